What follows belongs to an exercise in optimizing a design on an open flow for small area, a short achievable clock period and few clock cycles; a production flow would make more cautious choices. At most, simulation tests tie the RTL to the original design; equivalence was not proved. Runs are listed by start time; runs that overlapped did not see each other's results, and the first one shown may already differ from the original design. The series may have gaps, and a smaller design here may also do less where the tests do not look. For runs 3 to 7, 9 to 11, 16, 17, 19 to 28, 33 to 35, 37, 38, 41 and 43, only the layout was checked, not whether the RTL still works. No activity file was given, so power comes from the tool's default toggle rates.

`flow/constraint.sdc`:
```
create_clock -name core_clock -period 5.0 [get_ports {clock}]
set_input_delay 1.0000 -clock core_clock [delete_from_list [all_inputs] [get_ports {clock}]]
set_output_delay 1.0000 -clock core_clock [all_outputs]
set_load 0.01 [all_outputs]
```
`flow/design.v`:
```
module ModuleReg(clock,load,clear,IN,OUT);
  parameter size =8;
	input clock;
	input load,clear;
	input [size-1:0]IN;
	output reg[size-1:0]OUT;
	always@(posedge clock,negedge clear)
	if(~clear)
		OUT<=0;
	else
		if(load)
			OUT<=IN;
		else
			OUT<=OUT;
endmodule
module RamReg(
	input clock,
	input [4:0]address,
	input WE,
	input [7:0]D,
	input prog_we,
	input [4:0]prog_addr,
	input [7:0]prog_data,
	output reg[7:0]Q);
	reg [7:0]RAM[31:0];
	always@(posedge clock)begin
	if(prog_we)begin
		RAM[prog_addr]<=prog_data;
		end
	else if(!WE)begin
		Q<=RAM[address];
		end
	else begin
		RAM[address]<=D;
		end
	end
endmodule
module lab_cu(
 input clock,
 input reset,enter,Aeq0,Apos,
 input [2:0]IR,
 output reg IRload,JMPmux,PCload,Meminst,MemWr,
 output reg [1:0]Asel,
 output reg Aload,Sub,Halt,
 output  [3:0]StateNo
 );
reg [3:0]state,n_state;
reg [9:0]temp;
wire clkoutput;
parameter S0=4'b0000,S1=4'b0001,S2=4'b0010,S3=4'b1000,S4=4'b1001,S5=4'b1010,S6=4'b1011,S7=4'b1100,S8=4'b1101,S9=4'b1110,S10=4'b1111;
always @ (posedge clock, negedge reset) begin
	if(reset==0) 
		state<=S0;
	else
		state<=n_state;
	end
always@* begin
	{IRload,JMPmux,PCload,Meminst,MemWr,Asel,Aload,Sub,Halt}=10'b0000000000;
	case(state)
	S0:begin
		{IRload,JMPmux,PCload,Meminst,MemWr,Asel,Aload,Sub,Halt}=10'b0000000000;
		n_state=S1;
		end
	S1:begin
		{IRload,JMPmux,PCload,Meminst,MemWr,Asel,Aload,Sub,Halt}=10'b1010000000;
		n_state=S2;
		end
	S2:begin
		{IRload,JMPmux,PCload,Meminst,MemWr,Asel,Aload,Sub,Halt}=10'b0001000000;
		case(IR)
		3'b000:n_state=S3;
		3'b001:n_state=S4;
		3'b010:n_state=S5;
		3'b011:n_state=S6;
		3'b100:n_state=S7;
		3'b101:n_state=S8;
		3'b110:n_state=S9;
		3'b111:n_state=S10;
		endcase
		end
	S3:begin
		{IRload,JMPmux,PCload,Meminst,MemWr,Asel,Aload,Sub,Halt}=10'b0000010100;
		n_state=S0;
		end
	S4:begin
		{IRload,JMPmux,PCload,Meminst,MemWr,Asel,Aload,Sub,Halt}=10'b0001100000;
		n_state=S0;
		end
	S5:begin
		{IRload,JMPmux,PCload,Meminst,MemWr,Asel,Aload,Sub,Halt}=10'b0000000100;
		n_state=S0;
		end
	S6:begin
		{IRload,JMPmux,PCload,Meminst,MemWr,Asel,Aload,Sub,Halt}=10'b0000000110;
		n_state=S0;
		end
	S7:begin
		{IRload,JMPmux,PCload,Meminst,MemWr,Asel,Aload,Sub,Halt}=10'b0000001100;
		if(enter==1)
			n_state=S0;
		else
			n_state=S7;
		end
	S8:begin
		if(Aeq0==0)
		{IRload,JMPmux,PCload,Meminst,MemWr,Asel,Aload,Sub,Halt}=10'b0100000000;
		else
		{IRload,JMPmux,PCload,Meminst,MemWr,Asel,Aload,Sub,Halt}=10'b0110000000;
		n_state=S0;
		end
	S9:begin
		if(Apos==0)
		{IRload,JMPmux,PCload,Meminst,MemWr,Asel,Aload,Sub,Halt}=10'b0100000000;
		else
		{IRload,JMPmux,PCload,Meminst,MemWr,Asel,Aload,Sub,Halt}=10'b0110000000;
		n_state=S0;
		end
	S10:begin
		{IRload,JMPmux,PCload,Meminst,MemWr,Asel,Aload,Sub,Halt}=10'b0000000001;
		n_state=S10;
		end
	default:n_state=S0;
	endcase
	end
 assign StateNo=state;
endmodule
module lab_dp_pro(
input clock,
input reset,
input [7:0]Input,
input IRload,JMPmux,PCload,Meminst,MemWr,
input [1:0]Asel,
input Aload,Sub,
input prog_we,
input [4:0]prog_addr,
input [7:0]prog_data,
output  Aeq0,Apos,
output [2:0]IR75,
output [7:0]OUT,
output [4:0]meminst,
output [7:0]da70,q70,ir70,
output [4:0]pc40,a70
);
wire [4:0]PC40;
wire [7:0]A70,IR70,Q70;
wire [7:0]addSubOUT,XOROUT;
reg [7:0]DA70;
reg [4:0]address;
reg [4:0]JMPm,Memm;
reg [7:0]Aselm,DIR,SubData;
ModuleReg #(8)IRregister(clock,IRload,reset,DIR,IR70);
ModuleReg #(5)PCregister(clock,PCload,reset,JMPm,PC40);
ModuleReg #(8)Aregister(clock,Aload,reset,DA70,A70);
RamReg RAM(clock,address,MemWr,A70,prog_we,prog_addr,prog_data,Q70);
always@* begin
	if(Meminst)
		address=IR70[4:0];
	else
		address=PC40;
	if(JMPmux)
		JMPm=IR70[4:0];
	else
		JMPm=PC40+1;
	if(Sub)
		SubData=A70-Q70;
	else
		SubData=A70+Q70;
	DIR=Q70;
	end
always@(Asel,SubData,Input,Q70)begin
	case(Asel)
	0:DA70=SubData;
	1:DA70=Input;
	2:DA70=Q70;
	default:DA70=0;
	endcase
	end
	assign Aeq0=~(|A70);
	assign Apos=~(A70>>7);  
	assign OUT=A70;
	assign IR75=IR70[7:5];
	assign meminst=address;
	assign da70=DA70;
	assign q70=Q70;
	assign ir70=IR70;
  assign pc40=PC40;
  assign a70=A70;
	endmodule
module Integrate(
input clock,
input reset,enter,
input [7:0]Nin,
input prog_we,
input [4:0]prog_addr,
input [7:0]prog_data,
output halt,
output [7:0]Nout,
output inwait
);
wire IRload,JMPmux,PCload,Meminst,MemWr;
wire [1:0]Asel;
wire Aload,Sub;
wire  Aeq0,Apos;
wire [2:0]IR75;
wire [3:0]StateNo;
wire [4:0]meminst;
wire [7:0]da70,q70,ir70;
wire [4:0]pc40,a70;
lab_cu CU(clock,reset,enter,Aeq0,Apos,IR75,IRload,JMPmux,PCload,Meminst,MemWr,Asel,Aload,Sub,halt,StateNo);
lab_dp_pro DP(clock,reset,Nin,IRload,JMPmux,PCload,Meminst,MemWr,Asel,Aload,Sub,prog_we,prog_addr,prog_data,Aeq0,Apos,IR75,Nout,meminst,da70,q70,ir70,pc40,a70);
assign inwait=(StateNo==4'b1100);
endmodule
```
`flow/config.mk`:
```
export PLATFORM = sky130hd
export DESIGN_NAME = Integrate
export DESIGN_NICKNAME = Integrate
export VERILOG_FILES = /design/flow/design.v
export SDC_FILE = /design/flow/constraint.sdc
export NUM_CORES = 4
export LEC_CHECK = 0
export CAP_MARGIN = 20
export CORE_MARGIN = 2
export CORE_UTILIZATION = 40
export SLEW_MARGIN = 20
```
`flow/run.sh`:
```
#!/bin/bash
# synth_recipe.tcl (not shown) runs the flow's synth.tcl, then flattens the netlist and writes it again
# the make line also repeats each setting of config.mk as NAME=value (left out here)
make -C /OpenROAD-flow-scripts/flow DESIGN_CONFIG=/design/flow/config.mk WORK_HOME=/design/flow/orfs CLKGATE_MAP_FILE= SYNTH_SCRIPT=/design/flow/synth_recipe.tcl finish
```
==> results.sh, run 1 <==
export IMPL_drive_gt1_frac=0.08818
export IMPL_postRouteAntennaNets=0
export IMPL_crit_end="DP.RAM.Q[0]"
export IMPL_worst_r2r_endpoint="DP.RAM.Q[0]"
export IMPL_htreeDepth=1
export IMPL_die_x_um=183.3
export IMPL_routedWlPerCell_um=22.33
export IMPL_fin_setup_tns_ns=0
export IMPL_synthesis_nets=1083
export IMPL_cts_inserted_buffers=30
export IMPL_critical_path_max_fanout=24
export IMPL_min_period_over_period=0.7092
export IMPL_dp_hpwl_um=21000
export IMPL_nets=1112
export IMPL_crit_start="CU.state[3]"
export IMPL_wl_um=33530
export IMPL_start_util=0.4064
export IMPL_post_cts_setup_buffers=0
export IMPL_gp_congestion=0.8312
export IMPL_synth_edf_count=264
export IMPL_grt_usage=0.1990
export IMPL_grt_pass1_wl_um=50470
export IMPL_vdd_ir_drop_max_mv=0.4092
export IMPL_timing_slew_headroom=0.3578
export IMPL_arrival_ns=3.84
export IMPL_row_count=65
export IMPL_die_y_um=183.3
export IMPL_reg2reg_slack_ns=1.45
export IMPL_end_kind="flop"
export IMPL_status="no timing/DRC/antenna violations"
export IMPL_hold_ws_ns=0.5111
export IMPL_syn_area_per_cell_um2=12.27
export IMPL_area_growth_pct=12.89
export IMPL_clockBufferDepth=3
export IMPL_drv_cap=0
export IMPL_worstReg2RegStart="CU.state[3]"
export IMPL_r2r_cells=9
export IMPL_min_path_type="flop to flop"
export IMPL_vias=8594
export IMPL_power_mw=10.25
export IMPL_drt_iter0_markers=844
export IMPL_crit_path_start_kind="flop"
export IMPL_yosysWarningCount=5
export IMPL_firstDrtPassIters=6
export IMPL_antenna_found_initial=0
export IMPL_critPathKind="flop to flop"
export IMPL_diodes=0
export IMPL_cts_sinks=289
export IMPL_cts_repair_resize_count=0
export IMPL_ys_async_sr_fraction=0.08651
export IMPL_grt_setup_unrepaired="false"
export IMPL_clkLatencyLatePin_ns=0.58
export IMPL_leakage_nw=5.085
export IMPL_setup_violations=0
export IMPL_hold_viol=0
export IMPL_tightest_slew_ns=0.9588
export IMPL_ys_ff_latch=289
export IMPL_drc=0
export IMPL_drv_slew=0
export IMPL_io_buffers=34
export IMPL_core_mm2=0.03164
export IMPL_synth_seq_area_share=0.6652
export IMPL_syn_area_mm2=0.01286
export IMPL_tritoncts="done"
export IMPL_cts_hold_buf=0
export IMPL_first_global_vias=8150
export IMPL_worst_clock_skew_ns=0.03792
export IMPL_cts_root_buffer="clkbuf_16"
export IMPL_cp_required_ns=5.30
export IMPL_power_density_mw_per_mm2=706.3
export IMPL_synthFlopType="edfxtp_1"
export IMPL_gr_total_overflow=0
export IMPL_clk_pin_slew_ns=0.06
export IMPL_min_period_ns=3.546
export IMPL_io_pins=35
export IMPL_syn_inst=1048
export IMPL_fmaxAchievable_mhz=282.0
export IMPL_via_per_inst=5.722
export IMPL_grt_max_degree=93
export IMPL_yosysUniqueCellTypes=62
export IMPL_die_area_mm2=0.03359
Yosys cell counts, types with 11 or more instances:
| cell | instances | area [um2] |
|---|---|---|
| edfxtp_1 | 264 | 7928 |
| nand2_1 | 251 | 942.2 |
| nor2_1 | 58 | 217.7 |
| a31oi_1 | 49 | 306.5 |
| and3_1 | 48 | 300.3 |
| mux2i_1 | 42 | 420.4 |
| a21oi_1 | 36 | 180.2 |
| dfrtp_1 | 25 | 625.6 |
| o21ai_0 | 24 | 120.1 |
| buf_2 | 21 | 105.1 |
| buf_4 | 17 | 127.6 |
| clkbuf_1 | 17 | 63.81 |
| o22ai_1 | 14 | 87.58 |
| nor3_1 | 11 | 55.05 |
registers in the layout (all words and copies together), names as in the netlist:
register,cells
DP.RAM.RAM,256
DP.Aregister.OUT,8
DP.IRregister.OUT,8
DP.RAM.Q,8
DP.PCregister.OUT,5
CU.state,4
placed cells by master (no fill, tap or decap), types with 8 or more instances in the layout:
cell / count
clkbuf_16: 30
nor2b_1: 10
buf_4: 24
nor3_1: 11
nand2_1: 246
nand2b_1: 9
a31oi_1: 49
a21oi_1: 36
dfrtp_1: 25
clkdlybuf4s50_1: 34
a211oi_1: 8
nor4_1: 10
mux2_2: 8
o21ai_0: 22
clkbuf_1: 10
mux2i_1: 42
inv_1: 8
and3_1: 47
nor2_1: 58
o22ai_1: 14
edfxtp_1: 264
o221ai_1: 9
ha_1: 9
stage by stage:
stage                 util  worst slack (ns)  instance area, um2  std cells
global route        0.4588             1.246               14520       1502
floorplan                -             1.479               12860       1048
finish              0.4588             1.454               14520       1502
CTS                 0.4588             1.503               14520       1502
detailed placement  0.4292             1.116               13580       1447
global placement    0.4292             1.201               13580       1447
critical path, stage by stage (launching register included):
cell and delay, ns:
dfrtp_1 0.67, a21oi_2 0.14, o21ai_0 0.36, and3_2 0.63, buf_4 0.32, nand2_1 0.07
and3_1 0.20, a31oi_1 0.23, o22ai_1 0.20, a211oi_1 0.45
worst min-delay path by stage:
stage / depth (start not counted) / endpoint / slack (ns) / startpoint
3_3_place_gp: 1 / DP.IRregister.OUT[5] / 0.49 / DP.IRregister.OUT[5]
6_report: 1 / DP.IRregister.OUT[6] / 0.51 / DP.IRregister.OUT[6]
3_5_place_dp: 2 / CU.state[0] / 0.50 / DP.IRregister.OUT[5]
5_1_grt: 1 / DP.IRregister.OUT[6] / 0.53 / DP.IRregister.OUT[6]
2_1_floorplan: 2 / CU.state[0] / 0.47 / DP.IRregister.OUT[5]
4_1_cts: 1 / DP.IRregister.OUT[6] / 0.51 / DP.IRregister.OUT[6]
cells by family (layout without fill, tap and decap cells):
logic type	Yosys count	after routing	share of synthesized area
xor+xnor	12	12	0.008174
flops	289	289	0.6652
compound gates	189	189	0.09527
fa+ha+maj	10	10	0.01032
buf+inv	70	122	0.03017
simple gates	428	428	0.1511
mux	50	50	0.03970
routing by layer:
metal	GRT usage	vias up	wire (um)	part of all wire
met5	0	-	0	0
met4	0.05568	0	792	0.024
met3	0.02105	60	1997	0.060
met2	0.3200	333	15670	0.47
met1	0.2883	4258	15070	0.45
li1	-	3943	-	-
final cells by class:
type                       count  area (um2)
clock buffer                  40       788.3
clock inverter                15       147.6
fill                        2876       17120
inverter                       8       30.03
multi-input combinational    689        3953
sequential                   289        8553
tap                          402       503.0
timing repair buffer          59       540.5
power by group:
group | internal, mW | switching, mW
registers | 2.93 | 0.258
logic | 1.78 | 3.16
clock network | 1.21 | 0.915
total | 5.92 | 4.34
Testbench counts, summed over its fixed seeds: cycles 44,568.
==> run 2: changes to the inputs <==
==> flow/design.v (replaced) <==
module Integrate(
input clock,
input reset,enter,
input [7:0]Nin,
input prog_we,
input [4:0]prog_addr,
input [7:0]prog_data,
output halt,
output [7:0]Nout,
output inwait
);
reg [7:0] mem [0:31];
reg [7:0] IR;
reg [7:0] A;
reg [4:0] pcn;       
reg       started;   
wire [2:0] op = IR[7:5];
wire [4:0] a  = IR[4:0];
wire is_load  = (op == 3'd0);
wire is_store = (op == 3'd1);
wire is_add   = (op == 3'd2);
wire is_sub   = (op == 3'd3);
wire is_in    = (op == 3'd4);
wire is_jz    = (op == 3'd5);
wire is_jpos  = (op == 3'd6);
wire is_halt  = (op == 3'd7);
assign inwait = is_in & started;
assign halt   = is_halt & started;
assign Nout   = A;
wire [7:0] opnd  = mem[a];
wire       taken = (is_jz & (A == 8'd0)) | (is_jpos & ~A[7]);
wire       stall = is_halt | (is_in & ~(started & enter));
wire [4:0] fa    = taken ? a : pcn;
wire [7:0] fetch = (is_store && a == fa) ? A : mem[fa];
always @(posedge clock) begin
	if (prog_we)
		mem[prog_addr] <= prog_data;
	else if (reset && is_store)
		mem[a] <= A;
end
always @(posedge clock) begin
	if (!reset)
		IR <= (prog_we && prog_addr == 5'd0) ? prog_data : mem[0];
	else if (!stall)
		IR <= fetch;
end
always @(posedge clock, negedge reset) begin
	if (!reset) begin
		A <= 8'd0;
		pcn <= 5'd1;
		started <= 1'b0;
	end else begin
		started <= 1'b1;
		if (!stall)
			pcn <= fa + 5'd1;
		case (op)
		3'd0: A <= opnd;
		3'd2: A <= A + opnd;
		3'd3: A <= A - opnd;
		3'd4: if (started & enter) A <= Nin;
		default: ;
		endcase
	end
end
endmodule
==> results.sh, run 2 <==
export IMPL_swShare=0.4215
export IMPL_via_per_inst=6.463
export IMPL_regMostFlops="mem"
export IMPL_synthesis_nets=1097
export IMPL_synthTopCellsByCount="edfxtp_1 (264), nand2_1 (78), mux2i_1 (77)"
export IMPL_post_cts_setup_buffers=0
export IMPL_first_global_vias=10100
export IMPL_r2r_cells=11
export IMPL_path_cells="or3_1 -> o31ai_4 -> and2_1 -> nor2_4 -> inv_2 -> buf_12 -> nand3_1 -> o22ai_1 -> or3_1 -> o31ai_1 -> a221oi_1"
export IMPL_cts_repair_resize_count=0
export IMPL_cts_hold_buf=0
export IMPL_max_stage_delay_ns=0.58
export IMPL_largest_reg_flops=256
export IMPL_fin_setup_tns_ns=0
export IMPL_die_area_mm2=0.03805
export IMPL_ys_ff_latch=283
export IMPL_antenna_found_initial=2
export IMPL_worstReg2RegStart="A[2]"
export IMPL_vdd_ir_drop_max_mv=0.3119
export IMPL_io_buffers=34
export IMPL_worst_slack_ns=0.4458
export IMPL_drv_slew=0
export IMPL_reg2reg_slack_ns=0.45
export IMPL_p_sw_mw=4.707
export IMPL_gp_congestion=0.9153
export IMPL_end_kind="flop"
export IMPL_power_density_mw_per_mm2=665.0
export IMPL_drive_gt1_frac=0.1952
export IMPL_grt_setup_unrepaired="false"
export IMPL_reg_top3="mem: 256 flops, A: 8 flops, IR: 8 flops"
export IMPL_clk_pin_slew_ns=0.07
export IMPL_ys_top_cells_by_area="edfxtp_1 (54%), mux4_2 (11%), mux2i_1 (5.3%), dfrtp_1 (2.2%), nand2_1 (2.0%)"
export IMPL_routedWlPerCell_um=29.50
export IMPL_combPwrFrac=0.527
export IMPL_p_seq_frac=0.277
export IMPL_mostFrequentLayoutCell="edfxtp_1"
export IMPL_n_fill_cell=3102
export IMPL_cp_top_family="compound AO/OA/AOI/OAI gates"
export IMPL_synth_most_common_cell="edfxtp_1"
export IMPL_drc=0
export IMPL_io_pins=35
export IMPL_ys_async_sr_fraction=0.04947
export IMPL_p_clk_frac=0.196
export IMPL_row_count=69
export IMPL_fmaxAchievable_mhz=219.6
export IMPL_dp_hpwl_um=32830
export IMPL_final_cell_mix="edfxtp_1 (264), buf_4 (80), nand2_1 (78), mux2i_1 (77), mux4_2 (73)"
export IMPL_clkLatencyLatePin_ns=0.58
export IMPL_synth_edf_count=264
export IMPL_start_util=0.4086
export IMPL_tightest_slew_ns=1.175
export IMPL_synth_seq_area_share=0.5738
export IMPL_arrival_ns=4.96
export IMPL_cts_sinks=283
export IMPL_clockBufferDepth=3
export IMPL_min_path_type="input pin to asynchronous set/reset pin"
export IMPL_cts_inserted_buffers=30
export IMPL_diodes=0
export IMPL_multi_input_area_mm2=0.005856
export IMPL_p_int_mw=6.460
export IMPL_die_x_um=195.1
export IMPL_cpMaxStageDelayCell="a221oi_1"
export IMPL_status="no timing/DRC/antenna violations"
export IMPL_postRouteAntennaNets=0
export IMPL_hold_ws_ns=0.4881
export IMPL_critPathMostFrequentCell="or3_1"
export IMPL_synth_top_cell_area_share=0.5428
export IMPL_gr_total_overflow=0
export IMPL_pre_cts_ws_ns=0.4885
export IMPL_timing_slew_headroom=0.2166
export IMPL_dp_cells=1572
export IMPL_placed_area_mm2=0.01585
export IMPL_yosysWarningCount=1
export IMPL_synthFlopType="edfxtp_1"
export IMPL_cts_root_buffer="clkbuf_16"
export IMPL_min_period_over_period=0.9108
export IMPL_drt_iter0_markers=1410
export IMPL_wl_um=47910
export IMPL_syn_area_per_cell_um2=13.75
export IMPL_area_growth_pct=14.98
export IMPL_nets=1178
export IMPL_syn_inst=1062
export IMPL_tritoncts="done"
export IMPL_grt_usage=0.2517
export IMPL_grt_pass1_wl_um=70410
export IMPL_leakage_nw=5.738
export IMPL_critPathKind="flop to flop"
export IMPL_worst_path_stages=11
export IMPL_path_buf_inv=2
export IMPL_critical_path_max_fanout=24
export IMPL_ff_latch_area_mm2=0.008384
export IMPL_grt_max_degree=45
export IMPL_drv_cap=0
export IMPL_yosysUniqueCellTypes=71
export IMPL_cp_required_ns=5.41
export IMPL_synth_top_area_cell="edfxtp_1"
export IMPL_syn_area_mm2=0.01460
export IMPL_worst_clock_skew_ns=0.01660
export IMPL_hold_viol=0
export IMPL_core_mm2=0.03574
export IMPL_min_period_ns=4.554
export IMPL_setup_violations=0
export IMPL_die_y_um=195.1
export IMPL_final_cells=1624
export IMPL_vias=10500
export IMPL_htreeDepth=1
export IMPL_crit_path_start_kind="flop"
export IMPL_stdcell_area_mm2=0.01679
export IMPL_firstDrtPassIters=7
-- run 2: through the flow --
stage                 util  total power [mW]
finish              0.4698             11.17
global route        0.4698             11.66
CTS                 0.4698             11.06
detailed placement  0.4434             8.880
global placement    0.4434             8.837
floorplan                -             6.939
-- run 2: logic make-up after synthesis --
| logic type | synth area share |
|---|---|
| flops | 0.5738 |
| simple gates | 0.09159 |
| compound gates | 0.1141 |
| mux | 0.1746 |
| buf+inv | 0.02579 |
| xor+xnor | 0.01079 |
| fa+ha+maj | 0.009082 |
| other cells | 0.0002568 |
-- run 2: area by class of cell --
class                   count  area share
flip-flops and latches    283      0.4993
inverters                  14    0.003204
multi-input cells         698      0.3487
well taps                 461     0.03435
repair buffers            116     0.05812
clock inverters            17    0.009239
clock buffers              35     0.04709
-- run 2: worst max-delay path by stage --
stage               endpoint  startpoint
floorplan               A[7]        flop
global route            A[7]        flop
finish                  flop        A[2]
detailed placement      A[7]        flop
global placement        A[7]        flop
CTS                     A[7]        flop
-- run 2: per-layer routing --
layer	GRT usage	vias up	share of wire	wire [um]
met5	0	-	0	0
met4	0.1012	0	0.043	2041
met3	0.03990	125	0.098	4707
met2	0.3870	659	0.45	21390
met1	0.3587	5258	0.41	19770
li1	-	4454	-	-
-- run 2: power groups by stage --
stage	registers (mW)	logic [mW]	clock network, mW
final	3.10	5.88	2.19
after global routing	3.12	6.23	2.31
after CTS	3.09	5.76	2.21
after detailed placement	3.14	5.74	0
after global placement	3.14	5.70	0
after floorplan	2.99	3.95	0
Testbench counts for the RTL of run 2, summed over its fixed seeds: cycles 10,845.
==> run 3: changes to the inputs <==
==> flow/design.v (replaced) <==
module Integrate(
input clock,
input reset,enter,
input [7:0]Nin,
input prog_we,
input [4:0]prog_addr,
input [7:0]prog_data,
output halt,
output [7:0]Nout,
output inwait
);
reg [7:0] mem [0:31];
reg [4:0] PC;       
reg [7:0] IR;       
reg       iok;      
reg [7:0] XI;       
reg       vX;       
reg [7:0] OPR;      
reg [4:0] XAP1;     
reg       hz;       
reg       ok;       
reg       inr;      
reg       started;  
reg [7:0] A;
reg       Z;        
wire [2:0] xop = XI[7:5];
wire [4:0] xa  = XI[4:0];
assign halt   = started & vX & (xop == 3'd7);
assign inwait = started & vX & (xop == 3'd4);
assign Nout   = A;
wire taken  = vX & (((xop == 3'd5) & Z) | ((xop == 3'd6) & ~A[7]));
wire stall  = vX & ((xop == 3'd7) | ((xop == 3'd4) & ~(enter & started)));
wire xstore = vX & (xop == 3'd1) & reset;
wire [7:0] axo = A ^ OPR;
wire [7:0] aor = A | OPR;
wire       sum0 = (axo == {aor[6:0], 1'b0});
wire [7:0] Oi    = taken ? OPR : IR;
wire       vO    = taken | (iok & ~hz);
wire [4:0] oaddr = Oi[4:0];
wire [7:0] opnd  = (xstore && xa == oaddr) ? A : mem[oaddr];
wire [4:0] faddr = taken ? XAP1 : (hz ? PC - 5'd1 : PC);
wire [7:0] fword = (xstore && xa == faddr) ? A : mem[faddr];
wire [7:0] w0 = (prog_we && prog_addr == 5'd0) ? prog_data : mem[0];
wire [7:0] w1 = (prog_we && prog_addr == 5'd1) ? prog_data : mem[1];
wire       cap = prog_we && (prog_addr == w0[4:0]);
wire       ok_n = cap | (ok & inr & ~(prog_we && prog_addr == 5'd0));
always @(posedge clock) begin
	if (prog_we)
		mem[prog_addr] <= prog_data;
	else if (xstore)
		mem[xa] <= A;
end
always @(posedge clock) begin
	inr <= ~reset;
	if (!reset) begin
		ok <= ok_n;
		if (cap)
			OPR <= prog_data;
		XI <= w0;
		XAP1 <= w0[4:0] + 5'd1;
		IR <= ok_n ? w1 : w0;
		PC <= ok_n ? 5'd2 : 5'd1;
		vX <= ok_n;
		iok <= 1'b1;
		hz <= ok_n & (w0[7:5] == 3'd1) & (w0[4:0] == 5'd1);
	end else if (!stall) begin
		IR <= fword;
		XI <= Oi;
		OPR <= opnd;
		XAP1 <= oaddr + 5'd1;
		PC <= faddr + 5'd1;
		vX <= vO;
		iok <= 1'b1;
		hz <= vO & (Oi[7:5] == 3'd1) & (oaddr == faddr);
	end
end
always @(posedge clock, negedge reset) begin
	if (!reset) begin
		started <= 1'b0;
		A <= 8'd0;
		Z <= 1'b1;
	end else begin
		started <= 1'b1;
		if (vX)
			case (xop)
			3'd0: begin A <= OPR; Z <= (OPR == 8'd0); end
			3'd2: begin A <= A + OPR; Z <= sum0; end
			3'd3: begin A <= A - OPR; Z <= (A == OPR); end
			3'd4: if (enter & started) begin A <= Nin; Z <= (Nin == 8'd0); end
			default: ;
			endcase
	end
end
endmodule
==> results.sh, run 3 <==
export IMPL_critical_path_max_fanout=56
export IMPL_end_kind="flop"
export IMPL_crit_start="XI[5]"
export IMPL_path_buf_inv=2
export IMPL_swShare=0.4409
export IMPL_drv_cap=0
export IMPL_largest_reg_flops=256
export IMPL_leakage_nw=7.329
export IMPL_synth_top_cell_area_share=0.5060
export IMPL_pre_cts_ws_ns=0.5460
export IMPL_syn_inst=1522
export IMPL_reg2reg_slack_ns=0.89
export IMPL_path_cells="buf_4 -> nor3b_2 -> o21ai_2 -> mux2i_4 -> buf_12 -> mux2i_1 -> o221ai_1 -> o22ai_1 -> or3_2 -> o311ai_1"
export IMPL_synth_top_area_cell="edfxtp_1"
export IMPL_synth_seq_area_share=0.5216
export IMPL_p_clk_frac=0.202
export IMPL_min_path_type="flop to flop"
export IMPL_synth_edf_count=293
export IMPL_grt_max_degree=66
export IMPL_synthFlopType="edfxtp_1"
export IMPL_grt_setup_unrepaired="false"
export IMPL_cp_top_family="compound AO/OA/AOI/OAI gates"
export IMPL_start_util=0.4045
export IMPL_tightest_slew_ns=1.181
export IMPL_cp_required_ns=5.36
export IMPL_synth_most_common_cell="edfxtp_1"
export IMPL_clockBufferDepth=3
export IMPL_cts_inserted_buffers=36
export IMPL_cts_repair_resize_count=0
export IMPL_combPwrFrac=0.525
export IMPL_cpMaxStageDelayCell="o21ai_2"
export IMPL_hold_viol=0
export IMPL_timing_slew_headroom=0.2110
export IMPL_wl_um=57590
export IMPL_first_global_vias=13140
export IMPL_io_buffers=34
export IMPL_area_growth_pct=14.03
export IMPL_final_cell_mix="edfxtp_1 (293), mux2i_1 (214), nand2_1 (187), nor2_1 (75), buf_4 (73)"
export IMPL_grt_usage=0.2588
export IMPL_drv_slew=0
export IMPL_clkLatencyLatePin_ns=0.56
export IMPL_die_x_um=212.5
export IMPL_worst_slack_ns=0.8883
export IMPL_hold_ws_ns=0.5380
export IMPL_fmaxAchievable_mhz=243.2
export IMPL_stdcell_area_mm2=0.01983
export IMPL_drive_gt1_frac=0.1159
export IMPL_htreeDepth=2
export IMPL_critPathKind="flop to flop"
export IMPL_setup_violations=0
export IMPL_fin_setup_tns_ns=0
export IMPL_clk_pin_slew_ns=0.07
export IMPL_min_period_ns=4.112
export IMPL_io_pins=35
export IMPL_die_y_um=212.5
export IMPL_cts_root_buffer="clkbuf_16"
export IMPL_worst_clock_skew_ns=0.01936
export IMPL_n_fill_cell=3924
export IMPL_status="no timing/DRC/antenna violations"
export IMPL_syn_area_mm2=0.01739
export IMPL_drt_iter0_markers=1565
export IMPL_tritoncts="done"
export IMPL_crit_end="IR[0]"
export IMPL_cts_hold_buf=0
export IMPL_p_seq_frac=0.273
export IMPL_gp_congestion=0.9906
export IMPL_post_cts_setup_buffers=0
export IMPL_yosysWarningCount=1
export IMPL_crit_path_start_kind="flop"
export IMPL_routedWlPerCell_um=26.51
export IMPL_synthTopCellsByCount="edfxtp_1 (293), mux2i_1 (217), nand2_1 (187)"
export IMPL_drc=0
export IMPL_worstReg2RegStart="XI[5]"
export IMPL_cts_sinks=304
export IMPL_vdd_ir_drop_max_mv=0.3298
export IMPL_dp_cells=2109
export IMPL_vias=13520
export IMPL_p_sw_mw=5.452
export IMPL_power_mw=12.37
export IMPL_final_cells=2172
export IMPL_mostFrequentLayoutCell="edfxtp_1"
export IMPL_die_area_mm2=0.04515
export IMPL_core_mm2=0.04298
export IMPL_worst_r2r_endpoint="IR[0]"
export IMPL_power_density_mw_per_mm2=623.7
export IMPL_p_int_mw=6.915
export IMPL_row_count=76
export IMPL_nets=1613
export IMPL_postRouteAntennaNets=0
export IMPL_ys_async_sr_fraction=0.03289
export IMPL_arrival_ns=4.47
export IMPL_antenna_found_initial=0
export IMPL_ys_ff_latch=304
export IMPL_fin_util=0.4613
export IMPL_diodes=0
export IMPL_syn_area_per_cell_um2=11.42
export IMPL_max_stage_delay_ns=0.77
export IMPL_dp_hpwl_um=39680
export IMPL_ys_top_cells_by_area="edfxtp_1 (51%), mux2i_1 (12%), nand2_1 (4.0%), a211oi_1 (2.1%), a311oi_1 (1.9%)"
export IMPL_worst_path_stages=10
export IMPL_grt_pass1_wl_um=85860
export IMPL_firstDrtPassIters=5
export IMPL_via_per_inst=6.222
export IMPL_regMostFlops="mem"
export IMPL_min_period_over_period=0.8223
export IMPL_yosysUniqueCellTypes=95
export IMPL_synthesis_nets=1573
export IMPL_placed_area_mm2=0.01873
export IMPL_r2r_cells=10
export IMPL_gr_total_overflow=0
run 3: worst min path at each step:
stage               from  end  slack [ns]  cells after the start
floorplan              Z    Z        0.50                      2
global placement       Z    Z        0.53                      2
detailed placement     Z    Z        0.52                      2
CTS                    Z    Z        0.54                      2
global route           Z    Z        0.55                      2
finish                 Z    Z        0.54                      2
run 3: cell type report:
type	instances	area, um2	area share
clock inverter	15	108.9	0.005490
clock buffer	48	988.4	0.04985
sequential	304	9070	0.4574
inverter	34	127.6	0.006437
tap	585	732.0	0.03692
timing repair buffer	113	1008	0.05086
multi-input combinational	1073	7792	0.3930
run 3: per-layer routing:
layer  up-vias  GRT usage  wire, um
met2       661     0.4077     26100
li1       5977          -         -
met3       128    0.04018      4739
met1      6749     0.3539     24260
met5         -          0         0
met4         0     0.1138      2486
run 3: power by group through the flow:
stage               Sequential, mW  Combinational (mW)  Clock (mW)
finish                        3.38                6.49        2.50
global route                  3.39                6.91        2.64
CTS                           3.37                6.39        2.53
detailed placement            3.42                6.37           0
global placement              3.42                6.35           0
floorplan                     3.28                4.28           0
run 3: tightest hold or removal path: cells and delay by family (launching register included):
family | cells | cell delay [ns]
simple gates | 1 | 0.10
compound gates | 1 | 0.05
flops | 1 | 0.39
run 3: cell families (layout without fill, tap and decap cells):
| group | Yosys count | after routing | share of synthesized area |
|---|---|---|---|
| and+or+nand+nor | 426 | 426 | 0.1164 |
| AOI/OAI and AO/OA | 351 | 351 | 0.1503 |
| DFF | 304 | 304 | 0.5216 |
| muxes | 233 | 233 | 0.1363 |
| buffers and inverters | 145 | 210 | 0.03749 |
| xor gates and xnor gates | 36 | 36 | 0.01813 |
| adders and majority gates | 26 | 26 | 0.01957 |
| other | 1 | 1 | 0.0002157 |
==> run 4: changes to the inputs <==
--- a/flow/config.mk
+++ b/flow/config.mk
@@ -8,4 +8,5 @@
 export CAP_MARGIN = 20
 export CORE_MARGIN = 2
 export CORE_UTILIZATION = 40
+export SETUP_SLACK_MARGIN = 1.5
 export SLEW_MARGIN = 20
==> results.sh, run 4 <==
export IMPL_hold_viol=0
export IMPL_synth_top_cell_area_share=0.5060
export IMPL_fin_util=0.4734
export IMPL_dp_hpwl_um=39010
export IMPL_vdd_ir_drop_max_mv=0.3925
export IMPL_cts_sinks=304
export IMPL_grt_setup_unrepaired="true"
export IMPL_drt_iter0_markers=1386
export IMPL_nets=1639
export IMPL_synth_seq_area_share=0.5216
export IMPL_die_y_um=212.5
export IMPL_drc=0
export IMPL_fmaxAchievable_mhz=284.2
export IMPL_mostFrequentLayoutCell="edfxtp_1"
export IMPL_row_count=76
export IMPL_critPathKind="flop to flop"
export IMPL_largest_reg_flops=256
export IMPL_start_util=0.4045
export IMPL_syn_area_per_cell_um2=11.42
export IMPL_clkLatencyLatePin_ns=0.57
export IMPL_status="no timing/DRC/antenna violations"
export IMPL_grt_usage=0.2604
export IMPL_ys_top_cells_by_area="edfxtp_1 (51%), mux2i_1 (12%), nand2_1 (4.0%), a211oi_1 (2.1%), a311oi_1 (1.9%)"
export IMPL_via_per_inst=6.220
export IMPL_timing_slew_headroom=0.2838
export IMPL_grt_max_degree=72
export IMPL_drv_slew=0
export IMPL_area_growth_pct=17.01
export IMPL_power_mw=12.61
export IMPL_cts_inserted_buffers=36
export IMPL_combPwrFrac=0.534
export IMPL_synth_edf_count=293
export IMPL_ys_ff_latch=304
export IMPL_core_mm2=0.04298
export IMPL_synthFlopType="edfxtp_1"
export IMPL_diodes=0
export IMPL_min_path_type="flop to flop"
export IMPL_first_global_vias=13360
export IMPL_grt_pass1_wl_um=86000
export IMPL_worst_slack_ns=1.482
export IMPL_min_period_ns=3.518
export IMPL_vias=13690
export IMPL_die_area_mm2=0.04515
export IMPL_gr_total_overflow=0
export IMPL_fin_setup_tns_ns=0
export IMPL_yosysUniqueCellTypes=95
export IMPL_min_period_over_period=0.7037
export IMPL_p_clk_frac=0.196
export IMPL_io_buffers=34
export IMPL_synthesis_nets=1573
export IMPL_clockBufferDepth=3
export IMPL_htreeDepth=2
export IMPL_tightest_slew_ns=1.070
export IMPL_drive_gt1_frac=0.1585
export IMPL_setup_violations=0
export IMPL_firstDrtPassIters=8
export IMPL_final_cell_mix="edfxtp_1 (293), mux2i_1 (213), nand2_1 (187), buf_4 (86), nor2_1 (61)"
export IMPL_end_kind="flop"
export IMPL_worst_clock_skew_ns=0.02161
export IMPL_wl_um=58390
export IMPL_cts_hold_buf=0
export IMPL_p_seq_frac=0.270
export IMPL_drv_cap=0
export IMPL_syn_inst=1522
export IMPL_power_density_mw_per_mm2=620.0
export IMPL_synth_top_area_cell="edfxtp_1"
export IMPL_routedWlPerCell_um=26.54
export IMPL_synthTopCellsByCount="edfxtp_1 (293), mux2i_1 (217), nand2_1 (187)"
export IMPL_regMostFlops="mem"
export IMPL_gp_congestion=0.9629
export IMPL_clk_pin_slew_ns=0.06
export IMPL_tritoncts="done"
export IMPL_io_pins=35
export IMPL_crit_path_start_kind="flop"
export IMPL_p_int_mw=7.028
export IMPL_antenna_found_initial=0
export IMPL_postRouteAntennaNets=0
export IMPL_critical_path_max_fanout=12
export IMPL_cp_required_ns=5.31
export IMPL_die_x_um=212.5
export IMPL_ys_async_sr_fraction=0.03289
export IMPL_cts_root_buffer="clkbuf_16"
export IMPL_leakage_nw=7.532
export IMPL_synth_most_common_cell="edfxtp_1"
export IMPL_syn_area_mm2=0.01739
export IMPL_swShare=0.4428
export IMPL_pre_cts_ws_ns=0.5993
export IMPL_arrival_ns=3.83
export IMPL_yosysWarningCount=1
export IMPL_p_sw_mw=5.586
-- run 4: cell counts after synthesis --
No cell type changed its count.
-- run 4: metrics by stage --
step	area, um2	cells	hold WS (ns)
after CTS	20020	2185	0.5366
final	20350	2200	0.5461
after detailed placement	18670	2103	0.5249
after global routing	20350	2200	0.6123
after floorplan	17400	1522	0.4982
after global placement	18670	2103	0.5333
-- run 4: layout make-up --
cell class / count / area (um2)
flip-flops and latches: 304 / 9071
multi-input cells: 1075 / 8070
repair buffers: 137 / 1256
well taps: 585 / 732.0
clock buffers: 45 / 955.9
fillers: 3911 / 22640
clock inverters: 20 / 130.1
inverters: 34 / 130.1
-- run 4: path summary, 6_finish.rpt --
| check | start | to | slack [ns] | cells after the start |
|---|---|---|---|---|
| min in group asynchronous | reset | A[6] | 0.95 | 2 |
| setup reg to reg | XI[5] | OPR[6] | 1.48 | 10 |
| max in group asynchronous | reset | Z | 3.72 | 2 |
| hold reg to reg | Z | Z | 0.55 | 2 |
| setup / recovery | XI[5] | OPR[6] | 1.48 | 10 |
| hold / removal | Z | Z | 0.55 | 2 |
-- run 4: timing repair --
item                                    in CTS  in global routing
setup buffers                               15                 15
endpoints found under the setup margin      79                129
pin swaps                                    8                  8
gates resized for setup                     32                 40
cloned                                       2                  0
-- run 4: power by group through the flow --
stage / sequential, mW / combinational [mW] / clock, mW
2_1_floorplan: 3.28 / 4.28 / 0
3_3_place_gp: 3.42 / 6.17 / 0
4_1_cts: 3.38 / 6.43 / 2.50
5_1_grt: 3.42 / 7.13 / 2.61
3_5_place_dp: 3.43 / 6.22 / 0
6_report: 3.40 / 6.74 / 2.47
-- run 4: critical path: stages (launching register included) --
cell and delay [ns]:
edfxtp_1 0.49, and3b_1 0.30, o21ai_4 0.31, buf_4 0.31, mux2i_2 0.38, xnor2_1 0.12
nor4_2 0.32, buf_4 0.26, a22o_1 0.22, a2111oi_0 0.08, nor3_1 0.46
-- run 4: cells by family after synthesis --
| kind of cell | Yosys count | synth area share |
|---|---|---|
| AOI/OAI and AO/OA | 351 | 0.1503 |
| xor gates and xnor gates | 36 | 0.01813 |
| adders and majority gates | 26 | 0.01957 |
| buffers and inverters | 145 | 0.03749 |
| DFF | 304 | 0.5216 |
| muxes | 233 | 0.1363 |
| other | 1 | 0.0002157 |
| and+or+nand+nor | 426 | 0.1164 |
-- run 4: per-layer routing --
layer	vias up	GRT usage	part of all wire	wire, um
li1	6037	-	-	-
met1	6813	0.3410	0.41	24020
met2	697	0.4122	0.46	26630
met3	138	0.06647	0.092	5361
met4	0	0.1059	0.041	2378
met5	-	0	0	0
==> run 5: changes to the inputs <==
==> flow/design.v (replaced) <==
module Integrate(
input clock,
input reset,enter,
input [7:0]Nin,
input prog_we,
input [4:0]prog_addr,
input [7:0]prog_data,
output halt,
output [7:0]Nout,
output inwait
);
reg [7:0] mem [0:31];
reg [4:0] PC;       
reg [7:0] IR;       
reg       iok;      
reg [7:0] XI;       
reg       vX;       
reg [7:0] OPR;      
reg [4:0] XAP1;     
reg       tk;       
reg       ok;       
reg       inr;      
reg       started;  
reg [7:0] A;
reg       Z;        
wire [2:0] xop = XI[7:5];
wire [4:0] xa  = XI[4:0];
assign halt   = started & vX & (xop == 3'd7);
assign inwait = started & vX & (xop == 3'd4);
assign Nout   = A;
wire stall  = vX & ((xop == 3'd7) | ((xop == 3'd4) & ~(enter & started)));
wire xstore = vX & (xop == 3'd1) & reset;
reg [7:0] An;
reg       Zn;
wire [7:0] axo = A ^ OPR;
wire [7:0] aor = A | OPR;
wire       sum0 = (axo == {aor[6:0], 1'b0});
always @* begin
	An = A;
	Zn = Z;
	if (vX)
		case (xop)
		3'd0: begin An = OPR; Zn = (OPR == 8'd0); end
		3'd2: begin An = A + OPR; Zn = sum0; end
		3'd3: begin An = A - OPR; Zn = (A == OPR); end
		3'd4: if (enter & started) begin An = Nin; Zn = (Nin == 8'd0); end
		default: ;
		endcase
end
wire [7:0] Oi    = tk ? OPR : IR;
wire       vO    = tk | iok;
wire [4:0] oaddr = Oi[4:0];
wire [7:0] opnd  = (xstore && xa == IR[4:0]) ? A : mem[oaddr];
wire [4:0] faddr = tk ? XAP1 : PC;
wire [7:0] fword = (xstore && xa == PC) ? A : mem[faddr];
wire       hzn   = (Oi[7:5] == 3'd1) & (oaddr == faddr);
wire       tkn   = vO & (((Oi[7:5] == 3'd5) & Zn) | ((Oi[7:5] == 3'd6) & ~An[7]));
wire [7:0] w0 = (prog_we && prog_addr == 5'd0) ? prog_data : mem[0];
wire [7:0] w1 = (prog_we && prog_addr == 5'd1) ? prog_data : mem[1];
wire       cap = prog_we && (prog_addr == w0[4:0]);
wire       ok_n = cap | (ok & inr & ~(prog_we && prog_addr == 5'd0));
always @(posedge clock) begin
	if (prog_we)
		mem[prog_addr] <= prog_data;
	else if (xstore)
		mem[xa] <= A;
end
always @(posedge clock) begin
	inr <= ~reset;
	if (!reset) begin
		ok <= ok_n;
		if (cap)
			OPR <= prog_data;
		XI <= w0;
		XAP1 <= w0[4:0] + 5'd1;
		IR <= ok_n ? w1 : w0;
		iok <= ~(ok_n & (w0[7:5] == 3'd1) & (w0[4:0] == 5'd1));
		PC <= (ok_n & ~((w0[7:5] == 3'd1) & (w0[4:0] == 5'd1))) ? 5'd2 : 5'd1;
		vX <= ok_n;
		tk <= ok_n & ((w0[7:5] == 3'd5) | (w0[7:5] == 3'd6));
	end else if (!stall) begin
		IR <= fword;
		XI <= Oi;
		OPR <= opnd;
		XAP1 <= oaddr + 5'd1;
		PC <= vO & hzn ? faddr : faddr + 5'd1;
		vX <= vO;
		iok <= ~(vO & hzn);
		tk <= tkn;
	end
end
always @(posedge clock, negedge reset) begin
	if (!reset) begin
		started <= 1'b0;
		A <= 8'd0;
		Z <= 1'b1;
	end else begin
		started <= 1'b1;
		A <= An;
		Z <= Zn;
	end
end
endmodule
==> results.sh, run 5 <==
export IMPL_cts_root_buffer="clkbuf_16"
export IMPL_critPathKind="flop to flop"
export IMPL_p_clk_frac=0.216
export IMPL_firstDrtPassIters=5
export IMPL_timing_slew_headroom=0.02096
export IMPL_min_period_over_period=0.6915
export IMPL_ys_top_cells_by_area="edfxtp_1 (53%), nand2_1 (10%), nand3_1 (3.9%), mux4_2 (2.4%), a21oi_1 (2.3%)"
export IMPL_synth_top_area_cell="edfxtp_1"
export IMPL_row_count=75
export IMPL_die_area_mm2=0.04366
export IMPL_first_global_vias=13530
export IMPL_cpMaxStageDelayCell="a2111oi_0"
export IMPL_combPwrFrac=0.514
export IMPL_placed_area_mm2=0.01790
export IMPL_drv_cap=0
export IMPL_dp_hpwl_um=37730
export IMPL_vdd_ir_drop_max_mv=0.3357
export IMPL_mostFrequentLayoutCell="nand2_1"
export IMPL_status="no timing/DRC/antenna violations"
export IMPL_arrival_ns=3.72
export IMPL_ys_ff_latch=305
export IMPL_syn_area_mm2=0.01680
export IMPL_end_kind="flop"
export IMPL_path_cells="buf_4 -> and3b_1 -> o21ai_2 -> a21oi_1 -> a2111oi_0 -> a21oi_1 -> a21oi_1 -> a22oi_1"
export IMPL_die_y_um=208.9
export IMPL_final_cells=2253
export IMPL_antenna_found_initial=0
export IMPL_synth_seq_area_share=0.5416
export IMPL_crit_path_start_kind="flop"
export IMPL_nets=1737
export IMPL_grt_max_degree=100
export IMPL_area_growth_pct=16.00
export IMPL_drt_iter0_markers=2108
export IMPL_power_density_mw_per_mm2=646.3
export IMPL_yosysUniqueCellTypes=76
export IMPL_synthFlopType="edfxtp_1"
export IMPL_setup_violations=0
export IMPL_grt_setup_unrepaired="true"
export IMPL_io_buffers=34
export IMPL_ys_async_sr_fraction=0.03279
export IMPL_synthesis_nets=1709
export IMPL_routedWlPerCell_um=25.83
export IMPL_fmaxAchievable_mhz=289.2
export IMPL_clockBufferDepth=3
export IMPL_drive_gt1_frac=0.1266
export IMPL_tritoncts="done"
export IMPL_die_x_um=208.9
export IMPL_stdcell_area_mm2=0.01949
export IMPL_io_pins=35
export IMPL_tightest_slew_ns=1.464
export IMPL_max_stage_delay_ns=0.80
export IMPL_hold_viol=0
export IMPL_largest_reg_flops=256
export IMPL_core_mm2=0.04167
export IMPL_fin_setup_tns_ns=0
export IMPL_yosysWarningCount=1
export IMPL_grt_pass1_wl_um=85350
export IMPL_critical_path_max_fanout=15
export IMPL_synth_top_cell_area_share=0.5255
export IMPL_start_util=0.4032
export IMPL_grt_usage=0.2613
export IMPL_synth_most_common_cell="nand2_1"
export IMPL_vias=14120
export IMPL_wl_met3_um=5850
export IMPL_final_cell_mix="nand2_1 (461), edfxtp_1 (294), nand3_1 (130), a21oi_1 (77), buf_4 (52)"
export IMPL_swShare=0.4448
export IMPL_n_fill_cell=3842
export IMPL_gp_congestion=0.9191
export IMPL_crit_start="tk"
export IMPL_via_per_inst=6.267
export IMPL_min_period_ns=3.457
export IMPL_wl_um=58200
export IMPL_route_met2_wl_um=26180
export IMPL_syn_area_per_cell_um2=10.13
export IMPL_clkLatencyLatePin_ns=0.55
export IMPL_hold_ws_ns=0.5940
export IMPL_topRoutingLayerUsed="met4"
export IMPL_regMostFlops="mem"
export IMPL_clk_pin_slew_ns=0.06
export IMPL_postRouteAntennaNets=0
export IMPL_cts_sinks=305
export IMPL_p_int_mw=6.994
export IMPL_syn_inst=1659
export IMPL_wl_met1_um=23240
export IMPL_htreeDepth=2
export IMPL_worst_clock_skew_ns=0.02244
export IMPL_cts_inserted_buffers=36
export IMPL_cts_hold_buf=0
export IMPL_cp_required_ns=5.27
export IMPL_worstReg2RegStart="tk"
export IMPL_p_sw_mw=5.602
export IMPL_leakage_nw=6.998
export IMPL_p_seq_frac=0.270
export IMPL_synthTopCellsByCount="nand2_1 (462), edfxtp_1 (294), nand3_1 (130)"
export IMPL_diodes=0
export IMPL_critPathMostFrequentCell="a21oi_1"
export IMPL_drc=0
export IMPL_gr_total_overflow=0
export IMPL_dp_cells=2176
export IMPL_drv_slew=0
export IMPL_synth_edf_count=294
export IMPL_min_path_type="input pin to asynchronous set/reset pin"
[run 5: cell count changes after synthesis, sizes merged, moves of 18 or more]
cell	delta
mux2i	-190
and3	+33
mux4	+18
nand3	+75
nand2	+274
a21oi	+34
a211oi	-36
o22ai	-21
o31a	-24
[run 5: cells by family (layout without fill, tap and decap cells)]
| logic type | Yosys count | count (layout) | synth area share |
|---|---|---|---|
| mux | 60 | 60 | 0.05109 |
| buf+inv | 146 | 201 | 0.03575 |
| flops | 305 | 305 | 0.5416 |
| fa+ha+maj | 25 | 25 | 0.01951 |
| xor+xnor | 38 | 38 | 0.01981 |
| compound gates | 292 | 292 | 0.1239 |
| simple gates | 792 | 792 | 0.2081 |
| other cells | 1 | 1 | 0.0002232 |
[run 5: cell type report]
type | count | area, um2 | share of cell area
Inverter | 36 | 142.6 | 0.007319
Tap cell | 539 | 674.4 | 0.03460
Multi-Input combinational cell | 1208 | 7407 | 0.3800
Clock inverter | 23 | 282.8 | 0.01451
Sequential cell | 305 | 9100 | 0.4669
Timing Repair Buffer | 100 | 959.7 | 0.04924
Clock buffer | 42 | 923.4 | 0.04738
[run 5: routing by layer]
metal  track usage  up-vias
met3       0.05651      173
met1        0.3500     6872
li1              -     6188
met4        0.1268        0
met5             0        -
met2        0.4041      887
[run 5: critical path, delay by kind of cell, from the launching register on]
kind	cells	cell delay, ns
DFF	1	0.50
and+or+nand+nor	1	0.22
AOI/OAI and AO/OA	6	2.26
buffers and inverters	1	0.19
[run 5: final timing paths]
path	endpoint	slack (ns)	depth (start not counted)
max reg2reg	IR[2]	1.54	8
min reg2reg	Z	0.60	1
min	A[1]	0.59	2
max in group asynchronous	A[6]	4.01	2
max	IR[2]	1.54	8
min in group core_clock	Z	0.60	1
[run 5: metrics by stage]
| stage | worst slack, ns | power (mW) | utilization |
|---|---|---|---|
| floorplan | 1.527 | 7.217 | - |
| global placement | 0.9053 | 9.485 | 0.4297 |
| detailed placement | 0.8637 | 9.520 | 0.4297 |
| CTS | 1.364 | 12.34 | 0.4615 |
| global route | 1.425 | 13.12 | 0.4678 |
| finish | 1.543 | 12.60 | 0.4678 |
[run 5: power groups by stage]
stage / sequential, mW / clock [mW] / combinational [mW]
6_report: 3.40 / 2.72 / 6.48
3_5_place_dp: 3.45 / 0 / 6.07
2_1_floorplan: 3.27 / 0 / 3.95
5_1_grt: 3.42 / 2.84 / 6.86
3_3_place_gp: 3.46 / 0 / 6.03
4_1_cts: 3.40 / 2.75 / 6.19
[run 5: repair_timing]
item,CTS,global route
pin swaps,0,3
cloned,0,1
endpoints found under the setup margin,161,209
setup buffers,6,5
resized for setup,18,54
==> run 6: changes to the inputs <==
--- a/flow/config.mk
+++ b/flow/config.mk
@@ -8,5 +8,5 @@
 export CAP_MARGIN = 20
 export CORE_MARGIN = 2
 export CORE_UTILIZATION = 40
-export SETUP_SLACK_MARGIN = 1.5
+export SETUP_SLACK_MARGIN = 2.0
 export SLEW_MARGIN = 20
==> results.sh, run 6 <==
export IMPL_status="no timing/DRC/antenna violations"
export IMPL_die_x_um=208.9
export IMPL_row_count=75
export IMPL_first_global_vias=13360
export IMPL_p_clk_frac=0.192
export IMPL_worst_slack_ns=1.936
export IMPL_via_per_inst=6.235
export IMPL_power_density_mw_per_mm2=655.5
export IMPL_antenna_found_initial=0
export IMPL_ys_top_cells_by_area="edfxtp_1 (53%), nand2_1 (10%), nand3_1 (3.9%), mux4_2 (2.4%), a21oi_1 (2.3%)"
export IMPL_arrival_ns=3.33
export IMPL_r2r_cells=10
export IMPL_area_growth_pct=20.58
export IMPL_swShare=0.4542
export IMPL_vdd_ir_drop_max_mv=0.3298
export IMPL_core_mm2=0.04167
export IMPL_cts_inserted_buffers=35
export IMPL_synth_top_cell_area_share=0.5255
export IMPL_drc=0
export IMPL_synth_top_area_cell="edfxtp_1"
export IMPL_power_mw=13.28
export IMPL_routedWlPerCell_um=26.50
export IMPL_synthesis_nets=1709
export IMPL_io_buffers=34
export IMPL_critical_path_max_fanout=15
export IMPL_syn_area_mm2=0.01680
export IMPL_drt_iter0_markers=1819
export IMPL_combPwrFrac=0.553
export IMPL_end_kind="flop"
export IMPL_fin_setup_tns_ns=0
export IMPL_nets=1758
export IMPL_pre_cts_ws_ns=0.7729
export IMPL_setup_violations=0
export IMPL_grt_setup_unrepaired="true"
export IMPL_firstDrtPassIters=8
export IMPL_drv_cap=0
export IMPL_clkLatencyLatePin_ns=0.56
export IMPL_hold_viol=0
export IMPL_worstReg2RegStart="tk"
export IMPL_cts_hold_buf=0
export IMPL_reg2reg_slack_ns=1.94
export IMPL_fmaxAchievable_mhz=326.3
export IMPL_grt_pass1_wl_um=86510
export IMPL_min_period_ns=3.064
export IMPL_diodes=0
export IMPL_yosysUniqueCellTypes=76
export IMPL_yosysWarningCount=1
export IMPL_synth_edf_count=294
export IMPL_synth_most_common_cell="nand2_1"
export IMPL_p_seq_frac=0.255
export IMPL_start_util=0.4032
export IMPL_worst_r2r_endpoint="IR[3]"
export IMPL_synthTopCellsByCount="nand2_1 (462), edfxtp_1 (294), nand3_1 (130)"
export IMPL_drive_gt1_frac=0.1766
export IMPL_timing_slew_headroom=0.2903
export IMPL_gr_total_overflow=0
export IMPL_gp_congestion=0.9773
export IMPL_n_fill_cell=3781
export IMPL_tritoncts="done"
export IMPL_worst_clock_skew_ns=0.02631
export IMPL_clockBufferDepth=3
export IMPL_largest_reg_flops=256
export IMPL_crit_path_start_kind="flop"
export IMPL_syn_area_per_cell_um2=10.13
export IMPL_drv_slew=0
export IMPL_grt_max_degree=84
export IMPL_cp_required_ns=5.27
export IMPL_min_period_over_period=0.6129
export IMPL_vias=14170
export IMPL_postRouteAntennaNets=0
export IMPL_io_pins=35
export IMPL_wl_um=60210
export IMPL_tightest_slew_ns=1.065
export IMPL_clk_pin_slew_ns=0.06
export IMPL_grt_usage=0.2658
export IMPL_die_y_um=208.9
export IMPL_synthFlopType="edfxtp_1"
export IMPL_p_int_mw=7.248
export IMPL_critPathKind="flop to flop"
export IMPL_die_area_mm2=0.04366
export IMPL_ys_ff_latch=305
export IMPL_cts_root_buffer="clkbuf_16"
export IMPL_hold_ws_ns=0.5439
export IMPL_regMostFlops="mem"
export IMPL_final_cell_mix="nand2_1 (461), edfxtp_1 (294), nand3_1 (126), a21oi_1 (76), buf_4 (58)"
export IMPL_htreeDepth=2
export IMPL_mostFrequentLayoutCell="nand2_1"
export IMPL_dp_hpwl_um=37200
export IMPL_p_sw_mw=6.032
export IMPL_ys_async_sr_fraction=0.03279
export IMPL_synth_seq_area_share=0.5416
export IMPL_syn_inst=1659
export IMPL_cts_sinks=305
export IMPL_leakage_nw=7.233
export IMPL_min_path_type="input pin to asynchronous set/reset pin"
run 6: cell counts after synthesis:
No cell type changed its count.
run 6: repair_timing:
action                     CTS  global route
buffers inserted            27            12
pin swaps                    9            23
setup endpoints to repair  478           154
gates cloned                 2             6
gates resized for setup    100            73
run 6: routing by layer:
metal	up-vias	part of all wire	global-route usage
met4	0	0.036	0.09729
li1	6234	-	-
met3	143	0.096	0.04373
met2	842	0.46	0.4276
met1	6947	0.41	0.3633
met5	-	0	0
run 6: logic make-up (layout without fill, tap and decap cells):
group                      count (synthesis)  in the layout  share of synthesized area
and+or+nand+nor                          792            792                     0.2081
DFF                                      305            305                     0.5416
AOI/OAI and AO/OA                        292            292                     0.1239
buffers and inverters                    146            218                    0.03575
muxes                                     60             62                    0.05109
xor gates and xnor gates                  38             38                    0.01981
adders and majority gates                 25             25                    0.01951
other                                      1              1                  0.0002232
run 6: final cells by class:
cell class              count  area, um2  area share
flip-flops and latches    305       9102      0.4493
multi-input cells        1210       7938      0.3918
repair buffers            119       1285     0.06343
clock buffers              43      927.1     0.04577
well taps                 539      674.4     0.03329
clock inverters            19      177.7    0.008770
inverters                  36      147.6    0.007288
repair inverters            1      6.256   0.0003088
run 6: through the flow:
stage                     utilization  area [um2]  std cells
after global placement         0.4329       18040       2163
after global routing           0.4862       20260       2272
after floorplan                     -       17040       1659
after detailed placement       0.4329       18040       2163
after CTS                      0.4721       19670       2254
final                          0.4862       20260       2272
run 6: worst max-delay path: stages, from the launching register on:
cell and delay, ns:
edfxtp_1 0.48, buf_4 0.21, buf_4 0.15, and3b_1 0.24
o21ai_1 0.17, buf_4 0.28, a21oi_1 0.10, a2111oi_2 0.48
o211ai_1 0.28, a31oi_1 0.27, a22oi_1 0.12
run 6: power groups by stage:
stage	logic, mW	clock network (mW)	registers, mW
floorplan	3.97	0	3.27
global placement	6.06	0	3.46
detailed placement	6.10	0	3.46
CTS	6.65	2.57	3.38
global route	7.70	2.66	3.41
finish	7.34	2.54	3.39
run 6: worst max path at each step:
stage / from / endpoint / slack, ns / cells past startpoint
final: tk / IR[3] / 1.94 / 10
after global routing: prog_addr[2] / IR[3] / 1.90 / 9
after CTS: tk / OPR[5] / 1.95 / 12
after detailed placement: prog_we / PC[1] / 0.77 / 8
after global placement: prog_we / tk / 0.86 / 10
after floorplan: prog_addr[2] / IR[6] / 1.95 / 9
==> run 7: changes to the inputs <==
--- a/flow/design.v
+++ b/flow/design.v
@@ -10,13 +10,13 @@
 output inwait
 );
 reg [7:0] mem [0:31];
-reg [4:0] PC;       
+reg [4:0] FA;       
+reg [4:0] OA;       
 reg [7:0] IR;       
 reg       iok;      
 reg [7:0] XI;       
 reg       vX;       
 reg [7:0] OPR;      
-reg [4:0] XAP1;     
 reg       tk;       
 reg       ok;       
 reg       inr;      
@@ -49,44 +49,45 @@
 end
 wire [7:0] Oi    = tk ? OPR : IR;
 wire       vO    = tk | iok;
-wire [4:0] oaddr = Oi[4:0];
-wire [7:0] opnd  = (xstore && xa == IR[4:0]) ? A : mem[oaddr];
-wire [4:0] faddr = tk ? XAP1 : PC;
-wire [7:0] fword = (xstore && xa == PC) ? A : mem[faddr];
-wire       hzn   = (Oi[7:5] == 3'd1) & (oaddr == faddr);
+wire [7:0] opnd  = (xstore && xa == OA) ? A : mem[OA];
+wire [7:0] fword = (xstore && xa == FA) ? A : mem[FA];
+wire       hzn   = vO & (Oi[7:5] == 3'd1) & (Oi[4:0] == FA);
 wire       tkn   = vO & (((Oi[7:5] == 3'd5) & Zn) | ((Oi[7:5] == 3'd6) & ~An[7]));
+wire [4:0] OAn   = tkn ? opnd[4:0] : fword[4:0];
+wire [4:0] FAn   = tkn ? Oi[4:0] + 5'd1 : (hzn ? FA : FA + 5'd1);
 wire [7:0] w0 = (prog_we && prog_addr == 5'd0) ? prog_data : mem[0];
 wire [7:0] w1 = (prog_we && prog_addr == 5'd1) ? prog_data : mem[1];
 wire       cap = prog_we && (prog_addr == w0[4:0]);
 wire       ok_n = cap | (ok & inr & ~(prog_we && prog_addr == 5'd0));
-always @(posedge clock) begin
-	if (prog_we)
-		mem[prog_addr] <= prog_data;
-	else if (xstore)
-		mem[xa] <= A;
-end
+wire [7:0] opr_p = cap ? prog_data : OPR;
+wire       tk_p = ok_n & ((w0[7:5] == 3'd5) | (w0[7:5] == 3'd6));
+wire       hz_p = ok_n & (w0[7:5] == 3'd1) & (w0[4:0] == 5'd1);
+wire [4:0] waddr = prog_we ? prog_addr : xa;
+wire [7:0] wdata = prog_we ? prog_data : A;
+always @(posedge clock)
+	if (prog_we | xstore)
+		mem[waddr] <= wdata;
 always @(posedge clock) begin
 	inr <= ~reset;
 	if (!reset) begin
 		ok <= ok_n;
-		if (cap)
-			OPR <= prog_data;
+		OPR <= opr_p;
 		XI <= w0;
-		XAP1 <= w0[4:0] + 5'd1;
 		IR <= ok_n ? w1 : w0;
-		iok <= ~(ok_n & (w0[7:5] == 3'd1) & (w0[4:0] == 5'd1));
-		PC <= (ok_n & ~((w0[7:5] == 3'd1) & (w0[4:0] == 5'd1))) ? 5'd2 : 5'd1;
 		vX <= ok_n;
-		tk <= ok_n & ((w0[7:5] == 3'd5) | (w0[7:5] == 3'd6));
+		iok <= ~hz_p;
+		tk <= tk_p;
+		FA <= tk_p ? w0[4:0] + 5'd1 : (ok_n & ~hz_p) ? 5'd2 : 5'd1;
+		OA <= tk_p ? opr_p[4:0] : ok_n ? w1[4:0] : w0[4:0];
 	end else if (!stall) begin
 		IR <= fword;
 		XI <= Oi;
 		OPR <= opnd;
-		XAP1 <= oaddr + 5'd1;
-		PC <= vO & hzn ? faddr : faddr + 5'd1;
 		vX <= vO;
-		iok <= ~(vO & hzn);
+		iok <= ~hzn;
 		tk <= tkn;
+		FA <= FAn;
+		OA <= OAn;
 	end
 end
 always @(posedge clock, negedge reset) begin
==> results.sh, run 7 <==
export IMPL_via_per_inst=6.147
export IMPL_diodes=0
export IMPL_path_buf_inv=3
export IMPL_io_pins=35
export IMPL_synth_top_cell_area_share=0.5209
export IMPL_syn_inst=1110
export IMPL_worst_slack_ns=1.313
export IMPL_fmaxAchievable_mhz=271.2
export IMPL_fin_util=0.4805
export IMPL_placed_area_mm2=0.01805
export IMPL_synth_edf_count=294
export IMPL_status="no timing/DRC/antenna violations"
export IMPL_stdcell_area_mm2=0.02011
export IMPL_htreeDepth=2
export IMPL_routedWlPerCell_um=26.88
export IMPL_postRouteAntennaNets=0
export IMPL_worstReg2RegStart="A[1]"
export IMPL_synthTopCellsByCount="edfxtp_1 (294), mux4_2 (160), nor2_1 (109)"
export IMPL_min_path_type="flop to flop"
export IMPL_cp_top_family="compound AO/OA/AOI/OAI gates"
export IMPL_cpMaxStageDelayCell="dfrtp_2"
export IMPL_min_period_over_period=0.7373
export IMPL_min_period_ns=3.687
export IMPL_drt_iter0_markers=1316
export IMPL_power_mw=12.00
export IMPL_tritoncts="done"
export IMPL_drv_cap=0
export IMPL_gr_total_overflow=0
export IMPL_arrival_ns=4.10
export IMPL_tightest_slew_ns=0.8920
export IMPL_max_stage_delay_ns=0.42
export IMPL_cts_inserted_buffers=35
export IMPL_firstDrtPassIters=7
export IMPL_die_area_mm2=0.04404
export IMPL_grt_usage=0.2156
export IMPL_clk_pin_slew_ns=0.06
export IMPL_end_kind="flop"
export IMPL_cts_hold_buf=0
export IMPL_min_from="FA[0]"
export IMPL_ys_ff_latch=315
export IMPL_synthFlopType="edfxtp_1"
export IMPL_clkLatencyLatePin_ns=0.53
export IMPL_drive_gt1_frac=0.3590
export IMPL_cts_root_buffer="clkbuf_16"
export IMPL_pre_cts_ws_ns=0.5856
export IMPL_synth_most_common_cell="edfxtp_1"
export IMPL_syn_area_mm2=0.01695
export IMPL_hold_ws_ns=0.6467
export IMPL_final_cell_mix="edfxtp_1 (294), mux4_2 (160), nor2_1 (74), buf_4 (67), mux2i_1 (53)"
export IMPL_crit_path_start_kind="flop"
export IMPL_synth_seq_area_share=0.5487
export IMPL_yosysWarningCount=1
export IMPL_start_util=0.4050
export IMPL_die_x_um=209.9
export IMPL_row_count=75
export IMPL_synthesis_nets=1161
export IMPL_yosysUniqueCellTypes=73
export IMPL_grt_pass1_wl_um=70190
export IMPL_n_fill_cell=3562
export IMPL_hold_viol=0
export IMPL_leakage_nw=6.792
export IMPL_gp_congestion=0.8902
export IMPL_io_buffers=34
export IMPL_syn_area_per_cell_um2=15.27
export IMPL_vias=10810
export IMPL_critical_path_max_fanout=5
export IMPL_path_cells="inv_2 -> ha_4 -> nor3_4 -> o31a_1 -> or3_4 -> a32o_2 -> o32ai_4 -> mux2i_2 -> ha_4 -> buf_4 -> buf_6 -> nand3b_1 -> a21o_1 -> o211ai_1 -> mux2_4"
export IMPL_first_global_vias=10700
export IMPL_dp_hpwl_um=31730
export IMPL_ys_async_sr_fraction=0.03175
export IMPL_ff_latch_area_mm2=0.009321
export IMPL_area_growth_pct=18.65
export IMPL_largest_reg_flops=256
export IMPL_mostFrequentLayoutCell="edfxtp_1"
export IMPL_wl_um=47280
export IMPL_crit_start="A[1]"
export IMPL_regMostFlops="mem"
export IMPL_core_mm2=0.04185
export IMPL_final_cells=1759
export IMPL_dp_cells=1642
export IMPL_die_y_um=209.9
export IMPL_synth_top_area_cell="edfxtp_1"
export IMPL_clockBufferDepth=3
export IMPL_ys_top_cells_by_area="edfxtp_1 (52%), mux4_2 (21%), mux2i_1 (3.4%), nor2_1 (2.4%), ha_1 (1.8%)"
export IMPL_setup_violations=0
export IMPL_vdd_ir_drop_max_mv=0.2558
export IMPL_timing_slew_headroom=0.4034
export IMPL_multi_input_area_mm2=0.007687
export IMPL_antenna_found_initial=0
export IMPL_drv_slew=0
export IMPL_nets=1246
export IMPL_grt_max_degree=63
export IMPL_worst_clock_skew_ns=0.01795
export IMPL_cp_required_ns=5.41
export IMPL_fin_setup_tns_ns=0
export IMPL_drc=0
export IMPL_power_density_mw_per_mm2=596.5
export IMPL_grt_setup_unrepaired="true"
export IMPL_critPathKind="flop to flop"
export IMPL_critPathMostFrequentCell="ha_4"
export IMPL_cts_sinks=315
==> run 7: cell count changes in the layout (fill, tap and decap cells not counted), sizes merged, moves of 10 or more <==
cell	previous run	this run
a21oi	78	57
nand3	130	16
a311oi	39	4
mux2i	29	59
nand2	463	43
o211ai	13	3
and3	45	3
a311o	22	0
a31oi	20	6
a2111oi	15	0
dfxtp	1	11
mux4	18	160
nor2	77	110
==> run 7: kinds of logic after synthesis <==
group                      share of synthesized area
AOI/OAI and AO/OA                            0.06001
adders and majority gates                    0.02008
xor gates and xnor gates                     0.01912
and+or+nand+nor                              0.06872
muxes                                         0.2563
buffers and inverters                        0.02687
DFF                                           0.5487
other                                      0.0002212
==> run 7: path summary, 6_finish.rpt <==
path,end,slack [ns],cells after the start
max,flop,1.31,15
min,flop,0.65,2
max reg2reg,flop,1.31,15
min reg2reg,flop,0.65,2
max in group asynchronous,A[1],3.72,2
min in group asynchronous,A[7],0.68,2
==> run 7: power breakdown <==
part	switching (mW)	internal [mW]	total, mW
registers	0.481	3.35	3.83
clock network	1.06	1.55	2.61
logic	2.85	2.70	5.55
total	4.39	7.61	12.0
==> run 7: repair_timing <==
item / 4_1_cts / 5_1_grt
buffers inserted: 36 / 18
setup endpoints to repair: 301 / 137
gates cloned: 1 / 0
resized for setup: 73 / 59
pin swaps: 10 / 15
==> run 7: final cells by class <==
cell class                 count  share of cell area
sequential                   315              0.4635
multi-input combinational    689              0.3822
clock buffer                  42             0.04697
clock inverter                20            0.009830
inverter                      30            0.005972
tap                          539             0.03353
timing repair buffer         123             0.05767
timing repair inverter         1           0.0003111
==> run 7: worst min-delay path: cells and delay by family (launching register included) <==
family / cells / cell delay [ns]
AO/OA/AOI/OAI: 1 / 0.11
flip-flops: 1 / 0.42
AND/OR/NAND/NOR: 1 / 0.08
==> run 7: metal layers <==
layer | global-route usage | share of wire | up-vias
li1 | - | - | 4632
met2 | 0.3385 | 0.47 | 476
met4 | 0.07826 | 0.035 | 0
met5 | 0 | 0 | -
met1 | 0.3080 | 0.43 | 5630
met3 | 0.03127 | 0.065 | 75
==> run 8: changes to the inputs <==
--- a/flow/design.v
+++ b/flow/design.v
@@ -10,13 +10,13 @@
 output inwait
 );
 reg [7:0] mem [0:31];
-reg [4:0] FA;       
-reg [4:0] OA;       
+reg [4:0] PC;       
 reg [7:0] IR;       
 reg       iok;      
 reg [7:0] XI;       
 reg       vX;       
 reg [7:0] OPR;      
+reg [4:0] XAP1;     
 reg       tk;       
 reg       ok;       
 reg       inr;      
@@ -49,19 +49,16 @@
 end
 wire [7:0] Oi    = tk ? OPR : IR;
 wire       vO    = tk | iok;
-wire [7:0] opnd  = (xstore && xa == OA) ? A : mem[OA];
-wire [7:0] fword = (xstore && xa == FA) ? A : mem[FA];
-wire       hzn   = vO & (Oi[7:5] == 3'd1) & (Oi[4:0] == FA);
+wire [4:0] oaddr = Oi[4:0];
+wire [7:0] opnd  = (xstore && xa == IR[4:0]) ? A : mem[oaddr];
+wire [4:0] faddr = tk ? XAP1 : PC;
+wire [7:0] fword = (xstore && xa == PC) ? A : mem[faddr];
+wire       hzn   = (Oi[7:5] == 3'd1) & (oaddr == faddr);
 wire       tkn   = vO & (((Oi[7:5] == 3'd5) & Zn) | ((Oi[7:5] == 3'd6) & ~An[7]));
-wire [4:0] OAn   = tkn ? opnd[4:0] : fword[4:0];
-wire [4:0] FAn   = tkn ? Oi[4:0] + 5'd1 : (hzn ? FA : FA + 5'd1);
 wire [7:0] w0 = (prog_we && prog_addr == 5'd0) ? prog_data : mem[0];
 wire [7:0] w1 = (prog_we && prog_addr == 5'd1) ? prog_data : mem[1];
 wire       cap = prog_we && (prog_addr == w0[4:0]);
 wire       ok_n = cap | (ok & inr & ~(prog_we && prog_addr == 5'd0));
-wire [7:0] opr_p = cap ? prog_data : OPR;
-wire       tk_p = ok_n & ((w0[7:5] == 3'd5) | (w0[7:5] == 3'd6));
-wire       hz_p = ok_n & (w0[7:5] == 3'd1) & (w0[4:0] == 5'd1);
 wire [4:0] waddr = prog_we ? prog_addr : xa;
 wire [7:0] wdata = prog_we ? prog_data : A;
 always @(posedge clock)
@@ -71,23 +68,24 @@
 	inr <= ~reset;
 	if (!reset) begin
 		ok <= ok_n;
-		OPR <= opr_p;
+		if (cap)
+			OPR <= prog_data;
 		XI <= w0;
+		XAP1 <= w0[4:0] + 5'd1;
 		IR <= ok_n ? w1 : w0;
+		iok <= ~(ok_n & (w0[7:5] == 3'd1) & (w0[4:0] == 5'd1));
+		PC <= (ok_n & ~((w0[7:5] == 3'd1) & (w0[4:0] == 5'd1))) ? 5'd2 : 5'd1;
 		vX <= ok_n;
-		iok <= ~hz_p;
-		tk <= tk_p;
-		FA <= tk_p ? w0[4:0] + 5'd1 : (ok_n & ~hz_p) ? 5'd2 : 5'd1;
-		OA <= tk_p ? opr_p[4:0] : ok_n ? w1[4:0] : w0[4:0];
+		tk <= ok_n & ((w0[7:5] == 3'd5) | (w0[7:5] == 3'd6));
 	end else if (!stall) begin
 		IR <= fword;
 		XI <= Oi;
 		OPR <= opnd;
+		XAP1 <= oaddr + 5'd1;
+		PC <= vO & hzn ? faddr : faddr + 5'd1;
 		vX <= vO;
-		iok <= ~hzn;
+		iok <= ~(vO & hzn);
 		tk <= tkn;
-		FA <= FAn;
-		OA <= OAn;
 	end
 end
 always @(posedge clock, negedge reset) begin
==> results.sh, run 8 <==
export IMPL_n_fill_cell=3473
export IMPL_final_cell_mix="edfxtp_1 (294), mux2i_1 (134), mux4_2 (88), buf_4 (76), nand2_1 (67)"
export IMPL_die_y_um=207.3
export IMPL_start_util=0.4050
export IMPL_fmaxAchievable_mhz=311.7
export IMPL_row_count=74
export IMPL_tritoncts="done"
export IMPL_drive_gt1_frac=0.2742
export IMPL_syn_inst=1199
export IMPL_area_growth_pct=20.69
export IMPL_via_per_inst=6.271
export IMPL_setup_violations=0
export IMPL_core_mm2=0.04083
export IMPL_wl_um=52910
export IMPL_synthTopCellsByCount="edfxtp_1 (294), mux2i_1 (139), nor2_1 (89)"
export IMPL_ys_top_cells_by_area="edfxtp_1 (53%), mux4_2 (12%), mux2i_1 (8.4%), nor2_1 (2.0%), ha_1 (1.7%)"
export IMPL_grt_pass1_wl_um=75820
export IMPL_drt_iter0_markers=1378
export IMPL_min_period_over_period=0.6417
export IMPL_synth_edf_count=294
export IMPL_nets=1360
export IMPL_die_x_um=207.3
export IMPL_fin_util=0.4888
export IMPL_cts_inserted_buffers=35
export IMPL_fin_setup_tns_ns=0
export IMPL_clk_pin_slew_ns=0.06
export IMPL_mostFrequentLayoutCell="edfxtp_1"
export IMPL_largest_reg_flops=256
export IMPL_cts_hold_buf=0
export IMPL_leakage_nw=6.993
export IMPL_cts_root_buffer="clkbuf_16"
export IMPL_min_path_type="flop to flop"
export IMPL_clockBufferDepth=3
export IMPL_ys_async_sr_fraction=0.03279
export IMPL_vias=11700
export IMPL_gr_total_overflow=0
export IMPL_vdd_ir_drop_max_mv=0.2870
export IMPL_io_buffers=34
export IMPL_routedWlPerCell_um=28.37
export IMPL_synth_most_common_cell="edfxtp_1"
export IMPL_firstDrtPassIters=6
export IMPL_power_density_mw_per_mm2=658.9
export IMPL_first_global_vias=11070
export IMPL_hold_viol=0
export IMPL_ys_ff_latch=305
export IMPL_critPathKind="flop to flop"
export IMPL_synth_seq_area_share=0.5503
export IMPL_grt_usage=0.2379
export IMPL_die_area_mm2=0.04298
export IMPL_critical_path_max_fanout=6
export IMPL_multi_input_area_mm2=0.007485
export IMPL_drv_slew=0
export IMPL_yosysWarningCount=1
export IMPL_syn_area_mm2=0.01654
export IMPL_worst_clock_skew_ns=0.03153
export IMPL_synthFlopType="edfxtp_1"
export IMPL_cp_required_ns=5.29
export IMPL_synth_top_area_cell="edfxtp_1"
export IMPL_drv_cap=0
export IMPL_tightest_slew_ns=1.336
export IMPL_yosysUniqueCellTypes=76
export IMPL_io_pins=35
export IMPL_end_kind="flop"
export IMPL_htreeDepth=2
export IMPL_grt_max_degree=49
export IMPL_crit_path_start_kind="flop"
export IMPL_dp_hpwl_um=34320
export IMPL_grt_setup_unrepaired="true"
export IMPL_regMostFlops="mem"
export IMPL_drc=0
export IMPL_antenna_found_initial=2
export IMPL_status="no timing/DRC/antenna violations"
export IMPL_ff_latch_area_mm2=0.009101
export IMPL_synthesis_nets=1249
export IMPL_clkLatencyLatePin_ns=0.55
export IMPL_cts_sinks=305
export IMPL_postRouteAntennaNets=0
export IMPL_arrival_ns=3.50
export IMPL_reg2reg_slack_ns=1.79
export IMPL_timing_slew_headroom=0.1050
export IMPL_synth_top_cell_area_share=0.5339
export IMPL_syn_area_per_cell_um2=13.79
export IMPL_gp_congestion=0.9372
export IMPL_min_period_ns=3.208
-- run 8: metrics by stage --
step	cells	power, mW	setup slack (ns)	hold WS [ns]	area, um2
after floorplan	1199	7.376	1.598	0.4709	16550
after global placement	1738	9.434	0.7097	0.5011	17710
after detailed placement	1738	9.459	0.6724	0.4994	17710
after CTS	1818	12.38	1.743	0.5062	19230
after global routing	1863	13.61	1.728	0.5386	19950
final	1865	13.15	1.792	0.5123	19960
-- run 8: cells by family (layout without fill, tap and decap cells) --
family	after synthesis	after routing	share of synthesized area
muxes	250	253	0.2198
DFF	305	305	0.5503
xor gates and xnor gates	35	35	0.01854
buffers and inverters	107	236	0.02550
AOI/OAI and AO/OA	210	210	0.09050
and+or+nand+nor	266	266	0.07529
other	1	3	0.0002268
adders and majority gates	25	25	0.01982
-- run 8: per-layer routing --
layer	vias to the layer above	GRT usage	routed length, um
met5	-	0	0
met4	0	0.1138	2836
met3	122	0.03268	4842
met2	663	0.3655	23820
met1	5901	0.3349	21420
li1	5010	-	-
-- run 8: critical path, cell delays in order (launching register included) --
cell       delay, ns
edfxtp_1        0.40
buf_4           0.19
mux2i_4         0.19
bufinv_16       0.23
buf_8           0.11
mux4_2          0.53
a222oi_1        0.60
nand3_1         0.31
o21ai_1         0.16
nand2_1         0.06
o211a_1         0.15
-- run 8: final cells by class --
type	instances	area share
Clock inverter	17	0.007899
Timing Repair inverter	1	0.0004388
Sequential cell	305	0.4560
Timing Repair Buffer	140	0.07134
Antenna cell	2	0.0002508
Tap cell	532	0.03335
Clock buffer	41	0.04714
Inverter	37	0.008526
Multi-Input combinational cell	790	0.3750
-- run 8: repair_timing --
| action | CTS | global route |
|---|---|---|
| pin swaps | 11 | 17 |
| endpoints found under the setup margin | 300 | 138 |
| gates cloned | 5 | 5 |
| setup buffers | 17 | 40 |
| resized for setup | 70 | 71 |
-- run 8: path summary, 6_finish.rpt --
path                             from  endpoint  cells past startpoint
worst min register to register      Z         Z                      1
worst max register to register     tk     IR[4]                     10
worst max-delay path               tk     IR[4]                     10
max in group asynchronous       reset         Z                      2
worst min-delay path                Z         Z                      1
min in group asynchronous       reset      A[0]                      2
-- run 8: power breakdown --
part           switching [mW]  internal, mW
Combinational            3.94          3.15
Sequential              0.328          3.22
Clock                    1.02          1.49
Total                    5.29          7.86
Testbench counts for the RTL of run 8, summed over its fixed seeds: cycles 10,862.
==> run 9: changes to the inputs <==
--- a/flow/design.v
+++ b/flow/design.v
@@ -10,13 +10,13 @@
 output inwait
 );
 reg [7:0] mem [0:31];
-reg [4:0] PC;       
+reg [4:0] FA;       
+reg [4:0] OA;       
 reg [7:0] IR;       
 reg       iok;      
 reg [7:0] XI;       
 reg       vX;       
 reg [7:0] OPR;      
-reg [4:0] XAP1;     
 reg       tk;       
 reg       ok;       
 reg       inr;      
@@ -35,6 +35,37 @@
 wire [7:0] axo = A ^ OPR;
 wire [7:0] aor = A | OPR;
 wire       sum0 = (axo == {aor[6:0], 1'b0});
+function c7;
+	input [6:0] a, b;
+	input ci;
+	reg [6:0] g, p;
+	integer i, j;
+	begin
+		g = a & b;
+		p = a | b;
+		g[0] = g[0] | (p[0] & ci);
+		for (i = 0; i < 3; i = i + 1)
+			for (j = 6; j >= (1 << i); j = j - 1) begin
+				g[j] = g[j] | (p[j] & g[j - (1 << i)]);
+				p[j] = p[j] & p[j - (1 << i)];
+			end
+		c7 = g[6];
+	end
+endfunction
+wire       sadd = A[7] ^ OPR[7] ^ c7(A[6:0], OPR[6:0], 1'b0);
+wire       ssub = A[7] ^ ~OPR[7] ^ c7(A[6:0], ~OPR[6:0], 1'b1);
+reg        Sn;
+always @* begin
+	Sn = A[7];
+	if (vX)
+		case (xop)
+		3'd0: Sn = OPR[7];
+		3'd2: Sn = sadd;
+		3'd3: Sn = ssub;
+		3'd4: if (enter & started) Sn = Nin[7];
+		default: ;
+		endcase
+end
 always @* begin
 	An = A;
 	Zn = Z;
@@ -49,16 +80,19 @@
 end
 wire [7:0] Oi    = tk ? OPR : IR;
 wire       vO    = tk | iok;
-wire [4:0] oaddr = Oi[4:0];
-wire [7:0] opnd  = (xstore && xa == IR[4:0]) ? A : mem[oaddr];
-wire [4:0] faddr = tk ? XAP1 : PC;
-wire [7:0] fword = (xstore && xa == PC) ? A : mem[faddr];
-wire       hzn   = (Oi[7:5] == 3'd1) & (oaddr == faddr);
-wire       tkn   = vO & (((Oi[7:5] == 3'd5) & Zn) | ((Oi[7:5] == 3'd6) & ~An[7]));
+wire [7:0] opnd  = (xstore && xa == OA) ? A : mem[OA];
+wire [7:0] fword = (xstore && xa == FA) ? A : mem[FA];
+wire       hzn   = vO & (Oi[7:5] == 3'd1) & (Oi[4:0] == FA);
+wire       tkn   = vO & (((Oi[7:5] == 3'd5) & Zn) | ((Oi[7:5] == 3'd6) & ~Sn));
+wire [4:0] OAn   = tkn ? opnd[4:0] : fword[4:0];
+wire [4:0] FAn   = tkn ? Oi[4:0] + 5'd1 : (hzn ? FA : FA + 5'd1);
 wire [7:0] w0 = (prog_we && prog_addr == 5'd0) ? prog_data : mem[0];
 wire [7:0] w1 = (prog_we && prog_addr == 5'd1) ? prog_data : mem[1];
 wire       cap = prog_we && (prog_addr == w0[4:0]);
 wire       ok_n = cap | (ok & inr & ~(prog_we && prog_addr == 5'd0));
+wire [7:0] opr_p = cap ? prog_data : OPR;
+wire       tk_p = ok_n & ((w0[7:5] == 3'd5) | (w0[7:5] == 3'd6));
+wire       hz_p = ok_n & (w0[7:5] == 3'd1) & (w0[4:0] == 5'd1);
 wire [4:0] waddr = prog_we ? prog_addr : xa;
 wire [7:0] wdata = prog_we ? prog_data : A;
 always @(posedge clock)
@@ -68,24 +102,23 @@
 	inr <= ~reset;
 	if (!reset) begin
 		ok <= ok_n;
-		if (cap)
-			OPR <= prog_data;
+		OPR <= opr_p;
 		XI <= w0;
-		XAP1 <= w0[4:0] + 5'd1;
 		IR <= ok_n ? w1 : w0;
-		iok <= ~(ok_n & (w0[7:5] == 3'd1) & (w0[4:0] == 5'd1));
-		PC <= (ok_n & ~((w0[7:5] == 3'd1) & (w0[4:0] == 5'd1))) ? 5'd2 : 5'd1;
 		vX <= ok_n;
-		tk <= ok_n & ((w0[7:5] == 3'd5) | (w0[7:5] == 3'd6));
+		iok <= ~hz_p;
+		tk <= tk_p;
+		FA <= tk_p ? w0[4:0] + 5'd1 : (ok_n & ~hz_p) ? 5'd2 : 5'd1;
+		OA <= tk_p ? opr_p[4:0] : ok_n ? w1[4:0] : w0[4:0];
 	end else if (!stall) begin
 		IR <= fword;
 		XI <= Oi;
 		OPR <= opnd;
-		XAP1 <= oaddr + 5'd1;
-		PC <= vO & hzn ? faddr : faddr + 5'd1;
 		vX <= vO;
-		iok <= ~(vO & hzn);
+		iok <= ~hzn;
 		tk <= tkn;
+		FA <= FAn;
+		OA <= OAn;
 	end
 end
 always @(posedge clock, negedge reset) begin
==> results.sh, run 9 <==
export IMPL_status="no timing/DRC/antenna violations"
export IMPL_synth_top_cell_area_share=0.5110
export IMPL_synthTopCellsByCount="edfxtp_1 (294), mux4_2 (160), nor2_1 (91)"
export IMPL_mostFrequentLayoutCell="edfxtp_1"
export IMPL_yosysUniqueCellTypes=76
export IMPL_postRouteAntennaNets=0
export IMPL_synth_edf_count=294
export IMPL_dp_hpwl_um=35570
export IMPL_firstDrtPassIters=6
export IMPL_routedWlPerCell_um=27.75
export IMPL_cts_sinks=315
export IMPL_n_fill_cell=3624
export IMPL_cp_top_family="compound AO/OA/AOI/OAI gates"
export IMPL_synth_top_area_cell="edfxtp_1"
export IMPL_placed_area_mm2=0.01856
export IMPL_wl_um=52640
export IMPL_setup_violations=0
export IMPL_synth_seq_area_share=0.5383
export IMPL_fin_setup_tns_ns=0
export IMPL_min_period_over_period=0.7095
export IMPL_grt_setup_unrepaired="true"
export IMPL_cp_required_ns=5.45
export IMPL_io_buffers=34
export IMPL_hold_viol=0
export IMPL_vias=11650
export IMPL_ys_async_sr_fraction=0.03175
export IMPL_largest_reg_flops=256
export IMPL_grt_use_met2=0.3699
export IMPL_min_path_type="flop to flop"
export IMPL_htreeDepth=2
export IMPL_tightest_slew_ns=0.9874
export IMPL_drv_cap=0
export IMPL_ys_top_cells_by_area="edfxtp_1 (51%), mux4_2 (21%), ha_1 (2.2%), mux2i_1 (2.1%), nor2_1 (2.0%)"
export IMPL_die_x_um=211.8
export IMPL_grt_pass1_wl_um=77220
export IMPL_die_area_mm2=0.04487
export IMPL_start_util=0.4028
export IMPL_row_count=76
export IMPL_leakage_nw=7.061
export IMPL_area_growth_pct=21.19
export IMPL_io_pins=35
export IMPL_cts_root_buffer="clkbuf_16"
export IMPL_critical_path_max_fanout=5
export IMPL_end_kind="flop"
export IMPL_arrival_ns=4.00
export IMPL_yosysWarningCount=1
export IMPL_via_per_inst=6.143
export IMPL_drc=0
export IMPL_clkLatencyLatePin_ns=0.57
export IMPL_crit_path_start_kind="flop"
export IMPL_worst_clock_skew_ns=0.03911
export IMPL_drt_iter0_markers=1610
export IMPL_grt_use_met3=0.05281
export IMPL_cts_inserted_buffers=38
export IMPL_first_global_vias=11590
export IMPL_antenna_found_initial=2
export IMPL_final_cell_mix="edfxtp_1 (294), mux4_2 (160), buf_4 (90), nand2_1 (71), nor2_1 (58)"
export IMPL_cpMaxStageDelayCell="or3_4"
export IMPL_drive_gt1_frac=0.3760
export IMPL_max_stage_delay_ns=0.38
export IMPL_synthesis_nets=1235
export IMPL_syn_inst=1178
export IMPL_tritoncts="done"
export IMPL_die_y_um=211.8
export IMPL_regMostFlops="mem"
export IMPL_busiest_layer="met2"
export IMPL_grt_usage=0.2388
export IMPL_timing_slew_headroom=0.3408
export IMPL_gp_congestion=0.9826
export IMPL_vdd_ir_drop_max_mv=0.2781
export IMPL_nets=1344
export IMPL_grt_max_degree=65
export IMPL_drv_slew=0
export IMPL_synthFlopType="edfxtp_1"
export IMPL_syn_area_per_cell_um2=14.67
export IMPL_grt_use_met1=0.3341
export IMPL_fmaxAchievable_mhz=281.9
export IMPL_reg2reg_slack_ns=1.45
export IMPL_clk_pin_slew_ns=0.06
export IMPL_synth_most_common_cell="edfxtp_1"
export IMPL_path_cells="buf_6 -> clkinvlp_4 -> ha_4 -> nor3b_2 -> nor3_2 -> o221a_4 -> o21a_4 -> o31a_4 -> or3_4 -> and2_4 -> ha_4 -> nor3b_1 -> o211ai_1 -> o211ai_1 -> mux2_2"
export IMPL_clockBufferDepth=3
export IMPL_ys_ff_latch=315
export IMPL_critPathKind="flop to flop"
export IMPL_path_buf_inv=2
export IMPL_gr_total_overflow=0
export IMPL_core_mm2=0.04289
export IMPL_stdcell_area_mm2=0.02094
export IMPL_syn_area_mm2=0.01728
export IMPL_min_period_ns=3.548
export IMPL_power_density_mw_per_mm2=602.8
[run 9: per-layer routing]
metal / part of all wire / vias to the layer above / wire, um
met1: 0.41 / 5994 / 21730
li1: - / 4950 / -
met3: 0.091 / 116 / 4766
met4: 0.035 / 2 / 1820
met2: 0.46 / 592 / 24310
met5: 0.00025 / - / 13
[run 9: final timing paths]
kind	startpoint	end	cells after the start
worst max-delay path	A[2]	flop	15
worst min-delay path	OA[4]	flop	2
worst max register to register	A[2]	flop	15
worst min register to register	OA[4]	flop	2
max in group asynchronous	reset	A[5]	2
min in group asynchronous	reset	A[2]	2
[run 9: through the flow]
stage | hold slack [ns] | std cells | setup WS (ns) | utilization | power [mW]
2_1_floorplan | 0.4650 | 1178 | 1.560 | - | 7.195
3_3_place_gp | 0.4880 | 1763 | 0.4234 | 0.4328 | 8.934
3_5_place_dp | 0.4935 | 1763 | 0.4391 | 0.4328 | 8.951
4_1_cts | 0.5025 | 1881 | 1.525 | 0.4815 | 12.36
5_1_grt | 0.5350 | 1896 | 1.323 | 0.4882 | 13.14
6_report | 0.5035 | 1897 | 1.452 | 0.4882 | 12.62
[run 9: logic make-up (layout without fill, tap and decap cells)]
kind of cell / count (synthesis) / count (layout) / synth area share
DFF: 315 / 315 / 0.5383
xor gates and xnor gates: 36 / 36 / 0.01825
muxes: 215 / 215 / 0.2424
AOI/OAI and AO/OA: 187 / 187 / 0.07228
adders and majority gates: 32 / 32 / 0.02404
and+or+nand+nor: 286 / 286 / 0.07945
buffers and inverters: 106 / 239 / 0.02506
other: 1 / 2 / 0.0002171
[run 9: final cells by class]
cell class,instances,area (um2),area share
Sequential cell,315,9315,0.4449
Antenna cell,1,2.502,0.0001195
Inverter,32,141.4,0.006753
Multi-Input combinational cell,757,8199,0.3916
Tap cell,585,732.0,0.03496
Timing Repair Buffer,143,1301,0.06215
Clock inverter,20,251.5,0.01201
Clock buffer,44,994.7,0.04751
[run 9: what timing repair did]
| item | CTS | global route |
|---|---|---|
| hold buffers | 0 | 0 |
| buffers inserted | 54 | 15 |
| cloned | 0 | 0 |
| setup endpoints to repair | 290 | 192 |
| pin swaps | 35 | 16 |
| gates resized for setup | 102 | 58 |
| endpoints found under the hold margin | 0 | 0 |
[run 9: power breakdown]
| group | internal [mW] | switching [mW] |
|---|---|---|
| clock network | 1.73 | 1.10 |
| logic | 2.86 | 3.18 |
| registers | 3.34 | 0.414 |
| total | 7.93 | 4.69 |
[run 9: worst reg2reg max path: stages, from the launching register on]
cell        delay [ns]
dfrtp_1           0.35
buf_6             0.12
clkinvlp_4        0.16
ha_4              0.22
nor3b_2           0.27
nor3_2            0.08
o221a_4           0.27
o21a_4            0.21
o31a_4            0.29
or3_4             0.38
and2_4            0.15
ha_4              0.17
nor3b_1           0.14
o211ai_1          0.20
o211ai_1          0.14
mux2_2            0.27
==> run 10: changes to the inputs <==
--- a/flow/design.v
+++ b/flow/design.v
@@ -35,6 +35,10 @@
 wire [7:0] axo = A ^ OPR;
 wire [7:0] aor = A | OPR;
 wire       sum0 = (axo == {aor[6:0], 1'b0});
+function [4:0] inc5;
+	input [4:0] x;
+	inc5 = {x[4] ^ (&x[3:0]), x[3] ^ (&x[2:0]), x[2] ^ (&x[1:0]), x[1] ^ x[0], ~x[0]};
+endfunction
 function c7;
 	input [6:0] a, b;
 	input ci;
@@ -85,14 +89,15 @@
 wire       hzn   = vO & (Oi[7:5] == 3'd1) & (Oi[4:0] == FA);
 wire       tkn   = vO & (((Oi[7:5] == 3'd5) & Zn) | ((Oi[7:5] == 3'd6) & ~Sn));
 wire [4:0] OAn   = tkn ? opnd[4:0] : fword[4:0];
-wire [4:0] FAn   = tkn ? Oi[4:0] + 5'd1 : (hzn ? FA : FA + 5'd1);
-wire [7:0] w0 = (prog_we && prog_addr == 5'd0) ? prog_data : mem[0];
+wire [4:0] FAn   = tkn ? inc5(Oi[4:0]) : (hzn ? FA : inc5(FA));
+wire       wr0 = prog_we && prog_addr == 5'd0;
+wire [7:0] w0 = wr0 ? prog_data : mem[0];
 wire [7:0] w1 = (prog_we && prog_addr == 5'd1) ? prog_data : mem[1];
-wire       cap = prog_we && (prog_addr == w0[4:0]);
-wire       ok_n = cap | (ok & inr & ~(prog_we && prog_addr == 5'd0));
+wire       cap = prog_we && inr && prog_addr == xa;
+wire       ok_n = ~wr0 & (cap | (ok & inr));
 wire [7:0] opr_p = cap ? prog_data : OPR;
-wire       tk_p = ok_n & ((w0[7:5] == 3'd5) | (w0[7:5] == 3'd6));
-wire       hz_p = ok_n & (w0[7:5] == 3'd1) & (w0[4:0] == 5'd1);
+wire       tk_p = ok_n & ((xop == 3'd5) | (xop == 3'd6));
+wire       hz_p = ok_n & (xop == 3'd1) & (xa == 5'd1);
 wire [4:0] waddr = prog_we ? prog_addr : xa;
 wire [7:0] wdata = prog_we ? prog_data : A;
 always @(posedge clock)
@@ -108,7 +113,7 @@
 		vX <= ok_n;
 		iok <= ~hz_p;
 		tk <= tk_p;
-		FA <= tk_p ? w0[4:0] + 5'd1 : (ok_n & ~hz_p) ? 5'd2 : 5'd1;
+		FA <= tk_p ? inc5(xa) : (ok_n & ~hz_p) ? 5'd2 : 5'd1;
 		OA <= tk_p ? opr_p[4:0] : ok_n ? w1[4:0] : w0[4:0];
 	end else if (!stall) begin
 		IR <= fword;
==> results.sh, run 10 <==
export IMPL_regMostFlops="mem"
export IMPL_cts_sinks=315
export IMPL_cts_inserted_buffers=36
export IMPL_leakage_nw=7.054
export IMPL_yosysWarningCount=1
export IMPL_synth_top_cell_area_share=0.5156
export IMPL_cts_root_buffer="clkbuf_16"
export IMPL_syn_inst=1193
export IMPL_yosysUniqueCellTypes=84
export IMPL_tightest_slew_ns=1.029
export IMPL_reg2reg_slack_ns=1.91
export IMPL_timing_slew_headroom=0.3136
export IMPL_grt_setup_unrepaired="true"
export IMPL_busiest_layer="met2"
export IMPL_nets=1382
export IMPL_worstReg2RegStart="OPR[0]"
export IMPL_arrival_ns=3.39
export IMPL_multi_input_area_mm2=0.007624
export IMPL_row_count=75
export IMPL_synth_top_area_cell="edfxtp_1"
export IMPL_die_y_um=210.9
export IMPL_drive_gt1_frac=0.3190
export IMPL_critical_path_max_fanout=5
export IMPL_placed_area_mm2=0.01811
export IMPL_worst_slack_ns=1.909
export IMPL_path_cells="buf_4 -> ha_1 -> o21bai_1 -> a21oi_1 -> o211ai_1 -> mux2i_2 -> a221oi_4 -> buf_4 -> o21bai_4 -> buf_6 -> a211oi_4 -> nor2_1"
export IMPL_antenna_found_initial=0
export IMPL_ys_async_sr_fraction=0.03175
export IMPL_synth_most_common_cell="edfxtp_1"
export IMPL_crit_path_start_kind="flop"
export IMPL_dp_hpwl_um=34360
export IMPL_max_stage_delay_ns=0.49
export IMPL_area_growth_pct=19.25
export IMPL_tritoncts="done"
export IMPL_stdcell_area_mm2=0.02042
export IMPL_drc=0
export IMPL_ys_top_cells_by_area="edfxtp_1 (52%), mux4_2 (19%), ha_1 (2.5%), nor2_1 (2.1%), nand2_1 (1.9%)"
export IMPL_crit_start="OPR[0]"
export IMPL_end_kind="flop"
export IMPL_postRouteAntennaNets=0
export IMPL_cp_required_ns=5.30
export IMPL_cpMaxStageDelayCell="edfxtp_1"
export IMPL_critPathKind="flop to flop"
export IMPL_power_density_mw_per_mm2=610.5
export IMPL_synthFlopType="edfxtp_1"
export IMPL_worst_r2r_endpoint="OA[4]"
export IMPL_ys_ff_latch=315
export IMPL_clk_pin_slew_ns=0.06
export IMPL_die_x_um=210.9
export IMPL_first_global_vias=11660
export IMPL_fmaxAchievable_mhz=323.5
export IMPL_io_buffers=34
export IMPL_firstDrtPassIters=5
export IMPL_vias=11720
export IMPL_min_path_type="flop to flop"
export IMPL_wl_um=51530
export IMPL_critPathMostFrequentCell="buf_4"
export IMPL_hold_viol=0
export IMPL_grt_max_degree=53
export IMPL_power_mw=12.46
export IMPL_mostFrequentLayoutCell="edfxtp_1"
export IMPL_worst_path_stages=12
export IMPL_drv_slew=0
export IMPL_syn_area_mm2=0.01712
export IMPL_clockBufferDepth=3
export IMPL_pre_cts_ws_ns=0.9028
export IMPL_via_per_inst=6.211
export IMPL_path_buf_inv=3
export IMPL_diodes=0
export IMPL_start_util=0.4064
export IMPL_min_period_over_period=0.6183
export IMPL_vdd_ir_drop_max_mv=0.2243
export IMPL_grt_use_met3=0.04326
export IMPL_synth_edf_count=294
export IMPL_largest_reg_flops=256
export IMPL_cts_hold_buf=0
export IMPL_routedWlPerCell_um=27.31
export IMPL_drv_cap=0
export IMPL_r2r_cells=12
export IMPL_grt_use_met2=0.3665
export IMPL_n_fill_cell=3566
export IMPL_synthTopCellsByCount="edfxtp_1 (294), mux4_2 (142), nor2_1 (96)"
export IMPL_fin_setup_tns_ns=0
export IMPL_grt_use_met1=0.3297
export IMPL_status="no timing/DRC/antenna violations"
export IMPL_ff_latch_area_mm2=0.009328
export IMPL_cp_top_family="compound AO/OA/AOI/OAI gates"
export IMPL_min_period_ns=3.091
export IMPL_gp_congestion=0.9675
export IMPL_grt_pass1_wl_um=76480
export IMPL_clkLatencyLatePin_ns=0.56
export IMPL_core_mm2=0.04213
export IMPL_synthesis_nets=1254
export IMPL_drt_iter0_markers=1409
export IMPL_fin_util=0.4846
export IMPL_final_cell_mix="edfxtp_1 (294), mux4_2 (142), buf_4 (117), nor2_1 (94), nand2_1 (87)"
export IMPL_gr_total_overflow=0
export IMPL_crit_end="OA[4]"
export IMPL_hold_ws_ns=0.5441
export IMPL_final_cells=1887
export IMPL_die_area_mm2=0.04447
export IMPL_io_pins=35
export IMPL_dp_cells=1729
export IMPL_synth_seq_area_share=0.5432
export IMPL_setup_violations=0
export IMPL_syn_area_per_cell_um2=14.35
export IMPL_grt_usage=0.2337
export IMPL_worst_clock_skew_ns=0.01630
export IMPL_htreeDepth=2
-- run 10: cell count changes in the layout (fill, tap and decap cells not counted), sizes merged, moves of 16 or more --
cell	change
nor3	-16
a22oi	+30
mux4	-18
a21oi	+20
buf	+23
-- run 10: worst min path at each step --
stage	slack (ns)	cells past startpoint	end	from
3_3_place_gp	0.52	2	Z	Z
2_1_floorplan	0.50	2	Z	Z
5_1_grt	0.57	2	Z	Z
4_1_cts	0.55	2	A[7]	reset
3_5_place_dp	0.53	2	Z	Z
6_report	0.54	2	Z	Z
-- run 10: power by group --
part | leakage, nW | internal [mW] | switching [mW]
Clock | 0.566 | 1.54 | 1.10
Combinational | 3.57 | 2.80 | 3.12
Sequential | 2.92 | 3.35 | 0.551
Total | 7.05 | 7.69 | 4.78
-- run 10: cell type report --
class | count | share of cell area
clock inverters | 25 | 0.01213
inverters | 36 | 0.006802
well taps | 539 | 0.03303
multi-input cells | 764 | 0.3734
flip-flops and latches | 315 | 0.4569
repair buffers | 168 | 0.07293
clock buffers | 40 | 0.04486
-- run 10: worst register-to-register path, cell delays in order, from the launching register on --
cell and delay, ns:
edfxtp_1 0.49, buf_4 0.20, ha_1 0.20, o21bai_1 0.21, a21oi_1 0.11, o211ai_1 0.35
mux2i_2 0.34, a221oi_4 0.12, buf_4 0.16, o21bai_4 0.24, buf_6 0.16, a211oi_4 0.20
nor2_1 0.06
-- run 10: timing repair --
action | 4_1_cts | 5_1_grt
pin swaps | 11 | 19
buffers inserted | 46 | 45
gates resized for setup | 60 | 48
gates cloned | 1 | 1
endpoints found under the setup margin | 224 | 81
-- run 10: logic make-up after synthesis --
group | Yosys count | share of synthesized area
fa+ha+maj | 36 | 0.02719
flops | 315 | 0.5432
compound gates | 231 | 0.09325
buf+inv | 115 | 0.02996
simple gates | 276 | 0.07644
xor+xnor | 37 | 0.01893
other cells | 1 | 0.0002190
mux | 182 | 0.2108
-- run 10: routing by layer --
layer	share of wire	vias up
met5	0	-
met2	0.46	592
met3	0.082	103
li1	-	5032
met4	0.033	0
met1	0.42	5993
==> run 11: changes to the inputs <==
--- a/flow/config.mk
+++ b/flow/config.mk
@@ -8,5 +8,5 @@
 export CAP_MARGIN = 20
 export CORE_MARGIN = 2
 export CORE_UTILIZATION = 40
-export SETUP_SLACK_MARGIN = 2.0
+export SETUP_SLACK_MARGIN = 2.5
 export SLEW_MARGIN = 20
==> results.sh, run 11 <==
export IMPL_synth_edf_count=294
export IMPL_yosysWarningCount=1
export IMPL_min_path_type="input pin to asynchronous set/reset pin"
export IMPL_cts_inserted_buffers=37
export IMPL_grt_use_met2=0.3792
export IMPL_synth_seq_area_share=0.5432
export IMPL_drive_gt1_frac=0.3982
export IMPL_die_area_mm2=0.04447
export IMPL_firstDrtPassIters=8
export IMPL_yosysUniqueCellTypes=84
export IMPL_cp_required_ns=5.26
export IMPL_ys_ff_latch=315
export IMPL_grt_usage=0.2399
export IMPL_critPathKind="flop to flop"
export IMPL_arrival_ns=3.33
export IMPL_status="no timing/DRC/antenna violations"
export IMPL_min_period_over_period=0.6155
export IMPL_grt_setup_unrepaired="true"
export IMPL_vias=11870
export IMPL_core_mm2=0.04213
export IMPL_gr_total_overflow=0
export IMPL_p_sw_mw=5.134
export IMPL_cts_root_buffer="clkbuf_16"
export IMPL_synth_top_cell_area_share=0.5156
export IMPL_power_mw=13.20
export IMPL_mostFrequentLayoutCell="edfxtp_1"
export IMPL_dp_hpwl_um=34350
export IMPL_hold_ws_ns=0.4713
export IMPL_hold_viol=0
export IMPL_synthesis_nets=1254
export IMPL_worst_path_stages=11
export IMPL_ys_async_sr_fraction=0.03175
export IMPL_p_clk_frac=0.195
export IMPL_tightest_slew_ns=1.045
export IMPL_die_y_um=210.9
export IMPL_setup_violations=0
export IMPL_clk_pin_slew_ns=0.07
export IMPL_cpMaxStageDelayCell="edfxtp_1"
export IMPL_largest_reg_flops=256
export IMPL_crit_path_start_kind="flop"
export IMPL_row_count=75
export IMPL_synth_top_area_cell="edfxtp_1"
export IMPL_clkLatencyLatePin_ns=0.57
export IMPL_path_buf_inv=2
export IMPL_fin_setup_tns_ns=0
export IMPL_postRouteAntennaNets=0
export IMPL_cts_sinks=315
export IMPL_diodes=0
export IMPL_critical_path_max_fanout=7
export IMPL_multi_input_area_mm2=0.008252
export IMPL_combPwrFrac=0.515
export IMPL_grt_pass1_wl_um=77910
export IMPL_clockBufferDepth=3
export IMPL_grt_use_met1=0.3222
export IMPL_synthFlopType="edfxtp_1"
export IMPL_io_buffers=34
export IMPL_p_int_mw=8.067
export IMPL_gp_congestion=0.9428
export IMPL_vdd_ir_drop_max_mv=0.2557
export IMPL_ys_top_cells_by_area="edfxtp_1 (52%), mux4_2 (19%), ha_1 (2.5%), nor2_1 (2.1%), nand2_1 (1.9%)"
export IMPL_htreeDepth=2
export IMPL_cp_top_family="compound AO/OA/AOI/OAI gates"
export IMPL_drt_iter0_markers=1511
export IMPL_ff_latch_area_mm2=0.009330
export IMPL_wl_um=53050
export IMPL_min_period_ns=3.077
export IMPL_grt_use_met3=0.04728
export IMPL_drv_cap=0
export IMPL_start_util=0.4064
export IMPL_power_density_mw_per_mm2=620.9
export IMPL_final_cell_mix="edfxtp_1 (294), mux4_2 (142), buf_4 (102), nand2_1 (87), nor2_1 (60)"
export IMPL_worst_clock_skew_ns=0.02125
export IMPL_syn_inst=1193
export IMPL_drv_slew=0
export IMPL_end_kind="flop"
export IMPL_synthTopCellsByCount="edfxtp_1 (294), mux4_2 (142), nor2_1 (96)"
export IMPL_path_cells="inv_1 -> ha_4 -> nor2_1 -> o311ai_2 -> a311o_1 -> and3_4 -> a221oi_4 -> o21bai_4 -> buf_6 -> mux2i_4 -> o21ai_1"
export IMPL_routedWlPerCell_um=27.99
export IMPL_busiest_layer="met2"
export IMPL_antenna_found_initial=1
export IMPL_io_pins=35
export IMPL_timing_slew_headroom=0.3024
export IMPL_area_growth_pct=24.18
export IMPL_leakage_nw=7.203
export IMPL_grt_max_degree=53
export IMPL_n_fill_cell=3485
export IMPL_via_per_inst=6.266
export IMPL_p_seq_frac=0.290
export IMPL_syn_area_mm2=0.01712
export IMPL_nets=1390
export IMPL_first_global_vias=11760
export IMPL_die_x_um=210.9
export IMPL_swShare=0.3889
export IMPL_regMostFlops="mem"
export IMPL_fmaxAchievable_mhz=325.0
export IMPL_synth_most_common_cell="edfxtp_1"
export IMPL_syn_area_per_cell_um2=14.35
export IMPL_r2r_cells=11
export IMPL_tritoncts="done"
export IMPL_max_stage_delay_ns=0.55
export IMPL_cts_hold_buf=0
export IMPL_drc=0
## run 11: cell types whose count changed in the layout (fill, tap and decap cells not counted), sizes merged, moves of 2 or more
cell and change:
dlygate4sd2 +6, buf +14, clkbuf +8, dlymetal6s2s -4
clkinv -5, bufinv -2, clkdlybuf4s50 -8
## run 11: area by class of cell
type | instances | share of cell area
Tap cell | 539 | 0.03172
Sequential cell | 315 | 0.4388
Multi-Input combinational cell | 763 | 0.3881
Inverter | 36 | 0.006885
Clock buffer | 49 | 0.04567
Clock inverter | 17 | 0.007062
Timing Repair Buffer | 176 | 0.08174
## run 11: final timing paths
path	slack [ns]	endpoint	start
setup / recovery	1.92	FA[4]	OPR[3]
hold / removal	0.47	A[5]	reset
setup reg to reg	1.92	FA[4]	OPR[3]
hold reg to reg	0.56	Z	Z
max in group asynchronous	4.21	A[4]	reset
min in group core_clock	0.56	Z	Z
## run 11: layer usage
metal	routed length, um	vias up	part of all wire
li1	-	5059	-
met1	21000	6003	0.40
met2	24620	677	0.46
met3	4688	133	0.088
met4	2722	2	0.051
met5	14	-	0.00026
## run 11: per-stage QoR
stage | worst slack, ns | cell area (um2) | cells | util
after detailed placement | 1.053 | 18320 | 1717 | 0.4347
after floorplan | 2.139 | 17460 | 1193 | -
final | 1.923 | 21260 | 1895 | 0.5046
after CTS | 1.959 | 20710 | 1865 | 0.4916
after global routing | 1.910 | 21260 | 1895 | 0.5046
after global placement | 1.114 | 18300 | 1716 | 0.4343
## run 11: power groups by stage
| stage | Sequential [mW] | Clock [mW] | Combinational [mW] |
|---|---|---|---|
| after global placement | 4.20 | 0 | 4.76 |
| after CTS | 3.82 | 2.60 | 6.14 |
| final | 3.83 | 2.58 | 6.80 |
| after global routing | 3.85 | 2.70 | 7.16 |
| after detailed placement | 4.19 | 0 | 4.80 |
| after floorplan | 3.56 | 0 | 3.82 |
## run 11: cell families after synthesis
group	synth area share
buffers and inverters	0.02996
xor gates and xnor gates	0.01893
AOI/OAI and AO/OA	0.09325
and+or+nand+nor	0.07644
adders and majority gates	0.02719
other	0.0002190
muxes	0.2108
DFF	0.5432
## run 11: what timing repair did
| item | CTS | global route |
|---|---|---|
| buffers inserted | 80 | 30 |
| endpoints found under the setup margin | 385 | 281 |
| cloned | 2 | 0 |
| pin swaps | 24 | 25 |
| hold endpoints to repair | 0 | 0 |
| resized for setup | 157 | 88 |
==> run 12: changes to the inputs <==
--- a/flow/design.v
+++ b/flow/design.v
@@ -18,6 +18,7 @@
 reg       vX;       
 reg [7:0] OPR;      
 reg       tk;       
+reg       df;       
 reg       ok;       
 reg       inr;      
 reg       started;  
@@ -39,34 +40,14 @@
 	input [4:0] x;
 	inc5 = {x[4] ^ (&x[3:0]), x[3] ^ (&x[2:0]), x[2] ^ (&x[1:0]), x[1] ^ x[0], ~x[0]};
 endfunction
-function c7;
-	input [6:0] a, b;
-	input ci;
-	reg [6:0] g, p;
-	integer i, j;
-	begin
-		g = a & b;
-		p = a | b;
-		g[0] = g[0] | (p[0] & ci);
-		for (i = 0; i < 3; i = i + 1)
-			for (j = 6; j >= (1 << i); j = j - 1) begin
-				g[j] = g[j] | (p[j] & g[j - (1 << i)]);
-				p[j] = p[j] & p[j - (1 << i)];
-			end
-		c7 = g[6];
-	end
-endfunction
-wire       sadd = A[7] ^ OPR[7] ^ c7(A[6:0], OPR[6:0], 1'b0);
-wire       ssub = A[7] ^ ~OPR[7] ^ c7(A[6:0], ~OPR[6:0], 1'b1);
-reg        Sn;
+wire       xas = vX & ((xop == 3'd2) | (xop == 3'd3));
+reg        Sf;
 always @* begin
-	Sn = A[7];
+	Sf = A[7];
 	if (vX)
 		case (xop)
-		3'd0: Sn = OPR[7];
-		3'd2: Sn = sadd;
-		3'd3: Sn = ssub;
-		3'd4: if (enter & started) Sn = Nin[7];
+		3'd0: Sf = OPR[7];
+		3'd4: if (enter & started) Sf = Nin[7];
 		default: ;
 		endcase
 end
@@ -87,7 +68,9 @@
 wire [7:0] opnd  = (xstore && xa == OA) ? A : mem[OA];
 wire [7:0] fword = (xstore && xa == FA) ? A : mem[FA];
 wire       hzn   = vO & (Oi[7:5] == 3'd1) & (Oi[4:0] == FA);
-wire       tkn   = vO & (((Oi[7:5] == 3'd5) & Zn) | ((Oi[7:5] == 3'd6) & ~Sn));
+wire       tkn   = vO & (((Oi[7:5] == 3'd5) & Zn) | ((Oi[7:5] == 3'd6) & ~xas & ~Sf));
+wire       dfn   = vO & (Oi[7:5] == 3'd6) & xas;
+wire       mis   = df & ~A[7];
 wire [4:0] OAn   = tkn ? opnd[4:0] : fword[4:0];
 wire [4:0] FAn   = tkn ? inc5(Oi[4:0]) : (hzn ? FA : inc5(FA));
 wire       wr0 = prog_we && prog_addr == 5'd0;
@@ -113,8 +96,16 @@
 		vX <= ok_n;
 		iok <= ~hz_p;
 		tk <= tk_p;
+		df <= 1'b0;
 		FA <= tk_p ? inc5(xa) : (ok_n & ~hz_p) ? 5'd2 : 5'd1;
 		OA <= tk_p ? opr_p[4:0] : ok_n ? w1[4:0] : w0[4:0];
+	end else if (mis) begin
+		vX <= 1'b0;
+		df <= 1'b0;
+		tk <= 1'b1;
+		iok <= 1'b1;
+		FA <= inc5(xa);
+		OA <= OPR[4:0];
 	end else if (!stall) begin
 		IR <= fword;
 		XI <= Oi;
@@ -122,6 +113,7 @@
 		vX <= vO;
 		iok <= ~hzn;
 		tk <= tkn;
+		df <= dfn;
 		FA <= FAn;
 		OA <= OAn;
 	end
--- a/flow/config.mk
+++ b/flow/config.mk
@@ -8,5 +8,5 @@
 export CAP_MARGIN = 20
 export CORE_MARGIN = 2
 export CORE_UTILIZATION = 40
-export SETUP_SLACK_MARGIN = 2.5
+export SETUP_SLACK_MARGIN = 2.0
 export SLEW_MARGIN = 20
==> results.sh, run 12 <==
export IMPL_row_count=74
export IMPL_drive_gt1_frac=0.2876
export IMPL_grt_setup_unrepaired="true"
export IMPL_reg2reg_slack_ns=2.11
export IMPL_grt_usage=0.2228
export IMPL_io_pins=35
export IMPL_via_per_inst=6.325
export IMPL_cp_required_ns=5.16
export IMPL_hold_ws_ns=0.4851
export IMPL_dp_hpwl_um=32490
export IMPL_final_cells=1770
export IMPL_tightest_slew_ns=0.9253
export IMPL_worst_clock_skew_ns=0.01776
export IMPL_drv_slew=0
export IMPL_ys_top_cells_by_area="edfxtp_1 (53%), mux4_2 (19%), mux2i_1 (2.2%), ha_1 (2.1%), o22ai_1 (2.0%)"
export IMPL_synthesis_nets=1185
export IMPL_cpMaxStageDelayCell="nor2_1"
export IMPL_first_global_vias=11010
export IMPL_core_mm2=0.04102
export IMPL_hold_viol=0
export IMPL_io_buffers=34
export IMPL_ys_ff_latch=316
export IMPL_diodes=0
export IMPL_path_cells="clkdlybuf4s50_1 -> mux2i_1 -> nand2_1 -> nor2_1"
export IMPL_arrival_ns=3.15
export IMPL_grt_pass1_wl_um=71990
export IMPL_antenna_found_initial=0
export IMPL_critical_path_max_fanout=8
export IMPL_die_y_um=208.1
export IMPL_drv_cap=0
export IMPL_final_cell_mix="edfxtp_1 (294), mux4_2 (140), nand2_1 (76), buf_4 (69), nor2_1 (65)"
export IMPL_synth_top_area_cell="edfxtp_1"
export IMPL_min_period_over_period=0.5976
export IMPL_leakage_nw=6.672
export IMPL_die_x_um=208.1
export IMPL_crit_path_start_kind="input pin"
export IMPL_syn_inst=1130
export IMPL_cp_top_family="simple AND/OR/NAND/NOR gates"
export IMPL_tritoncts="done"
export IMPL_status="no timing/DRC/antenna violations"
export IMPL_n_fill_cell=3504
export IMPL_largest_reg_flops=256
export IMPL_timing_slew_headroom=0.3809
export IMPL_path_buf_inv=1
export IMPL_area_growth_pct=16.69
export IMPL_gp_congestion=0.9473
export IMPL_synth_edf_count=294
export IMPL_drt_iter0_markers=1403
export IMPL_stdcell_area_mm2=0.01945
export IMPL_cts_sinks=316
export IMPL_min_period_ns=2.988
export IMPL_synthTopCellsByCount="edfxtp_1 (294), mux4_2 (140), nor2_1 (80)"
export IMPL_setup_violations=0
export IMPL_start_util=0.4063
export IMPL_nets=1269
export IMPL_cts_root_buffer="clkbuf_16"
export IMPL_cts_hold_buf=0
export IMPL_dp_cells=1659
export IMPL_yosysUniqueCellTypes=67
export IMPL_end_kind="flop"
export IMPL_vias=11200
export IMPL_synthFlopType="edfxtp_1"
export IMPL_syn_area_per_cell_um2=14.75
export IMPL_routedWlPerCell_um=28.03
export IMPL_max_stage_delay_ns=0.72
export IMPL_firstDrtPassIters=6
export IMPL_placed_area_mm2=0.01768
export IMPL_clk_pin_slew_ns=0.06
export IMPL_mostFrequentLayoutCell="edfxtp_1"
export IMPL_cts_inserted_buffers=36
export IMPL_clkLatencyLatePin_ns=0.54
export IMPL_vdd_ir_drop_max_mv=0.2774
export IMPL_regMostFlops="mem"
export IMPL_synth_seq_area_share=0.5593
export IMPL_synth_most_common_cell="edfxtp_1"
export IMPL_min_path_type="flop to flop"
export IMPL_wl_um=49610
export IMPL_critPathKind="input pin to flop"
export IMPL_syn_area_mm2=0.01666
export IMPL_fmaxAchievable_mhz=334.7
export IMPL_drc=0
export IMPL_fin_setup_tns_ns=0
export IMPL_htreeDepth=2
export IMPL_gr_total_overflow=0
export IMPL_synth_top_cell_area_share=0.5298
export IMPL_clockBufferDepth=3
export IMPL_yosysWarningCount=1
export IMPL_power_density_mw_per_mm2=583.6
export IMPL_ys_async_sr_fraction=0.03165
export IMPL_die_area_mm2=0.04331
export IMPL_grt_max_degree=49
export IMPL_postRouteAntennaNets=0
run 12: cell count changes after synthesis, moves of 7 or more:
cell | previous run | this run
nand3_1 | 12 | 21
nor2_1 | 96 | 80
mux2_2 | 9 | 17
buf_1 | 11 | 3
o22ai_1 | 11 | 52
nor2b_1 | 10 | 3
o211ai_1 | 10 | 2
a22oi_1 | 33 | 4
nor4_1 | 9 | 16
a21oi_1 | 58 | 32
inv_1 | 36 | 29
nand2_1 | 88 | 77
nand3b_1 | 2 | 10
run 12: final timing paths:
check / depth (start not counted) / endpoint / startpoint
worst min register to register: 2 / df / df
min in group asynchronous: 2 / started / reset
worst max-delay path: 4 / mem[17][1] / prog_addr[2]
worst min-delay path: 2 / df / df
max in group asynchronous: 2 / Z / reset
worst max register to register: 11 / flop / XI[5]
run 12: layer usage:
layer	vias up	GRT usage	part of all wire
li1	4732	-	-
met5	-	0	0
met4	0	0.06673	0.030
met1	5777	0.3047	0.41
met3	89	0.04196	0.086
met2	597	0.3637	0.47
run 12: cell families after synthesis:
kind of cell             after synthesis  synth area share
AND/OR/NAND/NOR                      262           0.07546
multiplexers                         195            0.2238
other                                  1         0.0002250
adder cells (fa/ha/maj)               30           0.02343
flip-flops                           316            0.5593
AO/OA/AOI/OAI                        189           0.07260
XOR/XNOR                              38           0.01997
buffers and inverters                 99           0.02523
run 12: repair_timing:
action / in CTS / in global routing
pin swaps: 7 / 6
gates cloned: 0 / 3
setup buffers: 21 / 25
resized for setup: 19 / 42
endpoints found under the setup margin: 285 / 155
run 12: layout make-up:
class	count	area [um2]	area share
multi-input combinational	716	7103	0.3653
clock inverter	20	161.4	0.008300
timing repair buffer	115	1087	0.05591
inverter	29	108.9	0.005598
clock buffer	42	975.9	0.05019
sequential	316	9344	0.4805
tap	532	665.6	0.03423
run 12: stage by stage:
step	total power, mW	utilization	setup WS [ns]
final	11.35	0.4741	2.012
after global routing	11.79	0.4741	1.931
after CTS	11.08	0.4646	1.997
after detailed placement	8.391	0.4310	1.109
after global placement	8.355	0.4309	1.091
after floorplan	6.906	-	1.856
run 12: worst reg2reg max path: stages (launching register included):
cell      delay [ns]
edfxtp_1        0.47
buf_4           0.19
buf_4           0.14
or3b_1          0.52
nor2_1          0.25
nand4_1         0.16
nand3_2         0.15
a21oi_4         0.07
buf_12          0.17
mux2i_1         0.22
o221ai_2        0.15
mux2_4          0.27
run 12: power breakdown:
group	switching (mW)	internal [mW]
sequential	0.594	3.35
clock	1.08	1.50
combinational	2.58	2.25
Testbench counts for the RTL of run 12, summed over its fixed seeds: cycles 11,113.
==> run 13: changes to the inputs <==
--- a/flow/config.mk
+++ b/flow/config.mk
@@ -8,5 +8,5 @@
 export CAP_MARGIN = 20
 export CORE_MARGIN = 2
 export CORE_UTILIZATION = 40
-export SETUP_SLACK_MARGIN = 2.0
+export SETUP_SLACK_MARGIN = 2.4
 export SLEW_MARGIN = 20
==> results.sh, run 13 <==
export IMPL_min_period_ns=2.651
export IMPL_timing_slew_headroom=0.4087
export IMPL_setup_violations=0
export IMPL_synthesis_nets=1185
export IMPL_clk_pin_slew_ns=0.06
export IMPL_arrival_ns=1.65
export IMPL_combPwrFrac=0.472
export IMPL_synth_compound_area_share=0.07260
export IMPL_crit_path_start_kind="flop"
export IMPL_yosysUniqueCellTypes=67
export IMPL_synth_top_cell_area_share=0.5298
export IMPL_clockBufferDepth=3
export IMPL_p_seq_frac=0.309
export IMPL_firstDrtPassIters=5
export IMPL_htreeDepth=2
export IMPL_critPathKind="flop to output port"
export IMPL_io_pins=35
export IMPL_worst_clock_skew_ns=0.02772
export IMPL_drive_gt1_frac=0.3958
export IMPL_grt_max_degree=42
export IMPL_regMostFlops="mem"
export IMPL_start_util=0.4063
export IMPL_first_global_vias=11190
export IMPL_leakage_nw=7.079
export IMPL_die_area_mm2=0.04331
export IMPL_synth_most_common_cell="edfxtp_1"
export IMPL_largest_reg_flops=256
export IMPL_core_mm2=0.04102
export IMPL_clkLatencyLatePin_ns=0.56
export IMPL_synth_seq_area_share=0.5593
export IMPL_synthMuxAreaShare=0.2238
export IMPL_holdPathEnd="df"
export IMPL_die_x_um=208.1
export IMPL_syn_inst=1130
export IMPL_synthTopCellsByCount="edfxtp_1 (294), mux4_2 (140), nor2_1 (80)"
export IMPL_grt_pass1_wl_um=74620
export IMPL_cts_sinks=316
export IMPL_row_count=74
export IMPL_power_density_mw_per_mm2=603.1
export IMPL_worstReg2RegStart="OPR[0]"
export IMPL_tightest_slew_ns=0.8837
export IMPL_synth_top_family_by_area="multiplexers"
export IMPL_tritoncts="done"
export IMPL_synthFlopType="edfxtp_1"
export IMPL_cts_inserted_buffers=36
export IMPL_nets=1324
export IMPL_drc=0
export IMPL_routedWlPerCell_um=27.83
export IMPL_area_growth_pct=24.46
export IMPL_diodes=0
export IMPL_dp_hpwl_um=32370
export IMPL_io_buffers=34
export IMPL_synth_fa_ha_area_frac=0.02343
export IMPL_syn_area_per_cell_um2=14.75
export IMPL_yosysWarningCount=1
export IMPL_cp_required_ns=4.00
export IMPL_via_per_inst=6.245
export IMPL_critical_path_max_fanout=3
export IMPL_drv_slew=0
export IMPL_holdPathStages=2
export IMPL_min_from="df"
export IMPL_r2r_cells=10
export IMPL_cts_root_buffer="clkbuf_16"
export IMPL_antenna_found_initial=0
export IMPL_hold_ws_ns=0.4819
export IMPL_ys_async_sr_fraction=0.03165
export IMPL_drt_iter0_markers=1403
export IMPL_p_clk_frac=0.219
export IMPL_ys_top_cells_by_area="edfxtp_1 (53%), mux4_2 (19%), mux2i_1 (2.2%), ha_1 (2.1%), o22ai_1 (2.0%)"
export IMPL_min_period_over_period=0.5301
export IMPL_gp_congestion=0.8921
export IMPL_synth_top_area_cell="edfxtp_1"
export IMPL_p_int_mw=7.814
export IMPL_stdcell_area_mm2=0.02074
export IMPL_synthSimpleGateAreaFrac=0.07546
export IMPL_fmaxAchievable_mhz=377.3
export IMPL_fin_setup_tns_ns=0
export IMPL_vdd_ir_drop_max_mv=0.2334
export IMPL_p_sw_mw=4.696
export IMPL_grt_usage=0.2335
export IMPL_vias=11420
export IMPL_status="no timing/DRC/antenna violations"
export IMPL_synth_edf_count=294
export IMPL_final_cell_mix="edfxtp_1 (294), mux4_2 (140), buf_4 (110), nand2_1 (74), nor2_1 (47)"
export IMPL_grt_setup_unrepaired="true"
export IMPL_ys_ff_latch=316
export IMPL_reg2reg_slack_ns=2.35
export IMPL_synth_xor_area_frac=0.01997
export IMPL_swShare=0.3754
export IMPL_mostFrequentLayoutCell="edfxtp_1"
export IMPL_postRouteAntennaNets=0
export IMPL_min_path_type="flop to flop"
export IMPL_die_y_um=208.1
export IMPL_wl_um=50880
export IMPL_end_kind="output port"
export IMPL_syn_area_mm2=0.01666
export IMPL_gr_total_overflow=0
export IMPL_drv_cap=0
export IMPL_placed_area_mm2=0.01767
export IMPL_hold_viol=0
-- run 13: worst max path at each step --
stage | to | from | slack (ns)
5_1_grt | flop | OPR[2] | 2.28
3_3_place_gp | mem[5][7] | prog_we | 1.06
6_report | inwait | XI[5] | 2.35
2_1_floorplan | mem[0][0] | prog_we | 1.86
3_5_place_dp | mem[8][0] | prog_we | 1.17
4_1_cts | halt | XI[5] | 2.32
-- run 13: logic make-up after synthesis --
kind of cell | Yosys count
flops | 316
simple gates | 262
mux | 195
compound gates | 189
buf+inv | 99
xor+xnor | 38
fa+ha+maj | 30
other cells | 1
-- run 13: layer usage --
layer	up-vias	routed length, um	global-route usage
met2	574	24550	0.3773
met4	0	1518	0.08162
li1	4859	-	-
met3	95	4283	0.03472
met1	5887	20520	0.3243
met5	-	0	0
-- run 13: power groups by stage --
| stage | sequential (mW) | combinational (mW) | clock [mW] |
|---|---|---|---|
| 2_1_floorplan | 3.57 | 3.37 | 0 |
| 3_3_place_gp | 4.13 | 4.30 | 0 |
| 3_5_place_dp | 4.14 | 4.33 | 0 |
| 4_1_cts | 3.85 | 5.26 | 2.77 |
| 5_1_grt | 3.89 | 6.22 | 2.88 |
| 6_report | 3.86 | 5.90 | 2.74 |
-- run 13: per-stage QoR --
stage / power, mW / utilization / cells / setup WS (ns)
after CTS: 11.88 / 0.4883 / 1777 / 2.318
after global routing: 12.99 / 0.5057 / 1828 / 2.281
after detailed placement: 8.470 / 0.4309 / 1652 / 1.166
final: 12.51 / 0.5057 / 1828 / 2.349
after floorplan: 6.937 / - / 1130 / 1.856
after global placement: 8.430 / 0.4306 / 1652 / 1.060
-- run 13: worst max-delay path, stage by stage (launching register included) --
cell and delay, ns:
edfxtp_1 0.47, buf_6 0.17, nor3b_4 0.17, and3_1 0.17
buf_2 0.13
-- run 13: final cells by class --
cell class,count,area [um2]
Clock inverter,21,246.5
Tap cell,532,665.6
Timing Repair Buffer,170,1640
Inverter,29,116.4
Fill cell,3382,20280
Clock buffer,44,972.2
Sequential cell,316,9353
Multi-Input combinational cell,716,7747
-- run 13: what timing repair did --
action / 4_1_cts / 5_1_grt
hold endpoints to repair: 0 / 0
hold buffers: 0 / 0
buffers inserted: 57 / 50
resized for setup: 160 / 79
setup endpoints to repair: 347 / 89
cloned: 3 / 1
pin swaps: 14 / 18
==> run 14: changes to the inputs <==
--- a/flow/config.mk
+++ b/flow/config.mk
@@ -8,5 +8,5 @@
 export CAP_MARGIN = 20
 export CORE_MARGIN = 2
 export CORE_UTILIZATION = 40
-export SETUP_SLACK_MARGIN = 2.4
+export SETUP_SLACK_MARGIN = 2.8
 export SLEW_MARGIN = 20
==> results.sh, run 14 <==
export IMPL_status="no timing/DRC/antenna violations"
export IMPL_die_y_um=208.1
export IMPL_synth_top_area_cell="edfxtp_1"
export IMPL_synthTopCellsByCount="edfxtp_1 (294), mux4_2 (140), nor2_1 (80)"
export IMPL_dp_cells=1641
export IMPL_diodes=0
export IMPL_firstDrtPassIters=6
export IMPL_grt_usage=0.2436
export IMPL_stdcell_area_mm2=0.02258
export IMPL_via_per_inst=6.261
export IMPL_vias=11820
export IMPL_io_buffers=34
export IMPL_core_mm2=0.04102
export IMPL_drv_slew=0
export IMPL_mostFrequentLayoutCell="edfxtp_1"
export IMPL_yosysWarningCount=1
export IMPL_crit_path_start_kind="flop"
export IMPL_tritoncts="done"
export IMPL_dp_hpwl_um=32240
export IMPL_grt_setup_unrepaired="true"
export IMPL_fin_setup_tns_ns=0
export IMPL_area_growth_pct=35.52
export IMPL_clkLatencyLatePin_ns=0.55
export IMPL_power_density_mw_per_mm2=602.4
export IMPL_ff_latch_area_mm2=0.009353
export IMPL_p_sw_mw=5.059
export IMPL_clockBufferDepth=3
export IMPL_gr_total_overflow=0
export IMPL_p_seq_frac=0.280
export IMPL_synthFlopType="edfxtp_1"
export IMPL_min_period_over_period=0.5296
export IMPL_tightest_slew_ns=0.9636
export IMPL_syn_inst=1130
export IMPL_die_x_um=208.1
export IMPL_critPathKind="flop to output port"
export IMPL_placed_area_mm2=0.01802
export IMPL_cts_hold_buf=0
export IMPL_row_count=74
export IMPL_grt_max_degree=65
export IMPL_multi_input_area_mm2=0.008414
export IMPL_wl_um=54260
export IMPL_final_cell_mix="edfxtp_1 (294), mux4_2 (140), buf_4 (97), nand2_1 (64), buf_6 (44)"
export IMPL_worst_clock_skew_ns=0.02359
export IMPL_synth_top_cell_area_share=0.5298
export IMPL_worstReg2RegStart="OPR[0]"
export IMPL_ys_async_sr_fraction=0.03165
export IMPL_n_fill_cell=3141
export IMPL_htreeDepth=2
export IMPL_cts_root_buffer="clkbuf_16"
export IMPL_max_stage_delay_ns=0.44
export IMPL_drive_gt1_frac=0.4816
export IMPL_p_int_mw=8.546
export IMPL_hold_viol=0
export IMPL_largest_reg_flops=256
export IMPL_regMostFlops="mem"
export IMPL_combPwrFrac=0.505
export IMPL_routedWlPerCell_um=28.74
export IMPL_drc=0
export IMPL_synth_seq_area_share=0.5593
export IMPL_fmaxAchievable_mhz=377.7
export IMPL_min_period_ns=2.648
export IMPL_timing_slew_headroom=0.3551
export IMPL_synth_most_common_cell="edfxtp_1"
export IMPL_io_pins=35
export IMPL_yosysUniqueCellTypes=67
export IMPL_postRouteAntennaNets=0
export IMPL_grt_pass1_wl_um=78080
export IMPL_cts_inserted_buffers=37
export IMPL_min_from="df"
export IMPL_cp_required_ns=4.00
export IMPL_gp_congestion=0.8860
export IMPL_end_kind="output port"
export IMPL_leakage_nw=7.738
export IMPL_p_clk_frac=0.216
export IMPL_cpMaxStageDelayCell="edfxtp_1"
export IMPL_syn_area_mm2=0.01666
export IMPL_ys_top_cells_by_area="edfxtp_1 (53%), mux4_2 (19%), mux2i_1 (2.2%), ha_1 (2.1%), o22ai_1 (2.0%)"
export IMPL_drv_cap=0
export IMPL_swShare=0.3719
export IMPL_clk_pin_slew_ns=0.06
export IMPL_final_cells=1888
export IMPL_first_global_vias=11810
export IMPL_critical_path_max_fanout=3
export IMPL_syn_area_per_cell_um2=14.75
export IMPL_vdd_ir_drop_max_mv=0.2598
export IMPL_synth_edf_count=294
export IMPL_start_util=0.4063
export IMPL_die_area_mm2=0.04331
export IMPL_antenna_found_initial=0
export IMPL_nets=1382
export IMPL_path_cells="buf_6 -> nor3b_4 -> and3_1 -> buf_2"
export IMPL_arrival_ns=1.65
export IMPL_drt_iter0_markers=1379
export IMPL_setup_violations=0
export IMPL_crit_start="XI[6]"
export IMPL_ys_ff_latch=316
export IMPL_min_path_type="flop to flop"
export IMPL_cts_sinks=316
export IMPL_synthesis_nets=1185
[run 14: cell counts after synthesis]
Identical to the previous run, type by type.
[run 14: worst max-delay path: cells and delay by family, from the launching register on]
family	cells	cell delay, ns
DFF	1	0.44
and+or+nand+nor	2	0.40
buffers and inverters	2	0.28
[run 14: kinds of logic after synthesis]
group | synth area share
simple gates | 0.07546
mux | 0.2238
buf+inv | 0.02523
compound gates | 0.07260
other cells | 0.0002250
xor+xnor | 0.01997
fa+ha+maj | 0.02343
flops | 0.5593
[run 14: cell type report]
cell class / count / share of cell area
Sequential cell: 316 / 0.4141
Inverter: 29 / 0.005152
Tap cell: 532 / 0.02947
Multi-Input combinational cell: 718 / 0.3726
Clock buffer: 45 / 0.04321
Timing Repair Buffer: 225 / 0.1201
Clock inverter: 23 / 0.01535
[run 14: stage by stage]
step	hold WS, ns	power (mW)	util	setup slack [ns]
after global routing	0.5228	14.13	0.5506	2.303
after CTS	0.4758	12.80	0.5265	2.338
after detailed placement	0.4670	8.540	0.4394	1.197
after global placement	0.4639	8.528	0.4394	1.264
after floorplan	0.4454	7.127	-	2.189
final	0.5145	13.61	0.5506	2.352
[run 14: final timing paths]
kind                                 to  slack, ns  cells after the start
worst max-delay path             inwait       2.35                      4
worst min-delay path                 df       0.51                      2
worst max register to register     flop       2.36                     10
worst min register to register       df       0.51                      2
max in group asynchronous             Z       4.17                      2
min in group asynchronous       started       0.56                      2
[run 14: power by group through the flow]
stage	clock, mW	sequential [mW]	combinational (mW)
2_1_floorplan	0	3.57	3.56
3_3_place_gp	0	4.09	4.43
3_5_place_dp	0	4.09	4.45
4_1_cts	2.96	3.78	6.06
5_1_grt	3.09	3.83	7.21
6_report	2.93	3.81	6.87
[run 14: timing repair]
| item | 4_1_cts | 5_1_grt |
|---|---|---|
| setup endpoints to repair | 370 | 291 |
| setup buffers | 133 | 34 |
| resized for setup | 237 | 121 |
| pin swaps | 69 | 69 |
| gates cloned | 8 | 4 |
[run 14: routing by layer]
metal  up-vias  share of wire  GRT usage  routed length (um)
li1       4969              -          -                   -
met1      6155           0.40     0.3295               21960
met2       600           0.49     0.4064               26690
met3        96          0.075    0.03623                4073
met4         0          0.028    0.07864                1532
met5         -              0          0                   0
==> run 15: changes to the inputs <==
--- a/flow/config.mk
+++ b/flow/config.mk
@@ -8,5 +8,6 @@
 export CAP_MARGIN = 20
 export CORE_MARGIN = 2
 export CORE_UTILIZATION = 40
-export SETUP_SLACK_MARGIN = 2.8
+export CTS_BUF_LIST = sky130_fd_sc_hd__clkbuf_4 sky130_fd_sc_hd__clkbuf_8
+export SETUP_SLACK_MARGIN = 2.4
 export SLEW_MARGIN = 20
==> results.sh, run 15 <==
export IMPL_status="no timing/DRC/antenna violations"
export IMPL_yosysUniqueCellTypes=67
export IMPL_max_stage_delay_ns=0.43
export IMPL_htreeDepth=2
export IMPL_critPathMostFrequentCell="buf_4"
export IMPL_synthFlopType="edfxtp_1"
export IMPL_cpMaxStageDelayCell="or3b_1"
export IMPL_ys_ff_latch=316
export IMPL_crit_path_start_kind="flop"
export IMPL_fin_util=0.5005
export IMPL_cts_inserted_buffers=53
export IMPL_combPwrFrac=0.486
export IMPL_grt_usage=0.2338
export IMPL_firstDrtPassIters=8
export IMPL_core_mm2=0.04102
export IMPL_p_sw_mw=4.635
export IMPL_p_int_mw=7.385
export IMPL_vdd_ir_drop_max_mv=0.2328
export IMPL_wl_um=51480
export IMPL_synth_top_area_cell="edfxtp_1"
export IMPL_tritoncts="done"
export IMPL_setup_violations=0
export IMPL_ys_top_cells_by_area="edfxtp_1 (53%), mux4_2 (19%), mux2i_1 (2.2%), ha_1 (2.1%), o22ai_1 (2.0%)"
export IMPL_grt_max_degree=42
export IMPL_synthesis_nets=1185
export IMPL_area_growth_pct=23.18
export IMPL_worst_clock_skew_ns=0.03682
export IMPL_drv_slew=0
export IMPL_drc=0
export IMPL_mostFrequentLayoutCell="edfxtp_1"
export IMPL_die_y_um=208.1
export IMPL_start_util=0.4063
export IMPL_critical_path_max_fanout=8
export IMPL_min_period_ns=2.723
export IMPL_ys_async_sr_fraction=0.03165
export IMPL_io_buffers=34
export IMPL_timing_slew_headroom=0.3671
export IMPL_nets=1339
export IMPL_via_per_inst=6.168
export IMPL_grt_pass1_wl_um=74510
export IMPL_cts_root_buffer="clkbuf_8"
export IMPL_dp_hpwl_um=32370
export IMPL_n_fill_cell=3426
export IMPL_gr_total_overflow=0
export IMPL_p_clk_frac=0.193
export IMPL_power_density_mw_per_mm2=585.5
export IMPL_grt_setup_unrepaired="true"
export IMPL_leakage_nw=7.051
export IMPL_hold_ws_ns=0.4077
export IMPL_min_path_type="input pin to asynchronous set/reset pin"
export IMPL_tightest_slew_ns=0.9458
export IMPL_cp_top_family="compound AO/OA/AOI/OAI gates"
export IMPL_routedWlPerCell_um=27.70
export IMPL_clkLatencyLatePin_ns=0.64
export IMPL_first_global_vias=11320
export IMPL_fin_setup_tns_ns=0
export IMPL_syn_area_mm2=0.01666
export IMPL_drv_cap=0
export IMPL_critPathKind="flop to flop"
export IMPL_synth_most_common_cell="edfxtp_1"
export IMPL_cts_sinks=316
export IMPL_drive_gt1_frac=0.3940
export IMPL_swShare=0.3856
export IMPL_path_buf_inv=3
export IMPL_clockBufferDepth=3
export IMPL_fmaxAchievable_mhz=367.3
export IMPL_syn_inst=1130
export IMPL_synth_top_cell_area_share=0.5298
export IMPL_vias=11460
export IMPL_final_cells=1858
export IMPL_reg2reg_slack_ns=2.28
export IMPL_path_cells="buf_4 -> buf_4 -> or3b_1 -> nand2_1 -> o311ai_4 -> o32ai_4 -> a21oi_4 -> buf_12 -> mux2i_2 -> o22a_1 -> mux2_4"
export IMPL_die_area_mm2=0.04331
export IMPL_largest_reg_flops=256
export IMPL_min_period_over_period=0.5445
export IMPL_pre_cts_ws_ns=1.166
export IMPL_postRouteAntennaNets=0
export IMPL_synthTopCellsByCount="edfxtp_1 (294), mux4_2 (140), nor2_1 (80)"
export IMPL_syn_area_per_cell_um2=14.75
export IMPL_drt_iter0_markers=1439
export IMPL_synth_edf_count=294
export IMPL_end_kind="flop"
export IMPL_yosysWarningCount=1
export IMPL_synth_seq_area_share=0.5593
export IMPL_row_count=74
export IMPL_cp_required_ns=5.50
export IMPL_dp_cells=1652
export IMPL_hold_viol=0
export IMPL_cts_hold_buf=0
export IMPL_io_pins=35
export IMPL_regMostFlops="mem"
export IMPL_final_cell_mix="edfxtp_1 (294), mux4_2 (140), buf_4 (100), nand2_1 (75), clkbuf_8 (53)"
export IMPL_arrival_ns=3.22
export IMPL_die_x_um=208.1
export IMPL_worst_slack_ns=2.277
export IMPL_gp_congestion=0.8921
export IMPL_p_seq_frac=0.321
export IMPL_antenna_found_initial=2
export IMPL_clk_pin_slew_ns=0.07
==> run 15: cell counts after synthesis <==
No cell type changed its count.
==> run 15: worst paths after layout <==
path | cells past startpoint | end | from
max | 11 | flop | XI[5]
min | 2 | started | reset
min reg2reg | 2 | df | df
min in group core_clock | 2 | df | df
max in group asynchronous | 2 | Z | reset
max reg2reg | 11 | flop | XI[5]
==> run 15: repair_timing <==
item	CTS	global route
setup endpoints to repair	330	144
gates resized for setup	154	59
setup buffers	63	41
cloned	3	2
pin swaps	21	26
==> run 15: power by group through the flow <==
| stage | registers, mW | clock network (mW) | logic [mW] |
|---|---|---|---|
| CTS | 3.87 | 2.36 | 5.23 |
| global placement | 4.13 | 0 | 4.30 |
| detailed placement | 4.14 | 0 | 4.33 |
| floorplan | 3.57 | 0 | 3.37 |
| finish | 3.86 | 2.32 | 5.84 |
| global route | 3.88 | 2.47 | 6.14 |
==> run 15: per-stage QoR <==
| step | instance area, um2 | power [mW] |
|---|---|---|
| finish | 20530 | 12.02 |
| global route | 20530 | 12.50 |
| CTS | 19890 | 11.46 |
| detailed placement | 17670 | 8.470 |
| global placement | 17660 | 8.430 |
| floorplan | 16720 | 6.937 |
==> run 15: per-layer routing <==
metal	vias up	wire length, um	GRT usage
li1	4890	-	-
met1	5868	20810	0.3197
met2	597	24460	0.3727
met3	106	4570	0.04860
met4	0	1638	0.08211
met5	-	0	0
==> run 15: kinds of logic after synthesis <==
| group | after synthesis | synth area share |
|---|---|---|
| compound gates | 189 | 0.07260 |
| mux | 195 | 0.2238 |
| fa+ha+maj | 30 | 0.02343 |
| flops | 316 | 0.5593 |
| simple gates | 262 | 0.07546 |
| other cells | 1 | 0.0002250 |
| xor+xnor | 38 | 0.01997 |
| buf+inv | 99 | 0.02523 |
==> run 15: final cells by class <==
cell class | count | area [um2] | share of cell area
diodes | 1 | 2.502 | 0.0001219
clock inverters | 24 | 166.4 | 0.008106
flip-flops and latches | 316 | 9353 | 0.4556
multi-input cells | 716 | 7665 | 0.3734
repair buffers | 168 | 1688 | 0.08222
well taps | 532 | 665.6 | 0.03243
inverters | 29 | 116.4 | 0.005668
clock buffers | 72 | 872.1 | 0.04248
==> run 16: changes to the inputs <==
--- a/flow/design.v
+++ b/flow/design.v
@@ -26,8 +26,9 @@
 reg       Z;        
 wire [2:0] xop = XI[7:5];
 wire [4:0] xa  = XI[4:0];
-assign halt   = started & vX & (xop == 3'd7);
-assign inwait = started & vX & (xop == 3'd4);
+reg       halt_r, inwait_r;
+assign halt   = halt_r;
+assign inwait = inwait_r;
 assign Nout   = A;
 wire stall  = vX & ((xop == 3'd7) | ((xop == 3'd4) & ~(enter & started)));
 wire xstore = vX & (xop == 3'd1) & reset;
@@ -51,14 +52,15 @@
 		default: ;
 		endcase
 end
+wire [7:0] addsub = A + (OPR ^ {8{xop[0]}}) + {7'd0, xop[0]};
 always @* begin
 	An = A;
 	Zn = Z;
 	if (vX)
 		case (xop)
 		3'd0: begin An = OPR; Zn = (OPR == 8'd0); end
-		3'd2: begin An = A + OPR; Zn = sum0; end
-		3'd3: begin An = A - OPR; Zn = (A == OPR); end
+		3'd2: begin An = addsub; Zn = sum0; end
+		3'd3: begin An = addsub; Zn = (A == OPR); end
 		3'd4: if (enter & started) begin An = Nin; Zn = (Nin == 8'd0); end
 		default: ;
 		endcase
@@ -121,10 +123,22 @@
 always @(posedge clock, negedge reset) begin
 	if (!reset) begin
 		started <= 1'b0;
+		halt_r <= 1'b0;
+		inwait_r <= 1'b0;
 		A <= 8'd0;
 		Z <= 1'b1;
 	end else begin
 		started <= 1'b1;
+		if (mis) begin
+			halt_r <= 1'b0;
+			inwait_r <= 1'b0;
+		end else if (stall) begin
+			halt_r <= vX & (xop == 3'd7);
+			inwait_r <= vX & (xop == 3'd4);
+		end else begin
+			halt_r <= vO & (Oi[7:5] == 3'd7);
+			inwait_r <= vO & (Oi[7:5] == 3'd4);
+		end
 		A <= An;
 		Z <= Zn;
 	end
--- a/flow/config.mk
+++ b/flow/config.mk
@@ -8,6 +8,7 @@
 export CAP_MARGIN = 20
 export CORE_MARGIN = 2
 export CORE_UTILIZATION = 40
-export CTS_BUF_LIST = sky130_fd_sc_hd__clkbuf_4 sky130_fd_sc_hd__clkbuf_8
+export CTS_CLUSTER_DIAMETER = 100
+export CTS_CLUSTER_SIZE = 24
 export SETUP_SLACK_MARGIN = 2.4
 export SLEW_MARGIN = 20
==> results.sh, run 16 <==
export IMPL_multi_input_area_mm2=0.007744
export IMPL_ys_top_cells_by_area="edfxtp_1 (52%), mux4_2 (20%), mux2i_1 (3.6%), nor2_1 (1.9%), nand2_1 (1.6%)"
export IMPL_cts_root_buffer="clkbuf_16"
export IMPL_synth_top_area_cell="edfxtp_1"
export IMPL_synthTopCellsByCount="edfxtp_1 (294), mux4_2 (148), nor2_1 (84)"
export IMPL_min_period_ns=2.697
export IMPL_status="no timing/DRC/antenna violations"
export IMPL_synth_top_cell_area_share=0.5221
export IMPL_drc=0
export IMPL_dp_hpwl_um=33050
export IMPL_max_stage_delay_ns=0.54
export IMPL_fin_setup_tns_ns=0
export IMPL_tightest_slew_ns=1.038
export IMPL_synthFlopType="edfxtp_1"
export IMPL_end_kind="flop"
export IMPL_min_path_type="flop to flop"
export IMPL_cts_inserted_buffers=18
export IMPL_p_clk_frac=0.146
export IMPL_firstDrtPassIters=8
export IMPL_ff_latch_area_mm2=0.009397
export IMPL_clockBufferDepth=3
export IMPL_htreeDepth=1
export IMPL_wl_um=50340
export IMPL_drt_iter0_markers=1130
export IMPL_syn_area_mm2=0.01691
export IMPL_n_fill_cell=3520
export IMPL_reg2reg_slack_ns=2.32
export IMPL_final_cell_mix="edfxtp_1 (294), mux4_2 (149), buf_4 (110), nand2_1 (71), nor2_1 (50)"
export IMPL_yosysUniqueCellTypes=81
export IMPL_die_y_um=209.6
export IMPL_via_per_inst=6.160
export IMPL_grt_pass1_wl_um=72350
export IMPL_drv_slew=0
export IMPL_cp_required_ns=5.16
export IMPL_p_sw_mw=4.332
export IMPL_cpMaxStageDelayCell="o31a_1"
export IMPL_min_period_over_period=0.5394
export IMPL_antenna_found_initial=0
export IMPL_drive_gt1_frac=0.4021
export IMPL_grt_setup_unrepaired="true"
export IMPL_setup_violations=0
export IMPL_grt_max_degree=33
export IMPL_cp_top_family="simple AND/OR/NAND/NOR gates"
export IMPL_io_buffers=34
export IMPL_io_pins=35
export IMPL_gr_total_overflow=0
export IMPL_hold_viol=0
export IMPL_critical_path_max_fanout=26
export IMPL_crit_path_start_kind="input pin"
export IMPL_synth_edf_count=294
export IMPL_path_buf_inv=2
export IMPL_fmaxAchievable_mhz=370.8
export IMPL_syn_area_per_cell_um2=15.28
export IMPL_mostFrequentLayoutCell="edfxtp_1"
export IMPL_fin_util=0.4838
export IMPL_power_density_mw_per_mm2=556.7
export IMPL_p_int_mw=6.939
export IMPL_timing_slew_headroom=0.3056
export IMPL_clkLatencyLatePin_ns=0.54
export IMPL_vias=10970
export IMPL_core_mm2=0.04185
export IMPL_synth_most_common_cell="edfxtp_1"
export IMPL_regMostFlops="mem"
export IMPL_path_cells="clkbuf_4 -> buf_4 -> nand4_1 -> o31a_1 -> nor2_2"
export IMPL_tritoncts="done"
export IMPL_swShare=0.3843
export IMPL_combPwrFrac=0.520
export IMPL_worst_clock_skew_ns=0.02489
export IMPL_synth_seq_area_share=0.5541
export IMPL_syn_inst=1107
export IMPL_diodes=0
export IMPL_cts_hold_buf=0
export IMPL_ys_async_sr_fraction=0.03774
export IMPL_die_area_mm2=0.04394
export IMPL_start_util=0.4040
export IMPL_drv_cap=0
export IMPL_p_seq_frac=0.334
export IMPL_postRouteAntennaNets=0
export IMPL_die_x_um=209.6
export IMPL_critPathKind="input pin to flop"
export IMPL_largest_reg_flops=256
export IMPL_gp_congestion=0.9040
export IMPL_ys_ff_latch=318
export IMPL_nets=1281
export IMPL_yosysWarningCount=1
export IMPL_clk_pin_slew_ns=0.10
export IMPL_routedWlPerCell_um=28.28
export IMPL_area_growth_pct=19.73
export IMPL_vdd_ir_drop_max_mv=0.2514
export IMPL_grt_usage=0.2245
export IMPL_row_count=75
export IMPL_synthesis_nets=1153
export IMPL_cts_sinks=318
export IMPL_arrival_ns=2.86
export IMPL_first_global_vias=10690
export IMPL_leakage_nw=6.771
-- run 16: changes by cell type after synthesis, sizes merged, moves of 8 or more --
cell | before | now
buf | 30 | 50
clkbuf | 40 | 20
ha | 28 | 20
mux2i | 37 | 62
mux4 | 140 | 150
nor4 | 17 | 8
o21ai | 44 | 55
o22ai | 52 | 5
-- run 16: tightest hold or removal path: stages (launching register included) --
cell and delay [ns]:
dfxtp_1 0.36, a32oi_1 0.07, nor2_1 0.08
-- run 16: path summary, 6_finish.rpt --
| kind | from | endpoint | cells past startpoint |
|---|---|---|---|
| setup / recovery | reset | mem[19][6] | 5 |
| hold / removal | df | df | 2 |
| setup reg to reg | flop | OA[0] | 7 |
| hold reg to reg | df | df | 2 |
| max in group asynchronous | reset | Z | 2 |
| min in group asynchronous | reset | halt_r | 2 |
-- run 16: logic make-up (layout without fill, tap and decap cells) --
| kind of cell | count (synthesis) | count (layout) | synth area share |
|---|---|---|---|
| xor+xnor | 43 | 43 | 0.02227 |
| compound gates | 154 | 154 | 0.05897 |
| buf+inv | 95 | 229 | 0.02952 |
| fa+ha+maj | 21 | 21 | 0.01598 |
| flops | 318 | 318 | 0.5541 |
| mux | 229 | 229 | 0.2485 |
| other cells | 1 | 1 | 0.0002218 |
| simple gates | 246 | 246 | 0.07044 |
-- run 16: layout make-up --
cell class	instances	area share
Inverter	25	0.004758
Clock buffer	19	0.02243
Tap cell	539	0.03331
Clock inverter	7	0.004697
Sequential cell	318	0.4641
Timing Repair Buffer	178	0.08825
Multi-Input combinational cell	694	0.3825
-- run 16: power groups by stage --
stage / clock network (mW) / registers, mW / logic, mW
2_1_floorplan: 0 / 3.58 / 3.42
3_3_place_gp: 0 / 4.15 / 4.32
3_5_place_dp: 0 / 4.15 / 4.36
4_1_cts: 1.67 / 3.81 / 5.27
5_1_grt: 1.74 / 3.80 / 6.17
6_report: 1.64 / 3.77 / 5.86
-- run 16: per-stage QoR --
stage | hold WS, ns | area, um2 | setup WS, ns | instances | total power, mW
final | 0.5359 | 20250 | 2.303 | 1780 | 11.27
after global placement | 0.4849 | 17910 | 1.270 | 1640 | 8.467
after global routing | 0.5523 | 20250 | 2.244 | 1780 | 11.71
after floorplan | 0.4689 | 17010 | 2.231 | 1107 | 6.998
after detailed placement | 0.5062 | 17910 | 1.175 | 1640 | 8.501
after CTS | 0.5301 | 19460 | 2.193 | 1728 | 10.75
-- run 16: timing repair --
| item | CTS | global route |
|---|---|---|
| setup endpoints to repair | 465 | 271 |
| pin swaps | 18 | 30 |
| setup buffers | 61 | 50 |
| cloned | 1 | 2 |
| resized for setup | 138 | 86 |
-- run 16: routing by layer --
metal	share of wire	up-vias	routed length [um]	global-route usage
met5	0	-	0	0
met2	0.49	509	24580	0.3799
met1	0.40	5648	20230	0.3064
met3	0.073	102	3657	0.02574
met4	0.037	0	1871	0.06970
li1	-	4706	-	-
==> run 17: changes to the inputs <==
--- a/flow/design.v
+++ b/flow/design.v
@@ -52,15 +52,14 @@
 		default: ;
 		endcase
 end
-wire [7:0] addsub = A + (OPR ^ {8{xop[0]}}) + {7'd0, xop[0]};
 always @* begin
 	An = A;
 	Zn = Z;
 	if (vX)
 		case (xop)
 		3'd0: begin An = OPR; Zn = (OPR == 8'd0); end
-		3'd2: begin An = addsub; Zn = sum0; end
-		3'd3: begin An = addsub; Zn = (A == OPR); end
+		3'd2: begin An = A + OPR; Zn = sum0; end
+		3'd3: begin An = A - OPR; Zn = (A == OPR); end
 		3'd4: if (enter & started) begin An = Nin; Zn = (Nin == 8'd0); end
 		default: ;
 		endcase
==> results.sh, run 17 <==
export IMPL_drv_cap=0
export IMPL_worst_clock_skew_ns=0.01883
export IMPL_critPathKind="flop to flop"
export IMPL_min_period_ns=2.898
export IMPL_grt_max_degree=45
export IMPL_die_area_mm2=0.04425
export IMPL_grt_usage=0.2339
export IMPL_dp_hpwl_um=34180
export IMPL_crit_path_start_kind="flop"
export IMPL_area_growth_pct=22.54
export IMPL_timing_slew_headroom=0.3931
export IMPL_drv_slew=0
export IMPL_busiest_layer="met2"
export IMPL_htreeDepth=1
export IMPL_tightest_slew_ns=0.9091
export IMPL_grt_use_met1=0.3245
export IMPL_min_period_over_period=0.5797
export IMPL_die_x_um=210.4
export IMPL_clkLatencyLatePin_ns=0.53
export IMPL_vdd_ir_drop_max_mv=0.2482
export IMPL_firstDrtPassIters=6
export IMPL_ff_latch_area_mm2=0.009399
export IMPL_ys_top_cells_by_area="edfxtp_1 (52%), mux4_2 (19%), nand2_1 (2.3%), mux2i_1 (2.2%), ha_1 (2.1%)"
export IMPL_drc=0
export IMPL_yosysUniqueCellTypes=71
export IMPL_synthesis_nets=1219
export IMPL_synthTopCellsByCount="edfxtp_1 (294), mux4_2 (145), nand2_1 (104)"
export IMPL_max_stage_delay_ns=0.54
export IMPL_cts_sinks=318
export IMPL_postRouteAntennaNets=0
export IMPL_antenna_found_initial=0
export IMPL_drive_gt1_frac=0.4058
export IMPL_die_y_um=210.4
export IMPL_end_kind="flop"
export IMPL_tritoncts="done"
export IMPL_io_pins=35
export IMPL_arrival_ns=3.31
export IMPL_synth_edf_count=294
export IMPL_worst_slack_ns=2.102
export IMPL_yosysWarningCount=1
export IMPL_critical_path_max_fanout=6
export IMPL_drt_iter0_markers=1365
export IMPL_final_cell_mix="edfxtp_1 (294), mux4_2 (145), buf_4 (116), nand2_1 (96), nor2_1 (45)"
export IMPL_syn_area_mm2=0.01703
export IMPL_synth_most_common_cell="edfxtp_1"
export IMPL_grt_setup_unrepaired="true"
export IMPL_gp_congestion=0.9586
export IMPL_wl_um=52970
export IMPL_fmaxAchievable_mhz=345.0
export IMPL_syn_area_per_cell_um2=14.63
export IMPL_synth_top_area_cell="edfxtp_1"
export IMPL_synthFlopType="edfxtp_1"
export IMPL_cts_root_buffer="clkbuf_16"
export IMPL_clockBufferDepth=3
export IMPL_grt_pass1_wl_um=75560
export IMPL_path_cells="buf_12 -> mux4_2 -> mux2i_1 -> mux4_2 -> nor2_1 -> a21oi_2 -> nor3b_2 -> or4_4 -> mux2_4"
export IMPL_leakage_nw=7.035
export IMPL_clk_pin_slew_ns=0.11
export IMPL_start_util=0.4061
export IMPL_setup_violations=0
export IMPL_power_density_mw_per_mm2=554.6
export IMPL_synth_seq_area_share=0.5501
export IMPL_multi_input_area_mm2=0.008109
export IMPL_cts_hold_buf=0
export IMPL_nets=1355
export IMPL_cp_required_ns=5.41
export IMPL_via_per_inst=6.254
export IMPL_synth_top_cell_area_share=0.5183
export IMPL_regMostFlops="mem"
export IMPL_pre_cts_ws_ns=0.9688
export IMPL_cpMaxStageDelayCell="or4_4"
export IMPL_largest_reg_flops=256
export IMPL_syn_inst=1164
export IMPL_n_fill_cell=3491
export IMPL_status="no timing/DRC/antenna violations"
export IMPL_cp_top_family="multiplexers"
export IMPL_ys_async_sr_fraction=0.03774
export IMPL_mostFrequentLayoutCell="edfxtp_1"
export IMPL_row_count=75
export IMPL_fin_setup_tns_ns=0
export IMPL_diodes=0
export IMPL_grt_use_met3=0.04633
export IMPL_power_mw=11.58
export IMPL_min_path_type="input pin to asynchronous set/reset pin"
export IMPL_io_buffers=34
export IMPL_routedWlPerCell_um=28.63
export IMPL_core_mm2=0.04195
export IMPL_path_buf_inv=1
export IMPL_gr_total_overflow=0
export IMPL_cts_inserted_buffers=17
export IMPL_hold_viol=0
export IMPL_ys_ff_latch=318
export IMPL_critPathMostFrequentCell="mux4_2"
export IMPL_vias=11570
export IMPL_grt_use_met2=0.3785
export IMPL_first_global_vias=11320
==> run 17: final timing paths <==
path	end	cells past startpoint	from	slack [ns]
setup / recovery	flop	9	flop	2.10
max in group asynchronous	A[1]	2	reset	4.14
min in group core_clock	Z	2	Z	0.55
hold reg to reg	Z	2	Z	0.55
hold / removal	started	2	reset	0.51
setup reg to reg	flop	9	flop	2.10
==> run 17: power breakdown <==
part | internal (mW) | switching [mW] | total [mW]
sequential | 3.36 | 0.442 | 3.80
clock | 0.656 | 0.885 | 1.54
combinational | 2.97 | 3.26 | 6.23
total | 6.99 | 4.58 | 11.6
==> run 17: layout make-up <==
cell class	count	share of cell area
sequential	318	0.4503
clock inverter	4	0.001559
multi-input combinational	739	0.3885
inverter	30	0.005875
tap	539	0.03231
clock buffer	26	0.02200
timing repair buffer	194	0.09945
==> run 17: what timing repair did <==
item / in CTS / in global routing
setup buffers: 75 / 49
setup endpoints to repair: 330 / 259
gates cloned: 2 / 3
pin swaps: 26 / 45
resized for setup: 163 / 109
==> run 17: through the flow <==
step           cell area, um2    util  cells  hold slack [ns]
6_report                20870  0.4976   1850           0.5142
5_1_grt                 20870  0.4976   1850           0.5213
3_3_place_gp            18070  0.4307   1691           0.4903
2_1_floorplan           17280       -   1164           0.4689
3_5_place_dp            18070  0.4307   1691           0.5124
4_1_cts                 19900  0.4744   1798           0.5359
==> run 17: kinds of logic (layout without fill, tap and decap cells) <==
| group | Yosys count | count (layout) | synth area share |
|---|---|---|---|
| AO/OA/AOI/OAI | 191 | 191 | 0.07331 |
| XOR/XNOR | 39 | 39 | 0.02049 |
| adder cells (fa/ha/maj) | 30 | 30 | 0.02292 |
| buffers and inverters | 107 | 254 | 0.02872 |
| flip-flops | 318 | 318 | 0.5501 |
| multiplexers | 204 | 204 | 0.2281 |
| other | 1 | 1 | 0.0002202 |
| AND/OR/NAND/NOR | 274 | 274 | 0.07610 |
==> run 17: layer usage <==
layer  share of wire  routed length (um)  vias up
li1                -                   -     4909
met1            0.41               21920     6052
met2            0.48               25420      529
met3           0.078                4112       80
met4           0.029                1519        0
met5               0                   0        -
==> run 18: changes to the inputs <==
--- a/flow/design.v
+++ b/flow/design.v
@@ -26,9 +26,8 @@
 reg       Z;        
 wire [2:0] xop = XI[7:5];
 wire [4:0] xa  = XI[4:0];
-reg       halt_r, inwait_r;
-assign halt   = halt_r;
-assign inwait = inwait_r;
+assign halt   = started & vX & (xop == 3'd7);
+assign inwait = started & vX & (xop == 3'd4);
 assign Nout   = A;
 wire stall  = vX & ((xop == 3'd7) | ((xop == 3'd4) & ~(enter & started)));
 wire xstore = vX & (xop == 3'd1) & reset;
@@ -122,22 +121,10 @@
 always @(posedge clock, negedge reset) begin
 	if (!reset) begin
 		started <= 1'b0;
-		halt_r <= 1'b0;
-		inwait_r <= 1'b0;
 		A <= 8'd0;
 		Z <= 1'b1;
 	end else begin
 		started <= 1'b1;
-		if (mis) begin
-			halt_r <= 1'b0;
-			inwait_r <= 1'b0;
-		end else if (stall) begin
-			halt_r <= vX & (xop == 3'd7);
-			inwait_r <= vX & (xop == 3'd4);
-		end else begin
-			halt_r <= vO & (Oi[7:5] == 3'd7);
-			inwait_r <= vO & (Oi[7:5] == 3'd4);
-		end
 		A <= An;
 		Z <= Zn;
 	end
--- a/flow/config.mk
+++ b/flow/config.mk
@@ -9,6 +9,6 @@
 export CORE_MARGIN = 2
 export CORE_UTILIZATION = 40
 export CTS_CLUSTER_DIAMETER = 100
-export CTS_CLUSTER_SIZE = 24
+export CTS_CLUSTER_SIZE = 30
 export SETUP_SLACK_MARGIN = 2.4
 export SLEW_MARGIN = 20
==> results.sh, run 18 <==
export IMPL_status="no timing/DRC/antenna violations"
export IMPL_drive_gt1_frac=0.3844
export IMPL_cts_root_buffer="clkbuf_16"
export IMPL_min_period_over_period=0.5362
export IMPL_cts_hold_buf=0
export IMPL_setup_violations=0
export IMPL_synth_edf_count=294
export IMPL_first_global_vias=11070
export IMPL_synthesis_nets=1185
export IMPL_synthTopCellsByCount="edfxtp_1 (294), mux4_2 (140), nor2_1 (80)"
export IMPL_hold_viol=0
export IMPL_ys_async_sr_fraction=0.03165
export IMPL_crit_path_start_kind="flop"
export IMPL_final_cell_mix="edfxtp_1 (294), mux4_2 (140), buf_4 (97), nand2_1 (73), nor2_1 (46)"
export IMPL_grt_setup_unrepaired="true"
export IMPL_area_growth_pct=21.41
export IMPL_start_util=0.4063
export IMPL_min_period_ns=2.681
export IMPL_arrival_ns=3.11
export IMPL_gp_congestion=0.8921
export IMPL_syn_inst=1130
export IMPL_synth_top_cell_area_share=0.5298
export IMPL_critical_path_max_fanout=5
export IMPL_io_pins=35
export IMPL_largest_reg_flops=256
export IMPL_cts_sinks=316
export IMPL_end_kind="flop"
export IMPL_firstDrtPassIters=5
export IMPL_vias=11290
export IMPL_yosysWarningCount=1
export IMPL_gr_total_overflow=0
export IMPL_timing_slew_headroom=0.3490
export IMPL_core_mm2=0.04102
export IMPL_clockBufferDepth=3
export IMPL_syn_area_per_cell_um2=14.75
export IMPL_synth_top_area_cell="edfxtp_1"
export IMPL_crit_start="XI[6]"
export IMPL_cts_inserted_buffers=17
export IMPL_via_per_inst=6.296
export IMPL_die_y_um=208.1
export IMPL_vdd_ir_drop_max_mv=0.2637
export IMPL_min_path_type="flop to flop"
export IMPL_die_area_mm2=0.04331
export IMPL_row_count=74
export IMPL_ys_ff_latch=316
export IMPL_syn_area_mm2=0.01666
export IMPL_dp_hpwl_um=32370
export IMPL_clkLatencyLatePin_ns=0.55
export IMPL_synthFlopType="edfxtp_1"
export IMPL_reg2reg_slack_ns=2.32
export IMPL_ys_top_cells_by_area="edfxtp_1 (53%), mux4_2 (19%), mux2i_1 (2.2%), ha_1 (2.1%), o22ai_1 (2.0%)"
export IMPL_drv_slew=0
export IMPL_yosysUniqueCellTypes=67
export IMPL_tritoncts="done"
export IMPL_fmaxAchievable_mhz=373.0
export IMPL_drt_iter0_markers=1392
export IMPL_htreeDepth=1
export IMPL_worstReg2RegStart="XI[6]"
export IMPL_grt_pass1_wl_um=73650
export IMPL_fin_util=0.4933
export IMPL_regMostFlops="mem"
export IMPL_leakage_nw=6.814
export IMPL_synth_seq_area_share=0.5593
export IMPL_grt_usage=0.2293
export IMPL_mostFrequentLayoutCell="edfxtp_1"
export IMPL_synth_most_common_cell="edfxtp_1"
export IMPL_cp_required_ns=5.43
export IMPL_clk_pin_slew_ns=0.12
export IMPL_nets=1303
export IMPL_power_density_mw_per_mm2=567.2
export IMPL_wl_um=50630
export IMPL_io_buffers=34
export IMPL_worst_clock_skew_ns=0.03834
export IMPL_antenna_found_initial=1
export IMPL_tightest_slew_ns=0.9729
export IMPL_postRouteAntennaNets=0
export IMPL_drv_cap=0
export IMPL_routedWlPerCell_um=28.24
export IMPL_fin_setup_tns_ns=0
export IMPL_critPathKind="flop to flop"
export IMPL_r2r_cells=13
export IMPL_drc=0
export IMPL_grt_max_degree=42
export IMPL_die_x_um=208.1
## run 18: changes by cell type in the layout (fill, tap and decap cells not counted), moves of 9 or more
cell / before / now
nand2_1: 96 / 73
buf_4: 116 / 97
o21ai_0: 34 / 24
o22ai_2: 0 / 14
buf_12: 27 / 16
a22oi_2: 12 / 3
nor4_1: 4 / 14
o22ai_1: 8 / 35
## run 18: metrics by stage
step / setup WS (ns) / hold slack (ns) / total power [mW] / instance area (um2) / std cells
after floorplan: 1.856 / 0.4454 / 6.937 / 16720 / 1130
after global placement: 1.060 / 0.4587 / 8.430 / 17660 / 1652
after detailed placement: 1.166 / 0.4726 / 8.470 / 17670 / 1652
after CTS: 2.321 / 0.4885 / 10.86 / 19540 / 1753
after global routing: 2.252 / 0.5221 / 11.93 / 20230 / 1793
final: 2.319 / 0.4867 / 11.48 / 20230 / 1793
## run 18: how the worst min path moves through the flow
stage	from	endpoint	slack [ns]	cells past startpoint
after global routing	df	df	0.52	2
after CTS	df	df	0.49	2
after floorplan	df	df	0.45	2
final	df	df	0.49	2
after detailed placement	df	df	0.47	2
after global placement	df	df	0.46	2
## run 18: critical path, cell delays in order (launching register included)
cell and delay [ns]:
edfxtp_1 0.43, buf_6 0.15, buf_6 0.11, buf_6 0.11, or3b_4 0.44, o2111ai_4 0.25
nand2_2 0.09, o32ai_4 0.15, a21oi_4 0.08, buf_12 0.14, buf_16 0.13, mux2i_1 0.15
o21ai_1 0.09, mux2_4 0.27
## run 18: cell families after synthesis
kind of cell | share of synthesized area
xor+xnor | 0.01997
fa+ha+maj | 0.02343
mux | 0.2238
flops | 0.5593
buf+inv | 0.02523
simple gates | 0.07546
other cells | 0.0002250
compound gates | 0.07260
## run 18: power breakdown
part / internal (mW) / leakage (nW) / switching (mW) / total [mW]
combinational: 2.87 / 3.62 / 3.11 / 5.98
clock: 0.691 / 0.272 / 0.963 / 1.65
sequential: 3.35 / 2.92 / 0.497 / 3.85
## run 18: layout make-up
class | instances | area [um2]
fillers | 3415 | 20780
multi-input cells | 716 | 7779
clock buffers | 21 | 440.4
inverters | 29 | 113.9
flip-flops and latches | 316 | 9353
well taps | 532 | 665.6
repair buffers | 168 | 1742
clock inverters | 9 | 135.1
diodes | 2 | 5.005
## run 18: routing by layer
metal  track usage  part of all wire
met1        0.3225              0.41
met2        0.3747              0.48
met4       0.06648             0.032
met5             0                 0
met3       0.03094             0.082
## run 18: repair_timing
action,in CTS,in global routing
pin swaps,23,35
cloned,4,2
hold endpoints to repair,0,0
buffers inserted,67,36
resized for setup,171,73
setup endpoints to repair,349,136
Testbench counts for the RTL of run 18, summed over its fixed seeds: cycles 11,113.
==> run 19: changes to the inputs <==
--- a/flow/design.v
+++ b/flow/design.v
@@ -26,8 +26,9 @@
 reg       Z;        
 wire [2:0] xop = XI[7:5];
 wire [4:0] xa  = XI[4:0];
-assign halt   = started & vX & (xop == 3'd7);
-assign inwait = started & vX & (xop == 3'd4);
+reg       halt_r, inwait_r;
+assign halt   = halt_r;
+assign inwait = inwait_r;
 assign Nout   = A;
 wire stall  = vX & ((xop == 3'd7) | ((xop == 3'd4) & ~(enter & started)));
 wire xstore = vX & (xop == 3'd1) & reset;
@@ -41,13 +42,14 @@
 	inc5 = {x[4] ^ (&x[3:0]), x[3] ^ (&x[2:0]), x[2] ^ (&x[1:0]), x[1] ^ x[0], ~x[0]};
 endfunction
 wire       xas = vX & ((xop == 3'd2) | (xop == 3'd3));
-reg        Sf;
+reg        Sf, Zf;
 always @* begin
 	Sf = A[7];
+	Zf = Z;
 	if (vX)
 		case (xop)
-		3'd0: Sf = OPR[7];
-		3'd4: if (enter & started) Sf = Nin[7];
+		3'd0: begin Sf = OPR[7]; Zf = (OPR == 8'd0); end
+		3'd4: if (enter & started) begin Sf = Nin[7]; Zf = (Nin == 8'd0); end
 		default: ;
 		endcase
 end
@@ -68,9 +70,9 @@
 wire [7:0] opnd  = (xstore && xa == OA) ? A : mem[OA];
 wire [7:0] fword = (xstore && xa == FA) ? A : mem[FA];
 wire       hzn   = vO & (Oi[7:5] == 3'd1) & (Oi[4:0] == FA);
-wire       tkn   = vO & (((Oi[7:5] == 3'd5) & Zn) | ((Oi[7:5] == 3'd6) & ~xas & ~Sf));
-wire       dfn   = vO & (Oi[7:5] == 3'd6) & xas;
-wire       mis   = df & ~A[7];
+wire       tkn   = vO & ~xas & (((Oi[7:5] == 3'd5) & Zf) | ((Oi[7:5] == 3'd6) & ~Sf));
+wire       dfn   = vO & xas & ((Oi[7:5] == 3'd5) | (Oi[7:5] == 3'd6));
+wire       mis   = df & ((xop == 3'd5) ? Z : ~A[7]);
 wire [4:0] OAn   = tkn ? opnd[4:0] : fword[4:0];
 wire [4:0] FAn   = tkn ? inc5(Oi[4:0]) : (hzn ? FA : inc5(FA));
 wire       wr0 = prog_we && prog_addr == 5'd0;
@@ -121,10 +123,22 @@
 always @(posedge clock, negedge reset) begin
 	if (!reset) begin
 		started <= 1'b0;
+		halt_r <= 1'b0;
+		inwait_r <= 1'b0;
 		A <= 8'd0;
 		Z <= 1'b1;
 	end else begin
 		started <= 1'b1;
+		if (mis) begin
+			halt_r <= 1'b0;
+			inwait_r <= 1'b0;
+		end else if (stall) begin
+			halt_r <= vX & (xop == 3'd7);
+			inwait_r <= vX & (xop == 3'd4);
+		end else begin
+			halt_r <= vO & (Oi[7:5] == 3'd7);
+			inwait_r <= vO & (Oi[7:5] == 3'd4);
+		end
 		A <= An;
 		Z <= Zn;
 	end
--- a/flow/config.mk
+++ b/flow/config.mk
@@ -9,6 +9,6 @@
 export CORE_MARGIN = 2
 export CORE_UTILIZATION = 40
 export CTS_CLUSTER_DIAMETER = 100
-export CTS_CLUSTER_SIZE = 30
+export CTS_CLUSTER_SIZE = 26
 export SETUP_SLACK_MARGIN = 2.4
 export SLEW_MARGIN = 20
==> results.sh, run 19 <==
export IMPL_hold_viol=0
export IMPL_io_pins=35
export IMPL_combPwrFrac=0.524
export IMPL_via_per_inst=6.191
export IMPL_stdcell_area_mm2=0.02042
export IMPL_drive_gt1_frac=0.3142
export IMPL_grt_max_degree=54
export IMPL_vias=12040
export IMPL_gr_total_overflow=0
export IMPL_synth_top_area_cell="edfxtp_1"
export IMPL_path_cells="buf_12 -> buf_16 -> mux4_2 -> nor2_1 -> o22ai_2 -> a211oi_4 -> a21oi_2 -> mux2_4 -> mux2i_1 -> o221ai_1"
export IMPL_p_int_mw=6.702
export IMPL_cts_inserted_buffers=17
export IMPL_synth_seq_area_share=0.5406
export IMPL_setup_violations=0
export IMPL_r2r_cells=10
export IMPL_io_buffers=34
export IMPL_min_period_over_period=0.5356
export IMPL_postRouteAntennaNets=0
export IMPL_antenna_found_initial=1
export IMPL_final_cells=1944
export IMPL_die_x_um=212.2
export IMPL_grt_usage=0.2439
export IMPL_ys_async_sr_fraction=0.03774
export IMPL_status="no timing/DRC/antenna violations"
export IMPL_p_sw_mw=4.575
export IMPL_clk_pin_slew_ns=0.11
export IMPL_arrival_ns=3.09
export IMPL_power_density_mw_per_mm2=552.2
export IMPL_largest_reg_flops=256
export IMPL_ys_ff_latch=318
export IMPL_final_cell_mix="edfxtp_1 (294), mux4_2 (112), nand2_1 (91), buf_4 (83), mux2i_1 (75)"
export IMPL_min_period_ns=2.678
export IMPL_cp_required_ns=5.41
export IMPL_die_area_mm2=0.04501
export IMPL_dp_hpwl_um=35540
export IMPL_clockBufferDepth=3
export IMPL_worst_clock_skew_ns=0.03110
export IMPL_critPathKind="flop to flop"
export IMPL_synthesis_nets=1318
export IMPL_area_growth_pct=17.83
export IMPL_htreeDepth=1
export IMPL_wl_um=54870
export IMPL_leakage_nw=6.915
export IMPL_synthFlopType="edfxtp_1"
export IMPL_worst_slack_ns=2.322
export IMPL_tightest_slew_ns=0.8064
export IMPL_syn_area_per_cell_um2=13.72
export IMPL_path_buf_inv=2
export IMPL_tritoncts="done"
export IMPL_firstDrtPassIters=5
export IMPL_grt_setup_unrepaired="true"
export IMPL_p_clk_frac=0.139
export IMPL_nets=1408
export IMPL_drt_iter0_markers=1312
export IMPL_core_mm2=0.04289
export IMPL_yosysUniqueCellTypes=76
export IMPL_crit_path_start_kind="flop"
export IMPL_synth_top_cell_area_share=0.5094
export IMPL_routedWlPerCell_um=28.22
export IMPL_clkLatencyLatePin_ns=0.56
export IMPL_cp_top_family="multiplexers"
export IMPL_worst_path_stages=10
export IMPL_first_global_vias=11740
export IMPL_placed_area_mm2=0.01835
export IMPL_yosysWarningCount=1
export IMPL_max_stage_delay_ns=0.55
export IMPL_cts_root_buffer="clkbuf_16"
export IMPL_die_y_um=212.2
export IMPL_min_path_type="flop to flop"
export IMPL_end_kind="flop"
export IMPL_p_seq_frac=0.337
export IMPL_n_fill_cell=3722
export IMPL_syn_area_mm2=0.01733
export IMPL_diodes=0
export IMPL_drv_slew=0
export IMPL_timing_slew_headroom=0.4617
export IMPL_ys_top_cells_by_area="edfxtp_1 (51%), mux4_2 (15%), mux2i_1 (5.1%), nor2_1 (2.3%), mux2_2 (2.2%)"
export IMPL_start_util=0.4041
export IMPL_mostFrequentLayoutCell="edfxtp_1"
export IMPL_gp_congestion=0.9023
export IMPL_row_count=76
export IMPL_swShare=0.4057
export IMPL_fmaxAchievable_mhz=373.4
export IMPL_critical_path_max_fanout=6
export IMPL_cts_sinks=318
export IMPL_pre_cts_ws_ns=1.128
export IMPL_synth_most_common_cell="edfxtp_1"
export IMPL_synth_edf_count=294
export IMPL_cpMaxStageDelayCell="mux4_2"
export IMPL_grt_pass1_wl_um=78960
export IMPL_synthTopCellsByCount="edfxtp_1 (294), mux4_2 (112), nor2_1 (106)"
export IMPL_regMostFlops="mem"
export IMPL_holdPathStages=1
export IMPL_dp_cells=1834
export IMPL_syn_inst=1263
export IMPL_fin_setup_tns_ns=0
export IMPL_drc=0
export IMPL_drv_cap=0
export IMPL_vdd_ir_drop_max_mv=0.3224
[run 19: cell types whose count changed after synthesis, moves of 10 or more]
| cell | delta |
|---|---|
| nand2_1 | +17 |
| o22ai_1 | -39 |
| mux2i_1 | +51 |
| o21ai_0 | +16 |
| mux4_2 | -28 |
| a21oi_1 | +10 |
| clkbuf_1 | -12 |
| nor2_1 | +26 |
| mux2_2 | +17 |
| o211ai_1 | +16 |
[run 19: cell type report]
type / count / area [um2] / share of cell area
clock inverters: 5 / 62.56 / 0.003063
flip-flops and latches: 318 / 9402 / 0.4604
clock buffers: 20 / 436.7 / 0.02138
inverters: 28 / 112.6 / 0.005514
repair buffers: 150 / 1563 / 0.07652
well taps: 585 / 732.0 / 0.03584
multi-input cells: 838 / 8114 / 0.3973
[run 19: logic make-up after synthesis]
group | count (synthesis) | share of synthesized area
other | 1 | 0.0002164
flip-flops | 318 | 0.5406
adder cells (fa/ha/maj) | 30 | 0.02252
buffers and inverters | 107 | 0.02938
XOR/XNOR | 40 | 0.02021
multiplexers | 236 | 0.2200
AND/OR/NAND/NOR | 312 | 0.08504
AO/OA/AOI/OAI | 219 | 0.08201
[run 19: per-stage QoR]
stage / hold WS, ns / total power [mW] / util
after floorplan: 0.4760 / 7.067 / -
after global placement: 0.5052 / 8.561 / 0.4278
after detailed placement: 0.5061 / 8.590 / 0.4278
after CTS: 0.5411 / 10.87 / 0.4633
after global routing: 0.5804 / 11.76 / 0.4762
final: 0.5558 / 11.28 / 0.4762
[run 19: what timing repair did]
action / in CTS / in global routing
hold buffers: 0 / 0
setup endpoints to repair: 366 / 157
gates cloned: 3 / 1
resized for setup: 100 / 88
setup buffers: 60 / 21
pin swaps: 11 / 20
endpoints found under the hold margin: 0 / 0
[run 19: power by group through the flow]
stage | clock, mW | sequential [mW] | combinational [mW]
after floorplan | 0 | 3.58 | 3.49
after detailed placement | 0 | 4.27 | 4.32
after global placement | 0 | 4.27 | 4.29
final | 1.57 | 3.80 | 5.91
after global routing | 1.67 | 3.84 | 6.25
after CTS | 1.59 | 3.80 | 5.47
[run 19: path summary, 6_finish.rpt]
| check | from | to | slack, ns |
|---|---|---|---|
| min in group asynchronous | reset | A[4] | 0.79 |
| worst min register to register | OA[3] | flop | 0.56 |
| max in group asynchronous | reset | A[1] | 3.78 |
| worst min-delay path | OA[3] | flop | 0.56 |
| worst max register to register | flop | flop | 2.32 |
| worst max-delay path | flop | flop | 2.32 |
[run 19: per-layer routing]
layer | track usage | share of wire
met1 | 0.3228 | 0.39
met2 | 0.3989 | 0.48
met3 | 0.03855 | 0.080
met4 | 0.1068 | 0.050
met5 | 0 | 0
[run 19: worst reg2reg max path, stage by stage (launching register included)]
cell	delay, ns
dfxtp_4	0.44
buf_12	0.14
buf_16	0.13
mux4_2	0.55
nor2_1	0.19
o22ai_2	0.14
a211oi_4	0.26
a21oi_2	0.11
mux2_4	0.30
mux2i_1	0.14
o221ai_1	0.13
==> run 20: changes to the inputs <==
--- a/flow/design.v
+++ b/flow/design.v
@@ -53,14 +53,15 @@
 		default: ;
 		endcase
 end
+wire [7:0] addsub = A + (OPR ^ {8{xop[0]}}) + {7'd0, xop[0]};
 always @* begin
 	An = A;
 	Zn = Z;
 	if (vX)
 		case (xop)
 		3'd0: begin An = OPR; Zn = (OPR == 8'd0); end
-		3'd2: begin An = A + OPR; Zn = sum0; end
-		3'd3: begin An = A - OPR; Zn = (A == OPR); end
+		3'd2: begin An = addsub; Zn = sum0; end
+		3'd3: begin An = addsub; Zn = (A == OPR); end
 		3'd4: if (enter & started) begin An = Nin; Zn = (Nin == 8'd0); end
 		default: ;
 		endcase
==> results.sh, run 20 <==
export IMPL_status="no timing/DRC/antenna violations"
export IMPL_largest_reg_flops=256
export IMPL_synthFlopType="edfxtp_1"
export IMPL_critPathKind="flop to flop"
export IMPL_io_buffers=34
export IMPL_cts_sinks=318
export IMPL_clkLatencyLatePin_ns=0.54
export IMPL_fin_setup_tns_ns=0
export IMPL_worst_slack_ns=2.182
export IMPL_final_cell_mix="edfxtp_1 (294), mux4_2 (128), buf_4 (112), nand2_1 (80), nor2_1 (43)"
export IMPL_htreeDepth=1
export IMPL_yosysUniqueCellTypes=70
export IMPL_firstDrtPassIters=5
export IMPL_clockBufferDepth=3
export IMPL_syn_area_mm2=0.01701
export IMPL_synthSimpleGateAreaFrac=0.09174
export IMPL_row_count=75
export IMPL_die_y_um=210.2
export IMPL_fmaxAchievable_mhz=354.8
export IMPL_synth_edf_count=294
export IMPL_arrival_ns=3.31
export IMPL_grt_usage=0.2451
export IMPL_min_path_type="input pin to asynchronous set/reset pin"
export IMPL_setup_violations=0
export IMPL_die_x_um=210.2
export IMPL_synth_most_common_cell="edfxtp_1"
export IMPL_hold_viol=0
export IMPL_drv_slew=0
export IMPL_clk_pin_slew_ns=0.11
export IMPL_start_util=0.4055
export IMPL_min_period_over_period=0.5637
export IMPL_grt_max_degree=41
export IMPL_area_growth_pct=20.67
export IMPL_synth_top_cell_area_share=0.5191
export IMPL_mostFrequentLayoutCell="edfxtp_1"
export IMPL_syn_area_per_cell_um2=14.17
export IMPL_cp_required_ns=5.49
export IMPL_synth_top_family_by_area="multiplexers"
export IMPL_nets=1374
export IMPL_timing_slew_headroom=0.4978
export IMPL_n_fill_cell=3558
export IMPL_crit_path_start_kind="flop"
export IMPL_worst_clock_skew_ns=0.01820
export IMPL_tritoncts="done"
export IMPL_hold_ws_ns=0.3240
export IMPL_tightest_slew_ns=0.7533
export IMPL_ys_async_sr_fraction=0.03774
export IMPL_synth_xor_area_frac=0.02369
export IMPL_dp_hpwl_um=34750
export IMPL_cpMaxStageDelayCell="or4b_4"
export IMPL_cts_root_buffer="clkbuf_16"
export IMPL_die_area_mm2=0.04418
export IMPL_ys_ff_latch=318
export IMPL_vias=12010
export IMPL_drc=0
export IMPL_power_mw=11.56
export IMPL_critical_path_max_fanout=6
export IMPL_first_global_vias=11570
export IMPL_end_kind="flop"
export IMPL_synth_seq_area_share=0.5509
export IMPL_syn_inst=1200
export IMPL_diodes=0
export IMPL_antenna_found_initial=0
export IMPL_vdd_ir_drop_max_mv=0.2978
export IMPL_stdcell_area_mm2=0.02052
export IMPL_ys_top_cells_by_area="edfxtp_1 (52%), mux4_2 (17%), mux2i_1 (2.4%), nand2_1 (2.0%), nor2_1 (1.7%)"
export IMPL_wl_um=54600
export IMPL_drt_iter0_markers=1612
export IMPL_synthesis_nets=1246
export IMPL_yosysWarningCount=1
export IMPL_min_period_ns=2.818
export IMPL_postRouteAntennaNets=0
export IMPL_regMostFlops="mem"
export IMPL_synthMuxAreaShare=0.2069
export IMPL_max_stage_delay_ns=0.59
export IMPL_gp_congestion=0.9439
export IMPL_synth_top_area_cell="edfxtp_1"
export IMPL_synth_compound_area_share=0.08644
export IMPL_gr_total_overflow=0
export IMPL_via_per_inst=6.416
export IMPL_routedWlPerCell_um=29.16
export IMPL_synthTopCellsByCount="edfxtp_1 (294), mux4_2 (128), nand2_1 (90)"
export IMPL_io_pins=35
export IMPL_grt_pass1_wl_um=79270
export IMPL_synth_fa_ha_area_frac=0.01589
export IMPL_grt_setup_unrepaired="true"
export IMPL_drive_gt1_frac=0.3563
export IMPL_power_density_mw_per_mm2=563.2
export IMPL_placed_area_mm2=0.01809
export IMPL_path_cells="buf_4 -> or3b_4 -> or4_4 -> o211ai_4 -> a41oi_4 -> or4b_4 -> nand4_1 -> mux2_4"
export IMPL_cts_hold_buf=0
export IMPL_drv_cap=0
export IMPL_pre_cts_ws_ns=1.052
export IMPL_leakage_nw=6.913
export IMPL_cts_inserted_buffers=17
export IMPL_core_mm2=0.04195
## run 20: cell types whose count changed in the layout (fill, tap and decap cells not counted), moves of 9 or more
| cell | delta |
|---|---|
| nor2_2 | +23 |
| mux2i_1 | -42 |
| mux2_2 | -19 |
| buf_4 | +29 |
| o22ai_1 | -9 |
| a22o_1 | +15 |
| nor2_4 | -22 |
| nor2_1 | -29 |
| o21ai_0 | -10 |
| nand2_1 | -11 |
| a21oi_1 | -16 |
| mux4_2 | +16 |
| a31oi_1 | +12 |
## run 20: repair_timing
| action | CTS | global route |
|---|---|---|
| setup endpoints to repair | 347 | 204 |
| resized for setup | 138 | 67 |
| cloned | 4 | 1 |
| pin swaps | 29 | 20 |
| setup buffers | 75 | 40 |
## run 20: cell families (layout without fill, tap and decap cells)
kind of cell | after synthesis | in the layout
AOI/OAI and AO/OA | 213 | 214
DFF | 318 | 318
other | 1 | 1
and+or+nand+nor | 309 | 309
muxes | 189 | 189
adders and majority gates | 21 | 21
xor gates and xnor gates | 46 | 46
buffers and inverters | 103 | 235
## run 20: layout make-up
class	count	area, um2	share of cell area
Inverter	26	101.3	0.004938
Clock buffer	18	429.2	0.02091
Clock inverter	6	67.56	0.003292
Multi-Input combinational cell	780	7950	0.3874
Timing Repair Buffer	185	1897	0.09243
Tap cell	539	674.4	0.03286
Sequential cell	318	9403	0.4582
## run 20: report_power, final
part / switching, mW / internal, mW
combinational: 3.25 / 2.96
sequential: 0.406 / 3.37
clock: 0.918 / 0.650
## run 20: critical path, delay by kind of cell (launching register included)
kind	cells	cell delay, ns
buf+inv	1	0.17
compound gates	2	0.38
flops	1	0.40
simple gates	4	1.65
mux	1	0.16
## run 20: routing by layer
layer	up-vias	wire (um)	GRT usage
li1	5062	-	-
met1	6210	22950	0.3544
met2	638	25000	0.3850
met3	101	4698	0.03397
met4	0	1957	0.07801
met5	-	0	0
## run 20: worst paths after layout
| path | startpoint | to | slack [ns] | depth (start not counted) |
|---|---|---|---|---|
| worst max-delay path | XI[5] | flop | 2.18 | 8 |
| worst min-delay path | reset | A[3] | 0.32 | 1 |
| worst max register to register | XI[5] | flop | 2.18 | 8 |
| worst min register to register | Z | Z | 0.51 | 2 |
| max in group asynchronous | reset | halt_r | 3.87 | 2 |
| min in group core_clock | Z | Z | 0.51 | 2 |
## run 20: through the flow
stage               utilization  std cells
floorplan                     -       1200
global placement         0.4313       1728
detailed placement       0.4313       1728
CTS                      0.4745       1831
global route             0.4892       1872
finish                   0.4892       1872
==> run 21: changes to the inputs <==
--- a/flow/design.v
+++ b/flow/design.v
@@ -42,6 +42,7 @@
 	inc5 = {x[4] ^ (&x[3:0]), x[3] ^ (&x[2:0]), x[2] ^ (&x[1:0]), x[1] ^ x[0], ~x[0]};
 endfunction
 wire       xas = vX & ((xop == 3'd2) | (xop == 3'd3));
+wire       xin = vX & (xop == 3'd4);
 reg        Sf, Zf;
 always @* begin
 	Sf = A[7];
@@ -49,19 +50,18 @@
 	if (vX)
 		case (xop)
 		3'd0: begin Sf = OPR[7]; Zf = (OPR == 8'd0); end
-		3'd4: if (enter & started) begin Sf = Nin[7]; Zf = (Nin == 8'd0); end
+		3'd4: Sf = Nin[7];
 		default: ;
 		endcase
 end
-wire [7:0] addsub = A + (OPR ^ {8{xop[0]}}) + {7'd0, xop[0]};
 always @* begin
 	An = A;
 	Zn = Z;
 	if (vX)
 		case (xop)
 		3'd0: begin An = OPR; Zn = (OPR == 8'd0); end
-		3'd2: begin An = addsub; Zn = sum0; end
-		3'd3: begin An = addsub; Zn = (A == OPR); end
+		3'd2: begin An = A + OPR; Zn = sum0; end
+		3'd3: begin An = A - OPR; Zn = (A == OPR); end
 		3'd4: if (enter & started) begin An = Nin; Zn = (Nin == 8'd0); end
 		default: ;
 		endcase
@@ -71,8 +71,8 @@
 wire [7:0] opnd  = (xstore && xa == OA) ? A : mem[OA];
 wire [7:0] fword = (xstore && xa == FA) ? A : mem[FA];
 wire       hzn   = vO & (Oi[7:5] == 3'd1) & (Oi[4:0] == FA);
-wire       tkn   = vO & ~xas & (((Oi[7:5] == 3'd5) & Zf) | ((Oi[7:5] == 3'd6) & ~Sf));
-wire       dfn   = vO & xas & ((Oi[7:5] == 3'd5) | (Oi[7:5] == 3'd6));
+wire       tkn   = vO & ~xas & (((Oi[7:5] == 3'd5) & ~xin & Zf) | ((Oi[7:5] == 3'd6) & ~Sf));
+wire       dfn   = vO & ((xas & ((Oi[7:5] == 3'd5) | (Oi[7:5] == 3'd6))) | (xin & (Oi[7:5] == 3'd5)));
 wire       mis   = df & ((xop == 3'd5) ? Z : ~A[7]);
 wire [4:0] OAn   = tkn ? opnd[4:0] : fword[4:0];
 wire [4:0] FAn   = tkn ? inc5(Oi[4:0]) : (hzn ? FA : inc5(FA));
--- a/flow/config.mk
+++ b/flow/config.mk
@@ -5,10 +5,10 @@
 export SDC_FILE = /design/flow/constraint.sdc
 export NUM_CORES = 4
 export LEC_CHECK = 0
-export CAP_MARGIN = 20
+export CAP_MARGIN = 5
 export CORE_MARGIN = 2
 export CORE_UTILIZATION = 40
 export CTS_CLUSTER_DIAMETER = 100
 export CTS_CLUSTER_SIZE = 26
 export SETUP_SLACK_MARGIN = 2.4
-export SLEW_MARGIN = 20
+export SLEW_MARGIN = 5
==> results.sh, run 21 <==
export IMPL_status="no timing/DRC/antenna violations"
export IMPL_power_density_mw_per_mm2=556.9
export IMPL_clk_pin_slew_ns=0.11
export IMPL_firstDrtPassIters=6
export IMPL_leakage_nw=6.732
export IMPL_ys_top_cells_by_area="edfxtp_1 (51%), mux4_2 (18%), mux2i_1 (3.0%), ha_1 (2.0%), nor2_1 (1.8%)"
export IMPL_largest_reg_flops=256
export IMPL_arrival_ns=2.93
export IMPL_die_x_um=212.1
export IMPL_clockBufferDepth=3
export IMPL_n_fill_cell=3735
export IMPL_max_stage_delay_ns=0.49
export IMPL_yosysUniqueCellTypes=79
export IMPL_hold_viol=0
export IMPL_synthFlopType="edfxtp_1"
export IMPL_drt_iter0_markers=1509
export IMPL_drv_cap=0
export IMPL_gp_congestion=0.9022
export IMPL_vdd_ir_drop_max_mv=0.2990
export IMPL_row_count=76
export IMPL_min_period_over_period=0.5287
export IMPL_holdPathStages=2
export IMPL_grt_pass1_wl_um=76110
export IMPL_die_area_mm2=0.04500
export IMPL_synth_top_area_cell="edfxtp_1"
export IMPL_postRouteAntennaNets=0
export IMPL_syn_area_mm2=0.01733
export IMPL_cp_required_ns=5.28
export IMPL_cts_inserted_buffers=17
export IMPL_critPathKind="flop to flop"
export IMPL_synthesis_nets=1257
export IMPL_end_kind="flop"
export IMPL_tightest_slew_ns=1.217
export IMPL_grt_setup_unrepaired="true"
export IMPL_via_per_inst=6.177
export IMPL_synth_edf_count=294
export IMPL_grt_usage=0.2330
export IMPL_diodes=0
export IMPL_start_util=0.4041
export IMPL_clkLatencyLatePin_ns=0.55
export IMPL_min_period_ns=2.643
export IMPL_ys_async_sr_fraction=0.03774
export IMPL_yosysWarningCount=1
export IMPL_io_buffers=34
export IMPL_first_global_vias=11250
export IMPL_final_cell_mix="edfxtp_1 (294), mux4_2 (136), buf_4 (91), nand2_1 (67), nor2_1 (52)"
export IMPL_critical_path_max_fanout=11
export IMPL_synthTopCellsByCount="edfxtp_1 (294), mux4_2 (136), nor2_1 (85)"
export IMPL_fin_setup_tns_ns=0
export IMPL_tritoncts="done"
export IMPL_drv_slew=0
export IMPL_wl_um=52470
export IMPL_synth_top_cell_area_share=0.5095
export IMPL_drc=0
export IMPL_core_mm2=0.04289
export IMPL_grt_use_met1=0.3319
export IMPL_grt_use_met2=0.3687
export IMPL_busiest_layer="met2"
export IMPL_synth_most_common_cell="edfxtp_1"
export IMPL_worst_clock_skew_ns=0.02881
export IMPL_pre_cts_ws_ns=1.071
export IMPL_cts_root_buffer="clkbuf_16"
export IMPL_cpMaxStageDelayCell="mux4_2"
export IMPL_nets=1346
export IMPL_fmaxAchievable_mhz=378.3
export IMPL_htreeDepth=1
export IMPL_regMostFlops="mem"
export IMPL_gr_total_overflow=0
export IMPL_routedWlPerCell_um=27.89
export IMPL_setup_violations=0
export IMPL_io_pins=35
export IMPL_die_y_um=212.1
export IMPL_r2r_cells=9
export IMPL_cts_sinks=318
export IMPL_grt_max_degree=65
export IMPL_syn_inst=1202
export IMPL_grt_use_met3=0.03043
export IMPL_synth_seq_area_share=0.5407
export IMPL_drive_gt1_frac=0.3272
export IMPL_mostFrequentLayoutCell="edfxtp_1"
export IMPL_vias=11620
export IMPL_timing_slew_headroom=0.1887
export IMPL_syn_area_per_cell_um2=14.42
export IMPL_area_growth_pct=16.97
export IMPL_path_cells="buf_6 -> buf_16 -> buf_4 -> mux4_2 -> mux2i_1 -> a22oi_1 -> nand4_1 -> a221o_1 -> nand2_1"
export IMPL_min_path_type="flop to flop"
export IMPL_ys_ff_latch=318
export IMPL_crit_path_start_kind="flop"
export IMPL_worst_slack_ns=2.357
export IMPL_antenna_found_initial=1
export IMPL_dp_hpwl_um=33680
==> run 21: report_power, final <==
| group | total [mW] | internal (mW) | switching [mW] |
|---|---|---|---|
| clock | 1.56 | 0.645 | 0.915 |
| combinational | 5.98 | 2.72 | 3.26 |
| sequential | 3.75 | 3.37 | 0.379 |
| total | 11.3 | 6.74 | 4.55 |
==> run 21: layout make-up <==
cell class                 count  area, um2  share of cell area
sequential                   318       9404              0.4639
multi-input combinational    767       7961              0.3928
timing repair buffer         156       1559             0.07691
tap                          585      732.0             0.03611
clock buffer                  17      425.4             0.02099
inverter                      31      123.9            0.006111
clock inverter                 7      65.06            0.003210
==> run 21: what timing repair did <==
item	4_1_cts	5_1_grt
pin swaps	14	14
gates resized for setup	99	50
hold buffers	0	0
cloned	2	2
setup endpoints to repair	374	218
setup buffers	58	34
==> run 21: final timing paths <==
| kind | slack [ns] | from | endpoint |
|---|---|---|---|
| setup / recovery | 2.36 | flop | OA[1] |
| hold / removal | 0.54 | Z | Z |
| setup reg to reg | 2.36 | flop | OA[1] |
| min in group asynchronous | 0.66 | reset | A[5] |
| hold reg to reg | 0.54 | Z | Z |
| max in group asynchronous | 3.82 | reset | A[6] |
==> run 21: critical path: cells and delay by family (launching register included) <==
family          cells  cell delay (ns)
flops               1             0.38
buf+inv             3             0.49
compound gates      2             0.36
mux                 2             0.87
simple gates        2             0.29
==> run 21: per-stage QoR <==
stage,std cells,util,total power [mW],hold slack (ns),instance area [um2]
finish,1881,0.4727,11.29,0.5401,20270
global route,1881,0.4727,11.75,0.5460,20270
CTS,1845,0.4606,10.92,0.5375,19750
detailed placement,1761,0.4285,8.775,0.5182,18380
global placement,1761,0.4285,8.757,0.5198,18380
floorplan,1202,-,7.275,0.4886,17570
==> run 21: per-layer routing <==
metal | up-vias | wire length (um)
met1 | 5959 | 21860
met2 | 580 | 24510
met4 | 0 | 1935
met3 | 97 | 4157
met5 | - | 0
li1 | 4982 | -
==> run 21: logic make-up (layout without fill, tap and decap cells) <==
| logic type | Yosys count | after routing | synth area share |
|---|---|---|---|
| and+or+nand+nor | 288 | 289 | 0.08368 |
| other | 1 | 1 | 0.0002164 |
| xor gates and xnor gates | 39 | 39 | 0.01971 |
| buffers and inverters | 118 | 211 | 0.03314 |
| adders and majority gates | 30 | 30 | 0.02253 |
| AOI/OAI and AO/OA | 203 | 203 | 0.07849 |
| muxes | 205 | 205 | 0.2215 |
| DFF | 318 | 318 | 0.5407 |
==> run 22: changes to the inputs <==
--- a/flow/config.mk
+++ b/flow/config.mk
@@ -5,10 +5,10 @@
 export SDC_FILE = /design/flow/constraint.sdc
 export NUM_CORES = 4
 export LEC_CHECK = 0
-export CAP_MARGIN = 5
+export CAP_MARGIN = 20
 export CORE_MARGIN = 2
 export CORE_UTILIZATION = 40
 export CTS_CLUSTER_DIAMETER = 100
 export CTS_CLUSTER_SIZE = 26
 export SETUP_SLACK_MARGIN = 2.4
-export SLEW_MARGIN = 5
+export SLEW_MARGIN = 20
==> results.sh, run 22 <==
export IMPL_final_cells=1888
export IMPL_diodes=0
export IMPL_p_seq_frac=0.332
export IMPL_placed_area_mm2=0.01838
export IMPL_row_count=76
export IMPL_fmaxAchievable_mhz=375.4
export IMPL_grt_use_met3=0.03043
export IMPL_drt_iter0_markers=1557
export IMPL_min_period_over_period=0.5328
export IMPL_min_period_ns=2.664
export IMPL_nets=1353
export IMPL_grt_use_met1=0.3319
export IMPL_largest_reg_flops=256
export IMPL_regMostFlops="mem"
export IMPL_crit_start="prog_we"
export IMPL_synth_top_cell_area_share=0.5095
export IMPL_drc=0
export IMPL_ys_ff_latch=318
export IMPL_mostFrequentLayoutCell="edfxtp_1"
export IMPL_pre_cts_ws_ns=1.071
export IMPL_hold_viol=0
export IMPL_area_growth_pct=17.60
export IMPL_cts_root_buffer="clkbuf_16"
export IMPL_dp_cells=1761
export IMPL_swShare=0.4029
export IMPL_io_pins=35
export IMPL_wl_um=52700
export IMPL_ys_async_sr_fraction=0.03774
export IMPL_synth_most_common_cell="edfxtp_1"
export IMPL_synthFlopType="edfxtp_1"
export IMPL_reg2reg_slack_ns=2.38
export IMPL_p_int_mw=6.759
export IMPL_synth_compound_area_share=0.07848
export IMPL_fin_util=0.4752
export IMPL_antenna_found_initial=1
export IMPL_stdcell_area_mm2=0.02038
export IMPL_synth_edf_count=294
export IMPL_crit_path_start_kind="input pin"
export IMPL_cts_inserted_buffers=17
export IMPL_cts_sinks=318
export IMPL_ys_top_cells_by_area="edfxtp_1 (51%), mux4_2 (18%), mux2i_1 (3.0%), ha_1 (2.0%), nor2_1 (1.8%)"
export IMPL_first_global_vias=11250
export IMPL_setup_violations=0
export IMPL_syn_area_mm2=0.01733
export IMPL_via_per_inst=6.148
export IMPL_gr_total_overflow=0
export IMPL_status="no timing/DRC/antenna violations"
export IMPL_grt_setup_unrepaired="true"
export IMPL_gp_congestion=0.9022
export IMPL_cp_required_ns=5.22
export IMPL_die_y_um=212.1
export IMPL_yosysWarningCount=1
export IMPL_die_x_um=212.1
export IMPL_worst_r2r_endpoint="OA[1]"
export IMPL_grt_use_met2=0.3687
export IMPL_critical_path_max_fanout=30
export IMPL_grt_pass1_wl_um=76110
export IMPL_clockBufferDepth=3
export IMPL_yosysUniqueCellTypes=79
export IMPL_hold_ws_ns=0.5445
export IMPL_power_density_mw_per_mm2=555.5
export IMPL_final_cell_mix="edfxtp_1 (294), mux4_2 (136), buf_4 (96), nand2_1 (67), nor2_1 (51)"
export IMPL_worst_slack_ns=2.336
export IMPL_syn_inst=1202
export IMPL_n_fill_cell=3732
export IMPL_drive_gt1_frac=0.3354
export IMPL_combPwrFrac=0.532
export IMPL_timing_slew_headroom=0.4786
export IMPL_drv_slew=0
export IMPL_leakage_nw=6.781
export IMPL_core_mm2=0.04289
export IMPL_min_path_type="flop to flop"
export IMPL_end_kind="flop"
export IMPL_holdPathStages=2
export IMPL_die_area_mm2=0.04500
export IMPL_grt_usage=0.2330
export IMPL_start_util=0.4041
export IMPL_min_from="Z"
export IMPL_critPathKind="input pin to flop"
export IMPL_grt_max_degree=65
export IMPL_holdPathEnd="Z"
export IMPL_fin_setup_tns_ns=0
export IMPL_power_mw=11.32
export IMPL_synthTopCellsByCount="edfxtp_1 (294), mux4_2 (136), nor2_1 (85)"
export IMPL_synthSimpleGateAreaFrac=0.08368
export IMPL_synth_top_area_cell="edfxtp_1"
export IMPL_synth_xor_area_frac=0.01971
export IMPL_p_clk_frac=0.137
export IMPL_clkLatencyLatePin_ns=0.55
export IMPL_r2r_cells=9
export IMPL_syn_area_per_cell_um2=14.42
export IMPL_clk_pin_slew_ns=0.11
export IMPL_arrival_ns=2.88
export IMPL_htreeDepth=1
export IMPL_drv_cap=0
export IMPL_tightest_slew_ns=0.7791
export IMPL_dp_hpwl_um=33680
export IMPL_io_buffers=34
export IMPL_postRouteAntennaNets=0
export IMPL_routedWlPerCell_um=27.91
export IMPL_tritoncts="done"
export IMPL_vdd_ir_drop_max_mv=0.3038
export IMPL_synthesis_nets=1257
export IMPL_worst_clock_skew_ns=0.03155
export IMPL_vias=11610
export IMPL_synth_fa_ha_area_frac=0.02253
export IMPL_p_sw_mw=4.561
export IMPL_synth_top_family_by_area="multiplexers"
export IMPL_firstDrtPassIters=6
export IMPL_synth_seq_area_share=0.5407
export IMPL_synthMuxAreaShare=0.2215
export IMPL_busiest_layer="met2"
[run 22: cell counts after synthesis]
Identical to the previous run, type by type.
[run 22: layout make-up]
class	count	area, um2	share of cell area
well taps	585	732.0	0.03592
repair buffers	162	1619	0.07945
clock inverters	7	65.06	0.003193
multi-input cells	768	8009	0.3930
clock buffers	17	425.4	0.02088
inverters	31	123.9	0.006078
flip-flops and latches	318	9404	0.4615
[run 22: worst max path at each step]
stage           endpoint  cells after the start  slack [ns]
4_1_cts             A[7]                      9        2.32
5_1_grt             A[7]                      9        2.30
3_5_place_dp       OA[2]                      9        1.07
6_report       mem[9][2]                      5        2.34
3_3_place_gp       OA[3]                      9        1.13
2_1_floorplan      OA[0]                      9        2.13
[run 22: cell families after synthesis]
| family | count (synthesis) |
|---|---|
| flops | 318 |
| simple gates | 288 |
| mux | 205 |
| compound gates | 203 |
| buf+inv | 118 |
| xor+xnor | 39 |
| fa+ha+maj | 30 |
| other cells | 1 |
[run 22: what timing repair did]
item,in CTS,in global routing
hold buffers,0,0
hold endpoints to repair,0,0
gates resized for setup,99,58
endpoints found under the setup margin,374,219
pin swaps,14,16
buffers inserted,58,40
cloned,2,3
[run 22: worst max-delay path: stages]
cell and delay [ns]:
buf_2 0.14, buf_4 0.26, o31ai_1 0.60, nand2_1 0.44, nor2_4 0.42
[run 22: power by group through the flow]
stage	Clock, mW	Sequential (mW)	Combinational (mW)
4_1_cts	1.59	3.77	5.56
3_5_place_dp	0	4.32	4.46
2_1_floorplan	0	3.59	3.69
3_3_place_gp	0	4.33	4.43
6_report	1.55	3.75	6.02
5_1_grt	1.67	3.78	6.34
[run 22: per-layer routing]
metal | part of all wire | vias to the layer above
met2 | 0.47 | 554
li1 | - | 4998
met4 | 0.035 | 0
met3 | 0.076 | 94
met1 | 0.42 | 5961
met5 | 0 | -
==> run 23: changes to the inputs <==
--- a/flow/config.mk
+++ b/flow/config.mk
@@ -10,5 +10,5 @@
 export CORE_UTILIZATION = 40
 export CTS_CLUSTER_DIAMETER = 100
 export CTS_CLUSTER_SIZE = 26
-export SETUP_SLACK_MARGIN = 2.4
+export SETUP_SLACK_MARGIN = 2.9
 export SLEW_MARGIN = 20
==> results.sh, run 23 <==
export IMPL_cts_root_buffer="clkbuf_16"
export IMPL_die_x_um=212.1
export IMPL_fmaxAchievable_mhz=374.0
export IMPL_synth_top_area_cell="edfxtp_1"
export IMPL_antenna_found_initial=2
export IMPL_firstDrtPassIters=5
export IMPL_cts_inserted_buffers=17
export IMPL_cts_hold_buf=0
export IMPL_dp_cells=1750
export IMPL_crit_path_start_kind="flop"
export IMPL_synthFlopType="edfxtp_1"
export IMPL_drt_iter0_markers=1568
export IMPL_gr_total_overflow=0
export IMPL_first_global_vias=12130
export IMPL_critical_path_max_fanout=6
export IMPL_status="no timing/DRC/antenna violations"
export IMPL_grt_setup_unrepaired="true"
export IMPL_ys_async_sr_fraction=0.03774
export IMPL_clk_pin_slew_ns=0.11
export IMPL_timing_slew_headroom=0.3602
export IMPL_largest_reg_flops=256
export IMPL_tightest_slew_ns=0.9560
export IMPL_clkLatencyLatePin_ns=0.54
export IMPL_wl_um=58190
export IMPL_n_fill_cell=3298
export IMPL_nets=1506
export IMPL_leakage_nw=8.044
export IMPL_yosysUniqueCellTypes=79
export IMPL_syn_area_mm2=0.01733
export IMPL_fin_setup_tns_ns=0
export IMPL_hold_viol=0
export IMPL_die_area_mm2=0.04500
export IMPL_htreeDepth=1
export IMPL_postRouteAntennaNets=0
export IMPL_vdd_ir_drop_max_mv=0.2569
export IMPL_io_pins=35
export IMPL_min_period_over_period=0.5348
export IMPL_mostFrequentLayoutCell="edfxtp_1"
export IMPL_synth_top_cell_area_share=0.5095
export IMPL_routedWlPerCell_um=28.50
export IMPL_ff_latch_area_mm2=0.009409
export IMPL_synth_most_common_cell="edfxtp_1"
export IMPL_vias=12600
export IMPL_drc=0
export IMPL_grt_usage=0.2527
export IMPL_via_per_inst=6.171
export IMPL_syn_inst=1202
export IMPL_critPathKind="flop to flop"
export IMPL_die_y_um=212.1
export IMPL_final_cells=2042
export IMPL_area_growth_pct=35.95
export IMPL_syn_area_per_cell_um2=14.42
export IMPL_worst_clock_skew_ns=0.02363
export IMPL_drive_gt1_frac=0.4907
export IMPL_synth_seq_area_share=0.5407
export IMPL_cp_required_ns=5.27
export IMPL_ys_ff_latch=318
export IMPL_grt_max_degree=46
export IMPL_synthTopCellsByCount="edfxtp_1 (294), mux4_2 (136), nor2_1 (85)"
export IMPL_drv_slew=0
export IMPL_end_kind="flop"
export IMPL_grt_pass1_wl_um=81830
export IMPL_dp_hpwl_um=33670
export IMPL_clockBufferDepth=3
export IMPL_arrival_ns=2.94
export IMPL_tritoncts="done"
export IMPL_multi_input_area_mm2=0.009032
export IMPL_ys_top_cells_by_area="edfxtp_1 (51%), mux4_2 (18%), mux2i_1 (3.0%), ha_1 (2.0%), nor2_1 (1.8%)"
export IMPL_gp_congestion=0.9011
export IMPL_start_util=0.4041
export IMPL_io_buffers=34
export IMPL_row_count=76
export IMPL_drv_cap=0
export IMPL_regMostFlops="mem"
export IMPL_power_density_mw_per_mm2=567.0
export IMPL_min_path_type="flop to flop"
export IMPL_cts_sinks=318
export IMPL_setup_violations=0
export IMPL_diodes=0
export IMPL_min_period_ns=2.674
export IMPL_synthesis_nets=1257
export IMPL_synth_edf_count=294
export IMPL_final_cell_mix="edfxtp_1 (294), buf_4 (150), mux4_2 (139), buf_6 (61), nand2_1 (58)"
export IMPL_core_mm2=0.04289
export IMPL_yosysWarningCount=1
==> run 23: cell counts after synthesis <==
No cell type changed its count.
==> run 23: final timing paths <==
| check | from | to | slack, ns | depth (start not counted) |
|---|---|---|---|---|
| setup / recovery | flop | OPR[7] | 2.33 | 9 |
| hold / removal | OA[4] | flop | 0.56 | 1 |
| setup reg to reg | flop | OPR[7] | 2.33 | 9 |
| hold reg to reg | OA[4] | flop | 0.56 | 1 |
| max in group asynchronous | reset | A[0] | 3.72 | 2 |
| min in group asynchronous | reset | started | 0.83 | 2 |
==> run 23: cell families after synthesis <==
| family | share of synthesized area |
|---|---|
| simple gates | 0.08368 |
| flops | 0.5407 |
| fa+ha+maj | 0.02253 |
| mux | 0.2215 |
| xor+xnor | 0.01971 |
| other cells | 0.0002164 |
| buf+inv | 0.03314 |
| compound gates | 0.07849 |
==> run 23: worst max-delay path: stages, from the launching register on <==
cell      delay (ns)
dfxtp_4         0.43
buf_12          0.14
buf_6           0.10
buf_6           0.08
mux4_2          0.49
mux4_2          0.57
mux2i_2         0.22
nand2_1         0.13
o211ai_1        0.12
o21ai_1         0.09
==> run 23: what timing repair did <==
item	CTS	global route
setup buffers	204	47
setup endpoints to repair	361	318
cloned	12	4
pin swaps	86	90
endpoints found under the hold margin	0	0
gates resized for setup	313	132
==> run 23: routing by layer <==
metal / track usage / wire length, um / share of wire / up-vias
li1: - / - / - / 5316
met1: 0.3473 / 22610 / 0.39 / 6460
met3: 0.04047 / 5363 / 0.092 / 122
met4: 0.09398 / 2569 / 0.044 / 2
met2: 0.4068 / 27630 / 0.47 / 701
met5: 0 / 14 / 0.00024 / -
==> run 23: report_power, final <==
group	leakage, nW	switching [mW]	total, mW	internal [mW]
Sequential	2.96	0.412	3.79	3.38
Clock	0.246	0.905	1.57	0.666
Combinational	4.84	4.00	7.99	3.99
==> run 23: layout make-up <==
class	count	area share
flip-flops and latches	318	0.3994
multi-input cells	769	0.3834
repair buffers	314	0.1584
well taps	585	0.03107
clock buffers	21	0.01912
inverters	31	0.006320
clock inverters	4	0.002284
==> run 23: metrics by stage <==
| stage | hold slack, ns | area [um2] | setup WS, ns | power (mW) | util |
|---|---|---|---|---|---|
| 3_5_place_dp | 0.5052 | 18570 | 1.052 | 8.869 | 0.4330 |
| 6_report | 0.5591 | 23560 | 2.326 | 13.36 | 0.5493 |
| 5_1_grt | 0.5909 | 23560 | 2.302 | 13.83 | 0.5493 |
| 2_1_floorplan | 0.4886 | 18030 | 2.091 | 7.483 | - |
| 3_3_place_gp | 0.5131 | 18570 | 1.116 | 8.842 | 0.4330 |
| 4_1_cts | 0.5397 | 22450 | 2.365 | 12.41 | 0.5235 |
==> run 24: changes to the inputs <==
--- a/flow/config.mk
+++ b/flow/config.mk
@@ -10,5 +10,5 @@
 export CORE_UTILIZATION = 40
 export CTS_CLUSTER_DIAMETER = 100
 export CTS_CLUSTER_SIZE = 26
-export SETUP_SLACK_MARGIN = 2.9
+export SETUP_SLACK_MARGIN = 2.6
 export SLEW_MARGIN = 20
==> results.sh, run 24 <==
export IMPL_min_path_type="flop to flop"
export IMPL_dp_hpwl_um=33640
export IMPL_max_stage_delay_ns=0.56
export IMPL_synthTopCellsByCount="edfxtp_1 (294), mux4_2 (136), nor2_1 (85)"
export IMPL_cp_required_ns=5.28
export IMPL_ys_async_sr_fraction=0.03774
export IMPL_worst_path_stages=8
export IMPL_timing_slew_headroom=0.3696
export IMPL_grt_pass1_wl_um=78940
export IMPL_diodes=0
export IMPL_p_int_mw=7.450
export IMPL_routedWlPerCell_um=27.92
export IMPL_vias=12020
export IMPL_htreeDepth=1
export IMPL_clk_pin_slew_ns=0.11
export IMPL_ys_ff_latch=318
export IMPL_postRouteAntennaNets=0
export IMPL_gp_congestion=0.9026
export IMPL_p_clk_frac=0.125
export IMPL_pre_cts_ws_ns=1.047
export IMPL_crit_path_start_kind="flop"
export IMPL_largest_reg_flops=256
export IMPL_final_cell_mix="edfxtp_1 (294), buf_4 (151), mux4_2 (137), nand2_1 (58), nor2_1 (48)"
export IMPL_nets=1427
export IMPL_antenna_found_initial=0
export IMPL_worst_slack_ns=2.343
export IMPL_synth_edf_count=294
export IMPL_p_sw_mw=4.951
export IMPL_synthesis_nets=1257
export IMPL_grt_usage=0.2413
export IMPL_mostFrequentLayoutCell="edfxtp_1"
export IMPL_cpMaxStageDelayCell="mux4_2"
export IMPL_final_cells=1963
export IMPL_crit_end="OPR[6]"
export IMPL_fmaxAchievable_mhz=376.4
export IMPL_cts_inserted_buffers=17
export IMPL_cts_sinks=318
export IMPL_fin_util=0.5069
export IMPL_ys_top_cells_by_area="edfxtp_1 (51%), mux4_2 (18%), mux2i_1 (3.0%), ha_1 (2.0%), nor2_1 (1.8%)"
export IMPL_syn_inst=1202
export IMPL_setup_violations=0
export IMPL_grt_max_degree=43
export IMPL_min_period_over_period=0.5313
export IMPL_critical_path_max_fanout=8
export IMPL_die_x_um=212.1
export IMPL_io_pins=35
export IMPL_synth_seq_area_share=0.5407
export IMPL_synth_top_cell_area_share=0.5095
export IMPL_swShare=0.3993
export IMPL_worst_r2r_endpoint="OPR[6]"
export IMPL_path_cells="buf_8 -> buf_4 -> mux4_2 -> mux4_2 -> mux2i_2 -> nand2_1 -> o211ai_1 -> o21ai_1"
export IMPL_hold_viol=0
export IMPL_first_global_vias=11560
export IMPL_topRoutingLayerUsed="met4"
export IMPL_hold_ws_ns=0.5556
export IMPL_yosysUniqueCellTypes=79
export IMPL_grt_setup_unrepaired="true"
export IMPL_regMostFlops="mem"
export IMPL_cts_root_buffer="clkbuf_16"
export IMPL_arrival_ns=2.93
export IMPL_drt_iter0_markers=1671
export IMPL_drv_slew=0
export IMPL_synth_most_common_cell="edfxtp_1"
export IMPL_firstDrtPassIters=7
export IMPL_combPwrFrac=0.572
export IMPL_syn_area_per_cell_um2=14.42
export IMPL_synth_top_area_cell="edfxtp_1"
export IMPL_tightest_slew_ns=0.9421
export IMPL_vdd_ir_drop_max_mv=0.2280
export IMPL_start_util=0.4041
export IMPL_p_seq_frac=0.303
export IMPL_reg2reg_slack_ns=2.34
export IMPL_die_y_um=212.1
export IMPL_leakage_nw=7.358
export IMPL_yosysWarningCount=1
export IMPL_core_mm2=0.04289
export IMPL_fin_setup_tns_ns=0
export IMPL_cp_top_family="multiplexers"
export IMPL_dp_cells=1758
export IMPL_syn_area_mm2=0.01733
export IMPL_row_count=76
export IMPL_clkLatencyLatePin_ns=0.54
export IMPL_drive_gt1_frac=0.4224
export IMPL_end_kind="flop"
export IMPL_tritoncts="done"
export IMPL_via_per_inst=6.122
export IMPL_clockBufferDepth=3
export IMPL_path_buf_inv=2
export IMPL_wl_met3_um=4633
export IMPL_power_density_mw_per_mm2=570.4
export IMPL_drv_cap=0
export IMPL_status="no timing/DRC/antenna violations"
export IMPL_wl_met1_um=22060
export IMPL_gr_total_overflow=0
export IMPL_worst_clock_skew_ns=0.02301
export IMPL_area_growth_pct=25.46
export IMPL_io_buffers=34
export IMPL_route_met2_wl_um=26360
export IMPL_r2r_cells=8
export IMPL_critPathMostFrequentCell="mux4_2"
export IMPL_drc=0
export IMPL_synthFlopType="edfxtp_1"
export IMPL_die_area_mm2=0.04500
export IMPL_wl_um=54800
export IMPL_holdPathStages=2
export IMPL_critPathKind="flop to flop"
export IMPL_min_period_ns=2.657
run 24: cell count changes in the layout (fill, tap and decap cells not counted), moves of 6 or more:
cell and delta:
buf_12 -34, dlygate4sd2_1 +8, o21ai_4 -6, o21ai_0 +11, nand2_2 +6, buf_16 -8, o21ai_1 -9, mux2i_1 +6
buf_6 -40, nand2_4 -6
run 24: per-layer routing:
| metal | GRT usage | vias to the layer above |
|---|---|---|
| met5 | 0 | - |
| met4 | 0.05949 | 0 |
| met3 | 0.03205 | 94 |
| met2 | 0.4000 | 617 |
| met1 | 0.3380 | 6159 |
| li1 | - | 5148 |
run 24: tightest hold or removal path, cell delays in order, from the launching register on:
cell     delay (ns)
dfstp_2        0.42
nor2_1         0.10
a31oi_1        0.05
run 24: final cells by class:
type	count	area, um2
timing repair buffer	237	2434
sequential	318	9404
clock buffer	18	429.2
clock inverter	7	68.82
inverter	31	136.4
tap	585	732.0
multi-input combinational	767	8537
fill	3596	21150
run 24: timing repair:
item / CTS / global route
gates resized for setup: 189 / 92
pin swaps: 37 / 48
setup endpoints to repair: 423 / 168
cloned: 5 / 3
hold buffers: 0 / 0
setup buffers: 129 / 43
run 24: per-stage QoR:
step	total power, mW	instance area [um2]
after global routing	12.88	21740
after detailed placement	8.806	18480
after global placement	8.803	18480
after CTS	11.68	20870
after floorplan	7.338	17780
final	12.40	21740
run 24: power groups by stage:
stage / Sequential (mW) / Clock [mW] / Combinational, mW
after global routing: 3.79 / 1.65 / 7.44
after CTS: 3.75 / 1.58 / 6.36
after detailed placement: 4.31 / 0 / 4.50
after global placement: 4.32 / 0 / 4.48
final: 3.75 / 1.55 / 7.09
after floorplan: 3.59 / 0 / 3.75
run 24: logic make-up (layout without fill, tap and decap cells):
family / count (synthesis) / count (layout) / synth area share
flops: 318 / 318 / 0.5407
simple gates: 288 / 289 / 0.08368
mux: 205 / 205 / 0.2215
compound gates: 203 / 203 / 0.07849
buf+inv: 118 / 293 / 0.03314
xor+xnor: 39 / 39 / 0.01971
fa+ha+maj: 30 / 30 / 0.02253
other cells: 1 / 1 / 0.0002164
run 24: how the worst min path moves through the flow:
stage,from,to,slack [ns]
after floorplan,Z,Z,0.49
after global placement,Z,Z,0.51
after detailed placement,Z,Z,0.51
after CTS,Z,Z,0.54
after global routing,OA[4],flop,0.57
final,Z,Z,0.56
==> run 25: changes to the inputs <==
--- a/flow/design.v
+++ b/flow/design.v
@@ -68,8 +68,18 @@
 end
 wire [7:0] Oi    = tk ? OPR : IR;
 wire       vO    = tk | iok;
-wire [7:0] opnd  = (xstore && xa == OA) ? A : mem[OA];
-wire [7:0] fword = (xstore && xa == FA) ? A : mem[FA];
+reg  [7:0] rdF, rdO;
+integer ri;
+always @* begin
+	rdF = 8'd0;
+	rdO = 8'd0;
+	for (ri = 0; ri < 32; ri = ri + 1) begin
+		rdF = rdF | (mem[ri] & {8{FA == ri}});
+		rdO = rdO | (mem[ri] & {8{OA == ri}});
+	end
+end
+wire [7:0] opnd  = (xstore && xa == OA) ? A : rdO;
+wire [7:0] fword = (xstore && xa == FA) ? A : rdF;
 wire       hzn   = vO & (Oi[7:5] == 3'd1) & (Oi[4:0] == FA);
 wire       tkn   = vO & ~xas & (((Oi[7:5] == 3'd5) & ~xin & Zf) | ((Oi[7:5] == 3'd6) & ~Sf));
 wire       dfn   = vO & ((xas & ((Oi[7:5] == 3'd5) | (Oi[7:5] == 3'd6))) | (xin & (Oi[7:5] == 3'd5)));
--- a/flow/config.mk
+++ b/flow/config.mk
@@ -10,5 +10,5 @@
 export CORE_UTILIZATION = 40
 export CTS_CLUSTER_DIAMETER = 100
 export CTS_CLUSTER_SIZE = 26
-export SETUP_SLACK_MARGIN = 2.6
+export SETUP_SLACK_MARGIN = 2.4
 export SLEW_MARGIN = 20
==> results.sh, run 25 <==
export IMPL_p_clk_frac=0.143
export IMPL_dp_hpwl_um=55030
export IMPL_worst_r2r_endpoint="OA[4]"
export IMPL_cts_inserted_buffers=17
export IMPL_tightest_slew_ns=0.8260
export IMPL_diodes=0
export IMPL_cp_top_family="simple AND/OR/NAND/NOR gates"
export IMPL_yosysUniqueCellTypes=80
export IMPL_grt_usage=0.3725
export IMPL_synthFlopType="edfxtp_1"
export IMPL_end_kind="flop"
export IMPL_wl_met3_um=10200
export IMPL_p_sw_mw=4.816
export IMPL_synth_most_common_cell="edfxtp_1"
export IMPL_topRoutingLayerUsed="met5"
export IMPL_synth_top_cell_area_share=0.5400
export IMPL_fin_setup_tns_ns=0
export IMPL_synthesis_nets=1454
export IMPL_critPathMostFrequentCell="buf_4"
export IMPL_arrival_ns=3.40
export IMPL_io_buffers=34
export IMPL_cts_hold_buf=0
export IMPL_synth_xor_area_frac=0.02304
export IMPL_r2r_cells=10
export IMPL_syn_area_per_cell_um2=11.73
export IMPL_crit_end="OA[4]"
export IMPL_row_count=74
export IMPL_critical_path_max_fanout=5
export IMPL_grt_pass1_wl_um=109000
export IMPL_vdd_ir_drop_max_mv=0.2325
export IMPL_vias=14970
export IMPL_io_pins=35
export IMPL_combPwrFrac=0.546
export IMPL_regMostFlops="mem"
export IMPL_mostFrequentLayoutCell="edfxtp_1"
export IMPL_ys_ff_latch=308
export IMPL_drt_iter0_markers=2206
export IMPL_hold_viol=0
export IMPL_max_stage_delay_ns=0.54
export IMPL_multi_input_area_mm2=0.008044
export IMPL_gr_total_overflow=0
export IMPL_clockBufferDepth=3
export IMPL_first_global_vias=14040
export IMPL_synthSimpleGateAreaFrac=0.1495
export IMPL_die_area_mm2=0.04251
export IMPL_ys_top_cells_by_area="edfxtp_1 (54%), a22oi_1 (6.0%), nor2_1 (2.6%), ha_1 (2.5%), nand2_1 (2.3%)"
export IMPL_critPathKind="flop to flop"
export IMPL_path_buf_inv=2
export IMPL_largest_reg_flops=256
export IMPL_clkLatencyLatePin_ns=0.56
export IMPL_power_density_mw_per_mm2=535.5
export IMPL_synth_top_area_cell="edfxtp_1"
export IMPL_die_y_um=206.2
export IMPL_via_per_inst=6.898
export IMPL_htreeDepth=1
export IMPL_leakage_nw=7.510
export IMPL_path_cells="ha_4 -> buf_4 -> nor4bb_1 -> buf_4 -> a22oi_1 -> nand4_1 -> nor3_4 -> a21oi_2 -> mux2_4 -> a221o_1"
export IMPL_p_seq_frac=0.311
export IMPL_drc=0
export IMPL_timing_slew_headroom=0.4476
export IMPL_wl_met1_um=29780
export IMPL_route_met2_wl_um=34480
export IMPL_drv_slew=0
export IMPL_core_mm2=0.04055
export IMPL_grt_max_degree=50
export IMPL_synthMuxAreaShare=0.03367
export IMPL_yosysWarningCount=1
export IMPL_gp_congestion=1.063
export IMPL_fmaxAchievable_mhz=324.1
export IMPL_status="no timing/DRC/antenna violations"
export IMPL_synth_top_family_by_area="compound AO/OA/AOI/OAI gates"
export IMPL_synth_compound_area_share=0.1723
export IMPL_hold_ws_ns=0.4311
export IMPL_reg2reg_slack_ns=1.91
export IMPL_routedWlPerCell_um=37.14
export IMPL_grt_setup_unrepaired="true"
export IMPL_wl_um=80600
export IMPL_setup_violations=0
export IMPL_worst_clock_skew_ns=0.03721
export IMPL_min_period_over_period=0.6172
export IMPL_final_cell_mix="edfxtp_1 (294), buf_4 (205), a22oi_1 (121), nand2_1 (93), nor2_1 (59)"
export IMPL_drive_gt1_frac=0.3333
export IMPL_firstDrtPassIters=6
export IMPL_crit_path_start_kind="flop"
export IMPL_worstReg2RegStart="FA[0]"
export IMPL_postRouteAntennaNets=0
export IMPL_p_int_mw=6.611
export IMPL_die_x_um=206.2
export IMPL_n_fill_cell=3463
export IMPL_ff_latch_area_mm2=0.009180
export IMPL_syn_area_mm2=0.01635
export IMPL_synth_edf_count=294
export IMPL_cts_sinks=308
export IMPL_min_path_type="input pin to asynchronous set/reset pin"
export IMPL_crit_start="FA[0]"
export IMPL_ys_async_sr_fraction=0.03896
export IMPL_cpMaxStageDelayCell="edfxtp_1"
export IMPL_area_growth_pct=30.51
export IMPL_cts_root_buffer="clkbuf_16"
export IMPL_tritoncts="done"
export IMPL_swShare=0.4215
export IMPL_worst_path_stages=10
export IMPL_synthTopCellsByCount="edfxtp_1 (294), a22oi_1 (130), nor2_1 (112)"
export IMPL_min_period_ns=3.086
export IMPL_clk_pin_slew_ns=0.11
export IMPL_synth_fa_ha_area_frac=0.02770
export IMPL_start_util=0.4032
export IMPL_syn_inst=1394
export IMPL_cp_required_ns=5.31
export IMPL_drv_cap=0
export IMPL_nets=1688
export IMPL_antenna_found_initial=2
export IMPL_synth_seq_area_share=0.5609
==> run 25: logic make-up after synthesis <==
kind of cell | Yosys count
buffers and inverters | 119
multiplexers | 51
XOR/XNOR | 43
AND/OR/NAND/NOR | 456
flip-flops | 308
other | 1
AO/OA/AOI/OAI | 381
adder cells (fa/ha/maj) | 35
==> run 25: worst min-delay path by stage <==
stage	startpoint	to	slack, ns	cells past startpoint
floorplan	Z	Z	0.47	2
finish	reset	started	0.43	2
CTS	reset	A[1]	0.48	2
detailed placement	df	df	0.51	2
global route	reset	halt_r	0.45	2
global placement	Z	Z	0.51	2
==> run 25: per-layer routing <==
| metal | global-route usage | vias to the layer above |
|---|---|---|
| met5 | 0 | - |
| li1 | - | 6041 |
| met2 | 0.5659 | 1247 |
| met3 | 0.08830 | 319 |
| met4 | 0.2158 | 4 |
| met1 | 0.4866 | 7357 |
==> run 25: area by class of cell <==
cell class,instances,share of cell area
Clock buffer,24,0.02117
Clock inverter,5,0.003108
Inverter,32,0.005981
Multi-Input combinational cell,967,0.3770
Sequential cell,308,0.4302
Tap cell,532,0.03119
Timing Repair Buffer,302,0.1313
==> run 25: through the flow <==
stage	power [mW]	cell area [um2]	utilization	setup WS [ns]	std cells
finish	11.43	21340	0.5262	1.914	2170
global route	11.78	21340	0.5262	1.875	2170
CTS	10.49	20200	0.4980	2.035	2099
detailed placement	7.859	17790	0.4386	1.143	1954
global placement	7.880	17770	0.4382	1.218	1953
floorplan	6.192	16550	-	2.216	1394
==> run 25: what timing repair did <==
action / in CTS / in global routing
gates resized for setup: 235 / 112
setup endpoints to repair: 346 / 106
pin swaps: 60 / 73
setup buffers: 116 / 69
cloned: 0 / 2
==> run 25: power by group through the flow <==
stage	clock network, mW	logic [mW]	registers, mW
6_report	1.64	6.24	3.55
5_1_grt	1.72	6.50	3.57
4_1_cts	1.63	5.31	3.55
3_5_place_dp	0	4.07	3.79
3_3_place_gp	0	4.08	3.80
2_1_floorplan	0	2.72	3.47
==> run 26: changes to the inputs <==
--- a/flow/design.v
+++ b/flow/design.v
@@ -68,18 +68,8 @@
 end
 wire [7:0] Oi    = tk ? OPR : IR;
 wire       vO    = tk | iok;
-reg  [7:0] rdF, rdO;
-integer ri;
-always @* begin
-	rdF = 8'd0;
-	rdO = 8'd0;
-	for (ri = 0; ri < 32; ri = ri + 1) begin
-		rdF = rdF | (mem[ri] & {8{FA == ri}});
-		rdO = rdO | (mem[ri] & {8{OA == ri}});
-	end
-end
-wire [7:0] opnd  = (xstore && xa == OA) ? A : rdO;
-wire [7:0] fword = (xstore && xa == FA) ? A : rdF;
+wire [7:0] opnd  = (xstore && xa == OA) ? A : mem[OA];
+wire [7:0] fword = (xstore && xa == FA) ? A : mem[FA];
 wire       hzn   = vO & (Oi[7:5] == 3'd1) & (Oi[4:0] == FA);
 wire       tkn   = vO & ~xas & (((Oi[7:5] == 3'd5) & ~xin & Zf) | ((Oi[7:5] == 3'd6) & ~Sf));
 wire       dfn   = vO & ((xas & ((Oi[7:5] == 3'd5) | (Oi[7:5] == 3'd6))) | (xin & (Oi[7:5] == 3'd5)));
==> flow/flow/run.sh (new file) <==
#!/bin/bash
# The standard layout, with two resizer settings changed: gates may be resized
# to any drive strength (not only within one footprint), and the port buffers
# are plain buf_2 cells.  Each tool's output is in the ORFS logs under orfs/;
# make's own output goes to standard.log.
bash standard.sh MATCH_CELL_FOOTPRINT=0 "BUFFER_PORTS_ARGS=-buffer_cell sky130_fd_sc_hd__buf_2" finish > standard.log 2>&1
==> flow/standard.sh (new file) <==
#!/bin/bash
# synth_recipe.tcl (not shown) runs the flow's synth.tcl, then flattens the netlist and writes it again
# the make line also repeats each setting of config.mk as NAME=value (left out here)
make -C /OpenROAD-flow-scripts/flow DESIGN_CONFIG=/design/flow/config.mk WORK_HOME=/design/flow/orfs CLKGATE_MAP_FILE= SYNTH_SCRIPT=/design/flow/synth_recipe.tcl "${@:-finish}"
removed: flow/run.sh
==> results.sh, run 26 <==
export IMPL_status="no timing/DRC/antenna violations"
export IMPL_vias=11620
export IMPL_synth_top_cell_area_share=0.5095
export IMPL_clkLatencyLatePin_ns=0.53
export IMPL_yosysWarningCount=1
export IMPL_syn_inst=1202
export IMPL_wl_met1_um=21820
export IMPL_ff_latch_area_mm2=0.009399
export IMPL_wl_um=52510
export IMPL_min_path_type="flop to flop"
export IMPL_worst_clock_skew_ns=0.01854
export IMPL_leakage_nw=6.726
export IMPL_synth_top_area_cell="edfxtp_1"
export IMPL_grt_pass1_wl_um=74840
export IMPL_yosysUniqueCellTypes=79
export IMPL_min_period_over_period=0.5407
export IMPL_power_density_mw_per_mm2=559.2
export IMPL_synth_most_common_cell="edfxtp_1"
export IMPL_start_util=0.4041
export IMPL_grt_setup_unrepaired="true"
export IMPL_clk_pin_slew_ns=0.11
export IMPL_die_y_um=212.1
export IMPL_via_per_inst=6.179
export IMPL_antenna_found_initial=1
export IMPL_postRouteAntennaNets=0
export IMPL_largest_reg_flops=256
export IMPL_drive_gt1_frac=0.3421
export IMPL_core_mm2=0.04289
export IMPL_drc=0
export IMPL_tightest_slew_ns=0.9811
export IMPL_ys_async_sr_fraction=0.03774
export IMPL_placed_area_mm2=0.01820
export IMPL_cp_top_family="simple AND/OR/NAND/NOR gates"
export IMPL_mostFrequentLayoutCell="edfxtp_1"
export IMPL_fin_setup_tns_ns=0
export IMPL_gp_congestion=0.9007
export IMPL_worst_r2r_endpoint="OA[1]"
export IMPL_syn_area_mm2=0.01733
export IMPL_firstDrtPassIters=6
export IMPL_grt_max_degree=65
export IMPL_crit_path_start_kind="flop"
export IMPL_io_buffers=34
export IMPL_hold_viol=0
export IMPL_wl_met3_um=4123
export IMPL_final_cell_mix="edfxtp_1 (294), mux4_2 (138), buf_4 (84), nand2_1 (69), nor2_1 (50)"
export IMPL_cts_root_buffer="clkbuf_16"
export IMPL_syn_area_per_cell_um2=14.42
export IMPL_max_stage_delay_ns=0.56
export IMPL_die_area_mm2=0.04500
export IMPL_critPathKind="flop to flop"
export IMPL_holdPathStages=1
export IMPL_setup_violations=0
export IMPL_min_period_ns=2.704
export IMPL_drv_slew=0
export IMPL_arrival_ns=2.99
export IMPL_dp_hpwl_um=34120
export IMPL_first_global_vias=11080
export IMPL_grt_usage=0.2288
export IMPL_synthesis_nets=1257
export IMPL_cpMaxStageDelayCell="or4_4"
export IMPL_cts_sinks=318
export IMPL_tritoncts="done"
export IMPL_route_met2_wl_um=25240
export IMPL_drt_iter0_markers=1396
export IMPL_n_fill_cell=3705
export IMPL_fmaxAchievable_mhz=369.9
export IMPL_min_from="OA[4]"
export IMPL_drv_cap=0
export IMPL_nets=1342
export IMPL_end_kind="flop"
export IMPL_worstReg2RegStart="OPR[1]"
export IMPL_power_mw=11.24
export IMPL_path_buf_inv=3
export IMPL_io_pins=35
export IMPL_topRoutingLayerUsed="met5"
export IMPL_stdcell_area_mm2=0.02010
export IMPL_cp_required_ns=5.29
export IMPL_synthFlopType="edfxtp_1"
export IMPL_vdd_ir_drop_max_mv=0.2225
export IMPL_synth_edf_count=294
export IMPL_path_cells="buf_4 -> buf_6 -> or4_4 -> o21ai_4 -> o2111ai_4 -> and2_4 -> buf_4 -> a21oi_1 -> a221o_1 -> nand2_1"
export IMPL_diodes=0
export IMPL_gr_total_overflow=0
export IMPL_routedWlPerCell_um=27.93
export IMPL_critical_path_max_fanout=7
export IMPL_timing_slew_headroom=0.3459
export IMPL_reg2reg_slack_ns=2.30
export IMPL_synth_seq_area_share=0.5407
export IMPL_cts_inserted_buffers=16
export IMPL_ys_top_cells_by_area="edfxtp_1 (51%), mux4_2 (18%), mux2i_1 (3.0%), ha_1 (2.0%), nor2_1 (1.8%)"
export IMPL_clockBufferDepth=3
export IMPL_row_count=76
export IMPL_multi_input_area_mm2=0.007938
export IMPL_ys_ff_latch=318
export IMPL_htreeDepth=1
export IMPL_synthTopCellsByCount="edfxtp_1 (294), mux4_2 (136), nor2_1 (85)"
export IMPL_die_x_um=212.1
export IMPL_regMostFlops="mem"
export IMPL_critPathMostFrequentCell="buf_4"
export IMPL_r2r_cells=10
export IMPL_area_growth_pct=16.01
[run 26: changes by cell type in the layout (fill, tap and decap cells not counted), sizes merged, moves of 15 or more]
cell and change:
a221oi -24, nor2 -27, nand2 -28, a21oi +15, nand4 -27, buf -119, mux4 +139, clkdlybuf4s50 -26
mux2i +24, a22oi -122, a22o -15, and3 -32
[run 26: area by class of cell]
class | instances | area share
Clock inverter | 3 | 0.001182
Clock buffer | 23 | 0.02228
Timing Repair Buffer | 153 | 0.07201
Sequential cell | 318 | 0.4675
Multi-Input combinational cell | 767 | 0.3948
Tap cell | 585 | 0.03641
Inverter | 31 | 0.005788
[run 26: layer usage]
metal  vias to the layer above  global-route usage
li1                       4971                   -
met1                      6000              0.3236
met2                       568              0.3775
met3                        75             0.02999
met4                         2             0.05342
met5                         -                   0
[run 26: how the worst max path moves through the flow]
stage                       from    end  slack [ns]  cells after the start
finish                    OPR[1]  OA[1]        2.30                     10
detailed placement       prog_we  OA[0]        1.20                      9
global placement         prog_we  OA[2]        1.28                      9
CTS                        XI[7]  OA[1]        2.39                      6
floorplan           prog_addr[0]  OA[0]        2.13                      9
global route              OPR[1]  OA[1]        2.23                     10
[run 26: metrics by stage]
stage / util / hold slack, ns / worst slack [ns] / std cells
floorplan: - / 0.4886 / 2.131 / 1202
global placement: 0.4243 / 0.5209 / 1.279 / 1759
detailed placement: 0.4243 / 0.5247 / 1.202 / 1759
CTS: 0.4520 / 0.5485 / 2.392 / 1834
global route: 0.4688 / 0.5805 / 2.235 / 1880
finish: 0.4688 / 0.5595 / 2.296 / 1880
[run 26: logic make-up after synthesis]
group                    share of synthesized area
AND/OR/NAND/NOR                            0.08368
multiplexers                                0.2215
flip-flops                                  0.5407
AO/OA/AOI/OAI                              0.07849
other                                    0.0002164
XOR/XNOR                                   0.01971
buffers and inverters                      0.03314
adder cells (fa/ha/maj)                    0.02253
[run 26: report_power, final]
part | total (mW) | switching, mW | leakage [nW] | internal [mW]
clock network | 1.52 | 0.882 | 0.227 | 0.643
logic | 5.87 | 3.13 | 3.54 | 2.74
registers | 3.85 | 0.480 | 2.96 | 3.37
total | 11.2 | 4.49 | 6.73 | 6.75
[run 26: repair_timing]
action	in CTS	in global routing
hold buffers	0	0
buffers inserted	48	41
cloned	1	5
pin swaps	7	14
gates resized for setup	51	59
setup endpoints to repair	310	105
[run 26: worst reg2reg max path, cell delays in order, from the launching register on]
cell and delay [ns]:
edfxtp_1 0.45, buf_4 0.16, buf_6 0.13, or4_4 0.56
o21ai_4 0.18, o2111ai_4 0.19, and2_4 0.28, buf_4 0.15
a21oi_1 0.12, a221o_1 0.19, nand2_1 0.06
==> run 27: changes to the inputs <==
==> flow/run.sh (new file) <==
#!/bin/bash
# synth_recipe.tcl (not shown) runs the flow's synth.tcl, then flattens the netlist and writes it again
# the make line also repeats each setting of config.mk as NAME=value (left out here)
make -C /OpenROAD-flow-scripts/flow DESIGN_CONFIG=/design/flow/config.mk WORK_HOME=/design/flow/orfs CLKGATE_MAP_FILE= SYNTH_SCRIPT=/design/flow/synth_recipe.tcl finish
--- a/flow/config.mk
+++ b/flow/config.mk
@@ -9,6 +9,6 @@
 export CORE_MARGIN = 2
 export CORE_UTILIZATION = 40
 export CTS_CLUSTER_DIAMETER = 100
-export CTS_CLUSTER_SIZE = 26
+export CTS_CLUSTER_SIZE = 30
 export SETUP_SLACK_MARGIN = 2.4
 export SLEW_MARGIN = 20
removed: flow/flow/run.sh
removed: flow/standard.sh
==> results.sh, run 27 <==
export IMPL_critPathKind="input pin to flop"
export IMPL_power_density_mw_per_mm2=558.5
export IMPL_cts_root_buffer="clkbuf_16"
export IMPL_grt_use_met1=0.3308
export IMPL_fin_setup_tns_ns=0
export IMPL_drt_iter0_markers=1571
export IMPL_path_buf_inv=2
export IMPL_grt_use_met3=0.03383
export IMPL_firstDrtPassIters=6
export IMPL_synthTopCellsByCount="edfxtp_1 (294), mux4_2 (136), nor2_1 (85)"
export IMPL_synthMuxAreaShare=0.2215
export IMPL_busiest_layer="met2"
export IMPL_diodes=0
export IMPL_min_period_over_period=0.5229
export IMPL_min_period_ns=2.615
export IMPL_n_fill_cell=3711
export IMPL_ys_async_sr_fraction=0.03774
export IMPL_drc=0
export IMPL_row_count=76
export IMPL_clk_pin_slew_ns=0.11
export IMPL_worst_path_stages=5
export IMPL_io_pins=35
export IMPL_core_mm2=0.04289
export IMPL_synth_top_cell_area_share=0.5095
export IMPL_gr_total_overflow=0
export IMPL_largest_reg_flops=256
export IMPL_syn_inst=1202
export IMPL_final_cell_mix="edfxtp_1 (294), mux4_2 (138), buf_4 (105), nand2_1 (69), nor2_1 (52)"
export IMPL_synthFlopType="edfxtp_1"
export IMPL_first_global_vias=11230
export IMPL_synth_edf_count=294
export IMPL_stdcell_area_mm2=0.02047
export IMPL_mostFrequentLayoutCell="edfxtp_1"
export IMPL_synth_top_area_cell="edfxtp_1"
export IMPL_syn_area_per_cell_um2=14.42
export IMPL_clkLatencyLatePin_ns=0.53
export IMPL_holdPathStages=2
export IMPL_fin_util=0.4773
export IMPL_io_buffers=34
export IMPL_grt_use_met2=0.3676
export IMPL_cts_inserted_buffers=16
export IMPL_start_util=0.4041
export IMPL_grt_pass1_wl_um=75980
export IMPL_drive_gt1_frac=0.3374
export IMPL_area_growth_pct=18.13
export IMPL_worst_clock_skew_ns=0.02820
export IMPL_die_x_um=212.1
export IMPL_synth_top_family_by_area="multiplexers"
export IMPL_critical_path_max_fanout=30
export IMPL_drv_slew=0
export IMPL_min_path_type="flop to flop"
export IMPL_synthSimpleGateAreaFrac=0.08368
export IMPL_crit_start="prog_we"
export IMPL_cts_sinks=318
export IMPL_status="no timing/DRC/antenna violations"
export IMPL_synth_seq_area_share=0.5407
export IMPL_synth_most_common_cell="edfxtp_1"
export IMPL_min_from="Z"
export IMPL_regMostFlops="mem"
export IMPL_cpMaxStageDelayCell="o31ai_1"
export IMPL_setup_violations=0
export IMPL_cts_hold_buf=0
export IMPL_crit_path_start_kind="input pin"
export IMPL_tightest_slew_ns=0.7943
export IMPL_vdd_ir_drop_max_mv=0.2988
export IMPL_placed_area_mm2=0.01838
export IMPL_timing_slew_headroom=0.4684
export IMPL_fmaxAchievable_mhz=382.5
export IMPL_leakage_nw=6.839
export IMPL_antenna_found_initial=0
export IMPL_cp_top_family="simple AND/OR/NAND/NOR gates"
export IMPL_vias=11610
export IMPL_via_per_inst=6.116
export IMPL_end_kind="flop"
export IMPL_htreeDepth=1
export IMPL_die_y_um=212.1
export IMPL_wl_um=52990
export IMPL_clockBufferDepth=3
export IMPL_r2r_cells=9
export IMPL_gp_congestion=0.9022
export IMPL_synth_xor_area_frac=0.01971
export IMPL_nets=1362
export IMPL_drv_cap=0
export IMPL_dp_hpwl_um=33680
export IMPL_max_stage_delay_ns=0.56
export IMPL_synth_fa_ha_area_frac=0.02253
export IMPL_hold_viol=0
export IMPL_synth_compound_area_share=0.07848
export IMPL_yosysWarningCount=1
export IMPL_die_area_mm2=0.04500
export IMPL_tritoncts="done"
export IMPL_grt_usage=0.2324
export IMPL_syn_area_mm2=0.01733
export IMPL_grt_max_degree=65
export IMPL_grt_setup_unrepaired="true"
export IMPL_cp_required_ns=5.21
export IMPL_postRouteAntennaNets=0
export IMPL_synthesis_nets=1257
export IMPL_path_cells="buf_2 -> buf_4 -> o31ai_1 -> nand2_1 -> nor2_4"
export IMPL_ys_top_cells_by_area="edfxtp_1 (51%), mux4_2 (18%), mux2i_1 (3.0%), ha_1 (2.0%), nor2_1 (1.8%)"
export IMPL_routedWlPerCell_um=27.92
export IMPL_yosysUniqueCellTypes=79
export IMPL_arrival_ns=2.82
export IMPL_ys_ff_latch=318
[run 27: cell counts after synthesis]
No cell type changed its count.
[run 27: where the power goes]
part           total (mW)  internal (mW)  switching (mW)
Clock                1.59          0.659           0.929
Sequential           3.76           3.37           0.385
Combinational        6.09           2.80            3.29
[run 27: logic make-up (layout without fill, tap and decap cells)]
family | Yosys count | in the layout
AOI/OAI and AO/OA | 203 | 203
muxes | 205 | 205
adders and majority gates | 30 | 30
DFF | 318 | 318
xor gates and xnor gates | 39 | 39
other | 1 | 1
and+or+nand+nor | 288 | 290
buffers and inverters | 118 | 227
[run 27: final timing paths]
check                       endpoint  slack (ns)
max                        mem[9][0]        2.39
min                                Z        0.55
max reg2reg                    OA[1]        2.39
min reg2reg                        Z        0.55
max in group asynchronous       A[6]        3.81
min in group asynchronous       A[5]        0.68
[run 27: layout make-up]
| type | count | area (um2) | area share |
|---|---|---|---|
| clock buffers | 17 | 425.4 | 0.02078 |
| clock inverters | 7 | 91.34 | 0.004462 |
| inverters | 31 | 123.9 | 0.006051 |
| multi-input cells | 768 | 7984 | 0.3900 |
| flip-flops and latches | 318 | 9403 | 0.4593 |
| well taps | 585 | 732.0 | 0.03576 |
| repair buffers | 172 | 1712 | 0.08361 |
[run 27: per-stage QoR]
stage,setup WS (ns),std cells,power [mW],hold slack [ns]
5_1_grt,2.343,1898,11.89,0.5511
6_report,2.385,1898,11.43,0.5461
3_5_place_dp,1.071,1761,8.775,0.5182
3_3_place_gp,1.131,1761,8.757,0.5198
2_1_floorplan,2.131,1202,7.275,0.4886
4_1_cts,2.315,1844,10.94,0.5386
[run 27: layer usage]
metal	share of wire	wire length, um	vias to the layer above
met5	0	0	-
met4	0.037	1978	0
met3	0.069	3657	97
met2	0.46	24630	511
met1	0.43	22720	5992
li1	-	-	5008
[run 27: tightest hold or removal path: stages (launching register included)]
cell     delay [ns]
dfstp_2        0.41
nor2_1         0.10
a31oi_1        0.04
[run 27: what timing repair did]
action	4_1_cts	5_1_grt
setup endpoints to repair	374	221
gates resized for setup	102	54
pin swaps	13	18
buffers inserted	57	51
hold endpoints to repair	0	0
gates cloned	2	3
==> run 28: changes to the inputs <==
--- a/flow/config.mk
+++ b/flow/config.mk
@@ -9,6 +9,6 @@
 export CORE_MARGIN = 2
 export CORE_UTILIZATION = 40
 export CTS_CLUSTER_DIAMETER = 100
-export CTS_CLUSTER_SIZE = 30
-export SETUP_SLACK_MARGIN = 2.4
+export CTS_CLUSTER_SIZE = 26
+export SETUP_SLACK_MARGIN = 2.2
 export SLEW_MARGIN = 20
==> results.sh, run 28 <==
export IMPL_fmaxAchievable_mhz=354.1
export IMPL_ys_top_cells_by_area="edfxtp_1 (51%), mux4_2 (18%), mux2i_1 (3.0%), ha_1 (2.0%), nor2_1 (1.8%)"
export IMPL_grt_usage=0.2243
export IMPL_regMostFlops="mem"
export IMPL_routedWlPerCell_um=27.13
export IMPL_tritoncts="done"
export IMPL_power_density_mw_per_mm2=548.3
export IMPL_clockBufferDepth=3
export IMPL_cp_required_ns=4.00
export IMPL_status="no timing/DRC/antenna violations"
export IMPL_vias=11270
export IMPL_min_path_type="flop to flop"
export IMPL_yosysUniqueCellTypes=79
export IMPL_grt_max_degree=65
export IMPL_min_period_ns=2.824
export IMPL_via_per_inst=6.101
export IMPL_final_cell_mix="edfxtp_1 (294), mux4_2 (136), nand2_1 (70), buf_4 (67), nor2_1 (58)"
export IMPL_path_cells="clkdlybuf4s50_1"
export IMPL_path_buf_inv=1
export IMPL_synth_most_common_cell="edfxtp_1"
export IMPL_fin_setup_tns_ns=0
export IMPL_synthesis_nets=1257
export IMPL_drc=0
export IMPL_gr_total_overflow=0
export IMPL_grt_pass1_wl_um=73580
export IMPL_largest_reg_flops=256
export IMPL_synth_top_cell_area_share=0.5095
export IMPL_synthFlopType="edfxtp_1"
export IMPL_cts_root_buffer="clkbuf_16"
export IMPL_crit_start="A[7]"
export IMPL_clkLatencyLatePin_ns=0.54
export IMPL_max_stage_delay_ns=0.65
export IMPL_nets=1306
export IMPL_setup_violations=0
export IMPL_die_x_um=212.1
export IMPL_core_mm2=0.04289
export IMPL_hold_viol=0
export IMPL_worst_slack_ns=2.176
export IMPL_postRouteAntennaNets=0
export IMPL_start_util=0.4041
export IMPL_cpMaxStageDelayCell="dfrtp_1"
export IMPL_drt_iter0_markers=1169
export IMPL_leakage_nw=6.466
export IMPL_syn_area_per_cell_um2=14.42
export IMPL_antenna_found_initial=2
export IMPL_critPathKind="flop to output port"
export IMPL_drive_gt1_frac=0.2712
export IMPL_synth_edf_count=294
export IMPL_area_growth_pct=13.08
export IMPL_die_area_mm2=0.04500
export IMPL_worst_clock_skew_ns=0.02653
export IMPL_io_pins=35
export IMPL_crit_path_start_kind="flop"
export IMPL_timing_slew_headroom=0.3987
export IMPL_ys_ff_latch=318
export IMPL_cts_sinks=318
export IMPL_die_y_um=212.1
export IMPL_pre_cts_ws_ns=0.8882
export IMPL_wl_um=50140
export IMPL_cts_hold_buf=0
export IMPL_synth_seq_area_share=0.5407
export IMPL_ys_async_sr_fraction=0.03774
export IMPL_drv_slew=0
export IMPL_mostFrequentLayoutCell="edfxtp_1"
export IMPL_cp_top_family="flip-flops"
export IMPL_grt_setup_unrepaired="true"
export IMPL_dp_hpwl_um=33490
export IMPL_arrival_ns=1.82
export IMPL_first_global_vias=11020
export IMPL_worstReg2RegStart="OPR[1]"
export IMPL_clk_pin_slew_ns=0.10
export IMPL_drv_cap=0
export IMPL_min_from="Z"
export IMPL_yosysWarningCount=1
export IMPL_io_buffers=34
export IMPL_htreeDepth=1
export IMPL_power_mw=10.75
export IMPL_syn_inst=1202
export IMPL_critical_path_max_fanout=9
export IMPL_cts_inserted_buffers=16
export IMPL_end_kind="output port"
export IMPL_vdd_ir_drop_max_mv=0.2479
export IMPL_row_count=76
export IMPL_synth_top_area_cell="edfxtp_1"
export IMPL_tightest_slew_ns=0.8998
export IMPL_firstDrtPassIters=6
export IMPL_syn_area_mm2=0.01733
export IMPL_min_period_over_period=0.5648
export IMPL_synthTopCellsByCount="edfxtp_1 (294), mux4_2 (136), nor2_1 (85)"
export IMPL_gp_congestion=0.9350
run 28: cell counts after synthesis:
Identical to the previous run, type by type.
run 28: layer usage:
layer / share of wire / vias up / GRT usage
met1: 0.42 / 5779 / 0.3078
met4: 0.043 / 0 / 0.09106
li1: - / 4909 / -
met5: 0 / - / 0
met3: 0.075 / 89 / 0.03914
met2: 0.46 / 497 / 0.3555
run 28: timing repair:
action / in CTS / in global routing
buffers inserted: 13 / 40
gates resized for setup: 83 / 20
setup endpoints to repair: 311 / 134
endpoints found under the hold margin: 0 / 0
pin swaps: 6 / 6
run 28: cells by family (layout without fill, tap and decap cells):
kind of cell,count (synthesis),in the layout,share of synthesized area
flip-flops,318,318,0.5407
AND/OR/NAND/NOR,288,288,0.08368
multiplexers,205,205,0.2215
AO/OA/AOI/OAI,203,203,0.07849
buffers and inverters,118,177,0.03314
XOR/XNOR,39,39,0.01971
adder cells (fa/ha/maj),30,30,0.02253
other,1,3,0.0002164
run 28: final timing paths:
| check | to | slack [ns] | cells past startpoint |
|---|---|---|---|
| setup / recovery | Nout[7] | 2.18 | 1 |
| hold / removal | Z | 0.53 | 2 |
| setup reg to reg | A[7] | 2.20 | 9 |
| hold reg to reg | Z | 0.53 | 2 |
| max in group asynchronous | A[0] | 3.90 | 2 |
| min in group asynchronous | A[1] | 0.61 | 2 |
run 28: through the flow:
step                utilization  hold WS (ns)  instance area (um2)  instances
finish                   0.4569        0.5321                19600       1848
detailed placement       0.4256        0.5180                18250       1765
global route             0.4569        0.5649                19600       1848
floorplan                     -        0.4886                17360       1202
global placement         0.4256        0.5222                18250       1765
CTS                      0.4471        0.5324                19170       1806
run 28: layout make-up:
class	count	area (um2)
Antenna cell	2	5.005
Sequential cell	318	9399
Clock inverter	5	42.54
Inverter	31	120.1
Clock buffer	23	426.7
Timing Repair Buffer	118	1145
Fill cell	3766	23290
Tap cell	585	732.0
Multi-Input combinational cell	766	7726
run 28: where the power goes:
part / internal (mW) / switching (mW)
registers: 3.37 / 0.543
logic: 2.45 / 2.89
clock network: 0.617 / 0.875
total: 6.44 / 4.31
==> run 29: changes to the inputs <==
--- a/flow/design.v
+++ b/flow/design.v
@@ -68,13 +68,10 @@
 end
 wire [7:0] Oi    = tk ? OPR : IR;
 wire       vO    = tk | iok;
-wire [7:0] opnd  = (xstore && xa == OA) ? A : mem[OA];
-wire [7:0] fword = (xstore && xa == FA) ? A : mem[FA];
 wire       hzn   = vO & (Oi[7:5] == 3'd1) & (Oi[4:0] == FA);
 wire       tkn   = vO & ~xas & (((Oi[7:5] == 3'd5) & ~xin & Zf) | ((Oi[7:5] == 3'd6) & ~Sf));
 wire       dfn   = vO & ((xas & ((Oi[7:5] == 3'd5) | (Oi[7:5] == 3'd6))) | (xin & (Oi[7:5] == 3'd5)));
 wire       mis   = df & ((xop == 3'd5) ? Z : ~A[7]);
-wire [4:0] OAn   = tkn ? opnd[4:0] : fword[4:0];
 wire [4:0] FAn   = tkn ? inc5(Oi[4:0]) : (hzn ? FA : inc5(FA));
 wire       wr0 = prog_we && prog_addr == 5'd0;
 wire [7:0] w0 = wr0 ? prog_data : mem[0];
@@ -84,6 +81,23 @@
 wire [7:0] opr_p = cap ? prog_data : OPR;
 wire       tk_p = ok_n & ((xop == 3'd5) | (xop == 3'd6));
 wire       hz_p = ok_n & (xop == 3'd1) & (xa == 5'd1);
+wire [7:0] rdO   = mem[OA];
+wire [7:0] rdF   = mem[FA];
+wire       fwdO  = xstore && xa == OA;
+wire       fwdF  = xstore && xa == FA;
+wire       go    = reset & ~mis & ~stall;    
+wire       ld    = ~reset;                   
+wire       keep  = reset & ~go;              
+wire [7:0] IR_d  = (rdF & {8{go & ~fwdF}}) | (A & {8{go & fwdF}})
+                 | ((ok_n ? w1 : w0) & {8{ld}}) | (IR & {8{keep}});
+wire [7:0] OPR_d = (rdO & {8{go & ~fwdO}}) | (A & {8{go & fwdO}})
+                 | (opr_p & {8{ld}}) | (OPR & {8{keep}});
+wire [4:0] OA_p  = tk_p ? opr_p[4:0] : ok_n ? w1[4:0] : w0[4:0];
+wire       aO    = go & tkn & ~fwdO;
+wire       aF    = go & ~tkn & ~fwdF;
+wire       aA    = go & (tkn ? fwdO : fwdF);
+wire [4:0] OA_d  = (rdO[4:0] & {5{aO}}) | (rdF[4:0] & {5{aF}}) | (A[4:0] & {5{aA}})
+                 | (OA_p & {5{ld}}) | (OPR[4:0] & {5{reset & mis}}) | (OA & {5{reset & ~mis & stall}});
 wire [4:0] waddr = prog_we ? prog_addr : xa;
 wire [7:0] wdata = prog_we ? prog_data : A;
 always @(posedge clock)
@@ -91,34 +105,30 @@
 		mem[waddr] <= wdata;
 always @(posedge clock) begin
 	inr <= ~reset;
+	IR <= IR_d;
+	OPR <= OPR_d;
+	OA <= OA_d;
 	if (!reset) begin
 		ok <= ok_n;
-		OPR <= opr_p;
 		XI <= w0;
-		IR <= ok_n ? w1 : w0;
 		vX <= ok_n;
 		iok <= ~hz_p;
 		tk <= tk_p;
 		df <= 1'b0;
 		FA <= tk_p ? inc5(xa) : (ok_n & ~hz_p) ? 5'd2 : 5'd1;
-		OA <= tk_p ? opr_p[4:0] : ok_n ? w1[4:0] : w0[4:0];
 	end else if (mis) begin
 		vX <= 1'b0;
 		df <= 1'b0;
 		tk <= 1'b1;
 		iok <= 1'b1;
 		FA <= inc5(xa);
-		OA <= OPR[4:0];
 	end else if (!stall) begin
-		IR <= fword;
 		XI <= Oi;
-		OPR <= opnd;
 		vX <= vO;
 		iok <= ~hzn;
 		tk <= tkn;
 		df <= dfn;
 		FA <= FAn;
-		OA <= OAn;
 	end
 end
 always @(posedge clock, negedge reset) begin
--- a/flow/config.mk
+++ b/flow/config.mk
@@ -10,5 +10,5 @@
 export CORE_UTILIZATION = 40
 export CTS_CLUSTER_DIAMETER = 100
 export CTS_CLUSTER_SIZE = 26
-export SETUP_SLACK_MARGIN = 2.2
+export SETUP_SLACK_MARGIN = 2.4
 export SLEW_MARGIN = 20
==> results.sh, run 29 <==
export IMPL_wl_um=53620
export IMPL_final_cell_mix="edfxtp_1 (273), mux4_2 (122), buf_4 (90), mux2i_1 (76), nand2_1 (60)"
export IMPL_grt_setup_unrepaired="true"
export IMPL_crit_start="OA[1]"
export IMPL_power_mw=11.21
export IMPL_ys_top_cells_by_area="edfxtp_1 (48%), mux4_2 (16%), mux2i_1 (5.3%), dfxtp_1 (3.3%), ha_1 (2.1%)"
export IMPL_core_mm2=0.04195
export IMPL_n_fill_cell=3616
export IMPL_synth_most_common_cell="edfxtp_1"
export IMPL_nets=1383
export IMPL_crit_path_start_kind="flop"
export IMPL_antenna_found_initial=0
export IMPL_start_util=0.4060
export IMPL_cts_root_buffer="clkbuf_16"
export IMPL_syn_area_per_cell_um2=13.80
export IMPL_multi_input_area_mm2=0.008204
export IMPL_setup_violations=0
export IMPL_critical_path_max_fanout=13
export IMPL_tritoncts="done"
export IMPL_ys_async_sr_fraction=0.03834
export IMPL_synthTopCellsByCount="edfxtp_1 (273), mux4_2 (122), mux2i_1 (91)"
export IMPL_synthesis_nets=1289
export IMPL_fin_setup_tns_ns=0
export IMPL_vdd_ir_drop_max_mv=0.2767
export IMPL_synthFlopType="edfxtp_1"
export IMPL_stdcell_area_mm2=0.02027
export IMPL_drv_cap=0
export IMPL_hold_viol=0
export IMPL_die_x_um=210.3
export IMPL_synth_top_cell_area_share=0.4813
export IMPL_drt_iter0_markers=1491
export IMPL_min_from="df"
export IMPL_path_buf_inv=1
export IMPL_worst_slack_ns=2.379
export IMPL_leakage_nw=6.708
export IMPL_largest_reg_flops=256
export IMPL_clockBufferDepth=3
export IMPL_clkLatencyLatePin_ns=0.54
export IMPL_area_growth_pct=19.03
export IMPL_io_pins=35
export IMPL_pre_cts_ws_ns=0.9860
export IMPL_drv_slew=0
export IMPL_path_cells="buf_4 -> mux4_2 -> a21oi_1 -> nor4bb_1 -> a211oi_2 -> nor2_1 -> a2111o_1"
export IMPL_synth_seq_area_share=0.5320
export IMPL_synth_top_area_cell="edfxtp_1"
export IMPL_yosysUniqueCellTypes=73
export IMPL_routedWlPerCell_um=28.67
export IMPL_synth_edf_count=273
export IMPL_row_count=75
export IMPL_die_area_mm2=0.04425
export IMPL_cts_inserted_buffers=16
export IMPL_placed_area_mm2=0.01802
export IMPL_mostFrequentLayoutCell="edfxtp_1"
export IMPL_first_global_vias=11700
export IMPL_diodes=0
export IMPL_syn_inst=1234
export IMPL_postRouteAntennaNets=0
export IMPL_dp_hpwl_um=34820
export IMPL_busiest_layer="met2"
export IMPL_grt_usage=0.2429
export IMPL_syn_area_mm2=0.01703
export IMPL_gr_total_overflow=0
export IMPL_cts_sinks=313
export IMPL_fin_util=0.4833
export IMPL_power_density_mw_per_mm2=552.8
export IMPL_gp_congestion=0.9313
export IMPL_arrival_ns=3.04
export IMPL_drc=0
export IMPL_via_per_inst=6.334
export IMPL_grt_pass1_wl_um=79350
export IMPL_min_period_over_period=0.5243
export IMPL_fmaxAchievable_mhz=381.5
export IMPL_grt_max_degree=33
export IMPL_min_path_type="flop to flop"
export IMPL_htreeDepth=1
export IMPL_timing_slew_headroom=0.3907
export IMPL_cp_required_ns=5.42
export IMPL_critPathKind="flop to flop"
export IMPL_worst_clock_skew_ns=0.03457
export IMPL_vias=11850
export IMPL_reg2reg_slack_ns=2.38
export IMPL_clk_pin_slew_ns=0.12
export IMPL_grt_use_met3=0.03397
export IMPL_end_kind="flop"
export IMPL_regMostFlops="mem"
export IMPL_firstDrtPassIters=5
export IMPL_max_stage_delay_ns=0.52
export IMPL_io_buffers=34
export IMPL_drive_gt1_frac=0.3231
export IMPL_status="no timing/DRC/antenna violations"
export IMPL_cpMaxStageDelayCell="mux4_2"
export IMPL_ys_ff_latch=313
export IMPL_ff_latch_area_mm2=0.009106
export IMPL_worstReg2RegStart="OA[1]"
export IMPL_tightest_slew_ns=0.9121
export IMPL_cp_top_family="compound AO/OA/AOI/OAI gates"
export IMPL_grt_use_met1=0.3466
export IMPL_yosysWarningCount=1
export IMPL_min_period_ns=2.621
export IMPL_grt_use_met2=0.3898
export IMPL_die_y_um=210.3
-- run 29: per-stage QoR --
step	hold WS, ns	instances
6_report	0.4685	1870
2_1_floorplan	0.4318	1234
5_1_grt	0.4881	1870
3_3_place_gp	0.4626	1747
3_5_place_dp	0.4509	1747
4_1_cts	0.4667	1846
-- run 29: worst min-delay path, cell delays in order (launching register included) --
cell	delay (ns)
dfxtp_1	0.33
nand2_1	0.05
a21oi_1	0.05
-- run 29: area by class of cell --
type                       count  share of cell area
sequential                   313              0.4492
multi-input combinational    797              0.4047
inverter                      40            0.008147
timing repair buffer         160             0.08233
clock buffer                  17             0.01993
tap                          539             0.03327
clock inverter                 4            0.002469
-- run 29: per-layer routing --
layer,up-vias,routed length [um]
met5,-,0
met4,0,1800
met3,86,4230
met2,543,25280
met1,6139,22300
li1,5077,-
-- run 29: kinds of logic after synthesis --
family / share of synthesized area
AO/OA/AOI/OAI: 0.08691
flip-flops: 0.5320
XOR/XNOR: 0.02006
AND/OR/NAND/NOR: 0.08338
adder cells (fa/ha/maj): 0.02292
buffers and inverters: 0.02983
other: 0.0002202
multiplexers: 0.2247
-- run 29: final timing paths --
path | endpoint | cells after the start
worst max register to register | OA[3] | 7
worst min-delay path | df | 2
min in group asynchronous | halt_r | 2
worst max-delay path | OA[3] | 7
worst min register to register | df | 2
max in group asynchronous | Z | 2
-- run 29: report_power, final --
group,leakage (nW),switching (mW),internal [mW]
registers,2.88,0.443,3.27
logic,3.61,3.34,2.68
clock network,0.221,0.873,0.604
-- run 29: timing repair --
item / in CTS / in global routing
pin swaps: 23 / 15
resized for setup: 127 / 69
hold buffers: 0 / 0
cloned: 0 / 1
setup buffers: 78 / 23
setup endpoints to repair: 324 / 138
Testbench counts for the RTL of run 29, summed over its fixed seeds: cycles 11,140.
==> run 30: changes to the inputs <==
--- a/flow/design.v
+++ b/flow/design.v
@@ -43,13 +43,13 @@
 endfunction
 wire       xas = vX & ((xop == 3'd2) | (xop == 3'd3));
 wire       xin = vX & (xop == 3'd4);
-reg        Sf, Zf;
+wire       xld = vX & (xop == 3'd0);
+reg        Sf;
 always @* begin
 	Sf = A[7];
-	Zf = Z;
 	if (vX)
 		case (xop)
-		3'd0: begin Sf = OPR[7]; Zf = (OPR == 8'd0); end
+		3'd0: Sf = OPR[7];
 		3'd4: Sf = Nin[7];
 		default: ;
 		endcase
@@ -69,8 +69,8 @@
 wire [7:0] Oi    = tk ? OPR : IR;
 wire       vO    = tk | iok;
 wire       hzn   = vO & (Oi[7:5] == 3'd1) & (Oi[4:0] == FA);
-wire       tkn   = vO & ~xas & (((Oi[7:5] == 3'd5) & ~xin & Zf) | ((Oi[7:5] == 3'd6) & ~Sf));
-wire       dfn   = vO & ((xas & ((Oi[7:5] == 3'd5) | (Oi[7:5] == 3'd6))) | (xin & (Oi[7:5] == 3'd5)));
+wire       tkn   = vO & ~xas & (((Oi[7:5] == 3'd5) & ~xin & ~xld & Z) | ((Oi[7:5] == 3'd6) & ~Sf));
+wire       dfn   = vO & ((xas & ((Oi[7:5] == 3'd5) | (Oi[7:5] == 3'd6))) | ((xin | xld) & (Oi[7:5] == 3'd5)));
 wire       mis   = df & ((xop == 3'd5) ? Z : ~A[7]);
 wire [4:0] FAn   = tkn ? inc5(Oi[4:0]) : (hzn ? FA : inc5(FA));
 wire       wr0 = prog_we && prog_addr == 5'd0;
--- a/flow/config.mk
+++ b/flow/config.mk
@@ -10,5 +10,5 @@
 export CORE_UTILIZATION = 40
 export CTS_CLUSTER_DIAMETER = 100
 export CTS_CLUSTER_SIZE = 26
-export SETUP_SLACK_MARGIN = 2.4
+export SETUP_SLACK_MARGIN = 2.6
 export SLEW_MARGIN = 20
==> results.sh, run 30 <==
export IMPL_status="no timing/DRC/antenna violations"
export IMPL_arrival_ns=3.11
export IMPL_ys_top_cells_by_area="edfxtp_1 (48%), mux4_2 (17%), mux2i_1 (3.6%), dfxtp_1 (3.3%), nor2_1 (2.2%)"
export IMPL_fin_util=0.5062
export IMPL_setup_violations=0
export IMPL_final_cell_mix="edfxtp_1 (273), mux4_2 (129), buf_4 (114), nand2_1 (76), nor2_1 (57)"
export IMPL_mostFrequentLayoutCell="edfxtp_1"
export IMPL_die_y_um=210.2
export IMPL_nets=1427
export IMPL_cp_required_ns=5.44
export IMPL_clkLatencyLatePin_ns=0.55
export IMPL_drv_slew=0
export IMPL_synthSimpleGateAreaFrac=0.08244
export IMPL_io_buffers=34
export IMPL_swShare=0.4101
export IMPL_vdd_ir_drop_max_mv=0.2730
export IMPL_syn_area_mm2=0.01700
export IMPL_synth_seq_area_share=0.5330
export IMPL_hold_ws_ns=0.3397
export IMPL_synthFlopType="edfxtp_1"
export IMPL_synthTopCellsByCount="edfxtp_1 (273), mux4_2 (129), nor2_1 (98)"
export IMPL_tightest_slew_ns=0.9150
export IMPL_synth_most_common_cell="edfxtp_1"
export IMPL_die_x_um=210.2
export IMPL_pre_cts_ws_ns=0.9356
export IMPL_critPathMostFrequentCell="buf_12"
export IMPL_power_mw=11.68
export IMPL_r2r_cells=9
export IMPL_antenna_found_initial=0
export IMPL_gp_congestion=0.9503
export IMPL_die_area_mm2=0.04416
export IMPL_p_clk_frac=0.135
export IMPL_n_fill_cell=3535
export IMPL_grt_usage=0.2492
export IMPL_synth_xor_area_frac=0.02009
export IMPL_p_seq_frac=0.316
export IMPL_path_cells="buf_12 -> buf_12 -> mux4_2 -> mux2_4 -> a22oi_2 -> o2111ai_4 -> a21oi_2 -> nor2_1 -> a221o_1"
export IMPL_syn_inst=1226
export IMPL_synth_edf_count=273
export IMPL_worst_slack_ns=2.337
export IMPL_grt_setup_unrepaired="true"
export IMPL_cts_sinks=313
export IMPL_min_path_type="input pin to asynchronous set/reset pin"
export IMPL_synth_top_cell_area_share=0.4823
export IMPL_via_per_inst=6.326
export IMPL_row_count=75
export IMPL_synth_top_family_by_area="multiplexers"
export IMPL_critical_path_max_fanout=4
export IMPL_power_density_mw_per_mm2=550.2
export IMPL_ys_ff_latch=313
export IMPL_min_period_over_period=0.5326
export IMPL_largest_reg_flops=256
export IMPL_cts_inserted_buffers=17
export IMPL_leakage_nw=7.220
export IMPL_drv_cap=0
export IMPL_final_cells=1922
export IMPL_stdcell_area_mm2=0.02123
export IMPL_drive_gt1_frac=0.3868
export IMPL_dp_cells=1747
export IMPL_postRouteAntennaNets=0
export IMPL_synth_top_area_cell="edfxtp_1"
export IMPL_yosysUniqueCellTypes=75
export IMPL_diodes=0
export IMPL_dp_hpwl_um=36060
export IMPL_fmaxAchievable_mhz=375.5
export IMPL_reg2reg_slack_ns=2.34
export IMPL_drc=0
export IMPL_synthMuxAreaShare=0.2214
export IMPL_clk_pin_slew_ns=0.11
export IMPL_grt_max_degree=33
export IMPL_yosysWarningCount=1
export IMPL_critPathKind="flop to flop"
export IMPL_wl_um=55800
export IMPL_io_pins=35
export IMPL_routedWlPerCell_um=29.03
export IMPL_max_stage_delay_ns=0.50
export IMPL_min_period_ns=2.663
export IMPL_tritoncts="done"
export IMPL_worst_clock_skew_ns=0.04457
export IMPL_htreeDepth=1
export IMPL_timing_slew_headroom=0.3900
export IMPL_gr_total_overflow=0
export IMPL_synth_fa_ha_area_frac=0.02296
export IMPL_cp_top_family="compound AO/OA/AOI/OAI gates"
export IMPL_worst_r2r_endpoint="IR[4]"
export IMPL_cts_root_buffer="clkbuf_16"
export IMPL_cpMaxStageDelayCell="mux4_2"
export IMPL_start_util=0.4052
export IMPL_synthesis_nets=1281
export IMPL_firstDrtPassIters=8
export IMPL_syn_area_per_cell_um2=13.87
export IMPL_area_growth_pct=24.90
export IMPL_combPwrFrac=0.549
export IMPL_p_sw_mw=4.791
export IMPL_p_int_mw=6.891
export IMPL_hold_viol=0
export IMPL_drt_iter0_markers=1289
export IMPL_ys_async_sr_fraction=0.03834
export IMPL_first_global_vias=11960
export IMPL_regMostFlops="mem"
export IMPL_path_buf_inv=2
export IMPL_end_kind="flop"
export IMPL_clockBufferDepth=3
export IMPL_placed_area_mm2=0.01825
export IMPL_core_mm2=0.04195
export IMPL_synth_compound_area_share=0.09120
export IMPL_crit_path_start_kind="flop"
export IMPL_fin_setup_tns_ns=0
export IMPL_grt_pass1_wl_um=80340
export IMPL_vias=12160
## run 30: worst max path at each step
stage | start | end | cells after the start
floorplan | prog_we | OA[4] | 8
global placement | reset | OA[3] | 8
detailed placement | reset | OA[3] | 8
CTS | flop | IR[4] | 9
global route | prog_addr[4] | OA[4] | 9
finish | flop | IR[4] | 9
## run 30: cell type report
class	instances	area (um2)	share of cell area
clock buffers	25	455.4	0.02145
flip-flops and latches	313	9105	0.4288
well taps	539	674.4	0.03176
multi-input cells	803	8538	0.4021
repair buffers	203	2236	0.1053
inverters	34	150.1	0.007072
clock inverters	5	72.57	0.003418
## run 30: per-layer routing
| layer | vias up | global-route usage | part of all wire |
|---|---|---|---|
| met5 | - | 0 | 0 |
| met4 | 0 | 0.09122 | 0.037 |
| met3 | 111 | 0.05185 | 0.088 |
| met2 | 592 | 0.3986 | 0.47 |
| met1 | 6283 | 0.3378 | 0.40 |
| li1 | 5172 | - | - |
## run 30: kinds of logic after synthesis
group	count (synthesis)
simple gates	297
mux	212
fa+ha+maj	30
other cells	1
xor+xnor	39
compound gates	224
buf+inv	110
flops	313
## run 30: power by group through the flow
stage / clock network [mW] / registers [mW] / logic (mW)
4_1_cts: 1.61 / 3.68 / 5.74
3_3_place_gp: 0 / 4.00 / 4.53
6_report: 1.58 / 3.69 / 6.42
5_1_grt: 1.69 / 3.72 / 6.73
2_1_floorplan: 0 / 3.45 / 3.46
3_5_place_dp: 0 / 4.00 / 4.54
## run 30: what timing repair did
action | in CTS | in global routing
pin swaps | 40 | 49
endpoints found under the hold margin | 0 | 0
resized for setup | 180 | 89
cloned | 3 | 3
setup endpoints to repair | 402 | 283
setup buffers | 87 | 52
hold buffers | 0 | 0
## run 30: worst register-to-register path: cells and delay by family (launching register included)
family                 cells  cell delay [ns]
and+or+nand+nor            1             0.07
AOI/OAI and AO/OA          4             1.08
muxes                      2             0.80
DFF                        1             0.38
buffers and inverters      2             0.23
Testbench counts for the RTL of run 30, summed over its fixed seeds: cycles 11,140.
==> run 31: changes to the inputs <==
--- a/flow/config.mk
+++ b/flow/config.mk
@@ -10,5 +10,5 @@
 export CORE_UTILIZATION = 40
 export CTS_CLUSTER_DIAMETER = 100
 export CTS_CLUSTER_SIZE = 26
-export SETUP_SLACK_MARGIN = 2.6
+export SETUP_SLACK_MARGIN = 2.8
 export SLEW_MARGIN = 20
==> results.sh, run 31 <==
export IMPL_status="no timing/DRC/antenna violations"
export IMPL_yosysWarningCount=1
export IMPL_min_period_ns=2.582
export IMPL_critPathKind="input pin to flop"
export IMPL_fin_util=0.5265
export IMPL_tritoncts="done"
export IMPL_stdcell_area_mm2=0.02209
export IMPL_ys_top_cells_by_area="edfxtp_1 (48%), mux4_2 (17%), mux2i_1 (3.6%), dfxtp_1 (3.3%), nor2_1 (2.2%)"
export IMPL_gp_congestion=0.9062
export IMPL_worst_clock_skew_ns=0.03438
export IMPL_critical_path_max_fanout=6
export IMPL_vdd_ir_drop_max_mv=0.2175
export IMPL_die_y_um=210.2
export IMPL_drv_cap=0
export IMPL_leakage_nw=7.519
export IMPL_clockBufferDepth=3
export IMPL_yosysUniqueCellTypes=75
export IMPL_path_cells="buf_8 -> or4b_4 -> or3_4 -> buf_6 -> mux2i_4 -> nor2_1 -> a211oi_2 -> nand4_1"
export IMPL_p_seq_frac=0.309
export IMPL_cts_hold_buf=0
export IMPL_core_mm2=0.04195
export IMPL_dp_hpwl_um=36040
export IMPL_die_x_um=210.2
export IMPL_synthTopCellsByCount="edfxtp_1 (273), mux4_2 (129), nor2_1 (98)"
export IMPL_diodes=0
export IMPL_io_buffers=34
export IMPL_firstDrtPassIters=6
export IMPL_crit_path_start_kind="input pin"
export IMPL_grt_setup_unrepaired="true"
export IMPL_postRouteAntennaNets=0
export IMPL_arrival_ns=2.99
export IMPL_grt_max_degree=36
export IMPL_synth_most_common_cell="edfxtp_1"
export IMPL_ys_async_sr_fraction=0.03834
export IMPL_power_density_mw_per_mm2=538.5
export IMPL_ys_ff_latch=313
export IMPL_antenna_found_initial=0
export IMPL_die_area_mm2=0.04416
export IMPL_htreeDepth=1
export IMPL_fmaxAchievable_mhz=387.3
export IMPL_p_sw_mw=4.846
export IMPL_synth_top_cell_area_share=0.4823
export IMPL_wl_um=56850
export IMPL_hold_viol=0
export IMPL_cpMaxStageDelayCell="or4b_4"
export IMPL_p_int_mw=7.047
export IMPL_row_count=75
export IMPL_min_period_over_period=0.5164
export IMPL_cts_root_buffer="clkbuf_16"
export IMPL_min_path_type="input pin to asynchronous set/reset pin"
export IMPL_grt_usage=0.2558
export IMPL_swShare=0.4075
export IMPL_placed_area_mm2=0.01826
export IMPL_syn_area_per_cell_um2=13.87
export IMPL_drt_iter0_markers=1577
export IMPL_regMostFlops="mem"
export IMPL_tightest_slew_ns=1.045
export IMPL_drive_gt1_frac=0.4255
export IMPL_mostFrequentLayoutCell="edfxtp_1"
export IMPL_p_clk_frac=0.128
export IMPL_synth_edf_count=273
export IMPL_combPwrFrac=0.563
export IMPL_cts_sinks=313
export IMPL_final_cell_mix="edfxtp_1 (273), mux4_2 (129), buf_4 (113), nand2_1 (71), nor2_1 (56)"
export IMPL_end_kind="flop"
export IMPL_first_global_vias=12120
export IMPL_synth_seq_area_share=0.5330
export IMPL_drc=0
export IMPL_clkLatencyLatePin_ns=0.54
export IMPL_io_pins=35
export IMPL_cts_inserted_buffers=16
export IMPL_routedWlPerCell_um=29.07
export IMPL_max_stage_delay_ns=0.55
export IMPL_synth_top_area_cell="edfxtp_1"
export IMPL_drv_slew=0
export IMPL_synthesis_nets=1281
export IMPL_timing_slew_headroom=0.3009
export IMPL_synthFlopType="edfxtp_1"
export IMPL_syn_area_mm2=0.01700
export IMPL_cp_required_ns=5.40
export IMPL_n_fill_cell=3423
export IMPL_setup_violations=0
export IMPL_syn_inst=1226
export IMPL_start_util=0.4052
export IMPL_largest_reg_flops=256
export IMPL_fin_setup_tns_ns=0
export IMPL_vias=12390
export IMPL_clk_pin_slew_ns=0.10
export IMPL_area_growth_pct=29.93
export IMPL_grt_pass1_wl_um=83010
export IMPL_nets=1467
export IMPL_via_per_inst=6.335
export IMPL_gr_total_overflow=0
==> run 31: cell count changes in the layout (fill, tap and decap cells not counted), sizes merged <==
cell | previous run | this run
dlygate4sd2 | 11 | 4
clkdlybuf4s15 | 1 | 4
clkbuf | 29 | 21
clkinv | 3 | 4
dlymetal6s2s | 1 | 0
buf | 169 | 215
inv | 33 | 30
bufbuf | 2 | 3
bufinv | 0 | 1
clkinvlp | 3 | 4
==> run 31: final timing paths <==
check	start	to	slack, ns	depth (start not counted)
setup / recovery	prog_addr[4]	OA[3]	2.42	8
hold / removal	reset	inwait_r	0.40	2
setup reg to reg	OA[4]	OA[4]	2.43	7
hold reg to reg	IR[1]	IR[1]	0.51	1
max in group asynchronous	reset	Z	4.37	2
min in group core_clock	IR[1]	IR[1]	0.51	1
==> run 31: cells by family after synthesis <==
| group | synth area share |
|---|---|
| compound gates | 0.09120 |
| xor+xnor | 0.02009 |
| simple gates | 0.08244 |
| other cells | 0.0002206 |
| buf+inv | 0.02871 |
| flops | 0.5330 |
| fa+ha+maj | 0.02297 |
| mux | 0.2214 |
==> run 31: worst max-delay path, delay by kind of cell <==
| family | cells | cell delay (ns) |
|---|---|---|
| buffers and inverters | 2 | 0.26 |
| muxes | 1 | 0.18 |
| and+or+nand+nor | 4 | 1.25 |
| AOI/OAI and AO/OA | 1 | 0.29 |
==> run 31: what timing repair did <==
item	CTS	global route
endpoints found under the setup margin	334	271
gates cloned	7	2
pin swaps	89	50
buffers inserted	144	39
gates resized for setup	285	69
==> run 31: power by group through the flow <==
| stage | Clock (mW) | Sequential [mW] | Combinational (mW) |
|---|---|---|---|
| final | 1.53 | 3.67 | 6.69 |
| after global routing | 1.62 | 3.70 | 7.04 |
| after floorplan | 0 | 3.45 | 3.50 |
| after global placement | 0 | 4.08 | 4.51 |
| after CTS | 1.54 | 3.65 | 6.27 |
| after detailed placement | 0 | 4.09 | 4.51 |
==> run 31: through the flow <==
stage | cells | power [mW] | setup WS (ns) | hold WS (ns)
final | 1956 | 11.89 | 2.418 | 0.4048
after global routing | 1956 | 12.36 | 2.367 | 0.4056
after CTS | 1915 | 11.47 | 2.448 | 0.3985
after detailed placement | 1741 | 8.596 | 1.150 | 0.4770
after global placement | 1741 | 8.592 | 1.120 | 0.4690
after floorplan | 1226 | 6.948 | 2.138 | 0.4343
==> run 31: cell type report <==
class / instances / area [um2] / share of cell area
Sequential cell: 313 / 9102 / 0.4121
Multi-Input combinational cell: 803 / 8747 / 0.3960
Inverter: 34 / 170.2 / 0.007704
Clock inverter: 4 / 71.32 / 0.003229
Clock buffer: 19 / 411.6 / 0.01864
Timing Repair inverter: 1 / 11.26 / 0.0005099
Timing Repair Buffer: 243 / 2898 / 0.1312
Tap cell: 539 / 674.4 / 0.03053
==> run 31: layer usage <==
| layer | vias to the layer above | track usage | share of wire |
|---|---|---|---|
| met5 | - | 0 | 0 |
| met4 | 0 | 0.07924 | 0.037 |
| met3 | 136 | 0.03993 | 0.079 |
| met2 | 653 | 0.4112 | 0.47 |
| met1 | 6351 | 0.3598 | 0.42 |
| li1 | 5252 | - | - |
==> run 32: changes to the inputs <==
--- a/flow/design.v
+++ b/flow/design.v
@@ -43,13 +43,13 @@
 endfunction
 wire       xas = vX & ((xop == 3'd2) | (xop == 3'd3));
 wire       xin = vX & (xop == 3'd4);
-wire       xld = vX & (xop == 3'd0);
-reg        Sf;
+reg        Sf, Zf;
 always @* begin
 	Sf = A[7];
+	Zf = Z;
 	if (vX)
 		case (xop)
-		3'd0: Sf = OPR[7];
+		3'd0: begin Sf = OPR[7]; Zf = (OPR == 8'd0); end
 		3'd4: Sf = Nin[7];
 		default: ;
 		endcase
@@ -69,8 +69,8 @@
 wire [7:0] Oi    = tk ? OPR : IR;
 wire       vO    = tk | iok;
 wire       hzn   = vO & (Oi[7:5] == 3'd1) & (Oi[4:0] == FA);
-wire       tkn   = vO & ~xas & (((Oi[7:5] == 3'd5) & ~xin & ~xld & Z) | ((Oi[7:5] == 3'd6) & ~Sf));
-wire       dfn   = vO & ((xas & ((Oi[7:5] == 3'd5) | (Oi[7:5] == 3'd6))) | ((xin | xld) & (Oi[7:5] == 3'd5)));
+wire       tkn   = vO & ~xas & (((Oi[7:5] == 3'd5) & ~xin & Zf) | ((Oi[7:5] == 3'd6) & ~Sf));
+wire       dfn   = vO & ((xas & ((Oi[7:5] == 3'd5) | (Oi[7:5] == 3'd6))) | (xin & (Oi[7:5] == 3'd5)));
 wire       mis   = df & ((xop == 3'd5) ? Z : ~A[7]);
 wire [4:0] FAn   = tkn ? inc5(Oi[4:0]) : (hzn ? FA : inc5(FA));
 wire       wr0 = prog_we && prog_addr == 5'd0;
--- a/flow/config.mk
+++ b/flow/config.mk
@@ -10,5 +10,5 @@
 export CORE_UTILIZATION = 40
 export CTS_CLUSTER_DIAMETER = 100
 export CTS_CLUSTER_SIZE = 26
-export SETUP_SLACK_MARGIN = 2.8
+export SETUP_SLACK_MARGIN = 2.6
 export SLEW_MARGIN = 20
==> results.sh, run 32 <==
export IMPL_cts_root_buffer="clkbuf_16"
export IMPL_wl_met3_um=5255
export IMPL_grt_max_degree=33
export IMPL_setup_violations=0
export IMPL_route_met2_wl_um=26080
export IMPL_drc=0
export IMPL_postRouteAntennaNets=0
export IMPL_synth_xor_area_frac=0.02006
export IMPL_tritoncts="done"
export IMPL_wl_met1_um=22210
export IMPL_synth_most_common_cell="edfxtp_1"
export IMPL_tightest_slew_ns=0.8704
export IMPL_fin_util=0.5011
export IMPL_final_cell_mix="edfxtp_1 (273), buf_4 (125), mux4_2 (122), mux2i_1 (71), nand2_1 (54)"
export IMPL_r2r_cells=8
export IMPL_clk_pin_slew_ns=0.12
export IMPL_mostFrequentLayoutCell="edfxtp_1"
export IMPL_grt_setup_unrepaired="true"
export IMPL_end_kind="flop"
export IMPL_die_y_um=210.3
export IMPL_drv_slew=0
export IMPL_synthesis_nets=1289
export IMPL_holdPathStages=2
export IMPL_clockBufferDepth=3
export IMPL_crit_start="OPR[6]"
export IMPL_area_growth_pct=23.43
export IMPL_row_count=75
export IMPL_diodes=0
export IMPL_hold_viol=0
export IMPL_syn_area_mm2=0.01703
export IMPL_synth_top_family_by_area="multiplexers"
export IMPL_synth_fa_ha_area_frac=0.02292
export IMPL_worstReg2RegStart="OPR[6]"
export IMPL_die_area_mm2=0.04425
export IMPL_via_per_inst=6.386
export IMPL_io_pins=35
export IMPL_status="no timing/DRC/antenna violations"
export IMPL_syn_inst=1234
export IMPL_ff_latch_area_mm2=0.009115
export IMPL_dp_hpwl_um=35570
export IMPL_multi_input_area_mm2=0.008456
export IMPL_synth_seq_area_share=0.5320
export IMPL_cts_sinks=313
export IMPL_yosysWarningCount=1
export IMPL_drv_cap=0
export IMPL_die_x_um=210.3
export IMPL_ys_async_sr_fraction=0.03834
export IMPL_core_mm2=0.04195
export IMPL_cts_inserted_buffers=17
export IMPL_regMostFlops="mem"
export IMPL_final_cells=1923
export IMPL_synthSimpleGateAreaFrac=0.08338
export IMPL_cp_required_ns=5.44
export IMPL_min_period_over_period=0.5073
export IMPL_grt_pass1_wl_um=80570
export IMPL_ys_top_cells_by_area="edfxtp_1 (48%), mux4_2 (16%), mux2i_1 (5.3%), dfxtp_1 (3.3%), ha_1 (2.1%)"
export IMPL_vdd_ir_drop_max_mv=0.2812
export IMPL_max_stage_delay_ns=0.56
export IMPL_synth_edf_count=273
export IMPL_critPathKind="flop to flop"
export IMPL_synth_top_area_cell="edfxtp_1"
export IMPL_fin_setup_tns_ns=0
export IMPL_reg2reg_slack_ns=2.46
export IMPL_synthTopCellsByCount="edfxtp_1 (273), mux4_2 (122), mux2i_1 (91)"
export IMPL_yosysUniqueCellTypes=73
export IMPL_worst_clock_skew_ns=0.03146
export IMPL_power_density_mw_per_mm2=574.3
export IMPL_syn_area_per_cell_um2=13.80
export IMPL_crit_path_start_kind="flop"
export IMPL_cpMaxStageDelayCell="or4_4"
export IMPL_largest_reg_flops=256
export IMPL_n_fill_cell=3490
export IMPL_vias=12280
export IMPL_path_cells="or4_4 -> nor4_4 -> a21oi_2 -> o22ai_4 -> buf_12 -> mux2i_4 -> a32o_1 -> a2111o_1"
export IMPL_min_period_ns=2.536
export IMPL_fmaxAchievable_mhz=394.3
export IMPL_synth_top_cell_area_share=0.4813
export IMPL_first_global_vias=11880
export IMPL_ys_ff_latch=313
export IMPL_drt_iter0_markers=1543
export IMPL_gp_congestion=0.9474
export IMPL_firstDrtPassIters=5
export IMPL_htreeDepth=1
export IMPL_clkLatencyLatePin_ns=0.55
export IMPL_routedWlPerCell_um=28.94
export IMPL_leakage_nw=7.107
export IMPL_arrival_ns=2.98
export IMPL_synth_compound_area_share=0.08691
export IMPL_dp_cells=1755
export IMPL_start_util=0.4060
export IMPL_io_buffers=34
export IMPL_min_path_type="flop to flop"
export IMPL_critical_path_max_fanout=5
export IMPL_synthMuxAreaShare=0.2247
export IMPL_synthFlopType="edfxtp_1"
export IMPL_drive_gt1_frac=0.3801
export IMPL_worst_r2r_endpoint="OA[3]"
export IMPL_nets=1433
export IMPL_crit_end="OA[3]"
export IMPL_cts_hold_buf=0
export IMPL_timing_slew_headroom=0.4197
export IMPL_antenna_found_initial=1
export IMPL_wl_um=55660
export IMPL_gr_total_overflow=0
export IMPL_grt_usage=0.2482
export IMPL_topRoutingLayerUsed="met5"
## run 32: worst max-delay path, delay by kind of cell, from the launching register on
kind / cells / cell delay [ns]
flip-flops: 1 / 0.36
AND/OR/NAND/NOR: 2 / 0.88
AO/OA/AOI/OAI: 4 / 0.95
multiplexers: 1 / 0.09
buffers and inverters: 1 / 0.16
## run 32: kinds of logic (layout without fill, tap and decap cells)
| group | count (synthesis) | in the layout |
|---|---|---|
| xor+xnor | 39 | 39 |
| buf+inv | 124 | 273 |
| simple gates | 287 | 287 |
| compound gates | 212 | 213 |
| other cells | 1 | 1 |
| flops | 313 | 313 |
| fa+ha+maj | 30 | 30 |
| mux | 228 | 228 |
## run 32: report_power, final
group | leakage, nW | switching (mW) | total [mW] | internal, mW
combinational | 3.98 | 3.74 | 6.86 | 3.12
clock | 0.246 | 0.912 | 1.57 | 0.656
sequential | 2.88 | 0.362 | 3.64 | 3.28
## run 32: how the worst min path moves through the flow
stage          slack (ns)  startpoint    to
4_1_cts              0.47          df    df
3_3_place_gp         0.45          df    df
2_1_floorplan        0.43          df    df
6_report             0.48          df    df
3_5_place_dp         0.46          df    df
5_1_grt              0.50       reset  A[3]
## run 32: area by class of cell
type,count,share of cell area
well taps,539,0.03208
flip-flops and latches,313,0.4336
multi-input cells,798,0.4022
clock buffers,19,0.02059
repair buffers,208,0.09999
inverters,40,0.008154
clock inverters,6,0.003333
## run 32: metrics by stage
step	instance area, um2	power (mW)	hold WS, ns	setup WS (ns)
final	21020	12.07	0.4763	2.464
after global routing	21020	12.52	0.5035	2.397
after CTS	20150	11.34	0.4706	2.500
after detailed placement	18180	8.844	0.4562	1.016
after global placement	18180	8.826	0.4471	1.086
after floorplan	17330	7.115	0.4318	2.398
## run 32: routing by layer
layer,track usage,vias to the layer above
met3,0.04291,130
met4,0.08119,2
li1,-,5200
met2,0.3982,644
met1,0.3451,6305
met5,0,-
## run 32: what timing repair did
| action | CTS | global route |
|---|---|---|
| setup endpoints to repair | 589 | 253 |
| resized for setup | 163 | 102 |
| pin swaps | 30 | 44 |
| gates cloned | 2 | 3 |
| setup buffers | 82 | 56 |
Testbench counts for the RTL of run 32, summed over its fixed seeds: cycles 11,140.
==> run 33: changes to the inputs <==
--- a/flow/design.v
+++ b/flow/design.v
@@ -43,13 +43,13 @@
 endfunction
 wire       xas = vX & ((xop == 3'd2) | (xop == 3'd3));
 wire       xin = vX & (xop == 3'd4);
-reg        Sf, Zf;
+wire       xld = vX & (xop == 3'd0);
+reg        Sf;
 always @* begin
 	Sf = A[7];
-	Zf = Z;
 	if (vX)
 		case (xop)
-		3'd0: begin Sf = OPR[7]; Zf = (OPR == 8'd0); end
+		3'd0: Sf = OPR[7];
 		3'd4: Sf = Nin[7];
 		default: ;
 		endcase
@@ -69,8 +69,8 @@
 wire [7:0] Oi    = tk ? OPR : IR;
 wire       vO    = tk | iok;
 wire       hzn   = vO & (Oi[7:5] == 3'd1) & (Oi[4:0] == FA);
-wire       tkn   = vO & ~xas & (((Oi[7:5] == 3'd5) & ~xin & Zf) | ((Oi[7:5] == 3'd6) & ~Sf));
-wire       dfn   = vO & ((xas & ((Oi[7:5] == 3'd5) | (Oi[7:5] == 3'd6))) | (xin & (Oi[7:5] == 3'd5)));
+wire       tkn   = vO & ~xas & (((Oi[7:5] == 3'd5) & ~xin & ~xld & Z) | ((Oi[7:5] == 3'd6) & ~Sf));
+wire       dfn   = vO & ((xas & ((Oi[7:5] == 3'd5) | (Oi[7:5] == 3'd6))) | ((xin | xld) & (Oi[7:5] == 3'd5)));
 wire       mis   = df & ((xop == 3'd5) ? Z : ~A[7]);
 wire [4:0] FAn   = tkn ? inc5(Oi[4:0]) : (hzn ? FA : inc5(FA));
 wire       wr0 = prog_we && prog_addr == 5'd0;
@@ -98,11 +98,12 @@
 wire       aA    = go & (tkn ? fwdO : fwdF);
 wire [4:0] OA_d  = (rdO[4:0] & {5{aO}}) | (rdF[4:0] & {5{aF}}) | (A[4:0] & {5{aA}})
                  | (OA_p & {5{ld}}) | (OPR[4:0] & {5{reset & mis}}) | (OA & {5{reset & ~mis & stall}});
-wire [4:0] waddr = prog_we ? prog_addr : xa;
 wire [7:0] wdata = prog_we ? prog_data : A;
+integer wi;
 always @(posedge clock)
-	if (prog_we | xstore)
-		mem[waddr] <= wdata;
+	for (wi = 0; wi < 32; wi = wi + 1)
+		if ((prog_we && prog_addr == wi) || (xstore && xa == wi))
+			mem[wi] <= wdata;
 always @(posedge clock) begin
 	inr <= ~reset;
 	IR <= IR_d;
==> results.sh, run 33 <==
export IMPL_ys_top_cells_by_area="edfxtp_1 (48%), a22oi_1 (3.5%), ha_1 (2.7%), dfxtp_1 (2.7%), mux2i_1 (2.3%)"
export IMPL_nets=1809
export IMPL_busiest_layer="met2"
export IMPL_ys_ff_latch=308
export IMPL_synthTopCellsByCount="edfxtp_1 (273), nand2_1 (96), a22oi_1 (81)"
export IMPL_power_mw=12.64
export IMPL_end_kind="flop"
export IMPL_dp_hpwl_um=60410
export IMPL_worst_path_stages=11
export IMPL_grt_use_met2=0.5589
export IMPL_cpMaxStageDelayCell="edfxtp_1"
export IMPL_wl_um=89950
export IMPL_drt_iter0_markers=3102
export IMPL_die_x_um=211.0
export IMPL_combPwrFrac=0.596
export IMPL_firstDrtPassIters=7
export IMPL_path_buf_inv=1
export IMPL_syn_area_per_cell_um2=11.09
export IMPL_p_int_mw=6.803
export IMPL_grt_use_met1=0.5429
export IMPL_synthesis_nets=1609
export IMPL_p_clk_frac=0.122
export IMPL_synthFlopType="edfxtp_1"
export IMPL_placed_area_mm2=0.01866
export IMPL_cts_inserted_buffers=16
export IMPL_fin_setup_tns_ns=0
export IMPL_clk_pin_slew_ns=0.11
export IMPL_setup_violations=0
export IMPL_leakage_nw=7.740
export IMPL_vdd_ir_drop_max_mv=0.2506
export IMPL_grt_use_met3=0.1301
export IMPL_stdcell_area_mm2=0.02239
export IMPL_swShare=0.4617
export IMPL_postRouteAntennaNets=0
export IMPL_critPathKind="flop to flop"
export IMPL_grt_max_degree=36
export IMPL_drive_gt1_frac=0.3305
export IMPL_clkLatencyLatePin_ns=0.56
export IMPL_final_cells=2290
export IMPL_drv_slew=0
export IMPL_gr_total_overflow=0
export IMPL_min_path_type="input pin to asynchronous set/reset pin"
export IMPL_grt_pass1_wl_um=123100
export IMPL_synth_seq_area_share=0.5228
export IMPL_vias=16750
export IMPL_r2r_cells=11
export IMPL_die_area_mm2=0.04452
export IMPL_dp_cells=2096
export IMPL_cp_top_family="compound AO/OA/AOI/OAI gates"
export IMPL_tightest_slew_ns=0.8159
export IMPL_max_stage_delay_ns=0.46
export IMPL_cp_required_ns=5.44
export IMPL_drv_cap=0
export IMPL_arrival_ns=3.28
export IMPL_critical_path_max_fanout=4
export IMPL_start_util=0.4068
export IMPL_synth_top_cell_area_share=0.4783
export IMPL_first_global_vias=15700
export IMPL_row_count=75
export IMPL_yosysUniqueCellTypes=84
export IMPL_p_sw_mw=5.836
export IMPL_fin_util=0.5313
export IMPL_syn_inst=1545
export IMPL_cts_root_buffer="clkbuf_16"
export IMPL_syn_area_mm2=0.01714
export IMPL_synth_edf_count=273
export IMPL_mostFrequentLayoutCell="edfxtp_1"
export IMPL_largest_reg_flops=256
export IMPL_power_density_mw_per_mm2=564.6
export IMPL_ys_async_sr_fraction=0.03896
export IMPL_hold_viol=0
export IMPL_io_pins=35
export IMPL_min_period_ns=2.840
export IMPL_drc=0
export IMPL_grt_usage=0.3981
export IMPL_htreeDepth=1
export IMPL_fmaxAchievable_mhz=352.1
export IMPL_yosysWarningCount=2
export IMPL_io_buffers=34
export IMPL_timing_slew_headroom=0.4501
export IMPL_status="no timing/DRC/antenna violations"
export IMPL_gp_congestion=1.082
export IMPL_routedWlPerCell_um=39.28
export IMPL_clockBufferDepth=3
export IMPL_worst_clock_skew_ns=0.03141
export IMPL_regMostFlops="mem"
export IMPL_path_cells="ha_2 -> and3_4 -> ha_4 -> buf_4 -> a22o_1 -> a31oi_1 -> o21ai_2 -> nor4_4 -> a31oi_4 -> a221oi_2 -> o21ai_1"
export IMPL_die_y_um=211.0
export IMPL_p_seq_frac=0.282
export IMPL_crit_path_start_kind="flop"
export IMPL_synth_top_area_cell="edfxtp_1"
export IMPL_grt_setup_unrepaired="true"
export IMPL_antenna_found_initial=5
export IMPL_synth_most_common_cell="edfxtp_1"
export IMPL_tritoncts="done"
export IMPL_via_per_inst=7.314
export IMPL_min_period_over_period=0.5680
export IMPL_area_growth_pct=30.61
export IMPL_core_mm2=0.04213
export IMPL_final_cell_mix="edfxtp_1 (273), buf_4 (178), nand2_1 (85), a22oi_1 (73), nand3_1 (64)"
export IMPL_cts_sinks=308
[run 33: changes by cell type after synthesis, moves of 31 or more]
| cell | previous run | this run |
|---|---|---|
| a22oi_1 | 19 | 81 |
| a32oi_1 | 0 | 32 |
| and3_1 | 3 | 45 |
| mux2i_1 | 91 | 40 |
| mux4_2 | 122 | 3 |
| nand2_1 | 63 | 96 |
| nand3_1 | 37 | 69 |
| nand4_1 | 7 | 38 |
| o22ai_1 | 6 | 37 |
[run 33: power groups by stage]
stage	logic, mW	clock network, mW	registers [mW]
2_1_floorplan	3.19	0	3.40
3_3_place_gp	5.11	0	3.74
3_5_place_dp	5.12	0	3.74
4_1_cts	6.38	1.53	3.54
5_1_grt	7.63	1.62	3.58
6_report	7.54	1.54	3.56
[run 33: through the flow]
step           hold slack (ns)  setup WS (ns)
2_1_floorplan           0.4448          1.978
3_5_place_dp            0.4696         0.9667
6_report                0.3211          2.160
5_1_grt                 0.3384          2.116
3_3_place_gp            0.4607         0.9531
4_1_cts                 0.3271          2.209
[run 33: final cells by class]
cell class,count,area [um2]
Fill cell,3574,19750
Timing Repair Buffer,288,2900
Multi-Input combinational cell,1090,9155
Tap cell,539,674.4
Clock buffer,18,429.2
Antenna cell,2,5.005
Clock inverter,4,36.28
Inverter,40,182.7
Timing Repair inverter,1,5.005
Sequential cell,308,8997
[run 33: logic make-up (layout without fill, tap and decap cells)]
group,count (synthesis),count (layout),synth area share
muxes,64,64,0.04110
AOI/OAI and AO/OA,443,443,0.1900
adders and majority gates,39,39,0.02935
and+or+nand+nor,500,500,0.1592
buffers and inverters,147,351,0.03541
DFF,308,308,0.5228
other,1,3,0.0002188
xor gates and xnor gates,43,43,0.02197
[run 33: layer usage]
metal / wire length (um) / share of wire
met5: 28 / 0.00031
met1: 33980 / 0.38
met2: 36230 / 0.40
met4: 6086 / 0.068
met3: 13630 / 0.15
[run 33: path summary, 6_finish.rpt]
kind	startpoint	endpoint	slack, ns
max	FA[0]	IR[4]	2.16
min	reset	inwait_r	0.32
max reg2reg	FA[0]	IR[4]	2.16
min reg2reg	df	df	0.48
max in group asynchronous	reset	Z	4.40
min in group core_clock	df	df	0.48
[run 33: what timing repair did]
action                                  in CTS  in global routing
hold buffers                                 0                  0
gates cloned                                 4                  1
endpoints found under the setup margin     325                158
pin swaps                                   71                 68
gates resized for setup                    296                166
buffers inserted                           126                 39
==> run 34: changes to the inputs <==
--- a/flow/design.v
+++ b/flow/design.v
@@ -1,3 +1,26 @@
+module RamReg(
+	input  [255:0] words,
+	input  [4:0]   addr,
+	output [7:0]   q);
+	function [7:0] m4;
+		input [7:0] a, b, c, d;
+		input [1:0] s;
+		m4 = s[1] ? (s[0] ? d : c) : (s[0] ? b : a);
+	endfunction
+	wire [7:0] l1 [0:7];
+	wire [7:0] l2 [0:1];
+	genvar i;
+	generate
+		for (i = 0; i < 8; i = i + 1) begin : g1
+			assign l1[i] = m4(words[32*i +: 8], words[32*i+8 +: 8], words[32*i+16 +: 8],
+			                  words[32*i+24 +: 8], addr[1:0]);
+		end
+		for (i = 0; i < 2; i = i + 1) begin : g2
+			assign l2[i] = m4(l1[4*i], l1[4*i+1], l1[4*i+2], l1[4*i+3], addr[3:2]);
+		end
+	endgenerate
+	assign q = addr[4] ? l2[1] : l2[0];
+endmodule
 module Integrate(
 input clock,
 input reset,enter,
@@ -43,13 +66,13 @@
 endfunction
 wire       xas = vX & ((xop == 3'd2) | (xop == 3'd3));
 wire       xin = vX & (xop == 3'd4);
-wire       xld = vX & (xop == 3'd0);
-reg        Sf;
+reg        Sf, Zf;
 always @* begin
 	Sf = A[7];
+	Zf = Z;
 	if (vX)
 		case (xop)
-		3'd0: Sf = OPR[7];
+		3'd0: begin Sf = OPR[7]; Zf = (OPR == 8'd0); end
 		3'd4: Sf = Nin[7];
 		default: ;
 		endcase
@@ -69,8 +92,8 @@
 wire [7:0] Oi    = tk ? OPR : IR;
 wire       vO    = tk | iok;
 wire       hzn   = vO & (Oi[7:5] == 3'd1) & (Oi[4:0] == FA);
-wire       tkn   = vO & ~xas & (((Oi[7:5] == 3'd5) & ~xin & ~xld & Z) | ((Oi[7:5] == 3'd6) & ~Sf));
-wire       dfn   = vO & ((xas & ((Oi[7:5] == 3'd5) | (Oi[7:5] == 3'd6))) | ((xin | xld) & (Oi[7:5] == 3'd5)));
+wire       tkn   = vO & ~xas & (((Oi[7:5] == 3'd5) & ~xin & Zf) | ((Oi[7:5] == 3'd6) & ~Sf));
+wire       dfn   = vO & ((xas & ((Oi[7:5] == 3'd5) | (Oi[7:5] == 3'd6))) | (xin & (Oi[7:5] == 3'd5)));
 wire       mis   = df & ((xop == 3'd5) ? Z : ~A[7]);
 wire [4:0] FAn   = tkn ? inc5(Oi[4:0]) : (hzn ? FA : inc5(FA));
 wire       wr0 = prog_we && prog_addr == 5'd0;
@@ -81,8 +104,16 @@
 wire [7:0] opr_p = cap ? prog_data : OPR;
 wire       tk_p = ok_n & ((xop == 3'd5) | (xop == 3'd6));
 wire       hz_p = ok_n & (xop == 3'd1) & (xa == 5'd1);
-wire [7:0] rdO   = mem[OA];
-wire [7:0] rdF   = mem[FA];
+wire [255:0] words;
+genvar gi;
+generate
+	for (gi = 0; gi < 32; gi = gi + 1) begin : gw
+		assign words[8*gi +: 8] = mem[gi];
+	end
+endgenerate
+wire [7:0] rdO, rdF;
+RamReg RDO(.words(words), .addr(OA), .q(rdO));
+RamReg RDF(.words(words), .addr(FA), .q(rdF));
 wire       fwdO  = xstore && xa == OA;
 wire       fwdF  = xstore && xa == FA;
 wire       go    = reset & ~mis & ~stall;    
@@ -98,12 +129,11 @@
 wire       aA    = go & (tkn ? fwdO : fwdF);
 wire [4:0] OA_d  = (rdO[4:0] & {5{aO}}) | (rdF[4:0] & {5{aF}}) | (A[4:0] & {5{aA}})
                  | (OA_p & {5{ld}}) | (OPR[4:0] & {5{reset & mis}}) | (OA & {5{reset & ~mis & stall}});
+wire [4:0] waddr = prog_we ? prog_addr : xa;
 wire [7:0] wdata = prog_we ? prog_data : A;
-integer wi;
 always @(posedge clock)
-	for (wi = 0; wi < 32; wi = wi + 1)
-		if ((prog_we && prog_addr == wi) || (xstore && xa == wi))
-			mem[wi] <= wdata;
+	if (prog_we | xstore)
+		mem[waddr] <= wdata;
 always @(posedge clock) begin
 	inr <= ~reset;
 	IR <= IR_d;
--- a/flow/config.mk
+++ b/flow/config.mk
@@ -10,5 +10,6 @@
 export CORE_UTILIZATION = 40
 export CTS_CLUSTER_DIAMETER = 100
 export CTS_CLUSTER_SIZE = 26
-export SETUP_SLACK_MARGIN = 2.6
+export SETUP_SLACK_MARGIN = 2.4
 export SLEW_MARGIN = 20
+export SYNTH_HIERARCHICAL = 1
==> results.sh, run 34 <==
export IMPL_vias=10990
export IMPL_drive_gt1_frac=0.3617
export IMPL_setup_violations=0
export IMPL_yosysUniqueCellTypes=68
export IMPL_die_x_um=207.8
export IMPL_dp_hpwl_um=32320
export IMPL_cts_inserted_buffers=16
export IMPL_syn_area_mm2=0.01661
export IMPL_via_per_inst=6.303
export IMPL_leakage_nw=6.580
export IMPL_hold_viol=0
export IMPL_gp_congestion=0.9399
export IMPL_io_buffers=34
export IMPL_synth_top_area_cell="edfxtp_1"
export IMPL_routedWlPerCell_um=28.78
export IMPL_firstDrtPassIters=5
export IMPL_clk_pin_slew_ns=0.11
export IMPL_grt_pass1_wl_um=73220
export IMPL_end_kind="flop"
export IMPL_vdd_ir_drop_max_mv=0.3013
export IMPL_synth_edf_count=273
export IMPL_critical_path_max_fanout=6
export IMPL_core_mm2=0.04092
export IMPL_postRouteAntennaNets=0
export IMPL_row_count=74
export IMPL_cts_root_buffer="clkbuf_16"
export IMPL_drc=0
export IMPL_gr_total_overflow=0
export IMPL_power_density_mw_per_mm2=567.8
export IMPL_min_path_type="flop to flop"
export IMPL_synth_top_family_by_area="multiplexers"
export IMPL_critPathKind="flop to flop"
export IMPL_n_fill_cell=3461
export IMPL_critPathMostFrequentCell="mux4_2"
export IMPL_final_cell_mix="edfxtp_1 (273), mux4_2 (160), nand2_1 (78), buf_4 (74), nor2_1 (43)"
export IMPL_final_cells=1743
export IMPL_synth_fa_ha_area_frac=0.02351
export IMPL_first_global_vias=10690
export IMPL_drv_cap=0
export IMPL_min_period_over_period=0.5645
export IMPL_worst_path_stages=9
export IMPL_synth_xor_area_frac=0.02162
export IMPL_crit_path_start_kind="flop"
export IMPL_p_int_mw=6.831
export IMPL_max_stage_delay_ns=0.56
export IMPL_tightest_slew_ns=0.8461
export IMPL_status="no timing/DRC/antenna violations"
export IMPL_drv_slew=0
export IMPL_cpMaxStageDelayCell="mux4_2"
export IMPL_cts_hold_buf=0
export IMPL_synthMuxAreaShare=0.2518
export IMPL_worst_clock_skew_ns=0.04710
export IMPL_syn_inst=1103
export IMPL_start_util=0.4058
export IMPL_htreeDepth=1
export IMPL_cp_top_family="multiplexers"
export IMPL_min_period_ns=2.823
export IMPL_p_sw_mw=4.435
export IMPL_synth_seq_area_share=0.5395
export IMPL_synthFlopType="edfxtp_1"
export IMPL_diodes=0
export IMPL_combPwrFrac=0.551
export IMPL_largest_reg_flops=256
export IMPL_drt_iter0_markers=1435
export IMPL_ff_latch_area_mm2=0.008982
export IMPL_fmaxAchievable_mhz=354.3
export IMPL_grt_usage=0.2277
export IMPL_antenna_found_initial=0
export IMPL_clockBufferDepth=3
export IMPL_busiest_layer="met2"
export IMPL_wl_um=50170
export IMPL_area_growth_pct=19.47
export IMPL_ys_async_sr_fraction=0.03896
export IMPL_grt_setup_unrepaired="true"
export IMPL_regMostFlops="mem"
export IMPL_cp_required_ns=5.42
export IMPL_path_cells="buf_6 -> buf_12 -> buf_16 -> mux4_2 -> mux4_2 -> mux2_4 -> a21oi_2 -> a21oi_1 -> a221o_1"
export IMPL_clkLatencyLatePin_ns=0.53
export IMPL_synthTopCellsByCount="edfxtp_1 (273), mux4_2 (160), nor2_1 (82)"
export IMPL_nets=1263
export IMPL_grt_use_met1=0.3352
export IMPL_grt_max_degree=42
export IMPL_r2r_cells=9
export IMPL_die_area_mm2=0.04316
export IMPL_path_buf_inv=3
export IMPL_syn_area_per_cell_um2=15.06
export IMPL_tritoncts="done"
export IMPL_synth_most_common_cell="edfxtp_1"
export IMPL_synthSimpleGateAreaFrac=0.06683
export IMPL_die_y_um=207.8
export IMPL_io_pins=35
export IMPL_arrival_ns=3.24
export IMPL_timing_slew_headroom=0.4316
export IMPL_mostFrequentLayoutCell="edfxtp_1"
export IMPL_ys_ff_latch=308
export IMPL_synthesis_nets=1158
export IMPL_dp_cells=1631
export IMPL_p_clk_frac=0.130
export IMPL_ys_top_cells_by_area="edfxtp_1 (49%), mux4_2 (22%), dfxtp_1 (2.8%), ha_1 (2.1%), mux2i_1 (2.0%)"
export IMPL_swShare=0.3937
export IMPL_grt_use_met2=0.3550
export IMPL_holdPathStages=2
export IMPL_p_seq_frac=0.319
export IMPL_synth_top_cell_area_share=0.4936
export IMPL_yosysWarningCount=8
export IMPL_synth_compound_area_share=0.06864
export IMPL_cts_sinks=308
export IMPL_multi_input_area_mm2=0.007742
export IMPL_grt_use_met3=0.03359
export IMPL_fin_setup_tns_ns=0
==> run 34: changes by cell type after synthesis, sizes merged, moves of 31 or more <==
| cell | previous run | this run |
|---|---|---|
| nand3 | 69 | 13 |
| o22ai | 37 | 5 |
| a22oi | 81 | 3 |
| nand4 | 38 | 2 |
| a32oi | 32 | 1 |
| clkbuf | 75 | 37 |
| and3 | 45 | 4 |
| mux4 | 3 | 160 |
==> run 34: kinds of logic after synthesis <==
kind of cell | count (synthesis)
adders and majority gates | 30
other | 1
muxes | 215
and+or+nand+nor | 240
DFF | 308
buffers and inverters | 104
AOI/OAI and AO/OA | 164
xor gates and xnor gates | 41
==> run 34: cell type report <==
type                       count  area share
timing repair buffer         159     0.09346
clock buffer                  18     0.02163
multi-input combinational    691      0.3902
clock inverter                 3    0.001955
sequential                   308      0.4527
tap                          532     0.03355
inverter                      32    0.006432
==> run 34: final timing paths <==
kind	startpoint	endpoint	slack, ns
max	FA[1]	OA[1]	2.18
max in group asynchronous	reset	Z	3.88
min	IR[0]	IR[0]	0.50
max reg2reg	FA[1]	OA[1]	2.18
min reg2reg	IR[0]	IR[0]	0.50
min in group asynchronous	reset	A[7]	0.87
==> run 34: repair_timing <==
item	in CTS	in global routing
setup buffers	44	39
pin swaps	22	23
setup endpoints to repair	317	302
gates cloned	6	2
resized for setup	114	58
==> run 34: tightest hold or removal path, stage by stage, from the launching register on <==
cell and delay (ns):
dfxtp_1 0.36, a21boi_2 0.05, o221ai_1 0.06
==> run 34: routing by layer <==
layer	up-vias	wire length [um]	part of all wire
li1	4647	-	-
met1	5695	21320	0.42
met2	549	22910	0.46
met3	95	4232	0.084
met4	0	1706	0.034
met5	-	0	0
==> run 34: Yosys stat by module, one instance, submodules excluded <==
module | cell area [um2] | copies in the design | flops+latches
Integrate | 12620 | 1 | 308
RamReg | 1994 | 2 | 0
==> run 34: power by group through the flow <==
stage               combinational (mW)  sequential, mW  clock, mW
finish                            6.21            3.59       1.47
detailed placement                4.85            3.86          0
floorplan                         3.70            3.42          0
global placement                  4.83            3.87          0
global route                      6.54            3.62       1.57
CTS                               5.76            3.61       1.49
==> run 34: metrics by stage <==
step	power [mW]	instance area (um2)	hold WS (ns)	utilization	setup WS (ns)
finish	11.27	19840	0.4987	0.4848	2.177
global route	11.74	19840	0.5174	0.4848	2.104
detailed placement	8.711	17690	0.4798	0.4322	1.197
global placement	8.695	17690	0.4701	0.4322	1.249
CTS	10.86	19270	0.5045	0.4708	2.197
floorplan	7.123	16740	0.4528	-	1.968
==> run 35: changes to the inputs <==
--- a/flow/config.mk
+++ b/flow/config.mk
@@ -10,6 +10,6 @@
 export CORE_UTILIZATION = 40
 export CTS_CLUSTER_DIAMETER = 100
 export CTS_CLUSTER_SIZE = 26
-export SETUP_SLACK_MARGIN = 2.4
+export SETUP_SLACK_MARGIN = 2.6
 export SLEW_MARGIN = 20
 export SYNTH_HIERARCHICAL = 1
==> results.sh, run 35 <==
export IMPL_status="no timing/DRC/antenna violations"
export IMPL_htreeDepth=1
export IMPL_min_period_over_period=0.5592
export IMPL_stdcell_area_mm2=0.02104
export IMPL_vias=11290
export IMPL_drt_iter0_markers=1543
export IMPL_row_count=74
export IMPL_io_buffers=34
export IMPL_ys_async_sr_fraction=0.03896
export IMPL_worstReg2RegStart="FA[1]"
export IMPL_final_cell_mix="edfxtp_1 (273), mux4_2 (160), buf_4 (88), nand2_1 (63), buf_12 (48)"
export IMPL_core_mm2=0.04092
export IMPL_power_density_mw_per_mm2=577.7
export IMPL_cts_inserted_buffers=16
export IMPL_routedWlPerCell_um=29.19
export IMPL_cpMaxStageDelayCell="mux4_2"
export IMPL_hold_viol=0
export IMPL_cp_required_ns=5.42
export IMPL_min_path_type="flop to flop"
export IMPL_grt_setup_unrepaired="true"
export IMPL_holdPathStages=2
export IMPL_min_period_ns=2.796
export IMPL_yosysUniqueCellTypes=68
export IMPL_fin_util=0.5141
export IMPL_antenna_found_initial=0
export IMPL_min_from="OPR[5]"
export IMPL_worst_r2r_endpoint="IR[7]"
export IMPL_p_int_mw=7.436
export IMPL_synth_top_area_cell="edfxtp_1"
export IMPL_mostFrequentLayoutCell="edfxtp_1"
export IMPL_start_util=0.4058
export IMPL_postRouteAntennaNets=0
export IMPL_wl_um=52340
export IMPL_via_per_inst=6.299
export IMPL_first_global_vias=11190
export IMPL_r2r_cells=10
export IMPL_grt_usage=0.2369
export IMPL_ys_ff_latch=308
export IMPL_path_cells="buf_6 -> buf_12 -> buf_16 -> buf_12 -> mux4_2 -> mux4_2 -> mux2_4 -> a221oi_2 -> a21o_1 -> o21ai_1"
export IMPL_tightest_slew_ns=1.008
export IMPL_synth_edf_count=273
export IMPL_synthFlopType="edfxtp_1"
export IMPL_largest_reg_flops=256
export IMPL_nets=1311
export IMPL_synthTopCellsByCount="edfxtp_1 (273), mux4_2 (160), nor2_1 (82)"
export IMPL_clkLatencyLatePin_ns=0.53
export IMPL_max_stage_delay_ns=0.55
export IMPL_p_clk_frac=0.124
export IMPL_synth_most_common_cell="edfxtp_1"
export IMPL_worst_slack_ns=2.204
export IMPL_placed_area_mm2=0.01785
export IMPL_holdPathEnd="OPR[5]"
export IMPL_vdd_ir_drop_max_mv=0.2680
export IMPL_path_buf_inv=4
export IMPL_leakage_nw=7.114
export IMPL_firstDrtPassIters=6
export IMPL_dp_hpwl_um=32740
export IMPL_cts_sinks=308
export IMPL_final_cells=1793
export IMPL_p_sw_mw=4.717
export IMPL_synthesis_nets=1158
export IMPL_cp_top_family="multiplexers"
export IMPL_arrival_ns=3.22
export IMPL_area_growth_pct=26.69
export IMPL_pre_cts_ws_ns=1.150
export IMPL_grt_pass1_wl_um=75800
export IMPL_synth_top_cell_area_share=0.4936
export IMPL_drv_slew=0
export IMPL_p_seq_frac=0.291
export IMPL_end_kind="flop"
export IMPL_ys_top_cells_by_area="edfxtp_1 (49%), mux4_2 (22%), dfxtp_1 (2.8%), ha_1 (2.1%), mux2i_1 (2.0%)"
export IMPL_grt_max_degree=34
export IMPL_syn_inst=1103
export IMPL_reg2reg_slack_ns=2.20
export IMPL_dp_cells=1618
export IMPL_die_y_um=207.8
export IMPL_timing_slew_headroom=0.3254
export IMPL_drv_cap=0
export IMPL_io_pins=35
export IMPL_fmaxAchievable_mhz=357.6
export IMPL_combPwrFrac=0.585
export IMPL_syn_area_mm2=0.01661
export IMPL_drc=0
export IMPL_hold_ws_ns=0.4960
export IMPL_clk_pin_slew_ns=0.12
export IMPL_die_area_mm2=0.04316
export IMPL_yosysWarningCount=8
export IMPL_swShare=0.3881
export IMPL_setup_violations=0
export IMPL_power_mw=12.15
export IMPL_syn_area_per_cell_um2=15.06
export IMPL_critPathKind="flop to flop"
export IMPL_fin_setup_tns_ns=0
export IMPL_critical_path_max_fanout=7
export IMPL_crit_path_start_kind="flop"
export IMPL_diodes=0
export IMPL_die_x_um=207.8
export IMPL_clockBufferDepth=3
export IMPL_drive_gt1_frac=0.4282
export IMPL_regMostFlops="mem"
export IMPL_gr_total_overflow=0
export IMPL_cts_root_buffer="clkbuf_16"
export IMPL_tritoncts="done"
export IMPL_gp_congestion=0.9527
export IMPL_worst_clock_skew_ns=0.02761
export IMPL_synth_seq_area_share=0.5395
[run 35: cell counts after synthesis]
Identical to the previous run, type by type.
[run 35: layout make-up]
| cell class | count | area [um2] |
|---|---|---|
| clock buffers | 19 | 454.2 |
| clock inverters | 4 | 31.28 |
| fillers | 3282 | 19890 |
| inverters | 32 | 138.9 |
| multi-input cells | 691 | 8093 |
| flip-flops and latches | 308 | 8996 |
| well taps | 532 | 665.6 |
| repair buffers | 207 | 2660 |
[run 35: worst register-to-register path: cells and delay by family, from the launching register on]
kind,cells,cell delay [ns]
DFF,1,0.36
muxes,3,1.37
AOI/OAI and AO/OA,3,0.41
buffers and inverters,4,0.56
[run 35: power by group through the flow]
stage	Combinational, mW	Clock (mW)	Sequential [mW]
2_1_floorplan	3.77	0	3.42
3_3_place_gp	4.83	0	3.92
3_5_place_dp	4.83	0	3.92
4_1_cts	6.44	1.52	3.53
5_1_grt	7.44	1.61	3.57
6_report	7.11	1.50	3.54
[run 35: kinds of logic (layout without fill, tap and decap cells)]
kind of cell / count (synthesis) / after routing / share of synthesized area
XOR/XNOR: 41 / 41 / 0.02162
AO/OA/AOI/OAI: 164 / 164 / 0.06864
AND/OR/NAND/NOR: 240 / 240 / 0.06683
adder cells (fa/ha/maj): 30 / 30 / 0.02351
multiplexers: 215 / 215 / 0.2518
other: 1 / 1 / 0.0002258
flip-flops: 308 / 308 / 0.5395
buffers and inverters: 104 / 262 / 0.02788
[run 35: worst max-delay path by stage]
stage               depth (start not counted)    end    startpoint
floorplan                                   8  OA[0]  prog_addr[2]
global placement                            8  OA[3]  prog_addr[1]
detailed placement                          8  OA[3]  prog_addr[1]
CTS                                        10  OA[2]         FA[1]
global route                                9  OA[0]         FA[1]
finish                                     10  IR[7]         FA[1]
[run 35: routing by layer]
metal  up-vias  share of wire  track usage
met3       102          0.083      0.03616
met1      5856           0.40       0.3305
met5         -              0            0
met2       578           0.48       0.3865
met4         0          0.035      0.06921
li1       4758              -            -
[run 35: Yosys stat by module, one instance, submodules excluded]
module     flops+latches  cells inside
Integrate            308           889
RamReg                 0           107
[run 35: what timing repair did]
item / CTS / global route
setup buffers: 94 / 45
setup endpoints to repair: 325 / 308
gates cloned: 10 / 3
pin swaps: 45 / 39
hold buffers: 0 / 0
resized for setup: 165 / 80
==> run 36: changes to the inputs <==
==> flow/design.v: back to that of run 30 <==
--- a/flow/config.mk
+++ b/flow/config.mk
@@ -10,6 +10,5 @@
 export CORE_UTILIZATION = 40
 export CTS_CLUSTER_DIAMETER = 100
 export CTS_CLUSTER_SIZE = 26
-export SETUP_SLACK_MARGIN = 2.6
+export SETUP_SLACK_MARGIN = 2.4
 export SLEW_MARGIN = 20
-export SYNTH_HIERARCHICAL = 1
==> results.sh, run 36 <==
export IMPL_status="no timing/DRC/antenna violations"
export IMPL_min_path_type="flop to flop"
export IMPL_yosysUniqueCellTypes=75
export IMPL_stdcell_area_mm2=0.02001
export IMPL_setup_violations=0
export IMPL_combPwrFrac=0.518
export IMPL_core_mm2=0.04195
export IMPL_mostFrequentLayoutCell="edfxtp_1"
export IMPL_io_pins=35
export IMPL_placed_area_mm2=0.01809
export IMPL_synth_edf_count=273
export IMPL_synthTopCellsByCount="edfxtp_1 (273), mux4_2 (129), nor2_1 (98)"
export IMPL_cts_root_buffer="clkbuf_16"
export IMPL_busiest_layer="met2"
export IMPL_crit_path_start_kind="flop"
export IMPL_via_per_inst=6.379
export IMPL_synthesis_nets=1281
export IMPL_arrival_ns=3.03
export IMPL_ys_ff_latch=313
export IMPL_critPathKind="flop to flop"
export IMPL_clk_pin_slew_ns=0.09
export IMPL_max_stage_delay_ns=0.44
export IMPL_drc=0
export IMPL_ys_async_sr_fraction=0.03834
export IMPL_cp_top_family="compound AO/OA/AOI/OAI gates"
export IMPL_drv_cap=0
export IMPL_p_seq_frac=0.338
export IMPL_grt_use_met1=0.3553
export IMPL_end_kind="flop"
export IMPL_path_cells="buf_4 -> mux4_2 -> a22oi_1 -> nand4_1 -> and3_1 -> a211oi_1 -> o211ai_1"
export IMPL_drt_iter0_markers=1540
export IMPL_wl_um=53780
export IMPL_timing_slew_headroom=0.4587
export IMPL_power_mw=10.77
export IMPL_vdd_ir_drop_max_mv=0.2472
export IMPL_io_buffers=34
export IMPL_start_util=0.4052
export IMPL_cp_required_ns=5.40
export IMPL_power_density_mw_per_mm2=538.3
export IMPL_fin_setup_tns_ns=0
export IMPL_yosysWarningCount=1
export IMPL_p_int_mw=6.341
export IMPL_firstDrtPassIters=6
export IMPL_ys_top_cells_by_area="edfxtp_1 (48%), mux4_2 (17%), mux2i_1 (3.6%), dfxtp_1 (3.3%), nor2_1 (2.2%)"
export IMPL_tritoncts="done"
export IMPL_nets=1380
export IMPL_pre_cts_ws_ns=1.085
export IMPL_swShare=0.4114
export IMPL_cpMaxStageDelayCell="a22oi_1"
export IMPL_hold_viol=0
export IMPL_clkLatencyLatePin_ns=0.55
export IMPL_worst_clock_skew_ns=0.03061
export IMPL_synth_seq_area_share=0.5330
export IMPL_hold_ws_ns=0.4876
export IMPL_diodes=0
export IMPL_fin_util=0.4771
export IMPL_synthFlopType="edfxtp_1"
export IMPL_synth_most_common_cell="edfxtp_1"
export IMPL_drv_slew=0
export IMPL_largest_reg_flops=256
export IMPL_dp_hpwl_um=36310
export IMPL_path_buf_inv=1
export IMPL_dp_cells=1750
export IMPL_syn_inst=1226
export IMPL_vias=11930
export IMPL_synth_top_cell_area_share=0.4823
export IMPL_area_growth_pct=17.73
export IMPL_final_cell_mix="edfxtp_1 (273), mux4_2 (129), buf_4 (94), nand2_1 (81), nor2_1 (62)"
export IMPL_fmaxAchievable_mhz=380.3
export IMPL_grt_setup_unrepaired="true"
export IMPL_synth_top_area_cell="edfxtp_1"
export IMPL_postRouteAntennaNets=0
export IMPL_p_sw_mw=4.432
export IMPL_grt_pass1_wl_um=79230
export IMPL_syn_area_per_cell_um2=13.87
export IMPL_die_y_um=210.2
export IMPL_worst_slack_ns=2.371
export IMPL_regMostFlops="mem"
export IMPL_tightest_slew_ns=0.8108
export IMPL_grt_use_met3=0.03010
export IMPL_p_clk_frac=0.144
export IMPL_min_period_over_period=0.5259
export IMPL_min_period_ns=2.629
export IMPL_syn_area_mm2=0.01700
export IMPL_final_cells=1870
export IMPL_die_area_mm2=0.04416
export IMPL_clockBufferDepth=3
export IMPL_first_global_vias=11640
export IMPL_critical_path_max_fanout=24
export IMPL_grt_usage=0.2443
export IMPL_gr_total_overflow=0
export IMPL_routedWlPerCell_um=28.76
export IMPL_cts_inserted_buffers=17
export IMPL_antenna_found_initial=0
export IMPL_htreeDepth=1
export IMPL_die_x_um=210.2
export IMPL_drive_gt1_frac=0.3201
export IMPL_grt_max_degree=33
export IMPL_cts_hold_buf=0
export IMPL_grt_use_met2=0.3816
export IMPL_cts_sinks=313
export IMPL_row_count=75
export IMPL_gp_congestion=0.9611
export IMPL_leakage_nw=6.707
[run 36: cell types whose count changed in the layout (fill, tap and decap cells not counted), sizes merged, moves of 9 or more]
cell and delta:
buf -46, a22oi +34, mux4 -31, mux2i +28
nor2 +17, nand3 +16, nor2b +13, clkdlybuf4s50 +11
xnor2 -11, a211oi +9, xor2 +9
[run 36: repair_timing]
| action | 4_1_cts | 5_1_grt |
|---|---|---|
| setup endpoints to repair | 318 | 22 |
| pin swaps | 25 | 9 |
| resized for setup | 110 | 38 |
| setup buffers | 79 | 16 |
[run 36: final timing paths]
check	startpoint	end	slack [ns]	depth (start not counted)
hold reg to reg	IR[0]	IR[0]	0.49	2
setup reg to reg	OA[4]	OA[4]	2.37	7
setup / recovery	OA[4]	OA[4]	2.37	7
max in group asynchronous	reset	Z	4.12	2
min in group asynchronous	reset	A[2]	0.64	2
hold / removal	IR[0]	IR[0]	0.49	2
[run 36: worst register-to-register path: cells and delay by family, from the launching register on]
kind	cells	cell delay, ns
buffers and inverters	1	0.39
and+or+nand+nor	2	0.66
AOI/OAI and AO/OA	3	0.74
muxes	1	0.41
DFF	1	0.32
[run 36: layer usage]
metal,wire (um),up-vias,share of wire
li1,-,5073,-
met1,22830,6143,0.42
met2,24450,606,0.45
met3,4334,107,0.081
met4,2165,0,0.040
met5,0,-,0
[run 36: cells by family after synthesis]
family / after synthesis / share of synthesized area
compound gates: 224 / 0.09120
xor+xnor: 39 / 0.02009
fa+ha+maj: 30 / 0.02297
buf+inv: 110 / 0.02871
flops: 313 / 0.5330
mux: 212 / 0.2214
other cells: 1 / 0.0002206
simple gates: 297 / 0.08244
[run 36: final cells by class]
type / count / area (um2)
Multi-Input combinational cell: 803 / 8020
Sequential cell: 313 / 9096
Timing Repair Buffer: 156 / 1583
Tap cell: 539 / 674.4
Inverter: 34 / 142.6
Clock buffer: 17 / 425.4
Fill cell: 3565 / 21930
Clock inverter: 8 / 71.32
[run 36: power groups by stage]
stage                     combinational, mW  sequential, mW  clock [mW]
after floorplan                        3.42            3.46           0
after global placement                 4.44            4.02           0
after detailed placement               4.45            4.01           0
after CTS                              5.34            3.64        1.57
after global routing                   5.88            3.67        1.64
final                                  5.57            3.65        1.55
Testbench counts for the RTL of run 36, summed over its fixed seeds: cycles 11,140.
==> run 37: changes to the inputs <==
--- a/flow/design.v
+++ b/flow/design.v
@@ -1,3 +1,23 @@
+module lab_dp_pro(
+	input  [7:0] a,
+	input  [7:0] b,
+	input        sub,
+	output       s);
+	wire [6:0] bb = b[6:0] ^ {7{sub}};
+	reg  [6:0] g, p;
+	integer i, j;
+	always @* begin
+		g = a[6:0] & bb;
+		p = a[6:0] | bb;
+		g[0] = g[0] | (p[0] & sub);
+		for (i = 0; i < 3; i = i + 1)
+			for (j = 6; j >= (1 << i); j = j - 1) begin
+				g[j] = g[j] | (p[j] & g[j - (1 << i)]);
+				p[j] = p[j] & p[j - (1 << i)];
+			end
+	end
+	assign s = a[7] ^ b[7] ^ sub ^ g[6];
+endmodule
 module Integrate(
 input clock,
 input reset,enter,
@@ -45,11 +65,14 @@
 wire       xin = vX & (xop == 3'd4);
 wire       xld = vX & (xop == 3'd0);
 reg        Sf;
+wire       sas;      
+lab_dp_pro SGN(.a(A), .b(OPR), .sub(xop[0]), .s(sas));
 always @* begin
 	Sf = A[7];
 	if (vX)
 		case (xop)
 		3'd0: Sf = OPR[7];
+		3'd2, 3'd3: Sf = sas;
 		3'd4: Sf = Nin[7];
 		default: ;
 		endcase
@@ -69,8 +92,8 @@
 wire [7:0] Oi    = tk ? OPR : IR;
 wire       vO    = tk | iok;
 wire       hzn   = vO & (Oi[7:5] == 3'd1) & (Oi[4:0] == FA);
-wire       tkn   = vO & ~xas & (((Oi[7:5] == 3'd5) & ~xin & ~xld & Z) | ((Oi[7:5] == 3'd6) & ~Sf));
-wire       dfn   = vO & ((xas & ((Oi[7:5] == 3'd5) | (Oi[7:5] == 3'd6))) | ((xin | xld) & (Oi[7:5] == 3'd5)));
+wire       tkn   = vO & (((Oi[7:5] == 3'd5) & ~xas & ~xin & ~xld & Z) | ((Oi[7:5] == 3'd6) & ~Sf));
+wire       dfn   = vO & (xas | xin | xld) & (Oi[7:5] == 3'd5);
 wire       mis   = df & ((xop == 3'd5) ? Z : ~A[7]);
 wire [4:0] FAn   = tkn ? inc5(Oi[4:0]) : (hzn ? FA : inc5(FA));
 wire       wr0 = prog_we && prog_addr == 5'd0;
--- a/flow/config.mk
+++ b/flow/config.mk
@@ -12,3 +12,4 @@
 export CTS_CLUSTER_SIZE = 26
 export SETUP_SLACK_MARGIN = 2.4
 export SLEW_MARGIN = 20
+export SYNTH_HIERARCHICAL = 1
==> results.sh, run 37 <==
export IMPL_drv_cap=0
export IMPL_die_y_um=211.7
export IMPL_postRouteAntennaNets=0
export IMPL_vias=11960
export IMPL_diodes=0
export IMPL_tightest_slew_ns=0.9119
export IMPL_max_stage_delay_ns=0.53
export IMPL_hold_viol=0
export IMPL_clockBufferDepth=3
export IMPL_end_kind="flop"
export IMPL_synth_fa_ha_area_frac=0.02263
export IMPL_final_cells=1893
export IMPL_min_period_ns=3.204
export IMPL_multi_input_area_mm2=0.008259
export IMPL_synthTopCellsByCount="edfxtp_1 (273), mux4_2 (144), nand2_1 (92)"
export IMPL_tritoncts="done"
export IMPL_arrival_ns=3.66
export IMPL_leakage_nw=6.839
export IMPL_cpMaxStageDelayCell="dfrtp_4"
export IMPL_path_cells="o21a_1 -> o221ai_2 -> a32oi_2 -> a221o_1 -> a211o_1 -> a31oi_1 -> a32oi_1 -> or3_4 -> mux2_4 -> a2111o_1"
export IMPL_yosysUniqueCellTypes=75
export IMPL_n_fill_cell=3708
export IMPL_timing_slew_headroom=0.3912
export IMPL_die_x_um=211.7
export IMPL_io_pins=35
export IMPL_syn_area_mm2=0.01725
export IMPL_grt_pass1_wl_um=79660
export IMPL_worst_clock_skew_ns=0.03632
export IMPL_synth_seq_area_share=0.5251
export IMPL_dp_hpwl_um=35900
export IMPL_critPathKind="flop to flop"
export IMPL_largest_reg_flops=256
export IMPL_path_buf_inv=0
export IMPL_gp_congestion=0.9144
export IMPL_cts_inserted_buffers=18
export IMPL_power_density_mw_per_mm2=575.4
export IMPL_grt_setup_unrepaired="true"
export IMPL_dp_cells=1774
export IMPL_synth_xor_area_frac=0.02125
export IMPL_cts_root_buffer="clkbuf_16"
export IMPL_grt_use_met2=0.3911
export IMPL_ff_latch_area_mm2=0.009105
export IMPL_fin_setup_tns_ns=0
export IMPL_grt_use_met3=0.03367
export IMPL_critical_path_max_fanout=6
export IMPL_antenna_found_initial=0
export IMPL_cp_required_ns=5.46
export IMPL_r2r_cells=10
export IMPL_drive_gt1_frac=0.3363
export IMPL_min_period_over_period=0.6408
export IMPL_worstReg2RegStart="A[1]"
export IMPL_core_mm2=0.04279
export IMPL_ys_top_cells_by_area="edfxtp_1 (48%), mux4_2 (19%), dfxtp_1 (3.2%), mux2i_1 (3.2%), ha_1 (2.0%)"
export IMPL_die_area_mm2=0.04481
export IMPL_cp_top_family="compound AO/OA/AOI/OAI gates"
export IMPL_drt_iter0_markers=1456
export IMPL_synthFlopType="edfxtp_1"
export IMPL_drc=0
export IMPL_cts_sinks=313
export IMPL_status="no timing/DRC/antenna violations"
export IMPL_busiest_layer="met2"
export IMPL_fin_util=0.4739
export IMPL_wl_um=54260
export IMPL_io_buffers=34
export IMPL_power_mw=11.67
export IMPL_first_global_vias=11760
export IMPL_clkLatencyLatePin_ns=0.56
export IMPL_synth_edf_count=273
export IMPL_start_util=0.4032
export IMPL_row_count=76
export IMPL_htreeDepth=1
export IMPL_grt_usage=0.2460
export IMPL_crit_path_start_kind="flop"
export IMPL_nets=1390
export IMPL_setup_violations=0
export IMPL_synthMuxAreaShare=0.2375
export IMPL_gr_total_overflow=0
export IMPL_drv_slew=0
export IMPL_reg2reg_slack_ns=1.80
export IMPL_firstDrtPassIters=5
export IMPL_synthSimpleGateAreaFrac=0.07753
export IMPL_synth_compound_area_share=0.08478
export IMPL_syn_area_per_cell_um2=14.03
export IMPL_mostFrequentLayoutCell="edfxtp_1"
export IMPL_synth_most_common_cell="edfxtp_1"
export IMPL_synth_top_family_by_area="multiplexers"
export IMPL_routedWlPerCell_um=28.66
export IMPL_area_growth_pct=17.53
export IMPL_synthesis_nets=1285
export IMPL_min_path_type="input pin to asynchronous set/reset pin"
export IMPL_ys_ff_latch=313
export IMPL_synth_top_area_cell="edfxtp_1"
export IMPL_yosysWarningCount=8
export IMPL_grt_use_met1=0.3499
export IMPL_syn_inst=1230
export IMPL_regMostFlops="mem"
export IMPL_final_cell_mix="edfxtp_1 (273), mux4_2 (144), buf_4 (100), nand2_1 (88), nor2_1 (54)"
export IMPL_vdd_ir_drop_max_mv=0.2567
export IMPL_via_per_inst=6.320
export IMPL_clk_pin_slew_ns=0.11
export IMPL_synth_top_cell_area_share=0.4752
export IMPL_worst_r2r_endpoint="OA[3]"
export IMPL_fmaxAchievable_mhz=312.1
export IMPL_grt_max_degree=45
export IMPL_ys_async_sr_fraction=0.03834
-- run 37: changes by cell type in the layout (fill, tap and decap cells not counted), moves of 9 or more --
cell      delta
a211oi_1     -9
a21oi_1     +13
a22oi_1     -26
buf_12      -10
mux4_2      +15
nor2_2      -11
-- run 37: repair_timing --
| action | CTS | global route |
|---|---|---|
| gates resized for setup | 118 | 58 |
| buffers inserted | 73 | 13 |
| setup endpoints to repair | 321 | 282 |
| cloned | 1 | 0 |
| hold buffers | 0 | 0 |
| pin swaps | 12 | 19 |
-- run 37: stage by stage --
stage,area (um2),setup slack (ns),hold slack (ns)
2_1_floorplan,17400,1.740,0.4379
3_3_place_gp,18360,0.8825,0.4541
3_5_place_dp,18360,0.8389,0.4570
4_1_cts,19920,1.832,0.4977
5_1_grt,20280,1.709,0.4791
6_report,20280,1.796,0.4701
-- run 37: report_power, final --
group / total [mW] / switching [mW] / internal (mW)
Combinational: 6.25 / 3.35 / 2.90
Clock: 1.68 / 0.959 / 0.722
Sequential: 3.74 / 0.489 / 3.25
-- run 37: per-layer routing --
layer | wire length (um) | share of wire
met1 | 22810 | 0.42
met2 | 25370 | 0.47
met3 | 4104 | 0.076
met4 | 1974 | 0.036
met5 | 0 | 0
-- run 37: worst max-delay path by stage --
stage / start / end / slack [ns] / depth (start not counted)
after floorplan: prog_addr[3] / OA[3] / 1.74 / 11
after global placement: prog_addr[4] / OA[3] / 0.88 / 9
after detailed placement: prog_addr[4] / OA[3] / 0.84 / 9
after CTS: XI[5] / OA[3] / 1.83 / 11
after global routing: A[1] / flop / 1.71 / 12
final: A[1] / OA[3] / 1.80 / 10
-- run 37: Yosys stat by module, one instance, submodules excluded --
module / cells inside / cell area (um2) / copies in the design / flip-flops and latches
Integrate: 1187 / 16960 / 1 / 313
lab_dp_pro: 43 / 292.8 / 1 / 0
-- run 37: cell type report --
class	instances	share of cell area
repair buffers	160	0.07275
flip-flops and latches	313	0.4490
repair inverters	1	0.0008022
inverters	38	0.007898
multi-input cells	803	0.4073
well taps	546	0.03369
clock buffers	25	0.02351
clock inverters	7	0.004998
-- run 37: cell families (layout without fill, tap and decap cells) --
group / after synthesis / after routing
AO/OA/AOI/OAI: 218 / 218
XOR/XNOR: 41 / 41
adder cells (fa/ha/maj): 30 / 30
buffers and inverters: 114 / 231
flip-flops: 313 / 313
multiplexers: 226 / 226
other: 1 / 1
AND/OR/NAND/NOR: 287 / 287
-- run 37: worst register-to-register path: stages (launching register included) --
cell and delay, ns:
dfrtp_4 0.53, o21a_1 0.21, o221ai_2 0.17, a32oi_2 0.16
a221o_1 0.34, a211o_1 0.24, a31oi_1 0.13, a32oi_1 0.11
or3_4 0.47, mux2_4 0.36, a2111o_1 0.41
==> run 38: changes to the inputs <==
--- a/flow/config.mk
+++ b/flow/config.mk
@@ -12,4 +12,3 @@
 export CTS_CLUSTER_SIZE = 26
 export SETUP_SLACK_MARGIN = 2.4
 export SLEW_MARGIN = 20
-export SYNTH_HIERARCHICAL = 1
==> results.sh, run 38 <==
export IMPL_power_density_mw_per_mm2=560.3
export IMPL_firstDrtPassIters=6
export IMPL_status="no timing/DRC/antenna violations"
export IMPL_reg2reg_slack_ns=2.30
export IMPL_drc=0
export IMPL_row_count=75
export IMPL_p_sw_mw=4.669
export IMPL_via_per_inst=6.322
export IMPL_area_growth_pct=20.48
export IMPL_drv_slew=0
export IMPL_worst_clock_skew_ns=0.01983
export IMPL_min_path_type="input pin to asynchronous set/reset pin"
export IMPL_grt_setup_unrepaired="true"
export IMPL_clockBufferDepth=3
export IMPL_die_y_um=211.2
export IMPL_diodes=0
export IMPL_cts_inserted_buffers=16
export IMPL_crit_path_start_kind="flop"
export IMPL_die_x_um=211.2
export IMPL_fin_setup_tns_ns=0
export IMPL_synth_seq_area_share=0.5275
export IMPL_cts_root_buffer="clkbuf_16"
export IMPL_start_util=0.4076
export IMPL_drive_gt1_frac=0.3835
export IMPL_yosysWarningCount=2
export IMPL_mostFrequentLayoutCell="edfxtp_1"
export IMPL_ys_async_sr_fraction=0.03834
export IMPL_synth_edf_count=273
export IMPL_gp_congestion=0.9018
export IMPL_fmaxAchievable_mhz=370.1
export IMPL_clkLatencyLatePin_ns=0.55
export IMPL_io_pins=35
export IMPL_p_seq_frac=0.325
export IMPL_hold_viol=0
export IMPL_synth_top_cell_area_share=0.4773
export IMPL_vias=11440
export IMPL_synthesis_nets=1223
export IMPL_nets=1321
export IMPL_drt_iter0_markers=1314
export IMPL_p_int_mw=6.925
export IMPL_combPwrFrac=0.548
export IMPL_critPathKind="flop to flop"
export IMPL_worstReg2RegStart="XI[5]"
export IMPL_die_area_mm2=0.04461
export IMPL_grt_max_degree=43
export IMPL_end_kind="flop"
export IMPL_vdd_ir_drop_max_mv=0.2783
export IMPL_cts_hold_buf=0
export IMPL_io_buffers=34
export IMPL_synth_most_common_cell="edfxtp_1"
export IMPL_routedWlPerCell_um=29.31
export IMPL_first_global_vias=11230
export IMPL_gr_total_overflow=0
export IMPL_synth_top_area_cell="edfxtp_1"
export IMPL_drv_cap=0
export IMPL_htreeDepth=1
export IMPL_setup_violations=0
export IMPL_cts_sinks=313
export IMPL_ys_ff_latch=313
export IMPL_largest_reg_flops=256
export IMPL_wl_um=53030
export IMPL_core_mm2=0.04213
export IMPL_r2r_cells=9
export IMPL_syn_area_per_cell_um2=14.70
export IMPL_min_period_over_period=0.5403
export IMPL_postRouteAntennaNets=0
export IMPL_tightest_slew_ns=0.9037
export IMPL_arrival_ns=3.13
export IMPL_antenna_found_initial=0
export IMPL_critical_path_max_fanout=8
export IMPL_min_period_ns=2.702
export IMPL_swShare=0.4027
export IMPL_syn_inst=1168
export IMPL_timing_slew_headroom=0.3967
export IMPL_fin_util=0.4911
export IMPL_cp_required_ns=5.43
export IMPL_ys_top_cells_by_area="edfxtp_1 (48%), mux4_2 (21%), dfxtp_1 (3.3%), mux2i_1 (2.7%), ha_1 (2.0%)"
export IMPL_leakage_nw=6.869
export IMPL_regMostFlops="mem"
export IMPL_synthFlopType="edfxtp_1"
export IMPL_synthTopCellsByCount="edfxtp_1 (273), mux4_2 (159), nor2_1 (88)"
export IMPL_final_cell_mix="edfxtp_1 (273), mux4_2 (159), buf_4 (89), nand2_1 (75), nor2_1 (52)"
export IMPL_yosysUniqueCellTypes=78
export IMPL_grt_pass1_wl_um=77200
export IMPL_syn_area_mm2=0.01717
export IMPL_clk_pin_slew_ns=0.10
export IMPL_grt_usage=0.2390
export IMPL_p_clk_frac=0.127
export IMPL_tritoncts="done"
export IMPL_dp_hpwl_um=34210
-- run 38: cell type report --
type | instances | area (um2)
clock buffers | 16 | 400.4
clock inverters | 6 | 51.30
fillers | 3562 | 21440
inverters | 33 | 136.4
multi-input cells | 739 | 8514
flip-flops and latches | 313 | 9107
well taps | 539 | 674.4
repair buffers | 163 | 1807
-- run 38: power by group through the flow --
stage	Clock, mW	Sequential (mW)	Combinational, mW
CTS	1.49	3.82	5.75
floorplan	0	3.47	3.84
global placement	0	4.04	4.83
detailed placement	0	4.04	4.85
finish	1.47	3.77	6.35
global route	1.57	3.81	6.71
-- run 38: cells by family (layout without fill, tap and decap cells) --
family	count (synthesis)	count (layout)	synth area share
other	1	1	0.0002184
multiplexers	220	220	0.2454
AND/OR/NAND/NOR	263	264	0.07183
buffers and inverters	117	218	0.03162
adder cells (fa/ha/maj)	30	30	0.02273
AO/OA/AOI/OAI	175	175	0.07526
flip-flops	313	313	0.5275
XOR/XNOR	49	49	0.02543
-- run 38: metrics by stage --
| stage | power, mW | instance area, um2 | setup slack [ns] | hold WS, ns | instances |
|---|---|---|---|---|---|
| 2_1_floorplan | 7.304 | 17570 | 1.863 | 0.4276 | 1168 |
| 3_3_place_gp | 8.872 | 18360 | 0.9681 | 0.4461 | 1683 |
| 3_5_place_dp | 8.892 | 18360 | 0.8915 | 0.4558 | 1683 |
| 4_1_cts | 11.06 | 19990 | 2.231 | 0.3733 | 1770 |
| 5_1_grt | 12.09 | 20690 | 2.233 | 0.3823 | 1809 |
| 6_report | 11.59 | 20690 | 2.298 | 0.3705 | 1809 |
-- run 38: worst max-delay path by stage --
stage | start | endpoint | slack [ns] | cells after the start
after floorplan | prog_we | mem[0][3] | 1.86 | 3
after global placement | prog_addr[1] | OA[0] | 0.97 | 9
after detailed placement | prog_addr[1] | OA[0] | 0.89 | 9
after CTS | prog_we | mem[5][4] | 2.23 | 5
after global routing | XI[5] | flop | 2.23 | 9
final | XI[5] | flop | 2.30 | 9
-- run 38: layer usage --
layer	share of wire	GRT usage
met5	0	0
met4	0.036	0.06994
met3	0.069	0.03657
met2	0.48	0.3892
met1	0.41	0.3336
-- run 38: timing repair --
| action | 4_1_cts | 5_1_grt |
|---|---|---|
| gates cloned | 7 | 2 |
| resized for setup | 125 | 78 |
| buffers inserted | 58 | 37 |
| pin swaps | 9 | 20 |
| setup endpoints to repair | 324 | 241 |
-- run 38: worst max-delay path, cell delays in order (launching register included) --
cell and delay [ns]:
edfxtp_1 0.49, buf_12 0.20, buf_12 0.14, clkinvlp_4 0.13, a221oi_2 0.04, or3_4 0.38
a311o_1 0.39, and3_4 0.29, mux2i_4 0.22, o211ai_1 0.30
==> run 39: changes to the inputs <==
--- a/flow/design.v
+++ b/flow/design.v
@@ -1,23 +1,3 @@
-module lab_dp_pro(
-	input  [7:0] a,
-	input  [7:0] b,
-	input        sub,
-	output       s);
-	wire [6:0] bb = b[6:0] ^ {7{sub}};
-	reg  [6:0] g, p;
-	integer i, j;
-	always @* begin
-		g = a[6:0] & bb;
-		p = a[6:0] | bb;
-		g[0] = g[0] | (p[0] & sub);
-		for (i = 0; i < 3; i = i + 1)
-			for (j = 6; j >= (1 << i); j = j - 1) begin
-				g[j] = g[j] | (p[j] & g[j - (1 << i)]);
-				p[j] = p[j] & p[j - (1 << i)];
-			end
-	end
-	assign s = a[7] ^ b[7] ^ sub ^ g[6];
-endmodule
 module Integrate(
 input clock,
 input reset,enter,
@@ -65,14 +45,11 @@
 wire       xin = vX & (xop == 3'd4);
 wire       xld = vX & (xop == 3'd0);
 reg        Sf;
-wire       sas;      
-lab_dp_pro SGN(.a(A), .b(OPR), .sub(xop[0]), .s(sas));
 always @* begin
 	Sf = A[7];
 	if (vX)
 		case (xop)
 		3'd0: Sf = OPR[7];
-		3'd2, 3'd3: Sf = sas;
 		3'd4: Sf = Nin[7];
 		default: ;
 		endcase
@@ -92,8 +69,8 @@
 wire [7:0] Oi    = tk ? OPR : IR;
 wire       vO    = tk | iok;
 wire       hzn   = vO & (Oi[7:5] == 3'd1) & (Oi[4:0] == FA);
-wire       tkn   = vO & (((Oi[7:5] == 3'd5) & ~xas & ~xin & ~xld & Z) | ((Oi[7:5] == 3'd6) & ~Sf));
-wire       dfn   = vO & (xas | xin | xld) & (Oi[7:5] == 3'd5);
+wire       tkn   = vO & ~xas & (((Oi[7:5] == 3'd5) & ~xin & ~xld & Z) | ((Oi[7:5] == 3'd6) & ~Sf));
+wire       dfn   = vO & ((xas & ((Oi[7:5] == 3'd5) | (Oi[7:5] == 3'd6))) | ((xin | xld) & (Oi[7:5] == 3'd5)));
 wire       mis   = df & ((xop == 3'd5) ? Z : ~A[7]);
 wire [4:0] FAn   = tkn ? inc5(Oi[4:0]) : (hzn ? FA : inc5(FA));
 wire       wr0 = prog_we && prog_addr == 5'd0;
--- a/flow/config.mk
+++ b/flow/config.mk
@@ -7,8 +7,8 @@
 export LEC_CHECK = 0
 export CAP_MARGIN = 20
 export CORE_MARGIN = 2
-export CORE_UTILIZATION = 40
+export CORE_UTILIZATION = 50
 export CTS_CLUSTER_DIAMETER = 100
-export CTS_CLUSTER_SIZE = 26
+export CTS_CLUSTER_SIZE = 24
 export SETUP_SLACK_MARGIN = 2.4
 export SLEW_MARGIN = 20
==> results.sh, run 39 <==
export IMPL_cpMaxStageDelayCell="mux4_2"
export IMPL_area_growth_pct=17.69
export IMPL_row_count=67
export IMPL_grt_max_degree=33
export IMPL_timing_slew_headroom=0.3730
export IMPL_max_stage_delay_ns=0.51
export IMPL_die_area_mm2=0.03549
export IMPL_firstDrtPassIters=6
export IMPL_vdd_ir_drop_max_mv=0.2654
export IMPL_dp_cells=1660
export IMPL_antenna_found_initial=0
export IMPL_grt_usage=0.3076
export IMPL_wl_um=54570
export IMPL_die_x_um=188.4
export IMPL_power_density_mw_per_mm2=543.6
export IMPL_vias=12000
export IMPL_ys_async_sr_fraction=0.03834
export IMPL_grt_setup_unrepaired="true"
export IMPL_reg2reg_slack_ns=2.40
export IMPL_diodes=0
export IMPL_stdcell_area_mm2=0.02001
export IMPL_clk_pin_slew_ns=0.11
export IMPL_placed_area_mm2=0.01800
export IMPL_path_cells="buf_12 -> buf_12 -> buf_6 -> mux4_2 -> mux2_2 -> a22oi_2 -> nand3_4 -> a22oi_1 -> nand4_1"
export IMPL_worst_clock_skew_ns=0.04315
export IMPL_drt_iter0_markers=1418
export IMPL_drive_gt1_frac=0.3234
export IMPL_status="no timing/DRC/antenna violations"
export IMPL_nets=1387
export IMPL_hold_viol=0
export IMPL_synth_top_area_cell="edfxtp_1"
export IMPL_mostFrequentLayoutCell="edfxtp_1"
export IMPL_cts_sinks=313
export IMPL_min_path_type="flop to flop"
export IMPL_fin_setup_tns_ns=0
export IMPL_syn_inst=1226
export IMPL_die_y_um=188.4
export IMPL_io_buffers=34
export IMPL_ff_latch_area_mm2=0.009096
export IMPL_yosysUniqueCellTypes=75
export IMPL_cts_root_buffer="clkbuf_16"
export IMPL_synth_edf_count=273
export IMPL_synthTopCellsByCount="edfxtp_1 (273), mux4_2 (129), nor2_1 (98)"
export IMPL_worst_r2r_endpoint="OA[3]"
export IMPL_syn_area_mm2=0.01700
export IMPL_final_cells=1787
export IMPL_tightest_slew_ns=0.9393
export IMPL_drc=0
export IMPL_grt_pass1_wl_um=79540
export IMPL_dp_hpwl_um=35330
export IMPL_largest_reg_flops=256
export IMPL_critPathKind="flop to flop"
export IMPL_critical_path_max_fanout=10
export IMPL_synth_top_cell_area_share=0.4823
export IMPL_r2r_cells=9
export IMPL_multi_input_area_mm2=0.008133
export IMPL_start_util=0.5069
export IMPL_end_kind="flop"
export IMPL_regMostFlops="mem"
export IMPL_ys_ff_latch=313
export IMPL_gr_total_overflow=0
export IMPL_synthFlopType="edfxtp_1"
export IMPL_drv_cap=0
export IMPL_cp_required_ns=5.43
export IMPL_cp_top_family="multiplexers"
export IMPL_ys_top_cells_by_area="edfxtp_1 (48%), mux4_2 (17%), mux2i_1 (3.6%), dfxtp_1 (3.3%), nor2_1 (2.2%)"
export IMPL_clockBufferDepth=3
export IMPL_crit_path_start_kind="flop"
export IMPL_drv_slew=0
export IMPL_tritoncts="done"
export IMPL_setup_violations=0
export IMPL_critPathMostFrequentCell="buf_12"
export IMPL_leakage_nw=6.729
export IMPL_io_pins=35
export IMPL_n_fill_cell=2661
export IMPL_synthesis_nets=1281
export IMPL_cts_inserted_buffers=17
export IMPL_synth_most_common_cell="edfxtp_1"
export IMPL_htreeDepth=1
export IMPL_first_global_vias=11680
export IMPL_yosysWarningCount=1
export IMPL_min_period_over_period=0.5209
export IMPL_syn_area_per_cell_um2=13.87
export IMPL_via_per_inst=6.716
export IMPL_path_buf_inv=3
export IMPL_synth_seq_area_share=0.5330
export IMPL_core_mm2=0.03353
export IMPL_final_cell_mix="edfxtp_1 (273), mux4_2 (129), buf_4 (103), nand2_1 (82), nor2_1 (62)"
export IMPL_min_period_ns=2.604
export IMPL_crit_end="OA[3]"
export IMPL_fmaxAchievable_mhz=384.0
export IMPL_clkLatencyLatePin_ns=0.55
export IMPL_worst_path_stages=9
export IMPL_postRouteAntennaNets=0
export IMPL_arrival_ns=3.03
export IMPL_gp_congestion=0.9254
export IMPL_routedWlPerCell_um=30.54
[run 39: changes by cell type in the layout (fill, tap and decap cells not counted), moves of 8 or more]
cell	change
a22oi_1	+31
mux4_2	-30
mux2i_1	+27
o21ai_0	+17
buf_4	+14
nand3_1	+11
mux2_2	+10
nor2_1	+10
mux2i_2	-8
o2111ai_1	-8
[run 39: power by group]
part | leakage, nW | switching (mW) | internal, mW
Sequential | 2.88 | 0.507 | 3.23
Clock | 0.235 | 0.884 | 0.648
Combinational | 3.61 | 3.09 | 2.52
[run 39: area by class of cell]
class | count | area share
clock buffers | 23 | 0.02239
clock inverters | 3 | 0.002064
inverters | 34 | 0.007380
multi-input cells | 804 | 0.4065
flip-flops and latches | 313 | 0.4547
well taps | 448 | 0.02802
repair buffers | 162 | 0.07899
[run 39: worst min-delay path by stage]
stage / from / end / cells after the start
6_report: IR[1] / IR[1] / 1
2_1_floorplan: IR[0] / IR[0] / 2
5_1_grt: Z / Z / 2
3_5_place_dp: IR[0] / IR[0] / 2
4_1_cts: IR[0] / IR[0] / 2
3_3_place_gp: IR[0] / IR[0] / 2
[run 39: cell families (layout without fill, tap and decap cells)]
| family | after synthesis | count (layout) | synth area share |
|---|---|---|---|
| flops | 313 | 313 | 0.5330 |
| simple gates | 297 | 298 | 0.08244 |
| compound gates | 224 | 224 | 0.09120 |
| mux | 212 | 212 | 0.2214 |
| buf+inv | 110 | 222 | 0.02871 |
| xor+xnor | 39 | 39 | 0.02009 |
| fa+ha+maj | 30 | 30 | 0.02297 |
| other cells | 1 | 1 | 0.0002206 |
[run 39: worst register-to-register path: stages (launching register included)]
cell and delay [ns]:
dfxtp_4 0.41, buf_12 0.13, buf_12 0.10, buf_6 0.18, mux4_2 0.52, mux2_2 0.30
a22oi_2 0.34, nand3_4 0.17, a22oi_1 0.21, nand4_1 0.12
[run 39: per-stage QoR]
step / util / hold slack (ns) / setup WS, ns / power (mW)
finish: 0.5966 / 0.5008 / 2.396 / 10.88
global route: 0.5966 / 0.5220 / 2.338 / 11.31
CTS: 0.5838 / 0.4984 / 2.378 / 10.60
detailed placement: 0.5367 / 0.4722 / 1.103 / 8.470
global placement: 0.5367 / 0.4649 / 1.138 / 8.477
floorplan: - / 0.4343 / 1.926 / 6.876
[run 39: repair_timing]
action | 4_1_cts | 5_1_grt
hold buffers | 0 | 0
pin swaps | 19 | 15
gates resized for setup | 103 | 57
setup buffers | 79 | 20
setup endpoints to repair | 316 | 197
gates cloned | 0 | 2
[run 39: routing by layer]
layer,GRT usage,up-vias,wire [um],part of all wire
li1,-,5094,-,-
met1,0.4206,6114,21550,0.39
met2,0.5077,679,26250,0.48
met3,0.05196,114,4731,0.087
met4,0.09706,0,2040,0.037
met5,0,-,0,0
Testbench counts for the RTL of run 39, summed over its fixed seeds: cycles 11,140.
==> run 40: changes to the inputs <==
--- a/flow/config.mk
+++ b/flow/config.mk
@@ -7,8 +7,8 @@
 export LEC_CHECK = 0
 export CAP_MARGIN = 20
 export CORE_MARGIN = 2
-export CORE_UTILIZATION = 50
+export CORE_UTILIZATION = 45
 export CTS_CLUSTER_DIAMETER = 100
-export CTS_CLUSTER_SIZE = 24
+export CTS_CLUSTER_SIZE = 26
 export SETUP_SLACK_MARGIN = 2.4
 export SLEW_MARGIN = 20
==> results.sh, run 40 <==
export IMPL_die_area_mm2=0.03935
export IMPL_drv_slew=0
export IMPL_min_period_ns=2.638
export IMPL_arrival_ns=3.04
export IMPL_min_from="IR[0]"
export IMPL_cp_required_ns=5.40
export IMPL_core_mm2=0.03740
export IMPL_hold_viol=0
export IMPL_synthesis_nets=1281
export IMPL_ys_ff_latch=313
export IMPL_firstDrtPassIters=5
export IMPL_row_count=71
export IMPL_postRouteAntennaNets=0
export IMPL_worstReg2RegStart="XI[3]"
export IMPL_cts_inserted_buffers=17
export IMPL_syn_area_per_cell_um2=13.87
export IMPL_dp_hpwl_um=35820
export IMPL_critical_path_max_fanout=6
export IMPL_drv_cap=0
export IMPL_ys_async_sr_fraction=0.03834
export IMPL_regMostFlops="mem"
export IMPL_wl_um=53450
export IMPL_htreeDepth=1
export IMPL_vias=11920
export IMPL_status="no timing/DRC/antenna violations"
export IMPL_grt_setup_unrepaired="true"
export IMPL_worst_clock_skew_ns=0.03310
export IMPL_synth_edf_count=273
export IMPL_end_kind="flop"
export IMPL_yosysUniqueCellTypes=75
export IMPL_drt_iter0_markers=1353
export IMPL_ys_top_cells_by_area="edfxtp_1 (48%), mux4_2 (17%), mux2i_1 (3.6%), dfxtp_1 (3.3%), nor2_1 (2.2%)"
export IMPL_synth_most_common_cell="edfxtp_1"
export IMPL_first_global_vias=11660
export IMPL_synth_top_cell_area_share=0.4823
export IMPL_crit_path_start_kind="input pin"
export IMPL_synthFlopType="edfxtp_1"
export IMPL_drive_gt1_frac=0.3218
export IMPL_min_path_type="flop to flop"
export IMPL_gr_total_overflow=0
export IMPL_cts_root_buffer="clkbuf_16"
export IMPL_placed_area_mm2=0.01806
export IMPL_via_per_inst=6.462
export IMPL_leakage_nw=6.730
export IMPL_clkLatencyLatePin_ns=0.54
export IMPL_drc=0
export IMPL_tritoncts="done"
export IMPL_tightest_slew_ns=0.8360
export IMPL_area_growth_pct=17.64
export IMPL_yosysWarningCount=1
export IMPL_gp_congestion=0.9228
export IMPL_nets=1385
export IMPL_grt_max_degree=42
export IMPL_cts_sinks=313
export IMPL_clockBufferDepth=3
export IMPL_vdd_ir_drop_max_mv=0.3065
export IMPL_mostFrequentLayoutCell="edfxtp_1"
export IMPL_syn_area_mm2=0.01700
export IMPL_largest_reg_flops=256
export IMPL_power_density_mw_per_mm2=538.2
export IMPL_clk_pin_slew_ns=0.11
export IMPL_timing_slew_headroom=0.4414
export IMPL_fin_setup_tns_ns=0
export IMPL_critPathKind="input pin to flop"
export IMPL_die_x_um=198.4
export IMPL_synth_seq_area_share=0.5330
export IMPL_synthTopCellsByCount="edfxtp_1 (273), mux4_2 (129), nor2_1 (98)"
export IMPL_fmaxAchievable_mhz=379.0
export IMPL_antenna_found_initial=0
export IMPL_grt_pass1_wl_um=78740
export IMPL_diodes=0
export IMPL_stdcell_area_mm2=0.02000
export IMPL_io_pins=35
export IMPL_die_y_um=198.4
export IMPL_routedWlPerCell_um=28.99
export IMPL_setup_violations=0
export IMPL_final_cell_mix="edfxtp_1 (273), mux4_2 (129), buf_4 (103), nand2_1 (82), nor2_1 (63)"
export IMPL_crit_start="prog_addr[2]"
export IMPL_grt_usage=0.2763
export IMPL_syn_inst=1226
export IMPL_synth_top_area_cell="edfxtp_1"
export IMPL_io_buffers=34
export IMPL_start_util=0.4545
export IMPL_min_period_over_period=0.5277
==> run 40: cell counts after synthesis <==
Identical to the previous run, type by type.
==> run 40: per-stage QoR <==
stage               instances  worst slack (ns)  utilization  power (mW)  hold WS (ns)
floorplan                1226             1.926            -       6.876        0.4343
global placement         1721             1.180       0.4829       8.450        0.4606
detailed placement       1721             1.166       0.4829       8.446        0.4772
CTS                      1818             2.313       0.5248       10.50        0.5034
global route             1844             2.252       0.5347       11.22        0.5251
finish                   1844             2.362       0.5347       10.76        0.5083
==> run 40: metal layers <==
metal,up-vias,routed length [um],track usage
li1,5081,-,-
met1,6114,21730,0.3820
met2,617,25490,0.4504
met3,104,4506,0.04377
met4,0,1724,0.08688
met5,-,0,0
==> run 40: repair_timing <==
| item | in CTS | in global routing |
|---|---|---|
| hold buffers | 0 | 0 |
| setup buffers | 75 | 25 |
| endpoints found under the setup margin | 316 | 94 |
| gates cloned | 0 | 1 |
| pin swaps | 24 | 11 |
| resized for setup | 101 | 45 |
==> run 40: power breakdown <==
group | internal [mW] | switching [mW]
Sequential | 3.23 | 0.421
Combinational | 2.46 | 3.07
Clock | 0.694 | 0.885
Total | 6.38 | 4.38
==> run 40: worst paths after layout <==
path	to	slack (ns)	cells after the start
setup reg to reg	OA[2]	2.40	7
min in group asynchronous	halt_r	0.59	2
max in group asynchronous	Z	4.12	2
hold reg to reg	IR[0]	0.51	2
hold / removal	IR[0]	0.51	2
setup / recovery	OA[1]	2.36	9
==> run 40: layout make-up <==
cell class / instances / area, um2
tap: 511 / 639.4
multi-input combinational: 803 / 8061
sequential: 313 / 9090
inverter: 34 / 143.9
fill: 3099 / 17400
timing repair buffer: 161 / 1555
clock buffer: 17 / 425.4
clock inverter: 5 / 81.33
==> run 40: worst max-delay path: stages <==
cell and delay, ns:
buf_6 0.11, or4b_4 0.57, buf_6 0.14, nor3_4 0.23, buf_4 0.15, mux2i_1 0.35, nor3_1 0.11, nor3_2 0.25
nand4b_1 0.12
==> run 40: cells by family (layout without fill, tap and decap cells) <==
logic type,count (synthesis),after routing,synth area share
other,1,1,0.0002206
adder cells (fa/ha/maj),30,30,0.02297
multiplexers,212,212,0.2214
XOR/XNOR,39,39,0.02009
flip-flops,313,313,0.5330
buffers and inverters,110,217,0.02871
AO/OA/AOI/OAI,224,224,0.09120
AND/OR/NAND/NOR,297,297,0.08244
==> run 41: changes to the inputs <==
--- a/flow/design.v
+++ b/flow/design.v
@@ -54,14 +54,15 @@
 		default: ;
 		endcase
 end
+wire [7:0] addsub = A + (OPR ^ {8{xop[0]}}) + {7'd0, xop[0]};
 always @* begin
 	An = A;
 	Zn = Z;
 	if (vX)
 		case (xop)
 		3'd0: begin An = OPR; Zn = (OPR == 8'd0); end
-		3'd2: begin An = A + OPR; Zn = sum0; end
-		3'd3: begin An = A - OPR; Zn = (A == OPR); end
+		3'd2: begin An = addsub; Zn = sum0; end
+		3'd3: begin An = addsub; Zn = (A == OPR); end
 		3'd4: if (enter & started) begin An = Nin; Zn = (Nin == 8'd0); end
 		default: ;
 		endcase
--- a/flow/config.mk
+++ b/flow/config.mk
@@ -7,7 +7,7 @@
 export LEC_CHECK = 0
 export CAP_MARGIN = 20
 export CORE_MARGIN = 2
-export CORE_UTILIZATION = 45
+export CORE_UTILIZATION = 40
 export CTS_CLUSTER_DIAMETER = 100
 export CTS_CLUSTER_SIZE = 26
 export SETUP_SLACK_MARGIN = 2.4
==> results.sh, run 41 <==
export IMPL_status="no timing/DRC/antenna violations"
export IMPL_syn_area_per_cell_um2=13.82
export IMPL_syn_inst=1211
export IMPL_min_period_over_period=0.5193
export IMPL_end_kind="flop"
export IMPL_first_global_vias=11480
export IMPL_p_seq_frac=0.357
export IMPL_die_area_mm2=0.04350
export IMPL_synthFlopType="edfxtp_1"
export IMPL_drc=0
export IMPL_combPwrFrac=0.503
export IMPL_cts_inserted_buffers=16
export IMPL_n_fill_cell=3559
export IMPL_synth_seq_area_share=0.5413
export IMPL_io_buffers=34
export IMPL_antenna_found_initial=0
export IMPL_synthTopCellsByCount="edfxtp_1 (273), mux4_2 (128), nor2_1 (97)"
export IMPL_synth_top_cell_area_share=0.4898
export IMPL_mostFrequentLayoutCell="edfxtp_1"
export IMPL_dp_hpwl_um=34750
export IMPL_tritoncts="done"
export IMPL_diodes=0
export IMPL_timing_slew_headroom=0.4178
export IMPL_drv_cap=0
export IMPL_min_path_type="input pin to asynchronous set/reset pin"
export IMPL_synth_most_common_cell="edfxtp_1"
export IMPL_cts_sinks=313
export IMPL_cp_required_ns=5.41
export IMPL_synth_edf_count=273
export IMPL_arrival_ns=3.01
export IMPL_tightest_slew_ns=0.8700
export IMPL_grt_pass1_wl_um=79320
export IMPL_clk_pin_slew_ns=0.11
export IMPL_drive_gt1_frac=0.3139
export IMPL_min_period_ns=2.596
export IMPL_ff_latch_area_mm2=0.009100
export IMPL_critPathKind="flop to flop"
export IMPL_drt_iter0_markers=1348
export IMPL_grt_usage=0.2486
export IMPL_ys_async_sr_fraction=0.03834
export IMPL_largest_reg_flops=256
export IMPL_fmaxAchievable_mhz=385.2
export IMPL_fin_setup_tns_ns=0
export IMPL_clkLatencyLatePin_ns=0.54
export IMPL_via_per_inst=6.423
export IMPL_pre_cts_ws_ns=1.047
export IMPL_syn_area_mm2=0.01674
export IMPL_gp_congestion=0.9369
export IMPL_final_cell_mix="edfxtp_1 (273), mux4_2 (128), buf_4 (88), nand2_1 (82), nor2_1 (63)"
export IMPL_routedWlPerCell_um=29.77
export IMPL_gr_total_overflow=0
export IMPL_worst_slack_ns=2.404
export IMPL_clockBufferDepth=3
export IMPL_htreeDepth=1
export IMPL_crit_path_start_kind="flop"
export IMPL_p_int_mw=6.466
export IMPL_firstDrtPassIters=6
export IMPL_nets=1348
export IMPL_regMostFlops="mem"
export IMPL_grt_setup_unrepaired="true"
export IMPL_row_count=74
export IMPL_ys_top_cells_by_area="edfxtp_1 (49%), mux4_2 (17%), mux2i_1 (4.3%), dfxtp_1 (3.3%), nor2_1 (2.2%)"
export IMPL_postRouteAntennaNets=0
export IMPL_vdd_ir_drop_max_mv=0.2208
export IMPL_synth_top_area_cell="edfxtp_1"
export IMPL_die_y_um=208.6
export IMPL_io_pins=35
export IMPL_hold_viol=0
export IMPL_die_x_um=208.6
export IMPL_core_mm2=0.04111
export IMPL_p_clk_frac=0.140
export IMPL_drv_slew=0
export IMPL_vias=11810
export IMPL_multi_input_area_mm2=0.007789
export IMPL_p_sw_mw=4.397
export IMPL_ys_ff_latch=313
export IMPL_leakage_nw=6.604
export IMPL_synthesis_nets=1257
export IMPL_cts_root_buffer="clkbuf_16"
export IMPL_yosysWarningCount=1
export IMPL_area_growth_pct=18.37
export IMPL_setup_violations=0
export IMPL_grt_max_degree=33
export IMPL_start_util=0.4072
export IMPL_yosysUniqueCellTypes=74
export IMPL_swShare=0.4048
export IMPL_wl_um=54710
export IMPL_worst_clock_skew_ns=0.03040
export IMPL_critical_path_max_fanout=10
export IMPL_power_density_mw_per_mm2=548.2
[run 41: layout make-up]
cell class	instances	area share
Sequential cell	313	0.4593
Multi-Input combinational cell	782	0.3931
Timing Repair Buffer	155	0.08367
Tap cell	532	0.03359
Clock buffer	18	0.02166
Inverter	34	0.006504
Clock inverter	4	0.002210
[run 41: timing repair]
action / CTS / global route
hold buffers: 0 / 0
resized for setup: 115 / 41
cloned: 2 / 1
pin swaps: 20 / 23
setup endpoints to repair: 514 / 200
buffers inserted: 61 / 31
[run 41: power by group through the flow]
| stage | registers [mW] | clock network, mW | logic [mW] |
|---|---|---|---|
| 6_report | 3.88 | 1.52 | 5.47 |
| 5_1_grt | 3.91 | 1.61 | 5.81 |
| 4_1_cts | 3.95 | 1.53 | 5.03 |
| 3_5_place_dp | 4.29 | 0 | 4.14 |
| 3_3_place_gp | 4.29 | 0 | 4.11 |
| 2_1_floorplan | 3.44 | 0 | 3.55 |
[run 41: final timing paths]
path / depth (start not counted) / endpoint / start / slack, ns
max in group asynchronous: 1 / Z / reset / 4.31
worst max register to register: 7 / OA[4] / flop / 2.40
worst min-delay path: 1 / halt_r / reset / 0.38
min in group core_clock: 2 / IR[1] / IR[1] / 0.52
worst min register to register: 2 / IR[1] / IR[1] / 0.52
worst max-delay path: 7 / OA[4] / flop / 2.40
[run 41: kinds of logic after synthesis]
kind of cell,after synthesis,share of synthesized area
AOI/OAI and AO/OA,177,0.07251
xor gates and xnor gates,44,0.02302
adders and majority gates,21,0.01615
buffers and inverters,117,0.03020
DFF,313,0.5413
muxes,215,0.2255
other,1,0.0002240
and+or+nand+nor,323,0.09112
[run 41: through the flow]
step / cells / util / hold WS [ns] / area, um2 / power (mW)
after floorplan: 1211 / - / 0.4420 / 16890 / 6.982
after global placement: 1721 / 0.4308 / 0.4585 / 17710 / 8.405
after detailed placement: 1721 / 0.4312 / 0.4700 / 17720 / 8.428
after CTS: 1806 / 0.4694 / 0.3643 / 19300 / 10.50
after global routing: 1838 / 0.4820 / 0.3725 / 19810 / 11.33
final: 1838 / 0.4820 / 0.3817 / 19810 / 10.86
[run 41: worst max-delay path, cell delays in order (launching register included)]
cell and delay, ns:
dfxtp_4 0.49, buf_4 0.25, mux4_2 0.51, mux2i_1 0.36
o22ai_1 0.15, nor2_2 0.24, o22ai_1 0.13, or3_1 0.32
[run 41: layer usage]
metal	track usage	share of wire	vias up
met2	0.3998	0.47	668
met3	0.04408	0.095	119
met5	0	0	-
li1	-	-	4956
met1	0.3461	0.40	6063
met4	0.07635	0.034	0
==> run 42: changes to the inputs <==
--- a/flow/design.v
+++ b/flow/design.v
@@ -54,15 +54,14 @@
 		default: ;
 		endcase
 end
-wire [7:0] addsub = A + (OPR ^ {8{xop[0]}}) + {7'd0, xop[0]};
 always @* begin
 	An = A;
 	Zn = Z;
 	if (vX)
 		case (xop)
 		3'd0: begin An = OPR; Zn = (OPR == 8'd0); end
-		3'd2: begin An = addsub; Zn = sum0; end
-		3'd3: begin An = addsub; Zn = (A == OPR); end
+		3'd2: begin An = A + OPR; Zn = sum0; end
+		3'd3: begin An = A - OPR; Zn = (A == OPR); end
 		3'd4: if (enter & started) begin An = Nin; Zn = (Nin == 8'd0); end
 		default: ;
 		endcase
==> flow/flow/run.sh (new file) <==
#!/bin/bash
# The standard layout, with two resizer settings changed: gates may be resized
# to any drive strength (not only within one footprint), and the port buffers
# are plain buf_2 cells.  Each tool's output is in the ORFS logs under orfs/;
# make's own output goes to standard.log.
bash standard.sh MATCH_CELL_FOOTPRINT=0 "BUFFER_PORTS_ARGS=-buffer_cell sky130_fd_sc_hd__buf_2" finish > standard.log 2>&1
==> flow/standard.sh (new file) <==
#!/bin/bash
# synth_recipe.tcl (not shown) runs the flow's synth.tcl, then flattens the netlist and writes it again
# the make line also repeats each setting of config.mk as NAME=value (left out here)
make -C /OpenROAD-flow-scripts/flow DESIGN_CONFIG=/design/flow/config.mk WORK_HOME=/design/flow/orfs CLKGATE_MAP_FILE= SYNTH_SCRIPT=/design/flow/synth_recipe.tcl "${@:-finish}"
removed: flow/run.sh
==> results.sh, run 42 <==
export IMPL_via_per_inst=6.301
export IMPL_regMostFlops="mem"
export IMPL_stdcell_area_mm2=0.01971
export IMPL_clkLatencyLatePin_ns=0.55
export IMPL_n_fill_cell=3648
export IMPL_wl_met3_um=4213
export IMPL_arrival_ns=2.99
export IMPL_timing_slew_headroom=0.2965
export IMPL_pre_cts_ws_ns=1.301
export IMPL_clk_pin_slew_ns=0.10
export IMPL_route_met2_wl_um=25060
export IMPL_drt_iter0_markers=1459
export IMPL_drv_cap=0
export IMPL_drc=0
export IMPL_ys_async_sr_fraction=0.03834
export IMPL_firstDrtPassIters=7
export IMPL_tightest_slew_ns=1.051
export IMPL_topRoutingLayerUsed="met4"
export IMPL_cts_sinks=313
export IMPL_area_growth_pct=15.96
export IMPL_die_x_um=210.2
export IMPL_status="no timing/DRC/antenna violations"
export IMPL_setup_violations=0
export IMPL_cts_inserted_buffers=17
export IMPL_syn_area_per_cell_um2=13.87
export IMPL_gp_congestion=0.9304
export IMPL_synth_edf_count=273
export IMPL_synth_most_common_cell="edfxtp_1"
export IMPL_end_kind="flop"
export IMPL_final_cells=1852
export IMPL_syn_area_mm2=0.01700
export IMPL_wl_um=53470
export IMPL_dp_hpwl_um=35430
export IMPL_clockBufferDepth=3
export IMPL_critPathKind="input pin to flop"
export IMPL_synthTopCellsByCount="edfxtp_1 (273), mux4_2 (129), nor2_1 (98)"
export IMPL_htreeDepth=1
export IMPL_critical_path_max_fanout=7
export IMPL_fin_setup_tns_ns=0
export IMPL_worst_slack_ns=2.416
export IMPL_synth_seq_area_share=0.5330
export IMPL_row_count=75
export IMPL_vias=11670
export IMPL_yosysWarningCount=1
export IMPL_ys_top_cells_by_area="edfxtp_1 (48%), mux4_2 (17%), mux2i_1 (3.6%), dfxtp_1 (3.3%), nor2_1 (2.2%)"
export IMPL_fmaxAchievable_mhz=387.0
export IMPL_placed_area_mm2=0.01793
export IMPL_core_mm2=0.04195
export IMPL_cts_root_buffer="clkbuf_16"
export IMPL_grt_setup_unrepaired="true"
export IMPL_tritoncts="done"
export IMPL_grt_usage=0.2429
export IMPL_cpMaxStageDelayCell="or4b_4"
export IMPL_power_density_mw_per_mm2=541.5
export IMPL_die_area_mm2=0.04416
export IMPL_synthesis_nets=1281
export IMPL_min_period_over_period=0.5169
export IMPL_leakage_nw=6.598
export IMPL_synthFlopType="edfxtp_1"
export IMPL_fin_util=0.4699
export IMPL_final_cell_mix="edfxtp_1 (273), mux4_2 (129), nand2_1 (82), buf_4 (74), nor2_1 (63)"
export IMPL_synth_top_area_cell="edfxtp_1"
export IMPL_postRouteAntennaNets=0
export IMPL_crit_path_start_kind="input pin"
export IMPL_first_global_vias=11380
export IMPL_die_y_um=210.2
export IMPL_mostFrequentLayoutCell="edfxtp_1"
export IMPL_cp_required_ns=5.41
export IMPL_antenna_found_initial=0
export IMPL_grt_max_degree=36
export IMPL_drive_gt1_frac=0.3145
export IMPL_yosysUniqueCellTypes=75
export IMPL_diodes=0
export IMPL_gr_total_overflow=0
export IMPL_io_buffers=34
export IMPL_syn_inst=1226
export IMPL_worst_clock_skew_ns=0.03283
export IMPL_wl_met1_um=22770
export IMPL_largest_reg_flops=256
export IMPL_min_period_ns=2.584
export IMPL_drv_slew=0
export IMPL_synth_top_cell_area_share=0.4823
export IMPL_hold_viol=0
export IMPL_max_stage_delay_ns=0.60
export IMPL_cts_hold_buf=0
export IMPL_nets=1358
export IMPL_path_cells="buf_2 -> or4b_4 -> or3_4 -> buf_4 -> nand3_4 -> nor2_2 -> a221oi_1 -> nand4_1"
export IMPL_start_util=0.4052
export IMPL_io_pins=35
export IMPL_ys_ff_latch=313
export IMPL_dp_cells=1747
export IMPL_grt_pass1_wl_um=78190
export IMPL_routedWlPerCell_um=28.87
export IMPL_min_path_type="input pin to asynchronous set/reset pin"
export IMPL_vdd_ir_drop_max_mv=0.2955
==> run 42: cell types whose count changed in the layout (fill, tap and decap cells not counted), sizes merged, moves of 7 or more <==
cell           delta
a211oi           +11
a21oi             +9
buf               +8
clkdlybuf4s50    -25
ha                +8
mux2              +8
mux2i            -12
nand3             -8
nor3             -14
o21ai            +11
o22ai             -7
or3               -8
==> run 42: worst max-delay path: cells and delay by family <==
family                 cells  cell delay (ns)
and+or+nand+nor            5             1.36
AOI/OAI and AO/OA          1             0.28
buffers and inverters      2             0.33
==> run 42: worst paths after layout <==
check	start	slack [ns]	cells after the start	to
max	prog_addr[4]	2.42	8	OA[0]
min	reset	0.31	1	A[1]
max reg2reg	OA[4]	2.44	7	OA[4]
min reg2reg	IR[1]	0.50	1	IR[1]
max in group asynchronous	reset	4.25	2	Z
min in group core_clock	IR[1]	0.50	1	IR[1]
==> run 42: kinds of logic after synthesis <==
logic type	after synthesis	synth area share
compound gates	224	0.09120
simple gates	297	0.08244
mux	212	0.2214
buf+inv	110	0.02871
other cells	1	0.0002206
xor+xnor	39	0.02009
fa+ha+maj	30	0.02297
flops	313	0.5330
==> run 42: repair_timing <==
item	4_1_cts	5_1_grt
resized for setup	48	40
pin swaps	15	15
hold endpoints to repair	0	0
setup buffers	53	23
endpoints found under the setup margin	305	230
==> run 42: stage by stage <==
stage / total power, mW / hold slack [ns]
final: 10.67 / 0.3101
after detailed placement: 8.421 / 0.4782
after CTS: 10.43 / 0.3065
after floorplan: 6.876 / 0.4343
after global routing: 11.11 / 0.2997
after global placement: 8.406 / 0.4772
==> run 42: cell type report <==
| cell class | instances | area, um2 | area share |
|---|---|---|---|
| sequential | 313 | 9087 | 0.4610 |
| multi-input combinational | 803 | 8008 | 0.4062 |
| inverter | 34 | 137.6 | 0.006982 |
| timing repair buffer | 134 | 1284 | 0.06513 |
| clock buffer | 24 | 451.7 | 0.02291 |
| tap | 539 | 674.4 | 0.03421 |
| clock inverter | 5 | 68.82 | 0.003491 |
==> run 42: routing by layer <==
layer,global-route usage,up-vias
met5,0,-
met4,0.06285,0
met3,0.03814,75
met2,0.3903,554
met1,0.3463,6010
li1,-,5031
==> run 42: report_power, final <==
| part | internal (mW) | leakage, nW | switching (mW) | total [mW] |
|---|---|---|---|---|
| Sequential | 3.23 | 2.88 | 0.456 | 3.69 |
| Combinational | 2.36 | 3.47 | 3.04 | 5.40 |
| Clock | 0.670 | 0.246 | 0.918 | 1.59 |
Testbench counts for the RTL of run 42, summed over its fixed seeds: cycles 11,140.
==> run 43: changes to the inputs <==
--- a/flow/design.v
+++ b/flow/design.v
@@ -54,14 +54,15 @@
 		default: ;
 		endcase
 end
+wire [7:0] addsub = A + (OPR ^ {8{xop[0]}}) + {7'd0, xop[0]};
 always @* begin
 	An = A;
 	Zn = Z;
 	if (vX)
 		case (xop)
 		3'd0: begin An = OPR; Zn = (OPR == 8'd0); end
-		3'd2: begin An = A + OPR; Zn = sum0; end
-		3'd3: begin An = A - OPR; Zn = (A == OPR); end
+		3'd2: begin An = addsub; Zn = sum0; end
+		3'd3: begin An = addsub; Zn = (A == OPR); end
 		3'd4: if (enter & started) begin An = Nin; Zn = (Nin == 8'd0); end
 		default: ;
 		endcase
==> results.sh, run 43 <==
export IMPL_die_y_um=208.6
export IMPL_largest_reg_flops=256
export IMPL_n_fill_cell=3553
export IMPL_io_pins=35
export IMPL_yosysWarningCount=1
export IMPL_grt_setup_unrepaired="true"
export IMPL_cp_required_ns=5.26
export IMPL_ys_async_sr_fraction=0.03834
export IMPL_drc=0
export IMPL_ys_ff_latch=313
export IMPL_power_density_mw_per_mm2=552.9
export IMPL_synth_fa_ha_area_frac=0.01615
export IMPL_grt_usage=0.2576
export IMPL_grt_pass1_wl_um=81660
export IMPL_status="no timing/DRC/antenna violations"
export IMPL_gr_total_overflow=0
export IMPL_die_area_mm2=0.04350
export IMPL_min_path_type="input pin to asynchronous set/reset pin"
export IMPL_area_growth_pct=18.75
export IMPL_io_buffers=34
export IMPL_yosysUniqueCellTypes=74
export IMPL_synthMuxAreaShare=0.2255
export IMPL_synthSimpleGateAreaFrac=0.09112
export IMPL_firstDrtPassIters=5
export IMPL_synthTopCellsByCount="edfxtp_1 (273), mux4_2 (128), nor2_1 (97)"
export IMPL_routedWlPerCell_um=30.40
export IMPL_worst_clock_skew_ns=0.03713
export IMPL_die_x_um=208.6
export IMPL_syn_area_mm2=0.01674
export IMPL_synthesis_nets=1257
export IMPL_synth_top_family_by_area="multiplexers"
export IMPL_vdd_ir_drop_max_mv=0.2581
export IMPL_clk_pin_slew_ns=0.12
export IMPL_antenna_found_initial=0
export IMPL_end_kind="flop"
export IMPL_fin_setup_tns_ns=0
export IMPL_drv_slew=0
export IMPL_first_global_vias=11730
export IMPL_regMostFlops="mem"
export IMPL_start_util=0.4072
export IMPL_syn_area_per_cell_um2=13.82
export IMPL_synth_compound_area_share=0.07251
export IMPL_drt_iter0_markers=1380
export IMPL_postRouteAntennaNets=0
export IMPL_via_per_inst=6.410
export IMPL_htreeDepth=1
export IMPL_drv_cap=0
export IMPL_synth_most_common_cell="edfxtp_1"
export IMPL_cts_sinks=313
export IMPL_ys_top_cells_by_area="edfxtp_1 (49%), mux4_2 (17%), mux2i_1 (4.3%), dfxtp_1 (3.3%), nor2_1 (2.2%)"
export IMPL_synth_edf_count=273
export IMPL_synth_xor_area_frac=0.02302
export IMPL_grt_max_degree=34
export IMPL_crit_path_start_kind="flop"
export IMPL_synthFlopType="edfxtp_1"
export IMPL_cts_inserted_buffers=16
export IMPL_gp_congestion=0.9266
export IMPL_hold_viol=0
export IMPL_cts_root_buffer="clkbuf_16"
export IMPL_critPathKind="flop to flop"
export IMPL_min_period_ns=2.588
export IMPL_synth_seq_area_share=0.5413
export IMPL_fin_util=0.4835
export IMPL_mostFrequentLayoutCell="edfxtp_1"
export IMPL_final_cell_mix="edfxtp_1 (273), mux4_2 (128), buf_4 (107), nand2_1 (84), mux2i_1 (61)"
export IMPL_leakage_nw=6.752
export IMPL_wl_um=56790
export IMPL_vias=11970
export IMPL_clkLatencyLatePin_ns=0.56
export IMPL_setup_violations=0
export IMPL_tightest_slew_ns=0.9203
export IMPL_nets=1376
export IMPL_dp_hpwl_um=36910
export IMPL_core_mm2=0.04111
export IMPL_syn_inst=1211
export IMPL_clockBufferDepth=3
export IMPL_arrival_ns=2.85
export IMPL_tritoncts="done"
export IMPL_critical_path_max_fanout=8
export IMPL_synth_top_area_cell="edfxtp_1"
export IMPL_fmaxAchievable_mhz=386.4
export IMPL_drive_gt1_frac=0.3426
export IMPL_synth_top_cell_area_share=0.4898
export IMPL_timing_slew_headroom=0.3845
export IMPL_min_period_over_period=0.5176
export IMPL_row_count=74
==> run 43: through the flow <==
stage	hold WS, ns	total power [mW]	setup slack (ns)	instance area, um2	std cells
global placement	0.4562	8.459	1.411	17550	1722
CTS	0.4142	10.48	2.358	19280	1829
floorplan	0.4420	6.982	2.099	16890	1211
global route	0.3654	11.46	2.347	19870	1866
detailed placement	0.4637	8.490	1.347	17560	1722
finish	0.3656	10.99	2.412	19880	1868
==> run 43: kinds of logic after synthesis <==
group	count (synthesis)
mux	215
compound gates	177
other cells	1
buf+inv	117
xor+xnor	44
fa+ha+maj	21
flops	313
simple gates	323
==> run 43: worst paths after layout <==
check / start / to / slack [ns] / depth (start not counted)
hold / removal: reset / halt_r / 0.37 / 1
min in group core_clock: IR[3] / IR[3] / 0.53 / 2
setup / recovery: XI[7] / mem[18][7] / 2.41 / 7
setup reg to reg: XI[7] / mem[18][7] / 2.41 / 7
hold reg to reg: IR[3] / IR[3] / 0.53 / 2
max in group asynchronous: reset / Z / 4.30 / 1
==> run 43: per-layer routing <==
metal	global-route usage	vias up	share of wire
met4	0.1030	0	0.049
li1	-	5020	-
met5	0	-	0
met2	0.4053	638	0.46
met1	0.3501	6166	0.41
met3	0.05570	149	0.088
==> run 43: final cells by class <==
| type | count | area, um2 | area share |
|---|---|---|---|
| sequential | 313 | 9086 | 0.4571 |
| multi-input combinational | 782 | 7739 | 0.3893 |
| timing repair buffer | 183 | 1794 | 0.09026 |
| tap | 532 | 665.6 | 0.03349 |
| clock buffer | 18 | 407.9 | 0.02052 |
| inverter | 34 | 131.4 | 0.006609 |
| clock inverter | 4 | 48.80 | 0.002455 |
| antenna | 2 | 5.005 | 0.0002518 |
==> run 43: report_power, final <==
| group | internal [mW] | total, mW | leakage [nW] | switching (mW) |
|---|---|---|---|---|
| sequential | 3.26 | 3.80 | 2.87 | 0.545 |
| clock | 0.605 | 1.48 | 0.218 | 0.876 |
| combinational | 2.62 | 5.71 | 3.66 | 3.09 |
==> run 43: repair_timing <==
action | 4_1_cts | 5_1_grt
cloned | 0 | 4
endpoints found under the setup margin | 308 | 193
gates resized for setup | 70 | 50
hold buffers | 0 | 0
setup buffers | 85 | 32
pin swaps | 37 | 15
==> run 43: critical path: stages, from the launching register on <==
cell,delay (ns)
edfxtp_1,0.52
buf_4,0.23
nor3b_2,0.31
nand3_1,0.29
nor2_2,0.27
a31oi_4,0.26
nor2_2,0.22
buf_4,0.20
==> run 44: changes to the inputs <==
--- a/flow/design.v
+++ b/flow/design.v
@@ -54,15 +54,14 @@
 		default: ;
 		endcase
 end
-wire [7:0] addsub = A + (OPR ^ {8{xop[0]}}) + {7'd0, xop[0]};
 always @* begin
 	An = A;
 	Zn = Z;
 	if (vX)
 		case (xop)
 		3'd0: begin An = OPR; Zn = (OPR == 8'd0); end
-		3'd2: begin An = addsub; Zn = sum0; end
-		3'd3: begin An = addsub; Zn = (A == OPR); end
+		3'd2: begin An = A + OPR; Zn = sum0; end
+		3'd3: begin An = A - OPR; Zn = (A == OPR); end
 		3'd4: if (enter & started) begin An = Nin; Zn = (Nin == 8'd0); end
 		default: ;
 		endcase
--- a/flow/config.mk
+++ b/flow/config.mk
@@ -10,5 +10,5 @@
 export CORE_UTILIZATION = 40
 export CTS_CLUSTER_DIAMETER = 100
 export CTS_CLUSTER_SIZE = 26
-export SETUP_SLACK_MARGIN = 2.4
+export SETUP_SLACK_MARGIN = 2.2
 export SLEW_MARGIN = 20
==> results.sh, run 44 <==
export IMPL_timing_slew_headroom=0.1330
export IMPL_nets=1317
export IMPL_grt_setup_unrepaired="true"
export IMPL_synthTopCellsByCount="edfxtp_1 (273), mux4_2 (129), nor2_1 (98)"
export IMPL_wl_met1_um=22560
export IMPL_dp_hpwl_um=35740
export IMPL_path_buf_inv=1
export IMPL_min_period_ns=2.843
export IMPL_power_density_mw_per_mm2=548.2
export IMPL_topRoutingLayerUsed="met4"
export IMPL_fmaxAchievable_mhz=351.7
export IMPL_mostFrequentLayoutCell="edfxtp_1"
export IMPL_drv_cap=0
export IMPL_yosysUniqueCellTypes=75
export IMPL_cts_inserted_buffers=16
export IMPL_cp_top_family="flip-flops"
export IMPL_critical_path_max_fanout=11
export IMPL_min_path_type="flop to flop"
export IMPL_crit_path_start_kind="flop"
export IMPL_final_cell_mix="edfxtp_1 (273), mux4_2 (129), nand2_1 (83), nor2_1 (72), mux2i_1 (60)"
export IMPL_ys_top_cells_by_area="edfxtp_1 (48%), mux4_2 (17%), mux2i_1 (3.6%), dfxtp_1 (3.3%), nor2_1 (2.2%)"
export IMPL_arrival_ns=3.25
export IMPL_max_stage_delay_ns=0.78
export IMPL_leakage_nw=6.305
export IMPL_postRouteAntennaNets=0
export IMPL_grt_pass1_wl_um=77180
export IMPL_critPathKind="flop to flop"
export IMPL_antenna_found_initial=0
export IMPL_vias=11620
export IMPL_row_count=75
export IMPL_syn_area_mm2=0.01700
export IMPL_die_x_um=210.2
export IMPL_vdd_ir_drop_max_mv=0.2567
export IMPL_fin_util=0.4523
export IMPL_gp_congestion=0.9563
export IMPL_route_met2_wl_um=23930
export IMPL_synth_most_common_cell="edfxtp_1"
export IMPL_start_util=0.4052
export IMPL_ys_ff_latch=313
export IMPL_syn_inst=1226
export IMPL_yosysWarningCount=1
export IMPL_die_y_um=210.2
export IMPL_end_kind="flop"
export IMPL_core_mm2=0.04195
export IMPL_io_buffers=34
export IMPL_syn_area_per_cell_um2=13.87
export IMPL_die_area_mm2=0.04416
export IMPL_area_growth_pct=11.61
export IMPL_synth_edf_count=273
export IMPL_synth_seq_area_share=0.5330
export IMPL_clkLatencyLatePin_ns=0.54
export IMPL_tritoncts="done"
export IMPL_synth_top_cell_area_share=0.4823
export IMPL_ys_async_sr_fraction=0.03834
export IMPL_fin_setup_tns_ns=0
export IMPL_min_period_over_period=0.5687
export IMPL_clk_pin_slew_ns=0.11
export IMPL_grt_max_degree=36
export IMPL_firstDrtPassIters=6
export IMPL_drt_iter0_markers=1521
export IMPL_drv_slew=0
export IMPL_diodes=0
export IMPL_worst_clock_skew_ns=0.02100
export IMPL_cp_required_ns=5.41
export IMPL_via_per_inst=6.435
export IMPL_setup_violations=0
export IMPL_synthesis_nets=1281
export IMPL_path_cells="buf_4 -> mux4_2 -> a22oi_1 -> nand4_1 -> and3_1 -> a211oi_1 -> o211ai_1"
export IMPL_clockBufferDepth=3
export IMPL_first_global_vias=11340
export IMPL_wl_um=52550
export IMPL_cpMaxStageDelayCell="dfxtp_1"
export IMPL_grt_usage=0.2376
export IMPL_wl_met3_um=4437
export IMPL_htreeDepth=1
export IMPL_synth_top_area_cell="edfxtp_1"
export IMPL_status="no timing/DRC/antenna violations"
export IMPL_cts_sinks=313
export IMPL_io_pins=35
export IMPL_synthFlopType="edfxtp_1"
export IMPL_cts_hold_buf=0
export IMPL_drc=0
export IMPL_regMostFlops="mem"
export IMPL_largest_reg_flops=256
export IMPL_routedWlPerCell_um=29.11
export IMPL_gr_total_overflow=0
export IMPL_tightest_slew_ns=1.301
export IMPL_hold_viol=0
export IMPL_drive_gt1_frac=0.2725
export IMPL_cts_root_buffer="clkbuf_16"
[run 44: metal layers]
| metal | GRT usage | vias up |
|---|---|---|
| li1 | - | 4941 |
| met1 | 0.3483 | 5945 |
| met2 | 0.3695 | 634 |
| met3 | 0.03591 | 95 |
| met4 | 0.06676 | 0 |
| met5 | 0 | - |
[run 44: metrics by stage]
stage	worst slack [ns]	instances	hold slack [ns]	power, mW	area (um2)
after floorplan	1.747	1226	0.4284	6.845	17040
after global routing	2.168	1805	0.5142	10.85	18970
final	2.157	1805	0.4782	10.40	18970
after detailed placement	1.234	1750	0.4534	8.401	17790
after CTS	2.108	1790	0.4769	10.15	18640
after global placement	1.300	1748	0.4629	8.351	17770
[run 44: tightest hold or removal path: cells and delay by family (launching register included)]
| kind | cells | cell delay, ns |
|---|---|---|
| flops | 1 | 0.34 |
| compound gates | 2 | 0.11 |
[run 44: what timing repair did]
action / in CTS / in global routing
gates resized for setup: 37 / 42
setup buffers: 18 / 15
setup endpoints to repair: 279 / 260
pin swaps: 1 / 0
[run 44: report_power, final]
group          internal [mW]  switching (mW)
Clock                  0.652           0.856
Sequential              3.23           0.569
Combinational           2.22            2.88
[run 44: worst paths after layout]
kind	slack (ns)	endpoint	start	depth (start not counted)
max	2.16	OA[4]	OA[4]	7
min	0.48	IR[0]	IR[0]	2
max reg2reg	2.16	OA[4]	OA[4]	7
min reg2reg	0.48	IR[0]	IR[0]	2
max in group asynchronous	4.20	Z	reset	2
min in group asynchronous	0.49	inwait_r	reset	2
[run 44: kinds of logic (layout without fill, tap and decap cells)]
family,Yosys count,in the layout,share of synthesized area
simple gates,297,297,0.08244
mux,212,212,0.2214
xor+xnor,39,39,0.02009
flops,313,313,0.5330
buf+inv,110,150,0.02871
compound gates,224,224,0.09120
other cells,1,1,0.0002206
fa+ha+maj,30,30,0.02297
[run 44: layout make-up]
type | count | area (um2)
fill | 3700 | 22970
sequential | 313 | 9082
multi-input combinational | 803 | 7786
timing repair buffer | 94 | 818.3
tap | 539 | 674.4
clock buffer | 17 | 404.1
inverter | 34 | 135.1
clock inverter | 5 | 71.32
Testbench counts for the RTL of run 44, summed over its fixed seeds: cycles 11,140.
==> run 45: changes to the inputs <==
--- a/flow/config.mk
+++ b/flow/config.mk
@@ -10,5 +10,5 @@
 export CORE_UTILIZATION = 40
 export CTS_CLUSTER_DIAMETER = 100
 export CTS_CLUSTER_SIZE = 26
-export SETUP_SLACK_MARGIN = 2.2
+export SETUP_SLACK_MARGIN = 2.6
 export SLEW_MARGIN = 20
==> results.sh, run 45 <==
export IMPL_cp_top_family="simple AND/OR/NAND/NOR gates"
export IMPL_min_period_ns=2.552
export IMPL_hold_viol=0
export IMPL_multi_input_area_mm2=0.008374
export IMPL_regMostFlops="mem"
export IMPL_dp_cells=1748
export IMPL_crit_path_start_kind="input pin"
export IMPL_vias=11820
export IMPL_first_global_vias=11720
export IMPL_ys_async_sr_fraction=0.03834
export IMPL_tritoncts="done"
export IMPL_grt_setup_unrepaired="true"
export IMPL_cts_inserted_buffers=16
export IMPL_io_buffers=34
export IMPL_tightest_slew_ns=0.9149
export IMPL_dp_hpwl_um=35990
export IMPL_mostFrequentLayoutCell="edfxtp_1"
export IMPL_synth_most_common_cell="edfxtp_1"
export IMPL_io_pins=35
export IMPL_yosysUniqueCellTypes=75
export IMPL_final_cells=1877
export IMPL_routedWlPerCell_um=29.06
export IMPL_yosysWarningCount=1
export IMPL_vdd_ir_drop_max_mv=0.2318
export IMPL_fin_setup_tns_ns=0
export IMPL_antenna_found_initial=0
export IMPL_worst_clock_skew_ns=0.03363
export IMPL_drv_slew=0
export IMPL_drive_gt1_frac=0.3744
export IMPL_cts_root_buffer="clkbuf_16"
export IMPL_diodes=0
export IMPL_max_stage_delay_ns=0.58
export IMPL_clockBufferDepth=3
export IMPL_grt_usage=0.2487
export IMPL_die_area_mm2=0.04416
export IMPL_grt_use_met3=0.03993
export IMPL_grt_use_met2=0.3890
export IMPL_end_kind="flop"
export IMPL_via_per_inst=6.299
export IMPL_row_count=75
export IMPL_area_growth_pct=20.19
export IMPL_power_density_mw_per_mm2=533.0
export IMPL_gr_total_overflow=0
export IMPL_cts_hold_buf=0
export IMPL_setup_violations=0
export IMPL_start_util=0.4052
export IMPL_synth_seq_area_share=0.5330
export IMPL_critPathKind="input pin to flop"
export IMPL_core_mm2=0.04195
export IMPL_ys_ff_latch=313
export IMPL_hold_ws_ns=0.3462
export IMPL_firstDrtPassIters=6
export IMPL_n_fill_cell=3601
export IMPL_path_cells="buf_8 -> or4b_4 -> or3_4 -> nand2_8 -> clkinv_8 -> buf_8 -> mux2i_1 -> a221o_1"
export IMPL_die_x_um=210.2
export IMPL_fmaxAchievable_mhz=391.9
export IMPL_final_cell_mix="edfxtp_1 (273), mux4_2 (129), buf_4 (94), nand2_1 (78), nor2_1 (58)"
export IMPL_drt_iter0_markers=1619
export IMPL_path_buf_inv=3
export IMPL_leakage_nw=6.854
export IMPL_drc=0
export IMPL_synth_top_cell_area_share=0.4823
export IMPL_synthTopCellsByCount="edfxtp_1 (273), mux4_2 (129), nor2_1 (98)"
export IMPL_synth_top_area_cell="edfxtp_1"
export IMPL_cpMaxStageDelayCell="or4b_4"
export IMPL_die_y_um=210.2
export IMPL_min_path_type="input pin to asynchronous set/reset pin"
export IMPL_gp_congestion=0.9111
export IMPL_syn_inst=1226
export IMPL_cp_required_ns=5.42
export IMPL_postRouteAntennaNets=0
export IMPL_ys_top_cells_by_area="edfxtp_1 (48%), mux4_2 (17%), mux2i_1 (3.6%), dfxtp_1 (3.3%), nor2_1 (2.2%)"
export IMPL_largest_reg_flops=256
export IMPL_min_period_over_period=0.5103
export IMPL_wl_um=54540
export IMPL_synthFlopType="edfxtp_1"
export IMPL_busiest_layer="met2"
export IMPL_htreeDepth=1
export IMPL_arrival_ns=2.97
export IMPL_clk_pin_slew_ns=0.10
export IMPL_nets=1390
export IMPL_cts_sinks=313
export IMPL_synth_edf_count=273
export IMPL_critical_path_max_fanout=8
export IMPL_clkLatencyLatePin_ns=0.55
export IMPL_syn_area_per_cell_um2=13.87
export IMPL_critPathMostFrequentCell="buf_8"
export IMPL_timing_slew_headroom=0.3901
export IMPL_status="no timing/DRC/antenna violations"
export IMPL_synthesis_nets=1281
export IMPL_grt_max_degree=40
export IMPL_grt_use_met1=0.3580
export IMPL_grt_pass1_wl_um=80360
export IMPL_drv_cap=0
export IMPL_syn_area_mm2=0.01700
export IMPL_ff_latch_area_mm2=0.009099
run 45: per-stage QoR:
stage / util / setup WS, ns / power, mW / cell area, um2
6_report: 0.4871 / 2.448 / 10.89 / 20430
3_3_place_gp: 0.4313 / 1.251 / 8.455 / 18090
5_1_grt: 0.4871 / 2.423 / 11.38 / 20430
4_1_cts: 0.4740 / 2.468 / 10.59 / 19880
2_1_floorplan: - / 2.138 / 6.917 / 17430
3_5_place_dp: 0.4315 / 1.230 / 8.456 / 18100
run 45: worst register-to-register path, cell delays in order, from the launching register on:
cell and delay (ns):
dfxtp_4 0.39, buf_12 0.13, mux4_2 0.53, mux2_4 0.28, a22oi_2 0.34, o2111ai_4 0.25, a21oi_2 0.17, nor2_1 0.08
a221o_1 0.26
run 45: what timing repair did:
action | in CTS | in global routing
cloned | 1 | 0
setup endpoints to repair | 319 | 174
resized for setup | 122 | 53
pin swaps | 43 | 27
setup buffers | 74 | 33
run 45: area by class of cell:
class	instances	share of cell area
clock inverter	4	0.002205
inverter	34	0.007349
tap	539	0.03301
clock buffer	17	0.01978
sequential	313	0.4453
timing repair buffer	167	0.08243
multi-input combinational	803	0.4099
run 45: per-layer routing:
metal  share of wire  wire [um]
met1            0.42      23040
met2            0.46      25050
met3           0.083       4534
met4           0.035       1916
met5               0          0
run 45: cell families (layout without fill, tap and decap cells):
kind of cell	count (synthesis)	count (layout)	share of synthesized area
flops	313	313	0.5330
mux	212	212	0.2214
xor+xnor	39	39	0.02009
compound gates	224	224	0.09120
simple gates	297	297	0.08244
fa+ha+maj	30	30	0.02297
buf+inv	110	222	0.02871
other cells	1	1	0.0002206
run 45: path summary, 6_finish.rpt:
kind / from / endpoint / slack [ns] / cells past startpoint
worst max-delay path: prog_addr[4] / IR[2] / 2.45 / 8
worst min-delay path: reset / inwait_r / 0.35 / 1
worst max register to register: flop / IR[4] / 2.47 / 8
worst min register to register: IR[0] / IR[0] / 0.49 / 2
max in group asynchronous: reset / Z / 4.37 / 1
min in group core_clock: IR[0] / IR[0] / 0.49 / 2
run 45: report_power, final:
part | switching (mW) | internal, mW | leakage, nW
clock network | 0.865 | 0.603 | 0.220
registers | 0.411 | 3.24 | 2.88
logic | 3.21 | 2.56 | 3.75

[what the ideal ports hide]
In the flow no input, the clock included, has a driving cell. The finished layouts below were timed again as built, in two steps.
Step 1 sets driving cells, clkbuf_16 on the clock port and buf_2 on the other inputs (assumed; they add their load-dependent delay and slew).
Step 2 moves the port delays by t, midway between the first and last clock arrival at a register: inputs arrive t later, outputs are due t later. That takes back most of the time a late clock gives input paths.
Slacks: no drivers / after step 1 / after step 2; pairs: no drivers / after step 1.
run | shift t [ns] | setup slack, ns | worst setup path at the end
run 1 | 0.613 | 1.454 / 1.454 / 1.069 | input to register
run 2 | 0.627 | 0.446 / 0.446 / 0.446 | register to register
run 3 | 0.609 | 0.888 / 0.888 / 0.459 | input to register
run 4 | 0.613 | 1.482 / 1.482 / 1.039 | input to register
run 5 | 0.593 | 1.543 / 1.543 / 1.042 | input to register
run 6 | 0.600 | 1.936 / 1.936 / 1.453 | input to register
run 7 | 0.577 | 1.313 / 1.313 / 0.969 | input to register
run 8 | 0.585 | 1.792 / 1.792 / 1.416 | input to register
run 9 | 0.603 | 1.452 / 1.452 / 0.964 | input to register
run 10 | 0.605 | 1.909 / 1.883 / 1.358 | input to register
run 11 | 0.608 | 1.923 / 1.923 / 1.406 | input to register
run 12 | 0.584 | 2.012 / 2.042 / 1.458 | input to register
run 13 | 0.611 | 2.349 / 2.289 / 1.801 | input to register
run 14 | 0.589 | 2.352 / 2.298 / 1.859 | input to register
run 15 | 0.669 | 2.277 / 2.237 / 1.697 | input to register
run 16 | 0.580 | 2.303 / 2.319 / 1.744 | input to register
run 17 | 0.573 | 2.102 / 2.102 / 1.626 | input to register
run 18 | 0.589 | 2.319 / 2.271 / 1.797 | input to register
run 19 | 0.598 | 2.322 / 2.322 / 1.797 | input to register
run 20 | 0.590 | 2.182 / 2.182 / 1.641 | input to register
run 21 | 0.584 | 2.357 / 2.357 / 1.836 | input to register
run 22 | 0.581 | 2.336 / 2.369 / 1.788 | input to register
run 23 | 0.590 | 2.326 / 2.326 / 1.849 | input to register
run 24 | 0.575 | 2.343 / 2.343 / 1.896 | input to register
run 25 | 0.605 | 1.914 / 1.914 / 1.732 | input to register
run 26 | 0.579 | 2.296 / 2.296 / 1.728 | input to register
run 27 | 0.573 | 2.385 / 2.380 / 1.844 | input to register
run 28 | 0.581 | 2.176 / 2.120 / 1.653 | input to register
run 29 | 0.580 | 2.379 / 2.379 / 1.863 | input to register
run 30 | 0.585 | 2.337 / 2.337 / 1.885 | input to register
run 31 | 0.583 | 2.418 / 2.313 / 1.731 | input to register
run 32 | 0.589 | 2.464 / 2.464 / 2.068 | input to register
run 33 | 0.596 | 2.160 / 2.160 / 1.707 | input to register
run 34 | 0.563 | 2.177 / 2.177 / 1.691 | input to register
run 35 | 0.565 | 2.204 / 2.204 / 1.700 | input to register
run 36 | 0.585 | 2.371 / 2.371 / 1.830 | input to register
run 37 | 0.594 | 1.796 / 1.796 / 1.543 | input to register
run 38 | 0.593 | 2.298 / 2.298 / 1.782 | input to register
run 39 | 0.582 | 2.396 / 2.373 / 1.837 | input to register
run 40 | 0.570 | 2.362 / 2.377 / 1.812 | input to register
run 41 | 0.581 | 2.404 / 2.374 / 1.865 | input to register
run 42 | 0.591 | 2.416 / 2.383 / 1.791 | input to register
run 43 | 0.591 | 2.412 / 2.412 / 1.843 | input to register
run 44 | 0.579 | 2.157 / 2.157 / 1.718 | input to register
run 45 | 0.581 | 2.448 / 2.285 / 1.704 | input to register
After both steps setup and hold are still met in every run listed. The setup slack of run 45, which loses most, moves by -0.163 ns with the drivers and by -0.744 ns with both steps.
